This design comes from an exercise in tuning for small area, a short achievable clock period and few clock cycles per item on the open sky130 flow, not from production work.
At most, simulation tests tie the RTL to the original design; equivalence was not proved.
Order is by start time. A run may have started before the one above it ended, and the first run may already hold edits.
Some runs may be left out. An edit can pass the tests and still lose a function that they never use.
The RTL of runs 2 to 4, 7 to 9, 13, 17 to 19, 22, 25 to 27, 29, 36, 38 and 42 to 45 was laid out without a check of its function.
Power is estimated from default activity; no workload was simulated.

File: flow/run.sh
#!/bin/bash
# synth_recipe.tcl (not shown) runs the flow's synth.tcl, then flattens the netlist and writes it again
# the make line also repeats each setting of config.mk as NAME=value (left out here)
make -C /OpenROAD-flow-scripts/flow DESIGN_CONFIG=/design/flow/config.mk WORK_HOME=/design/flow/orfs CLKGATE_MAP_FILE= SYNTH_SCRIPT=/design/flow/synth_recipe.tcl finish
File: flow/config.mk
export PLATFORM = sky130hd
export DESIGN_NAME = e203_muldiv
export DESIGN_NICKNAME = e203_muldiv
export VERILOG_FILES = /design/flow/design.v
export SDC_FILE = /design/flow/constraint.sdc
export NUM_CORES = 8
export LEC_CHECK = 0
export CAP_MARGIN = 20
export CORE_MARGIN = 2
export CORE_UTILIZATION = 40
export SLEW_MARGIN = 20
File: flow/constraint.sdc
create_clock -name core_clock -period 11.0 [get_ports {clk}]
set_input_delay 2.2000 -clock core_clock [delete_from_list [all_inputs] [get_ports {clk}]]
set_output_delay 2.2000 -clock core_clock [all_outputs]
set_load 0.01 [all_outputs]
File: flow/design.v
module sirv_gnrl_dfflr # (
  parameter DW = 32
) (
  input               lden, 
  input      [DW-1:0] dnxt,
  output     [DW-1:0] qout,
  input               clk,
  input               rst_n
);
reg [DW-1:0] qout_r;
always @(posedge clk or negedge rst_n)
begin : DFFLR_PROC
  if (rst_n == 1'b0)
    qout_r <= {DW{1'b0}};
  else if (lden == 1'b1)
    qout_r <= dnxt;
end
assign qout = qout_r;
endmodule
module sirv_gnrl_dffl # (
  parameter DW = 32
) (
  input               lden, 
  input      [DW-1:0] dnxt,
  output     [DW-1:0] qout,
  input               clk 
);
reg [DW-1:0] qout_r;
always @(posedge clk)
begin : DFFL_PROC
  if (lden == 1'b1)
    qout_r <= dnxt;
end
assign qout = qout_r;
endmodule
module e203_exu_alu_muldiv(
  input  mdv_nob2b,
  input  muldiv_i_valid,  
  output muldiv_i_ready,  
  input  [32-1:0] muldiv_i_rs1,
  input  [32-1:0] muldiv_i_rs2,
  input  [32-1:0] muldiv_i_imm,
  input  [((((((((((((((((((((((0+3-1)+1)+1-1)+1)+1-1)+1)+1-1)+1)+1-1)+1)+1-1)+1)+1-1)+1)+1-1)+1)+1-1)+1)+1-1)+1)+1-1)+1)-1:0] muldiv_i_info,
  input  [1-1:0] muldiv_i_itag,
  output muldiv_i_longpipe,
  input  flush_pulse,
  output muldiv_o_valid,  
  input  muldiv_o_ready,  
  output [32-1:0] muldiv_o_wbck_wdat,
  output muldiv_o_wbck_err,   
  output [35-1:0] muldiv_req_alu_op1,
  output [35-1:0] muldiv_req_alu_op2,
  output                                muldiv_req_alu_add ,
  output                                muldiv_req_alu_sub ,
  input  [35-1:0] muldiv_req_alu_res,
  output          muldiv_sbf_0_ena,
  output [33-1:0] muldiv_sbf_0_nxt,
  input  [33-1:0] muldiv_sbf_0_r,
  output          muldiv_sbf_1_ena,
  output [33-1:0] muldiv_sbf_1_nxt,
  input  [33-1:0] muldiv_sbf_1_r,
  input  clk,
  input  rst_n
  );
  wire muldiv_i_hsked = muldiv_i_valid & muldiv_i_ready;
  wire muldiv_o_hsked = muldiv_o_valid & muldiv_o_ready;
  wire flushed_r;
  wire flushed_set = flush_pulse;
  wire flushed_clr = muldiv_o_hsked & (~flush_pulse);
  wire flushed_ena = flushed_set | flushed_clr;
  wire flushed_nxt = flushed_set | (~flushed_clr);
  sirv_gnrl_dfflr #(1) flushed_dfflr (flushed_ena, flushed_nxt, flushed_r, clk, rst_n);
  wire i_mul    = muldiv_i_info[(((((0+3-1)+1)+1-1)+1)+1-1):((((0+3-1)+1)+1-1)+1)   ]; 
  wire i_mulh   = muldiv_i_info[(((((((0+3-1)+1)+1-1)+1)+1-1)+1)+1-1):((((((0+3-1)+1)+1-1)+1)+1-1)+1)  ];
  wire i_mulhsu = muldiv_i_info[(((((((((0+3-1)+1)+1-1)+1)+1-1)+1)+1-1)+1)+1-1):((((((((0+3-1)+1)+1-1)+1)+1-1)+1)+1-1)+1)];
  wire i_mulhu  = muldiv_i_info[(((((((((((0+3-1)+1)+1-1)+1)+1-1)+1)+1-1)+1)+1-1)+1)+1-1):((((((((((0+3-1)+1)+1-1)+1)+1-1)+1)+1-1)+1)+1-1)+1) ];
  wire i_div    = muldiv_i_info[(((((((((((((0+3-1)+1)+1-1)+1)+1-1)+1)+1-1)+1)+1-1)+1)+1-1)+1)+1-1):((((((((((((0+3-1)+1)+1-1)+1)+1-1)+1)+1-1)+1)+1-1)+1)+1-1)+1)   ];
  wire i_divu   = muldiv_i_info[(((((((((((((((0+3-1)+1)+1-1)+1)+1-1)+1)+1-1)+1)+1-1)+1)+1-1)+1)+1-1)+1)+1-1):((((((((((((((0+3-1)+1)+1-1)+1)+1-1)+1)+1-1)+1)+1-1)+1)+1-1)+1)+1-1)+1)  ];
  wire i_rem    = muldiv_i_info[(((((((((((((((((0+3-1)+1)+1-1)+1)+1-1)+1)+1-1)+1)+1-1)+1)+1-1)+1)+1-1)+1)+1-1)+1)+1-1):((((((((((((((((0+3-1)+1)+1-1)+1)+1-1)+1)+1-1)+1)+1-1)+1)+1-1)+1)+1-1)+1)+1-1)+1)   ];
  wire i_remu   = muldiv_i_info[(((((((((((((((((((0+3-1)+1)+1-1)+1)+1-1)+1)+1-1)+1)+1-1)+1)+1-1)+1)+1-1)+1)+1-1)+1)+1-1)+1)+1-1):((((((((((((((((((0+3-1)+1)+1-1)+1)+1-1)+1)+1-1)+1)+1-1)+1)+1-1)+1)+1-1)+1)+1-1)+1)+1-1)+1)  ];
  wire i_b2b    = muldiv_i_info[(((((((((((((((((((((0+3-1)+1)+1-1)+1)+1-1)+1)+1-1)+1)+1-1)+1)+1-1)+1)+1-1)+1)+1-1)+1)+1-1)+1)+1-1)+1)+1-1):((((((((((((((((((((0+3-1)+1)+1-1)+1)+1-1)+1)+1-1)+1)+1-1)+1)+1-1)+1)+1-1)+1)+1-1)+1)+1-1)+1)+1-1)+1)   ] & (~flushed_r) & (~mdv_nob2b);
  wire back2back_seq = i_b2b;
  wire mul_rs1_sign = (i_mulhu)            ? 1'b0 : muldiv_i_rs1[32-1];
  wire mul_rs2_sign = (i_mulhsu | i_mulhu) ? 1'b0 : muldiv_i_rs2[32-1];
  wire [32:0] mul_op1 = {mul_rs1_sign, muldiv_i_rs1};
  wire [32:0] mul_op2 = {mul_rs2_sign, muldiv_i_rs2};
  wire i_op_mul = i_mul | i_mulh | i_mulhsu | i_mulhu;
  wire i_op_div = i_div | i_divu | i_rem    | i_remu;
  localparam MULDIV_STATE_WIDTH = 3;
  wire [MULDIV_STATE_WIDTH-1:0] muldiv_state_nxt;
  wire [MULDIV_STATE_WIDTH-1:0] muldiv_state_r;
  wire muldiv_state_ena;
  localparam MULDIV_STATE_0TH = 3'd0;
  localparam MULDIV_STATE_EXEC = 3'd1;
  localparam MULDIV_STATE_REMD_CHCK = 3'd2;
  localparam MULDIV_STATE_QUOT_CORR = 3'd3;
  localparam MULDIV_STATE_REMD_CORR = 3'd4;
  wire [MULDIV_STATE_WIDTH-1:0] state_0th_nxt;
  wire [MULDIV_STATE_WIDTH-1:0] state_exec_nxt;
  wire [MULDIV_STATE_WIDTH-1:0] state_remd_chck_nxt;
  wire [MULDIV_STATE_WIDTH-1:0] state_quot_corr_nxt;
  wire [MULDIV_STATE_WIDTH-1:0] state_remd_corr_nxt;
  wire state_0th_exit_ena;
  wire state_exec_exit_ena;
  wire state_remd_chck_exit_ena;
  wire state_quot_corr_exit_ena;
  wire state_remd_corr_exit_ena;
  wire special_cases;
  wire muldiv_i_valid_nb2b = muldiv_i_valid & (~back2back_seq) & (~special_cases);
  wire   muldiv_sta_is_0th       = (muldiv_state_r == MULDIV_STATE_0TH   );
  wire   muldiv_sta_is_exec      = (muldiv_state_r == MULDIV_STATE_EXEC   );
  wire   muldiv_sta_is_remd_chck  = (muldiv_state_r == MULDIV_STATE_REMD_CHCK   );
  wire   muldiv_sta_is_quot_corr = (muldiv_state_r == MULDIV_STATE_QUOT_CORR   );
  wire   muldiv_sta_is_remd_corr = (muldiv_state_r == MULDIV_STATE_REMD_CORR   );
  assign state_0th_exit_ena = muldiv_sta_is_0th & muldiv_i_valid_nb2b & (~flush_pulse);
  assign state_0th_nxt      = MULDIV_STATE_EXEC;
  wire div_need_corrct; 
  wire mul_exec_last_cycle; 
  wire div_exec_last_cycle; 
  wire exec_last_cycle; 
  assign state_exec_exit_ena =  muldiv_sta_is_exec & ((
                           exec_last_cycle 
                         & (i_op_div ? 1'b1
                                            : muldiv_o_hsked))
            | flush_pulse);
  assign state_exec_nxt      = 
                (
                         flush_pulse ? MULDIV_STATE_0TH :
                         i_op_div ? MULDIV_STATE_REMD_CHCK
                                         : MULDIV_STATE_0TH
                );
  assign state_remd_chck_exit_ena = (muldiv_sta_is_remd_chck & ( 
                                              (div_need_corrct ? 1'b1
                                                         : muldiv_o_hsked) 
                                              | flush_pulse )) ;
  assign state_remd_chck_nxt      = flush_pulse ? MULDIV_STATE_0TH :
                         div_need_corrct ? MULDIV_STATE_QUOT_CORR
                                         : MULDIV_STATE_0TH;
  assign state_quot_corr_exit_ena = (muldiv_sta_is_quot_corr & (flush_pulse | 1'b1));
  assign state_quot_corr_nxt      = flush_pulse ? MULDIV_STATE_0TH : MULDIV_STATE_REMD_CORR;
  assign state_remd_corr_exit_ena = (muldiv_sta_is_remd_corr & (flush_pulse | muldiv_o_hsked));
  assign state_remd_corr_nxt      = flush_pulse ? MULDIV_STATE_0TH : MULDIV_STATE_0TH;
  assign muldiv_state_ena = state_0th_exit_ena 
                          | state_exec_exit_ena  
                          | state_remd_chck_exit_ena  
                          | state_quot_corr_exit_ena  
                          | state_remd_corr_exit_ena;  
  assign muldiv_state_nxt = 
              ({MULDIV_STATE_WIDTH{state_0th_exit_ena      }} & state_0th_nxt      )
            | ({MULDIV_STATE_WIDTH{state_exec_exit_ena     }} & state_exec_nxt     )
            | ({MULDIV_STATE_WIDTH{state_remd_chck_exit_ena}} & state_remd_chck_nxt)
            | ({MULDIV_STATE_WIDTH{state_quot_corr_exit_ena}} & state_quot_corr_nxt)
            | ({MULDIV_STATE_WIDTH{state_remd_corr_exit_ena}} & state_remd_corr_nxt)
              ;
  sirv_gnrl_dfflr #(MULDIV_STATE_WIDTH) muldiv_state_dfflr (muldiv_state_ena, muldiv_state_nxt, muldiv_state_r, clk, rst_n);
  wire state_exec_enter_ena = muldiv_state_ena & (muldiv_state_nxt == MULDIV_STATE_EXEC);
  localparam EXEC_CNT_W  = 6;
  localparam EXEC_CNT_1  = 6'd1 ;
  localparam EXEC_CNT_16 = 6'd16;
  localparam EXEC_CNT_32 = 6'd32;
  wire[EXEC_CNT_W-1:0] exec_cnt_r;
  wire exec_cnt_set = state_exec_enter_ena;
  wire exec_cnt_inc = muldiv_sta_is_exec & (~exec_last_cycle); 
  wire exec_cnt_ena = exec_cnt_inc | exec_cnt_set; 
  wire[EXEC_CNT_W-1:0] exec_cnt_nxt = exec_cnt_set ? EXEC_CNT_1 : (exec_cnt_r + 1'b1);
  sirv_gnrl_dfflr #(EXEC_CNT_W) exec_cnt_dfflr (exec_cnt_ena, exec_cnt_nxt, exec_cnt_r, clk, rst_n);
  wire cycle_0th  = muldiv_sta_is_0th;
  wire cycle_16th = (exec_cnt_r == EXEC_CNT_16);
  wire cycle_32nd = (exec_cnt_r == EXEC_CNT_32);
  assign mul_exec_last_cycle = cycle_16th;
  assign div_exec_last_cycle = cycle_32nd;
  assign exec_last_cycle = i_op_mul ? mul_exec_last_cycle : div_exec_last_cycle;
  wire [32:0] part_prdt_hi_r;
  wire [32:0] part_prdt_lo_r;
  wire [32:0] part_prdt_hi_nxt;
  wire [32:0] part_prdt_lo_nxt;
  wire part_prdt_sft1_r;
  wire [2:0] booth_code = cycle_0th  ? {muldiv_i_rs1[1:0],1'b0}
                        : cycle_16th ? {mul_rs1_sign,part_prdt_lo_r[0],part_prdt_sft1_r}
                        : {part_prdt_lo_r[1:0],part_prdt_sft1_r};
  wire booth_sel_zero = (booth_code == 3'b000) | (booth_code == 3'b111);
  wire booth_sel_two  = (booth_code == 3'b011) | (booth_code == 3'b100);
  wire booth_sel_one  = (~booth_sel_zero) & (~booth_sel_two);
  wire booth_sel_sub  = booth_code[2];  
  wire [35-1:0] mul_exe_alu_res = muldiv_req_alu_res;
  wire [35-1:0] mul_exe_alu_op2 = 
      ({35{booth_sel_zero}} & 35'b0) 
    | ({35{booth_sel_one }} & {mul_rs2_sign,mul_rs2_sign,mul_rs2_sign,muldiv_i_rs2}) 
    | ({35{booth_sel_two }} & {mul_rs2_sign,mul_rs2_sign,muldiv_i_rs2,1'b0}) 
      ;
  wire [35-1:0] mul_exe_alu_op1 =
       cycle_0th ? 35'b0 : {part_prdt_hi_r[32],part_prdt_hi_r[32],part_prdt_hi_r};  
  wire mul_exe_alu_add = (~booth_sel_sub);
  wire mul_exe_alu_sub = booth_sel_sub;
  assign part_prdt_hi_nxt = mul_exe_alu_res[34:2];
  assign part_prdt_lo_nxt = {mul_exe_alu_res[1:0],
                         (cycle_0th ? {mul_rs1_sign,muldiv_i_rs1[31:2]} : part_prdt_lo_r[32:2])
                         };
  wire part_prdt_sft1_nxt = cycle_0th ? muldiv_i_rs1[1] : part_prdt_lo_r[1];
  wire mul_exe_cnt_set = exec_cnt_set & i_op_mul;
  wire mul_exe_cnt_inc = exec_cnt_inc & i_op_mul; 
  wire part_prdt_hi_ena = mul_exe_cnt_set | mul_exe_cnt_inc | state_exec_exit_ena;
  wire part_prdt_lo_ena = part_prdt_hi_ena;
  sirv_gnrl_dfflr #(1) part_prdt_sft1_dfflr (part_prdt_lo_ena, part_prdt_sft1_nxt, part_prdt_sft1_r, clk, rst_n);
  wire[32-1:0] mul_res = i_mul ? part_prdt_lo_r[32:1] : mul_exe_alu_res[31:0];
  wire [32:0] part_remd_r;
  wire [32:0] part_quot_r;
  wire div_rs1_sign = (i_divu | i_remu) ? 1'b0 : muldiv_i_rs1[32-1];
  wire div_rs2_sign = (i_divu | i_remu) ? 1'b0 : muldiv_i_rs2[32-1];
  wire [65:0] dividend = {{33{div_rs1_sign}}, div_rs1_sign, muldiv_i_rs1};
  wire [33:0] divisor  = {div_rs2_sign, div_rs2_sign, muldiv_i_rs2};
  wire quot_0cycl = (dividend[65] ^ divisor[33]) ? 1'b0 : 1'b1; 
  wire [66:0] dividend_lsft1 = {dividend[65:0],quot_0cycl};
  wire prev_quot = cycle_0th ? quot_0cycl : part_quot_r[0];
  wire part_remd_sft1_r;
  wire [33:0] div_exe_alu_res = muldiv_req_alu_res[33:0];
  wire [33:0] div_exe_alu_op1 = cycle_0th ? dividend_lsft1[66:33] : {part_remd_sft1_r, part_remd_r[32:0]};
  wire [33:0] div_exe_alu_op2 = divisor;
  wire div_exe_alu_add = (~prev_quot);
  wire div_exe_alu_sub =   prev_quot ;
  wire current_quot = (div_exe_alu_res[33] ^ divisor[33]) ? 1'b0 : 1'b1;
  wire [66:0] div_exe_part_remd;
  assign div_exe_part_remd[66:33] = div_exe_alu_res;
  assign div_exe_part_remd[32: 0] = cycle_0th ? dividend_lsft1[32:0] : part_quot_r[32:0];
  wire [67:0] div_exe_part_remd_lsft1 = {div_exe_part_remd[66:0],current_quot};
  wire part_remd_ena;
  sirv_gnrl_dfflr #(1) part_remd_sft1_dfflr (part_remd_ena, div_exe_alu_res[32], part_remd_sft1_r, clk, rst_n);
  wire div_exe_cnt_set = exec_cnt_set & i_op_div;
  wire div_exe_cnt_inc = exec_cnt_inc & i_op_div; 
  wire corrct_phase = muldiv_sta_is_remd_corr | muldiv_sta_is_quot_corr;
  wire check_phase  = muldiv_sta_is_remd_chck;
  wire [33:0] div_quot_corr_alu_res;
  wire [33:0] div_remd_corr_alu_res;
  wire [32:0] div_remd = check_phase  ? part_remd_r [32:0]:
                         corrct_phase ? div_remd_corr_alu_res[32:0] :
                                        div_exe_part_remd[65:33];
  wire [32:0] div_quot = check_phase  ? part_quot_r [32:0]:
                         corrct_phase ? part_quot_r [32:0]: 
                                        {div_exe_part_remd[31:0],1'b1};
  wire [32:0] part_remd_nxt = corrct_phase ? div_remd_corr_alu_res[32:0] :
                              (muldiv_sta_is_exec & div_exec_last_cycle) ? div_remd :
                                                          div_exe_part_remd_lsft1[65:33];
  wire [32:0] part_quot_nxt = corrct_phase ? div_quot_corr_alu_res[32:0] :
                              (muldiv_sta_is_exec & div_exec_last_cycle) ? div_quot :
                                                          div_exe_part_remd_lsft1[32: 0];
  wire [33:0] div_remd_chck_alu_res = muldiv_req_alu_res[33:0];
  wire [33:0] div_remd_chck_alu_op1 = {part_remd_r[32], part_remd_r};
  wire [33:0] div_remd_chck_alu_op2 = divisor;
  wire div_remd_chck_alu_add = 1'b1;
  wire div_remd_chck_alu_sub = 1'b0;
  wire remd_is_0 = ~(|part_remd_r);
  wire remd_is_neg_divs = ~(|div_remd_chck_alu_res); 
  wire remd_is_divs = (part_remd_r == divisor[32:0]);
  assign div_need_corrct = i_op_div & (
                                ((part_remd_r[32] ^ dividend[65]) & (~remd_is_0))
                              | remd_is_neg_divs
                              | remd_is_divs
                            );
  wire remd_inc_quot_dec = (part_remd_r[32] ^ divisor[33]);
  assign div_quot_corr_alu_res = muldiv_req_alu_res[33:0];
  wire [33:0] div_quot_corr_alu_op1 = {part_quot_r[32], part_quot_r};
  wire [33:0] div_quot_corr_alu_op2 = 34'b1;
  wire div_quot_corr_alu_add = (~remd_inc_quot_dec);
  wire div_quot_corr_alu_sub = remd_inc_quot_dec;
  assign div_remd_corr_alu_res = muldiv_req_alu_res[33:0];
  wire [33:0] div_remd_corr_alu_op1 = {part_remd_r[32], part_remd_r};
  wire [33:0] div_remd_corr_alu_op2 = divisor;
  wire div_remd_corr_alu_add = remd_inc_quot_dec;
  wire div_remd_corr_alu_sub = ~remd_inc_quot_dec;
  assign part_remd_ena = div_exe_cnt_set | div_exe_cnt_inc | state_exec_exit_ena | state_remd_corr_exit_ena;
  wire part_quot_ena = div_exe_cnt_set | div_exe_cnt_inc | state_exec_exit_ena | state_quot_corr_exit_ena;
  wire[32-1:0] div_res = (i_div | i_divu) ? div_quot[32-1:0] : div_remd[32-1:0];
  wire div_by_0 = ~(|muldiv_i_rs2); 
  wire div_ovf  = (i_div | i_rem) & (&muldiv_i_rs2)   
                & muldiv_i_rs1[32-1] & (~(|muldiv_i_rs1[32-2:0]));
  wire[32-1:0] div_by_0_res_quot = ~32'b0;
  wire[32-1:0] div_by_0_res_remd = dividend[32-1:0];
  wire[32-1:0] div_by_0_res = (i_div | i_divu) ? div_by_0_res_quot : div_by_0_res_remd;
  wire[32-1:0] div_ovf_res_quot  = {1'b1,{32-1{1'b0}}};
  wire[32-1:0] div_ovf_res_remd  = 32'b0;
  wire[32-1:0] div_ovf_res = (i_div | i_divu) ? div_ovf_res_quot : div_ovf_res_remd;
  wire div_special_cases = i_op_div & (div_by_0 | div_ovf);
  wire[32-1:0] div_special_res = div_by_0 ? div_by_0_res : div_ovf_res;
  assign special_cases = div_special_cases; 
  wire[32-1:0] special_res = div_special_res; 
  wire [32-1:0] back2back_mul_res = {part_prdt_lo_r[32-2:0],part_prdt_sft1_r}; 
  wire [32-1:0] back2back_mul_rem = part_remd_r[32-1:0];
  wire [32-1:0] back2back_mul_div = part_quot_r[32-1:0];
  wire [32-1:0] back2back_res = (
             ({32{i_mul         }} & back2back_mul_res)
           | ({32{i_rem | i_remu}} & back2back_mul_rem)
           | ({32{i_div | i_divu}} & back2back_mul_div)
     );
  wire wbck_condi = (back2back_seq | special_cases) ? 1'b1 : 
                       (
                           (muldiv_sta_is_exec & exec_last_cycle & (~i_op_div))
                         | (muldiv_sta_is_remd_chck & (~div_need_corrct)) 
                         | muldiv_sta_is_remd_corr 
                       );
  assign muldiv_o_valid = wbck_condi & muldiv_i_valid;
  assign muldiv_i_ready = wbck_condi & muldiv_o_ready;
  wire res_sel_spl = special_cases;
  wire res_sel_b2b  = back2back_seq & (~special_cases);
  wire res_sel_div  = (~back2back_seq) & (~special_cases) & i_op_div;
  wire res_sel_mul  = (~back2back_seq) & (~special_cases) & i_op_mul;
  assign muldiv_o_wbck_wdat = 
               ({32{res_sel_b2b}} & back2back_res)
             | ({32{res_sel_spl}} & special_res)
             | ({32{res_sel_div}} & div_res)
             | ({32{res_sel_mul}} & mul_res);
  assign muldiv_o_wbck_err = 1'b0;
  wire req_alu_sel1 = i_op_mul;
  wire req_alu_sel2 = i_op_div & (muldiv_sta_is_0th | muldiv_sta_is_exec);
  wire req_alu_sel3 = i_op_div & muldiv_sta_is_quot_corr;
  wire req_alu_sel4 = i_op_div & muldiv_sta_is_remd_corr;
  wire req_alu_sel5 = i_op_div & muldiv_sta_is_remd_chck;
  assign muldiv_req_alu_op1 = 
             ({35{req_alu_sel1}} & mul_exe_alu_op1      )
           | ({35{req_alu_sel2}} & {{35-34{1'b0}},div_exe_alu_op1      })
           | ({35{req_alu_sel3}} & {{35-34{1'b0}},div_quot_corr_alu_op1})
           | ({35{req_alu_sel4}} & {{35-34{1'b0}},div_remd_corr_alu_op1}) 
           | ({35{req_alu_sel5}} & {{35-34{1'b0}},div_remd_chck_alu_op1});
  assign muldiv_req_alu_op2 = 
             ({35{req_alu_sel1}} & mul_exe_alu_op2      )
           | ({35{req_alu_sel2}} & {{35-34{1'b0}},div_exe_alu_op2      })
           | ({35{req_alu_sel3}} & {{35-34{1'b0}},div_quot_corr_alu_op2})
           | ({35{req_alu_sel4}} & {{35-34{1'b0}},div_remd_corr_alu_op2}) 
           | ({35{req_alu_sel5}} & {{35-34{1'b0}},div_remd_chck_alu_op2});
  assign muldiv_req_alu_add  = 
             (req_alu_sel1 & mul_exe_alu_add      )
           | (req_alu_sel2 & div_exe_alu_add      )
           | (req_alu_sel3 & div_quot_corr_alu_add)
           | (req_alu_sel4 & div_remd_corr_alu_add) 
           | (req_alu_sel5 & div_remd_chck_alu_add);
  assign muldiv_req_alu_sub  = 
             (req_alu_sel1 & mul_exe_alu_sub      )
           | (req_alu_sel2 & div_exe_alu_sub      )
           | (req_alu_sel3 & div_quot_corr_alu_sub)
           | (req_alu_sel4 & div_remd_corr_alu_sub) 
           | (req_alu_sel5 & div_remd_chck_alu_sub);
  assign muldiv_sbf_0_ena = part_remd_ena | part_prdt_hi_ena;
  assign muldiv_sbf_0_nxt = i_op_mul ? part_prdt_hi_nxt : part_remd_nxt;
  assign muldiv_sbf_1_ena = part_quot_ena | part_prdt_lo_ena;
  assign muldiv_sbf_1_nxt = i_op_mul ? part_prdt_lo_nxt : part_quot_nxt;
  assign part_remd_r = muldiv_sbf_0_r;
  assign part_quot_r = muldiv_sbf_1_r;
  assign part_prdt_hi_r = muldiv_sbf_0_r;
  assign part_prdt_lo_r = muldiv_sbf_1_r;
  assign muldiv_i_longpipe = 1'b0;
endmodule                                      
module e203_muldiv (
  input         clk,
  input         rst_n,
  input         i_valid,
  output        i_ready,
  input  [2:0]  i_op,
  input  [31:0] i_rs1,
  input  [31:0] i_rs2,
  output        o_valid,
  input         o_ready,
  output [31:0] o_wdat
);
  wire [((((((((((((((((((((((0+3-1)+1)+1-1)+1)+1-1)+1)+1-1)+1)+1-1)+1)+1-1)+1)+1-1)+1)+1-1)+1)+1-1)+1)+1-1)+1)+1-1)+1)-1:0] info =
       {{((((((((((((((((((((((0+3-1)+1)+1-1)+1)+1-1)+1)+1-1)+1)+1-1)+1)+1-1)+1)+1-1)+1)+1-1)+1)+1-1)+1)+1-1)+1)+1-1)+1)-1{1'b0}}, 1'b1} << (((((0+3-1)+1)+1-1)+1) + i_op);
  wire [35-1:0] req_alu_op1;
  wire [35-1:0] req_alu_op2;
  wire                                req_alu_add;
  wire                                req_alu_sub;
  wire [35-1:0] req_alu_res;
  wire          sbf_0_ena;
  wire [33-1:0] sbf_0_nxt;
  wire [33-1:0] sbf_0_r;
  wire          sbf_1_ena;
  wire [33-1:0] sbf_1_nxt;
  wire [33-1:0] sbf_1_r;
  e203_exu_alu_muldiv u_muldiv (
    .mdv_nob2b          (1'b1),
    .muldiv_i_valid     (i_valid),
    .muldiv_i_ready     (i_ready),
    .muldiv_i_rs1       (i_rs1),
    .muldiv_i_rs2       (i_rs2),
    .muldiv_i_imm       (32'b0),
    .muldiv_i_info      (info),
    .muldiv_i_itag      ({1{1'b0}}),
    .muldiv_i_longpipe  (),
    .flush_pulse        (1'b0),
    .muldiv_o_valid     (o_valid),
    .muldiv_o_ready     (o_ready),
    .muldiv_o_wbck_wdat (o_wdat),
    .muldiv_o_wbck_err  (),
    .muldiv_req_alu_op1 (req_alu_op1),
    .muldiv_req_alu_op2 (req_alu_op2),
    .muldiv_req_alu_add (req_alu_add),
    .muldiv_req_alu_sub (req_alu_sub),
    .muldiv_req_alu_res (req_alu_res),
    .muldiv_sbf_0_ena   (sbf_0_ena),
    .muldiv_sbf_0_nxt   (sbf_0_nxt),
    .muldiv_sbf_0_r     (sbf_0_r),
    .muldiv_sbf_1_ena   (sbf_1_ena),
    .muldiv_sbf_1_nxt   (sbf_1_nxt),
    .muldiv_sbf_1_r     (sbf_1_r),
    .clk                (clk),
    .rst_n              (rst_n)
  );
  wire adder_addsub = req_alu_add | req_alu_sub;
  wire [35-1:0] adder_in1 = {35{adder_addsub}} & req_alu_op1;
  wire [35-1:0] adder_in2 = {35{adder_addsub}} & (req_alu_sub ? (~req_alu_op2) : req_alu_op2);
  wire adder_cin = adder_addsub & req_alu_sub;
  assign req_alu_res = adder_in1 + adder_in2 + {{35-1{1'b0}}, adder_cin};
  sirv_gnrl_dffl #(33) sbf_0_dffl (sbf_0_ena, sbf_0_nxt, sbf_0_r, clk);
  sirv_gnrl_dffl #(33) sbf_1_dffl (sbf_1_ena, sbf_1_nxt, sbf_1_r, clk);
endmodule
==> results of run 1 <==
-- report_power, final --
group | total (W) | switching [W] | internal (W)
clock network | 0.000357 | 0.000134 | 0.000223
registers | 0.000319 | 0.00000000000000000155 | 0.000319
logic | 0.000338 | 0.000201 | 0.000137
total | 0.00101 | 0.000335 | 0.000679
-- cell usage in the layout (no fill, tap or decap), types with 7 or more instances in the layout --
master and instances:
a211oi_1 8, a21boi_0 15, a21o_1 20, a21oi_1 177, a221o_1 10, a221oi_1 9
a22oi_1 35, a31oi_1 10, and2_1 16, buf_4 61, clkbuf_16 9, clkdlybuf4s50_1 102
dfrtp_1 11, edfxtp_1 66, ha_1 35, inv_1 15, mux2_2 11, mux2i_1 67
nand2_1 214, nand2b_1 11, nand3_1 16, nand4_1 30, nor2_1 144, nor3_1 16
nor4_1 32, o211ai_1 25, o21ai_0 183, o221ai_1 59, o22ai_1 16, o31ai_1 7
xnor2_1 21, xor2_1 49
-- sequential cells by signal, summed over array words and instances (netlist names) --
register and flops:
sbf_1_dffl.qout_r 33, u_muldiv.muldiv_state_dfflr.qout_r 3, u_muldiv.part_remd_sft1_dfflr.qout_r 1, u_muldiv.part_prdt_sft1_dfflr.qout_r 1
sbf_0_dffl.qout_r 33, u_muldiv.exec_cnt_dfflr.qout_r 6
-- layout make-up --
type | count | area [sq um] | area share, %
Timing Repair Buffer | 165 | 1500 | 11.8
Inverter | 17 | 63.8 | 0.499
Tap cell | 341 | 427 | 3.34
Clock inverter | 6 | 111 | 0.871
Sequential cell | 77 | 2260 | 17.7
Clock buffer | 10 | 229 | 1.79
Multi-Input combinational cell | 1321 | 8200 | 64.1
-- worst paths after layout --
path | startpoint | to | cells after the start
max | i_op[0] | i_ready | 22
min | u_muldiv.part_remd_sft1_dfflr.qout_r | u_muldiv.part_remd_sft1_dfflr.qout_r | 2
max reg2reg | u_muldiv.muldiv_state_dfflr.qout_r[1] | sbf_1_dffl.qout_r[15] | 21
min reg2reg | u_muldiv.part_remd_sft1_dfflr.qout_r | u_muldiv.part_remd_sft1_dfflr.qout_r | 2
max in group asynchronous | rst_n | u_muldiv.exec_cnt_dfflr.qout_r[1] | 1
min in group asynchronous | rst_n | u_muldiv.exec_cnt_dfflr.qout_r[0] | 1
-- logic make-up after synthesis --
kind of cell             Yosys count  share of synthesized area (%)
buffers and inverters            138                           4.81
AND/OR/NAND/NOR                  522                           21.7
XOR/XNOR                          72                           5.91
adder cells (fa/ha/maj)           37                           4.38
AO/OA/AOI/OAI                    612                           35.2
flip-flops                        77                           20.7
multiplexers                      78                           7.28
-- worst register-to-register path: cells and delay by family (launching register included) --
family                   cells  cell delay (ns)
adder cells (fa/ha/maj)      2             1.03
XOR/XNOR                     1             0.55
flip-flops                   1             0.94
AND/OR/NAND/NOR              5             1.73
AO/OA/AOI/OAI               11             2.65
multiplexers                 1             0.14
buffers and inverters        1             0.31
-- synthesized netlist by cell type, drive strengths merged (17+ instances only) --
library cell,count
o21ai,184
clkbuf,106
mux2i,67
nor3,19
ha,35
xnor2,22
a21oi,179
a22oi,35
nor2,150
o22ai,17
nand3,17
nand4,30
o221ai,59
xor2,50
a21o,20
edfxtp,66
nor4,32
nand2,215
o211ai,25
-- routing by layer --
layer  global-route usage (%)  up-vias  wire length (um)
met3                     8.49       93              6440
met1                     49.8     6179             21500
met4                     9.36        0              1490
li1                         -     5934                 -
met5                        0        -                 0
met2                     48.8      864             20400
-- timing repair --
item / CTS / global route
buffers inserted: 0 / 0
gates resized for setup: 0 / 1
setup endpoints to repair: 0 / 2
-- through the flow --
stage	util [%]	setup WS [ns]
after floorplan	-	1.66
after global placement	46.2	0.588
after detailed placement	46.2	0.480
after CTS	47.5	0.461
after global routing	47.6	0.0140
final	47.6	0.356
==> run notes, run 1 <==
outcome finished clean; CP startpoint kind input pin; DPL Wire Length 36300 um; leading area contributor after synthesis edfxtp_1; Worst setup EP type output port; Pins Over Slew Limit 0; sequential area share after synthesis 20.7%; CTS sink cnt 77; wire per inst 25.7 um; initial core utilization 40.6%; vias in the first global route 11900; Layout Skew 0.0148 ns; reg-to-reg slack, setup 3.31 ns; slew at the pin with the worst max-slew slack 1.01 ns; total power 0.00101 W; Post-DP Area 12400 sq um; gp weighted congestion 0.976; Clock transition at path regs 0.07 ns; Num CTS Buffers 9; hold_ws 0.580 ns; CP Data Required Time 8.80 ns; Synth top area share 18.1%; Syn Area/Cell 7.11 sq um; Ys Warns 4; # setup viols final 0; core area 26900 sq um; fmax 93.9 MHz; drt initial violations 1983; Fin. Hold Viols 0; TNS Setup 0 ns; initial antenna violation count 0; post-layout net count 1699; cell chain of the critical path clkdlybuf4s50_1 -> a31oi_1 -> mux2_2 -> a21oi_1 -> mux2i_1 -> o21ai_0 -> and2_1 -> buf_4 -> a22oi_1 -> mux2i_1 -> fa_1 -> a21o_1 -> a221o_2 -> a211oi_1 -> o41ai_1 -> xnor2_1 -> and4_1 -> and4b_1 -> nand4bb_2 -> o211ai_1 -> a21boi_1 -> clkdlybuf4s50_1; asr flop ratio synth 14.3%; largest net degree at the start of global routing 96; die extent in y 169 um; via count 13100; Routed Antenna Nets 0; Critical Path Fanout Max 30; CTS H-Tree Depth 3; final worst-path cycle share 96.8%; die footprint 28600 sq um; unrepaired setup endpoints after global routing no; 1st-pass router iterations 8; Post-synth EDFFs 66; Hold Buf Count CTS 0; critical path's top delay family compound AO/OA/AOI/OAI gates; fraction of layout cells with a size suffix above 1 7.52%; WL final 49800 um; Fillers 2793; total leakage power 4.85 nW; slowest CP cell clkdlybuf4s50_1; placed cells 1920; Hold Crit Class flop to flop; Final min period 10.64 ns; Remaining DRCs 0; final instance area 12800 sq um; syn_nets 1644; #FFs+latches synth 77; CTS tree yes; Skew-Pair Late Insertion Delay 0.35 ns; Port Buf Inserts 104; vias per cell 6.75; # diodes 0; relative slew slack 32.7%; Top FF cell, synth edfxtp_1; VDD IR max 0.0656 mV; Overflow after GRT 0; clock root buffer clkbuf_16; PD cells 79.3 nW/um^2; Synth Cell Area 10900 sq um; die width 169 um; Synth cell types 77; Total GRT Usage 33.9%; Bufs and invs on worst path 3; Worst EP arrival 8.44 ns; Largest stage delay, worst path 0.60 ns; site row count 60; area delta synth->final 17.1%; critical path type input pin to output port; first-pass GRT wire length 74500 um; Layout Cells excl Fill 1937; Synth area leaders edfxtp_1, o21ai_0, a21oi_1; Syn Inst Count 1536; MaxCap Viol Count 0; Max Buffers Root-to-Sink 2; io pins 105
Testbench counts, summed over its fixed seeds: cycles 547,702, ops 24,000.
## Run 2: large edit since run 1, in outline
flow/design.v: 412 -> 605 lines; modules unchanged: 0
  e203_muldiv: edited, 62 -> 167 lines, not shown
  mdv_csa: new, 438 lines, not shown
  removed: sirv_gnrl_dfflr, sirv_gnrl_dffl, e203_exu_alu_muldiv
==> run 2 against run 1 <==
Compared with the run above:
- still clean on timing, DRC and antenna
- critical path type is now flop to flop
- global-route usage shrank 5.7 points
- critical endpoint is now rr[5]
- synthesized area rose to 3.2 times the previous value
- clock-buffer cell count increased by 40
- register-to-register slack got worse by 2.2 ns
==> run notes, run 2 <==
RR Startpoint rr[0]; die extent in y 300 um (+77%); io pins 105 (unchanged); Largest stage delay, worst path 0.57 ns (-0.03 ns); fmax 101 MHz (+7.2%); Fillers 8557 (+210%); core area 86600 sq um (+220%); relative slew slack 10.7% (-22 points); WP depth 35 (+59%); Final min period 9.93 ns (-0.712 ns); Worst setup EP type flop; Hold Crit Class flop to flop; slowest CP cell o21a_1; CTS sink cnt 297 (+290%); Synth top cells by count nand2_1, inv_1, xnor2_1, a21oi_1, nor2_1; critical path type flop to flop; post-layout net count 4488 (+160%); Register Area 8580 sq um (+280%); most frequent CP cell o21ai_0; asr flop ratio synth 0.673% (-14 points); Skew-Pair Late Insertion Delay 0.59 ns (+0.24 ns); Top FF cell, synth edfxtp_1; Post-CTS Setup Bufs 0 (unchanged); worst flop-to-flop path endpoint rr[5]; Syn Inst Count 4087 (+170%); commonest non-fill, non-tap cell in the layout nand2_1; Bufs and invs on worst path 5 (+2); Worst EP arrival 10.22 ns (+1.78 ns); fraction of layout cells with a size suffix above 1 6.23% (-1.3 points); CP startpoint kind flop; post-CTS sizing 0 (unchanged); Total GRT Usage 28.2% (-5.7 points); Remaining DRCs 0 (unchanged); Synth cell types 100 (+30%); unrepaired setup endpoints after global routing no; Layout Skew 0.0363 ns (+0.0215 ns); Port Buf Inserts 104 (unchanged); die width 300 um (+77%); first-pass GRT wire length 196000 um (+160%); vias in the first global route 30700 (+160%); commonest cells after routing, fill and taps aside nand2_1, inv_1, xnor2_1, nor2_1, a21oi_1; critical path's top delay family compound AO/OA/AOI/OAI gates; Num CTS Buffers 39 (+30); via count 32500 (+150%); Fin. Hold Viols 0 (unchanged); final worst-path cycle share 90.3% (-6.5 points); TNS Setup 0 ns (unchanged); Synth top area share 22.5% (+4.4 points); slew at the pin with the worst max-slew slack 1.32 ns (+0.309 ns); Largest regs dd: 34 flops, mp: 34 flops; leading area contributor after synthesis edfxtp_1; syn_nets 4513 (+170%); Post-synth EDFFs 262 (+300%); Syn Area/Cell 8.55 sq um (+20%); Ys Warns 1 (-3); gp weighted congestion 0.953 (-2.4%); Hold Buf Count CTS 0 (unchanged); DPL Wire Length 100000 um (+180%); die footprint 89700 sq um (+210%); 1st-pass router iterations 6 (-2); #FFs+latches synth 297 (+290%); reg-to-reg slack, setup 1.07 ns (-2.24 ns); wire per inst 24.7 um (-3.9%); CTS H-Tree Depth 2 (-1); CP startpoint rr[0]; Max Buffers Root-to-Sink 3 (+1); area delta synth->final 10.2%; sequential area share after synthesis 24.6% (+3.9 points); vias per cell 6.19 (-8.2%); Clock transition at path regs 0.06 ns (about the same); Critical Path Fanout Max 28 (-6.7%); Synth area leaders edfxtp_1, fa_1, xnor2_1; R2R depth 35 (+67%); CP Data Required Time 11.28 ns (+2.48 ns); drt initial violations 3828 (+93%); site row count 108 (+80%); # setup viols final 0 (unchanged); clock root buffer clkbuf_16; Overflow after GRT 0 (unchanged); Routed Antenna Nets 0 (unchanged); largest net degree at the start of global routing 78 (-19%); CTS tree yes; Synth Cell Area 34900 sq um (+220%); MaxCap Viol Count 0 (unchanged); most numerous cell in the Yosys netlist nand2_1; outcome finished clean; crit path capture rr[5]; WL final 130000 um (+160%); initial antenna violation count 5 (+5); initial core utilization 40.3% (-0.31 points); area of the multi-input gates 24400 sq um (+200%); Pins Over Slew Limit 0 (unchanged)
run 2: cell count changes after synthesis, sizes merged, moves of 91 or more:
cell	delta
ha	+157
o22ai	+169
mux2i	+91
inv	+291
fa	+161
edfxtp	+196
nand2	+177
a21oi	+107
xnor2	+265
nor2	+133
run 2: per-stage QoR:
step	hold WS [ns]	std cells	setup WS, ns	util [%]	cell area (sq um)
global placement	0.449	5173	1.38	42.8	37100
CTS	0.471	5244	1.21	44.4	38400
detailed placement	0.449	5173	1.24	42.8	37100
global route	0.502	5247	0.255	44.4	38500
floorplan	0.435	4087	0.868	-	34900
finish	0.474	5250	1.07	44.4	38500
run 2: worst min-delay path, delay by kind of cell (launching register included):
family / cells / cell delay (ns)
AO/OA/AOI/OAI: 1 / 0.06
flip-flops: 1 / 0.31
AND/OR/NAND/NOR: 1 / 0.05
run 2: cell families after synthesis:
logic type	count (synthesis)	synth area share, %
compound gates	1229	23.3
simple gates	1081	14.2
buf+inv	546	6.14
xor+xnor	371	9.36
fa+ha+maj	355	16.2
flops	297	24.6
mux	208	6.30
run 2: worst min path at each step:
stage	from	endpoint	slack, ns	cells after the start
5_1_grt	qq[20]	qq[20]	0.50	2
3_3_place_gp	qq[29]	qq[29]	0.45	2
3_5_place_dp	qq[29]	qq[29]	0.45	2
6_report	qq[29]	qq[29]	0.47	2
2_1_floorplan	qq[29]	qq[29]	0.44	2
4_1_cts	qq[29]	qq[29]	0.47	2
run 2: layout make-up:
cell class              instances  share of cell area (%)
flip-flops and latches        297                    22.3
diodes                          3                  0.0195
clock buffers                  50                    2.78
repair buffers                173                    4.13
well taps                    1155                    3.75
inverters                     307                    3.00
multi-input cells            3244                    63.3
clock inverters                21                   0.699
run 2: routing by layer:
| layer | track usage [%] | wire (um) | vias to the layer above |
|---|---|---|---|
| li1 | - | - | 14800 |
| met1 | 39.5 | 56700 | 15900 |
| met2 | 44.3 | 57800 | 1509 |
| met3 | 4.52 | 10300 | 255 |
| met4 | 9.67 | 4920 | 4 |
| met5 | 0 | 27 | - |
Power of run 2 is not shown: default switching activity piles up to over one toggle a cycle in this logic, so the estimate is an artifact.
==> run 3, diff against run 2 <==
--- a/flow/config.mk
+++ b/flow/config.mk
@@ -5,7 +5,9 @@
 export SDC_FILE = /design/flow/constraint.sdc
 export NUM_CORES = 8
 export LEC_CHECK = 0
+export ABC_CLOCK_PERIOD_IN_PS = 4000
 export CAP_MARGIN = 20
 export CORE_MARGIN = 2
 export CORE_UTILIZATION = 40
+export SETUP_SLACK_MARGIN = 5
 export SLEW_MARGIN = 20
==> run 3 against run 2 <==
Compared with the run above:
- still clean
- final area is 11% higher
- worst hold slack worse by 0.0099 ns
- non-clock buffer count is 203 higher
- fmax is 24% higher
- critical path type unchanged
- highest routed layer unchanged
==> run notes, run 3 <==
site row count 108 (unchanged); 1st-pass router iterations 8 (+2); RR Startpoint dd[23]; hold path cells 2 (unchanged); Worst setup EP type flop; commonest non-fill, non-tap cell in the layout nand2_1; CTS tree yes; CP startpoint kind flop; final instance area 42600 sq um (+11%); Remaining DRCs 0 (unchanged); MaxCap Viol Count 0 (unchanged); fraction of layout cells with a size suffix above 1 18.3% (+12 points); commonest cells after routing, fill and taps aside nand2_1, inv_1, xnor2_1, nor2_1, edfxtp_1; Synth Cell Area 34900 sq um (unchanged); initial antenna violation count 6 (+1); largest net degree at the start of global routing 85 (+9.0%); Syn Inst Count 4087 (unchanged); Overflow after GRT 0 (unchanged); via count 34200 (+5.2%); placed cells 5168 (-0.097%); Post-DP Area 37300 sq um (+0.60%); Synth cell types 100 (unchanged); critical path type flop to flop; post-synthesis mux area share 6.30% (unchanged); #FFs+latches synth 297 (unchanged); Fin. Hold Viols 0 (unchanged); Synth top cells by count nand2_1, inv_1, xnor2_1, a21oi_1, nor2_1; Hold Crit Class flop to flop; reg-to-reg slack, setup 2.97 ns (+1.90 ns); io pins 105 (unchanged); wire per inst 25.3 um (+2.3%); clock root buffer clkbuf_16; TNS Setup 0 ns (unchanged); leading area contributor after synthesis edfxtp_1; outcome finished clean; Routed Antenna Nets 0 (unchanged); Post-Synth Simple-Gate Area 14.2% (unchanged); die footprint 89700 sq um (unchanged); most numerous cell in the Yosys netlist nand2_1; final worst-path cycle share 73.0% (-17 points); Num CTS Buffers 40 (+2.6%); post-synthesis xor/xnor area fraction 9.36% (unchanged); drt initial violations 3834 (+0.16%); first-pass GRT wire length 203000 um (+4.0%); Layout Cells excl Fill 5459 (+4.0%); syn_nets 4513 (unchanged); initial core utilization 40.3% (unchanged); CTS sink cnt 297 (unchanged); Largest regs dd: 34 flops, mp: 34 flops; Synth area leaders edfxtp_1, fa_1, xnor2_1; vias in the first global route 32200 (+5.1%); area delta synth->final 21.9%; Clock transition at path regs 0.07 ns (about the same); Max Buffers Root-to-Sink 3 (unchanged); Syn Area/Cell 8.55 sq um (unchanged); main combinational cell family by area after synthesis compound AO/OA/AOI/OAI gates; post-layout net count 4698 (+4.7%); Largest stage delay, worst path 0.41 ns (-0.16 ns); fmax 125 MHz (+24%); CTS H-Tree Depth 2 (unchanged); Synth top area share 22.5% (unchanged); Top FF cell, synth edfxtp_1; Total GRT Usage 29.5% (+1.2 points); Min-Delay Endpoint qq[29]; unrepaired setup endpoints after global routing yes; Post-synth EDFFs 262 (unchanged); vias per cell 6.26 (+1.1%); post-synthesis compound-gate area fraction 23.3% (unchanged); hold_sp qq[29]; # setup viols final 0 (unchanged); Worst EP arrival 8.29 ns (-1.93 ns); Synth Area in Adders 16.2% (unchanged); Layout Skew 0.0300 ns (-0.00629 ns); WL final 138000 um (+6.4%); CP Data Required Time 11.26 ns (-0.02 ns); Hold Buf Count CTS 0 (unchanged); Critical Path Fanout Max 8 (-71%); die extent in y 300 um (unchanged); Final min period 8.03 ns (-1.90 ns); slowest CP cell edfxtp_1; DPL Wire Length 99700 um (-0.43%); sequential area share after synthesis 24.6% (unchanged); Pins Over Slew Limit 0 (unchanged); most frequent CP cell o21ai_4; core area 86600 sq um (unchanged); final core occ 49.2% (+4.7 points); Port Buf Inserts 104 (unchanged); die width 300 um (unchanged); R2R depth 34 (-2.9%); gp weighted congestion 0.928 (-2.6%); slew at the pin with the worst max-slew slack 1.16 ns (-0.162 ns); Ys Warns 1 (unchanged); relative slew slack 22.6% (+12 points); Fillers 8195 (-4.2%); Skew-Pair Late Insertion Delay 0.58 ns (about the same); asr flop ratio synth 0.673% (unchanged); worst flop-to-flop path endpoint rr[17]
[run 3: cell counts after synthesis]
No cell type changed its count.
[run 3: worst max path at each step]
stage	start	end	slack, ns	depth (start not counted)
2_1_floorplan	rr[0]	rr[24]	3.26	39
3_3_place_gp	rr[0]	rr[7]	1.78	34
3_5_place_dp	rr[0]	rr[4]	1.64	34
4_1_cts	rr[0]	rr[18]	3.06	37
5_1_grt	rr[11]	rr[21]	2.75	32
6_report	dd[23]	rr[17]	2.97	34
[run 3: layout make-up]
cell class	count	area [sq um]	area share [%]
tap	1155	1450	3.39
timing repair buffer	376	3540	8.31
multi-input combinational	3250	26500	62.3
antenna	2	5.00	0.0118
inverter	307	1170	2.75
clock inverter	24	268	0.629
sequential	297	8580	20.1
clock buffer	48	1030	2.42
[run 3: what timing repair did]
| action | 4_1_cts | 5_1_grt |
|---|---|---|
| gates cloned | 13 | 2 |
| endpoints found under the hold margin | 0 | 0 |
| pin swaps | 105 | 86 |
| setup endpoints to repair | 185 | 177 |
| resized for setup | 380 | 195 |
| buffers inserted | 134 | 66 |
[run 3: cell families (layout without fill, tap and decap cells)]
kind of cell    count (synthesis)  after routing
simple gates                 1081           1083
compound gates               1229           1233
flops                         297            297
xor+xnor                      371            371
mux                           208            208
fa+ha+maj                     355            355
other cells                     0              2
buf+inv                       546            755
[run 3: through the flow]
stage | setup WS (ns) | hold slack, ns
2_1_floorplan | 3.26 | 0.435
3_3_place_gp | 1.78 | 0.449
3_5_place_dp | 1.64 | 0.453
4_1_cts | 3.06 | 0.467
5_1_grt | 2.75 | 0.487
6_report | 2.97 | 0.464
[run 3: per-layer routing]
layer	GRT usage, %	part of all wire, %	vias up
met4	11.0	4.1	4
met5	0	0.019	-
met3	5.57	9.2	316
met1	40.4	42	16800
li1	-	-	15300
met2	46.1	45	1831
[run 3: worst max-delay path, delay by kind of cell (launching register included)]
family	cells	cell delay [ns]
adder cells (fa/ha/maj)	4	1.01
multiplexers	2	0.56
flip-flops	1	0.41
buffers and inverters	6	0.79
AND/OR/NAND/NOR	3	0.81
AO/OA/AOI/OAI	19	4.08
Power of run 3 is left out for the same reason.
==> run 4: too many edits to list; what changed since run 3 <==
flow/design.v: 605 -> 679 lines; modules unchanged: 0
  e203_muldiv: edited, 167 -> 164 lines, not shown
  mdv_csa: edited, 438 -> 515 lines, shown in part
==> module mdv_csa, changes in run 4, first 24 of 882 lines <==
@@ -1,11 +1,11 @@
 module mdv_csa (
   input  [32:0] x,
-  input  [10:0] y,
-  input  [32:0] s,
-  input  [32:0] c,
+  input  [12:0] y,
+  input  [33:0] s,
+  input  [33:0] c,
   input         g,
-  output [42:0] so,
-  output [42:0] co
+  output [45:0] so,
+  output [45:0] co
 );
   wire [33:0] x34 = {x[32], x};
   wire b0_one = y[0] ^ y[1];
@@ -33,8 +33,13 @@
   wire b4_neg = y[10];
   wire [33:0] m4 = ({34{b4_one}} & x34) | ({34{b4_two}} & {x34[32:0], 1'b0});
   wire [33:0] p4 = (m4 ^ {34{b4_neg}}) ^ 34'h200000000;
-  wire [32:0] se = {s[32] | g, s[31:0] & {32{~g}}};
-  wire [32:0] ce = c & {33{~g}};
+  wire b5_one = y[10] ^ y[11];
--- a/flow/config.mk
+++ b/flow/config.mk
@@ -5,7 +5,7 @@
 export SDC_FILE = /design/flow/constraint.sdc
 export NUM_CORES = 8
 export LEC_CHECK = 0
-export ABC_CLOCK_PERIOD_IN_PS = 4000
+export ABC_CLOCK_PERIOD_IN_PS = 5000
 export CAP_MARGIN = 20
 export CORE_MARGIN = 2
 export CORE_UTILIZATION = 40
==> run 4 against run 3 <==
Compared with the run above:
- sequential share of layout area is 11 points lower
- critical path type is now input pin to flop
- via count is 19% higher
- worst setup slack better by 0.10 ns
- fmax is 1.3% higher
- global-route usage is 11 points higher
- synthesized area is 5.8% lower
- still clean
- register-to-register slack better by 1.2 ns
- clock-buffer cell count is 29 lower
- first-iteration DRC count is 56% higher
- largest cell class unchanged
- critical path depth is 1 higher
==> run notes, run 4 <==
area delta synth->final 35.8%; Post-synth EDFFs 131 (-50%); asr flop ratio synth 1.50% (+0.83 points); via count 40800 (+19%); Remaining DRCs 0 (unchanged); site row count 105 (-2.8%); Total GRT Usage 40.9% (+11 points); Overflow after GRT 0 (unchanged); commonest cells after routing, fill and taps aside buf_4, a21oi_1, o21ai_0, nand2_1, nor2_1; Pins Over Slew Limit 0 (unchanged); critical path type input pin to flop; Synth top area share 12.0% (-11 points); 1st-pass router iterations 14 (+6); Synth Area in Adders 18.4% (+2.2 points); Synth cell types 85 (-15%); die footprint 84500 sq um (-5.8%); syn_nets 4929 (+9.2%); core area 81700 sq um (-5.7%); gp weighted congestion 1.04 (+12%); initial antenna violation count 11 (+5); drt initial violations 5997 (+56%); CTS sink cnt 133 (-55%); Max Buffers Root-to-Sink 2 (-1); sequential area share after synthesis 12.1% (-12 points); CTS H-Tree Depth 4 (+2); Num CTS Buffers 17 (-57%); Top FF cell, synth edfxtp_1; Ys Warns 1 (unchanged); Synth top cells by count o21ai_0, a21oi_1, clkbuf_1, nand2_1; fraction of layout cells with a size suffix above 1 30.5% (+12 points); most numerous cell in the Yosys netlist o21ai_0; Hold Crit Class flop to flop; post-layout net count 5252 (+12%); Synth Cell Area 32900 sq um (-5.8%); Largest stage delay, worst path 0.52 ns (+0.11 ns); # setup viols final 0 (unchanged); fmax 126 MHz (+1.3%); die width 291 um (-2.9%); CTS tree yes; vias per cell 6.91 (+10%); Hold Buf Count CTS 0 (unchanged); main combinational cell family by area after synthesis compound AO/OA/AOI/OAI gates; Fin. Hold Viols 0 (unchanged); vias in the first global route 37100 (+15%); DPL Wire Length 125000 um (+26%); clock root buffer clkbuf_16; first-pass GRT wire length 259000 um (+27%); Synth area leaders edfxtp_1, fa_1, o21ai_0; most frequent CP cell buf_6; Syn Inst Count 4491 (+9.9%); Layout Skew 0.0121 ns (-0.0179 ns); Routed Antenna Nets 0 (unchanged); leading area contributor after synthesis edfxtp_1; Final min period 7.93 ns (-0.101 ns); relative slew slack 17.1% (-5.5 points); initial core utilization 40.3% (-0.072 points); Skew-Pair Late Insertion Delay 0.46 ns (-0.12 ns); wire per inst 31.1 um (+23%); die extent in y 291 um (-2.9%); Fillers 7542 (-8.0%); commonest non-fill, non-tap cell in the layout buf_4; Biggest register cr; post-synthesis mux area share 6.34% (+0.036 points); TNS Setup 0 ns (unchanged); post-synthesis compound-gate area fraction 33.1% (+9.8 points); max reg flops 34; slowest CP cell dlygate4sd2_1; slew at the pin with the worst max-slew slack 1.21 ns (+0.0523 ns); CP Data Required Time 11.20 ns (-0.06 ns); Worst EP arrival 8.13 ns (-0.16 ns); largest net degree at the start of global routing 73 (-14%); Port Buf Inserts 104 (unchanged); final worst-path cycle share 72.1% (-0.92 points); MaxCap Viol Count 0 (unchanged); io pins 105 (unchanged); Critical Path Fanout Max 8 (unchanged); outcome finished clean; WL final 183000 um (+33%); Worst setup EP type flop; Clock transition at path regs 0.07 ns (about the same); post-synthesis xor/xnor area fraction 5.62% (-3.7 points); Syn Area/Cell 7.32 sq um (-14%); Largest regs cr: 34 flops, sr: 33 flops, lo: 24 flops; CP startpoint kind input pin; #FFs+latches synth 133 (-55%); unrepaired setup endpoints after global routing yes; Post-Synth Simple-Gate Area 15.7% (+1.5 points)
-- run 4: worst paths after layout --
kind / slack, ns / start / cells past startpoint / end
worst min-delay path: 0.67 / lo[21] / 2 / lo[23]
worst max register to register: 4.21 / cr[9] / 28 / sr[30]
worst min register to register: 0.67 / lo[21] / 2 / lo[23]
worst max-delay path: 3.07 / i_rs1[2] / 35 / cr[21]
min in group asynchronous: 1.90 / rst_n / 1 / done
max in group asynchronous: 8.99 / rst_n / 1 / busy
-- run 4: final cells by class --
class / count / area [sq um] / area share, %
antenna: 3 / 7.51 / 0.0168
clock buffer: 19 / 433 / 0.969
clock inverter: 13 / 174 / 0.389
inverter: 313 / 1270 / 2.84
multi-input combinational: 3627 / 30200 / 67.5
sequential: 133 / 3980 / 8.91
tap: 1070 / 1340 / 3.00
timing repair buffer: 720 / 7290 / 16.3
timing repair inverter: 2 / 20.0 / 0.0448
-- run 4: cell families (layout without fill, tap and decap cells) --
group / Yosys count / after routing
adder cells (fa/ha/maj): 367 / 367
other: 1 / 4
multiplexers: 202 / 202
buffers and inverters: 749 / 1067
XOR/XNOR: 211 / 211
AO/OA/AOI/OAI: 1719 / 1726
flip-flops: 133 / 133
AND/OR/NAND/NOR: 1109 / 1120
-- run 4: metrics by stage --
stage	cell area, sq um	utilization, %	setup slack (ns)	hold slack (ns)	cells
2_1_floorplan	33800	-	3.48	0.541	4491
3_3_place_gp	35300	43.1	1.24	0.628	5362
3_5_place_dp	35300	43.1	1.19	0.648	5362
4_1_cts	42500	52.0	3.24	0.662	5774
5_1_grt	44700	54.7	2.89	0.723	5898
6_report	44700	54.7	3.07	0.667	5900
-- run 4: layer usage --
metal	wire, um	track usage (%)
met2	75600	61.1
met5	173	0
met1	64900	49.6
met4	17700	28.4
met3	25100	13.6
-- run 4: worst max-delay path, delay by kind of cell --
family	cells	cell delay [ns]
AOI/OAI and AO/OA	17	2.99
buffers and inverters	7	1.27
adders and majority gates	3	0.84
and+or+nand+nor	6	0.50
muxes	2	0.31
-- run 4: what timing repair did --
action                     4_1_cts  5_1_grt
buffers inserted               336      122
setup endpoints to repair      126      120
cloned                          44        1
hold endpoints to repair         0        0
pin swaps                      278      211
resized for setup             1063      344
Power of run 4 is left out for the same reason.
==> run 5, diff against run 4 <==
==> flow/design.v (replaced) <==
module e203_muldiv (
  input         clk,
  input         rst_n,
  input         i_valid,
  output        i_ready,
  input  [2:0]  i_op,
  input  [31:0] i_rs1,
  input  [31:0] i_rs2,
  output        o_valid,
  input         o_ready,
  output [31:0] o_wdat
);
  function [5:0] bitlen;
    input [31:0] v;
    integer i;
    begin
      bitlen = 0;
      for (i = 0; i < 32; i = i + 1)
        if (v[i]) bitlen = i + 1;
    end
  endfunction
  reg busy, done;
  wire start = i_valid & ~busy;
  assign o_valid = done;
  assign i_ready = done & o_ready;
  wire fin = done & o_ready;
  reg        isdiv, rlo, rop, c2, sqn, anr, bz, dneg;
  reg [5:0]  cnt;
  reg [1:0]  nsel;
  reg [34:0] mc;           
  reg [33:0] mp;           
  reg [33:0] acc;          
  reg [35:0] lo;           
  wire op_div = i_op[2];
  wire [32:0] xin = {(i_op[1:0] != 2'd3) & i_rs1[31], i_rs1};
  wire [32:0] yin = {(i_op[1] == 1'b0) & i_rs2[31], i_rs2};
  function [1:0] wcls;
    input [32:0] v;
    begin
      if (v[32:7] == {26{v[32]}}) wcls = 2'd0;
      else if (v[32:11] == {22{v[32]}}) wcls = 2'd1;
      else if (v[32:19] == {14{v[32]}}) wcls = 2'd2;
      else wcls = 2'd3;
    end
  endfunction
  wire [1:0] cx = wcls(xin);
  wire [1:0] cy = wcls(yin);
  wire swap = cx < cy;
  wire [1:0] cm = swap ? cx : cy;
  wire a_neg = ~i_op[0] & i_rs1[31];
  wire b_neg = ~i_op[0] & i_rs2[31];
  wire [5:0] ma = bitlen(i_rs1 ^ {32{a_neg}});
  wire [5:0] mb = bitlen(i_rs2 ^ {32{b_neg}});
  wire [6:0] qs = {1'b0, ma} + {6'd0, a_neg} - {1'b0, mb};
  wire bzero = (i_rs2 == 32'd0);
  wire dskip = qs[6] | bzero;
  wire [32:0] a_ext = {a_neg, i_rs1};
  wire [33:0] r_init = {a_ext[32], a_ext} - {33'd0, a_neg};
  wire [2:0] bc0 = isdiv ? {dneg, dneg, ~dneg} : mp[2:0];
  wire [2:0] bc1 = isdiv ? 3'b000 : mp[4:2];
  function [37:0] booth;
    input [2:0] b;
    input [34:0] x;
    reg one, two, neg;
    reg [37:0] xe, m;
    begin
      one = b[0] ^ b[1];
      two = (b[2] & ~b[1] & ~b[0]) | (~b[2] & b[1] & b[0]);
      neg = b[2];
      xe = {{3{x[34]}}, x};
      m = ({38{one}} & xe) | ({38{two}} & {xe[36:0], 1'b0});
      booth = m ^ {38{neg}};
    end
  endfunction
  wire [37:0] ra = {{4{acc[33]}}, acc};
  wire [37:0] rb = booth(bc0, mc);
  wire [37:0] rc = {booth(bc1, mc), {2{bc1[2]}}};    
  wire [37:0] s1 = ra ^ rb ^ rc;
  wire [37:0] c1 = {(ra[36:0] & rb[36:0]) | (ra[36:0] & rc[36:0]) | (rb[36:0] & rc[36:0]), bc0[2]};
  wire [37:0] sum = s1 + c1 + {37'd0, bc1[2]};
  wire acc_ok = (sum[37] == anr);       
  always @(posedge clk or negedge rst_n) begin
    if (!rst_n) begin
      busy <= 1'b0;
      done <= 1'b0;
    end else if (fin) begin
      busy <= 1'b0;
      done <= 1'b0;
    end else if (start) begin
      busy <= 1'b1;
      done <= op_div & dskip;
    end else if (busy & ~done) begin
      done <= ~c2 & (cnt == 6'd1);
    end
  end
  always @(posedge clk) begin
    if (start) begin
      isdiv <= op_div;
      rlo <= (i_op[1:0] == 2'd0);
      rop <= i_op[1];
      bz <= bzero;
      sqn <= a_neg ^ b_neg;
      anr <= a_neg;
      dneg <= ~(a_neg ^ b_neg);
      nsel <= cm;
      if (op_div) begin
        c2 <= 1'b1;
        cnt <= qs[5:0] + 6'd1;
        acc <= r_init;
        mc <= {{3{i_rs2[31] & ~i_op[0]}}, i_rs2};
        mp <= 34'd0;
        lo <= {30'd0, qs[5:0]};
      end else begin
        c2 <= 1'b0;
        cnt <= (cm == 2'd0) ? 6'd2 : (cm == 2'd1) ? 6'd3 : (cm == 2'd2) ? 6'd5 : 6'd9;
        acc <= 34'd0;
        mc <= swap ? {{2{yin[32]}}, yin} : {{2{xin[32]}}, xin};
        mp <= swap ? {xin, 1'b0} : {yin, 1'b0};
      end
    end else if (busy & ~done) begin
      if (isdiv) begin
        if (c2) begin
          c2 <= 1'b0;
          mc <= mc << lo[5:0];
        end else begin
          cnt <= cnt - 6'd1;
          mc <= {mc[34], mc[34:1]};
          if (acc_ok) acc <= sum[33:0];
          mp <= {mp[32:0], acc_ok};
        end
      end else begin
        cnt <= cnt - 6'd1;
        acc <= sum[37:4];
        mp <= {{4{mp[33]}}, mp[33:4]};
        lo <= {sum[3:0], lo[35:4]};
      end
    end
  end
  reg [63:0] prod;
  always @* begin
    case (nsel)
      2'd0: prod = {{30{acc[33]}}, acc, lo[35:28]};
      2'd1: prod = {{26{acc[33]}}, acc, lo[35:24]};
      2'd2: prod = {{18{acc[33]}}, acc, lo[35:16]};
      default: prod = {acc[27:0], lo};
    endcase
  end
  wire [31:0] mres = rlo ? prod[31:0] : prod[63:32];
  wire [31:0] dval = rop ? acc[31:0] : mp[31:0];
  wire dinv = ~rop & sqn;
  wire dinc = rop ? anr : sqn;
  wire [31:0] dres = (bz & ~rop) ? 32'hFFFFFFFF : (dval ^ {32{dinv}}) + {31'd0, dinc};
  assign o_wdat = isdiv ? dres : mres;
endmodule
==> flow/flow/run.sh (new file) <==
#!/bin/bash
# The standard layout (standard.sh, unchanged synthesis), with timing
# repair aimed at a tighter target than the design's clock: repair_timing
# works until every path has this much setup slack at the design's period.
set -euo pipefail
MARGIN=$(cat flow/margin.txt)
bash standard.sh SETUP_SLACK_MARGIN=$MARGIN finish > run_make.log 2>&1
==> flow/flow/margin.txt (new file) <==
6.2
==> flow/standard.sh (new file) <==
#!/bin/bash
# synth_recipe.tcl (not shown) runs the flow's synth.tcl, then flattens the netlist and writes it again
# the make line also repeats each setting of config.mk as NAME=value (left out here)
make -C /OpenROAD-flow-scripts/flow DESIGN_CONFIG=/design/flow/config.mk WORK_HOME=/design/flow/orfs CLKGATE_MAP_FILE= SYNTH_SCRIPT=/design/flow/synth_recipe.tcl "${@:-finish}"
==> flow/config.mk (replaced) <==
export PLATFORM = sky130hd
export DESIGN_NAME = e203_muldiv
export DESIGN_NICKNAME = e203_muldiv
export VERILOG_FILES = /design/flow/design.v
export SDC_FILE = /design/flow/constraint.sdc
export NUM_CORES = 8
export LEC_CHECK = 0
export CAP_MARGIN = 20
export CORE_MARGIN = 2
export CORE_UTILIZATION = 60
export SLEW_MARGIN = 20
removed: flow/run.sh
==> run 5 against run 4 <==
Compared with the run above:
- first-iteration DRC count is 35% lower
- clock-buffer cell count is 1 lower
- synthesized cell count decreased by 48%
- sequential share of layout area rose by 9.7 points
- final cell count fell by 51%
- clock skew rose by 0.0045 ns
- non-clock buffer count shrank 419
- global-route usage is 7.7 points higher
- synthesized area down 39%
- wire length down 51%
- final area decreased by 44%
- worst setup slack better by 1.8 ns
- critical path type unchanged
- critical endpoint is now done
==> run notes, run 5 <==
post-synthesis compound-gate area fraction 22.6% (-11 points); Pins Over Slew Limit 0 (unchanged); Bufs and invs on worst path 3 (-4); relative slew slack 23.6% (+6.5 points); most frequent CP cell nor2_1; Hold Buf Count CTS 0 (unchanged); sequential area share after synthesis 23.6% (+11 points); die footprint 34700 sq um (-59%); Hold Crit Class flop to flop; Synth Area in Adders 7.62% (-11 points); Top FF cell, synth edfxtp_1; final worst-path cycle share 55.4% (-17 points); worst flop-to-flop path endpoint acc[4]; Fin. Hold Viols 0 (unchanged); Synth top area share 23.3% (+11 points); critical path type input pin to flop; Synth area leaders edfxtp_1, mux2i_1, xnor2_1; Critical Path Fanout Max 3 (-5); Layout Skew 0.0166 ns (+0.00451 ns); slew at the pin with the worst max-slew slack 1.14 ns (-0.0656 ns); hold path cells 1 (-1); Overflow after GRT 0 (unchanged); Post-Synth Simple-Gate Area 16.1% (+0.36 points); first-pass GRT wire length 124000 um (-52%); Post-DP Area 21300 sq um (-40%); hold_sp lo[13]; GR Layer Usage met2 71.4% (+10 points); wire per inst 31.0 um (-0.13%); CTS H-Tree Depth 4 (unchanged); 1st-pass router iterations 7 (-7); Synth top cells by count nand2_1, a21oi_1, nor2_1, mux2i_1, edfxtp_1; final instance area 25200 sq um (-44%); Synth Cell Area 19900 sq um (-39%); die extent in y 186 um (-36%); grt met1 use 62.3% (+13 points); TNS Setup 0 ns (unchanged); Num CTS Buffers 17 (unchanged); main combinational cell family by area after synthesis compound AO/OA/AOI/OAI gates; MaxCap Viol Count 0 (unchanged); Final min period 6.09 ns (-1.84 ns); slowest CP cell or3_1; post-synthesis mux area share 14.6% (+8.3 points); asr flop ratio synth 1.27% (-0.23 points); critical path's top delay family compound AO/OA/AOI/OAI gates; max reg flops 36 (+5.9%); Largest regs lo: 36 flops, mc: 35 flops; Ys Warns 1 (unchanged); unrepaired setup endpoints after global routing yes; Min-Delay Endpoint lo[9]; core area 32600 sq um (-60%); Clock transition at path regs 0.07 ns (about the same); Post-synth EDFFs 155 (+18%); most numerous cell in the Yosys netlist nand2_1; CTS sink cnt 157 (+18%); CP Data Required Time 11.36 ns (+0.16 ns); die width 186 um (-36%); Most Crowded Layer GR met2; fraction of layout cells with a size suffix above 1 28.1% (-2.4 points); WL final 90500 um (-51%); commonest non-fill, non-tap cell in the layout nand2_1; Remaining DRCs 0 (unchanged); post-layout net count 2626 (-50%); Port Buf Inserts 104 (unchanged); Biggest register lo; Max Buffers Root-to-Sink 2 (unchanged); largest net degree at the start of global routing 84 (+15%); drt initial violations 3906 (-35%); reg-to-reg slack, setup 4.92 ns (+0.71 ns); clock root buffer clkbuf_16; syn_nets 2510 (-49%); Largest stage delay, worst path 0.36 ns (-0.16 ns); vias in the first global route 19600 (-47%); initial core utilization 61.1% (+21 points); post-synthesis xor/xnor area fraction 9.51% (+3.9 points); CTS tree yes; R2R depth 20 (-29%); global-route met3 utilization 13.7% (+0.063 points); CP startpoint kind input pin; Worst EP arrival 6.45 ns (-1.68 ns); via count 22200 (-46%); DPL Wire Length 57200 um (-54%); outcome finished clean; Total GRT Usage 48.6% (+7.7 points); fmax 164 MHz (+30%); vias per cell 7.60 (+10%); area delta synth->final 26.5%; commonest cells after routing, fill and taps aside nand2_1, nor2_1, edfxtp_1, mux2i_1, a21oi_1; io pins 105 (unchanged); Worst setup EP type flop; Skew-Pair Late Insertion Delay 0.48 ns (+0.02 ns); site row count 66 (-37%); Routed Antenna Nets 0 (unchanged); Syn Inst Count 2341 (-48%); RR Startpoint mp[2]; leading area contributor after synthesis edfxtp_1; #FFs+latches synth 157 (+18%); Synth cell types 92 (+8.2%); gp weighted congestion 1.02 (-1.8%); Syn Area/Cell 8.52 sq um (+16%); # setup viols final 0 (unchanged); initial antenna violation count 4 (-7)
==> run 5: changes by cell type in the layout (fill, tap and decap cells not counted), moves of 58 or more <==
cell	change
nor2_1	-114
fa_1	-58
nand2_1	-128
inv_1	-192
buf_6	-81
ha_1	-105
o221ai_1	-103
o22ai_1	-94
a21oi_1	-240
fa_2	-99
buf_4	-274
o21ai_0	-259
==> run 5: through the flow <==
step | setup WS, ns | utilization (%) | std cells | hold WS [ns]
CTS | 4.81 | 73.7 | 2854 | 0.544
global placement | 3.10 | 65.2 | 2702 | 0.523
detailed placement | 3.06 | 65.2 | 2702 | 0.527
floorplan | 4.45 | - | 2341 | 0.485
finish | 4.91 | 77.3 | 2917 | 0.569
global route | 4.59 | 77.3 | 2912 | 0.592
==> run 5: worst register-to-register path: cells and delay by family, from the launching register on <==
| kind | cells | cell delay, ns |
|---|---|---|
| AO/OA/AOI/OAI | 10 | 1.94 |
| flip-flops | 1 | 0.41 |
| AND/OR/NAND/NOR | 2 | 0.69 |
| XOR/XNOR | 2 | 1.30 |
| adder cells (fa/ha/maj) | 2 | 0.89 |
| buffers and inverters | 4 | 0.61 |
==> run 5: kinds of logic after synthesis <==
family          Yosys count
simple gates            663
xor+xnor                215
flops                   157
buf+inv                 301
compound gates          683
fa+ha+maj                98
mux                     224
==> run 5: layout make-up <==
type,instances,area (sq um)
clock inverters,14,123
well taps,442,553
multi-input cells,1891,16100
repair buffers,301,2900
diodes,5,12.5
flip-flops and latches,157,4700
fillers,2092,7410
inverters,88,345
clock buffers,18,439
repair inverters,1,6.26
==> run 5: worst max-delay path by stage <==
stage / depth (start not counted) / startpoint / to
after CTS: 26 / i_rs2[9] / done
after detailed placement: 30 / i_rs1[31] / done
after floorplan: 32 / i_op[0] / done
after global placement: 30 / i_rs1[31] / done
final: 30 / i_op[0] / done
after global routing: 29 / i_op[0] / done
==> run 5: per-layer routing <==
metal | part of all wire, % | vias up
met2 | 41 | 2220
li1 | - | 8915
met4 | 9.9 | 6
met1 | 33 | 10400
met3 | 16 | 676
met5 | 0.11 | -
==> run 5: what timing repair did <==
| action | CTS | global route |
|---|---|---|
| endpoints found under the setup margin | 239 | 211 |
| buffers inserted | 101 | 58 |
| cloned | 19 | 0 |
| gates resized for setup | 496 | 265 |
| pin swaps | 120 | 132 |
| endpoints found under the hold margin | 0 | 0 |
Testbench counts for the RTL of run 5, summed over its fixed seeds: cycles 170,925, ops 24,000.
Power of run 5 is left out for the same reason.
==> run 6, diff against run 5 <==
==> flow/run.sh (new file) <==
#!/bin/bash
# synth_recipe.tcl (not shown) runs the flow's synth.tcl, then flattens the netlist and writes it again
# the make line also repeats each setting of config.mk as NAME=value (left out here)
make -C /OpenROAD-flow-scripts/flow DESIGN_CONFIG=/design/flow/config.mk WORK_HOME=/design/flow/orfs CLKGATE_MAP_FILE= SYNTH_SCRIPT=/design/flow/synth_recipe.tcl finish
--- a/flow/config.mk
+++ b/flow/config.mk
@@ -8,4 +8,5 @@
 export CAP_MARGIN = 20
 export CORE_MARGIN = 2
 export CORE_UTILIZATION = 60
+export SETUP_SLACK_MARGIN = 5
 export SLEW_MARGIN = 20
removed: flow/flow/run.sh
removed: flow/flow/margin.txt
removed: flow/standard.sh
==> run 6 against run 5 <==
Compared with the run above:
- final area shrank 12%
- worst setup slack lost 0.10 ns
- flip-flop and latch count is the same
- clock-buffer cell count is the same
- synthesized area is the same
- highest routed layer is now met4
==> run notes, run 6 <==
Remaining DRCs 0 (unchanged); gp weighted congestion 0.988 (-3.0%); post-synthesis mux area share 14.6% (unchanged); Biggest register lo; fraction of layout cells with a size suffix above 1 12.5% (-16 points); largest net degree at the start of global routing 83 (-1.2%); outcome finished clean; Synth Cell Area 19900 sq um (unchanged); area delta synth->final 11.4%; Hold Crit Class flop to flop; sequential area share after synthesis 23.6% (unchanged); die width 186 um (unchanged); initial antenna violation count 4 (unchanged); MaxCap Viol Count 0 (unchanged); most numerous cell in the Yosys netlist nand2_1; Routed Antenna Nets 0 (unchanged); Hold Buf Count CTS 0 (unchanged); io pins 105 (unchanged); Worst setup EP type flop; TNS Setup 0 ns (unchanged); main combinational cell family by area after synthesis compound AO/OA/AOI/OAI gates; core area 32600 sq um (unchanged); via count 19900 (-10%); vias per cell 7.17 (-5.6%); relative slew slack 26.1% (+2.5 points); slew at the pin with the worst max-slew slack 1.10 ns (-0.0388 ns); CTS sink cnt 157 (unchanged); CP Data Required Time 11.35 ns (about the same); Layout Skew 0.0142 ns (-0.00242 ns); Syn Inst Count 2341 (unchanged); Ys Warns 1 (unchanged); WL final 77500 um (-14%); Fin. Hold Viols 0 (unchanged); Largest regs lo: 36 flops, mc: 35 flops; first-pass GRT wire length 114000 um (-8.3%); asr flop ratio synth 1.27% (unchanged); post-synthesis compound-gate area fraction 22.6% (unchanged); Post-Synth Simple-Gate Area 16.1% (unchanged); Worst EP arrival 6.54 ns (+0.09 ns); commonest non-fill, non-tap cell in the layout nand2_1; post-layout net count 2494 (-5.0%); vias in the first global route 18200 (-7.5%); max reg flops 36 (unchanged); unrepaired setup endpoints after global routing yes; Overflow after GRT 0 (unchanged); Synth top cells by count nand2_1, a21oi_1, nor2_1, mux2i_1, edfxtp_1; Post-synth EDFFs 155 (unchanged); Critical Path Fanout Max 13 (+10); Pins Over Slew Limit 0 (unchanged); CTS tree yes; CP startpoint kind input pin; Synth cell types 92 (unchanged); Syn Area/Cell 8.52 sq um (unchanged); leading area contributor after synthesis edfxtp_1; syn_nets 2510 (unchanged); Total GRT Usage 44.5% (-4.1 points); 1st-pass router iterations 7 (unchanged); commonest cells after routing, fill and taps aside nand2_1, nor2_1, a21oi_1, mux2i_1, edfxtp_1; die footprint 34700 sq um (unchanged); CTS H-Tree Depth 4 (unchanged); Register Area 4700 sq um (unchanged); Synth top area share 23.3% (unchanged); Skew-Pair Late Insertion Delay 0.47 ns (about the same); #FFs+latches synth 157 (unchanged); Max Buffers Root-to-Sink 2 (unchanged); Final min period 6.19 ns (+0.102 ns); Top FF cell, synth edfxtp_1; critical path type input pin to flop; area of the multi-input gates 14400 sq um (-11%); final worst-path cycle share 56.3% (+0.93 points); post-synthesis xor/xnor area fraction 9.51% (unchanged); DPL Wire Length 56700 um (-0.71%); Clock transition at path regs 0.07 ns (about the same); die extent in y 186 um (unchanged); wire per inst 27.9 um (-10%); site row count 66 (unchanged); Synth area leaders edfxtp_1, mux2i_1, xnor2_1; fmax 161 MHz (-1.7%); Synth Area in Adders 7.62% (unchanged); drt initial violations 3406 (-13%); Fillers 2670 (+28%); clock root buffer clkbuf_16; initial core utilization 61.1% (unchanged); Num CTS Buffers 17 (unchanged); Port Buf Inserts 104 (unchanged); # setup viols final 0 (unchanged)
run 6: critical path, stage by stage:
cell and delay (ns):
clkdlybuf4s15_1 0.58, inv_1 0.16, o211ai_1 0.19, o21ai_0 0.12, o221ai_2 0.11, a31oi_1 0.12, o21ai_1 0.18, o221ai_2 0.14
nand3_2 0.11, a211oi_2 0.06, or3_1 0.36, ha_1 0.29, inv_2 0.04, ha_4 0.15, fa_2 0.36, a21oi_2 0.14
nor2_1 0.06, nor2_2 0.13, o21bai_1 0.08, a21oi_1 0.18, xor2_1 0.09, o21a_1 0.22, a41oi_2 0.18, a21oi_1 0.08
nor2_1 0.13, a211oi_2 0.05
run 6: cell type report:
cell class | instances | area share [%]
diodes | 2 | 0.0225
clock buffers | 18 | 1.93
clock inverters | 14 | 0.586
inverters | 88 | 1.52
multi-input cells | 1885 | 64.8
flip-flops and latches | 157 | 21.2
well taps | 442 | 2.49
repair buffers | 175 | 7.42
repair inverters | 1 | 0.0282
run 6: cell families after synthesis:
| group | count (synthesis) |
|---|---|
| flops | 157 |
| fa+ha+maj | 98 |
| compound gates | 683 |
| mux | 224 |
| simple gates | 663 |
| buf+inv | 301 |
| xor+xnor | 215 |
run 6: worst paths after layout:
check | startpoint | endpoint | slack [ns] | depth (start not counted)
setup / recovery | i_rs1[19] | done | 4.81 | 26
hold / removal | busy | busy | 0.55 | 2
setup reg to reg | mp[3] | acc[27] | 5.22 | 20
hold reg to reg | busy | busy | 0.55 | 2
max in group asynchronous | rst_n | busy | 8.96 | 1
min in group asynchronous | rst_n | done | 1.91 | 1
run 6: timing repair:
item / CTS / global route
setup buffers: 20 / 15
cloned: 6 / 0
gates resized for setup: 118 / 100
pin swaps: 29 / 34
endpoints found under the setup margin: 75 / 81
run 6: stage by stage:
step | utilization (%) | cells | hold WS [ns] | instance area, sq um | setup slack [ns]
finish | 68.1 | 2782 | 0.550 | 22200 | 4.81
global route | 68.1 | 2780 | 0.591 | 22200 | 4.61
CTS | 67.3 | 2764 | 0.554 | 21900 | 4.77
detailed placement | 64.4 | 2706 | 0.539 | 21000 | 3.04
global placement | 64.4 | 2706 | 0.527 | 21000 | 3.13
floorplan | - | 2341 | 0.485 | 20000 | 4.45
run 6: layer usage:
metal	part of all wire, %	global-route usage [%]
met5	0	0
met4	6.7	25.2
met2	43	65.3
met3	13	12.7
met1	37	59.0
Power of run 6 is left out for the same reason.
==> run 7: too many edits to list; what changed since run 6 <==
flow/design.v: 154 -> 679 lines; modules unchanged: 0
  e203_muldiv: edited, 154 -> 164 lines, not shown
  mdv_csa: new, 515 lines, not shown
==> run 7 against run 6 <==
Compared with the run above:
- the run now fails in global routing
- synthesized cell count up 94%
- synthesized area up 69%
==> run notes, run 7 <==
clock root buffer clkbuf_16; die width 241 um (+29%); most numerous cell in the Yosys netlist a21oi_1; leading area contributor after synthesis edfxtp_1; Top FF cell, synth edfxtp_1; Synth top cells by count a21oi_1, o21ai_0, clkbuf_1, nand2_1, nor2_1; Total GRT Usage 74.2%; gp weighted congestion 1.11 (+12%); initial core utilization 60.9% (-0.23 points); Synth area leaders edfxtp_1, fa_1, a21oi_1; CTS H-Tree Depth 4 (unchanged); worst slack at placement 2.00 ns (-1.04 ns); Synth top area share 11.9% (-11 points); placed cells 5090 (+88%); first error [ERROR GRT-0232] Routing congestion too high. Check the congestion heatmap in the GUI.; Port Buf Inserts 104 (unchanged); syn_nets 4989 (+99%); Max Buffers Root-to-Sink 2 (unchanged); Syn Area/Cell 7.40 sq um (-13%); outcome aborted with a tool error; asr flop ratio synth 1.48% (+0.21 points); Hold Buf Count CTS 0 (unchanged); largest net degree at the start of global routing 71; Post-synth EDFFs 133 (-14%); Synth Cell Area 33600 sq um (+69%); site row count 86 (+30%); Overflow after GRT 87; DPL Wire Length 116000 um (+110%); Ys Warns 1 (unchanged); Halt Stage global routing; Syn Inst Count 4541 (+94%); die extent in y 241 um (+29%); Num CTS Buffers 17 (unchanged); Synth cell types 85 (-7.6%); sequential area share after synthesis 12.0% (-12 points); #FFs+latches synth 135 (-14%); CTS sink cnt 135 (-14%); io pins 105 (unchanged)
run 7: cell count changes after synthesis, sizes merged, moves of 150 or more:
cell    change
a21oi     +303
clkbuf    +237
fa        +156
inv       +150
nand2     +160
o21ai     +329
run 7: worst max path at each step:
stage,from,to,cells after the start,slack (ns)
after floorplan,lowc[0],sr[28],37,4.11
after global placement,i_rs2[31],cr[1],20,2.08
after detailed placement,lowc[0],sr[1],33,2.00
after CTS,lowc[0],sr[28],34,3.49
run 7: logic make-up after synthesis:
family	Yosys count	share of synthesized area, %
AOI/OAI and AO/OA	1767	33.3
xor gates and xnor gates	271	7.11
adders and majority gates	377	18.4
buffers and inverters	679	7.65
DFF	135	12.0
muxes	186	5.85
and+or+nand+nor	1126	15.7
run 7: timing repair:
action	in CTS
pin swaps	320
resized for setup	1183
endpoints found under the setup margin	130
buffers inserted	349
cloned	54
run 7: stage by stage:
| step | util, % | instance area (sq um) | hold WS, ns |
|---|---|---|---|
| 3_5_place_dp | 65.3 | 36000 | 0.690 |
| 3_3_place_gp | 65.3 | 36000 | 0.665 |
| 2_1_floorplan | - | 35200 | 0.605 |
| 4_1_cts | 79.6 | 44000 | 0.708 |
run 7: metal layers:
layer | track usage (%) | GRT overflow
met3 | 57.0 | 0
met1 | 77.2 | 1
met4 | 70.2 | 27
met2 | 90.2 | 59
met5 | 29.4 | 0
==> run 8, diff against run 7 <==
==> flow/flow/run.sh (new file) <==
#!/bin/bash
# The standard layout (standard.sh, unchanged synthesis), with timing
# repair aimed at a tighter target than the design's clock: repair_timing
# works until every path has this much setup slack at the design's period.
set -euo pipefail
MARGIN=$(cat flow/margin.txt)
bash standard.sh SETUP_SLACK_MARGIN=$MARGIN finish > run_make.log 2>&1
==> flow/flow/margin.txt (new file) <==
5.6
==> flow/standard.sh (new file) <==
#!/bin/bash
# synth_recipe.tcl (not shown) runs the flow's synth.tcl, then flattens the netlist and writes it again
# the make line also repeats each setting of config.mk as NAME=value (left out here)
make -C /OpenROAD-flow-scripts/flow DESIGN_CONFIG=/design/flow/config.mk WORK_HOME=/design/flow/orfs CLKGATE_MAP_FILE= SYNTH_SCRIPT=/design/flow/synth_recipe.tcl "${@:-finish}"
--- a/flow/config.mk
+++ b/flow/config.mk
@@ -7,6 +7,5 @@
 export LEC_CHECK = 0
 export CAP_MARGIN = 20
 export CORE_MARGIN = 2
-export CORE_UTILIZATION = 60
-export SETUP_SLACK_MARGIN = 5
+export CORE_UTILIZATION = 45
 export SLEW_MARGIN = 20
removed: flow/run.sh
==> run 8 against run 7 <==
Compared with the run above:
- synthesized cell count did not move
- now clean on timing, DRC and antenna
- synthesized area did not move
==> run notes, run 8 <==
outcome finished clean; 1st-pass router iterations 14; die width 277 um (+15%); Worst EP arrival 7.90 ns; first-pass GRT wire length 266000 um; Synth top cells by count a21oi_1, o21ai_0, clkbuf_1, nand2_1, nor2_1; CP startpoint kind flop; Num CTS Buffers 17 (unchanged); Layout Skew 0.0212 ns; Biggest register sr; Post-Synth Simple-Gate Area 15.7% (unchanged); core area 74200 sq um; Hold Crit Class flop to flop; die footprint 76900 sq um; most numerous cell in the Yosys netlist a21oi_1; slew at the pin with the worst max-slew slack 1.26 ns; final worst-path cycle share 69.7%; Remaining DRCs 0; critical path's top delay family buffers and inverters; Syn Inst Count 4541 (unchanged); drt initial violations 6881; WL final 191000 um; largest net degree at the start of global routing 74; # setup viols final 0; post-synthesis xor/xnor area fraction 7.11% (unchanged); fmax 130 MHz; asr flop ratio synth 1.48% (unchanged); Bufs and invs on worst path 21; main combinational cell family by area after synthesis compound AO/OA/AOI/OAI gates; Fillers 6393; post-layout net count 5269; Synth Cell Area 33600 sq um (unchanged); area delta synth->final 37.5%; initial core utilization 45.3% (-16 points); wire per inst 32.8 um; Largest stage delay, worst path 0.44 ns; Max Buffers Root-to-Sink 2 (unchanged); max reg flops 34; Port Buf Inserts 104 (unchanged); Critical Path Fanout Max 7; Overflow after GRT 0; clock root buffer clkbuf_16; CTS sink cnt 135 (unchanged); commonest non-fill, non-tap cell in the layout buf_4; CP Data Required Time 11.23 ns; commonest cells after routing, fill and taps aside buf_4, a21oi_1, nand2_1, o21ai_0, nor2_1; gp weighted congestion 1.07 (-3.9%); CTS H-Tree Depth 4 (unchanged); Post-synth EDFFs 133 (unchanged); slowest CP cell edfxtp_1; Fin. Hold Viols 0; initial antenna violation count 6; vias in the first global route 37900; die extent in y 277 um (+15%); TNS Setup 0 ns; site row count 100 (+16%); CTS tree yes; Ys Warns 1 (unchanged); most frequent CP cell buf_4; Synth area leaders edfxtp_1, fa_1, a21oi_1; critical path type flop to flop; DPL Wire Length 122000 um (+4.5%); fraction of layout cells with a size suffix above 1 33.0%; leading area contributor after synthesis edfxtp_1; Skew-Pair Late Insertion Delay 0.49 ns; Final min period 7.67 ns; Routed Antenna Nets 0; post-synthesis compound-gate area fraction 33.3% (unchanged); Worst setup EP type flop; Syn Area/Cell 7.40 sq um (unchanged); Largest regs sr: 34 flops, cr: 33 flops, lo: 24 flops; #FFs+latches synth 135 (unchanged); Synth top area share 11.9% (unchanged); sequential area share after synthesis 12.0% (unchanged); Total GRT Usage 46.7%; Clock transition at path regs 0.07 ns; post-synthesis mux area share 5.85% (unchanged); Synth cell types 85 (unchanged); relative slew slack 15.2%; Synth Area in Adders 18.4% (unchanged); Pins Over Slew Limit 0; vias per cell 7.11; unrepaired setup endpoints after global routing yes; syn_nets 4989 (unchanged); final core occ 62.3%; io pins 105 (unchanged); MaxCap Viol Count 0; Top FF cell, synth edfxtp_1; via count 41300
==> run 8: cell counts after synthesis <==
Identical to the previous run, type by type.
==> run 8: cell families (layout without fill, tap and decap cells) <==
kind of cell,after synthesis,after routing
flip-flops,135,135
AO/OA/AOI/OAI,1767,1769
other,0,3
buffers and inverters,679,958
adder cells (fa/ha/maj),377,377
XOR/XNOR,271,272
AND/OR/NAND/NOR,1126,1137
multiplexers,186,186
==> run 8: final timing paths <==
| path | endpoint | depth (start not counted) | slack, ns | start |
|---|---|---|---|---|
| min | cnt[4] | 2 | 0.71 | cnt[4] |
| max | sr[5] | 43 | 3.33 | lowc[1] |
| max in group asynchronous | done | 1 | 8.99 | rst_n |
| min in group asynchronous | busy | 1 | 1.89 | rst_n |
| min reg2reg | cnt[4] | 2 | 0.71 | cnt[4] |
| max reg2reg | sr[5] | 43 | 3.33 | lowc[1] |
==> run 8: worst register-to-register path: cells and delay by family (launching register included) <==
family,cells,cell delay [ns]
buf+inv,21,2.71
mux,1,0.24
fa+ha+maj,3,0.76
flops,1,0.44
simple gates,7,1.18
compound gates,9,1.77
xor+xnor,2,0.35
==> run 8: what timing repair did <==
action | 4_1_cts | 5_1_grt
setup endpoints to repair | 146 | 125
resized for setup | 1150 | 295
setup buffers | 322 | 111
endpoints found under the hold margin | 0 | 0
gates cloned | 42 | 9
pin swaps | 302 | 243
hold buffers | 0 | 0
==> run 8: routing by layer <==
metal	share of wire (%)	global-route usage [%]	routed length (um)	vias up
met5	0.037	0	70	-
met4	11	37.4	20800	10
met3	13	13.4	24900	1110
met2	41	69.5	78800	3405
met1	35	56.4	66100	19400
li1	-	-	-	17300
==> run 8: area by class of cell <==
cell class	count	area [sq um]	share of cell area [%]
Timing Repair inverter	2	16.3	0.0352
Tap cell	969	1210	2.62
Clock inverter	14	196	0.425
Clock buffer	18	429	0.929
Inverter	240	988	2.14
Multi-Input combinational cell	3741	31900	69.1
Sequential cell	135	4040	8.75
Antenna cell	3	7.51	0.0162
Timing Repair Buffer	684	7370	15.9
==> run 8: stage by stage <==
stage	instances	hold WS, ns	setup WS, ns	area [sq um]
3_5_place_dp	5287	0.698	1.85	36400
4_1_cts	5683	0.719	3.49	43900
6_report	5806	0.711	3.33	46200
2_1_floorplan	4541	0.605	4.11	35500
5_1_grt	5803	0.761	3.09	46200
3_3_place_gp	5287	0.693	1.94	36400
Power of run 8 is left out for the same reason.
==> run 9, diff against run 8 <==
==> flow/run.sh (new file) <==
#!/bin/bash
# synth_recipe.tcl (not shown) runs the flow's synth.tcl, then flattens the netlist and writes it again
# the make line also repeats each setting of config.mk as NAME=value (left out here)
make -C /OpenROAD-flow-scripts/flow DESIGN_CONFIG=/design/flow/config.mk WORK_HOME=/design/flow/orfs CLKGATE_MAP_FILE= SYNTH_SCRIPT=/design/flow/synth_recipe.tcl finish
--- a/flow/config.mk
+++ b/flow/config.mk
@@ -8,4 +8,5 @@
 export CAP_MARGIN = 20
 export CORE_MARGIN = 2
 export CORE_UTILIZATION = 45
+export SETUP_SLACK_MARGIN = 5
 export SLEW_MARGIN = 20
removed: flow/flow/run.sh
removed: flow/flow/margin.txt
removed: flow/standard.sh
==> run 9 against run 8 <==
Compared with the run above:
- largest cell class unchanged
- critical path depth is 7 lower
- via count is 3.3% higher
- worst hold slack worse by 0.0030 ns
- global-route usage is 1.7 points higher
- critical endpoint is now sr[6]
==> run notes, run 9 <==
outcome finished clean; via count 42600 (+3.3%); initial core utilization 45.3% (unchanged); Worst setup EP type flop; Routed Antenna Nets 0 (unchanged); sequential area share after synthesis 12.0% (unchanged); Bufs and invs on worst path 7 (-67%); Biggest register sr; max reg flops 34 (unchanged); # setup viols final 0 (unchanged); RR Startpoint lowc[0]; die width 277 um (unchanged); Final min period 7.92 ns (+0.251 ns); Ys Warns 1 (unchanged); clock root buffer clkbuf_16; CTS sink cnt 135 (unchanged); post-synthesis mux area share 5.85% (unchanged); Critical Path Fanout Max 13 (+6); io pins 105 (unchanged); post-layout net count 5362 (+1.8%); reg-to-reg slack, setup 3.08 ns (-0.25 ns); fraction of layout cells with a size suffix above 1 33.7% (+0.68 points); CP Data Required Time 11.22 ns (about the same); slew at the pin with the worst max-slew slack 1.31 ns (+0.0468 ns); MaxCap Viol Count 0 (unchanged); area delta synth->final 38.9%; Largest regs sr: 34 flops, cr: 33 flops, lo: 24 flops; main combinational cell family by area after synthesis compound AO/OA/AOI/OAI gates; most frequent CP cell a21oi_2; unrepaired setup endpoints after global routing yes; hold path cells 2 (unchanged); worst flop-to-flop path endpoint sr[6]; WL final 198000 um (+3.9%); die footprint 76900 sq um (unchanged); Skew-Pair Late Insertion Delay 0.49 ns (about the same); Post-DP Area 36400 sq um (-0.21%); final core occ 62.9% (+0.64 points); initial antenna violation count 9 (+3); critical path's top delay family compound AO/OA/AOI/OAI gates; site row count 100 (unchanged); Port Buf Inserts 104 (unchanged); Post-Synth Simple-Gate Area 15.7% (unchanged); Worst EP arrival 8.14 ns (+0.24 ns); core area 74200 sq um (unchanged); Num CTS Buffers 17 (unchanged); Fin. Hold Viols 0 (unchanged); Post-synth EDFFs 133 (unchanged); Remaining DRCs 0 (unchanged); most numerous cell in the Yosys netlist a21oi_1; Largest stage delay, worst path 0.47 ns (+0.03 ns); Layout Skew 0.0273 ns (+0.00619 ns); largest net degree at the start of global routing 68 (-8.1%); vias per cell 7.22 (+1.6%); Hold Crit Class flop to flop; commonest cells after routing, fill and taps aside buf_4, a21oi_1, nand2_1, o21ai_0, nor2_1; drt initial violations 6975 (+1.4%); leading area contributor after synthesis edfxtp_1; slowest CP cell a2111oi_4; asr flop ratio synth 1.48% (unchanged); Total GRT Usage 48.4% (+1.7 points); CP startpoint kind flop; wire per inst 33.6 um (+2.3%); Synth cell types 85 (unchanged); TNS Setup 0 ns (unchanged); Synth Area in Adders 18.4% (unchanged); #FFs+latches synth 135 (unchanged); first-pass GRT wire length 276000 um (+3.7%); Synth top area share 11.9% (unchanged); vias in the first global route 39500 (+4.3%); Syn Area/Cell 7.40 sq um (unchanged); Pins Over Slew Limit 0 (unchanged); post-synthesis compound-gate area fraction 33.3% (unchanged); gp weighted congestion 1.03 (-3.8%); CTS H-Tree Depth 4 (unchanged); critical path type flop to flop; relative slew slack 12.0% (-3.2 points); R2R depth 36 (-16%); hold_sp done; 1st-pass router iterations 9 (-5); final worst-path cycle share 72.0% (+2.3 points); DPL Wire Length 124000 um (+1.8%); commonest non-fill, non-tap cell in the layout buf_4; Syn Inst Count 4541 (unchanged); Top FF cell, synth edfxtp_1; Overflow after GRT 0 (unchanged); Clock transition at path regs 0.07 ns (about the same); Setup WS post-layout 3.08 ns (-0.251 ns); Min-Delay Endpoint busy; Max Buffers Root-to-Sink 2 (unchanged); fmax 126 MHz (-3.2%); final instance area 46700 sq um (+1.0%); Synth top cells by count a21oi_1, o21ai_0, clkbuf_1, nand2_1, nor2_1; die extent in y 277 um (unchanged); Synth area leaders edfxtp_1, fa_1, a21oi_1; Synth Cell Area 33600 sq um (unchanged); syn_nets 4989 (unchanged); CTS tree yes; post-synthesis xor/xnor area fraction 7.11% (unchanged); worst slack at placement 1.60 ns (-0.248 ns)
-- run 9: cell families after synthesis --
logic type      after synthesis
simple gates               1126
mux                         186
fa+ha+maj                   377
xor+xnor                    271
flops                       135
buf+inv                     679
compound gates             1767
-- run 9: through the flow --
step,hold slack [ns],std cells
floorplan,0.605,4541
global placement,0.697,5309
detailed placement,0.692,5309
CTS,0.706,5785
global route,0.775,5896
finish,0.708,5901
-- run 9: worst max-delay path by stage --
stage             from     end  depth (start not counted)
2_1_floorplan  lowc[0]  sr[28]                         37
3_3_place_gp   lowc[0]   sr[5]                         33
3_5_place_dp   lowc[0]   sr[5]                         31
4_1_cts        lowc[0]   sr[5]                         36
5_1_grt        lowc[0]   sr[6]                         38
6_report       lowc[0]   sr[6]                         36
-- run 9: what timing repair did --
item / 4_1_cts / 5_1_grt
cloned: 45 / 9
pin swaps: 266 / 215
endpoints found under the setup margin: 131 / 121
hold buffers: 0 / 0
resized for setup: 1146 / 312
setup buffers: 399 / 101
-- run 9: cell type report --
class | count | area [sq um]
antenna | 5 | 12.5
tap | 969 | 1210
timing repair buffer | 772 | 7890
timing repair inverter | 6 | 52.6
fill | 6341 | 27500
clock buffer | 19 | 433
multi-input combinational | 3742 | 31900
clock inverter | 13 | 133
inverter | 240 | 1000
sequential | 135 | 4040
-- run 9: worst register-to-register path, delay by kind of cell, from the launching register on --
| family | cells | cell delay [ns] |
|---|---|---|
| muxes | 2 | 0.42 |
| adders and majority gates | 4 | 1.28 |
| AOI/OAI and AO/OA | 16 | 3.32 |
| DFF | 1 | 0.45 |
| buffers and inverters | 7 | 1.05 |
| and+or+nand+nor | 6 | 1.03 |
| xor gates and xnor gates | 1 | 0.14 |
-- run 9: per-layer routing --
metal / up-vias / GRT usage, % / share of wire (%)
li1: 17500 / - / -
met1: 20000 / 57.9 / 34
met2: 3797 / 70.4 / 40
met3: 1354 / 13.8 / 14
met4: 10 / 43.7 / 12
met5: - / 0 / 0.032
Power of run 9 is left out for the same reason.
==> run 10, diff against run 9 <==
==> flow/design.v: back to that of run 5 <==
==> flow/flow/run.sh (new file) <==
#!/bin/bash
# The standard layout (standard.sh, unchanged synthesis) with three
# changes to how it is made:
#  - ports are buffered with a plain buffer (not a delay cell),
#  - the resizer may change a cell's drive strength even when that changes
#    the cell's width (MATCH_CELL_FOOTPRINT 0),
#  - timing repair aims for more setup slack than the design's clock needs.
set -euo pipefail
MARGIN=$(cat flow/margin.txt)
bash standard.sh SETUP_SLACK_MARGIN=$MARGIN MATCH_CELL_FOOTPRINT=0 \
  "BUFFER_PORTS_ARGS=-buffer_cell sky130_fd_sc_hd__buf_4" finish > run_make.log 2>&1
==> flow/flow/margin.txt (new file) <==
5.8
==> flow/standard.sh (new file) <==
#!/bin/bash
# synth_recipe.tcl (not shown) runs the flow's synth.tcl, then flattens the netlist and writes it again
# the make line also repeats each setting of config.mk as NAME=value (left out here)
make -C /OpenROAD-flow-scripts/flow DESIGN_CONFIG=/design/flow/config.mk WORK_HOME=/design/flow/orfs CLKGATE_MAP_FILE= SYNTH_SCRIPT=/design/flow/synth_recipe.tcl "${@:-finish}"
--- a/flow/config.mk
+++ b/flow/config.mk
@@ -7,6 +7,5 @@
 export LEC_CHECK = 0
 export CAP_MARGIN = 20
 export CORE_MARGIN = 2
-export CORE_UTILIZATION = 45
-export SETUP_SLACK_MARGIN = 5
+export CORE_UTILIZATION = 60
 export SLEW_MARGIN = 20
removed: flow/run.sh
==> run 10 against run 9 <==
Compared with the run above:
- core utilization is 10 points higher
- flip-flop and latch count is 22 higher
- clock skew is 0.0042 ns lower
- critical path depth is 8 lower
- register-to-register slack better by 2.5 ns
- largest cell class unchanged
- fmax is 26% higher
- die area is 55% lower
- still clean on timing, DRC and antenna
- first-iteration DRC count is 49% lower
- synthesized cell count is 48% lower
- worst setup slack better by 1.7 ns
==> run notes, run 10 <==
die extent in y 186 um (-33%); Top FF cell, synth edfxtp_1; syn_nets 2510 (-50%); Synth top area share 23.3% (+11 points); most numerous cell in the Yosys netlist nand2_1; max reg flops 36 (+5.9%); vias in the first global route 18800 (-52%); WL final 85000 um (-57%); Total GRT Usage 46.7% (-1.7 points); Layout Skew 0.0232 ns (-0.00417 ns); Hold Crit Class flop to flop; slew at the pin with the worst max-slew slack 1.18 ns (-0.124 ns); Clock transition at path regs 0.06 ns (about the same); Remaining DRCs 0 (unchanged); Worst EP arrival 6.60 ns (-1.54 ns); RR Startpoint mp[0]; DPL Wire Length 57600 um (-53%); Critical Path Fanout Max 5 (-8); hold path cells 2 (unchanged); site row count 66 (-34%); # setup viols final 0 (unchanged); hold_sp busy; drt initial violations 3537 (-49%); Syn Inst Count 2341 (-48%); largest net degree at the start of global routing 70 (+2.9%); asr flop ratio synth 1.27% (-0.21 points); via count 21100 (-50%); area delta synth->final 19.8%; leading area contributor after synthesis edfxtp_1; Pins Over Slew Limit 0 (unchanged); TNS Setup 0 ns (unchanged); Synth Cell Area 19900 sq um (-41%); commonest cells after routing, fill and taps aside buf_4, nand2_1, nor2_1, edfxtp_1, mux2i_1; # diodes 0 (-5); MaxCap Viol Count 0 (unchanged); Num CTS Buffers 17 (unchanged); Routed Antenna Nets 0 (unchanged); Synth cell types 92 (+8.2%); outcome finished clean; Synth area leaders edfxtp_1, mux2i_1, xnor2_1; Largest regs lo: 36 flops, mc: 35 flops; area of the multi-input gates 15300 sq um (-52%); Fillers 2354 (-63%); Final min period 6.26 ns (-1.66 ns); die width 186 um (-33%); fraction of layout cells with a size suffix above 1 23.5% (-10 points); Syn Area/Cell 8.52 sq um (+15%); Min-Delay Endpoint busy; post-layout net count 2582 (-52%); gp weighted congestion 1.04 (+1.6%); worst flop-to-flop path endpoint acc[1]; die footprint 34700 sq um (-55%); Fin. Hold Viols 0 (unchanged); #FFs+latches synth 157 (+16%); CTS H-Tree Depth 4 (unchanged); CP Data Required Time 11.34 ns (+0.12 ns); Largest stage delay, worst path 0.35 ns (-0.12 ns); unrepaired setup endpoints after global routing yes; CTS sink cnt 157 (+16%); io pins 105 (unchanged); critical path type input pin to flop; final worst-path cycle share 56.9% (-15 points); reg-to-reg slack, setup 5.54 ns (+2.46 ns); core area 32600 sq um (-56%); fmax 160 MHz (+26%); Overflow after GRT 0 (unchanged); Ys Warns 1 (unchanged); commonest non-fill, non-tap cell in the layout buf_4; first-pass GRT wire length 119000 um (-57%); Worst setup EP type flop; CTS tree yes; Port Buf Inserts 104 (unchanged); initial core utilization 61.1% (+16 points); relative slew slack 21.2% (+9.2 points); 1st-pass router iterations 6 (-3); CP startpoint kind input pin; Max Buffers Root-to-Sink 2 (unchanged); vias per cell 7.36 (+1.9%); initial antenna violation count 3 (-6); Register Area 4700 sq um (+16%); Skew-Pair Late Insertion Delay 0.47 ns (-0.02 ns); clock root buffer clkbuf_16; Biggest register lo; most frequent CP cell nor2_1; R2R depth 21 (-42%); Synth top cells by count nand2_1, a21oi_1, nor2_1, mux2i_1, edfxtp_1; slowest CP cell fa_2; sequential area share after synthesis 23.6% (+12 points); wire per inst 29.6 um (-12%); Post-synth EDFFs 155 (+17%)
run 10: cell types whose count changed in the layout (fill, tap and decap cells not counted), moves of 99 or more:
cell | previous run | this run
o21ai_0 | 276 | 103
nand2_1 | 323 | 181
ha_1 | 136 | 37
a21oi_1 | 370 | 146
buf_4 | 466 | 210
o21ai_1 | 121 | 12
inv_1 | 187 | 80
o22ai_1 | 162 | 60
fa_2 | 112 | 5
run 10: how the worst max path moves through the flow:
stage,startpoint,endpoint,slack [ns],cells past startpoint
finish,i_op[0],done,4.74,28
global placement,i_op[0],done,3.79,30
CTS,i_op[0],done,4.83,30
global route,i_rs2[31],done,4.54,28
floorplan,i_op[0],done,4.49,32
detailed placement,i_op[0],done,3.70,30
run 10: through the flow:
stage	setup slack (ns)	std cells	instance area (sq um)	utilization [%]	hold WS [ns]
after global placement	3.79	2708	20900	64.0	0.516
final	4.74	2868	23900	73.2	0.563
after global routing	4.54	2868	23900	73.2	0.586
after detailed placement	3.70	2708	20900	64.0	0.537
after floorplan	4.49	2341	20200	-	0.485
after CTS	4.83	2811	22700	69.7	0.551
run 10: final cells by class:
type,count,area share [%]
clock buffer,20,1.87
timing repair inverter,1,0.0367
timing repair buffer,260,9.97
tap,442,2.32
clock inverter,12,0.775
sequential,157,19.7
inverter,88,1.44
multi-input combinational,1888,63.9
run 10: cells by family after synthesis:
logic type | Yosys count | share of synthesized area (%)
compound gates | 683 | 22.6
xor+xnor | 215 | 9.51
fa+ha+maj | 98 | 7.62
buf+inv | 301 | 6.02
flops | 157 | 23.6
mux | 224 | 14.6
simple gates | 663 | 16.1
run 10: per-layer routing:
| layer | part of all wire [%] | global-route usage, % | routed length (um) | vias up |
|---|---|---|---|---|
| li1 | - | - | - | 8821 |
| met1 | 36 | 60.7 | 30300 | 10000 |
| met2 | 42 | 68.6 | 35500 | 1845 |
| met3 | 14 | 13.7 | 12300 | 411 |
| met4 | 8.0 | 28.2 | 6840 | 8 |
| met5 | 0.087 | 1.14 | 74 | - |
run 10: repair_timing:
| item | 4_1_cts | 5_1_grt |
|---|---|---|
| resized for setup | 104 | 139 |
| buffers inserted | 61 | 50 |
| cloned | 10 | 7 |
| pin swaps | 71 | 100 |
| hold buffers | 0 | 0 |
| setup endpoints to repair | 111 | 111 |
run 10: critical path, delay by kind of cell:
family | cells | cell delay [ns]
AO/OA/AOI/OAI | 15 | 2.42
XOR/XNOR | 1 | 0.09
adder cells (fa/ha/maj) | 3 | 0.83
buffers and inverters | 3 | 0.32
AND/OR/NAND/NOR | 6 | 0.72
Testbench counts for the RTL of run 10, summed over its fixed seeds: cycles 170,925, ops 24,000.
Power of run 10 is left out for the same reason.
==> run 11, diff against run 10 <==
==> flow/design.v (replaced) <==
module e203_muldiv (
  input         clk,
  input         rst_n,
  input         i_valid,
  output        i_ready,
  input  [2:0]  i_op,
  input  [31:0] i_rs1,
  input  [31:0] i_rs2,
  output        o_valid,
  input         o_ready,
  output [31:0] o_wdat
);
  function [5:0] bitlen;
    input [31:0] v;
    integer i;
    begin
      bitlen = 0;
      for (i = 0; i < 32; i = i + 1)
        if (v[i]) bitlen = i + 1;
    end
  endfunction
  function [2:0] bsel;
    input [2:0] b;
    begin
      bsel[2] = b[0] ^ b[1];
      bsel[1] = (b[2] & ~b[1] & ~b[0]) | (~b[2] & b[1] & b[0]);
      bsel[0] = b[2];
    end
  endfunction
  reg busy, done;
  wire start = i_valid & ~busy;
  assign o_valid = done;
  assign i_ready = done & o_ready;
  wire fin = done & o_ready;
  reg        isdiv, rlo, rop, sqn, anr, bz, dsub;
  reg        dnorm, dfix;     
  reg [5:0]  cnt;
  reg [1:0]  nsel;
  reg [5:0]  ma, mb;
  reg [34:0] mc;           
  reg [33:0] mp;           
  reg [33:0] acc;          
  reg [35:0] lo;           
  reg [2:0]  s0, s1;       
  reg        p0, p1;       
  wire op_div = i_op[2];
  wire [32:0] xin = {(i_op[1:0] != 2'd3) & i_rs1[31], i_rs1};
  wire [32:0] yin = {(i_op[1] == 1'b0) & i_rs2[31], i_rs2};
  function [1:0] wcls;
    input [32:0] v;
    begin
      if (v[32:7] == {26{v[32]}}) wcls = 2'd0;
      else if (v[32:11] == {22{v[32]}}) wcls = 2'd1;
      else if (v[32:19] == {14{v[32]}}) wcls = 2'd2;
      else wcls = 2'd3;
    end
  endfunction
  wire [1:0] cx = wcls(xin);
  wire [1:0] cy = wcls(yin);
  wire swap = cx < cy;
  wire [1:0] cm = swap ? cx : cy;
  wire [32:0] mpl = swap ? xin : yin;
  wire a_neg = ~i_op[0] & i_rs1[31];
  wire b_neg = ~i_op[0] & i_rs2[31];
  wire [5:0] ma_c = bitlen(i_rs1 ^ {32{a_neg}});
  wire [5:0] mb_c = bitlen(i_rs2 ^ {32{b_neg}});
  wire bzero = (i_rs2 == 32'd0);
  wire dskip = bzero | ((ma_c < mb_c) & ~(a_neg & (ma_c + 6'd1 == mb_c)));
  wire [5:0] qs = ma + {5'd0, anr} - mb;
  function [37:0] pp;
    input [2:0] s;
    input [34:0] x;
    reg [37:0] xe;
    begin
      xe = {{3{x[34]}}, x};
      pp = (({38{s[2]}} & xe) | ({38{s[1]}} & {xe[36:0], 1'b0})) ^ {38{s[0]}};
    end
  endfunction
  wire [37:0] ra = {{4{acc[33]}}, acc};
  wire [37:0] rb = pp(s0, mc);
  wire [37:0] rc = {pp(s1, mc), {2{s1[0]}}};    
  wire [37:0] sx = ra ^ rb ^ rc;
  wire [37:0] cx1 = {(ra[36:0] & rb[36:0]) | (ra[36:0] & rc[36:0]) | (rb[36:0] & rc[36:0]), p0};
  wire [37:0] sum = sx + cx1 + {37'd0, p1};
  wire acc_ok = (sum[37] == anr);       
  always @(posedge clk or negedge rst_n) begin
    if (!rst_n) begin
      busy <= 1'b0;
      done <= 1'b0;
    end else if (fin) begin
      busy <= 1'b0;
      done <= 1'b0;
    end else if (start) begin
      busy <= 1'b1;
      done <= op_div & dskip;
    end else if (busy & ~done) begin
      done <= isdiv ? (dfix ? 1'b1 : dnorm ? 1'b0 : (cnt == 6'd1) & ~(rop & anr))
                    : (cnt == 6'd1);
    end
  end
  wire [4:0] mnext = mp[8:4];
  always @(posedge clk) begin
    if (start) begin
      isdiv <= op_div;
      rlo <= (i_op[1:0] == 2'd0);
      rop <= i_op[1];
      bz <= bzero;
      sqn <= a_neg ^ b_neg;
      anr <= a_neg;
      dsub <= ~(a_neg ^ b_neg);
      nsel <= cm;
      ma <= ma_c;
      mb <= mb_c;
      if (op_div) begin
        dnorm <= ~dskip;
        dfix <= 1'b0;
        acc <= {{2{a_neg}}, i_rs1};
        mc <= {{3{b_neg}}, i_rs2};
        mp <= 34'd0;
        lo <= {36{1'b1}};
        s0 <= {2'b00, a_neg};
        s1 <= 3'b000;
        p0 <= 1'b0;
        p1 <= 1'b0;
      end else begin
        dnorm <= 1'b0;
        dfix <= 1'b0;
        cnt <= (cm == 2'd0) ? 6'd2 : (cm == 2'd1) ? 6'd3 : (cm == 2'd2) ? 6'd5 : 6'd9;
        acc <= 34'd0;
        mc <= swap ? {{2{yin[32]}}, yin} : {{2{xin[32]}}, xin};
        mp <= {mpl, 1'b0};
        s0 <= bsel({mpl[1:0], 1'b0});
        s1 <= bsel(mpl[3:1]);
        p0 <= mpl[1];
        p1 <= mpl[3];
      end
    end else if (busy & ~done) begin
      if (isdiv) begin
        if (dnorm) begin
          dnorm <= 1'b0;
          cnt <= qs + 6'd1;
          mc <= mc << qs;
          acc <= sum[33:0];
          s0 <= {2'b10, dsub};
          p0 <= dsub;
          p1 <= 1'b0;
        end else if (dfix) begin
          acc <= sum[33:0];
        end else begin
          cnt <= cnt - 6'd1;
          mc <= {mc[34], mc[34:1]};
          if (acc_ok) acc <= sum[33:0];
          mp <= {mp[32:0], acc_ok};
          lo <= acc_ok ? {lo[35:32], mp[31:0]} << 1 : {lo[34:0], 1'b1};
          if (cnt == 6'd1) begin
            dfix <= rop & anr;
            s0 <= 3'b000;
            p0 <= 1'b0;
            p1 <= 1'b1;
          end
        end
      end else begin
        cnt <= cnt - 6'd1;
        acc <= sum[37:4];
        mp <= {{4{mp[33]}}, mp[33:4]};
        lo <= {sum[3:0], lo[35:4]};
        s0 <= bsel(mnext[2:0]);
        s1 <= bsel(mnext[4:2]);
        p0 <= mnext[2];
        p1 <= mnext[4];
      end
    end
  end
  reg [63:0] prod;
  always @* begin
    case (nsel)
      2'd0: prod = {{30{acc[33]}}, acc, lo[35:28]};
      2'd1: prod = {{26{acc[33]}}, acc, lo[35:24]};
      2'd2: prod = {{18{acc[33]}}, acc, lo[35:16]};
      default: prod = {acc[27:0], lo};
    endcase
  end
  wire [31:0] mres = rlo ? prod[31:0] : prod[63:32];
  wire [31:0] dres = rop ? acc[31:0] : (bz ? 32'hFFFFFFFF : sqn ? ~lo[31:0] : mp[31:0]);
  assign o_wdat = isdiv ? dres : mres;
endmodule
==> flow/run.sh (new file) <==
#!/bin/bash
# synth_recipe.tcl (not shown) runs the flow's synth.tcl, then flattens the netlist and writes it again
# the make line also repeats each setting of config.mk as NAME=value (left out here)
make -C /OpenROAD-flow-scripts/flow DESIGN_CONFIG=/design/flow/config.mk WORK_HOME=/design/flow/orfs CLKGATE_MAP_FILE= SYNTH_SCRIPT=/design/flow/synth_recipe.tcl finish
--- a/flow/config.mk
+++ b/flow/config.mk
@@ -8,4 +8,5 @@
 export CAP_MARGIN = 20
 export CORE_MARGIN = 2
 export CORE_UTILIZATION = 60
+export SETUP_SLACK_MARGIN = 5
 export SLEW_MARGIN = 20
removed: flow/flow/run.sh
removed: flow/flow/margin.txt
removed: flow/standard.sh
==> run 11 against run 10 <==
Compared with the run above:
- register-to-register slack about the same
- non-clock buffer count decreased by 119
- fmax increased by 5.7%
- synthesized cell count increased by 1.1%
- die area increased by 1.7%
- largest cell class unchanged
==> run notes, run 11 <==
Final min period 5.92 ns (-0.337 ns); wire per inst 28.3 um (-4.6%); most numerous cell in the Yosys netlist nand2_1; initial antenna violation count 3 (unchanged); Post-synth EDFFs 175 (+13%); Hold Crit Class flop to flop; Worst setup EP type flop; Largest stage delay, worst path 0.66 ns (+0.31 ns); Remaining DRCs 0 (unchanged); Top FF cell, synth edfxtp_1; # diodes 0 (unchanged); Bufs and invs on worst path 3 (unchanged); Min-Delay Endpoint mp[33]; vias per cell 7.33 (-0.44%); outcome finished clean; MaxCap Viol Count 0 (unchanged); CTS H-Tree Depth 4 (unchanged); WL final 77700 um (-8.6%); Syn Inst Count 2366 (+1.1%); Skew-Pair Late Insertion Delay 0.46 ns (about the same); Synth area leaders edfxtp_1, mux2i_1, mux4_2; critical path type input pin to flop; DPL Wire Length 55800 um (-3.1%); worst flop-to-flop path endpoint acc[16]; relative slew slack 26.9% (+5.7 points); Critical Path Fanout Max 47 (+42); clock root buffer clkbuf_16; Pins Over Slew Limit 0 (unchanged); cell chain of the critical path clkdlybuf4s50_1 -> or4_1 -> nor4_2 -> o22ai_1 -> a31oi_1 -> nand2b_1 -> a21oi_4 -> clkbuf_8 -> nor2_4 -> buf_8 -> mux2i_1 -> nor2_1 -> a221o_1; hold_sp mp[32]; Synth Cell Area 20300 sq um (+1.7%); Post-DP Area 21200 sq um (+1.7%); Port Buf Inserts 104 (unchanged); Num CTS Buffers 17 (unchanged); first-pass GRT wire length 115000 um (-3.2%); io pins 105 (unchanged); final instance area 22000 sq um (-7.7%); # setup viols final 0 (unchanged); die extent in y 188 um (+0.83%); unrepaired setup endpoints after global routing yes; CP Data Required Time 11.20 ns (-0.14 ns); CTS tree yes; CP startpoint kind input pin; site row count 67 (+1.5%); reg-to-reg slack, setup 5.54 ns (about the same); initial core utilization 60.8% (-0.35 points); fmax 169 MHz (+5.7%); Synth top cells by count nand2_1, o21ai_0, clkbuf_1, nor2_1, edfxtp_1; max reg flops 36 (unchanged); area of the multi-input gates 13900 sq um (-8.9%); Register Area 5330 sq um (+13%); Fillers 2852 (+21%); TNS Setup 0 ns (unchanged); drt initial violations 3344 (-5.5%); via count 20100 (-4.6%); Biggest register lo; die footprint 35300 sq um (+1.7%); Routed Antenna Nets 0 (unchanged); die width 188 um (+0.83%); slowest CP cell or4_1; Worst EP arrival 6.12 ns (-0.48 ns); Syn Area/Cell 8.57 sq um (+0.63%); 1st-pass router iterations 6 (unchanged); Largest regs lo: 36 flops, mc: 35 flops; Total GRT Usage 43.1% (-3.6 points); asr flop ratio synth 1.12% (-0.15 points); leading area contributor after synthesis edfxtp_1; Fin. Hold Viols 0 (unchanged); CTS sink cnt 178 (+13%); Clock transition at path regs 0.07 ns (about the same); hold path cells 1 (-1); commonest cells after routing, fill and taps aside nand2_1, o21ai_0, nor2_1, edfxtp_1, a21oi_1; post-layout net count 2457 (-4.8%); Synth top area share 25.9% (+2.6 points); core area 33400 sq um (+2.3%); slew at the pin with the worst max-slew slack 1.09 ns (-0.0921 ns); syn_nets 2536 (+1.0%); critical path's top delay family simple AND/OR/NAND/NOR gates; sequential area share after synthesis 26.3% (+2.7 points); commonest non-fill, non-tap cell in the layout nand2_1; largest net degree at the start of global routing 105 (+50%); R2R depth 16 (-24%); Synth cell types 85 (-7.6%); gp weighted congestion 1.02 (-1.8%); RR Startpoint s1[0]; #FFs+latches synth 178 (+13%); Ys Warns 1 (unchanged); Max Buffers Root-to-Sink 2 (unchanged); Hold Buf Count CTS 0 (unchanged); vias in the first global route 18500 (-1.7%); fraction of layout cells with a size suffix above 1 8.74% (-15 points); Overflow after GRT 0 (unchanged); Layout Skew 0.0151 ns (-0.00803 ns); final worst-path cycle share 53.8% (-3.1 points); area delta synth->final 8.68%
==> run 11: cell families after synthesis <==
family                     count (synthesis)  synth area share, %
AOI/OAI and AO/OA                        749                 23.7
xor gates and xnor gates                 138                 6.00
adders and majority gates                 99                 7.59
buffers and inverters                    298                 6.04
DFF                                      178                 26.3
muxes                                    228                 14.7
and+or+nand+nor                          676                 15.7
==> run 11: repair_timing <==
item,4_1_cts,5_1_grt
pin swaps,0,1
setup endpoints to repair,16,62
setup buffers,0,1
gates resized for setup,11,23
==> run 11: worst max-delay path by stage <==
stage                        to  cells past startpoint  slack (ns)       from
after CTS                 dnorm                     21        4.90    i_op[0]
after floorplan           dnorm                     19        5.37  i_rs2[31]
final                     mc[4]                     13        5.08  i_rs2[26]
after global routing      dnorm                     20        4.93  i_rs2[11]
after global placement    dnorm                     21        3.70  i_rs2[31]
after detailed placement  dnorm                     21        3.90  i_rs2[31]
==> run 11: final cells by class <==
cell class | count | share of cell area, %
Clock buffer | 17 | 1.93
Sequential cell | 178 | 24.2
Tap cell | 448 | 2.54
Clock inverter | 15 | 0.801
Inverter | 59 | 1.03
Multi-Input combinational cell | 1890 | 63.1
Timing Repair Buffer | 141 | 6.41
==> run 11: routing by layer <==
metal	part of all wire (%)	global-route usage, %	vias to the layer above
li1	-	-	8695
met1	36	57.5	9574
met2	43	63.4	1562
met3	13	9.53	308
met4	7.8	28.3	2
met5	0.017	0	-
==> run 11: stage by stage <==
stage               utilization [%]  setup WS, ns  hold slack, ns  std cells
floorplan                         -          5.37           0.501       2366
global placement               63.6          3.70           0.589       2712
detailed placement             63.6          3.90           0.600       2712
CTS                            65.5          4.90           0.605       2744
global route                   66.1          4.93           0.630       2748
finish                         66.1          5.08           0.609       2748
Testbench counts for the RTL of run 11, summed over its fixed seeds: cycles 171,308, ops 24,000.
Power of run 11 is left out for the same reason.
==> run 12, diff against run 11 <==
==> flow/flow/run.sh (new file) <==
#!/bin/bash
# The standard layout (standard.sh, unchanged synthesis) with three
# changes to how it is made:
#  - ports are buffered with a plain buffer (not a delay cell),
#  - the resizer may change a cell's drive strength even when that changes
#    the cell's width (MATCH_CELL_FOOTPRINT 0),
#  - timing repair aims for more setup slack than the design's clock needs.
set -euo pipefail
MARGIN=$(cat flow/margin.txt)
bash standard.sh SETUP_SLACK_MARGIN=$MARGIN MATCH_CELL_FOOTPRINT=0 \
  "BUFFER_PORTS_ARGS=-buffer_cell sky130_fd_sc_hd__buf_4" finish > run_make.log 2>&1
==> flow/flow/margin.txt (new file) <==
6.0
==> flow/standard.sh (new file) <==
#!/bin/bash
# synth_recipe.tcl (not shown) runs the flow's synth.tcl, then flattens the netlist and writes it again
# the make line also repeats each setting of config.mk as NAME=value (left out here)
make -C /OpenROAD-flow-scripts/flow DESIGN_CONFIG=/design/flow/config.mk WORK_HOME=/design/flow/orfs CLKGATE_MAP_FILE= SYNTH_SCRIPT=/design/flow/synth_recipe.tcl "${@:-finish}"
--- a/flow/config.mk
+++ b/flow/config.mk
@@ -8,5 +8,4 @@
 export CAP_MARGIN = 20
 export CORE_MARGIN = 2
 export CORE_UTILIZATION = 60
-export SETUP_SLACK_MARGIN = 5
 export SLEW_MARGIN = 20
removed: flow/run.sh
==> run 12 against run 11 <==
Compared with the run above:
- synthesized cell count stayed put
- core utilization increased by 0.84 points
- via count is 0.88% higher
- clock skew rose by 0.0066 ns
- final area grew 1.3%
==> run notes, run 12 <==
Synth cell types 85 (unchanged); DPL Wire Length 56000 um (+0.24%); Post-Synth Simple-Gate Area 15.7% (unchanged); Syn Inst Count 2366 (unchanged); asr flop ratio synth 1.12% (unchanged); Clock transition at path regs 0.08 ns (about the same); post-synthesis mux area share 14.7% (unchanged); wire per inst 28.3 um (+0.30%); site row count 67 (unchanged); relative slew slack 25.0% (-2.0 points); post-synthesis compound-gate area fraction 23.7% (unchanged); unrepaired setup endpoints after global routing yes; Worst EP arrival 5.39 ns (-0.73 ns); Critical Path Fanout Max 4 (-91%); # setup viols final 0 (unchanged); M1 WL 29100 um (+3.6%); hold path cells 2 (+1); largest net degree at the start of global routing 101 (-3.8%); Max Buffers Root-to-Sink 2 (unchanged); critical path type input pin to flop; die footprint 35300 sq um (unchanged); drt initial violations 3357 (+0.39%); Synth top cells by count nand2_1, o21ai_0, clkbuf_1, nor2_1, edfxtp_1; CTS sink cnt 178 (unchanged); die width 188 um (unchanged); final worst-path cycle share 47.0% (-6.8 points); Synth top area share 25.9% (unchanged); via count 20300 (+0.88%); # diodes 0 (unchanged); post-synthesis xor/xnor area fraction 6.00% (unchanged); CP Data Required Time 11.22 ns (+0.02 ns); die extent in y 188 um (unchanged); fraction of layout cells with a size suffix above 1 15.1% (+6.4 points); Layout Cells excl Fill 2779 (+1.1%); Layout Skew 0.0217 ns (+0.00656 ns); TNS Setup 0 ns (unchanged); slowest CP cell o221a_2; Biggest register lo; first-pass GRT wire length 116000 um (+0.19%); Fin. Hold Viols 0 (unchanged); routed wl met3 10500 um (+2.9%); Post-synth EDFFs 175 (unchanged); initial core utilization 60.8% (unchanged); Top FF cell, synth edfxtp_1; clock root buffer clkbuf_16; Total GRT Usage 43.5% (+0.34 points); core area 33400 sq um (unchanged); vias per cell 7.31 (-0.24%); Worst setup EP type flop; Largest stage delay, worst path 0.32 ns (-0.34 ns); initial antenna violation count 2 (-1); Remaining DRCs 0 (unchanged); met2 wire len 33800 um (+1.5%); Hold Buf Count CTS 0 (unchanged); fmax 193 MHz (+14%); syn_nets 2536 (unchanged); post-layout net count 2488 (+1.3%); Final min period 5.17 ns (-0.747 ns); Num CTS Buffers 17 (unchanged); CTS tree yes; max reg flops 36 (unchanged); Largest regs lo: 36 flops, mc: 35 flops; cell chain of the critical path buf_8 -> or2_4 -> a21o_1 -> a21oi_2 -> a32oi_2 -> o221ai_1 -> nand3_1 -> a21oi_1 -> o21ai_1 -> o221a_2 -> a2111oi_4 -> ha_2 -> nor2b_1 -> o21a_1 -> o21a_1 -> o21ai_1 -> nand2b_1 -> a21oi_2 -> o32ai_2 -> and3_1; 1st-pass router iterations 7 (+1); outcome finished clean; Overflow after GRT 0 (unchanged); MaxCap Viol Count 0 (unchanged); R2R depth 18 (+2); area delta synth->final 10.1%; gp weighted congestion 1.01 (-1.5%); sequential area share after synthesis 26.3% (unchanged); commonest cells after routing, fill and taps aside nand2_1, o21ai_0, nor2_1, edfxtp_1, a21oi_1; Routed Antenna Nets 0 (unchanged); Port Buf Inserts 104 (unchanged); #FFs+latches synth 178 (unchanged); most numerous cell in the Yosys netlist nand2_1; Pins Over Slew Limit 0 (unchanged); io pins 105 (unchanged); Synth Cell Area 20300 sq um (unchanged); top routing layer used met5; Synth Area in Adders 7.59% (unchanged); vias in the first global route 18500 (+0.23%); placed cells 2709 (-0.11%); Synth area leaders edfxtp_1, mux2i_1, mux4_2; Skew-Pair Late Insertion Delay 0.47 ns (about the same); WL final 78800 um (+1.4%); main combinational cell family by area after synthesis compound AO/OA/AOI/OAI gates; Ys Warns 1 (unchanged); Syn Area/Cell 8.57 sq um (unchanged); commonest non-fill, non-tap cell in the layout nand2_1; leading area contributor after synthesis edfxtp_1; slew at the pin with the worst max-slew slack 1.12 ns (+0.0272 ns); CP startpoint kind input pin; CTS H-Tree Depth 4 (unchanged); Hold Crit Class flop to flop
==> run 12: cells by family (layout without fill, tap and decap cells) <==
logic type,after synthesis,count (layout)
compound gates,749,751
xor+xnor,138,138
fa+ha+maj,99,99
buf+inv,298,259
flops,178,178
mux,228,228
simple gates,676,678
==> run 12: worst paths after layout <==
path                       slack [ns]     end       from
setup / recovery                 5.83   dnorm  i_rs2[11]
hold / removal                   0.66    busy       busy
setup reg to reg                 6.13  acc[8]      s0[0]
hold reg to reg                  0.66    busy       busy
max in group asynchronous        9.41    done      rst_n
min in group asynchronous        1.50    busy      rst_n
==> run 12: final cells by class <==
cell class,instances,area (sq um)
sequential,178,5330
multi-input combinational,1894,14100
fill,2840,11000
timing repair buffer,168,1490
inverter,59,231
tap,448,561
clock inverter,15,191
clock buffer,17,425
==> run 12: routing by layer <==
| metal | vias to the layer above | GRT usage [%] |
|---|---|---|
| met3 | 291 | 9.10 |
| li1 | 8757 | - |
| met4 | 4 | 26.0 |
| met5 | - | 0 |
| met2 | 1648 | 64.2 |
| met1 | 9619 | 59.0 |
==> run 12: through the flow <==
stage	hold WS, ns	instance area (sq um)	worst slack, ns	util [%]
finish	0.658	22300	5.83	66.9
global route	0.674	22300	5.69	66.9
CTS	0.638	21900	5.75	65.8
detailed placement	0.621	21000	4.86	62.9
global placement	0.599	21000	4.88	62.9
floorplan	0.501	20300	5.81	-
==> run 12: repair_timing <==
item | 4_1_cts | 5_1_grt
cloned | 5 | 2
gates resized for setup | 34 | 43
hold endpoints to repair | 0 | 0
pin swaps | 16 | 18
setup endpoints to repair | 117 | 107
setup buffers | 15 | 15
==> run 12: critical path: cells and delay by family <==
kind,cells,cell delay (ns)
compound gates,13,2.12
buf+inv,1,0.10
simple gates,5,0.71
fa+ha+maj,1,0.25
Power of run 12 is left out for the same reason.
==> run 13, diff against run 12 <==
--- a/flow/design.v
+++ b/flow/design.v
@@ -41,17 +41,17 @@
   reg [33:0] mp;           
   reg [33:0] acc;          
   reg [35:0] lo;           
-  reg [2:0]  s0, s1;       
-  reg        p0, p1;       
+  reg [2:0]  s0, s1, s2;   
+  reg        p0, p1, p2;   
   wire op_div = i_op[2];
   wire [32:0] xin = {(i_op[1:0] != 2'd3) & i_rs1[31], i_rs1};
   wire [32:0] yin = {(i_op[1] == 1'b0) & i_rs2[31], i_rs2};
   function [1:0] wcls;
     input [32:0] v;
     begin
-      if (v[32:7] == {26{v[32]}}) wcls = 2'd0;
+      if (v[32:5] == {28{v[32]}}) wcls = 2'd0;
       else if (v[32:11] == {22{v[32]}}) wcls = 2'd1;
-      else if (v[32:19] == {14{v[32]}}) wcls = 2'd2;
+      else if (v[32:17] == {16{v[32]}}) wcls = 2'd2;
       else wcls = 2'd3;
     end
   endfunction
@@ -67,22 +67,25 @@
   wire bzero = (i_rs2 == 32'd0);
   wire dskip = bzero | ((ma_c < mb_c) & ~(a_neg & (ma_c + 6'd1 == mb_c)));
   wire [5:0] qs = ma + {5'd0, anr} - mb;
-  function [37:0] pp;
+  function [39:0] pp;
     input [2:0] s;
     input [34:0] x;
-    reg [37:0] xe;
+    reg [39:0] xe;
     begin
-      xe = {{3{x[34]}}, x};
-      pp = (({38{s[2]}} & xe) | ({38{s[1]}} & {xe[36:0], 1'b0})) ^ {38{s[0]}};
+      xe = {{5{x[34]}}, x};
+      pp = (({40{s[2]}} & xe) | ({40{s[1]}} & {xe[38:0], 1'b0})) ^ {40{s[0]}};
     end
   endfunction
-  wire [37:0] ra = {{4{acc[33]}}, acc};
-  wire [37:0] rb = pp(s0, mc);
-  wire [37:0] rc = {pp(s1, mc), {2{s1[0]}}};    
-  wire [37:0] sx = ra ^ rb ^ rc;
-  wire [37:0] cx1 = {(ra[36:0] & rb[36:0]) | (ra[36:0] & rc[36:0]) | (rb[36:0] & rc[36:0]), p0};
-  wire [37:0] sum = sx + cx1 + {37'd0, p1};
-  wire acc_ok = (sum[37] == anr);       
+  wire [39:0] ra = {{6{acc[33]}}, acc};
+  wire [39:0] rb = pp(s0, mc);
+  wire [39:0] rc = {pp(s1, mc), {2{s1[0]}}};    
+  wire [39:0] rd = {pp(s2, mc), {4{s2[0]}}};    
+  wire [39:0] sx = ra ^ rb ^ rc;
+  wire [39:0] cx1 = {(ra[38:0] & rb[38:0]) | (ra[38:0] & rc[38:0]) | (rb[38:0] & rc[38:0]), p0};
+  wire [39:0] sy = sx ^ cx1 ^ rd;
+  wire [39:0] cy1 = {(sx[38:0] & cx1[38:0]) | (sx[38:0] & rd[38:0]) | (cx1[38:0] & rd[38:0]), p1};
+  wire [39:0] sum = sy + cy1 + {39'd0, p2};
+  wire acc_ok = (sum[39] == anr);       
   always @(posedge clk or negedge rst_n) begin
     if (!rst_n) begin
       busy <= 1'b0;
@@ -98,7 +101,7 @@
                     : (cnt == 6'd1);
     end
   end
-  wire [4:0] mnext = mp[8:4];
+  wire [6:0] mnext = mp[12:6];
   always @(posedge clk) begin
     if (start) begin
       isdiv <= op_div;
@@ -120,19 +123,23 @@
         lo <= {36{1'b1}};
         s0 <= {2'b00, a_neg};
         s1 <= 3'b000;
+        s2 <= 3'b000;
         p0 <= 1'b0;
         p1 <= 1'b0;
+        p2 <= 1'b0;
       end else begin
         dnorm <= 1'b0;
         dfix <= 1'b0;
-        cnt <= (cm == 2'd0) ? 6'd2 : (cm == 2'd1) ? 6'd3 : (cm == 2'd2) ? 6'd5 : 6'd9;
+        cnt <= (cm == 2'd0) ? 6'd1 : (cm == 2'd1) ? 6'd2 : (cm == 2'd2) ? 6'd3 : 6'd6;
         acc <= 34'd0;
         mc <= swap ? {{2{yin[32]}}, yin} : {{2{xin[32]}}, xin};
         mp <= {mpl, 1'b0};
         s0 <= bsel({mpl[1:0], 1'b0});
         s1 <= bsel(mpl[3:1]);
+        s2 <= bsel(mpl[5:3]);
         p0 <= mpl[1];
         p1 <= mpl[3];
+        p2 <= mpl[5];
       end
     end else if (busy & ~done) begin
       if (isdiv) begin
@@ -143,7 +150,6 @@
           acc <= sum[33:0];
           s0 <= {2'b10, dsub};
           p0 <= dsub;
-          p1 <= 1'b0;
         end else if (dfix) begin
           acc <= sum[33:0];
         end else begin
@@ -156,27 +162,29 @@
             dfix <= rop & anr;
             s0 <= 3'b000;
             p0 <= 1'b0;
-            p1 <= 1'b1;
+            p2 <= 1'b1;
           end
         end
       end else begin
         cnt <= cnt - 6'd1;
-        acc <= sum[37:4];
-        mp <= {{4{mp[33]}}, mp[33:4]};
-        lo <= {sum[3:0], lo[35:4]};
+        acc <= sum[39:6];
+        mp <= {{6{mp[33]}}, mp[33:6]};
+        lo <= {sum[5:0], lo[35:6]};
         s0 <= bsel(mnext[2:0]);
         s1 <= bsel(mnext[4:2]);
+        s2 <= bsel(mnext[6:4]);
         p0 <= mnext[2];
         p1 <= mnext[4];
+        p2 <= mnext[6];
       end
     end
   end
   reg [63:0] prod;
   always @* begin
     case (nsel)
-      2'd0: prod = {{30{acc[33]}}, acc, lo[35:28]};
-      2'd1: prod = {{26{acc[33]}}, acc, lo[35:24]};
-      2'd2: prod = {{18{acc[33]}}, acc, lo[35:16]};
+      2'd0: prod = {{24{acc[33]}}, acc, lo[35:30]};
+      2'd1: prod = {{18{acc[33]}}, acc, lo[35:24]};
+      2'd2: prod = {{12{acc[33]}}, acc, lo[35:18]};
       default: prod = {acc[27:0], lo};
     endcase
   end
==> run 13 against run 12 <==
Compared with the run above:
- final area up 16%
- clock-buffer cell count unchanged
- first-iteration DRC count up 15%
- core utilization up 4.3 points
- critical path depth up 2
- flip-flop and latch count up 3
- still clean on timing, DRC and antenna
- synthesized cell count up 9.6%
- wire length up 16%
- non-clock buffer count up 81
- sequential share of layout area down 2.9 points
- global-route usage up 3.3 points
- worst setup slack worse by 0.25 ns
==> run notes, run 13 <==
Hold Buf Count CTS 0 (unchanged); Critical Path Fanout Max 8 (+4); CTS sink cnt 181 (+1.7%); commonest non-fill, non-tap cell in the layout nor2_1; CP startpoint kind flop; fraction of layout cells with a size suffix above 1 20.4% (+5.2 points); CP Data Required Time 11.18 ns (-0.04 ns); most frequent CP cell buf_12; slowest CP cell fa_1; Top FF cell, synth edfxtp_1; fmax 184 MHz (-4.5%); Syn Inst Count 2592 (+9.6%); Synth top cells by count a21oi_1, nor2_1, clkbuf_1; CTS tree yes; area delta synth->final 17.5%; Synth cell types 86 (+1.2%); vias in the first global route 20800 (+12%); drt initial violations 3849 (+15%); DPL Wire Length 62000 um (+11%); final worst-path cycle share 49.3% (+2.2 points); Fillers 2783 (-2.0%); asr flop ratio synth 1.10% (-0.019 points); critical path type flop to flop; via count 22500 (+11%); Hold Crit Class flop to flop; unrepaired setup endpoints after global routing yes; outcome finished clean; Synth area leaders edfxtp_1, mux2i_1, fa_1; Largest stage delay, worst path 0.49 ns (+0.17 ns); Worst EP arrival 5.60 ns (+0.21 ns); Pins Over Slew Limit 0 (unchanged); cell chain of the critical path buf_6 -> buf_12 -> a22oi_1 -> xor2_1 -> fa_1 -> inv_1 -> fa_1 -> ha_1 -> a21o_1 -> a21oi_2 -> o21a_1 -> o21ai_2 -> nand4bb_4 -> a31oi_4 -> a211o_1 -> o311ai_4 -> buf_12 -> xor2_4 -> buf_12 -> buf_12 -> a21oi_4 -> clkbuf_16; Routed Antenna Nets 0 (unchanged); io pins 105 (unchanged); Port Buf Inserts 104 (unchanged); vias per cell 7.28 (-0.37%); Skew-Pair Late Insertion Delay 0.47 ns (about the same); die width 196 um (+4.1%); max reg flops 36 (unchanged); Post-synth EDFFs 178 (+1.7%); slew at the pin with the worst max-slew slack 1.29 ns (+0.168 ns); Total GRT Usage 46.8% (+3.3 points); Remaining DRCs 0 (unchanged); #FFs+latches synth 181 (+1.7%); CTS H-Tree Depth 4 (unchanged); die extent in y 196 um (+4.1%); Worst setup EP type flop; Fin. Hold Viols 0 (unchanged); gp weighted congestion 1.06 (+4.8%); Overflow after GRT 0 (unchanged); clock root buffer clkbuf_16; MaxCap Viol Count 0 (unchanged); syn_nets 2804 (+11%); leading area contributor after synthesis edfxtp_1; 1st-pass router iterations 10 (+3); sequential area share after synthesis 24.6% (-1.7 points); core area 36300 sq um (+8.9%); die footprint 38200 sq um (+8.4%); Largest regs lo: 36 flops, mc: 35 flops; Synth Cell Area 22000 sq um (+8.6%); Synth top area share 24.3% (-1.6 points); Ys Warns 1 (unchanged); initial core utilization 60.6% (-0.22 points); Layout Skew 0.0211 ns (-0.000587 ns); most numerous cell in the Yosys netlist a21oi_1; first-pass GRT wire length 133000 um (+15%); Max Buffers Root-to-Sink 2 (unchanged); Syn Area/Cell 8.49 sq um (-0.91%); WL final 91200 um (+16%); post-layout net count 2817 (+13%); wire per inst 29.5 um (+4.1%); Final min period 5.42 ns (+0.246 ns); site row count 70 (+4.5%); commonest cells after routing, fill and taps aside nor2_1, buf_4, a21oi_1, edfxtp_1, nand2_1; Clock transition at path regs 0.09 ns (about the same); # setup viols final 0 (unchanged); TNS Setup 0 ns (unchanged); Biggest register lo; Num CTS Buffers 17 (unchanged); relative slew slack 14.2% (-11 points); largest net degree at the start of global routing 82 (-19%); initial antenna violation count 1 (-1)
==> run 13: area by class of cell <==
cell class,count,area [sq um],share of cell area (%)
diodes,3,7.51,0.0290
clock buffers,17,425,1.64
clock inverters,15,198,0.764
inverters,161,648,2.51
multi-input cells,1993,16200,62.5
flip-flops and latches,181,5420,20.9
well taps,468,586,2.26
repair buffers,249,2390,9.25
repair inverters,2,17.5,0.0677
==> run 13: critical path: cells and delay by family (launching register included) <==
| kind | cells | cell delay (ns) |
|---|---|---|
| adders and majority gates | 3 | 1.26 |
| xor gates and xnor gates | 2 | 0.36 |
| buffers and inverters | 7 | 1.11 |
| and+or+nand+nor | 1 | 0.21 |
| AOI/OAI and AO/OA | 9 | 1.74 |
| DFF | 1 | 0.45 |
==> run 13: logic make-up (layout without fill, tap and decap cells) <==
logic type / after synthesis / in the layout / share of synthesized area, %
compound gates: 817 / 819 / 23.8
xor+xnor: 175 / 175 / 7.05
fa+ha+maj: 141 / 141 / 10.7
buf+inv: 421 / 444 / 7.55
flops: 181 / 181 / 24.6
mux: 237 / 237 / 13.4
other cells: 0 / 3 / 0
simple gates: 620 / 621 / 12.9
==> run 13: layer usage <==
metal | up-vias | global-route usage (%) | part of all wire [%]
met2 | 1943 | 66.9 | 42
met4 | 0 | 31.1 | 8.3
li1 | 9503 | - | -
met3 | 417 | 13.2 | 15
met5 | - | 0 | 0
met1 | 10600 | 61.9 | 35
==> run 13: repair_timing <==
| item | CTS | global route |
|---|---|---|
| setup endpoints to repair | 272 | 180 |
| buffers inserted | 72 | 22 |
| pin swaps | 56 | 96 |
| gates resized for setup | 142 | 117 |
| hold endpoints to repair | 0 | 0 |
| cloned | 19 | 2 |
==> run 13: path summary, 6_finish.rpt <==
kind	start	end	slack, ns	depth (start not counted)
min reg2reg	mp[32]	mp[33]	0.61	2
min in group asynchronous	rst_n	done	1.50	1
max	s0[2]	acc[20]	5.58	22
min	mp[32]	mp[33]	0.61	2
max reg2reg	s0[2]	acc[20]	5.58	22
max in group asynchronous	rst_n	busy	9.39	1
==> run 13: stage by stage <==
stage	setup WS [ns]	hold WS (ns)	cell area [sq um]	util, %	std cells
5_1_grt	5.47	0.639	25900	71.1	3086
3_5_place_dp	4.39	0.582	22800	62.7	2938
2_1_floorplan	5.68	0.508	22200	-	2592
4_1_cts	5.66	0.592	25100	68.9	3061
6_report	5.58	0.608	25900	71.2	3089
3_3_place_gp	4.40	0.557	22800	62.6	2937
Power of run 13 is left out for the same reason.
==> run 14, diff against run 13 <==
==> flow/design.v: back to that of run 11 <==
==> flow/flow/margin.txt (replaced) <==
6.4
==> run 14 against run 13 <==
Compared with the run above:
- still clean
- synthesized area is 7.9% lower
- worst hold slack worse by 0.016 ns
- clock skew fell by 0.0064 ns
- register-to-register slack better by 0.72 ns
- wire length fell by 6.8%
- via count fell by 5.2%
- final area fell by 7.5%
- global-route usage shrank 0.97 points
- core utilization is 0.52 points higher
- synthesized cell count fell by 8.7%
==> run notes, run 14 <==
outcome finished clean; Hold Crit Class flop to flop; 1st-pass router iterations 11 (+1); site row count 67 (-4.3%); final worst-path cycle share 48.0% (-1.3 points); asr flop ratio synth 1.12% (+0.019 points); most numerous cell in the Yosys netlist nand2_1; Ys Warns 1 (unchanged); Clock transition at path regs 0.07 ns (-0.02 ns); Syn Area/Cell 8.57 sq um (+0.92%); Fin. Hold Viols 0 (unchanged); CP startpoint i_rs2[22]; syn_nets 2536 (-9.6%); Synth top area share 25.9% (+1.6 points); gp weighted congestion 1.03 (-2.9%); CTS tree yes; # setup viols final 0 (unchanged); Biggest register lo; commonest cells after routing, fill and taps aside nand2_1, buf_4, nor2_1, edfxtp_1, o21ai_0; Skew-Pair Late Insertion Delay 0.46 ns (about the same); Worst EP arrival 5.49 ns (-0.11 ns); core area 33400 sq um (-8.2%); sequential area share after synthesis 26.3% (+1.7 points); final instance area 23900 sq um (-7.5%); relative slew slack 22.8% (+8.6 points); Layout Skew 0.0147 ns (-0.00642 ns); leading area contributor after synthesis edfxtp_1; CTS H-Tree Depth 4 (unchanged); Post-synth EDFFs 175 (-1.7%); via count 21300 (-5.2%); # diodes 0 (-3); max reg flops 36 (unchanged); WL final 85000 um (-6.8%); Max Buffers Root-to-Sink 2 (unchanged); Critical Path Fanout Max 12 (+4); CP startpoint kind input pin; Final min period 5.28 ns (-0.138 ns); slew at the pin with the worst max-slew slack 1.15 ns (-0.136 ns); Pins Over Slew Limit 0 (unchanged); Synth top cells by count nand2_1, o21ai_0, clkbuf_1, nor2_1, edfxtp_1; fraction of layout cells with a size suffix above 1 23.0% (+2.6 points); Routed Antenna Nets 0 (unchanged); Synth area leaders edfxtp_1, mux2i_1, mux4_2; unrepaired setup endpoints after global routing yes; Largest regs lo: 36 flops, mc: 35 flops; MaxCap Viol Count 0 (unchanged); drt initial violations 3427 (-11%); Syn Inst Count 2366 (-8.7%); vias in the first global route 19600 (-6.0%); Setup WS post-layout 5.72 ns (+0.138 ns); first-pass GRT wire length 122000 um (-8.2%); wire per inst 29.7 um (+0.66%); fmax 189 MHz (+2.6%); Remaining DRCs 0 (unchanged); io pins 105 (unchanged); initial antenna violation count 0 (-1); Post-DP Area 21000 sq um (-7.6%); clock root buffer clkbuf_16; vias per cell 7.46 (+2.4%); TNS Setup 0 ns (unchanged); die width 188 um (-3.9%); die footprint 35300 sq um (-7.7%); Overflow after GRT 0 (unchanged); Synth cell types 85 (-1.2%); DPL Wire Length 56400 um (-9.0%); initial core utilization 60.8% (+0.22 points); Total GRT Usage 45.8% (-0.97 points); #FFs+latches synth 178 (-1.7%); CTS sink cnt 178 (-1.7%); worst slack at placement 4.78 ns (+0.387 ns); die extent in y 188 um (-3.9%); critical path type input pin to flop; Num CTS Buffers 17 (unchanged); post-layout net count 2571 (-8.7%); RR Startpoint s0[2]; largest net degree at the start of global routing 111 (+35%); Port Buf Inserts 104 (unchanged); Synth Cell Area 20300 sq um (-7.9%); Worst setup EP type flop; commonest non-fill, non-tap cell in the layout nand2_1; Top FF cell, synth edfxtp_1; hold_sp busy; CP Data Required Time 11.21 ns (+0.03 ns); area delta synth->final 18.0%
-- run 14: through the flow --
stage	hold WS (ns)	util [%]	instances
global route	0.619	71.7	2860
finish	0.592	71.7	2860
CTS	0.589	68.3	2809
floorplan	0.507	-	2366
global placement	0.565	63.1	2709
detailed placement	0.573	63.1	2709
-- run 14: logic make-up (layout without fill, tap and decap cells) --
kind of cell    Yosys count  after routing  share of synthesized area (%)
simple gates            676            679                           15.7
xor+xnor                138            138                           6.00
flops                   178            178                           26.3
mux                     228            228                           14.7
buf+inv                 298            340                           6.04
compound gates          749            750                           23.7
fa+ha+maj                99             99                           7.59
-- run 14: final timing paths --
check | endpoint | slack [ns] | depth (start not counted)
min in group asynchronous | busy | 1.51 | 1
min | busy | 0.59 | 2
max | dnorm | 5.72 | 15
max in group asynchronous | done | 9.40 | 1
max reg2reg | acc[21] | 6.30 | 19
min reg2reg | busy | 0.59 | 2
-- run 14: per-layer routing --
layer	GRT usage (%)	share of wire [%]	vias up	wire length, um
met5	0	0	-	0
li1	-	-	8922	-
met3	12.9	15	533	12700
met1	59.2	34	9929	29100
met2	66.5	41	1957	35100
met4	31.8	9.5	0	8060
-- run 14: worst max-delay path, stage by stage --
cell	delay, ns
buf_4	0.16
or4_4	0.56
mux2i_1	0.38
o221ai_1	0.21
a31oi_1	0.58
nor2_1	0.14
inv_1	0.10
ha_1	0.23
o21a_1	0.11
o21a_1	0.16
o21ai_1	0.12
nand2b_1	0.08
a21oi_2	0.13
o32ai_2	0.08
and3_1	0.25
-- run 14: cell type report --
type | instances | area [sq um]
multi-input cells | 1894 | 14800
fillers | 2583 | 9450
flip-flops and latches | 178 | 5330
repair buffers | 250 | 2470
well taps | 448 | 561
clock buffers | 17 | 425
inverters | 59 | 235
clock inverters | 13 | 128
repair inverters | 1 | 7.51
-- run 14: timing repair --
action,4_1_cts,5_1_grt
setup buffers,54,44
endpoints found under the setup margin,202,195
endpoints found under the hold margin,0,0
gates resized for setup,112,159
pin swaps,28,64
hold buffers,0,0
gates cloned,16,7
Testbench counts for the RTL of run 14, summed over its fixed seeds: cycles 171,308, ops 24,000.
Power of run 14 is left out for the same reason.
==> run 15, diff against run 14 <==
==> flow/flow/margin.txt (replaced) <==
6.0
--- a/flow/config.mk
+++ b/flow/config.mk
@@ -7,5 +7,5 @@
 export LEC_CHECK = 0
 export CAP_MARGIN = 20
 export CORE_MARGIN = 2
-export CORE_UTILIZATION = 60
+export CORE_UTILIZATION = 70
 export SLEW_MARGIN = 20
==> run 15 against run 14 <==
Compared with the run above:
- die area shrank 14%
- wire length shrank 3.7%
- core utilization grew 5.6 points
- synthesized area is the same
- clock skew grew 0.0023 ns
- worst hold slack gained 0.025 ns
- synthesized cell count is the same
- final area shrank 7.5%
- worst setup slack gained 0.12 ns
- critical endpoint unchanged
==> run notes, run 15 <==
outcome finished clean; main combinational cell family by area after synthesis compound AO/OA/AOI/OAI gates; io pins 105 (unchanged); Clock transition at path regs 0.07 ns (about the same); post-synthesis xor/xnor area fraction 6.00% (unchanged); Hold Buf Count CTS 0 (unchanged); gp weighted congestion 1.04 (+1.2%); fraction of layout cells with a size suffix above 1 14.6% (-8.4 points); Synth Cell Area 20300 sq um (unchanged); area delta synth->final 9.07%; max reg flops 36 (unchanged); Synth cell types 85 (unchanged); leading area contributor after synthesis edfxtp_1; vias per cell 7.89 (+5.8%); core area 28600 sq um (-14%); vias in the first global route 19700 (+0.74%); Top FF cell, synth edfxtp_1; CTS sink cnt 178 (unchanged); relative slew slack 22.7% (-0.049 points); die width 174 um (-7.3%); post-layout net count 2485 (-3.3%); # setup viols final 0 (unchanged); MaxCap Viol Count 0 (unchanged); site row count 62 (-7.5%); Routed Antenna Nets 0 (unchanged); Port Buf Inserts 104 (unchanged); CTS H-Tree Depth 4 (unchanged); wire per inst 30.1 um (+1.4%); die footprint 30300 sq um (-14%); Pins Over Slew Limit 0 (unchanged); initial antenna violation count 3 (+3); Total GRT Usage 51.5% (+5.7 points); Remaining DRCs 0 (unchanged); CP Data Required Time 11.21 ns (about the same); #FFs+latches synth 178 (unchanged); Synth Area in Adders 7.59% (unchanged); Largest regs lo: 36 flops, mc: 35 flops; CP startpoint kind input pin; Num CTS Buffers 17 (unchanged); drt initial violations 4195 (+22%); Critical Path Fanout Max 2 (-10); Worst setup EP type flop; first-pass GRT wire length 119000 um (-2.7%); Fillers 1928 (-25%); Synth top cells by count nand2_1, o21ai_0, clkbuf_1, nor2_1, edfxtp_1; slew at the pin with the worst max-slew slack 1.16 ns (+0.00830 ns); Fin. Hold Viols 0 (unchanged); TNS Setup 0 ns (unchanged); Syn Area/Cell 8.57 sq um (unchanged); Synth top area share 25.9% (unchanged); reg-to-reg slack, setup 5.86 ns (-0.44 ns); Post-Synth Simple-Gate Area 15.7% (unchanged); DPL Wire Length 56100 um (-0.57%); critical path type input pin to flop; post-synthesis mux area share 14.7% (unchanged); Hold Crit Class flop to flop; fmax 194 MHz (+2.3%); Layout Skew 0.0170 ns (+0.00233 ns); asr flop ratio synth 1.12% (unchanged); Register Area 5330 sq um (unchanged); 1st-pass router iterations 12 (+1); CTS tree yes; sequential area share after synthesis 26.3% (unchanged); area of the multi-input gates 14000 sq um (-5.1%); final worst-path cycle share 47.0% (-1.1 points); commonest non-fill, non-tap cell in the layout nand2_1; Synth area leaders edfxtp_1, mux2i_1, mux4_2; most numerous cell in the Yosys netlist nand2_1; die extent in y 174 um (-7.3%); unrepaired setup endpoints after global routing yes; Skew-Pair Late Insertion Delay 0.45 ns (about the same); syn_nets 2536 (unchanged); Syn Inst Count 2366 (unchanged); post-synthesis compound-gate area fraction 23.7% (unchanged); Worst EP arrival 5.38 ns (-0.11 ns); via count 21400 (+0.47%); initial core utilization 70.8% (+10 points); Final min period 5.17 ns (-0.118 ns); largest net degree at the start of global routing 113 (+1.8%); Post-synth EDFFs 175 (unchanged); Biggest register lo; clock root buffer clkbuf_16; WL final 81800 um (-3.7%); Overflow after GRT 0 (unchanged); Ys Warns 1 (unchanged); Max Buffers Root-to-Sink 2 (unchanged); commonest cells after routing, fill and taps aside nand2_1, o21ai_0, nor2_1, edfxtp_1, mux2i_1
[run 15: cell counts after synthesis]
Identical to the previous run, type by type.
[run 15: cell type report]
type | count | share of cell area, %
sequential | 178 | 24.1
clock inverter | 14 | 0.458
antenna | 4 | 0.0453
timing repair buffer | 167 | 6.95
multi-input combinational | 1892 | 63.3
tap | 384 | 2.17
clock buffer | 18 | 1.94
inverter | 59 | 1.03
[run 15: what timing repair did]
item | CTS | global route
pin swaps | 18 | 17
hold endpoints to repair | 0 | 0
gates cloned | 2 | 3
gates resized for setup | 34 | 38
setup buffers | 15 | 13
setup endpoints to repair | 95 | 142
[run 15: critical path, stage by stage]
cell	delay [ns]
buf_8	0.09
or2_4	0.24
a21o_1	0.19
a21oi_2	0.14
a32oi_1	0.11
o221ai_1	0.20
nand3_1	0.13
a21oi_2	0.14
o21ai_1	0.08
o221a_2	0.34
a2111oi_4	0.27
ha_2	0.25
nor2b_2	0.04
o21a_1	0.17
o21a_1	0.16
o21ai_1	0.11
nand2b_1	0.09
a21oi_2	0.13
o32ai_2	0.08
and3_1	0.24
[run 15: per-stage QoR]
step                      worst slack [ns]  utilization (%)  instances  instance area [sq um]  hold WS (ns)
after floorplan                       5.81                -       2366                  20300         0.501
after global placement                4.94             73.0       2646                  20900         0.578
after detailed placement              4.92             73.1       2647                  20900         0.596
after CTS                             5.82             76.1       2696                  21800         0.615
after global routing                  5.64             77.2       2712                  22100         0.627
final                                 5.83             77.3       2716                  22100         0.617
[run 15: logic make-up (layout without fill, tap and decap cells)]
kind of cell,Yosys count,in the layout
AO/OA/AOI/OAI,749,750
AND/OR/NAND/NOR,676,677
buffers and inverters,298,258
multiplexers,228,228
flip-flops,178,178
XOR/XNOR,138,138
adder cells (fa/ha/maj),99,99
other,0,4
[run 15: path summary, 6_finish.rpt]
kind	startpoint	endpoint	cells after the start
setup / recovery	i_rs2[11]	dnorm	20
hold / removal	mp[32]	mp[33]	1
setup reg to reg	s0[2]	acc[2]	19
hold reg to reg	mp[32]	mp[33]	1
max in group asynchronous	rst_n	done	1
min in group asynchronous	rst_n	busy	1
[run 15: routing by layer]
metal,part of all wire (%),vias up,GRT usage (%)
met5,0,-,0
met4,9.4,0,34.2
met3,16,601,16.6
met2,42,2202,76.3
met1,33,9871,64.5
li1,-,8768,-
Power of run 15 is left out for the same reason.
==> run 16, diff against run 15 <==
--- a/flow/flow/run.sh
+++ b/flow/flow/run.sh
@@ -8,4 +8,4 @@
 set -euo pipefail
 MARGIN=$(cat flow/margin.txt)
 bash standard.sh SETUP_SLACK_MARGIN=$MARGIN MATCH_CELL_FOOTPRINT=0 \
-  "BUFFER_PORTS_ARGS=-buffer_cell sky130_fd_sc_hd__buf_4" finish > run_make.log 2>&1
+  "BUFFER_PORTS_ARGS=-buffer_cell sky130_fd_sc_hd__buf_2" finish > run_make.log 2>&1
--- a/flow/config.mk
+++ b/flow/config.mk
@@ -7,5 +7,6 @@
 export LEC_CHECK = 0
 export CAP_MARGIN = 20
 export CORE_MARGIN = 2
-export CORE_UTILIZATION = 70
+export CORE_UTILIZATION = 60
+export CTS_BUF_LIST = sky130_fd_sc_hd__clkbuf_4 sky130_fd_sc_hd__clkbuf_8
 export SLEW_MARGIN = 20
==> run 16 against run 15 <==
Compared with the run above:
- worst setup slack better by 0.0041 ns
- highest routed layer is now met5
- core utilization fell by 12 points
- still clean on timing, DRC and antenna
- final area shrank 1.6%
- global-route usage down 7.8 points
- fmax about the same
- register-to-register slack gained 0.15 ns
- clock skew up 0.0093 ns
- synthesized area is the same
==> run notes, run 16 <==
outcome finished clean; CP startpoint kind input pin; Largest regs lo: 36 flops, mc: 35 flops; Clock transition at path regs 0.10 ns (+0.03 ns); CTS sink cnt 178 (unchanged); CTS H-Tree Depth 4 (unchanged); clock root buffer clkbuf_8; commonest cells after routing, fill and taps aside nand2_1, o21ai_0, nor2_1, edfxtp_1, a21oi_1; RR Startpoint s0[2]; io pins 105 (unchanged); R2R depth 17 (-2); sequential area share after synthesis 26.3% (unchanged); core area 33400 sq um (+17%); Synth Cell Area 20300 sq um (unchanged); asr flop ratio synth 1.12% (unchanged); Fillers 2936 (+52%); vias per cell 7.26 (-8.1%); Post-synth EDFFs 175 (unchanged); WL final 78000 um (-4.7%); relative slew slack 24.6% (+1.9 points); die footprint 35300 sq um (+16%); #FFs+latches synth 178 (unchanged); CP Data Required Time 11.27 ns (+0.06 ns); Largest stage delay, worst path 0.32 ns (-0.02 ns); drt initial violations 3121 (-26%); # setup viols final 0 (unchanged); via count 20200 (-5.9%); Ys Warns 1 (unchanged); Final min period 5.16 ns (-0.00410 ns); commonest non-fill, non-tap cell in the layout nand2_1; Hold Crit Class flop to flop; Synth top area share 25.9% (unchanged); die extent in y 188 um (+7.8%); largest net degree at the start of global routing 111 (-1.8%); wire per inst 28.1 um (-6.8%); Biggest register lo; worst flop-to-flop path endpoint acc[7]; Skew-Pair Late Insertion Delay 0.53 ns (+0.08 ns); first-pass GRT wire length 117000 um (-1.8%); Syn Area/Cell 8.57 sq um (unchanged); Setup WS post-layout 5.84 ns (+0.00410 ns); final worst-path cycle share 46.9% (about the same); max reg flops 36 (unchanged); site row count 67 (+8.1%); Hold Buf Count CTS 0 (unchanged); slowest CP cell o221a_2; post-layout net count 2487 (+0.080%); 1st-pass router iterations 6 (-6); Fin. Hold Viols 0 (unchanged); crit path capture dnorm; area delta synth->final 7.37%; unrepaired setup endpoints after global routing yes; fmax 194 MHz (about the same); initial core utilization 60.8% (-10 points); TNS Setup 0 ns (unchanged); Routed Antenna Nets 0 (unchanged); CTS tree yes; Port Buf Inserts 104 (unchanged); Worst EP arrival 5.43 ns (+0.05 ns); MaxCap Viol Count 0 (unchanged); reg-to-reg slack, setup 6.01 ns (+0.15 ns); Synth cell types 85 (unchanged); Critical Path Fanout Max 2 (unchanged); initial antenna violation count 3 (unchanged); CP startpoint i_rs2[11]; leading area contributor after synthesis edfxtp_1; Synth top cells by count nand2_1, o21ai_0, clkbuf_1, nor2_1, edfxtp_1; Max Buffers Root-to-Sink 2 (unchanged); hold_sp mp[32]; slew at the pin with the worst max-slew slack 1.12 ns (-0.0349 ns); die width 188 um (+7.8%); syn_nets 2536 (unchanged); Syn Inst Count 2366 (unchanged); Worst setup EP type flop; gp weighted congestion 1.02 (-2.3%); Total GRT Usage 43.7% (-7.8 points); Top FF cell, synth edfxtp_1; most numerous cell in the Yosys netlist nand2_1; Remaining DRCs 0 (unchanged); Overflow after GRT 0 (unchanged); critical path's top delay family compound AO/OA/AOI/OAI gates; worst slack at placement 4.82 ns (-0.0964 ns); Bufs and invs on worst path 1 (unchanged); Layout Skew 0.0263 ns (+0.00927 ns); critical path type input pin to flop; vias in the first global route 18800 (-4.6%); cell chain of the critical path buf_8 -> or2_4 -> a21o_1 -> a21oi_2 -> a32oi_1 -> o221ai_1 -> nand3_1 -> a21oi_1 -> o21ai_1 -> o221a_2 -> a2111oi_4 -> ha_2 -> nor2b_1 -> o21a_1 -> o21a_1 -> o21ai_1 -> nand2b_1 -> a21oi_2 -> o32ai_2 -> and3_1; Num CTS Buffers 17 (unchanged); DPL Wire Length 56100 um (about the same); fraction of layout cells with a size suffix above 1 14.7% (+0.16 points); Pins Over Slew Limit 0 (unchanged); WP depth 20 (unchanged); Synth area leaders edfxtp_1, mux2i_1, mux4_2
[run 16: cell counts after synthesis]
No cell type changed its count.
[run 16: stage by stage]
step	util (%)	area [sq um]	hold WS, ns	std cells
final	65.3	21800	0.624	2779
after global routing	65.2	21800	0.647	2778
after CTS	64.4	21500	0.618	2761
after detailed placement	62.1	20700	0.595	2708
after global placement	62.1	20700	0.576	2708
after floorplan	-	20300	0.501	2366
[run 16: routing by layer]
metal | global-route usage [%] | up-vias | share of wire [%]
li1 | - | 8769 | -
met1 | 57.8 | 9519 | 37
met2 | 63.7 | 1599 | 42
met3 | 11.9 | 278 | 13
met4 | 26.7 | 6 | 7.2
met5 | 0 | - | 0.042
[run 16: cells by family (layout without fill, tap and decap cells)]
group	Yosys count	after routing	synth area share, %
adders and majority gates	99	99	7.59
DFF	178	178	26.3
xor gates and xnor gates	138	138	6.00
other	0	1	0
muxes	228	228	14.7
buffers and inverters	298	259	6.04
and+or+nand+nor	676	677	15.7
AOI/OAI and AO/OA	749	751	23.7
[run 16: worst min path at each step]
stage	end	slack [ns]	depth (start not counted)
final	mp[33]	0.62	1
after CTS	busy	0.62	2
after global routing	mp[33]	0.65	1
after global placement	busy	0.58	2
after floorplan	dfix	0.50	2
after detailed placement	busy	0.59	2
[run 16: timing repair]
item	in CTS	in global routing
pin swaps	15	14
setup buffers	18	15
cloned	3	2
endpoints found under the setup margin	126	146
resized for setup	52	36
[run 16: worst register-to-register path: cells and delay by family (launching register included)]
kind | cells | cell delay (ns)
AND/OR/NAND/NOR | 4 | 0.82
flip-flops | 1 | 0.43
AO/OA/AOI/OAI | 5 | 1.58
adder cells (fa/ha/maj) | 2 | 0.93
buffers and inverters | 4 | 0.65
XOR/XNOR | 2 | 0.33
[run 16: final cells by class]
class | count | area, sq um | area share (%)
repair buffers | 168 | 1220 | 5.59
clock inverters | 15 | 191 | 0.879
inverters | 59 | 231 | 1.06
well taps | 448 | 561 | 2.57
multi-input cells | 1893 | 14000 | 64.4
clock buffers | 17 | 234 | 1.07
flip-flops and latches | 178 | 5330 | 24.5
diodes | 1 | 2.50 | 0.0115
Power of run 16 is left out for the same reason.
==> run 17, diff against run 16 <==
--- a/flow/design.v
+++ b/flow/design.v
@@ -32,7 +32,7 @@
   assign o_valid = done;
   assign i_ready = done & o_ready;
   wire fin = done & o_ready;
-  reg        isdiv, rlo, rop, sqn, anr, bz, dsub;
+  reg        isdiv, rlo, rop, sqn, anr, bz, dsub, ap2, bp2;
   reg        dnorm, dfix;     
   reg [5:0]  cnt;
   reg [1:0]  nsel;
@@ -49,9 +49,9 @@
   function [1:0] wcls;
     input [32:0] v;
     begin
-      if (v[32:7] == {26{v[32]}}) wcls = 2'd0;
-      else if (v[32:11] == {22{v[32]}}) wcls = 2'd1;
-      else if (v[32:19] == {14{v[32]}}) wcls = 2'd2;
+      if (v[32:8] == {25{v[32]}}) wcls = 2'd0;
+      else if (v[32:12] == {21{v[32]}}) wcls = 2'd1;
+      else if (v[32:16] == {17{v[32]}}) wcls = 2'd2;
       else wcls = 2'd3;
     end
   endfunction
@@ -60,13 +60,21 @@
   wire swap = cx < cy;
   wire [1:0] cm = swap ? cx : cy;
   wire [32:0] mpl = swap ? xin : yin;
+  wire [32:0] mcd = swap ? yin : xin;
+  wire [33:0] t0 = {34{mpl[0]}} & {mcd[32], mcd};
   wire a_neg = ~i_op[0] & i_rs1[31];
   wire b_neg = ~i_op[0] & i_rs2[31];
-  wire [5:0] ma_c = bitlen(i_rs1 ^ {32{a_neg}});
-  wire [5:0] mb_c = bitlen(i_rs2 ^ {32{b_neg}});
+  wire [31:0] ax = i_rs1 ^ {32{a_neg}};
+  wire [31:0] bx = i_rs2 ^ {32{b_neg}};
+  wire [5:0] ma_c = bitlen(ax);
+  wire [5:0] mb_c = bitlen(bx);
+  wire a_p2 = a_neg & ~|(ax[31:1] & ~ax[30:0]);
+  wire b_p2 = b_neg & ~|(bx[31:1] & ~bx[30:0]);
   wire bzero = (i_rs2 == 32'd0);
-  wire dskip = bzero | ((ma_c < mb_c) & ~(a_neg & (ma_c + 6'd1 == mb_c)));
-  wire [5:0] qs = ma + {5'd0, anr} - mb;
+  wire mlt = ma_c < mb_c;
+  wire dskip = bzero | (a_p2 == b_p2 ? mlt : a_p2 ? mlt & (ma_c + 6'd1 != mb_c) : mlt | (ma_c == mb_c));
+  wire [6:0] qx = {1'b0, ma} + {6'd0, ap2} - {1'b0, mb} - {6'd0, bp2};
+  wire [5:0] qs = qx[6] ? 6'd0 : qx[5:0];
   function [37:0] pp;
     input [2:0] s;
     input [34:0] x;
@@ -107,6 +115,8 @@
       bz <= bzero;
       sqn <= a_neg ^ b_neg;
       anr <= a_neg;
+      ap2 <= a_p2;
+      bp2 <= b_p2;
       dsub <= ~(a_neg ^ b_neg);
       nsel <= cm;
       ma <= ma_c;
@@ -125,14 +135,15 @@
       end else begin
         dnorm <= 1'b0;
         dfix <= 1'b0;
-        cnt <= (cm == 2'd0) ? 6'd2 : (cm == 2'd1) ? 6'd3 : (cm == 2'd2) ? 6'd5 : 6'd9;
-        acc <= 34'd0;
-        mc <= swap ? {{2{yin[32]}}, yin} : {{2{xin[32]}}, xin};
-        mp <= {mpl, 1'b0};
-        s0 <= bsel({mpl[1:0], 1'b0});
-        s1 <= bsel(mpl[3:1]);
-        p0 <= mpl[1];
-        p1 <= mpl[3];
+        cnt <= (cm == 2'd0) ? 6'd2 : (cm == 2'd1) ? 6'd3 : (cm == 2'd2) ? 6'd4 : 6'd8;
+        acc <= {t0[33], t0[33:1]};
+        lo <= {t0[0], lo[35:1]};
+        mc <= {{2{mcd[32]}}, mcd};
+        mp <= {mpl[32], mpl[32:1], 1'b0};
+        s0 <= bsel({mpl[2:1], 1'b0});
+        s1 <= bsel(mpl[4:2]);
+        p0 <= mpl[2];
+        p1 <= mpl[4];
       end
     end else if (busy & ~done) begin
       if (isdiv) begin
@@ -174,10 +185,10 @@
   reg [63:0] prod;
   always @* begin
     case (nsel)
-      2'd0: prod = {{30{acc[33]}}, acc, lo[35:28]};
-      2'd1: prod = {{26{acc[33]}}, acc, lo[35:24]};
-      2'd2: prod = {{18{acc[33]}}, acc, lo[35:16]};
-      default: prod = {acc[27:0], lo};
+      2'd0: prod = {{21{acc[33]}}, acc, lo[35:27]};
+      2'd1: prod = {{17{acc[33]}}, acc, lo[35:23]};
+      2'd2: prod = {{13{acc[33]}}, acc, lo[35:19]};
+      default: prod = {acc[30:0], lo[35:3]};
     endcase
   end
   wire [31:0] mres = rlo ? prod[31:0] : prod[63:32];
--- a/flow/config.mk
+++ b/flow/config.mk
@@ -8,5 +8,5 @@
 export CAP_MARGIN = 20
 export CORE_MARGIN = 2
 export CORE_UTILIZATION = 60
-export CTS_BUF_LIST = sky130_fd_sc_hd__clkbuf_4 sky130_fd_sc_hd__clkbuf_8
+export CTS_BUF_LIST = sky130_fd_sc_hd__clkbuf_8
 export SLEW_MARGIN = 20
==> run 17 against run 16 <==
Compared with the run above:
- synthesized cell count increased by 6.0%
- flip-flop and latch count increased by 2
- synthesized area increased by 5.9%
- fmax decreased by 2.7%
- worst setup slack got worse by 0.15 ns
- critical path type unchanged
==> run notes, run 17 <==
MaxCap Viol Count 0 (unchanged); most numerous cell in the Yosys netlist mux2i_1; Total GRT Usage 47.9% (+4.2 points); CTS tree yes; WL final 91400 um (+17%); area delta synth->final 13.2%; Port Buf Inserts 104 (unchanged); Worst setup EP type flop; Pins Over Slew Limit 0 (unchanged); outcome finished clean; Biggest register lo; clock root buffer clkbuf_8; Max Buffers Root-to-Sink 2 (unchanged); CTS sink cnt 180 (+1.1%); Fin. Hold Viols 0 (unchanged); hold_ws 0.612 ns (-0.0116 ns); Remaining DRCs 0 (unchanged); initial core utilization 60.7% (-0.12 points); drt initial violations 4211 (+35%); Post-synth EDFFs 177 (+1.1%); critical path type input pin to flop; initial antenna violation count 2 (-1); Critical Path Fanout Max 11 (+9); first-pass GRT wire length 131000 um (+13%); io pins 105 (unchanged); Clock transition at path regs 0.09 ns (about the same); max reg flops 36 (unchanged); Routed Antenna Nets 0 (unchanged); # setup viols final 0 (unchanged); post-layout net count 2709 (+8.9%); Largest regs lo: 36 flops, mc: 35 flops; Ys Warns 1 (unchanged); Worst EP arrival 5.68 ns (+0.25 ns); Hold Crit Class flop to flop; # diodes 0 (-1); DPL Wire Length 62700 um (+12%); gp weighted congestion 1.03 (+1.8%); Synth area leaders edfxtp_1, mux2i_1, a21oi_1; Top FF cell, synth edfxtp_1; Skew-Pair Late Insertion Delay 0.50 ns (-0.03 ns); die width 193 um (+2.8%); slew at the pin with the worst max-slew slack 1.25 ns (+0.129 ns); Synth top cells by count mux2i_1, a21oi_1, nor2_1, clkbuf_1, edfxtp_1; fraction of layout cells with a size suffix above 1 18.2% (+3.5 points); commonest cells after routing, fill and taps aside mux2i_1, a21oi_1, nor2_1, edfxtp_1, o21ai_0; Synth Cell Area 21500 sq um (+5.9%); Synth cell types 91 (+7.1%); Layout Skew 0.0181 ns (-0.00820 ns); Syn Area/Cell 8.56 sq um (-0.11%); largest net degree at the start of global routing 166 (+50%); die footprint 37300 sq um (+5.8%); Final min period 5.31 ns (+0.145 ns); Overflow after GRT 0 (unchanged); final worst-path cycle share 48.2% (+1.3 points); Num CTS Buffers 17 (unchanged); CP startpoint kind input pin; fmax 188 MHz (-2.7%); CTS H-Tree Depth 4 (unchanged); Syn Inst Count 2508 (+6.0%); asr flop ratio synth 1.11% (-0.012 points); vias in the first global route 20700 (+9.8%); 1st-pass router iterations 9 (+3); reg-to-reg slack, setup 6.02 ns (about the same); Hold Buf Count CTS 0 (unchanged); TNS Setup 0 ns (unchanged); leading area contributor after synthesis edfxtp_1; site row count 69 (+3.0%); core area 35400 sq um (+6.1%); via count 22900 (+14%); commonest non-fill, non-tap cell in the layout mux2i_1; #FFs+latches synth 180 (+1.1%); syn_nets 2684 (+5.8%); sequential area share after synthesis 25.1% (-1.2 points); unrepaired setup endpoints after global routing yes; vias per cell 7.61 (+4.9%); die extent in y 193 um (+2.8%); relative slew slack 15.7% (-8.9 points); CP Data Required Time 11.38 ns (+0.11 ns); wire per inst 30.4 um (+8.4%); Synth top area share 24.8% (-1.2 points)
run 17: cell types whose count changed in the layout (fill, tap and decap cells not counted), sizes merged, moves of 15 or more:
cell	change
o31ai	+36
a221oi	+19
mux2i	+68
a222oi	+15
inv	+19
a21oi	+57
and3	-37
buf	+60
o21ai	-49
mux4	-16
nand2	-76
or3	+36
nor2	+26
clkbuf	+16
run 17: cell families (layout without fill, tap and decap cells):
family,count (synthesis),after routing,share of synthesized area [%]
multiplexers,289,290,15.9
adder cells (fa/ha/maj),105,105,7.59
AND/OR/NAND/NOR,646,649,14.5
buffers and inverters,322,355,6.03
XOR/XNOR,134,135,5.53
flip-flops,180,180,25.1
AO/OA/AOI/OAI,832,832,25.4
run 17: worst paths after layout:
check	to	start	cells after the start
max	done	i_rs2[16]	20
min	busy	busy	2
max reg2reg	acc[32]	mc[0]	17
min reg2reg	busy	busy	2
max in group asynchronous	busy	rst_n	1
min in group asynchronous	done	rst_n	1
run 17: area by class of cell:
class	instances	area [sq um]
tap	461	577
timing repair buffer	244	2120
multi-input combinational	2011	15500
clock buffer	17	234
clock inverter	15	145
inverter	79	322
sequential	180	5390
fill	2857	11100
run 17: routing by layer:
layer | routed length (um) | GRT usage [%]
met5 | 25 | 0
met4 | 7920 | 31.1
met3 | 14500 | 15.5
met2 | 36900 | 67.8
met1 | 32100 | 62.6
run 17: critical path, stage by stage:
cell and delay, ns:
clkbuf_4 0.28, inv_4 0.09, o211a_1 0.15, buf_4 0.14, nor3_2 0.10, o21bai_1 0.08
a22o_1 0.22, o31ai_2 0.25, a21oi_1 0.12, a221oi_2 0.27, nor3_2 0.07, or3_4 0.34
o311ai_4 0.12, ha_4 0.26, o21bai_4 0.18, nor3_4 0.18, nand2b_1 0.07, mux2_4 0.27
nor4b_2 0.21, nor2_1 0.06
run 17: metrics by stage:
step	worst slack (ns)	instance area, sq um	instances	utilization, %
after floorplan	5.39	21600	2508	-
after global placement	4.51	21900	2855	61.9
after detailed placement	4.36	21900	2855	61.9
after CTS	5.58	23600	2976	66.7
after global routing	5.60	24300	3007	68.6
final	5.69	24300	3007	68.6
run 17: timing repair:
item                       in CTS  in global routing
buffers inserted               79                 29
cloned                         10                  1
gates resized for setup       124                 96
setup endpoints to repair     165                134
pin swaps                      38                 39
Power of run 17 is left out for the same reason.
==> run 18, diff against run 17 <==
--- a/flow/design.v
+++ b/flow/design.v
@@ -32,10 +32,10 @@
   assign o_valid = done;
   assign i_ready = done & o_ready;
   wire fin = done & o_ready;
-  reg        isdiv, rlo, rop, sqn, anr, bz, dsub, ap2, bp2;
+  reg        isdiv, rop, qneg, anr, bz, dsub, ap2, bp2;
+  reg [3:0]  osl, osh;     
   reg        dnorm, dfix;     
   reg [5:0]  cnt;
-  reg [1:0]  nsel;
   reg [5:0]  ma, mb;
   reg [34:0] mc;           
   reg [33:0] mp;           
@@ -71,8 +71,18 @@
   wire a_p2 = a_neg & ~|(ax[31:1] & ~ax[30:0]);
   wire b_p2 = b_neg & ~|(bx[31:1] & ~bx[30:0]);
   wire bzero = (i_rs2 == 32'd0);
-  wire mlt = ma_c < mb_c;
-  wire dskip = bzero | (a_p2 == b_p2 ? mlt : a_p2 ? mlt & (ma_c + 6'd1 != mb_c) : mlt | (ma_c == mb_c));
+  function [31:0] pfor;
+    input [31:0] v;
+    integer i;
+    begin
+      pfor[31] = v[31];
+      for (i = 30; i >= 0; i = i - 1) pfor[i] = pfor[i + 1] | v[i];
+    end
+  endfunction
+  wire [31:0] ta0 = pfor(ax), tb0 = pfor(bx);
+  wire [32:0] ta = a_p2 ? {ta0, 1'b1} : {1'b0, ta0};
+  wire [32:0] tb = b_p2 ? {tb0, 1'b1} : {1'b0, tb0};
+  wire dskip = bzero | (|(tb & ~ta));
   wire [6:0] qx = {1'b0, ma} + {6'd0, ap2} - {1'b0, mb} - {6'd0, bp2};
   wire [5:0] qs = qx[6] ? 6'd0 : qx[5:0];
   function [37:0] pp;
@@ -102,7 +112,7 @@
       busy <= 1'b1;
       done <= op_div & dskip;
     end else if (busy & ~done) begin
-      done <= isdiv ? (dfix ? 1'b1 : dnorm ? 1'b0 : (cnt == 6'd1) & ~(rop & anr))
+      done <= isdiv ? (dfix ? 1'b1 : dnorm ? 1'b0 : (cnt == 6'd1) & ~(rop ? anr : qneg))
                     : (cnt == 6'd1);
     end
   end
@@ -110,15 +120,15 @@
   always @(posedge clk) begin
     if (start) begin
       isdiv <= op_div;
-      rlo <= (i_op[1:0] == 2'd0);
       rop <= i_op[1];
       bz <= bzero;
-      sqn <= a_neg ^ b_neg;
+      qneg <= (a_neg ^ b_neg) & ~dskip;
+      osl <= (i_op[1:0] == 2'd0) ? (4'b0001 << cm) : 4'b0000;
+      osh <= (i_op[1:0] != 2'd0) ? (4'b0001 << cm) : 4'b0000;
       anr <= a_neg;
       ap2 <= a_p2;
       bp2 <= b_p2;
       dsub <= ~(a_neg ^ b_neg);
-      nsel <= cm;
       ma <= ma_c;
       mb <= mb_c;
       if (op_div) begin
@@ -127,7 +137,6 @@
         acc <= {{2{a_neg}}, i_rs1};
         mc <= {{3{b_neg}}, i_rs2};
         mp <= 34'd0;
-        lo <= {36{1'b1}};
         s0 <= {2'b00, a_neg};
         s1 <= 3'b000;
         p0 <= 1'b0;
@@ -160,14 +169,15 @@
         end else begin
           cnt <= cnt - 6'd1;
           mc <= {mc[34], mc[34:1]};
-          if (acc_ok) acc <= sum[33:0];
+          if (cnt == 6'd1 & ~rop & qneg) acc <= 34'd0;
+          else if (acc_ok) acc <= sum[33:0];
           mp <= {mp[32:0], acc_ok};
-          lo <= acc_ok ? {lo[35:32], mp[31:0]} << 1 : {lo[34:0], 1'b1};
           if (cnt == 6'd1) begin
-            dfix <= rop & anr;
-            s0 <= 3'b000;
-            p0 <= 1'b0;
-            p1 <= 1'b1;
+            dfix <= rop ? anr : qneg;
+            mc <= {mp[33], mp[32:0], acc_ok};
+            s0 <= rop ? 3'b000 : 3'b101;
+            p0 <= ~rop;
+            p1 <= rop;
           end
         end
       end else begin
@@ -182,16 +192,14 @@
       end
     end
   end
-  reg [63:0] prod;
-  always @* begin
-    case (nsel)
-      2'd0: prod = {{21{acc[33]}}, acc, lo[35:27]};
-      2'd1: prod = {{17{acc[33]}}, acc, lo[35:23]};
-      2'd2: prod = {{13{acc[33]}}, acc, lo[35:19]};
-      default: prod = {acc[30:0], lo[35:3]};
-    endcase
-  end
-  wire [31:0] mres = rlo ? prod[31:0] : prod[63:32];
-  wire [31:0] dres = rop ? acc[31:0] : (bz ? 32'hFFFFFFFF : sqn ? ~lo[31:0] : mp[31:0]);
+  wire [63:0] p0w = {{21{acc[33]}}, acc, lo[35:27]};
+  wire [63:0] p1w = {{17{acc[33]}}, acc, lo[35:23]};
+  wire [63:0] p2w = {{13{acc[33]}}, acc, lo[35:19]};
+  wire [63:0] p3w = {acc[30:0], lo[35:3]};
+  wire [31:0] mres = ({32{osl[0]}} & p0w[31:0]) | ({32{osl[1]}} & p1w[31:0])
+                   | ({32{osl[2]}} & p2w[31:0]) | ({32{osl[3]}} & p3w[31:0])
+                   | ({32{osh[0]}} & p0w[63:32]) | ({32{osh[1]}} & p1w[63:32])
+                   | ({32{osh[2]}} & p2w[63:32]) | ({32{osh[3]}} & p3w[63:32]);
+  wire [31:0] dres = (rop | qneg) ? acc[31:0] : (bz ? 32'hFFFFFFFF : mp[31:0]);
   assign o_wdat = isdiv ? dres : mres;
 endmodule
--- a/flow/config.mk
+++ b/flow/config.mk
@@ -7,6 +7,6 @@
 export LEC_CHECK = 0
 export CAP_MARGIN = 20
 export CORE_MARGIN = 2
-export CORE_UTILIZATION = 60
+export CORE_UTILIZATION = 55
 export CTS_BUF_LIST = sky130_fd_sc_hd__clkbuf_8
 export SLEW_MARGIN = 20
==> run 18 against run 17 <==
Compared with the run above:
- via count up 6.8%
- final cell count is 6.0% higher
- final area grew 1.1%
- largest cell class unchanged
- flip-flop and latch count up 2
==> run notes, run 18 <==
Syn Inst Count 2681 (+6.9%); syn_nets 2850 (+6.2%); first-pass GRT wire length 146000 um (+11%); fraction of layout cells with a size suffix above 1 15.4% (-2.8 points); Layout Skew 0.0267 ns (+0.00858 ns); core area 39500 sq um (+12%); max reg flops 35 (-2.8%); Clock transition at path regs 0.12 ns (+0.03 ns); initial core utilization 55.5% (-5.2 points); asr flop ratio synth 1.10% (-0.012 points); Critical Path Fanout Max 14 (+3); drt initial violations 4520 (+7.3%); largest net degree at the start of global routing 70 (-58%); relative slew slack 19.6% (+3.9 points); Synth area leaders edfxtp_1, mux2i_1, a22oi_1; Top FF cell, synth edfxtp_1; Hold Crit Class flop to flop; Synth cell types 101 (+11%); gp weighted congestion 1.05 (+1.8%); # setup viols final 0 (unchanged); Worst EP arrival 5.52 ns (-0.16 ns); area delta synth->final 12.0%; Post-synth EDFFs 179 (+1.1%); Total GRT Usage 47.6% (-0.30 points); most numerous cell in the Yosys netlist nand2_1; WL final 102000 um (+11%); Biggest register mc; slew at the pin with the worst max-slew slack 1.21 ns (-0.0464 ns); wire per inst 31.9 um (+5.1%); vias per cell 7.68 (+0.84%); Fin. Hold Viols 0 (unchanged); Syn Area/Cell 8.18 sq um (-4.4%); io pins 105 (unchanged); fmax 198 MHz (+5.1%); sequential area share after synthesis 24.8% (-0.26 points); CP startpoint kind input pin; critical path type input pin to flop; outcome finished clean; final worst-path cycle share 45.9% (-2.3 points); via count 24500 (+6.8%); Overflow after GRT 0 (unchanged); Routed Antenna Nets 0 (unchanged); TNS Setup 0 ns (unchanged); commonest cells after routing, fill and taps aside nand2_1, edfxtp_1, mux2i_1, o21ai_0, nor2_1; Largest stage delay, worst path 0.55 ns (+0.21 ns); critical path's top delay family compound AO/OA/AOI/OAI gates; die footprint 41500 sq um (+11%); Worst setup EP type flop; die extent in y 204 um (+5.5%); CTS sink cnt 182 (+1.1%); CTS H-Tree Depth 4 (unchanged); commonest non-fill, non-tap cell in the layout nand2_1; Pins Over Slew Limit 0 (unchanged); CP Data Required Time 11.47 ns (+0.09 ns); 1st-pass router iterations 11 (+2); Remaining DRCs 0 (unchanged); CTS tree yes; Synth top area share 24.5% (-0.25 points); die width 204 um (+5.5%); Synth Cell Area 21900 sq um (+2.2%); Skew-Pair Late Insertion Delay 0.59 ns (+0.09 ns); MaxCap Viol Count 0 (unchanged); Ys Warns 1 (unchanged); Num CTS Buffers 17 (unchanged); clock root buffer clkbuf_8; slowest CP cell or4_4; Synth top cells by count nand2_1, clkbuf_1, mux2i_1, edfxtp_1, nor2_1; leading area contributor after synthesis edfxtp_1; Hold Buf Count CTS 0 (unchanged); Final min period 5.05 ns (-0.257 ns); Port Buf Inserts 104 (unchanged); DPL Wire Length 70300 um (+12%); cell chain of the critical path buf_2 -> inv_1 -> a2111oi_2 -> a22oi_2 -> a2111oi_4 -> nand3_4 -> o311a_1 -> o31ai_2 -> o2111ai_1 -> or4_4 -> nor4_4 -> buf_4 -> and2_4; Bufs and invs on worst path 3 (unchanged); unrepaired setup endpoints after global routing yes; site row count 73 (+5.8%); vias in the first global route 22300 (+8.0%); #FFs+latches synth 182 (+1.1%); initial antenna violation count 2 (unchanged); final core occ 62.1% (-6.5 points); Largest regs mc: 35 flops, acc: 34 flops, mp: 34 flops; Max Buffers Root-to-Sink 2 (unchanged); post-layout net count 2816 (+3.9%)
-- run 18: cell count changes after synthesis, sizes merged, moves of 36 or more --
cell / previous run / this run
nand2: 150 / 284
a21oi: 224 / 123
a22oi: 81 / 142
mux2i: 229 / 180
mux4: 38 / 0
a222oi: 15 / 51
-- run 18: path summary, 6_finish.rpt --
kind                                from      end  slack [ns]  depth (start not counted)
worst max-delay path            i_rs1[2]    dnorm        5.95                         13
worst min-delay path               lo[5]    lo[4]        0.58                          2
max in group asynchronous          rst_n     done        9.48                          1
worst min register to register     lo[5]    lo[4]        0.58                          2
min in group asynchronous          rst_n     busy        1.40                          1
worst max register to register     mc[5]  acc[26]        6.13                         17
-- run 18: cells by family after synthesis --
logic type | count (synthesis) | share of synthesized area, %
multiplexers | 202 | 9.34
AND/OR/NAND/NOR | 823 | 18.0
XOR/XNOR | 130 | 5.19
flip-flops | 182 | 24.8
AO/OA/AOI/OAI | 904 | 29.5
adder cells (fa/ha/maj) | 98 | 7.03
buffers and inverters | 342 | 6.15
-- run 18: cell type report --
class / count / area [sq um]
tap: 525 / 657
clock buffer: 17 / 234
clock inverter: 15 / 243
antenna: 1 / 2.50
timing repair inverter: 4 / 35.0
timing repair buffer: 201 / 1730
multi-input combinational: 2159 / 15900
inverter: 82 / 344
sequential: 182 / 5450
fill: 3520 / 15000
-- run 18: through the flow --
step | instance area (sq um) | std cells | setup slack, ns | hold WS, ns
global placement | 22400 | 3082 | 4.03 | 0.541
global route | 24600 | 3185 | 5.89 | 0.608
floorplan | 22000 | 2681 | 5.89 | 0.506
detailed placement | 22400 | 3082 | 3.91 | 0.551
finish | 24600 | 3186 | 5.95 | 0.577
CTS | 23500 | 3141 | 5.99 | 0.576
-- run 18: routing by layer --
layer / GRT usage, % / vias up / wire length, um
li1: - / 10200 / -
met1: 59.4 / 11400 / 35400
met2: 70.3 / 2185 / 41700
met3: 14.6 / 636 / 14800
met4: 32.5 / 6 / 9850
met5: 0 / - / 91
-- run 18: repair_timing --
| action | CTS | global route |
|---|---|---|
| gates cloned | 6 | 8 |
| gates resized for setup | 82 | 135 |
| pin swaps | 20 | 43 |
| endpoints found under the hold margin | 0 | 0 |
| setup endpoints to repair | 133 | 111 |
| buffers inserted | 21 | 35 |
-- run 18: worst min-delay path: stages, from the launching register on --
cell and delay (ns):
edfxtp_1 0.38, nand2_1 0.06, nand2_1 0.05
Power of run 18 is left out for the same reason.
==> run 19, diff against run 18 <==
--- a/flow/design.v
+++ b/flow/design.v
@@ -32,10 +32,10 @@
   assign o_valid = done;
   assign i_ready = done & o_ready;
   wire fin = done & o_ready;
-  reg        isdiv, rop, qneg, anr, bz, dsub, ap2, bp2;
-  reg [3:0]  osl, osh;     
+  reg        isdiv, rlo, rop, sqn, anr, bz, dsub;
   reg        dnorm, dfix;     
   reg [5:0]  cnt;
+  reg [1:0]  nsel;
   reg [5:0]  ma, mb;
   reg [34:0] mc;           
   reg [33:0] mp;           
@@ -64,27 +64,11 @@
   wire [33:0] t0 = {34{mpl[0]}} & {mcd[32], mcd};
   wire a_neg = ~i_op[0] & i_rs1[31];
   wire b_neg = ~i_op[0] & i_rs2[31];
-  wire [31:0] ax = i_rs1 ^ {32{a_neg}};
-  wire [31:0] bx = i_rs2 ^ {32{b_neg}};
-  wire [5:0] ma_c = bitlen(ax);
-  wire [5:0] mb_c = bitlen(bx);
-  wire a_p2 = a_neg & ~|(ax[31:1] & ~ax[30:0]);
-  wire b_p2 = b_neg & ~|(bx[31:1] & ~bx[30:0]);
+  wire [5:0] ma_c = bitlen(i_rs1 ^ {32{a_neg}});
+  wire [5:0] mb_c = bitlen(i_rs2 ^ {32{b_neg}});
   wire bzero = (i_rs2 == 32'd0);
-  function [31:0] pfor;
-    input [31:0] v;
-    integer i;
-    begin
-      pfor[31] = v[31];
-      for (i = 30; i >= 0; i = i - 1) pfor[i] = pfor[i + 1] | v[i];
-    end
-  endfunction
-  wire [31:0] ta0 = pfor(ax), tb0 = pfor(bx);
-  wire [32:0] ta = a_p2 ? {ta0, 1'b1} : {1'b0, ta0};
-  wire [32:0] tb = b_p2 ? {tb0, 1'b1} : {1'b0, tb0};
-  wire dskip = bzero | (|(tb & ~ta));
-  wire [6:0] qx = {1'b0, ma} + {6'd0, ap2} - {1'b0, mb} - {6'd0, bp2};
-  wire [5:0] qs = qx[6] ? 6'd0 : qx[5:0];
+  wire dskip = bzero | ((ma_c < mb_c) & ~(a_neg & (ma_c + 6'd1 == mb_c)));
+  wire [5:0] qs = ma + {5'd0, anr} - mb;
   function [37:0] pp;
     input [2:0] s;
     input [34:0] x;
@@ -112,7 +96,7 @@
       busy <= 1'b1;
       done <= op_div & dskip;
     end else if (busy & ~done) begin
-      done <= isdiv ? (dfix ? 1'b1 : dnorm ? 1'b0 : (cnt == 6'd1) & ~(rop ? anr : qneg))
+      done <= isdiv ? (dfix ? 1'b1 : dnorm ? 1'b0 : (cnt == 6'd1) & ~(rop & anr))
                     : (cnt == 6'd1);
     end
   end
@@ -120,15 +104,13 @@
   always @(posedge clk) begin
     if (start) begin
       isdiv <= op_div;
+      rlo <= (i_op[1:0] == 2'd0);
       rop <= i_op[1];
       bz <= bzero;
-      qneg <= (a_neg ^ b_neg) & ~dskip;
-      osl <= (i_op[1:0] == 2'd0) ? (4'b0001 << cm) : 4'b0000;
-      osh <= (i_op[1:0] != 2'd0) ? (4'b0001 << cm) : 4'b0000;
+      sqn <= a_neg ^ b_neg;
       anr <= a_neg;
-      ap2 <= a_p2;
-      bp2 <= b_p2;
       dsub <= ~(a_neg ^ b_neg);
+      nsel <= cm;
       ma <= ma_c;
       mb <= mb_c;
       if (op_div) begin
@@ -137,6 +119,7 @@
         acc <= {{2{a_neg}}, i_rs1};
         mc <= {{3{b_neg}}, i_rs2};
         mp <= 34'd0;
+        lo <= {36{1'b1}};
         s0 <= {2'b00, a_neg};
         s1 <= 3'b000;
         p0 <= 1'b0;
@@ -169,15 +152,14 @@
         end else begin
           cnt <= cnt - 6'd1;
           mc <= {mc[34], mc[34:1]};
-          if (cnt == 6'd1 & ~rop & qneg) acc <= 34'd0;
-          else if (acc_ok) acc <= sum[33:0];
+          if (acc_ok) acc <= sum[33:0];
           mp <= {mp[32:0], acc_ok};
+          lo <= acc_ok ? {lo[35:32], mp[31:0]} << 1 : {lo[34:0], 1'b1};
           if (cnt == 6'd1) begin
-            dfix <= rop ? anr : qneg;
-            mc <= {mp[33], mp[32:0], acc_ok};
-            s0 <= rop ? 3'b000 : 3'b101;
-            p0 <= ~rop;
-            p1 <= rop;
+            dfix <= rop & anr;
+            s0 <= 3'b000;
+            p0 <= 1'b0;
+            p1 <= 1'b1;
           end
         end
       end else begin
@@ -192,14 +174,16 @@
       end
     end
   end
-  wire [63:0] p0w = {{21{acc[33]}}, acc, lo[35:27]};
-  wire [63:0] p1w = {{17{acc[33]}}, acc, lo[35:23]};
-  wire [63:0] p2w = {{13{acc[33]}}, acc, lo[35:19]};
-  wire [63:0] p3w = {acc[30:0], lo[35:3]};
-  wire [31:0] mres = ({32{osl[0]}} & p0w[31:0]) | ({32{osl[1]}} & p1w[31:0])
-                   | ({32{osl[2]}} & p2w[31:0]) | ({32{osl[3]}} & p3w[31:0])
-                   | ({32{osh[0]}} & p0w[63:32]) | ({32{osh[1]}} & p1w[63:32])
-                   | ({32{osh[2]}} & p2w[63:32]) | ({32{osh[3]}} & p3w[63:32]);
-  wire [31:0] dres = (rop | qneg) ? acc[31:0] : (bz ? 32'hFFFFFFFF : mp[31:0]);
+  reg [63:0] prod;
+  always @* begin
+    case (nsel)
+      2'd0: prod = {{21{acc[33]}}, acc, lo[35:27]};
+      2'd1: prod = {{17{acc[33]}}, acc, lo[35:23]};
+      2'd2: prod = {{13{acc[33]}}, acc, lo[35:19]};
+      default: prod = {acc[30:0], lo[35:3]};
+    endcase
+  end
+  wire [31:0] mres = rlo ? prod[31:0] : prod[63:32];
+  wire [31:0] dres = rop ? acc[31:0] : (bz ? 32'hFFFFFFFF : sqn ? ~lo[31:0] : mp[31:0]);
   assign o_wdat = isdiv ? dres : mres;
 endmodule
--- a/flow/config.mk
+++ b/flow/config.mk
@@ -8,5 +8,5 @@
 export CAP_MARGIN = 20
 export CORE_MARGIN = 2
 export CORE_UTILIZATION = 55
-export CTS_BUF_LIST = sky130_fd_sc_hd__clkbuf_8
+export CTS_BUF_LIST = sky130_fd_sc_hd__clkbuf_8 sky130_fd_sc_hd__clkbuf_16
 export SLEW_MARGIN = 20
==> run 19 against run 18 <==
Compared with the run above:
- via count shrank 6.8%
- synthesized area shrank 5.0%
- worst setup slack lost 0.43 ns
- non-clock buffer count grew 49
- sequential share of layout area is essentially flat
- final cell count shrank 6.3%
- clock-buffer cell count is the same
- core utilization grew 2.0 points
- critical path type unchanged
- largest cell class unchanged
==> run notes, run 19 <==
final instance area 24000 sq um (-2.1%); Syn Area/Cell 8.51 sq um (+4.0%); met2 wire len 40500 um (-3.0%); Bufs and invs on worst path 2 (-1); die footprint 39500 sq um (-4.9%); Largest regs lo: 36 flops, mc: 35 flops; Synth top cells by count clkbuf_1, edfxtp_1, a21oi_1, nand2_1, nor2_1; syn_nets 2620 (-8.1%); Routed Antenna Nets 0 (unchanged); reg-to-reg slack, setup 6.00 ns (-0.13 ns); 1st-pass router iterations 10 (-1); CP Data Required Time 11.23 ns (-0.24 ns); Hold Crit Class flop to flop; Worst setup EP type flop; Layout Skew 0.0249 ns (-0.00180 ns); slowest CP cell buf_2; routed wl met3 15300 um (+3.6%); # setup viols final 0 (unchanged); Synth Cell Area 20800 sq um (-5.0%); vias per cell 7.64 (-0.54%); die width 199 um (-2.5%); critical path type input pin to flop; Synth area leaders edfxtp_1, mux2i_1, mux4_2; Skew-Pair Late Insertion Delay 0.48 ns (-0.11 ns); commonest non-fill, non-tap cell in the layout edfxtp_1; via count 22800 (-6.8%); R2R depth 16 (-1); Largest stage delay, worst path 0.31 ns (-0.24 ns); Final min period 5.47 ns (+0.425 ns); gp weighted congestion 1.04 (-1.6%); clock root buffer clkbuf_16; Total GRT Usage 48.7% (+1.1 points); Overflow after GRT 0 (unchanged); vias in the first global route 20600 (-7.5%); CP startpoint kind input pin; commonest cells after routing, fill and taps aside edfxtp_1, nand2_1, nor2_1, a21oi_1, o21ai_0; Post-DP Area 21400 sq um (-4.5%); Port Buf Inserts 104 (unchanged); cell chain of the critical path buf_2 -> o211ai_1 -> nand4_1 -> a32o_2 -> a21boi_1 -> o211ai_1 -> o221ai_2 -> a211oi_2 -> nor3_1 -> o211ai_1 -> ha_2 -> nor2b_1 -> o21a_1 -> o21a_1 -> o21ai_1 -> nand2b_1 -> a21oi_2 -> o41ai_4 -> buf_4 -> and3_1; max reg flops 36 (+2.9%); Synth cell types 88 (-13%); initial antenna violation count 1 (-1); Remaining DRCs 0 (unchanged); Synth top area share 25.2% (+0.71 points); outcome finished clean; most numerous cell in the Yosys netlist clkbuf_1; initial core utilization 55.6% (+0.14 points); TNS Setup 0 ns (unchanged); Pins Over Slew Limit 0 (unchanged); most frequent CP cell o211ai_1; top routing layer used met5; crit path capture dnorm; Max Buffers Root-to-Sink 2 (unchanged); Fin. Hold Viols 0 (unchanged); leading area contributor after synthesis edfxtp_1; critical path's top delay family compound AO/OA/AOI/OAI gates; fmax 183 MHz (-7.8%); io pins 105 (unchanged); M1 WL 33300 um (-5.8%); DPL Wire Length 67400 um (-4.1%); CTS sink cnt 178 (-2.2%); site row count 71 (-2.7%); Syn Inst Count 2450 (-8.6%); Ys Warns 1 (unchanged); wire per inst 32.8 um (+2.8%); first-pass GRT wire length 140000 um (-4.1%); drt initial violations 4520 (unchanged); Num CTS Buffers 17 (unchanged); die extent in y 199 um (-2.5%); unrepaired setup endpoints after global routing yes; RR Startpoint s1[0]; WP depth 20 (+7); CP startpoint i_rs2[5]; Clock transition at path regs 0.08 ns (-0.04 ns); worst flop-to-flop path endpoint acc[30]; core area 37500 sq um (-5.2%); slew at the pin with the worst max-slew slack 1.13 ns (-0.0749 ns); Biggest register lo; post-layout net count 2630 (-6.6%); Critical Path Fanout Max 9 (-5); final worst-path cycle share 49.8% (+3.9 points); largest net degree at the start of global routing 89 (+27%); WL final 98100 um (-3.6%); #FFs+latches synth 178 (-2.2%); Worst EP arrival 5.71 ns (+0.19 ns); asr flop ratio synth 1.12% (+0.025 points); CTS tree yes; Top FF cell, synth edfxtp_1; relative slew slack 24.6% (+5.0 points); CTS H-Tree Depth 4 (unchanged); area delta synth->final 15.3%; sequential area share after synthesis 25.5% (+0.72 points); fraction of layout cells with a size suffix above 1 19.8% (+4.4 points); Post-synth EDFFs 175 (-2.2%); MaxCap Viol Count 0 (unchanged)
[run 19: per-layer routing]
metal | vias up | global-route usage, %
li1 | 9425 | -
met1 | 10700 | 61.9
met2 | 2083 | 70.8
met3 | 575 | 15.9
met4 | 4 | 31.8
met5 | - | 1.40
[run 19: worst min path at each step]
| stage | to | depth (start not counted) | slack (ns) | start |
|---|---|---|---|---|
| after floorplan | dfix | 2 | 0.50 | dfix |
| after global placement | mp[33] | 2 | 0.54 | mp[32] |
| after detailed placement | busy | 2 | 0.55 | busy |
| after CTS | busy | 2 | 0.57 | busy |
| after global routing | mp[33] | 2 | 0.63 | mp[32] |
| final | busy | 2 | 0.57 | busy |
[run 19: cell type report]
type / instances / area, sq um
timing repair buffer: 250 / 2210
clock buffer: 17 / 425
multi-input combinational: 1948 / 15000
inverter: 65 / 259
tap: 511 / 639
fill: 3207 / 13400
sequential: 178 / 5330
antenna: 2 / 5.00
clock inverter: 15 / 143
[run 19: per-stage QoR]
stage | std cells | hold slack [ns] | setup WS (ns) | util [%]
6_report | 2986 | 0.574 | 5.53 | 64.1
4_1_cts | 2926 | 0.571 | 5.77 | 61.3
2_1_floorplan | 2450 | 0.498 | 5.75 | -
5_1_grt | 2984 | 0.629 | 5.55 | 64.1
3_5_place_dp | 2844 | 0.552 | 4.54 | 57.1
3_3_place_gp | 2841 | 0.539 | 4.36 | 56.9
[run 19: what timing repair did]
item | in CTS | in global routing
hold buffers | 0 | 0
pin swaps | 24 | 50
endpoints found under the setup margin | 166 | 99
cloned | 8 | 4
gates resized for setup | 142 | 104
buffers inserted | 42 | 53
[run 19: tightest hold or removal path, cell delays in order (launching register included)]
cell and delay [ns]:
dfrtp_1 0.40, nor2_1 0.06, nor2_1 0.07
[run 19: logic make-up (layout without fill, tap and decap cells)]
| logic type | Yosys count | after routing | share of synthesized area (%) |
|---|---|---|---|
| compound gates | 856 | 856 | 26.9 |
| xor+xnor | 131 | 131 | 5.50 |
| other cells | 0 | 2 | 0 |
| buf+inv | 327 | 347 | 6.41 |
| fa+ha+maj | 99 | 99 | 7.38 |
| flops | 178 | 178 | 25.5 |
| mux | 206 | 206 | 13.3 |
| simple gates | 653 | 656 | 15.0 |
Power of run 19 is left out for the same reason.
==> run 20, diff against run 19 <==
--- a/flow/design.v
+++ b/flow/design.v
@@ -32,10 +32,10 @@
   assign o_valid = done;
   assign i_ready = done & o_ready;
   wire fin = done & o_ready;
-  reg        isdiv, rlo, rop, sqn, anr, bz, dsub;
+  reg        isdiv, rop, qneg, anr, bz, dsub;
+  reg [3:0]  osl, osh;     
   reg        dnorm, dfix;     
   reg [5:0]  cnt;
-  reg [1:0]  nsel;
   reg [5:0]  ma, mb;
   reg [34:0] mc;           
   reg [33:0] mp;           
@@ -64,10 +64,23 @@
   wire [33:0] t0 = {34{mpl[0]}} & {mcd[32], mcd};
   wire a_neg = ~i_op[0] & i_rs1[31];
   wire b_neg = ~i_op[0] & i_rs2[31];
-  wire [5:0] ma_c = bitlen(i_rs1 ^ {32{a_neg}});
-  wire [5:0] mb_c = bitlen(i_rs2 ^ {32{b_neg}});
+  wire [31:0] ax = i_rs1 ^ {32{a_neg}};
+  wire [31:0] bx = i_rs2 ^ {32{b_neg}};
+  wire [5:0] ma_c = bitlen(ax);
+  wire [5:0] mb_c = bitlen(bx);
   wire bzero = (i_rs2 == 32'd0);
-  wire dskip = bzero | ((ma_c < mb_c) & ~(a_neg & (ma_c + 6'd1 == mb_c)));
+  function [31:0] pfor;
+    input [31:0] v;
+    integer i;
+    begin
+      pfor[31] = v[31];
+      for (i = 30; i >= 0; i = i - 1) pfor[i] = pfor[i + 1] | v[i];
+    end
+  endfunction
+  wire [31:0] ta0 = pfor(ax), tb0 = pfor(bx);
+  wire [32:0] ta = a_neg ? {ta0, 1'b1} : {1'b0, ta0};
+  wire [32:0] tb = {1'b0, tb0};
+  wire dskip = bzero | (|(tb & ~ta));
   wire [5:0] qs = ma + {5'd0, anr} - mb;
   function [37:0] pp;
     input [2:0] s;
@@ -96,7 +109,7 @@
       busy <= 1'b1;
       done <= op_div & dskip;
     end else if (busy & ~done) begin
-      done <= isdiv ? (dfix ? 1'b1 : dnorm ? 1'b0 : (cnt == 6'd1) & ~(rop & anr))
+      done <= isdiv ? (dfix ? 1'b1 : dnorm ? 1'b0 : (cnt == 6'd1) & ~(rop ? anr : qneg))
                     : (cnt == 6'd1);
     end
   end
@@ -104,13 +117,13 @@
   always @(posedge clk) begin
     if (start) begin
       isdiv <= op_div;
-      rlo <= (i_op[1:0] == 2'd0);
       rop <= i_op[1];
       bz <= bzero;
-      sqn <= a_neg ^ b_neg;
+      qneg <= (a_neg ^ b_neg) & ~dskip;
+      osl <= (i_op[1:0] == 2'd0) ? (4'b0001 << cm) : 4'b0000;
+      osh <= (i_op[1:0] != 2'd0) ? (4'b0001 << cm) : 4'b0000;
       anr <= a_neg;
       dsub <= ~(a_neg ^ b_neg);
-      nsel <= cm;
       ma <= ma_c;
       mb <= mb_c;
       if (op_div) begin
@@ -119,7 +132,6 @@
         acc <= {{2{a_neg}}, i_rs1};
         mc <= {{3{b_neg}}, i_rs2};
         mp <= 34'd0;
-        lo <= {36{1'b1}};
         s0 <= {2'b00, a_neg};
         s1 <= 3'b000;
         p0 <= 1'b0;
@@ -152,14 +164,15 @@
         end else begin
           cnt <= cnt - 6'd1;
           mc <= {mc[34], mc[34:1]};
-          if (acc_ok) acc <= sum[33:0];
+          if (cnt == 6'd1 & ~rop & qneg) acc <= 34'd0;
+          else if (acc_ok) acc <= sum[33:0];
           mp <= {mp[32:0], acc_ok};
-          lo <= acc_ok ? {lo[35:32], mp[31:0]} << 1 : {lo[34:0], 1'b1};
           if (cnt == 6'd1) begin
-            dfix <= rop & anr;
-            s0 <= 3'b000;
-            p0 <= 1'b0;
-            p1 <= 1'b1;
+            dfix <= rop ? anr : qneg;
+            mc <= {mp[33], mp[32:0], acc_ok};
+            s0 <= rop ? 3'b000 : 3'b101;
+            p0 <= ~rop;
+            p1 <= rop;
           end
         end
       end else begin
@@ -174,16 +187,14 @@
       end
     end
   end
-  reg [63:0] prod;
-  always @* begin
-    case (nsel)
-      2'd0: prod = {{21{acc[33]}}, acc, lo[35:27]};
-      2'd1: prod = {{17{acc[33]}}, acc, lo[35:23]};
-      2'd2: prod = {{13{acc[33]}}, acc, lo[35:19]};
-      default: prod = {acc[30:0], lo[35:3]};
-    endcase
-  end
-  wire [31:0] mres = rlo ? prod[31:0] : prod[63:32];
-  wire [31:0] dres = rop ? acc[31:0] : (bz ? 32'hFFFFFFFF : sqn ? ~lo[31:0] : mp[31:0]);
+  wire [63:0] p0w = {{21{acc[33]}}, acc, lo[35:27]};
+  wire [63:0] p1w = {{17{acc[33]}}, acc, lo[35:23]};
+  wire [63:0] p2w = {{13{acc[33]}}, acc, lo[35:19]};
+  wire [63:0] p3w = {acc[30:0], lo[35:3]};
+  wire [31:0] mres = ({32{osl[0]}} & p0w[31:0]) | ({32{osl[1]}} & p1w[31:0])
+                   | ({32{osl[2]}} & p2w[31:0]) | ({32{osl[3]}} & p3w[31:0])
+                   | ({32{osh[0]}} & p0w[63:32]) | ({32{osh[1]}} & p1w[63:32])
+                   | ({32{osh[2]}} & p2w[63:32]) | ({32{osh[3]}} & p3w[63:32]);
+  wire [31:0] dres = (rop | qneg) ? acc[31:0] : (bz ? 32'hFFFFFFFF : mp[31:0]);
   assign o_wdat = isdiv ? dres : mres;
 endmodule
==> run 20 against run 19 <==
Compared with the run above:
- still clean
- final cell count is 4.3% lower
- synthesized area is 4.2% lower
- non-clock buffer count shrank 69
- fmax grew 10%
- synthesized cell count shrank 0.61%
- critical path type is now flop to flop
- critical endpoint is now mc[31]
==> run notes, run 20 <==
Total GRT Usage 43.6% (-5.1 points); Top FF cell, synth edfxtp_1; vias in the first global route 19400 (-6.1%); Remaining DRCs 0 (unchanged); unrepaired setup endpoints after global routing yes; Synth area leaders edfxtp_1, nand2_1, mux2i_1; Overflow after GRT 0 (unchanged); final instance area 22100 sq um (-8.3%); slew at the pin with the worst max-slew slack 1.05 ns (-0.0859 ns); clock root buffer clkbuf_16; asr flop ratio synth 1.11% (-0.012 points); via count 21600 (-5.5%); max reg flops 35 (-2.8%); wire per inst 30.4 um (-7.5%); die footprint 37900 sq um (-4.1%); final worst-path cycle share 45.1% (-4.7 points); critical path type flop to flop; CP startpoint kind flop; area delta synth->final 10.4%; area of the multi-input gates 13900 sq um (-7.7%); Max Buffers Root-to-Sink 2 (unchanged); Final min period 4.96 ns (-0.517 ns); Fin. Hold Viols 0 (unchanged); io pins 105 (unchanged); core area 35700 sq um (-4.9%); Register Area 5390 sq um (+1.1%); die extent in y 195 um (-2.1%); Port Buf Inserts 104 (unchanged); vias per cell 7.54 (-1.2%); Hold Buf Count CTS 0 (unchanged); initial core utilization 56.0% (+0.43 points); Routed Antenna Nets 0 (unchanged); Pins Over Slew Limit 0 (unchanged); Biggest register mc; initial antenna violation count 0 (-1); outcome finished clean; Layout Skew 0.0243 ns (-0.000598 ns); Worst EP arrival 5.15 ns (-0.56 ns); Ys Warns 1 (unchanged); CP Data Required Time 11.19 ns (-0.04 ns); Synth top area share 26.6% (+1.4 points); site row count 69 (-2.8%); Syn Inst Count 2435 (-0.61%); gp weighted congestion 1.02 (-1.9%); Skew-Pair Late Insertion Delay 0.47 ns (about the same); Fillers 3157 (-1.6%); Post-DP Area 20500 sq um (-4.1%); hold_ws 0.568 ns (-0.00575 ns); DPL Wire Length 61400 um (-8.8%); Worst setup EP type flop; post-layout net count 2546 (-3.2%); commonest cells after routing, fill and taps aside nand2_1, edfxtp_1, nor2_1, a22oi_1, o21ai_0; MaxCap Viol Count 0 (unchanged); most numerous cell in the Yosys netlist nand2_1; CTS H-Tree Depth 4 (unchanged); Synth Cell Area 20000 sq um (-4.2%); Num CTS Buffers 17 (unchanged); Synth top cells by count nand2_1, clkbuf_1, edfxtp_1, nor2_1, o21ai_0; Post-synth EDFFs 177 (+1.1%); #FFs+latches synth 180 (+1.1%); # setup viols final 0 (unchanged); Critical Path Fanout Max 43 (+34); sequential area share after synthesis 27.0% (+1.4 points); first-pass GRT wire length 124000 um (-11%); drt initial violations 4210 (-6.9%); WL final 86800 um (-12%); CTS tree yes; commonest non-fill, non-tap cell in the layout nand2_1; CTS sink cnt 180 (+1.1%); Clock transition at path regs 0.08 ns (about the same); die width 195 um (-2.1%); Synth cell types 78 (-11%); leading area contributor after synthesis edfxtp_1; Largest regs mc: 35 flops, acc: 34 flops, mp: 34 flops; fmax 202 MHz (+10%); relative slew slack 29.6% (+5.0 points); largest net degree at the start of global routing 83 (-6.7%); syn_nets 2598 (-0.84%); Hold Crit Class flop to flop; fraction of layout cells with a size suffix above 1 14.1% (-5.7 points); Syn Area/Cell 8.20 sq um (-3.6%); TNS Setup 0 ns (unchanged); # diodes 0 (-2); 1st-pass router iterations 15 (+5)
==> run 20: cell count changes after synthesis, sizes merged, moves of 42 or more <==
cell   before  now
a21oi     175  121
mux4       55   13
a22oi      82  139
a31oi      69   20
nand2     170  300
o21ai     200  151
==> run 20: metal layers <==
metal	GRT usage [%]	wire length (um)
met5	0	26
met3	11.9	13700
met4	26.0	6640
met2	60.9	34300
met1	60.1	32100
==> run 20: metrics by stage <==
step	instances	util, %	setup WS [ns]
2_1_floorplan	2435	-	6.01
3_3_place_gp	2788	57.6	4.58
3_5_place_dp	2789	57.6	4.55
4_1_cts	2828	59.9	5.93
5_1_grt	2857	61.9	5.95
6_report	2857	61.9	6.04
==> run 20: timing repair <==
| action | in CTS | in global routing |
|---|---|---|
| gates cloned | 1 | 7 |
| endpoints found under the setup margin | 160 | 110 |
| setup buffers | 6 | 21 |
| pin swaps | 3 | 22 |
| resized for setup | 61 | 78 |
==> run 20: worst max-delay path, stage by stage (launching register included) <==
cell	delay, ns
edfxtp_1	0.40
ha_1	0.29
inv_1	0.04
ha_2	0.19
fa_2	0.57
buf_4	0.52
mux2_2	0.42
o21ai_0	0.81
nor2_1	0.07
a21oi_1	0.39
nand2_1	0.09
o21ai_0	0.26
nor2_1	0.09
a31oi_1	0.36
o221ai_1	0.17
==> run 20: cell families (layout without fill, tap and decap cells) <==
family                   count (synthesis)  in the layout  share of synthesized area (%)
buffers and inverters                  314            274                           6.24
AND/OR/NAND/NOR                        764            765                           17.3
multiplexers                           128            128                           7.28
adder cells (fa/ha/maj)                 92             92                           7.26
AO/OA/AOI/OAI                          823            823                           29.1
flip-flops                             180            180                           27.0
XOR/XNOR                               134            134                           5.87
==> run 20: final timing paths <==
kind                       depth (start not counted)   from     end  slack, ns
max in group asynchronous                          1  rst_n    done       9.40
min in group asynchronous                          1  rst_n    busy       1.51
min                                                2   busy    busy       0.57
max reg2reg                                       14  mb[0]  mc[31]       6.04
min reg2reg                                        2   busy    busy       0.57
max                                               14  mb[0]  mc[31]       6.04
==> run 20: final cells by class <==
cell class	instances	area share [%]
multi-input combinational	1942	62.9
inverter	61	1.11
clock buffer	18	1.99
sequential	180	24.4
timing repair buffer	181	6.38
tap	461	2.62
clock inverter	14	0.584
Testbench counts for the RTL of run 20, summed over its fixed seeds: cycles 160,453, ops 24,000.
Power of run 20 is left out for the same reason.
==> run 21, diff against run 20 <==
--- a/flow/design.v
+++ b/flow/design.v
@@ -36,11 +36,9 @@
   reg [3:0]  osl, osh;     
   reg        dnorm, dfix;     
   reg [5:0]  cnt;
-  reg [5:0]  ma, mb;
   reg [34:0] mc;           
-  reg [33:0] mp;           
+  reg [33:0] pl;
   reg [33:0] acc;          
-  reg [35:0] lo;           
   reg [2:0]  s0, s1;       
   reg        p0, p1;       
   wire op_div = i_op[2];
@@ -81,7 +79,7 @@
   wire [32:0] ta = a_neg ? {ta0, 1'b1} : {1'b0, ta0};
   wire [32:0] tb = {1'b0, tb0};
   wire dskip = bzero | (|(tb & ~ta));
-  wire [5:0] qs = ma + {5'd0, anr} - mb;
+  wire [5:0] qs = pl[5:0] + {5'd0, anr} - pl[11:6];
   function [37:0] pp;
     input [2:0] s;
     input [34:0] x;
@@ -113,7 +111,7 @@
                     : (cnt == 6'd1);
     end
   end
-  wire [4:0] mnext = mp[8:4];
+  wire [4:0] mnext = pl[8:4];
   always @(posedge clk) begin
     if (start) begin
       isdiv <= op_div;
@@ -124,14 +122,12 @@
       osh <= (i_op[1:0] != 2'd0) ? (4'b0001 << cm) : 4'b0000;
       anr <= a_neg;
       dsub <= ~(a_neg ^ b_neg);
-      ma <= ma_c;
-      mb <= mb_c;
       if (op_div) begin
         dnorm <= ~dskip;
         dfix <= 1'b0;
         acc <= {{2{a_neg}}, i_rs1};
         mc <= {{3{b_neg}}, i_rs2};
-        mp <= 34'd0;
+        pl <= {22'd0, {mb_c, ma_c} & {12{~dskip}}};    
         s0 <= {2'b00, a_neg};
         s1 <= 3'b000;
         p0 <= 1'b0;
@@ -141,9 +137,8 @@
         dfix <= 1'b0;
         cnt <= (cm == 2'd0) ? 6'd2 : (cm == 2'd1) ? 6'd3 : (cm == 2'd2) ? 6'd4 : 6'd8;
         acc <= {t0[33], t0[33:1]};
-        lo <= {t0[0], lo[35:1]};
         mc <= {{2{mcd[32]}}, mcd};
-        mp <= {mpl[32], mpl[32:1], 1'b0};
+        pl <= {t0[0], mpl[32:1], 1'b0};
         s0 <= bsel({mpl[2:1], 1'b0});
         s1 <= bsel(mpl[4:2]);
         p0 <= mpl[2];
@@ -155,6 +150,7 @@
           dnorm <= 1'b0;
           cnt <= qs + 6'd1;
           mc <= mc << qs;
+          pl <= 34'd0;
           acc <= sum[33:0];
           s0 <= {2'b10, dsub};
           p0 <= dsub;
@@ -166,10 +162,10 @@
           mc <= {mc[34], mc[34:1]};
           if (cnt == 6'd1 & ~rop & qneg) acc <= 34'd0;
           else if (acc_ok) acc <= sum[33:0];
-          mp <= {mp[32:0], acc_ok};
+          pl <= {pl[32:0], acc_ok};
           if (cnt == 6'd1) begin
             dfix <= rop ? anr : qneg;
-            mc <= {mp[33], mp[32:0], acc_ok};
+            mc <= {2'b00, pl[31:0], acc_ok};
             s0 <= rop ? 3'b000 : 3'b101;
             p0 <= ~rop;
             p1 <= rop;
@@ -178,8 +174,7 @@
       end else begin
         cnt <= cnt - 6'd1;
         acc <= sum[37:4];
-        mp <= {{4{mp[33]}}, mp[33:4]};
-        lo <= {sum[3:0], lo[35:4]};
+        pl <= {sum[3:0], pl[33:4]};
         s0 <= bsel(mnext[2:0]);
         s1 <= bsel(mnext[4:2]);
         p0 <= mnext[2];
@@ -187,14 +182,14 @@
       end
     end
   end
-  wire [63:0] p0w = {{21{acc[33]}}, acc, lo[35:27]};
-  wire [63:0] p1w = {{17{acc[33]}}, acc, lo[35:23]};
-  wire [63:0] p2w = {{13{acc[33]}}, acc, lo[35:19]};
-  wire [63:0] p3w = {acc[30:0], lo[35:3]};
+  wire [63:0] p0w = {{21{acc[33]}}, acc, pl[33:25]};
+  wire [63:0] p1w = {{17{acc[33]}}, acc, pl[33:21]};
+  wire [63:0] p2w = {{13{acc[33]}}, acc, pl[33:17]};
+  wire [63:0] p3w = {acc[30:0], pl[33:1]};
   wire [31:0] mres = ({32{osl[0]}} & p0w[31:0]) | ({32{osl[1]}} & p1w[31:0])
                    | ({32{osl[2]}} & p2w[31:0]) | ({32{osl[3]}} & p3w[31:0])
                    | ({32{osh[0]}} & p0w[63:32]) | ({32{osh[1]}} & p1w[63:32])
                    | ({32{osh[2]}} & p2w[63:32]) | ({32{osh[3]}} & p3w[63:32]);
-  wire [31:0] dres = (rop | qneg) ? acc[31:0] : (bz ? 32'hFFFFFFFF : mp[31:0]);
+  wire [31:0] dres = (rop | qneg) ? acc[31:0] : (bz ? 32'hFFFFFFFF : pl[31:0]);
   assign o_wdat = isdiv ? dres : mres;
 endmodule
==> run 21 against run 20 <==
Compared with the run above:
- final cell count barely moved
- non-clock buffer count up 25
- worst setup slack got worse by 0.097 ns
- critical path depth unchanged
- clock skew shrank 0.0098 ns
- fmax is 1.9% lower
- flip-flop and latch count shrank 45
- clock-buffer cell count grew 4
- wire length is 6.0% higher
- register-to-register slack worse by 0.04 ns
- still clean on timing, DRC and antenna
- largest cell class unchanged
==> run notes, run 21 <==
first-pass GRT wire length 131000 um (+5.2%); clock root buffer clkbuf_16; syn_nets 2575 (-0.89%); DPL Wire Length 65300 um (+6.3%); post-layout net count 2551 (+0.20%); drt initial violations 4369 (+3.8%); main combinational cell family by area after synthesis compound AO/OA/AOI/OAI gates; cell chain of the critical path buf_12 -> or4_4 -> nor3_4 -> a31oi_1 -> or3_4 -> ha_4 -> nor2_4 -> a31oi_4 -> buf_6 -> buf_12 -> nand2b_4 -> buf_12 -> mux2i_1 -> o221ai_1; vias per cell 7.78 (+3.1%); Routed Antenna Nets 0 (unchanged); critical path type input pin to flop; wire per inst 32.2 um (+6.0%); fmax 198 MHz (-1.9%); outcome finished clean; CTS H-Tree Depth 4 (unchanged); Max Buffers Root-to-Sink 2 (unchanged); max reg flops 35 (unchanged); area delta synth->final 11.7%; fraction of layout cells with a size suffix above 1 15.5% (+1.4 points); Synth Cell Area 19100 sq um (-4.3%); initial core utilization 55.6% (-0.43 points); Worst setup EP type flop; Synth top area share 20.7% (-5.9 points); leading area contributor after synthesis edfxtp_1; post-synthesis compound-gate area fraction 31.5% (+2.4 points); vias in the first global route 19800 (+1.9%); unrepaired setup endpoints after global routing yes; asr flop ratio synth 1.48% (+0.37 points); 1st-pass router iterations 11 (-4); Pins Over Slew Limit 0 (unchanged); Synth cell types 100 (+28%); Fillers 3083 (-2.3%); Port Buf Inserts 104 (unchanged); Clock transition at path regs 0.06 ns (-0.02 ns); Bufs and invs on worst path 4 (+2); Top FF cell, synth edfxtp_1; post-synthesis mux area share 8.96% (+1.7 points); commonest cells after routing, fill and taps aside nand2_1, nor2_1, o21ai_0, a22oi_1, edfxtp_1; most frequent CP cell buf_12; CTS tree yes; WL final 92000 um (+6.0%); CTS sink cnt 135 (-25%); relative slew slack 23.5% (-6.1 points); Largest regs mc: 35 flops, acc: 34 flops, pl: 34 flops; gp weighted congestion 1.08 (+5.9%); most numerous cell in the Yosys netlist nand2_1; Hold Buf Count CTS 0 (unchanged); Synth Area in Adders 7.59% (+0.33 points); final core occ 62.1% (+0.27 points); commonest non-fill, non-tap cell in the layout nand2_1; site row count 68 (-1.4%); CP startpoint kind input pin; Post-Synth Simple-Gate Area 17.5% (+0.22 points); MaxCap Viol Count 0 (unchanged); Remaining DRCs 0 (unchanged); post-synthesis xor/xnor area fraction 6.37% (+0.50 points); io pins 105 (unchanged); Total GRT Usage 48.9% (+5.3 points); die extent in y 190 um (-2.2%); Synth area leaders edfxtp_1, mux2i_1, a22oi_1; critical path's top delay family simple AND/OR/NAND/NOR gates; sequential area share after synthesis 21.1% (-5.8 points); TNS Setup 0 ns (unchanged); largest net degree at the start of global routing 56 (-33%); Overflow after GRT 0 (unchanged); slew at the pin with the worst max-slew slack 1.14 ns (+0.0913 ns); slowest CP cell or4_4; Hold Crit Class flop to flop; Largest stage delay, worst path 0.54 ns (-0.27 ns); Final min period 5.06 ns (+0.0970 ns); final worst-path cycle share 46.0% (+0.88 points); Biggest register mc; die width 190 um (-2.2%); Synth top cells by count nand2_1, o21ai_0, clkbuf_1, nor2_1, a22oi_1; # setup viols final 0 (unchanged); via count 22200 (+3.1%); Syn Area/Cell 7.92 sq um (-3.4%); CP Data Required Time 11.15 ns (-0.04 ns); Skew-Pair Late Insertion Delay 0.44 ns (-0.03 ns); Worst EP arrival 5.20 ns (+0.05 ns); initial antenna violation count 0 (unchanged); Critical Path Fanout Max 10 (-77%); Num CTS Buffers 17 (unchanged); core area 34400 sq um (-3.6%); Post-synth EDFFs 132 (-25%); Syn Inst Count 2412 (-0.94%); Fin. Hold Viols 0 (unchanged); Layout Skew 0.0145 ns (-0.00981 ns); Ys Warns 1 (unchanged); #FFs+latches synth 135 (-25%); die footprint 36300 sq um (-4.3%)
==> run 21: changes by cell type after synthesis, sizes merged, moves of 12 or more <==
cell    change
nand2      -66
o21ai      +46
edfxtp     -45
nor3       -37
a222oi     -27
a221oi     -19
a21oi      +17
nor2       +17
a22oi      +16
mux2i      +12
nand4      +12
o211ai     -12
o221ai     +12
==> run 21: worst paths after layout <==
path / startpoint / depth (start not counted) / endpoint / slack [ns]
setup reg to reg: acc[0] / 14 / acc[26] / 6.00
hold reg to reg: busy / 2 / done / 0.61
min in group asynchronous: rst_n / 1 / done / 1.54
setup / recovery: i_rs1[18] / 14 / mc[25] / 5.94
max in group asynchronous: rst_n / 1 / busy / 9.36
hold / removal: busy / 2 / done / 0.61
==> run 21: metrics by stage <==
step	cells	worst slack [ns]	instance area [sq um]	hold WS, ns
2_1_floorplan	2412	5.92	19200	0.529
3_3_place_gp	2763	4.77	19500	0.569
3_5_place_dp	2763	4.66	19500	0.580
4_1_cts	2819	6.01	20600	0.600
5_1_grt	2856	5.87	21300	0.642
6_report	2858	5.94	21400	0.609
==> run 21: what timing repair did <==
action	CTS	global route
resized for setup	57	86
endpoints found under the setup margin	155	136
pin swaps	3	18
setup buffers	17	30
cloned	7	5
==> run 21: area by class of cell <==
type	instances	area [sq um]	share of cell area, %
Multi-Input combinational cell	1972	14200	66.7
Sequential cell	135	4030	18.9
Timing Repair Buffer	206	1710	8.01
Tap cell	455	569	2.67
Clock buffer	22	494	2.31
Inverter	56	210	0.984
Clock inverter	10	82.6	0.387
Antenna cell	2	5.00	0.0234
==> run 21: cells by family (layout without fill, tap and decap cells) <==
| logic type | Yosys count | count (layout) |
|---|---|---|
| flip-flops | 135 | 135 |
| other | 0 | 2 |
| buffers and inverters | 306 | 294 |
| multiplexers | 151 | 151 |
| AO/OA/AOI/OAI | 875 | 876 |
| XOR/XNOR | 139 | 139 |
| AND/OR/NAND/NOR | 714 | 714 |
| adder cells (fa/ha/maj) | 92 | 92 |
==> run 21: routing by layer <==
layer | vias to the layer above | global-route usage (%) | wire length (um)
li1 | 9150 | - | -
met5 | - | 0 | 0
met2 | 2005 | 70.8 | 37100
met1 | 10500 | 63.1 | 32300
met4 | 0 | 31.3 | 8820
met3 | 586 | 15.1 | 13800
==> run 21: worst min-delay path: cells and delay by family, from the launching register on <==
| kind | cells | cell delay, ns |
|---|---|---|
| flops | 1 | 0.40 |
| compound gates | 1 | 0.11 |
| simple gates | 1 | 0.06 |
Testbench counts for the RTL of run 21, summed over its fixed seeds: cycles 160,453, ops 24,000.
Power of run 21 is left out for the same reason.
==> run 22, diff against run 21 <==
--- a/flow/design.v
+++ b/flow/design.v
@@ -79,7 +79,8 @@
   wire [32:0] ta = a_neg ? {ta0, 1'b1} : {1'b0, ta0};
   wire [32:0] tb = {1'b0, tb0};
   wire dskip = bzero | (|(tb & ~ta));
-  wire [5:0] qs = pl[5:0] + {5'd0, anr} - pl[11:6];
+  wire [5:0] qs_c = ma_c + {5'd0, a_neg} - mb_c;
+  wire [5:0] qs = pl[5:0];
   function [37:0] pp;
     input [2:0] s;
     input [34:0] x;
@@ -127,7 +128,8 @@
         dfix <= 1'b0;
         acc <= {{2{a_neg}}, i_rs1};
         mc <= {{3{b_neg}}, i_rs2};
-        pl <= {22'd0, {mb_c, ma_c} & {12{~dskip}}};    
+        pl <= {28'd0, qs_c & {6{~dskip}}};    
+        cnt <= qs_c + 6'd1;
         s0 <= {2'b00, a_neg};
         s1 <= 3'b000;
         p0 <= 1'b0;
@@ -148,7 +150,6 @@
       if (isdiv) begin
         if (dnorm) begin
           dnorm <= 1'b0;
-          cnt <= qs + 6'd1;
           mc <= mc << qs;
           pl <= 34'd0;
           acc <= sum[33:0];
==> run 22 against run 21 <==
Compared with the run above:
- still clean
- sequential share of layout area shrank 0.25 points
- flip-flop and latch count did not move
- final area grew 1.4%
- register-to-register slack improved by 0.06 ns
- critical path depth grew 8
- synthesized area down 3.2%
- wire length fell by 1.6%
- die area shrank 3.1%
- first-iteration DRC count decreased by 12%
- clock skew about the same
- clock-buffer cell count fell by 5
- critical path type unchanged
- critical endpoint is now pl[4]
==> run notes, run 22 <==
fraction of layout cells with a size suffix above 1 18.4% (+2.8 points); Synth Cell Area 18500 sq um (-3.2%); Hold Crit Class flop to flop; final worst-path cycle share 54.1% (+8.2 points); outcome finished clean; Post-DP Area 18900 sq um (-3.0%); Synth area leaders edfxtp_1, a22oi_1, xnor2_1; Synth cell types 93 (-7.0%); largest net degree at the start of global routing 72 (+29%); Overflow after GRT 0 (unchanged); Largest stage delay, worst path 0.42 ns (-0.12 ns); 1st-pass router iterations 14 (+3); Total GRT Usage 49.5% (+0.55 points); Syn Area/Cell 7.84 sq um (-1.0%); Ys Warns 1 (unchanged); post-synthesis xor/xnor area fraction 6.39% (+0.020 points); Syn Inst Count 2359 (-2.2%); CTS H-Tree Depth 4 (unchanged); most numerous cell in the Yosys netlist nand2_1; slew at the pin with the worst max-slew slack 1.14 ns (+0.00616 ns); Num CTS Buffers 17 (unchanged); CP startpoint kind input pin; critical path type input pin to flop; Post-Synth Simple-Gate Area 18.2% (+0.70 points); Routed Antenna Nets 0 (unchanged); TNS Setup 0 ns (unchanged); post-layout net count 2519 (-1.3%); commonest cells after routing, fill and taps aside nand2_1, a21oi_1, a22oi_1, o21ai_0, nor2_1; area of the multi-input gates 14200 sq um (-0.58%); main combinational cell family by area after synthesis compound AO/OA/AOI/OAI gates; io pins 105 (unchanged); area delta synth->final 16.9%; die footprint 35100 sq um (-3.1%); core area 33400 sq um (-2.9%); Largest regs mc: 35 flops, acc: 34 flops, pl: 34 flops; commonest non-fill, non-tap cell in the layout nand2_1; Layout Skew 0.0143 ns (-0.000122 ns); initial antenna violation count 4 (+4); vias in the first global route 20000 (+1.4%); post-synthesis mux area share 7.07% (-1.9 points); Synth Area in Adders 7.91% (+0.32 points); Register Area 4030 sq um (unchanged); wire per inst 32.1 um (-0.26%); Skew-Pair Late Insertion Delay 0.44 ns (about the same); Pins Over Slew Limit 0 (unchanged); placed cells 2691 (-2.6%); Biggest register mc; CTS tree yes; Fin. Hold Viols 0 (unchanged); clock root buffer clkbuf_16; via count 21800 (-1.7%); Critical Path Fanout Max 14 (+4); DPL Wire Length 62300 um (-4.6%); Clock transition at path regs 0.06 ns (about the same); first-pass GRT wire length 130000 um (-0.78%); drt initial violations 3841 (-12%); initial core utilization 55.5% (-0.14 points); WL final 90600 um (-1.6%); Post-synth EDFFs 132 (unchanged); asr flop ratio synth 1.48% (unchanged); fmax 168 MHz (-15%); syn_nets 2523 (-2.0%); Max Buffers Root-to-Sink 2 (unchanged); #FFs+latches synth 135 (unchanged); Hold Buf Count CTS 0 (unchanged); final instance area 21600 sq um (+1.4%); sequential area share after synthesis 21.8% (+0.69 points); die extent in y 187 um (-1.6%); relative slew slack 23.3% (-0.26 points); post-synthesis compound-gate area fraction 31.8% (+0.38 points); final core occ 64.9% (+2.7 points); slowest CP cell fa_2; site row count 67 (-1.5%); Top FF cell, synth edfxtp_1; # setup viols final 0 (unchanged); die width 187 um (-1.6%); CP Data Required Time 11.18 ns (+0.03 ns); Final min period 5.95 ns (+0.899 ns); Worst setup EP type flop; Port Buf Inserts 104 (unchanged); vias per cell 7.74 (-0.45%); Layout Cells excl Fill 2821 (-1.3%); gp weighted congestion 1.06 (-1.3%); MaxCap Viol Count 0 (unchanged); leading area contributor after synthesis edfxtp_1; Remaining DRCs 0 (unchanged); Worst EP arrival 6.14 ns (+0.94 ns); cell chain of the critical path clkbuf_4 -> or3_1 -> nand2_1 -> o221ai_2 -> a222oi_1 -> buf_4 -> o21ai_2 -> a21boi_2 -> o221ai_2 -> nand3_2 -> a21oi_1 -> o22a_1 -> ha_1 -> inv_2 -> ha_4 -> fa_2 -> a21oi_2 -> nor2_1 -> nor2_2 -> xnor2_2 -> buf_4 -> a221o_1; CTS sink cnt 135 (unchanged); unrepaired setup endpoints after global routing yes; Fillers 2942 (-4.6%); Synth top cells by count nand2_1, clkbuf_1, a21oi_1, a22oi_1, o21ai_0; Synth top area share 21.4% (+0.68 points); max reg flops 35 (unchanged)
## run 22: logic make-up after synthesis
logic type / count (synthesis)
fa+ha+maj: 93
buf+inv: 313
compound gates: 863
flops: 135
simple gates: 709
xor+xnor: 135
mux: 111
## run 22: final timing paths
check | cells after the start | slack [ns] | endpoint | start
setup / recovery | 22 | 5.05 | pl[4] | i_rs1[8]
setup reg to reg | 16 | 6.06 | acc[14] | s0[0]
hold reg to reg | 2 | 0.58 | busy | busy
max in group asynchronous | 1 | 9.37 | busy | rst_n
hold / removal | 2 | 0.58 | busy | busy
min in group asynchronous | 1 | 1.54 | done | rst_n
## run 22: repair_timing
| action | CTS | global route |
|---|---|---|
| pin swaps | 42 | 68 |
| resized for setup | 122 | 132 |
| setup buffers | 37 | 37 |
| setup endpoints to repair | 141 | 90 |
| cloned | 12 | 3 |
## run 22: through the flow
| step | hold WS [ns] | worst slack, ns |
|---|---|---|
| 2_1_floorplan | 0.510 | 4.91 |
| 3_3_place_gp | 0.545 | 3.57 |
| 3_5_place_dp | 0.569 | 3.50 |
| 4_1_cts | 0.579 | 5.05 |
| 5_1_grt | 0.634 | 4.91 |
| 6_report | 0.578 | 5.05 |
## run 22: critical path: cells and delay by family
family          cells  cell delay, ns
buf+inv             4            0.60
simple gates        5            0.81
fa+ha+maj           3            0.86
compound gates      9            1.56
xor+xnor            1            0.09
## run 22: area by class of cell
type	instances	share of cell area, %
diodes	5	0.0578
clock buffers	17	1.97
clock inverters	15	0.861
inverters	60	1.10
multi-input cells	1914	65.4
flip-flops and latches	135	18.6
well taps	448	2.59
repair buffers	225	9.26
repair inverters	2	0.0809
## run 22: layer usage
layer	global-route usage, %	vias up	part of all wire [%]
met5	0.962	-	0.0099
met2	71.6	2102	41
met3	18.1	538	16
met1	61.8	10200	35
li1	-	8976	-
met4	32.5	2	8.5
Power of run 22 is left out for the same reason.
==> run 23, diff against run 22 <==
--- a/flow/design.v
+++ b/flow/design.v
@@ -79,8 +79,7 @@
   wire [32:0] ta = a_neg ? {ta0, 1'b1} : {1'b0, ta0};
   wire [32:0] tb = {1'b0, tb0};
   wire dskip = bzero | (|(tb & ~ta));
-  wire [5:0] qs_c = ma_c + {5'd0, a_neg} - mb_c;
-  wire [5:0] qs = pl[5:0];
+  wire [5:0] qs = pl[5:0] + {5'd0, anr} - pl[11:6];
   function [37:0] pp;
     input [2:0] s;
     input [34:0] x;
@@ -128,8 +127,7 @@
         dfix <= 1'b0;
         acc <= {{2{a_neg}}, i_rs1};
         mc <= {{3{b_neg}}, i_rs2};
-        pl <= {28'd0, qs_c & {6{~dskip}}};    
-        cnt <= qs_c + 6'd1;
+        pl <= {22'd0, {mb_c, ma_c} & {12{~dskip}}};    
         s0 <= {2'b00, a_neg};
         s1 <= 3'b000;
         p0 <= 1'b0;
@@ -150,6 +148,7 @@
       if (isdiv) begin
         if (dnorm) begin
           dnorm <= 1'b0;
+          cnt <= qs + 6'd1;
           mc <= mc << qs;
           pl <= 34'd0;
           acc <= sum[33:0];
--- a/flow/config.mk
+++ b/flow/config.mk
@@ -9,4 +9,6 @@
 export CORE_MARGIN = 2
 export CORE_UTILIZATION = 55
 export CTS_BUF_LIST = sky130_fd_sc_hd__clkbuf_8 sky130_fd_sc_hd__clkbuf_16
+export CTS_CLUSTER_DIAMETER = 60
+export CTS_CLUSTER_SIZE = 30
 export SLEW_MARGIN = 20
==> run 23 against run 22 <==
Compared with the run above:
- still clean
- clock skew barely moved
- synthesized cell count rose by 2.2%
- fmax is 18% higher
- global-route usage is 0.55 points lower
- critical path depth shrank 8
- worst setup slack better by 0.90 ns
- flip-flop and latch count is the same
- critical path type unchanged
- highest routed layer is now met4
==> run notes, run 23 <==
# setup viols final 0 (unchanged); Largest stage delay, worst path 0.54 ns (+0.12 ns); Routed Antenna Nets 0 (unchanged); syn_nets 2575 (+2.1%); Min-Delay Endpoint done; die width 190 um (+1.6%); Synth top area share 20.7% (-0.68 points); drt initial violations 4369 (+14%); gp weighted congestion 1.08 (+1.3%); Syn Area/Cell 7.92 sq um (+1.0%); first-pass GRT wire length 131000 um (+0.79%); outcome finished clean; Largest regs mc: 35 flops, acc: 34 flops, pl: 34 flops; largest net degree at the start of global routing 56 (-22%); Synth Cell Area 19100 sq um (+3.3%); fmax 198 MHz (+18%); Synth top cells by count nand2_1, o21ai_0, clkbuf_1, nor2_1, a22oi_1; leading area contributor after synthesis edfxtp_1; Total GRT Usage 48.9% (-0.55 points); Syn Inst Count 2412 (+2.2%); via count 22200 (+1.8%); die extent in y 190 um (+1.6%); initial core utilization 55.6% (+0.14 points); Layout Skew 0.0145 ns (+0.000122 ns); initial antenna violation count 0 (-4); Post-synth EDFFs 132 (unchanged); Final min period 5.06 ns (-0.899 ns); Critical Path Fanout Max 10 (-4); 1st-pass router iterations 11 (-3); unrepaired setup endpoints after global routing yes; Hold Buf Count CTS 0 (unchanged); Remaining DRCs 0 (unchanged); Biggest register mc; WL final 92000 um (+1.6%); Max Buffers Root-to-Sink 2 (unchanged); reg-to-reg slack, setup 6.00 ns (-0.06 ns); Pins Over Slew Limit 0 (unchanged); post-layout net count 2551 (+1.3%); area of the multi-input gates 14200 sq um (+0.58%); hold_sp busy; vias in the first global route 19800 (-1.4%); Synth cell types 100 (+7.5%); Ys Warns 1 (unchanged); CTS H-Tree Depth 4 (unchanged); Overflow after GRT 0 (unchanged); CP startpoint kind input pin; Fillers 3083 (+4.8%); max reg flops 35 (unchanged); wire per inst 32.2 um (+0.26%); Top FF cell, synth edfxtp_1; Register Area 4030 sq um (unchanged); Num CTS Buffers 17 (unchanged); clock root buffer clkbuf_16; MaxCap Viol Count 0 (unchanged); CTS sink cnt 135 (unchanged); Worst EP arrival 5.20 ns (-0.94 ns); DPL Wire Length 65300 um (+4.8%); #FFs+latches synth 135 (unchanged); hold path cells 2 (unchanged); commonest cells after routing, fill and taps aside nand2_1, nor2_1, o21ai_0, a22oi_1, edfxtp_1; relative slew slack 23.5% (+0.26 points); CP Data Required Time 11.15 ns (-0.03 ns); critical path's top delay family simple AND/OR/NAND/NOR gates; io pins 105 (unchanged); slowest CP cell or4_4; TNS Setup 0 ns (unchanged); Skew-Pair Late Insertion Delay 0.44 ns (about the same); area delta synth->final 11.7%; critical path type input pin to flop; commonest non-fill, non-tap cell in the layout nand2_1; RR Startpoint acc[0]; R2R depth 14 (-2); slew at the pin with the worst max-slew slack 1.14 ns (-0.00616 ns); vias per cell 7.78 (+0.45%); final worst-path cycle share 46.0% (-8.2 points); die footprint 36300 sq um (+3.2%); core area 34400 sq um (+3.0%); sequential area share after synthesis 21.1% (-0.69 points); asr flop ratio synth 1.48% (unchanged); Port Buf Inserts 104 (unchanged); Fin. Hold Viols 0 (unchanged); Hold Crit Class flop to flop; Worst setup EP type flop; Clock transition at path regs 0.06 ns (about the same); most frequent CP cell buf_12; fraction of layout cells with a size suffix above 1 15.5% (-2.8 points); cell chain of the critical path buf_12 -> or4_4 -> nor3_4 -> a31oi_1 -> or3_4 -> ha_4 -> nor2_4 -> a31oi_4 -> buf_6 -> buf_12 -> nand2b_4 -> buf_12 -> mux2i_1 -> o221ai_1; Synth area leaders edfxtp_1, mux2i_1, a22oi_1; CTS tree yes; site row count 68 (+1.5%); Bufs and invs on worst path 4 (unchanged); worst flop-to-flop path endpoint acc[26]; most numerous cell in the Yosys netlist nand2_1
run 23: changes by cell type after synthesis, sizes merged, moves of 15 or more:
| cell | change |
|---|---|
| a21oi | -43 |
| nor2 | +36 |
| a221oi | -35 |
| mux2i | +33 |
| o21ai | +31 |
| nand2 | -26 |
| nand3 | +20 |
| a41o | +17 |
| o221ai | +15 |
run 23: final cells by class:
| cell class | instances | share of cell area [%] |
|---|---|---|
| clock inverters | 10 | 0.387 |
| repair buffers | 206 | 8.01 |
| flip-flops and latches | 135 | 18.9 |
| diodes | 2 | 0.0234 |
| multi-input cells | 1972 | 66.7 |
| clock buffers | 22 | 2.31 |
| well taps | 455 | 2.67 |
| inverters | 56 | 0.984 |
run 23: per-layer routing:
metal / vias to the layer above / wire length, um / global-route usage [%]
li1: 9150 / - / -
met1: 10500 / 32300 / 63.1
met2: 2005 / 37100 / 70.8
met3: 586 / 13800 / 15.1
met4: 0 / 8820 / 31.3
met5: - / 0 / 0
run 23: timing repair:
action	CTS	global route
buffers inserted	17	30
gates resized for setup	57	86
pin swaps	3	18
endpoints found under the setup margin	155	136
gates cloned	7	5
run 23: through the flow:
stage	hold slack, ns	utilization [%]	cell area, sq um	std cells	setup WS, ns
after floorplan	0.529	-	19200	2412	5.92
after global placement	0.569	56.8	19500	2763	4.77
after detailed placement	0.580	56.8	19500	2763	4.66
after CTS	0.600	60.0	20600	2819	6.01
after global routing	0.642	62.1	21300	2856	5.87
final	0.609	62.1	21400	2858	5.94
run 23: worst reg2reg max path, cell delays in order (launching register included):
cell	delay [ns]
edfxtp_1	0.65
inv_1	0.19
fa_1	0.66
inv_1	0.08
fa_2	0.41
fa_1	0.50
a211oi_2	0.29
o21ai_1	0.16
a311o_1	0.40
nand4_1	0.21
nand3_1	0.14
a31oi_2	0.29
xor2_2	0.31
o221ai_1	0.26
o21a_1	0.20
run 23: kinds of logic (layout without fill, tap and decap cells):
logic type / count (synthesis) / after routing / synth area share (%)
xor gates and xnor gates: 139 / 139 / 6.37
buffers and inverters: 306 / 294 / 6.98
and+or+nand+nor: 714 / 714 / 17.5
muxes: 151 / 151 / 8.96
DFF: 135 / 135 / 21.1
AOI/OAI and AO/OA: 875 / 876 / 31.5
adders and majority gates: 92 / 92 / 7.59
other: 0 / 2 / 0
run 23: how the worst max path moves through the flow:
stage,from,to,slack (ns),depth (start not counted)
after floorplan,i_rs1[23],pl[11],5.92,13
after detailed placement,i_rs1[31],acc[27],4.66,13
after CTS,i_rs1[21],mc[0],6.01,17
after global routing,i_rs1[18],mc[0],5.87,15
final,i_rs1[18],mc[25],5.94,14
after global placement,i_rs1[31],acc[27],4.77,13
Testbench counts for the RTL of run 23, summed over its fixed seeds: cycles 160,453, ops 24,000.
Power of run 23 is left out for the same reason.
==> run 24, diff against run 23 <==
==> flow/flow/margin.txt (replaced) <==
5.7
--- a/flow/config.mk
+++ b/flow/config.mk
@@ -9,6 +9,4 @@
 export CORE_MARGIN = 2
 export CORE_UTILIZATION = 55
 export CTS_BUF_LIST = sky130_fd_sc_hd__clkbuf_8 sky130_fd_sc_hd__clkbuf_16
-export CTS_CLUSTER_DIAMETER = 60
-export CTS_CLUSTER_SIZE = 30
 export SLEW_MARGIN = 20
==> run 24 against run 23 <==
Compared with the run above:
- register-to-register slack worse by 0.24 ns
- clock skew is 0.0038 ns lower
- die area stayed put
- first-iteration DRC count is 3.7% lower
- critical path depth is 2 lower
- core utilization is 2.6 points lower
- fmax is 4.6% lower
- synthesized area stayed put
- final area is 4.2% lower
- global-route usage is 1.1 points lower
- critical path type unchanged
- highest routed layer unchanged
==> run notes, run 24 <==
outcome finished clean; slew at the pin with the worst max-slew slack 1.15 ns (+0.0124 ns); 1st-pass router iterations 15 (+4); die extent in y 190 um (unchanged); most numerous cell in the Yosys netlist nand2_1; sequential area share after synthesis 21.1% (unchanged); commonest non-fill, non-tap cell in the layout nand2_1; io pins 105 (unchanged); Worst EP arrival 5.44 ns (+0.24 ns); Hold Crit Class flop to flop; Biggest register mc; Largest regs mc: 35 flops, acc: 34 flops, pl: 34 flops; first-pass GRT wire length 129000 um (-1.4%); Port Buf Inserts 104 (unchanged); Syn Area/Cell 7.92 sq um (unchanged); Top FF cell, synth edfxtp_1; area delta synth->final 7.04%; Num CTS Buffers 17 (unchanged); Critical Path Fanout Max 20 (+10); CP startpoint kind input pin; Fillers 3282 (+6.5%); TNS Setup 0 ns (unchanged); Pins Over Slew Limit 0 (unchanged); critical path type input pin to flop; gp weighted congestion 1.10 (+2.6%); Overflow after GRT 0 (unchanged); Total GRT Usage 47.8% (-1.1 points); CP Data Required Time 11.15 ns (about the same); reg-to-reg slack, setup 5.76 ns (-0.24 ns); Syn Inst Count 2412 (unchanged); DPL Wire Length 64400 um (-1.4%); Synth cell types 100 (unchanged); met2 wire len 36400 um (-1.8%); initial antenna violation count 3 (+3); Ys Warns 1 (unchanged); unrepaired setup endpoints after global routing no; clock root buffer clkbuf_16; #FFs+latches synth 135 (unchanged); Skew-Pair Late Insertion Delay 0.43 ns (about the same); final worst-path cycle share 48.2% (+2.2 points); CTS sink cnt 135 (unchanged); Synth top area share 20.7% (unchanged); Routed Antenna Nets 0 (unchanged); drt initial violations 4209 (-3.7%); M1 WL 32600 um (+0.91%); largest net degree at the start of global routing 53 (-5.4%); post-layout net count 2499 (-2.0%); Fin. Hold Viols 0 (unchanged); wire per inst 31.8 um (-1.4%); initial core utilization 55.6% (unchanged); die width 190 um (unchanged); fraction of layout cells with a size suffix above 1 12.1% (-3.4 points); leading area contributor after synthesis edfxtp_1; CTS H-Tree Depth 4 (unchanged); syn_nets 2575 (unchanged); fmax 189 MHz (-4.6%); relative slew slack 23.4% (-0.13 points); site row count 68 (unchanged); Worst setup EP type flop; CTS tree yes; Synth Cell Area 19100 sq um (unchanged); # setup viols final 0 (unchanged); Final min period 5.30 ns (+0.244 ns); top routing layer used met4; Layout Skew 0.0106 ns (-0.00380 ns); core area 34400 sq um (unchanged); asr flop ratio synth 1.48% (unchanged); commonest cells after routing, fill and taps aside nand2_1, o21ai_0, nor2_1, a22oi_1, a21oi_1; vias in the first global route 19600 (-0.84%); max reg flops 35 (unchanged); vias per cell 7.70 (-0.95%); WL final 89100 um (-3.2%); Remaining DRCs 0 (unchanged); MaxCap Viol Count 0 (unchanged); Synth top cells by count nand2_1, o21ai_0, clkbuf_1, nor2_1, a22oi_1; Max Buffers Root-to-Sink 2 (unchanged); Clock transition at path regs 0.06 ns (about the same); die footprint 36300 sq um (unchanged); Post-synth EDFFs 132 (unchanged); Synth area leaders edfxtp_1, mux2i_1, a22oi_1; via count 21600 (-2.7%); routed wl met3 13000 um (-5.7%)
[run 24: cell count changes in the layout (fill, tap and decap cells not counted), sizes merged]
cell,delta
nand2b,+2
buf,-48
inv,+1
bufinv,+2
clkbuf,-10
a21oi,-1
clkinv,+2
[run 24: logic make-up (layout without fill, tap and decap cells)]
group / Yosys count / in the layout / share of synthesized area [%]
buf+inv: 306 / 241 / 6.98
other cells: 0 / 2 / 0
compound gates: 875 / 875 / 31.5
flops: 135 / 135 / 21.1
mux: 151 / 151 / 8.96
xor+xnor: 139 / 139 / 6.37
simple gates: 714 / 716 / 17.5
fa+ha+maj: 92 / 92 / 7.59
[run 24: what timing repair did]
| action | 4_1_cts | 5_1_grt |
|---|---|---|
| pin swaps | 1 | 0 |
| gates cloned | 4 | 1 |
| hold endpoints to repair | 0 | 0 |
| endpoints found under the setup margin | 118 | 79 |
| buffers inserted | 4 | 3 |
| gates resized for setup | 27 | 24 |
| hold buffers | 0 | 0 |
[run 24: final timing paths]
| check | depth (start not counted) | start | end |
|---|---|---|---|
| worst min register to register | 2 | busy | done |
| worst max-delay path | 12 | i_rs1[29] | mc[28] |
| max in group asynchronous | 1 | rst_n | busy |
| worst min-delay path | 2 | busy | done |
| min in group asynchronous | 1 | rst_n | done |
| worst max register to register | 15 | s0[2] | acc[26] |
[run 24: worst max-delay path, cell delays in order]
cell      delay (ns)
buf_2           0.20
or4_1           0.56
nor3_2          0.16
a31oi_1         0.06
or3_1           0.42
ha_1            0.31
nor2_1          0.07
a31oi_4         0.18
buf_12          0.21
nand2b_2        0.35
a21oi_1         0.51
o221ai_1        0.20
[run 24: per-stage QoR]
stage                     util (%)  instance area (sq um)  hold WS (ns)  instances  worst slack (ns)
after floorplan                  -                  19100         0.529       2412              5.76
after global placement        56.6                  19500         0.560       2757              4.36
after detailed placement      56.6                  19500         0.566       2757              4.34
after CTS                     58.9                  20300         0.585       2797              5.72
after global routing          59.5                  20500         0.621       2804              5.70
final                         59.5                  20500         0.580       2806              5.70
[run 24: routing by layer]
metal  GRT usage [%]  vias to the layer above
met4            29.0                        0
met2            69.0                     1954
met5               0                        -
met3            14.1                      438
met1            63.0                    10200
li1                -                     9033
[run 24: area by class of cell]
| class | count | area (sq um) | share of cell area [%] |
|---|---|---|---|
| Clock inverter | 15 | 163 | 0.795 |
| Timing Repair Buffer | 153 | 1040 | 5.10 |
| Clock buffer | 17 | 425 | 2.08 |
| Multi-Input combinational cell | 1973 | 14000 | 68.5 |
| Antenna cell | 2 | 5.00 | 0.0245 |
| Sequential cell | 135 | 4030 | 19.7 |
| Tap cell | 455 | 569 | 2.78 |
| Inverter | 56 | 213 | 1.04 |
Power of run 24 is left out for the same reason.
==> run 25, diff against run 24 <==
--- a/flow/design.v
+++ b/flow/design.v
@@ -59,7 +59,15 @@
   wire [1:0] cm = swap ? cx : cy;
   wire [32:0] mpl = swap ? xin : yin;
   wire [32:0] mcd = swap ? yin : xin;
-  wire [33:0] t0 = {34{mpl[0]}} & {mcd[32], mcd};
+  wire [33:0] tx = {34{xin[0]}} & {yin[32], yin};
+  wire [33:0] ty = {34{yin[0]}} & {xin[32], xin};
+  wire [33:0] t0 = swap ? tx : ty;
+  wire [7:0] bx0 = {bsel({xin[2:1], 1'b0}), bsel(xin[4:2]), xin[2], xin[4]};
+  wire [7:0] by0 = {bsel({yin[2:1], 1'b0}), bsel(yin[4:2]), yin[2], yin[4]};
+  wire [7:0] bs0 = swap ? bx0 : by0;
+  wire [3:0] ohx = 4'b0001 << cx;
+  wire [3:0] ohy = 4'b0001 << cy;
+  wire [3:0] ohm = swap ? ohx : ohy;
   wire a_neg = ~i_op[0] & i_rs1[31];
   wire b_neg = ~i_op[0] & i_rs2[31];
   wire [31:0] ax = i_rs1 ^ {32{a_neg}};
@@ -118,8 +126,8 @@
       rop <= i_op[1];
       bz <= bzero;
       qneg <= (a_neg ^ b_neg) & ~dskip;
-      osl <= (i_op[1:0] == 2'd0) ? (4'b0001 << cm) : 4'b0000;
-      osh <= (i_op[1:0] != 2'd0) ? (4'b0001 << cm) : 4'b0000;
+      osl <= (i_op[1:0] == 2'd0) ? ohm : 4'b0000;
+      osh <= (i_op[1:0] != 2'd0) ? ohm : 4'b0000;
       anr <= a_neg;
       dsub <= ~(a_neg ^ b_neg);
       if (op_div) begin
@@ -135,14 +143,11 @@
       end else begin
         dnorm <= 1'b0;
         dfix <= 1'b0;
-        cnt <= (cm == 2'd0) ? 6'd2 : (cm == 2'd1) ? 6'd3 : (cm == 2'd2) ? 6'd4 : 6'd8;
+        cnt <= {2'b00, ohm[3], ohm[2], ohm[1] | ohm[0], ohm[1]};    
         acc <= {t0[33], t0[33:1]};
         mc <= {{2{mcd[32]}}, mcd};
         pl <= {t0[0], mpl[32:1], 1'b0};
-        s0 <= bsel({mpl[2:1], 1'b0});
-        s1 <= bsel(mpl[4:2]);
-        p0 <= mpl[2];
-        p1 <= mpl[4];
+        {s0, s1, p0, p1} <= bs0;
       end
     end else if (busy & ~done) begin
       if (isdiv) begin
==> flow/flow/margin.txt (replaced) <==
6.0
==> run 25 against run 24 <==
Compared with the run above:
- via count down 0.60%
- fmax up 3.5%
- critical endpoint is now cnt[3]
- global-route usage up 0.96 points
- flip-flop and latch count unchanged
- critical path type unchanged
- core utilization up 4.8 points
- highest routed layer is now met5
- register-to-register slack better by 0.30 ns
- die area down 4.2%
- worst setup slack better by 0.18 ns
==> run notes, run 25 <==
via count 21500 (-0.60%); Synth top area share 21.7% (+0.92 points); most numerous cell in the Yosys netlist nand2_1; Pins Over Slew Limit 0 (unchanged); Bufs and invs on worst path 3 (+1); initial core utilization 56.1% (+0.50 points); drt initial violations 4042 (-4.0%); hold_ws 0.711 ns (+0.131 ns); initial antenna violation count 3 (unchanged); die footprint 34700 sq um (-4.2%); 1st-pass router iterations 21 (+6); worst flop-to-flop path endpoint mc[28]; area delta synth->final 14.6%; TNS Setup 0 ns (unchanged); Most Crowded Layer GR met2; reg-to-reg slack, setup 6.06 ns (+0.30 ns); slew at the pin with the worst max-slew slack 1.23 ns (+0.0839 ns); first-pass GRT wire length 128000 um (-1.2%); outcome finished clean; io pins 105 (unchanged); Max Buffers Root-to-Sink 2 (unchanged); Top FF cell, synth edfxtp_1; Synth Cell Area 18300 sq um (-4.3%); Worst setup EP type flop; die width 186 um (-2.1%); Post-synth EDFFs 132 (unchanged); final instance area 21000 sq um (+2.5%); CTS sink cnt 135 (unchanged); Remaining DRCs 0 (unchanged); Layout Skew 0.0134 ns (+0.00273 ns); site row count 66 (-2.9%); MaxCap Viol Count 0 (unchanged); # setup viols final 0 (unchanged); vias per cell 7.71 (+0.11%); clock root buffer clkbuf_16; Synth cell types 89 (-11%); relative slew slack 17.8% (-5.6 points); largest net degree at the start of global routing 77 (+45%); fraction of layout cells with a size suffix above 1 17.1% (+5.0 points); gp weighted congestion 1.09 (-1.4%); critical path type input pin to flop; Clock transition at path regs 0.07 ns (about the same); Skew-Pair Late Insertion Delay 0.45 ns (+0.02 ns); final core occ 64.3% (+4.8 points); cell chain of the critical path buf_12 -> or4_4 -> nand4b_1 -> a21oi_2 -> and2_4 -> ha_4 -> nor2b_4 -> a221oi_4 -> buf_12 -> mux2i_1 -> inv_1 -> nand2_1 -> o21ai_0; R2R depth 10 (-5); commonest cells after routing, fill and taps aside nand2_1, o21ai_0, a22oi_1, nor2_1, a21oi_1; die extent in y 186 um (-2.1%); most frequent CP cell buf_12; max reg flops 35 (unchanged); WL final 88700 um (-0.44%); DPL Wire Length 61700 um (-4.2%); Final min period 5.12 ns (-0.179 ns); Ys Warns 1 (unchanged); commonest non-fill, non-tap cell in the layout nand2_1; Syn Area/Cell 7.80 sq um (-1.5%); GR Layer Usage met2 69.9% (+0.81 points); post-layout net count 2493 (-0.24%); Hold Crit Class flop to flop; grt met1 use 62.1% (-0.89 points); hold path cells 4 (+2); CP Data Required Time 11.17 ns (+0.02 ns); Hold Buf Count CTS 0 (unchanged); Min-Delay Endpoint mc[8]; Synth top cells by count nand2_1, clkbuf_1, o21ai_0, a22oi_1, nor2_1; hold_sp mc[9]; area of the multi-input gates 13900 sq um (-1.1%); CP startpoint kind input pin; syn_nets 2509 (-2.6%); Syn Inst Count 2345 (-2.8%); Port Buf Inserts 104 (unchanged); sequential area share after synthesis 22.0% (+0.94 points); Fin. Hold Viols 0 (unchanged); Worst EP arrival 5.29 ns (-0.15 ns); vias in the first global route 19500 (-0.46%); fmax 195 MHz (+3.5%); wire per inst 31.8 um (+0.27%); unrepaired setup endpoints after global routing yes; Largest regs mc: 35 flops, acc: 34 flops, pl: 34 flops; leading area contributor after synthesis edfxtp_1; #FFs+latches synth 135 (unchanged); Overflow after GRT 0 (unchanged); Synth area leaders edfxtp_1, a22oi_1, nand2_1; asr flop ratio synth 1.48% (unchanged); Num CTS Buffers 17 (unchanged); slowest CP cell or4_4; Critical Path Fanout Max 7 (-65%); global-route met3 utilization 16.6% (+2.5 points); core area 32600 sq um (-5.1%); Biggest register mc; critical path's top delay family simple AND/OR/NAND/NOR gates; CTS tree yes; Routed Antenna Nets 0 (unchanged); Post-DP Area 18900 sq um (-2.7%); CTS H-Tree Depth 4 (unchanged); Largest stage delay, worst path 0.54 ns (-0.02 ns); final worst-path cycle share 46.5% (-1.6 points); Register Area 4030 sq um (unchanged); Fillers 2906 (-11%); Total GRT Usage 48.8% (+0.96 points); RR Startpoint pl[7]
run 25: changes by cell type after synthesis, moves of 12 or more:
cell | previous run | this run
o31ai_1 | 22 | 5
o21a_1 | 19 | 7
nor2_1 | 180 | 167
mux2i_1 | 119 | 79
or3_1 | 36 | 53
nor3_1 | 59 | 36
a21oi_1 | 138 | 150
o22ai_1 | 32 | 13
a41o_1 | 18 | 0
a22oi_1 | 155 | 172
clkbuf_1 | 183 | 211
nand2_1 | 234 | 260
o221ai_1 | 36 | 23
o21ai_1 | 9 | 21
run 25: metrics by stage:
step	worst slack (ns)	cells
floorplan	5.83	2345
global placement	3.94	2679
detailed placement	3.84	2679
CTS	5.97	2756
global route	5.87	2785
finish	5.88	2786
run 25: worst max-delay path by stage:
stage / start / endpoint / cells past startpoint
floorplan: i_rs2[23] / pl[10] / 12
global placement: i_rs2[31] / acc[29] / 16
detailed placement: i_rs2[31] / acc[22] / 16
CTS: s0[2] / acc[22] / 17
global route: i_rs2[25] / mc[0] / 15
finish: i_rs2[25] / cnt[3] / 13
run 25: cells by family after synthesis:
| kind of cell | after synthesis | synth area share [%] |
|---|---|---|
| AOI/OAI and AO/OA | 872 | 32.4 |
| and+or+nand+nor | 708 | 18.2 |
| buffers and inverters | 300 | 6.24 |
| DFF | 135 | 22.0 |
| xor gates and xnor gates | 131 | 6.27 |
| muxes | 106 | 6.84 |
| adders and majority gates | 93 | 8.00 |
run 25: layer usage:
layer | vias to the layer above | part of all wire (%)
met3 | 533 | 16
met5 | - | 0.081
met2 | 2082 | 40
li1 | 8896 | -
met4 | 2 | 9.0
met1 | 9977 | 34
run 25: area by class of cell:
cell class,instances,share of cell area (%)
diodes,2,0.0239
clock buffers,18,2.09
clock inverters,14,0.763
inverters,49,0.936
multi-input cells,1911,66.0
flip-flops and latches,135,19.2
well taps,442,2.64
repair buffers,215,8.30
run 25: timing repair:
item | 4_1_cts | 5_1_grt
gates cloned | 7 | 4
pin swaps | 18 | 36
setup buffers | 38 | 20
gates resized for setup | 92 | 83
endpoints found under the setup margin | 158 | 113
run 25: worst reg2reg max path, cell delays in order, from the launching register on:
cell and delay (ns):
edfxtp_1 0.73, inv_1 0.14, ha_1 0.37, fa_4 1.17, mux2_2 0.43, o21ai_0 0.24
o21ai_0 0.25, o21ai_0 0.50, nor2_1 0.07, o21ai_0 0.52, o221ai_1 0.23
Power of run 25 is left out for the same reason.
==> run 26, diff against run 25 <==
--- a/flow/config.mk
+++ b/flow/config.mk
@@ -5,8 +5,9 @@
 export SDC_FILE = /design/flow/constraint.sdc
 export NUM_CORES = 8
 export LEC_CHECK = 0
+export ABC_AREA = 1
 export CAP_MARGIN = 20
 export CORE_MARGIN = 2
-export CORE_UTILIZATION = 55
+export CORE_UTILIZATION = 45
 export CTS_BUF_LIST = sky130_fd_sc_hd__clkbuf_8 sky130_fd_sc_hd__clkbuf_16
 export SLEW_MARGIN = 20
==> run 26 against run 25 <==
Compared with the run above:
- still clean on timing, DRC and antenna
- core utilization shrank 10 points
- final area grew 0.25%
- worst hold slack lost 0.14 ns
- via count grew 4.9%
==> run notes, run 26 <==
outcome finished clean; Final min period 5.08 ns (-0.0419 ns); commonest cells after routing, fill and taps aside nand2_1, o21ai_0, inv_1, nor2_1, a21oi_1; via count 22500 (+4.9%); Synth top area share 22.3% (+0.66 points); drt initial violations 4260 (+5.4%); Skew-Pair Late Insertion Delay 0.44 ns (about the same); 1st-pass router iterations 8 (-62%); worst flop-to-flop path endpoint mc[26]; initial core utilization 45.7% (-10 points); clock root buffer clkbuf_16; DPL Wire Length 77100 um (+25%); Clock transition at path regs 0.06 ns (about the same); hold_sp dfix; Synth cell types 66 (-26%); Largest regs mc: 35 flops, acc: 34 flops, pl: 34 flops; largest net degree at the start of global routing 71 (-7.8%); TNS Setup 0 ns (unchanged); Overflow after GRT 0 (unchanged); WL final 103000 um (+16%); most numerous cell in the Yosys netlist nand2_1; Hold Buf Count CTS 0 (unchanged); core area 38800 sq um (+19%); first-pass GRT wire length 142000 um (+11%); MaxCap Viol Count 0 (unchanged); wire per inst 31.7 um (-0.51%); RR Startpoint pl[7]; #FFs+latches synth 135 (unchanged); Pins Over Slew Limit 0 (unchanged); reg-to-reg slack, setup 5.98 ns (-0.08 ns); vias in the first global route 20300 (+4.0%); CTS tree yes; Hold Crit Class flop to flop; CTS H-Tree Depth 4 (unchanged); Min-Delay Endpoint dfix; site row count 72 (+9.1%); Remaining DRCs 0 (unchanged); Worst setup EP type output port; Fillers 3912 (+35%); final worst-path cycle share 46.2% (-0.38 points); Layout Skew 0.0115 ns (-0.00183 ns); Post-synth EDFFs 132 (unchanged); asr flop ratio synth 1.48% (unchanged); fmax 197 MHz (+0.82%); max reg flops 35 (unchanged); die width 203 um (+8.7%); unrepaired setup endpoints after global routing yes; die extent in y 203 um (+8.7%); # setup viols final 0 (unchanged); Critical Path Fanout Max 11 (+4); die footprint 41100 sq um (+18%); Synth top cells by count nand2_1, o21ai_0, inv_1, nor2_1, a21oi_1; CP startpoint kind flop; Num CTS Buffers 17 (unchanged); Routed Antenna Nets 0 (unchanged); critical path type flop to output port; R2R depth 12 (+2); Syn Area/Cell 6.80 sq um (-13%); vias per cell 6.92 (-10%); sequential area share after synthesis 22.7% (+0.67 points); Ys Warns 1 (unchanged); Biggest register mc; syn_nets 2775 (+11%); Worst EP arrival 2.88 ns (-2.41 ns); CTS sink cnt 135 (unchanged); initial antenna violation count 8 (+5); gp weighted congestion 1.09 (-0.16%); Fin. Hold Viols 0 (unchanged); hold path cells 2 (-2); leading area contributor after synthesis edfxtp_1; fraction of layout cells with a size suffix above 1 16.6% (-0.46 points); Top FF cell, synth edfxtp_1; CP Data Required Time 8.80 ns (-2.37 ns); area delta synth->final 18.4%; relative slew slack 14.5% (-3.3 points); Total GRT Usage 48.2% (-0.60 points); Syn Inst Count 2611 (+11%); Synth area leaders edfxtp_1, nand2_1, o21ai_0; Synth Cell Area 17800 sq um (-3.0%); Port Buf Inserts 104 (unchanged); commonest non-fill, non-tap cell in the layout nand2_1; io pins 105 (unchanged); post-layout net count 2889 (+16%); slew at the pin with the worst max-slew slack 1.27 ns (+0.0364 ns); Max Buffers Root-to-Sink 2 (unchanged)
## run 26: cell families after synthesis
kind of cell / count (synthesis) / share of synthesized area, %
AOI/OAI and AO/OA: 862 / 29.1
xor gates and xnor gates: 149 / 7.52
adders and majority gates: 93 / 8.24
buffers and inverters: 463 / 10.2
DFF: 135 / 22.7
muxes: 22 / 1.24
and+or+nand+nor: 887 / 21.0
## run 26: cell type report
class | count | area (sq um) | area share [%]
clock inverters | 15 | 130 | 0.619
repair inverters | 9 | 60.1 | 0.286
flip-flops and latches | 135 | 4030 | 19.2
diodes | 3 | 7.51 | 0.0357
inverters | 310 | 1260 | 5.98
clock buffers | 17 | 425 | 2.02
repair buffers | 238 | 1820 | 8.66
well taps | 518 | 648 | 3.08
multi-input cells | 2014 | 12600 | 60.1
## run 26: routing by layer
metal	wire length, um	global-route usage [%]
met5	61	0
met4	9570	32.5
met3	16300	17.3
met2	41800	70.5
met1	35500	59.5
## run 26: worst max-delay path by stage
stage,startpoint,endpoint
global route,s0[2],acc[25]
floorplan,s1[0],acc[0]
finish,osl[1],o_wdat[1]
detailed placement,s0[2],acc[18]
CTS,i_op[0],pl[3]
global placement,i_rs1[31],mc[17]
## run 26: repair_timing
item | CTS | global route
buffers inserted | 41 | 54
cloned | 13 | 5
pin swaps | 12 | 49
endpoints found under the setup margin | 135 | 128
gates resized for setup | 121 | 123
## run 26: worst max-delay path: stages (launching register included)
cell	delay [ns]
edfxtp_1	0.56
clkinvlp_4	0.33
o22ai_1	0.12
a221o_1	0.28
a221oi_1	0.43
a31oi_1	0.22
a21oi_2	0.27
inv_1	0.07
buf_2	0.14
## run 26: stage by stage
step	instances	instance area, sq um	worst slack (ns)	utilization, %	hold slack [ns]
global route	3256	21000	5.86	54.1	0.566
floorplan	2611	17800	6.01	-	0.490
detailed placement	3111	18600	4.22	47.8	0.535
CTS	3197	20000	5.95	51.4	0.543
finish	3259	21000	5.92	54.2	0.569
global placement	3111	18600	4.20	47.8	0.519
Power of run 26 is left out for the same reason.
==> run 27, diff against run 26 <==
--- a/flow/design.v
+++ b/flow/design.v
@@ -35,6 +35,7 @@
   reg        isdiv, rop, qneg, anr, bz, dsub;
   reg [3:0]  osl, osh;     
   reg        dnorm, dfix;     
+  reg        dfirst;          
   reg [5:0]  cnt;
   reg [34:0] mc;           
   reg [33:0] pl;
@@ -103,7 +104,10 @@
   wire [37:0] sx = ra ^ rb ^ rc;
   wire [37:0] cx1 = {(ra[36:0] & rb[36:0]) | (ra[36:0] & rc[36:0]) | (rb[36:0] & rc[36:0]), p0};
   wire [37:0] sum = sx + cx1 + {37'd0, p1};
-  wire acc_ok = (sum[37] == anr);       
+  wire rpos = (acc[33] == anr);
+  wire npos = (sum[37] == anr);
+  wire last = (cnt == 6'd1);
+  wire rfix = anr | ~npos;              
   always @(posedge clk or negedge rst_n) begin
     if (!rst_n) begin
       busy <= 1'b0;
@@ -115,7 +119,7 @@
       busy <= 1'b1;
       done <= op_div & dskip;
     end else if (busy & ~done) begin
-      done <= isdiv ? (dfix ? 1'b1 : dnorm ? 1'b0 : (cnt == 6'd1) & ~(rop ? anr : qneg))
+      done <= isdiv ? (dfix ? 1'b1 : dnorm ? 1'b0 : last & ~(rop ? rfix : qneg))
                     : (cnt == 6'd1);
     end
   end
@@ -160,20 +164,25 @@
           s0 <= {2'b10, dsub};
           p0 <= dsub;
           p1 <= 1'b0;
+          dfirst <= 1'b1;
         end else if (dfix) begin
           acc <= sum[33:0];
         end else begin
           cnt <= cnt - 6'd1;
-          mc <= {mc[34], mc[34:1]};
-          if (cnt == 6'd1 & ~rop & qneg) acc <= 34'd0;
-          else if (acc_ok) acc <= sum[33:0];
-          pl <= {pl[32:0], acc_ok};
-          if (cnt == 6'd1) begin
-            dfix <= rop ? anr : qneg;
-            mc <= {2'b00, pl[31:0], acc_ok};
-            s0 <= rop ? 3'b000 : 3'b101;
-            p0 <= ~rop;
-            p1 <= rop;
+          dfirst <= 1'b0;
+          acc <= (last & ~rop & qneg) ? 34'd0 : sum[33:0];
+          s0 <= {2'b10, ~(npos ^ dsub)};
+          p0 <= ~(npos ^ dsub);
+          if (~last) begin
+            mc <= {mc[34], mc[34:1]};
+            if (~dfirst) pl <= {pl[32:0], rpos};
+          end else begin
+            pl <= dfirst ? {pl[32:0], npos} : {pl[31:0], rpos, npos};
+            dfix <= rop ? rfix : qneg;
+            if (~rop) mc <= dfirst ? {2'b00, pl[31:0], npos} : {2'b00, pl[30:0], rpos, npos};
+            s0 <= rop ? (npos ? 3'b000 : {2'b10, ~dsub}) : 3'b101;
+            p0 <= rop ? ~npos & ~dsub : 1'b1;
+            p1 <= rop & anr;
           end
         end
       end else begin
--- a/flow/config.mk
+++ b/flow/config.mk
@@ -5,7 +5,6 @@
 export SDC_FILE = /design/flow/constraint.sdc
 export NUM_CORES = 8
 export LEC_CHECK = 0
-export ABC_AREA = 1
 export CAP_MARGIN = 20
 export CORE_MARGIN = 2
 export CORE_UTILIZATION = 45
==> run 27 against run 26 <==
Compared with the run above:
- still clean
- die area up 8.9%
- core utilization decreased by 2.9 points
- final cell count is 7.5% lower
- synthesized cell count fell by 3.4%
- fmax shrank 6.8%
- global-route usage fell by 5.6 points
- critical endpoint is now s0[0]
- highest routed layer unchanged
==> run notes, run 27 <==
outcome finished clean; via count 22300 (-1.2%); Clock transition at path regs 0.07 ns (about the same); Overflow after GRT 0 (unchanged); Worst setup EP type flop; die extent in y 211 um (+4.3%); critical path type flop to flop; drt initial violations 4287 (+0.63%); Max Buffers Root-to-Sink 2 (unchanged); asr flop ratio synth 1.47% (-0.011 points); CTS sink cnt 136 (+0.74%); Synth cell types 84 (+27%); Total GRT Usage 42.6% (-5.6 points); core area 42200 sq um (+8.8%); wire per inst 32.6 um (+2.8%); initial antenna violation count 3 (-5); Port Buf Inserts 104 (unchanged); slew at the pin with the worst max-slew slack 1.20 ns (-0.0697 ns); Synth top area share 20.6% (-1.7 points); Hold Crit Class flop to flop; CP startpoint kind flop; CTS H-Tree Depth 4 (unchanged); area delta synth->final 11.9%; post-layout net count 2629 (-9.0%); MaxCap Viol Count 0 (unchanged); first-pass GRT wire length 139000 um (-2.3%); vias per cell 7.39 (+6.8%); sequential area share after synthesis 21.0% (-1.7 points); unrepaired setup endpoints after global routing yes; Synth area leaders edfxtp_1, a22oi_1, nand2_1; Fin. Hold Viols 0 (unchanged); # diodes 0 (-3); commonest cells after routing, fill and taps aside nand2_1, a21oi_1, nor2_1, a22oi_1, o21ai_0; max reg flops 35 (unchanged); WL final 98200 um (-4.9%); relative slew slack 20.0% (+5.5 points); Synth top cells by count nand2_1, clkbuf_1, a21oi_1, nor2_1, a22oi_1; #FFs+latches synth 136 (+0.74%); Syn Area/Cell 7.67 sq um (+13%); initial core utilization 45.9% (+0.12 points); io pins 105 (unchanged); die footprint 44700 sq um (+8.9%); Fillers 4159 (+6.3%); Pins Over Slew Limit 0 (unchanged); CTS tree yes; Routed Antenna Nets 0 (unchanged); Critical Path Fanout Max 8 (-3); Layout Skew 0.0132 ns (+0.00165 ns); clock root buffer clkbuf_16; CP Data Required Time 11.23 ns (+2.43 ns); Skew-Pair Late Insertion Delay 0.46 ns (+0.02 ns); Worst EP arrival 5.67 ns (+2.79 ns); Top FF cell, synth edfxtp_1; Largest regs mc: 35 flops, acc: 34 flops, pl: 34 flops; fmax 184 MHz (-6.8%); syn_nets 2689 (-3.1%); Ys Warns 1 (unchanged); final worst-path cycle share 49.5% (+3.4 points); fraction of layout cells with a size suffix above 1 14.9% (-1.7 points); commonest non-fill, non-tap cell in the layout nand2_1; Num CTS Buffers 17 (unchanged); Syn Inst Count 2523 (-3.4%); Post-synth EDFFs 133 (+0.76%); Biggest register mc; gp weighted congestion 1.06 (-2.3%); 1st-pass router iterations 11 (+3); largest net degree at the start of global routing 65 (-8.5%); most numerous cell in the Yosys netlist nand2_1; Final min period 5.45 ns (+0.371 ns); vias in the first global route 20000 (-1.1%); # setup viols final 0 (unchanged); site row count 75 (+4.2%); leading area contributor after synthesis edfxtp_1; Synth Cell Area 19400 sq um (+9.1%); Remaining DRCs 0 (unchanged); die width 211 um (+4.3%); TNS Setup 0 ns (unchanged); DPL Wire Length 68800 um (-11%)
[run 27: worst paths after layout]
| path | end | cells after the start | startpoint | slack [ns] |
|---|---|---|---|---|
| worst max-delay path | s0[0] | 22 | mc[0] | 5.55 |
| worst min-delay path | dfix | 2 | dfix | 0.59 |
| worst max register to register | s0[0] | 22 | mc[0] | 5.55 |
| worst min register to register | dfix | 2 | dfix | 0.59 |
| max in group asynchronous | busy | 1 | rst_n | 9.40 |
| min in group asynchronous | done | 1 | rst_n | 1.51 |
[run 27: routing by layer]
layer / wire, um / vias up / track usage [%]
li1: - / 9405 / -
met1: 36300 / 10700 / 55.6
met2: 40400 / 1789 / 61.9
met3: 13800 / 405 / 12.4
met4: 7630 / 6 / 26.2
met5: 110 / - / 0.445
[run 27: through the flow]
step / std cells / util, % / cell area [sq um] / setup WS, ns / hold slack (ns)
3_3_place_gp: 2938 / 47.4 / 20000 / 4.89 / 0.539
2_1_floorplan: 2523 / - / 19500 / 5.87 / 0.472
4_1_cts: 2991 / 49.8 / 21000 / 5.41 / 0.566
5_1_grt: 3015 / 51.3 / 21700 / 5.39 / 0.642
3_5_place_dp: 2938 / 47.4 / 20000 / 4.76 / 0.546
6_report: 3015 / 51.3 / 21700 / 5.55 / 0.591
[run 27: cell families after synthesis]
kind of cell	count (synthesis)	synth area share, %
DFF	136	21.0
xor gates and xnor gates	138	6.24
AOI/OAI and AO/OA	891	31.8
muxes	138	7.93
and+or+nand+nor	788	18.6
adders and majority gates	95	7.69
buffers and inverters	337	6.75
[run 27: worst max-delay path, stage by stage, from the launching register on]
cell	delay [ns]
edfxtp_1	0.58
nand2_2	0.10
xor2_1	0.16
fa_1	0.49
inv_1	0.06
fa_2	0.35
a21o_1	0.22
a21oi_4	0.17
o21ai_2	0.09
a2111o_1	0.47
a22oi_2	0.32
o2111ai_4	0.20
a2111oi_4	0.35
nor3_2	0.10
a21o_1	0.19
xor2_2	0.25
ha_4	0.26
ha_4	0.15
nor3b_2	0.16
a21oi_1	0.07
o2111ai_1	0.21
nand2b_1	0.10
a21o_1	0.15
[run 27: timing repair]
action                     in CTS  in global routing
hold buffers                    0                  0
setup buffers                  16                 19
cloned                          5                  4
setup endpoints to repair     116                 86
gates resized for setup        63                 81
pin swaps                      20                 37
[run 27: layout make-up]
cell class | count | area [sq um] | share of cell area, %
Timing Repair Buffer | 190 | 1440 | 6.63
Multi-Input combinational cell | 2053 | 14700 | 67.8
Tap cell | 539 | 674 | 3.11
Inverter | 65 | 250 | 1.16
Sequential cell | 136 | 4060 | 18.8
Clock inverter | 15 | 129 | 0.595
Clock buffer | 17 | 425 | 1.96
Power of run 27 is left out for the same reason.
==> run 28, diff against run 27 <==
--- a/flow/design.v
+++ b/flow/design.v
@@ -35,7 +35,6 @@
   reg        isdiv, rop, qneg, anr, bz, dsub;
   reg [3:0]  osl, osh;     
   reg        dnorm, dfix;     
-  reg        dfirst;          
   reg [5:0]  cnt;
   reg [34:0] mc;           
   reg [33:0] pl;
@@ -45,19 +44,12 @@
   wire op_div = i_op[2];
   wire [32:0] xin = {(i_op[1:0] != 2'd3) & i_rs1[31], i_rs1};
   wire [32:0] yin = {(i_op[1] == 1'b0) & i_rs2[31], i_rs2};
-  function [1:0] wcls;
-    input [32:0] v;
-    begin
-      if (v[32:8] == {25{v[32]}}) wcls = 2'd0;
-      else if (v[32:12] == {21{v[32]}}) wcls = 2'd1;
-      else if (v[32:16] == {17{v[32]}}) wcls = 2'd2;
-      else wcls = 2'd3;
-    end
-  endfunction
-  wire [1:0] cx = wcls(xin);
-  wire [1:0] cy = wcls(yin);
-  wire swap = cx < cy;
-  wire [1:0] cm = swap ? cx : cy;
+  wire fx0 = (xin[32:8] == {25{xin[32]}}), fy0 = (yin[32:8] == {25{yin[32]}});
+  wire fx1 = (xin[32:12] == {21{xin[32]}}), fy1 = (yin[32:12] == {21{yin[32]}});
+  wire fx2 = (xin[32:16] == {17{xin[32]}}), fy2 = (yin[32:16] == {17{yin[32]}});
+  wire swap = (fx0 & ~fy0) | (fx1 & ~fy1) | (fx2 & ~fy2);
+  wire f0 = fx0 | fy0, f1 = fx1 | fy1, f2 = fx2 | fy2;
+  wire [3:0] ohm = {~f2, f2 & ~f1, f1 & ~f0, f0};
   wire [32:0] mpl = swap ? xin : yin;
   wire [32:0] mcd = swap ? yin : xin;
   wire [33:0] tx = {34{xin[0]}} & {yin[32], yin};
@@ -66,9 +58,6 @@
   wire [7:0] bx0 = {bsel({xin[2:1], 1'b0}), bsel(xin[4:2]), xin[2], xin[4]};
   wire [7:0] by0 = {bsel({yin[2:1], 1'b0}), bsel(yin[4:2]), yin[2], yin[4]};
   wire [7:0] bs0 = swap ? bx0 : by0;
-  wire [3:0] ohx = 4'b0001 << cx;
-  wire [3:0] ohy = 4'b0001 << cy;
-  wire [3:0] ohm = swap ? ohx : ohy;
   wire a_neg = ~i_op[0] & i_rs1[31];
   wire b_neg = ~i_op[0] & i_rs2[31];
   wire [31:0] ax = i_rs1 ^ {32{a_neg}};
@@ -104,10 +93,7 @@
   wire [37:0] sx = ra ^ rb ^ rc;
   wire [37:0] cx1 = {(ra[36:0] & rb[36:0]) | (ra[36:0] & rc[36:0]) | (rb[36:0] & rc[36:0]), p0};
   wire [37:0] sum = sx + cx1 + {37'd0, p1};
-  wire rpos = (acc[33] == anr);
-  wire npos = (sum[37] == anr);
-  wire last = (cnt == 6'd1);
-  wire rfix = anr | ~npos;              
+  wire acc_ok = (sum[37] == anr);       
   always @(posedge clk or negedge rst_n) begin
     if (!rst_n) begin
       busy <= 1'b0;
@@ -119,7 +105,7 @@
       busy <= 1'b1;
       done <= op_div & dskip;
     end else if (busy & ~done) begin
-      done <= isdiv ? (dfix ? 1'b1 : dnorm ? 1'b0 : last & ~(rop ? rfix : qneg))
+      done <= isdiv ? (dfix ? 1'b1 : dnorm ? 1'b0 : (cnt == 6'd1) & ~(rop ? anr : qneg))
                     : (cnt == 6'd1);
     end
   end
@@ -164,25 +150,20 @@
           s0 <= {2'b10, dsub};
           p0 <= dsub;
           p1 <= 1'b0;
-          dfirst <= 1'b1;
         end else if (dfix) begin
           acc <= sum[33:0];
         end else begin
           cnt <= cnt - 6'd1;
-          dfirst <= 1'b0;
-          acc <= (last & ~rop & qneg) ? 34'd0 : sum[33:0];
-          s0 <= {2'b10, ~(npos ^ dsub)};
-          p0 <= ~(npos ^ dsub);
-          if (~last) begin
-            mc <= {mc[34], mc[34:1]};
-            if (~dfirst) pl <= {pl[32:0], rpos};
-          end else begin
-            pl <= dfirst ? {pl[32:0], npos} : {pl[31:0], rpos, npos};
-            dfix <= rop ? rfix : qneg;
-            if (~rop) mc <= dfirst ? {2'b00, pl[31:0], npos} : {2'b00, pl[30:0], rpos, npos};
-            s0 <= rop ? (npos ? 3'b000 : {2'b10, ~dsub}) : 3'b101;
-            p0 <= rop ? ~npos & ~dsub : 1'b1;
-            p1 <= rop & anr;
+          mc <= {mc[34], mc[34:1]};
+          if (cnt == 6'd1 & ~rop & qneg) acc <= 34'd0;
+          else if (acc_ok) acc <= sum[33:0];
+          pl <= {pl[32:0], acc_ok};
+          if (cnt == 6'd1) begin
+            dfix <= rop ? anr : qneg;
+            mc <= {2'b00, pl[31:0], acc_ok};
+            s0 <= rop ? 3'b000 : 3'b101;
+            p0 <= ~rop;
+            p1 <= rop;
           end
         end
       end else begin
--- a/flow/config.mk
+++ b/flow/config.mk
@@ -5,6 +5,7 @@
 export SDC_FILE = /design/flow/constraint.sdc
 export NUM_CORES = 8
 export LEC_CHECK = 0
+export ABC_AREA = 1
 export CAP_MARGIN = 20
 export CORE_MARGIN = 2
 export CORE_UTILIZATION = 45
==> run 28 against run 27 <==
Compared with the run above:
- core utilization is 0.27 points higher
- non-clock buffer count shrank 17
- via count fell by 3.6%
- worst setup slack better by 0.40 ns
- sequential share of layout area grew 1.4 points
- synthesized area is 8.4% lower
- flip-flop and latch count down 1
- highest routed layer unchanged
==> run notes, run 28 <==
largest net degree at the start of global routing 73 (+12%); Synth top cells by count nand2_1, o21ai_0, inv_1, a21oi_1, nor2_1; Worst setup EP type output port; relative slew slack 37.2% (+17 points); final worst-path cycle share 45.9% (-3.6 points); Biggest register mc; # setup viols final 0 (unchanged); Post-synth EDFFs 132 (-0.75%); Synth Cell Area 17700 sq um (-8.4%); area delta synth->final 12.9%; TNS Setup 0 ns (unchanged); Max Buffers Root-to-Sink 2 (unchanged); initial antenna violation count 5 (+2); Pins Over Slew Limit 0 (unchanged); fmax 198 MHz (+7.8%); Overflow after GRT 0 (unchanged); Total GRT Usage 44.4% (+1.8 points); Hold Crit Class flop to flop; Fin. Hold Viols 0 (unchanged); Final min period 5.05 ns (-0.396 ns); Fillers 3931 (-5.5%); sequential area share after synthesis 22.7% (+1.7 points); Syn Inst Count 2573 (+2.0%); Critical Path Fanout Max 21 (+13); Post-DP Area 18600 sq um (-7.2%); commonest cells after routing, fill and taps aside nand2_1, inv_1, o21ai_0, a21oi_1, nor2_1; Clock transition at path regs 0.06 ns (about the same); CTS H-Tree Depth 4 (unchanged); unrepaired setup endpoints after global routing yes; CP Data Required Time 8.80 ns (-2.43 ns); slew at the pin with the worst max-slew slack 0.935 ns (-0.265 ns); Top FF cell, synth edfxtp_1; Remaining DRCs 0 (unchanged); Synth area leaders edfxtp_1, nand2_1, o21ai_0; Ys Warns 1 (unchanged); WL final 94600 um (-3.7%); via count 21500 (-3.6%); Syn Area/Cell 6.90 sq um (-10%); asr flop ratio synth 1.48% (+0.011 points); M1 WL 34700 um (-4.6%); Num CTS Buffers 17 (unchanged); 1st-pass router iterations 6 (-5); initial core utilization 45.7% (-0.16 points); core area 38800 sq um (-8.1%); Port Buf Inserts 104 (unchanged); CTS sink cnt 135 (-0.74%); met2 wire len 39600 um (-1.9%); Skew-Pair Late Insertion Delay 0.46 ns (about the same); critical path type flop to output port; drt initial violations 3493 (-19%); vias per cell 6.81 (-7.8%); io pins 105 (unchanged); Largest regs mc: 35 flops, acc: 34 flops, pl: 34 flops; MaxCap Viol Count 0 (unchanged); clock root buffer clkbuf_16; die extent in y 203 um (-4.2%); CP startpoint kind flop; leading area contributor after synthesis edfxtp_1; Synth cell types 70 (-17%); Layout Skew 0.0124 ns (-0.000822 ns); gp weighted congestion 1.04 (-2.1%); post-layout net count 2778 (+5.7%); die footprint 41000 sq um (-8.2%); final instance area 20000 sq um (-7.6%); fraction of layout cells with a size suffix above 1 11.9% (-3.0 points); most numerous cell in the Yosys netlist nand2_1; Worst EP arrival 2.85 ns (-2.82 ns); commonest non-fill, non-tap cell in the layout nand2_1; die width 203 um (-4.2%); R2R depth 26 (+18%); syn_nets 2735 (+1.7%); vias in the first global route 19900 (-0.91%); site row count 72 (-4.0%); Synth top area share 22.3% (+1.7 points); final core occ 51.6% (+0.27 points); wire per inst 30.0 um (-7.9%); #FFs+latches synth 135 (-0.74%); first-pass GRT wire length 133000 um (-4.0%); DPL Wire Length 71900 um (+4.5%); routed wl met3 12500 um (-9.3%); Routed Antenna Nets 0 (unchanged); max reg flops 35 (unchanged); hold path cells 2 (unchanged); top routing layer used met5; outcome finished clean; CTS tree yes; Hold Buf Count CTS 0 (unchanged)
[run 28: cell count changes in the layout (fill, tap and decap cells not counted), sizes merged, moves of 35 or more]
cell and delta:
nand2 +211, inv +207, o21ai +135, a22oi -120, xor2 +101, o22ai +99, xnor2 -90, mux2i -89
nor3 -46, nand3 +35
[run 28: routing by layer]
| layer | GRT usage (%) | vias to the layer above |
|---|---|---|
| li1 | - | 9222 |
| met4 | 29.8 | 2 |
| met3 | 11.2 | 379 |
| met2 | 66.1 | 1784 |
| met5 | 0 | - |
| met1 | 56.8 | 10100 |
[run 28: timing repair]
action,CTS,global route
setup buffers,12,18
resized for setup,64,64
pin swaps,8,21
endpoints found under the setup margin,143,109
gates cloned,5,5
[run 28: worst paths after layout]
kind                        start   endpoint  slack (ns)
max                        osl[1]  o_wdat[9]        5.95
min                          busy       busy        0.59
max reg2reg                 mc[2]     acc[1]        6.22
min reg2reg                  busy       busy        0.59
max in group asynchronous   rst_n       done        9.39
min in group asynchronous   rst_n       busy        1.52
[run 28: final cells by class]
class / instances / area [sq um] / area share, %
diodes: 5 / 12.5 / 0.0625
repair buffers: 173 / 1260 / 6.31
inverters: 284 / 1100 / 5.52
flip-flops and latches: 135 / 4030 / 20.1
clock inverters: 15 / 129 / 0.644
well taps: 518 / 648 / 3.24
multi-input cells: 2001 / 12400 / 61.8
clock buffers: 17 / 425 / 2.12
repair inverters: 4 / 30.0 / 0.150
[run 28: through the flow]
step                worst slack, ns  hold slack (ns)  instances
detailed placement             4.51            0.580       3074
global placement               4.61            0.562       3074
CTS                            5.98            0.596       3123
floorplan                      6.01            0.495       2573
finish                         5.95            0.593       3152
global route                   5.88            0.636       3147
[run 28: cells by family after synthesis]
group | after synthesis | share of synthesized area [%]
compound gates | 885 | 30.5
simple gates | 850 | 19.6
buf+inv | 438 | 9.65
xor+xnor | 149 | 7.93
flops | 135 | 22.7
fa+ha+maj | 91 | 8.11
mux | 25 | 1.41
[run 28: worst max-delay path, cell delays in order (launching register included)]
cell,delay (ns)
edfxtp_1,0.77
clkinvlp_4,0.60
o221ai_1,0.34
a221oi_1,0.11
a41oi_1,0.24
a21oi_1,0.09
inv_1,0.08
buf_2,0.16
Testbench counts for the RTL of run 28, summed over its fixed seeds: cycles 160,453, ops 24,000.
Power of run 28 is left out for the same reason.
==> run 29, diff against run 28 <==
--- a/flow/design.v
+++ b/flow/design.v
@@ -32,8 +32,9 @@
   assign o_valid = done;
   assign i_ready = done & o_ready;
   wire fin = done & o_ready;
-  reg        isdiv, rop, qneg, anr, bz, dsub;
+  reg        isdiv, rop, qneg, anr, dsub;
   reg [3:0]  osl, osh;     
+  reg        sda, sdq, sd1;   
   reg        dnorm, dfix;     
   reg [5:0]  cnt;
   reg [34:0] mc;           
@@ -44,9 +45,21 @@
   wire op_div = i_op[2];
   wire [32:0] xin = {(i_op[1:0] != 2'd3) & i_rs1[31], i_rs1};
   wire [32:0] yin = {(i_op[1] == 1'b0) & i_rs2[31], i_rs2};
-  wire fx0 = (xin[32:8] == {25{xin[32]}}), fy0 = (yin[32:8] == {25{yin[32]}});
-  wire fx1 = (xin[32:12] == {21{xin[32]}}), fy1 = (yin[32:12] == {21{yin[32]}});
-  wire fx2 = (xin[32:16] == {17{xin[32]}}), fy2 = (yin[32:16] == {17{yin[32]}});
+  wire xsg = (i_op[1:0] != 2'd3), ysg = (i_op[1] == 1'b0);
+  function [2:0] fits;
+    input [31:0] v;
+    input sg;
+    begin
+      fits[0] = sg ? (v[31:8] == {24{v[31]}}) : (v[31:8] == 24'd0);
+      fits[1] = sg ? (v[31:12] == {20{v[31]}}) : (v[31:12] == 20'd0);
+      fits[2] = sg ? (v[31:16] == {16{v[31]}}) : (v[31:16] == 16'd0);
+    end
+  endfunction
+  wire [2:0] fxs = fits(i_rs1, 1'b1), fxu = fits(i_rs1, 1'b0);
+  wire [2:0] fys = fits(i_rs2, 1'b1), fyu = fits(i_rs2, 1'b0);
+  wire [2:0] fxv = xsg ? fxs : fxu, fyv = ysg ? fys : fyu;
+  wire fx0 = fxv[0], fx1 = fxv[1], fx2 = fxv[2];
+  wire fy0 = fyv[0], fy1 = fyv[1], fy2 = fyv[2];
   wire swap = (fx0 & ~fy0) | (fx1 & ~fy1) | (fx2 & ~fy2);
   wire f0 = fx0 | fy0, f1 = fx1 | fy1, f2 = fx2 | fy2;
   wire [3:0] ohm = {~f2, f2 & ~f1, f1 & ~f0, f0};
@@ -114,10 +127,12 @@
     if (start) begin
       isdiv <= op_div;
       rop <= i_op[1];
-      bz <= bzero;
       qneg <= (a_neg ^ b_neg) & ~dskip;
-      osl <= (i_op[1:0] == 2'd0) ? ohm : 4'b0000;
-      osh <= (i_op[1:0] != 2'd0) ? ohm : 4'b0000;
+      osl <= (i_op == 3'd0) ? ohm : 4'b0000;
+      osh <= (~i_op[2] & (i_op[1:0] != 2'd0)) ? ohm : 4'b0000;
+      sda <= op_div & (i_op[1] | ((a_neg ^ b_neg) & ~dskip));
+      sdq <= op_div & ~i_op[1] & ~bzero & ~((a_neg ^ b_neg) & ~dskip);
+      sd1 <= op_div & ~i_op[1] & bzero;
       anr <= a_neg;
       dsub <= ~(a_neg ^ b_neg);
       if (op_div) begin
@@ -185,6 +200,5 @@
                    | ({32{osl[2]}} & p2w[31:0]) | ({32{osl[3]}} & p3w[31:0])
                    | ({32{osh[0]}} & p0w[63:32]) | ({32{osh[1]}} & p1w[63:32])
                    | ({32{osh[2]}} & p2w[63:32]) | ({32{osh[3]}} & p3w[63:32]);
-  wire [31:0] dres = (rop | qneg) ? acc[31:0] : (bz ? 32'hFFFFFFFF : pl[31:0]);
-  assign o_wdat = isdiv ? dres : mres;
+  assign o_wdat = mres | ({32{sda}} & acc[31:0]) | ({32{sdq}} & pl[31:0]) | {32{sd1}};
 endmodule
==> run 29 against run 28 <==
Compared with the run above:
- first-iteration DRC count rose by 7.0%
- global-route usage rose by 2.0 points
- critical path depth increased by 18
- synthesized area decreased by 0.93%
- critical endpoint is now acc[0]
- final area increased by 4.9%
- clock skew is 0.0071 ns lower
==> run notes, run 29 <==
core area 38600 sq um (-0.70%); Worst setup EP type flop; site row count 72 (unchanged); first-pass GRT wire length 138000 um (+3.4%); initial core utilization 45.6% (-0.11 points); die width 202 um (-0.46%); vias per cell 6.83 (+0.20%); Synth cell types 64 (-8.6%); CP Data Required Time 11.21 ns (+2.41 ns); Skew-Pair Late Insertion Delay 0.45 ns (about the same); Num CTS Buffers 17 (unchanged); Syn Inst Count 2553 (-0.78%); Post-synth EDFFs 134 (+1.5%); asr flop ratio synth 1.46% (-0.022 points); drt initial violations 3738 (+7.0%); largest net degree at the start of global routing 70 (-4.1%); Overflow after GRT 0 (unchanged); critical path type flop to flop; Layout Skew 0.00526 ns (-0.00711 ns); Syn Area/Cell 6.88 sq um (-0.15%); Largest stage delay, worst path 0.47 ns (-0.30 ns); Fillers 3944 (+0.33%); Routed Antenna Nets 0 (unchanged); Clock transition at path regs 0.06 ns (about the same); Synth top cells by count nand2_1, inv_1, o21ai_0, nor2_1, a21oi_1; vias in the first global route 20000 (+0.89%); CTS tree yes; Synth Cell Area 17600 sq um (-0.93%); Max Buffers Root-to-Sink 2 (unchanged); Synth top area share 22.9% (+0.55 points); MaxCap Viol Count 0 (unchanged); wire per inst 30.4 um (+1.3%); WL final 97100 um (+2.7%); Hold Crit Class flop to flop; CTS H-Tree Depth 4 (unchanged); Biggest register mc; initial antenna violation count 5 (unchanged); area delta synth->final 19.5%; die extent in y 202 um (-0.46%); Fin. Hold Viols 0 (unchanged); clock root buffer clkbuf_16; fraction of layout cells with a size suffix above 1 16.7% (+4.8 points); sequential area share after synthesis 23.3% (+0.56 points); unrepaired setup endpoints after global routing yes; gp weighted congestion 1.10 (+5.7%); TNS Setup 0 ns (unchanged); max reg flops 35 (unchanged); most numerous cell in the Yosys netlist nand2_1; #FFs+latches synth 137 (+1.5%); syn_nets 2717 (-0.66%); Ys Warns 1 (unchanged); Remaining DRCs 0 (unchanged); Largest regs mc: 35 flops, acc: 34 flops, pl: 34 flops; final instance area 21000 sq um (+4.9%); io pins 105 (unchanged); Post-DP Area 18400 sq um (-0.77%); Critical Path Fanout Max 8 (-62%); leading area contributor after synthesis edfxtp_1; Synth area leaders edfxtp_1, nand2_1, o21ai_0; Register Area 4090 sq um (+1.5%); slowest CP cell fa_1; 1st-pass router iterations 9 (+3); Port Buf Inserts 104 (unchanged); final worst-path cycle share 46.6% (+0.63 points); Top FF cell, synth edfxtp_1; Final min period 5.12 ns (+0.0697 ns); die footprint 40700 sq um (-0.91%); outcome finished clean; Total GRT Usage 46.4% (+2.0 points); via count 21800 (+1.6%); area of the multi-input gates 12800 sq um (+3.3%); slew at the pin with the worst max-slew slack 1.17 ns (+0.235 ns); commonest cells after routing, fill and taps aside nand2_1, inv_1, o21ai_0, nor2_1, a21oi_1; CTS sink cnt 137 (+1.5%); fmax 195 MHz (-1.4%); # setup viols final 0 (unchanged); CP startpoint kind flop; Worst EP arrival 5.33 ns (+2.48 ns); Pins Over Slew Limit 0 (unchanged); post-layout net count 2827 (+1.8%); relative slew slack 21.7% (-16 points); DPL Wire Length 71700 um (-0.32%); commonest non-fill, non-tap cell in the layout nand2_1
run 29: worst paths after layout:
kind                       start  endpoint  slack (ns)  depth (start not counted)
setup / recovery           s1[2]    acc[0]        5.88                         25
hold / removal              dfix      dfix        0.53                          2
setup reg to reg           s1[2]    acc[0]        5.88                         25
hold reg to reg             dfix      dfix        0.53                          2
max in group asynchronous  rst_n      done        9.39                          1
min in group asynchronous  rst_n      busy        1.52                          1
run 29: layout make-up:
cell class              count  share of cell area [%]
flip-flops and latches    137                    19.5
diodes                      2                  0.0238
inverters                 288                    5.45
repair inverters            5                   0.143
clock inverters            15                   0.566
repair buffers            224                    8.36
clock buffers              17                    2.03
well taps                 518                    3.09
multi-input cells        1990                    60.9
run 29: cells by family after synthesis:
logic type	after synthesis	synth area share [%]
adders and majority gates	93	8.33
xor gates and xnor gates	150	7.56
muxes	18	1.03
AOI/OAI and AO/OA	839	29.4
DFF	137	23.3
buffers and inverters	433	9.44
and+or+nand+nor	883	20.9
run 29: critical path, delay by kind of cell, from the launching register on:
family	cells	cell delay, ns
compound gates	10	1.66
buf+inv	5	0.94
fa+ha+maj	2	0.77
simple gates	6	0.67
flops	1	0.44
xor+xnor	2	0.36
run 29: per-stage QoR:
step	hold WS [ns]	setup WS, ns	util [%]	cells
floorplan	0.495	5.99	-	2553
global placement	0.523	4.01	47.8	3058
detailed placement	0.524	3.94	47.8	3058
CTS	0.534	5.92	52.5	3157
global route	0.578	5.80	54.5	3194
finish	0.532	5.88	54.5	3196
run 29: what timing repair did:
| action | CTS | global route |
|---|---|---|
| hold buffers | 0 | 0 |
| resized for setup | 140 | 113 |
| cloned | 14 | 6 |
| pin swaps | 44 | 48 |
| endpoints found under the setup margin | 147 | 129 |
| setup buffers | 53 | 31 |
run 29: layer usage:
layer	vias to the layer above	GRT usage (%)	wire length [um]
met5	-	0	57
met4	8	28.9	8020
met3	405	13.4	13400
met2	1896	68.6	40000
met1	10200	59.5	35700
li1	9271	-	-
Power of run 29 is left out for the same reason.
==> run 30, diff against run 29 <==
==> flow/design.v: back to that of run 28 <==
==> flow/flow/margin.txt (replaced) <==
5.6
==> run 30 against run 29 <==
Compared with the run above:
- critical path depth is 18 lower
- first-iteration DRC count down 2.5%
- synthesized area is 0.94% higher
- clock skew up 0.0086 ns
- sequential share of layout area rose by 1.1 points
- final cell count decreased by 2.1%
- worst setup slack worse by 0.30 ns
- clock-buffer cell count did not move
- final area shrank 6.9%
- critical path type is now flop to output port
- critical endpoint is now o_wdat[9]
- highest routed layer unchanged
==> run notes, run 30 <==
outcome finished clean; worst slack at placement 4.35 ns (+0.409 ns); sequential area share after synthesis 22.7% (-0.56 points); critical path type flop to output port; largest net degree at the start of global routing 75 (+7.1%); initial core utilization 45.7% (+0.11 points); io pins 105 (unchanged); hold path cells 2 (unchanged); die extent in y 203 um (+0.46%); worst flop-to-flop path endpoint acc[19]; Post-synth EDFFs 132 (-1.5%); Synth top cells by count nand2_1, o21ai_0, inv_1, a21oi_1, nor2_1; MaxCap Viol Count 0 (unchanged); # diodes 0 (-2); Worst setup EP type output port; # setup viols final 0 (unchanged); Min-Delay Endpoint dfix; syn_nets 2735 (+0.66%); Fin. Hold Viols 0 (unchanged); die footprint 41000 sq um (+0.92%); #FFs+latches synth 135 (-1.5%); Total GRT Usage 43.9% (-2.5 points); R2R depth 25 (unchanged); Worst EP arrival 3.22 ns (-2.11 ns); final instance area 19500 sq um (-6.9%); core area 38800 sq um (+0.70%); Pins Over Slew Limit 0 (unchanged); Port Buf Inserts 104 (unchanged); reg-to-reg slack, setup 5.82 ns (-0.06 ns); vias per cell 6.76 (-0.99%); die width 203 um (+0.46%); Synth Cell Area 17700 sq um (+0.94%); Layout Skew 0.0139 ns (+0.00864 ns); Top FF cell, synth edfxtp_1; post-layout net count 2760 (-2.4%); RR Startpoint s0[0]; Largest regs mc: 35 flops, acc: 34 flops, pl: 34 flops; relative slew slack 24.7% (+3.0 points); initial antenna violation count 2 (-3); Syn Area/Cell 6.90 sq um (+0.16%); hold_ws 0.590 ns (+0.0580 ns); CP Data Required Time 8.80 ns (-2.41 ns); vias in the first global route 19400 (-3.1%); final worst-path cycle share 49.3% (+2.8 points); Synth area leaders edfxtp_1, nand2_1, o21ai_0; CTS sink cnt 135 (-1.5%); commonest non-fill, non-tap cell in the layout nand2_1; Skew-Pair Late Insertion Delay 0.46 ns (about the same); fraction of layout cells with a size suffix above 1 9.92% (-6.8 points); Clock transition at path regs 0.07 ns (about the same); Num CTS Buffers 17 (unchanged); Synth cell types 70 (+9.4%); Overflow after GRT 0 (unchanged); Hold Crit Class flop to flop; Hold Buf Count CTS 0 (unchanged); asr flop ratio synth 1.48% (+0.022 points); unrepaired setup endpoints after global routing yes; Synth top area share 22.3% (-0.55 points); clock root buffer clkbuf_16; TNS Setup 0 ns (unchanged); CP startpoint kind flop; commonest cells after routing, fill and taps aside nand2_1, inv_1, o21ai_0, a21oi_1, nor2_1; wire per inst 29.5 um (-2.8%); Biggest register mc; Max Buffers Root-to-Sink 2 (unchanged); most numerous cell in the Yosys netlist nand2_1; max reg flops 35 (unchanged); Remaining DRCs 0 (unchanged); Post-DP Area 18600 sq um (+0.76%); Critical Path Fanout Max 21 (+13); gp weighted congestion 1.07 (-2.4%); drt initial violations 3646 (-2.5%); DPL Wire Length 71800 um (+0.25%); CTS tree yes; hold_sp dfix; via count 21100 (-3.1%); WL final 92400 um (-4.9%); fmax 184 MHz (-5.6%); slew at the pin with the worst max-slew slack 1.13 ns (-0.0452 ns); area delta synth->final 10.2%; Routed Antenna Nets 0 (unchanged); Syn Inst Count 2573 (+0.78%); Setup WS post-layout 5.58 ns (-0.303 ns); Ys Warns 1 (unchanged); 1st-pass router iterations 6 (-3); Final min period 5.42 ns (+0.303 ns); CTS H-Tree Depth 4 (unchanged); leading area contributor after synthesis edfxtp_1; Fillers 3974 (+0.76%); site row count 72 (unchanged); first-pass GRT wire length 131000 um (-4.9%)
[run 30: cell types whose count changed in the layout (fill, tap and decap cells not counted), sizes merged, moves of 9 or more]
cell,delta
buf,-64
a21oi,+26
o21ai,+21
a221oi,-17
a211oi,+16
nand3,-16
o211ai,+10
o22ai,-10
clkinvlp,-9
[run 30: per-layer routing]
metal | up-vias | GRT usage [%] | share of wire [%]
met5 | - | 0 | 0.029
met4 | 4 | 31.4 | 8.5
met3 | 357 | 9.20 | 12
met2 | 1682 | 65.6 | 42
met1 | 9920 | 56.4 | 37
li1 | 9184 | - | -
[run 30: kinds of logic after synthesis]
| group | count (synthesis) | synth area share, % |
|---|---|---|
| AOI/OAI and AO/OA | 885 | 30.5 |
| xor gates and xnor gates | 149 | 7.93 |
| adders and majority gates | 91 | 8.11 |
| buffers and inverters | 438 | 9.65 |
| DFF | 135 | 22.7 |
| muxes | 25 | 1.41 |
| and+or+nand+nor | 850 | 19.6 |
[run 30: how the worst max path moves through the flow]
| stage | from | endpoint | slack [ns] | depth (start not counted) |
|---|---|---|---|---|
| 2_1_floorplan | s0[0] | acc[0] | 5.82 | 24 |
| 3_3_place_gp | i_rs2[31] | mc[28] | 4.22 | 15 |
| 3_5_place_dp | i_rs2[31] | mc[28] | 4.35 | 15 |
| 4_1_cts | s1[0] | acc[12] | 5.61 | 25 |
| 5_1_grt | s0[1] | acc[30] | 5.45 | 20 |
| 6_report | osl[1] | o_wdat[9] | 5.58 | 7 |
[run 30: final cells by class]
class,count,area (sq um),area share [%]
sequential,135,4030,20.6
clock buffer,17,425,2.18
timing repair inverter,5,32.5,0.166
inverter,284,1100,5.61
timing repair buffer,154,985,5.04
multi-input combinational,2001,12200,62.3
clock inverter,15,153,0.781
tap,518,648,3.32
[run 30: repair_timing]
action / in CTS / in global routing
setup endpoints to repair: 108 / 122
buffers inserted: 12 / 4
resized for setup: 26 / 37
pin swaps: 0 / 3
cloned: 5 / 2
[run 30: worst max-delay path: stages, from the launching register on]
cell and delay, ns:
edfxtp_1 0.66, clkinvlp_4 0.45, o221ai_1 0.17, a221oi_1 0.32, a41oi_1 0.22, a21oi_1 0.68, inv_1 0.08, buf_2 0.17
[run 30: metrics by stage]
step                cells  utilization (%)
finish               3129             50.3
global route         3129             50.3
CTS                  3123             49.9
detailed placement   3074             47.8
global placement     3074             47.8
floorplan            2573                -
Testbench counts for the RTL of run 30, summed over its fixed seeds: cycles 160,453, ops 24,000.
Power of run 30 is left out for the same reason.
==> run 31, diff against run 30 <==
==> flow/flow/margin.txt (replaced) <==
6.2
==> run 31 against run 30 <==
Compared with the run above:
- clock skew shrank 0.0029 ns
- synthesized cell count is the same
- critical endpoint is now pl[13]
- via count grew 1.9%
- die area is the same
- worst hold slack lost 0.028 ns
- critical path depth grew 4
- largest cell class unchanged
- fmax grew 12%
- register-to-register slack gained 0.57 ns
==> run notes, run 31 <==
post-synthesis compound-gate area fraction 30.5% (unchanged); vias per cell 6.70 (-0.85%); die extent in y 203 um (unchanged); CTS H-Tree Depth 4 (unchanged); final instance area 20900 sq um (+7.0%); Synth cell types 70 (unchanged); first-pass GRT wire length 132000 um (+0.93%); most numerous cell in the Yosys netlist nand2_1; Skew-Pair Late Insertion Delay 0.44 ns (-0.02 ns); TNS Setup 0 ns (unchanged); drt initial violations 3664 (+0.49%); CP Data Required Time 11.15 ns (+2.35 ns); DPL Wire Length 69500 um (-3.2%); Fin. Hold Viols 0 (unchanged); via count 21600 (+1.9%); outcome finished clean; slowest CP cell o21ai_0; leading area contributor after synthesis edfxtp_1; RR Startpoint s1[1]; # setup viols final 0 (unchanged); area delta synth->final 17.9%; WL final 92800 um (+0.48%); commonest cells after routing, fill and taps aside nand2_1, o21ai_0, inv_1, a21oi_1, nor2_1; Pins Over Slew Limit 0 (unchanged); site row count 72 (unchanged); Synth top area share 22.3% (unchanged); Syn Inst Count 2573 (unchanged); Fillers 3871 (-2.6%); post-synthesis xor/xnor area fraction 7.93% (unchanged); Critical Path Fanout Max 14 (-33%); Remaining DRCs 0 (unchanged); critical path type input pin to flop; Total GRT Usage 43.8% (-0.094 points); Post-synth EDFFs 132 (unchanged); Largest regs mc: 35 flops, acc: 34 flops, pl: 34 flops; initial antenna violation count 1 (-1); worst flop-to-flop path endpoint acc[30]; R2R depth 21 (-16%); Syn Area/Cell 6.90 sq um (unchanged); Post-Synth Simple-Gate Area 19.6% (unchanged); MaxCap Viol Count 0 (unchanged); reg-to-reg slack, setup 6.39 ns (+0.57 ns); CTS sink cnt 135 (unchanged); largest net degree at the start of global routing 82 (+9.3%); Overflow after GRT 0 (unchanged); final worst-path cycle share 44.1% (-5.2 points); CP startpoint kind input pin; hold_ws 0.563 ns (-0.0276 ns); fraction of layout cells with a size suffix above 1 15.3% (+5.4 points); syn_nets 2735 (unchanged); sequential area share after synthesis 22.7% (unchanged); post-synthesis mux area share 1.41% (unchanged); crit path capture pl[13]; Post-DP Area 18600 sq um (about the same); commonest non-fill, non-tap cell in the layout nand2_1; Routed Antenna Nets 0 (unchanged); Final min period 4.85 ns (-0.575 ns); Synth Area in Adders 8.11% (unchanged); Port Buf Inserts 104 (unchanged); post-layout net count 2847 (+3.2%); die footprint 41000 sq um (unchanged); relative slew slack 30.9% (+6.2 points); Num CTS Buffers 17 (unchanged); CTS tree yes; # diodes 0 (unchanged); main combinational cell family by area after synthesis compound AO/OA/AOI/OAI gates; vias in the first global route 20000 (+3.2%); unrepaired setup endpoints after global routing yes; WP depth 11 (+4); Synth Cell Area 17700 sq um (unchanged); die width 203 um (unchanged); Register Area 4030 sq um (unchanged); Layout Skew 0.0110 ns (-0.00287 ns); clock root buffer clkbuf_16; initial core utilization 45.7% (unchanged); gp weighted congestion 1.12 (+4.3%); Worst EP arrival 5.00 ns (+1.78 ns); Synth top cells by count nand2_1, o21ai_0, inv_1, a21oi_1, nor2_1; Hold Crit Class flop to flop; Bufs and invs on worst path 1 (-2); slew at the pin with the worst max-slew slack 1.03 ns (-0.0919 ns); hold path cells 2 (unchanged); cell chain of the critical path clkbuf_4 -> nor4_1 -> nand4_1 -> nand2_1 -> nand4_1 -> nor2_1 -> o21ai_1 -> nand3_2 -> nand3_1 -> o21ai_0 -> o221ai_1; most frequent CP cell nand4_1; Largest stage delay, worst path 0.63 ns (-0.05 ns); Biggest register mc; core area 38800 sq um (unchanged); Clock transition at path regs 0.06 ns (about the same); Max Buffers Root-to-Sink 2 (unchanged); #FFs+latches synth 135 (unchanged); Ys Warns 1 (unchanged); fmax 206 MHz (+12%); wire per inst 28.9 um (-2.2%); Top FF cell, synth edfxtp_1; Synth area leaders edfxtp_1, nand2_1, o21ai_0; io pins 105 (unchanged); 1st-pass router iterations 10 (+4); asr flop ratio synth 1.48% (unchanged); max reg flops 35 (unchanged); CP startpoint i_rs2[24]; area of the multi-input gates 12500 sq um (+2.8%); Worst setup EP type flop; critical path's top delay family simple AND/OR/NAND/NOR gates
[run 31: worst min path at each step]
stage                     from   end  slack (ns)
after floorplan           dfix  dfix        0.50
after global placement    dfix  dfix        0.54
after detailed placement  dfix  dfix        0.55
after CTS                 dfix  dfix        0.56
after global routing      dfix  dfix        0.58
final                     dfix  dfix        0.56
[run 31: through the flow]
step | setup WS, ns | cells | utilization [%]
2_1_floorplan | 6.21 | 2573 | -
3_3_place_gp | 4.68 | 3071 | 47.8
3_5_place_dp | 4.58 | 3072 | 47.8
4_1_cts | 6.13 | 3158 | 51.6
5_1_grt | 6.15 | 3216 | 53.9
6_report | 6.15 | 3216 | 53.9
[run 31: cell families (layout without fill, tap and decap cells)]
group	after synthesis	count (layout)
and+or+nand+nor	850	851
muxes	25	25
AOI/OAI and AO/OA	885	885
DFF	135	135
xor gates and xnor gates	149	149
adders and majority gates	91	91
buffers and inverters	438	562
[run 31: worst reg2reg max path: stages, from the launching register on]
cell	delay (ns)
edfxtp_1	0.32
buf_4	0.16
clkinvlp_4	0.19
buf_4	0.19
buf_4	0.12
o22ai_1	0.13
xor2_1	0.21
fa_1	0.47
ha_1	0.37
a21oi_1	0.11
o21ai_0	0.18
a21oi_1	0.09
o21ai_1	0.25
a21oi_2	0.09
o21ai_2	0.19
a21boi_2	0.11
o21ai_2	0.19
a31oi_1	0.13
or2_2	0.29
a32o_1	0.29
nand2_1	0.09
nand3_1	0.15
[run 31: per-layer routing]
layer  share of wire, %  vias up  track usage (%)  routed length (um)
met4                8.6        2             29.5                8010
met3                 13      393             10.7               11800
li1                   -     9352                -                   -
met5              0.016        -                0                  15
met1                 37    10000             56.1               34300
met2                 42     1766             65.4               38700
[run 31: layout make-up]
type | instances | area share, %
clock buffers | 17 | 2.03
inverters | 284 | 5.43
repair buffers | 236 | 9.14
repair inverters | 10 | 0.323
well taps | 518 | 3.10
flip-flops and latches | 135 | 19.3
multi-input cells | 2001 | 59.8
clock inverters | 15 | 0.850
[run 31: what timing repair did]
action | in CTS | in global routing
setup endpoints to repair | 174 | 158
hold buffers | 0 | 0
resized for setup | 91 | 95
pin swaps | 15 | 43
setup buffers | 38 | 55
cloned | 16 | 3
Power of run 31 is left out for the same reason.
==> run 32, diff against run 31 <==
--- a/flow/flow/run.sh
+++ b/flow/flow/run.sh
@@ -8,4 +8,4 @@
 set -euo pipefail
 MARGIN=$(cat flow/margin.txt)
 bash standard.sh SETUP_SLACK_MARGIN=$MARGIN MATCH_CELL_FOOTPRINT=0 \
-  "BUFFER_PORTS_ARGS=-buffer_cell sky130_fd_sc_hd__buf_2" finish > run_make.log 2>&1
+  "BUFFER_PORTS_ARGS=-buffer_cell sky130_fd_sc_hd__buf_1" finish > run_make.log 2>&1
==> flow/flow/margin.txt (replaced) <==
6.0
--- a/flow/config.mk
+++ b/flow/config.mk
@@ -9,5 +9,5 @@
 export CAP_MARGIN = 20
 export CORE_MARGIN = 2
 export CORE_UTILIZATION = 45
-export CTS_BUF_LIST = sky130_fd_sc_hd__clkbuf_8 sky130_fd_sc_hd__clkbuf_16
+export CTS_BUF_LIST = sky130_fd_sc_hd__clkbuf_8
 export SLEW_MARGIN = 20
==> run 32 against run 31 <==
Compared with the run above:
- still clean
- wire length is 3.6% higher
- worst setup slack worse by 0.13 ns
- die area unchanged
- flip-flop and latch count unchanged
- synthesized area is the same
- synthesized cell count is the same
- first-iteration DRC count shrank 0.30%
- critical path depth rose by 7
- register-to-register slack got worse by 0.29 ns
- core utilization decreased by 1.7 points
- sequential share of layout area is 0.64 points higher
- fmax decreased by 2.6%
- highest routed layer unchanged
==> run notes, run 32 <==
commonest non-fill, non-tap cell in the layout nand2_1; fraction of layout cells with a size suffix above 1 10.7% (-4.6 points); crit path capture acc[33]; CP startpoint i_rs1[19]; routed wl met3 12400 um (+4.7%); die extent in y 203 um (unchanged); reg-to-reg slack, setup 6.10 ns (-0.29 ns); drt initial violations 3653 (-0.30%); CTS tree yes; TNS Setup 0 ns (unchanged); #FFs+latches synth 135 (unchanged); largest net degree at the start of global routing 69 (-16%); wire per inst 30.1 um (+4.4%); met2 wire len 40400 um (+4.4%); site row count 72 (unchanged); CP startpoint kind input pin; Biggest register mc; # setup viols final 0 (unchanged); post-layout net count 2820 (-0.95%); CTS H-Tree Depth 4 (unchanged); Final min period 4.98 ns (+0.128 ns); Overflow after GRT 0 (unchanged); Largest regs mc: 35 flops, acc: 34 flops, pl: 34 flops; Remaining DRCs 0 (unchanged); Ys Warns 1 (unchanged); Post-synth EDFFs 132 (unchanged); die width 203 um (unchanged); sequential area share after synthesis 22.7% (unchanged); asr flop ratio synth 1.48% (unchanged); Layout Cells excl Fill 3192 (-0.75%); outcome finished clean; placed cells 3077 (+0.16%); WP depth 18 (+7); Setup WS post-layout 6.02 ns (-0.128 ns); critical path's top delay family simple AND/OR/NAND/NOR gates; final instance area 20200 sq um (-3.2%); io pins 105 (unchanged); final worst-path cycle share 45.3% (+1.2 points); syn_nets 2735 (unchanged); MaxCap Viol Count 0 (unchanged); Syn Inst Count 2573 (unchanged); Num CTS Buffers 17 (unchanged); initial antenna violation count 4 (+3); Fin. Hold Viols 0 (unchanged); core area 38800 sq um (unchanged); Critical Path Fanout Max 19 (+5); Synth Cell Area 17700 sq um (unchanged); Syn Area/Cell 6.90 sq um (unchanged); WL final 96200 um (+3.6%); first-pass GRT wire length 134000 um (+1.0%); Post-DP Area 18500 sq um (-0.57%); CP Data Required Time 11.23 ns (+0.08 ns); Pins Over Slew Limit 0 (unchanged); vias per cell 6.78 (+1.2%); Top FF cell, synth edfxtp_1; Synth top cells by count nand2_1, o21ai_0, inv_1, a21oi_1, nor2_1; Clock transition at path regs 0.09 ns (+0.03 ns); critical path type input pin to flop; Total GRT Usage 44.8% (+0.96 points); most numerous cell in the Yosys netlist nand2_1; top routing layer used met5; Max Buffers Root-to-Sink 2 (unchanged); Synth area leaders edfxtp_1, nand2_1, o21ai_0; 1st-pass router iterations 7 (-3); gp weighted congestion 1.08 (-3.5%); initial core utilization 45.7% (unchanged); Worst setup EP type flop; CTS sink cnt 135 (unchanged); Synth cell types 70 (unchanged); vias in the first global route 19700 (-1.8%); relative slew slack 20.9% (-10 points); Hold Crit Class flop to flop; slowest CP cell o41ai_4; DPL Wire Length 71200 um (+2.5%); Synth top area share 22.3% (unchanged); unrepaired setup endpoints after global routing yes; Largest stage delay, worst path 0.41 ns (-0.22 ns); RR Startpoint pl[7]; Port Buf Inserts 104 (unchanged); Layout Skew 0.0151 ns (+0.00402 ns); cell chain of the critical path buf_1 -> inv_2 -> nor4_2 -> nand3_1 -> o41ai_4 -> nand2_2 -> nor2_4 -> nand3_2 -> nand2_4 -> buf_12 -> inv_2 -> nand2_4 -> buf_12 -> o21ai_1 -> nand3_1 -> o41ai_2 -> o21ai_2 -> o211ai_1; Fillers 3895 (+0.62%); worst slack at placement 4.30 ns (-0.280 ns); Routed Antenna Nets 0 (unchanged); area delta synth->final 14.1%; commonest cells after routing, fill and taps aside nand2_1, o21ai_0, inv_1, a21oi_1, nor2_1; max reg flops 35 (unchanged); fmax 201 MHz (-2.6%); slew at the pin with the worst max-slew slack 1.18 ns (+0.143 ns); worst flop-to-flop path endpoint cnt[5]; Worst EP arrival 5.21 ns (+0.21 ns); Hold Buf Count CTS 0 (unchanged); Skew-Pair Late Insertion Delay 0.51 ns (+0.07 ns); die footprint 41000 sq um (unchanged); M1 WL 35300 um (+2.7%); leading area contributor after synthesis edfxtp_1; via count 21600 (+0.45%); R2R depth 11 (-48%); clock root buffer clkbuf_8; Bufs and invs on worst path 5 (+4)
==> run 32: cell counts after synthesis <==
Identical to the previous run, type by type.
==> run 32: timing repair <==
action | 4_1_cts | 5_1_grt
setup endpoints to repair | 156 | 140
resized for setup | 68 | 98
gates cloned | 10 | 10
buffers inserted | 25 | 34
pin swaps | 6 | 34
==> run 32: layer usage <==
metal  up-vias  GRT usage [%]
met3       385           11.4
met4         4           31.3
met2      1798           66.5
met1     10200           56.9
met5         -              0
li1       9296              -
==> run 32: tightest hold or removal path: cells and delay by family, from the launching register on <==
family | cells | cell delay, ns
DFF | 1 | 0.31
buffers and inverters | 1 | 0.15
AOI/OAI and AO/OA | 1 | 0.09
==> run 32: worst min path at each step <==
stage,startpoint,to,depth (start not counted)
2_1_floorplan,dfix,dfix,2
3_3_place_gp,dfix,dfix,2
3_5_place_dp,dfix,dfix,2
4_1_cts,dfix,dfix,2
5_1_grt,dfix,dfix,2
6_report,dfix,dfix,2
==> run 32: stage by stage <==
step                util [%]  hold WS, ns
global placement        47.6        0.553
floorplan                  -        0.495
finish                  52.1        0.589
detailed placement      47.6        0.564
CTS                     49.9        0.580
global route            52.1        0.610
==> run 32: logic make-up after synthesis <==
group	Yosys count	synth area share, %
compound gates	885	30.5
simple gates	850	19.6
buf+inv	438	9.65
xor+xnor	149	7.93
flops	135	22.7
fa+ha+maj	91	8.11
mux	25	1.41
==> run 32: area by class of cell <==
type                    instances  area (sq um)  share of cell area [%]
repair buffers                209          1530                    7.54
inverters                     284          1140                    5.64
flip-flops and latches        135          4030                    19.9
clock inverters                15           134                   0.661
diodes                          3          7.51                  0.0371
well taps                     518           648                    3.20
multi-input cells            2002         12500                    61.5
repair inverters                9          66.3                   0.328
clock buffers                  17           234                    1.16
Power of run 32 is left out for the same reason.
==> run 33, diff against run 32 <==
--- a/flow/flow/run.sh
+++ b/flow/flow/run.sh
@@ -8,4 +8,4 @@
 set -euo pipefail
 MARGIN=$(cat flow/margin.txt)
 bash standard.sh SETUP_SLACK_MARGIN=$MARGIN MATCH_CELL_FOOTPRINT=0 \
-  "BUFFER_PORTS_ARGS=-buffer_cell sky130_fd_sc_hd__buf_1" finish > run_make.log 2>&1
+  "BUFFER_PORTS_ARGS=-buffer_cell sky130_fd_sc_hd__buf_2" finish > run_make.log 2>&1
--- a/flow/config.mk
+++ b/flow/config.mk
@@ -6,8 +6,8 @@
 export NUM_CORES = 8
 export LEC_CHECK = 0
 export ABC_AREA = 1
-export CAP_MARGIN = 20
+export CAP_MARGIN = 5
 export CORE_MARGIN = 2
 export CORE_UTILIZATION = 45
-export CTS_BUF_LIST = sky130_fd_sc_hd__clkbuf_8
-export SLEW_MARGIN = 20
+export CTS_BUF_LIST = sky130_fd_sc_hd__clkbuf_8 sky130_fd_sc_hd__clkbuf_16
+export SLEW_MARGIN = 5
==> run 33 against run 32 <==
Compared with the run above:
- worst hold slack improved by 0.0019 ns
- die area unchanged
- global-route usage down 0.36 points
- clock skew shrank 0.0054 ns
- clock-buffer cell count unchanged
- largest cell class unchanged
==> run notes, run 33 <==
outcome finished clean; max reg flops 35 (unchanged); first-pass GRT wire length 133000 um (-0.31%); syn_nets 2735 (unchanged); Synth cell types 70 (unchanged); largest net degree at the start of global routing 73 (+5.8%); Skew-Pair Late Insertion Delay 0.45 ns (-0.06 ns); Fin. Hold Viols 0 (unchanged); Top FF cell, synth edfxtp_1; Final min period 4.99 ns (+0.0111 ns); slowest CP cell o41ai_2; die width 203 um (unchanged); critical path type input pin to flop; TNS Setup 0 ns (unchanged); CP startpoint kind input pin; most numerous cell in the Yosys netlist nand2_1; area delta synth->final 12.9%; die footprint 41000 sq um (unchanged); final worst-path cycle share 45.4% (+0.10 points); #FFs+latches synth 135 (unchanged); Bufs and invs on worst path 7 (+2); post-layout net count 2782 (-1.3%); Remaining DRCs 0 (unchanged); Critical Path Fanout Max 19 (unchanged); Largest regs mc: 35 flops, acc: 34 flops, pl: 34 flops; Port Buf Inserts 104 (unchanged); Routed Antenna Nets 0 (unchanged); unrepaired setup endpoints after global routing yes; CTS sink cnt 135 (unchanged); Layout Skew 0.00970 ns (-0.00536 ns); MaxCap Viol Count 0 (unchanged); initial antenna violation count 5 (+1); reg-to-reg slack, setup 6.22 ns (+0.12 ns); Synth top cells by count nand2_1, o21ai_0, inv_1, a21oi_1, nor2_1; Num CTS Buffers 17 (unchanged); Total GRT Usage 44.4% (-0.36 points); commonest non-fill, non-tap cell in the layout nand2_1; CTS H-Tree Depth 4 (unchanged); via count 21600 (-0.14%); hold path cells 2 (unchanged); site row count 72 (unchanged); leading area contributor after synthesis edfxtp_1; Synth area leaders edfxtp_1, nand2_1, o21ai_0; Fillers 3938 (+1.1%); Hold Crit Class flop to flop; Max Buffers Root-to-Sink 2 (unchanged); R2R depth 26 (+15); Biggest register mc; Hold Buf Count CTS 0 (unchanged); CP Data Required Time 11.19 ns (-0.04 ns); DPL Wire Length 71900 um (+0.90%); drt initial violations 3609 (-1.2%); clock root buffer clkbuf_16; fmax 200 MHz (-0.22%); Post-synth EDFFs 132 (unchanged); gp weighted congestion 1.04 (-3.7%); 1st-pass router iterations 8 (+1); Largest stage delay, worst path 0.39 ns (-0.02 ns); Min-Delay Endpoint busy; vias per cell 6.85 (+0.96%); relative slew slack 15.8% (-5.1 points); Worst setup EP type flop; vias in the first global route 19900 (+0.88%); wire per inst 30.1 um (-0.23%); Overflow after GRT 0 (unchanged); Clock transition at path regs 0.06 ns (-0.03 ns); Synth Cell Area 17700 sq um (unchanged); Syn Inst Count 2573 (unchanged); fraction of layout cells with a size suffix above 1 12.0% (+1.3 points); Ys Warns 1 (unchanged); asr flop ratio synth 1.48% (unchanged); slew at the pin with the worst max-slew slack 1.26 ns (+0.0829 ns); Layout Cells excl Fill 3157 (-1.1%); worst flop-to-flop path endpoint acc[33]; critical path's top delay family compound AO/OA/AOI/OAI gates; core area 38800 sq um (unchanged); initial core utilization 45.7% (unchanged); Synth top area share 22.3% (unchanged); Syn Area/Cell 6.90 sq um (unchanged); RR Startpoint s0[0]; hold_sp busy; commonest cells after routing, fill and taps aside nand2_1, inv_1, o21ai_0, a21oi_1, nor2_1; placed cells 3074 (-0.097%); cell chain of the critical path clkbuf_4 -> clkinv_4 -> buf_4 -> o21ai_2 -> inv_1 -> nand3_1 -> o41ai_2 -> nand2_2 -> nor2_4 -> nand3_2 -> nand2_4 -> buf_12 -> inv_2 -> nand2_4 -> buf_12 -> o21ai_2 -> nand3_1 -> o41ai_2 -> a211oi_2 -> a31oi_1; Worst EP arrival 5.18 ns (-0.03 ns); CTS tree yes; WL final 94900 um (-1.3%); # setup viols final 0 (unchanged); die extent in y 203 um (unchanged); io pins 105 (unchanged); Pins Over Slew Limit 0 (unchanged); sequential area share after synthesis 22.7% (unchanged)
## run 33: cell counts after synthesis
Identical to the previous run, type by type.
## run 33: worst max path at each step
stage | from | end | slack [ns] | cells past startpoint
final | i_op[0] | acc[31] | 6.01 | 20
after global routing | i_op[0] | acc[33] | 5.93 | 21
after CTS | i_op[0] | acc[31] | 5.98 | 19
after detailed placement | s1[2] | acc[20] | 4.51 | 22
after global placement | s1[2] | acc[20] | 4.61 | 22
after floorplan | s1[0] | acc[0] | 6.01 | 21
## run 33: final cells by class
type / count / area, sq um / share of cell area (%)
multi-input cells: 2001 / 12400 / 61.7
flip-flops and latches: 135 / 4030 / 20.1
repair buffers: 175 / 1270 / 6.35
inverters: 284 / 1100 / 5.51
well taps: 518 / 648 / 3.24
clock buffers: 17 / 425 / 2.12
clock inverters: 15 / 129 / 0.643
repair inverters: 6 / 42.5 / 0.212
diodes: 6 / 15.0 / 0.0749
## run 33: cell families after synthesis
family                     Yosys count  synth area share (%)
AOI/OAI and AO/OA                  885                  30.5
xor gates and xnor gates           149                  7.93
adders and majority gates           91                  8.11
buffers and inverters              438                  9.65
DFF                                135                  22.7
muxes                               25                  1.41
and+or+nand+nor                    850                  19.6
## run 33: tightest hold or removal path, cell delays in order (launching register included)
cell and delay, ns:
dfrtp_1 0.41, inv_1 0.08, a21oi_1 0.06
## run 33: what timing repair did
item | in CTS | in global routing
hold endpoints to repair | 0 | 0
gates cloned | 5 | 7
setup buffers | 12 | 21
resized for setup | 64 | 64
pin swaps | 8 | 21
endpoints found under the setup margin | 143 | 110
## run 33: metrics by stage
| step | util [%] | hold slack (ns) | area [sq um] | worst slack, ns |
|---|---|---|---|---|
| final | 51.6 | 0.591 | 20000 | 6.01 |
| after global routing | 51.6 | 0.636 | 20000 | 5.93 |
| after detailed placement | 47.8 | 0.580 | 18600 | 4.51 |
| after floorplan | - | 0.495 | 17800 | 6.01 |
| after CTS | 50.2 | 0.596 | 19500 | 5.98 |
| after global placement | 47.8 | 0.562 | 18600 | 4.61 |
## run 33: metal layers
| layer | vias up | GRT usage [%] | part of all wire [%] |
|---|---|---|---|
| met4 | 2 | 29.8 | 8.6 |
| met2 | 1836 | 66.1 | 42 |
| met5 | - | 0 | 0.046 |
| li1 | 9229 | - | - |
| met1 | 10100 | 56.8 | 37 |
| met3 | 404 | 11.2 | 13 |
Power of run 33 is left out for the same reason.
==> run 34, diff against run 33 <==
--- a/flow/config.mk
+++ b/flow/config.mk
@@ -8,6 +8,6 @@
 export ABC_AREA = 1
 export CAP_MARGIN = 5
 export CORE_MARGIN = 2
-export CORE_UTILIZATION = 45
+export CORE_UTILIZATION = 38
 export CTS_BUF_LIST = sky130_fd_sc_hd__clkbuf_8 sky130_fd_sc_hd__clkbuf_16
 export SLEW_MARGIN = 5
==> run 34 against run 33 <==
Compared with the run above:
- still clean on timing, DRC and antenna
- non-clock buffer count rose by 22
- global-route usage fell by 3.6 points
- die area rose by 18%
- clock skew rose by 0.0011 ns
- first-iteration DRC count rose by 5.8%
- clock-buffer cell count did not move
- fmax rose by 1.5%
- critical path depth fell by 7
- critical endpoint is now mc[10]
- largest cell class unchanged
- highest routed layer is now met4
==> run notes, run 34 <==
Worst setup EP type flop; 1st-pass router iterations 8 (unchanged); Worst EP arrival 5.14 ns (-0.04 ns); #FFs+latches synth 135 (unchanged); Synth area leaders edfxtp_1, nand2_1, o21ai_0; Critical Path Fanout Max 33 (+14); Port Buf Inserts 104 (unchanged); cell chain of the critical path inv_1 -> ha_1 -> fa_1 -> a21oi_1 -> o21ai_0 -> xnor2_2 -> buf_4 -> clkinv_1 -> nor2_1 -> nand2_1 -> inv_1 -> a21oi_1 -> o21ai_0; Top FF cell, synth edfxtp_1; die extent in y 220 um (+8.6%); R2R depth 13 (-50%); sequential area share after synthesis 22.7% (unchanged); Num CTS Buffers 17 (unchanged); drt initial violations 3818 (+5.8%); Synth Cell Area 17700 sq um (unchanged); gp weighted congestion 1.11 (+7.1%); Skew-Pair Late Insertion Delay 0.45 ns (about the same); # setup viols final 0 (unchanged); core area 46400 sq um (+19%); wire per inst 31.1 um (+3.5%); largest net degree at the start of global routing 74 (+1.4%); Clock transition at path regs 0.07 ns (about the same); CP startpoint kind flop; outcome finished clean; post-layout net count 2803 (+0.75%); via count 21800 (+0.87%); most numerous cell in the Yosys netlist nand2_1; DPL Wire Length 77700 um (+8.1%); Fillers 4776 (+21%); slew at the pin with the worst max-slew slack 1.21 ns (-0.0480 ns); clock root buffer clkbuf_16; initial core utilization 38.3% (-7.4 points); CP Data Required Time 11.23 ns (+0.04 ns); first-pass GRT wire length 141000 um (+5.8%); Overflow after GRT 0 (unchanged); Synth top cells by count nand2_1, o21ai_0, inv_1, a21oi_1, nor2_1; CTS tree yes; vias per cell 6.68 (-2.4%); syn_nets 2735 (unchanged); CTS H-Tree Depth 4 (unchanged); site row count 79 (+9.7%); TNS Setup 0 ns (unchanged); commonest non-fill, non-tap cell in the layout nand2_1; Fin. Hold Viols 0 (unchanged); initial antenna violation count 2 (-3); Synth top area share 22.3% (unchanged); Post-synth EDFFs 132 (unchanged); final worst-path cycle share 44.7% (-0.67 points); vias in the first global route 19700 (-0.74%); area delta synth->final 15.9%; commonest cells after routing, fill and taps aside nand2_1, inv_1, o21ai_0, a21oi_1, nor2_1; Routed Antenna Nets 0 (unchanged); Pins Over Slew Limit 0 (unchanged); Hold Buf Count CTS 0 (unchanged); Largest regs mc: 35 flops, acc: 34 flops, pl: 34 flops; Biggest register mc; die footprint 48400 sq um (+18%); hold path cells 2 (unchanged); Total GRT Usage 40.8% (-3.6 points); relative slew slack 18.9% (+3.1 points); unrepaired setup endpoints after global routing no; die width 220 um (+8.6%); Max Buffers Root-to-Sink 2 (unchanged); Remaining DRCs 0 (unchanged); Hold Crit Class flop to flop; MaxCap Viol Count 0 (unchanged); asr flop ratio synth 1.48% (unchanged); Ys Warns 1 (unchanged); leading area contributor after synthesis edfxtp_1; CTS sink cnt 135 (unchanged); Largest stage delay, worst path 0.59 ns (+0.20 ns); max reg flops 35 (unchanged); fraction of layout cells with a size suffix above 1 13.9% (+1.9 points); Layout Skew 0.0108 ns (+0.00107 ns); WL final 102000 um (+7.0%); Final min period 4.92 ns (-0.0732 ns); slowest CP cell clkinv_1; critical path type flop to flop; fmax 203 MHz (+1.5%); Syn Inst Count 2573 (unchanged); Syn Area/Cell 6.90 sq um (unchanged); Synth cell types 70 (unchanged); io pins 105 (unchanged)
run 34: cell count changes in the layout (fill, tap and decap cells not counted), moves of 5 or more:
cell     before  now
o21ai_1      14   19
o22ai_1     120  115
o21ai_2      10   15
nand2_1     509  503
buf_4        57   77
o21ai_0     259  247
nor2_1      175  170
nor2_2        4    9
nand2_2       4   10
xor2_2       11   16
inv_1       261  256
run 34: what timing repair did:
item,CTS,global route
buffers inserted,16,40
cloned,5,4
pin swaps,6,22
setup endpoints to repair,155,129
resized for setup,70,102
run 34: cell families after synthesis:
group / after synthesis / share of synthesized area, %
flip-flops: 135 / 22.7
XOR/XNOR: 149 / 7.93
AO/OA/AOI/OAI: 885 / 30.5
buffers and inverters: 438 / 9.65
AND/OR/NAND/NOR: 850 / 19.6
adder cells (fa/ha/maj): 91 / 8.11
multiplexers: 25 / 1.41
run 34: through the flow:
| stage | instances | instance area, sq um | setup slack, ns | util, % | hold WS (ns) |
|---|---|---|---|---|---|
| 2_1_floorplan | 2573 | 17800 | 6.01 | - | 0.495 |
| 3_3_place_gp | 3164 | 18700 | 4.40 | 40.3 | 0.566 |
| 3_5_place_dp | 3164 | 18700 | 4.33 | 40.3 | 0.584 |
| 4_1_cts | 3216 | 19700 | 5.99 | 42.5 | 0.592 |
| 5_1_grt | 3260 | 20500 | 5.96 | 44.3 | 0.614 |
| 6_report | 3262 | 20600 | 6.08 | 44.3 | 0.598 |
run 34: metal layers:
| layer | vias up | routed length, um | track usage, % | part of all wire (%) |
|---|---|---|---|---|
| met2 | 1773 | 42900 | 61.8 | 42 |
| met4 | 0 | 8690 | 27.3 | 8.6 |
| met5 | - | 0 | 0 | 0 |
| met3 | 437 | 11900 | 8.65 | 12 |
| li1 | 9270 | - | - | - |
| met1 | 10300 | 38000 | 52.1 | 37 |
run 34: layout make-up:
| type | instances | area (sq um) | area share (%) |
|---|---|---|---|
| multi-input combinational | 2002 | 12600 | 61.1 |
| sequential | 135 | 4030 | 19.6 |
| timing repair buffer | 197 | 1440 | 7.00 |
| inverter | 284 | 1120 | 5.44 |
| tap | 607 | 759 | 3.69 |
| clock buffer | 17 | 425 | 2.07 |
| clock inverter | 14 | 186 | 0.907 |
| timing repair inverter | 4 | 27.5 | 0.134 |
| antenna | 2 | 5.00 | 0.0243 |
run 34: worst max-delay path, delay by kind of cell (launching register included):
family / cells / cell delay (ns)
compound gates: 4 / 0.69
xor+xnor: 1 / 0.16
simple gates: 2 / 0.49
flops: 1 / 0.47
fa+ha+maj: 2 / 0.85
buf+inv: 4 / 1.99
run 34: path summary, 6_finish.rpt:
check / start / endpoint / slack (ns)
setup / recovery: pl[7] / mc[10] / 6.08
hold / removal: dfix / dfix / 0.60
min in group asynchronous: rst_n / busy / 1.52
setup reg to reg: pl[7] / mc[10] / 6.08
max in group asynchronous: rst_n / done / 9.38
hold reg to reg: dfix / dfix / 0.60
Power of run 34 is left out for the same reason.
==> run 35, diff against run 34 <==
==> flow/flow/margin.txt (replaced) <==
6.1
--- a/flow/config.mk
+++ b/flow/config.mk
@@ -8,6 +8,6 @@
 export ABC_AREA = 1
 export CAP_MARGIN = 5
 export CORE_MARGIN = 2
-export CORE_UTILIZATION = 38
+export CORE_UTILIZATION = 45
 export CTS_BUF_LIST = sky130_fd_sc_hd__clkbuf_8 sky130_fd_sc_hd__clkbuf_16
 export SLEW_MARGIN = 5
==> run 35 against run 34 <==
Compared with the run above:
- final cell count is 1.8% lower
- worst setup slack improved by 0.038 ns
- critical path depth fell by 8
- final area rose by 0.82%
- global-route usage is 4.2 points higher
- largest cell class unchanged
- synthesized cell count stayed put
- critical endpoint is now o_wdat[9]
- critical path type is now flop to output port
- first-iteration DRC count increased by 0.76%
==> run notes, run 35 <==
slew at the pin with the worst max-slew slack 1.10 ns (-0.108 ns); final worst-path cycle share 44.3% (-0.34 points); Synth top cells by count nand2_1, o21ai_0, inv_1, a21oi_1, nor2_1; leading area contributor after synthesis edfxtp_1; wire per inst 30.2 um (-3.0%); CP startpoint bz; MaxCap Viol Count 0 (unchanged); Top FF cell, synth edfxtp_1; WL final 96700 um (-4.7%); outcome finished clean; drt initial violations 3847 (+0.76%); Synth top area share 22.3% (unchanged); TNS Setup 0 ns (unchanged); Total GRT Usage 45.0% (+4.2 points); Synth area leaders edfxtp_1, nand2_1, o21ai_0; syn_nets 2735 (unchanged); largest net degree at the start of global routing 81 (+9.5%); Layout Skew 0.00975 ns (-0.00102 ns); Critical Path Fanout Max 18 (-45%); commonest non-fill, non-tap cell in the layout nand2_1; Pins Over Slew Limit 0 (unchanged); CTS H-Tree Depth 4 (unchanged); Hold Buf Count CTS 0 (unchanged); 1st-pass router iterations 10 (+2); area delta synth->final 16.8%; site row count 72 (-8.9%); Skew-Pair Late Insertion Delay 0.45 ns (about the same); Num CTS Buffers 17 (unchanged); Worst EP arrival 2.68 ns (-2.46 ns); Overflow after GRT 0 (unchanged); Routed Antenna Nets 0 (unchanged); Synth Cell Area 17700 sq um (unchanged); post-layout net count 2827 (+0.86%); fraction of layout cells with a size suffix above 1 15.0% (+1.2 points); Fin. Hold Viols 0 (unchanged); CTS sink cnt 135 (unchanged); Synth cell types 70 (unchanged); via count 21800 (+0.14%); Biggest register mc; Ys Warns 1 (unchanged); Final min period 4.88 ns (-0.0376 ns); CTS tree yes; io pins 105 (unchanged); gp weighted congestion 1.08 (-2.7%); Clock transition at path regs 0.06 ns (about the same); die width 203 um (-8.0%); clock root buffer clkbuf_16; first-pass GRT wire length 135000 um (-4.4%); commonest cells after routing, fill and taps aside nand2_1, o21ai_0, inv_1, a21oi_1, nor2_1; Hold Crit Class flop to flop; Worst setup EP type output port; Syn Area/Cell 6.90 sq um (unchanged); asr flop ratio synth 1.48% (unchanged); vias in the first global route 20000 (+1.3%); RR Startpoint s0[2]; die footprint 41000 sq um (-15%); die extent in y 203 um (-8.0%); #FFs+latches synth 135 (unchanged); Syn Inst Count 2573 (unchanged); Max Buffers Root-to-Sink 2 (unchanged); worst flop-to-flop path endpoint acc[28]; sequential area share after synthesis 22.7% (unchanged); DPL Wire Length 72600 um (-6.6%); R2R depth 25 (+12); vias per cell 6.81 (+2.0%); max reg flops 35 (unchanged); Largest regs mc: 35 flops, acc: 34 flops, pl: 34 flops; reg-to-reg slack, setup 6.13 ns (+0.05 ns); Port Buf Inserts 104 (unchanged); CP Data Required Time 8.80 ns (-2.43 ns); initial core utilization 45.7% (+7.4 points); initial antenna violation count 8 (+6); most numerous cell in the Yosys netlist nand2_1; fmax 205 MHz (+0.77%); core area 38800 sq um (-16%); relative slew slack 26.5% (+7.6 points); critical path type flop to output port; # setup viols final 0 (unchanged); crit path capture o_wdat[9]; Post-synth EDFFs 132 (unchanged); Remaining DRCs 0 (unchanged); unrepaired setup endpoints after global routing yes; CP startpoint kind flop
==> run 35: cell types whose count changed in the layout (fill, tap and decap cells not counted), sizes merged <==
| cell | before | now |
|---|---|---|
| nand2 | 518 | 517 |
| inv | 274 | 272 |
| clkinv | 11 | 12 |
| bufinv | 3 | 2 |
| buf | 192 | 206 |
| clkbuf | 22 | 28 |
| clkinvlp | 14 | 22 |
| diode | 2 | 8 |
==> run 35: critical path: stages (launching register included) <==
cell        delay (ns)
edfxtp_1          0.81
clkinvlp_4        0.61
a31oi_1           0.43
a21oi_1           0.15
inv_1             0.07
buf_2             0.15
==> run 35: cell type report <==
type                       instances  area, sq um
timing repair buffer             217         1650
clock buffer                      17          425
fill                            3870        18100
antenna                            8         20.0
multi-input combinational       2001        12600
tap                              518          648
sequential                       135         4030
timing repair inverter             9         65.1
inverter                         284         1130
clock inverter                    15          151
==> run 35: timing repair <==
item                                    CTS  global route
cloned                                   11             7
buffers inserted                         33            42
endpoints found under the setup margin  164           121
pin swaps                                12            41
resized for setup                        82           104
==> run 35: cell families (layout without fill, tap and decap cells) <==
family	count (synthesis)	after routing	share of synthesized area, %
adders and majority gates	91	91	8.11
muxes	25	25	1.41
buffers and inverters	438	542	9.65
xor gates and xnor gates	149	149	7.93
AOI/OAI and AO/OA	885	885	30.5
DFF	135	135	22.7
other	0	8	0
and+or+nand+nor	850	851	19.6
==> run 35: how the worst min path moves through the flow <==
stage | startpoint | endpoint | slack [ns] | cells after the start
floorplan | dfix | dfix | 0.50 | 2
CTS | dfix | dfix | 0.59 | 2
global route | dfix | dfix | 0.61 | 2
finish | busy | busy | 0.59 | 2
detailed placement | dfix | dfix | 0.58 | 2
global placement | done | busy | 0.56 | 3
==> run 35: stage by stage <==
stage | utilization [%] | hold slack [ns] | setup WS, ns | instances | cell area, sq um
after floorplan | - | 0.495 | 6.13 | 2573 | 17800
after global placement | 47.8 | 0.555 | 4.48 | 3071 | 18600
after detailed placement | 47.8 | 0.580 | 4.44 | 3071 | 18600
after CTS | 51.0 | 0.588 | 6.10 | 3147 | 19800
after global routing | 53.3 | 0.613 | 6.01 | 3198 | 20700
final | 53.4 | 0.586 | 6.12 | 3204 | 20700
==> run 35: per-layer routing <==
layer | share of wire, % | up-vias | GRT usage, %
met5 | 0.031 | - | 0
li1 | - | 9323 | -
met1 | 36 | 10200 | 56.3
met2 | 42 | 1870 | 67.4
met4 | 8.8 | 4 | 31.0
met3 | 13 | 456 | 12.2
Power of run 35 is left out for the same reason.
==> run 36, diff against run 35 <==
--- a/flow/design.v
+++ b/flow/design.v
@@ -126,34 +126,23 @@
         acc <= {{2{a_neg}}, i_rs1};
         mc <= {{3{b_neg}}, i_rs2};
         pl <= {22'd0, {mb_c, ma_c} & {12{~dskip}}};    
-        s0 <= {2'b00, a_neg};
-        s1 <= 3'b000;
-        p0 <= 1'b0;
-        p1 <= 1'b0;
       end else begin
         dnorm <= 1'b0;
         dfix <= 1'b0;
-        cnt <= {2'b00, ohm[3], ohm[2], ohm[1] | ohm[0], ohm[1]};    
         acc <= {t0[33], t0[33:1]};
         mc <= {{2{mcd[32]}}, mcd};
         pl <= {t0[0], mpl[32:1], 1'b0};
-        {s0, s1, p0, p1} <= bs0;
       end
     end else if (busy & ~done) begin
       if (isdiv) begin
         if (dnorm) begin
           dnorm <= 1'b0;
-          cnt <= qs + 6'd1;
           mc <= mc << qs;
           pl <= 34'd0;
           acc <= sum[33:0];
-          s0 <= {2'b10, dsub};
-          p0 <= dsub;
-          p1 <= 1'b0;
         end else if (dfix) begin
           acc <= sum[33:0];
         end else begin
-          cnt <= cnt - 6'd1;
           mc <= {mc[34], mc[34:1]};
           if (cnt == 6'd1 & ~rop & qneg) acc <= 34'd0;
           else if (acc_ok) acc <= sum[33:0];
@@ -161,20 +150,39 @@
           if (cnt == 6'd1) begin
             dfix <= rop ? anr : qneg;
             mc <= {2'b00, pl[31:0], acc_ok};
-            s0 <= rop ? 3'b000 : 3'b101;
-            p0 <= ~rop;
-            p1 <= rop;
           end
         end
       end else begin
-        cnt <= cnt - 6'd1;
         acc <= sum[37:4];
         pl <= {sum[3:0], pl[33:4]};
-        s0 <= bsel(mnext[2:0]);
-        s1 <= bsel(mnext[4:2]);
-        p0 <= mnext[2];
-        p1 <= mnext[4];
       end
+    end
+  end
+  always @(posedge clk) begin
+    if (start) begin
+      if (op_div) begin
+        cnt <= 6'd0;
+        {s0, s1, p0, p1} <= {2'b00, a_neg, 3'b000, 2'b00};
+      end else begin
+        cnt <= {2'b00, ohm[3], ohm[2], ohm[1] | ohm[0], ohm[1]};    
+        {s0, s1, p0, p1} <= bs0;
+      end
+    end else if (isdiv) begin
+      if (dnorm) begin
+        cnt <= qs + 6'd1;
+        {s0, p0, p1} <= {2'b10, dsub, dsub, 1'b0};
+      end else begin
+        cnt <= cnt - 6'd1;
+        if (cnt == 6'd1) {s0, p0, p1} <= rop ? 5'b00001 : 5'b10110;
+        else {s0, p0, p1} <= {2'b10, dsub, dsub, 1'b0};
+      end
+      s1 <= 3'b000;
+    end else begin
+      cnt <= cnt - 6'd1;
+      s0 <= bsel(mnext[2:0]);
+      s1 <= bsel(mnext[4:2]);
+      p0 <= mnext[2];
+      p1 <= mnext[4];
     end
   end
   wire [63:0] p0w = {{21{acc[33]}}, acc, pl[33:25]};
==> flow/flow/margin.txt (replaced) <==
6.0
==> run 36 against run 35 <==
Compared with the run above:
- synthesized cell count up 2.0%
- final area decreased by 2.5%
- register-to-register slack worse by 0.098 ns
- clock-buffer cell count stayed put
- highest routed layer unchanged
==> run notes, run 36 <==
Critical Path Fanout Max 34 (+16); initial antenna violation count 2 (-6); site row count 72 (unchanged); Routed Antenna Nets 0 (unchanged); critical path type flop to flop; asr flop ratio synth 1.48% (unchanged); largest net degree at the start of global routing 74 (-8.6%); CTS H-Tree Depth 4 (unchanged); Layout Cells excl Fill 3214 (+0.31%); Layout Skew 0.0131 ns (+0.00340 ns); via count 21700 (-0.73%); unrepaired setup endpoints after global routing yes; CP Data Required Time 11.17 ns (+2.37 ns); commonest non-fill, non-tap cell in the layout nand2_1; drt initial violations 3601 (-6.4%); Hold Buf Count CTS 0 (unchanged); max reg flops 35 (unchanged); commonest cells after routing, fill and taps aside nand2_1, inv_1, o21ai_0, nor2_1, a21oi_1; Largest regs mc: 35 flops, acc: 34 flops, pl: 34 flops; Overflow after GRT 0 (unchanged); Synth area leaders edfxtp_1, nand2_1, o21ai_0; placed cells 3119 (+1.6%); final worst-path cycle share 45.2% (+0.82 points); sequential area share after synthesis 21.9% (-0.80 points); area delta synth->final 13.9%; CP startpoint pl[8]; Largest stage delay, worst path 0.70 ns (-0.11 ns); first-pass GRT wire length 134000 um (-0.89%); MaxCap Viol Count 0 (unchanged); Total GRT Usage 44.3% (-0.62 points); Syn Area/Cell 6.76 sq um (-1.9%); Clock transition at path regs 0.07 ns (about the same); TNS Setup 0 ns (unchanged); Final min period 4.97 ns (+0.0904 ns); Num CTS Buffers 17 (unchanged); fmax 201 MHz (-1.8%); clock root buffer clkbuf_16; Syn Inst Count 2624 (+2.0%); relative slew slack 10.2% (-16 points); most numerous cell in the Yosys netlist nand2_1; wire per inst 29.5 um (-2.1%); cell chain of the critical path inv_1 -> ha_1 -> ha_1 -> a21oi_1 -> inv_1 -> a31oi_1 -> or2_2 -> nand2_1 -> buf_4 -> clkinvlp_4 -> o21ai_1 -> o21ai_0 -> a21oi_1 -> o21ai_0; Port Buf Inserts 104 (unchanged); Ys Warns 1 (unchanged); Synth top area share 20.0% (-2.4 points); Synth cell types 66 (-5.7%); Worst setup EP type flop; fraction of layout cells with a size suffix above 1 13.7% (-1.4 points); vias in the first global route 19600 (-1.7%); # setup viols final 0 (unchanged); DPL Wire Length 71900 um (-0.91%); critical path's top delay family compound AO/OA/AOI/OAI gates; Skew-Pair Late Insertion Delay 0.44 ns (about the same); RR Startpoint pl[8]; die width 203 um (about the same); initial core utilization 45.7% (about the same); slew at the pin with the worst max-slew slack 1.33 ns (+0.230 ns); Worst EP arrival 5.14 ns (+2.46 ns); leading area contributor after synthesis edfxtp_1; io pins 105 (unchanged); gp weighted congestion 1.05 (-2.8%); syn_nets 2786 (+1.9%); CTS sink cnt 135 (unchanged); Synth Cell Area 17700 sq um (about the same); die extent in y 203 um (about the same); Pins Over Slew Limit 0 (unchanged); final core occ 52.0% (-1.3 points); 1st-pass router iterations 7 (-3); WL final 94900 um (-1.8%); Remaining DRCs 0 (unchanged); #FFs+latches synth 135 (unchanged); Post-synth EDFFs 118 (-11%); Top FF cell, synth edfxtp_1; Synth top cells by count nand2_1, inv_1, o21ai_0, nor2_1, a21oi_1; vias per cell 6.74 (-1.0%); Max Buffers Root-to-Sink 2 (unchanged); Hold Crit Class flop to flop; Bufs and invs on worst path 4 (+1); CP startpoint kind flop; slowest CP cell o21ai_1; Fin. Hold Viols 0 (unchanged); outcome finished clean; core area 38800 sq um (unchanged); post-layout net count 2843 (+0.57%); die footprint 41000 sq um (about the same); Biggest register mc; hold_sp cnt[5]; CTS tree yes
-- run 36: cell types whose count changed after synthesis, moves of 10 or more --
cell,before,now
inv_1,265,290
dfxtp_1,1,15
o2111ai_1,22,9
nand2_1,515,503
o22ai_1,122,144
nor2_1,182,196
edfxtp_1,132,118
nor4_1,15,25
nor3_1,24,39
a21oi_1,204,190
-- run 36: layout make-up --
| class | instances | area (sq um) |
|---|---|---|
| repair buffers | 181 | 1260 |
| multi-input cells | 2029 | 12500 |
| fillers | 4052 | 18600 |
| clock inverters | 15 | 140 |
| inverters | 309 | 1240 |
| diodes | 2 | 5.00 |
| repair inverters | 8 | 55.1 |
| flip-flops and latches | 135 | 3910 |
| well taps | 518 | 648 |
| clock buffers | 17 | 425 |
-- run 36: repair_timing --
item,4_1_cts,5_1_grt
gates resized for setup,77,102
endpoints found under the setup margin,140,142
cloned,7,7
pin swaps,9,27
buffers inserted,13,34
-- run 36: path summary, 6_finish.rpt --
check | cells after the start | slack, ns | to
hold / removal | 3 | 0.58 | cnt[5]
max in group asynchronous | 1 | 9.37 | busy
setup reg to reg | 14 | 6.03 | mc[28]
hold reg to reg | 3 | 0.58 | cnt[5]
min in group asynchronous | 1 | 1.54 | busy
setup / recovery | 14 | 6.03 | mc[28]
-- run 36: cells by family after synthesis --
kind of cell | after synthesis | share of synthesized area (%)
buffers and inverters | 463 | 10.4
multiplexers | 18 | 1.02
XOR/XNOR | 143 | 7.25
AO/OA/AOI/OAI | 876 | 30.0
flip-flops | 135 | 21.9
adder cells (fa/ha/maj) | 91 | 8.11
AND/OR/NAND/NOR | 898 | 21.3
-- run 36: metrics by stage --
step	setup slack, ns	area, sq um	hold slack [ns]
floorplan	6.00	17800	0.496
global placement	4.69	18500	0.549
detailed placement	4.64	18500	0.566
CTS	5.97	19500	0.582
global route	5.94	20200	0.633
finish	6.03	20200	0.583
-- run 36: worst min-delay path: cells and delay by family, from the launching register on --
| kind | cells | cell delay [ns] |
|---|---|---|
| AOI/OAI and AO/OA | 1 | 0.05 |
| DFF | 1 | 0.36 |
| xor gates and xnor gates | 1 | 0.08 |
| and+or+nand+nor | 1 | 0.05 |
-- run 36: routing by layer --
metal	vias to the layer above	GRT usage [%]	part of all wire, %
li1	9363	-	-
met1	10100	58.9	38
met2	1781	64.3	41
met3	385	12.1	14
met4	4	26.4	7.6
met5	-	0	0.028
Power of run 36 is left out for the same reason.
==> run 37, diff against run 36 <==
==> flow/design.v: back to that of run 21 <==
==> run 37 against run 36 <==
Compared with the run above:
- flip-flop and latch count unchanged
- synthesized cell count rose by 2.2%
- final area rose by 2.6%
- clock skew is essentially flat
- global-route usage decreased by 0.62 points
- critical path depth unchanged
- final cell count is 2.6% higher
- sequential share of layout area is 0.10 points higher
- wire length down 1.2%
- worst hold slack lost 0.041 ns
- via count increased by 0.50%
- die area increased by 0.99%
==> run notes, run 37 <==
outcome finished clean; Final min period 5.03 ns (+0.0659 ns); Most Crowded Layer GR met2; final worst-path cycle share 45.8% (+0.60 points); # setup viols final 0 (unchanged); Syn Area/Cell 6.68 sq um (-1.2%); Worst EP arrival 5.22 ns (+0.08 ns); Overflow after GRT 0 (unchanged); asr flop ratio synth 1.48% (unchanged); CTS tree yes; gp weighted congestion 1.05 (-0.38%); hold path cells 2 (-1); R2R depth 26 (+12); Layout Skew 0.0127 ns (-0.000485 ns); Synth area leaders edfxtp_1, nand2_1, o21ai_0; Synth Cell Area 17900 sq um (+1.0%); die footprint 41500 sq um (+0.99%); MaxCap Viol Count 0 (unchanged); fraction of layout cells with a size suffix above 1 14.0% (+0.32 points); Pins Over Slew Limit 0 (unchanged); grt met1 use 54.5% (-4.4 points); die width 204 um (+0.49%); Total GRT Usage 43.7% (-0.62 points); reg-to-reg slack, setup 6.14 ns (+0.11 ns); vias per cell 6.61 (-2.0%); Min-Delay Endpoint dfix; Hold Buf Count CTS 0 (unchanged); Synth top area share 22.1% (+2.1 points); vias in the first global route 20000 (+1.8%); GR Layer Usage met2 65.8% (+1.5 points); WL final 93800 um (-1.2%); max reg flops 35 (unchanged); Post-synth EDFFs 132 (+12%); Port Buf Inserts 104 (unchanged); unrepaired setup endpoints after global routing yes; relative slew slack 29.7% (+19 points); hold_sp dfix; leading area contributor after synthesis edfxtp_1; Top FF cell, synth edfxtp_1; Remaining DRCs 0 (unchanged); Synth top cells by count nand2_1, o21ai_0, inv_1, a21oi_1, nor2_1; Largest regs mc: 35 flops, acc: 34 flops, pl: 34 flops; Clock transition at path regs 0.07 ns (about the same); die extent in y 204 um (+0.49%); initial antenna violation count 3 (+1); io pins 105 (unchanged); 1st-pass router iterations 9 (+2); largest net degree at the start of global routing 75 (+1.4%); Max Buffers Root-to-Sink 2 (unchanged); Hold Crit Class flop to flop; initial core utilization 45.3% (-0.38 points); CTS sink cnt 135 (unchanged); Worst setup EP type flop; post-layout net count 2919 (+2.7%); Syn Inst Count 2683 (+2.2%); critical path type input pin to flop; Routed Antenna Nets 0 (unchanged); Biggest register mc; drt initial violations 3239 (-10%); wire per inst 28.4 um (-3.7%); RR Startpoint s0[2]; global-route met3 utilization 13.6% (+1.5 points); area delta synth->final 15.7%; Synth cell types 62 (-6.1%); slew at the pin with the worst max-slew slack 1.05 ns (-0.278 ns); first-pass GRT wire length 132000 um (-1.2%); core area 39500 sq um (+1.9%); via count 21800 (+0.50%); syn_nets 2846 (+2.2%); CTS H-Tree Depth 4 (unchanged); CP Data Required Time 11.18 ns (about the same); Num CTS Buffers 17 (unchanged); Critical Path Fanout Max 36 (+5.9%); DPL Wire Length 70400 um (-2.1%); commonest non-fill, non-tap cell in the layout nand2_1; most numerous cell in the Yosys netlist nand2_1; fmax 199 MHz (-1.3%); clock root buffer clkbuf_16; sequential area share after synthesis 22.5% (+0.56 points); worst flop-to-flop path endpoint acc[8]; site row count 73 (+1.4%); Fin. Hold Viols 0 (unchanged); Ys Warns 1 (unchanged); CP startpoint kind input pin; commonest cells after routing, fill and taps aside nand2_1, inv_1, o21ai_0, a21oi_1, nor2_1; #FFs+latches synth 135 (unchanged); Skew-Pair Late Insertion Delay 0.46 ns (+0.02 ns); TNS Setup 0 ns (unchanged)
==> run 37: cell count changes after synthesis, sizes merged, moves of 7 or more <==
cell	before	now
a21oi	190	180
a22oi	33	45
a41oi	8	1
dfxtp	15	1
edfxtp	118	132
inv	298	324
nand2	510	561
nand3	79	111
nor2	206	184
o211ai	74	27
o21ai	287	328
o22ai	144	128
or2	16	7
==> run 37: layout make-up <==
class / count / area, sq um
tap: 525 / 657
antenna: 2 / 5.00
multi-input combinational: 2061 / 12600
clock buffer: 17 / 425
timing repair buffer: 203 / 1520
sequential: 135 / 4030
timing repair inverter: 4 / 25.0
fill: 4030 / 18800
inverter: 334 / 1290
clock inverter: 15 / 156
==> run 37: timing repair <==
action,CTS,global route
buffers inserted,22,38
endpoints found under the setup margin,169,132
cloned,6,7
resized for setup,96,105
pin swaps,16,47
==> run 37: how the worst max path moves through the flow <==
| stage | slack [ns] | startpoint | endpoint | depth (start not counted) |
|---|---|---|---|---|
| 2_1_floorplan | 6.04 | i_valid | mc[34] | 9 |
| 3_3_place_gp | 4.41 | i_rs2[24] | acc[0] | 16 |
| 3_5_place_dp | 4.36 | i_rs2[24] | acc[0] | 16 |
| 4_1_cts | 6.00 | i_rs1[31] | mc[6] | 12 |
| 5_1_grt | 5.89 | i_rs1[31] | pl[0] | 37 |
| 6_report | 5.97 | i_rs2[31] | mc[16] | 14 |
==> run 37: routing by layer <==
metal,up-vias,wire (um)
met4,4,7120
met3,354,12400
li1,9519,-
met5,-,63
met2,1614,39900
met1,10300,34200
==> run 37: kinds of logic after synthesis <==
| group | Yosys count | synth area share [%] |
|---|---|---|
| buf+inv | 491 | 10.6 |
| simple gates | 941 | 21.9 |
| fa+ha+maj | 92 | 8.10 |
| compound gates | 857 | 28.5 |
| mux | 19 | 1.06 |
| xor+xnor | 148 | 7.36 |
| flops | 135 | 22.5 |
==> run 37: through the flow <==
step           hold slack, ns  instances  util [%]  cell area (sq um)  worst slack, ns
6_report                0.542       3296      52.4              20700             5.97
5_1_grt                 0.551       3294      52.4              20700             5.89
4_1_cts                 0.531       3249      50.4              19900             6.00
3_5_place_dp            0.520       3189      47.5              18800             4.36
3_3_place_gp            0.509       3189      47.5              18800             4.41
2_1_floorplan           0.484       2683         -              17900             6.04
==> run 37: critical path, stage by stage <==
cell and delay [ns]:
clkbuf_4 0.19, nor4_1 0.62, nand4_1 0.27, nand2_1 0.14, nand3_2 0.12, nor2_4 0.17, ha_4 0.22, nand2_4 0.13
nand2_8 0.13, buf_16 0.20, o21ai_0 0.24, o21ai_0 0.33, nand2_1 0.15, nand3_1 0.07
Testbench counts for the RTL of run 37, summed over its fixed seeds: cycles 160,453, ops 24,000.
Power of run 37 is left out for the same reason.
==> run 38, diff against run 37 <==
--- a/flow/design.v
+++ b/flow/design.v
@@ -59,7 +59,15 @@
   wire [1:0] cm = swap ? cx : cy;
   wire [32:0] mpl = swap ? xin : yin;
   wire [32:0] mcd = swap ? yin : xin;
-  wire [33:0] t0 = {34{mpl[0]}} & {mcd[32], mcd};
+  wire [33:0] tx = {34{xin[0]}} & {yin[32], yin};
+  wire [33:0] ty = {34{yin[0]}} & {xin[32], xin};
+  wire [33:0] t0 = swap ? tx : ty;
+  wire [7:0] bx0 = {bsel({xin[2:1], 1'b0}), bsel(xin[4:2]), xin[2], xin[4]};
+  wire [7:0] by0 = {bsel({yin[2:1], 1'b0}), bsel(yin[4:2]), yin[2], yin[4]};
+  wire [7:0] bs0 = swap ? bx0 : by0;
+  wire [3:0] ohx = 4'b0001 << cx;
+  wire [3:0] ohy = 4'b0001 << cy;
+  wire [3:0] ohm = swap ? ohx : ohy;
   wire a_neg = ~i_op[0] & i_rs1[31];
   wire b_neg = ~i_op[0] & i_rs2[31];
   wire [31:0] ax = i_rs1 ^ {32{a_neg}};
@@ -118,8 +126,8 @@
       rop <= i_op[1];
       bz <= bzero;
       qneg <= (a_neg ^ b_neg) & ~dskip;
-      osl <= (i_op[1:0] == 2'd0) ? (4'b0001 << cm) : 4'b0000;
-      osh <= (i_op[1:0] != 2'd0) ? (4'b0001 << cm) : 4'b0000;
+      osl <= (i_op[1:0] == 2'd0) ? ohm : 4'b0000;
+      osh <= (i_op[1:0] != 2'd0) ? ohm : 4'b0000;
       anr <= a_neg;
       dsub <= ~(a_neg ^ b_neg);
       if (op_div) begin
@@ -135,14 +143,11 @@
       end else begin
         dnorm <= 1'b0;
         dfix <= 1'b0;
-        cnt <= (cm == 2'd0) ? 6'd2 : (cm == 2'd1) ? 6'd3 : (cm == 2'd2) ? 6'd4 : 6'd8;
+        cnt <= {2'b00, ohm[3], ohm[2], ohm[1] | ohm[0], ohm[1]};    
         acc <= {t0[33], t0[33:1]};
         mc <= {{2{mcd[32]}}, mcd};
         pl <= {t0[0], mpl[32:1], 1'b0};
-        s0 <= bsel({mpl[2:1], 1'b0});
-        s1 <= bsel(mpl[4:2]);
-        p0 <= mpl[2];
-        p1 <= mpl[4];
+        {s0, s1, p0, p1} <= bs0;
       end
     end else if (busy & ~done) begin
       if (isdiv) begin
==> run 38 against run 37 <==
Compared with the run above:
- clock-buffer cell count is the same
- final cell count shrank 1.1%
- core utilization grew 1.7 points
- first-iteration DRC count grew 32%
- synthesized cell count shrank 2.7%
- final area grew 1.4%
- flip-flop and latch count is the same
- worst setup slack lost 0.044 ns
- still clean
- global-route usage grew 4.5 points
- critical path depth shrank 6
- synthesized area shrank 0.96%
- register-to-register slack lost 0.16 ns
==> run notes, run 38 <==
Ys Warns 1 (unchanged); leading area contributor after synthesis edfxtp_1; Post-Synth Simple-Gate Area 21.0% (-0.84 points); final worst-path cycle share 46.2% (+0.40 points); TNS Setup 0 ns (unchanged); most numerous cell in the Yosys netlist nand2_1; sequential area share after synthesis 22.7% (+0.22 points); Top FF cell, synth edfxtp_1; Hold Crit Class flop to flop; hold_sp dfix; post-layout net count 2889 (-1.0%); io pins 105 (unchanged); Remaining DRCs 0 (unchanged); Largest regs mc: 35 flops, acc: 34 flops, pl: 34 flops; asr flop ratio synth 1.48% (unchanged); Total GRT Usage 48.2% (+4.5 points); Overflow after GRT 0 (unchanged); fraction of layout cells with a size suffix above 1 16.6% (+2.6 points); post-synthesis xor/xnor area fraction 7.52% (+0.16 points); area delta synth->final 18.4%; first-pass GRT wire length 142000 um (+7.7%); syn_nets 2775 (-2.5%); commonest cells after routing, fill and taps aside nand2_1, o21ai_0, inv_1, nor2_1, a21oi_1; Pins Over Slew Limit 0 (unchanged); Synth Area in Adders 8.24% (+0.15 points); via count 22500 (+3.5%); Synth Cell Area 17800 sq um (-0.96%); commonest non-fill, non-tap cell in the layout nand2_1; drt initial violations 4260 (+32%); Synth top area share 22.3% (+0.21 points); MaxCap Viol Count 0 (unchanged); initial antenna violation count 8 (+5); die width 203 um (-0.47%); vias in the first global route 20300 (+1.3%); Final min period 5.08 ns (+0.0436 ns); Layout Skew 0.0115 ns (-0.00111 ns); area of the multi-input gates 12600 sq um (+0.23%); max reg flops 35 (unchanged); Synth area leaders edfxtp_1, nand2_1, o21ai_0; die extent in y 203 um (-0.47%); Fillers 3912 (-2.9%); CP Data Required Time 8.80 ns (-2.38 ns); Syn Area/Cell 6.80 sq um (+1.8%); relative slew slack 14.5% (-15 points); CP startpoint osl[1]; CTS tree yes; slew at the pin with the worst max-slew slack 1.27 ns (+0.215 ns); die footprint 41100 sq um (-0.94%); 1st-pass router iterations 8 (-1); site row count 72 (-1.4%); Fin. Hold Viols 0 (unchanged); CTS H-Tree Depth 4 (unchanged); CTS sink cnt 135 (unchanged); Clock transition at path regs 0.06 ns (about the same); Skew-Pair Late Insertion Delay 0.44 ns (-0.02 ns); #FFs+latches synth 135 (unchanged); CP startpoint kind flop; Post-synth EDFFs 132 (unchanged); Worst setup EP type output port; Worst EP arrival 2.88 ns (-2.34 ns); initial core utilization 45.7% (+0.40 points); Synth cell types 66 (+6.5%); gp weighted congestion 1.09 (+3.7%); DPL Wire Length 77100 um (+9.5%); post-synthesis compound-gate area fraction 29.1% (+0.57 points); Port Buf Inserts 104 (unchanged); Max Buffers Root-to-Sink 2 (unchanged); Routed Antenna Nets 0 (unchanged); RR Startpoint pl[7]; Num CTS Buffers 17 (unchanged); fmax 197 MHz (-0.86%); vias per cell 6.92 (+4.7%); Syn Inst Count 2611 (-2.7%); Synth top cells by count nand2_1, o21ai_0, inv_1, nor2_1, a21oi_1; clock root buffer clkbuf_16; post-synthesis mux area share 1.24% (+0.18 points); main combinational cell family by area after synthesis compound AO/OA/AOI/OAI gates; Critical Path Fanout Max 11 (-69%); wire per inst 31.7 um (+11%); WL final 103000 um (+10%); unrepaired setup endpoints after global routing yes; Register Area 4030 sq um (unchanged); critical path type flop to output port; largest net degree at the start of global routing 71 (-5.3%); # setup viols final 0 (unchanged); outcome finished clean; core area 38800 sq um (-1.8%); Biggest register mc
## run 38: changes by cell type in the layout (fill, tap and decap cells not counted), moves of 14 or more
| cell | change |
|---|---|
| nand2_1 | -56 |
| nand3_1 | -45 |
| inv_1 | -33 |
| nor2_1 | +30 |
| buf_4 | +29 |
| a21oi_1 | -15 |
| nor3_1 | +14 |
| o211ai_1 | +14 |
## run 38: area by class of cell
class / count / share of cell area (%)
clock buffer: 17 / 2.02
sequential: 135 / 19.2
clock inverter: 15 / 0.619
timing repair buffer: 238 / 8.66
tap: 518 / 3.08
inverter: 310 / 5.98
antenna: 3 / 0.0357
timing repair inverter: 9 / 0.286
multi-input combinational: 2014 / 60.1
## run 38: critical path, stage by stage, from the launching register on
cell and delay, ns:
edfxtp_1 0.56, clkinvlp_4 0.33, o22ai_1 0.12, a221o_1 0.28
a221oi_1 0.43, a31oi_1 0.22, a21oi_2 0.27, inv_1 0.07
buf_2 0.14
## run 38: repair_timing
item                       4_1_cts  5_1_grt
setup buffers                   41       54
resized for setup              121      123
hold buffers                     0        0
pin swaps                       12       49
setup endpoints to repair      135      128
cloned                          13        5
## run 38: cells by family (layout without fill, tap and decap cells)
| group | after synthesis | count (layout) |
|---|---|---|
| xor gates and xnor gates | 149 | 149 |
| adders and majority gates | 93 | 93 |
| DFF | 135 | 135 |
| AOI/OAI and AO/OA | 862 | 862 |
| other | 0 | 3 |
| buffers and inverters | 463 | 589 |
| muxes | 22 | 22 |
| and+or+nand+nor | 887 | 888 |
## run 38: path summary, 6_finish.rpt
path / to / slack, ns / depth (start not counted)
max reg2reg: mc[26] / 5.98 / 12
min: dfix / 0.57 / 2
max in group asynchronous: busy / 9.37 / 1
min reg2reg: dfix / 0.57 / 2
min in group asynchronous: done / 1.53 / 1
max: o_wdat[1] / 5.92 / 8
## run 38: through the flow
step / hold slack (ns) / setup slack [ns] / cells / utilization [%] / cell area, sq um
detailed placement: 0.535 / 4.22 / 3111 / 47.8 / 18600
finish: 0.569 / 5.92 / 3259 / 54.2 / 21000
global route: 0.566 / 5.86 / 3256 / 54.1 / 21000
CTS: 0.543 / 5.95 / 3197 / 51.4 / 20000
floorplan: 0.490 / 6.01 / 2611 / - / 17800
global placement: 0.519 / 4.20 / 3111 / 47.8 / 18600
## run 38: layer usage
layer  up-vias  global-route usage [%]  part of all wire (%)
li1       9390                       -                     -
met1     10400                    59.5                    34
met2      2182                    70.5                    40
met3       562                    17.3                    16
met4        10                    32.5                   9.3
met5         -                       0                 0.059
Power of run 38 is left out for the same reason.
==> run 39, diff against run 38 <==
--- a/flow/design.v
+++ b/flow/design.v
@@ -44,19 +44,12 @@
   wire op_div = i_op[2];
   wire [32:0] xin = {(i_op[1:0] != 2'd3) & i_rs1[31], i_rs1};
   wire [32:0] yin = {(i_op[1] == 1'b0) & i_rs2[31], i_rs2};
-  function [1:0] wcls;
-    input [32:0] v;
-    begin
-      if (v[32:8] == {25{v[32]}}) wcls = 2'd0;
-      else if (v[32:12] == {21{v[32]}}) wcls = 2'd1;
-      else if (v[32:16] == {17{v[32]}}) wcls = 2'd2;
-      else wcls = 2'd3;
-    end
-  endfunction
-  wire [1:0] cx = wcls(xin);
-  wire [1:0] cy = wcls(yin);
-  wire swap = cx < cy;
-  wire [1:0] cm = swap ? cx : cy;
+  wire fx0 = (xin[32:8] == {25{xin[32]}}), fy0 = (yin[32:8] == {25{yin[32]}});
+  wire fx1 = (xin[32:12] == {21{xin[32]}}), fy1 = (yin[32:12] == {21{yin[32]}});
+  wire fx2 = (xin[32:16] == {17{xin[32]}}), fy2 = (yin[32:16] == {17{yin[32]}});
+  wire swap = (fx0 & ~fy0) | (fx1 & ~fy1) | (fx2 & ~fy2);
+  wire f0 = fx0 | fy0, f1 = fx1 | fy1, f2 = fx2 | fy2;
+  wire [3:0] ohm = {~f2, f2 & ~f1, f1 & ~f0, f0};
   wire [32:0] mpl = swap ? xin : yin;
   wire [32:0] mcd = swap ? yin : xin;
   wire [33:0] tx = {34{xin[0]}} & {yin[32], yin};
@@ -65,9 +58,6 @@
   wire [7:0] bx0 = {bsel({xin[2:1], 1'b0}), bsel(xin[4:2]), xin[2], xin[4]};
   wire [7:0] by0 = {bsel({yin[2:1], 1'b0}), bsel(yin[4:2]), yin[2], yin[4]};
   wire [7:0] bs0 = swap ? bx0 : by0;
-  wire [3:0] ohx = 4'b0001 << cx;
-  wire [3:0] ohy = 4'b0001 << cy;
-  wire [3:0] ohm = swap ? ohx : ohy;
   wire a_neg = ~i_op[0] & i_rs1[31];
   wire b_neg = ~i_op[0] & i_rs2[31];
   wire [31:0] ax = i_rs1 ^ {32{a_neg}};
==> flow/run.sh (new file) <==
#!/bin/bash
# synth_recipe.tcl (not shown) runs the flow's synth.tcl, then flattens the netlist and writes it again
# the make line also repeats each setting of config.mk as NAME=value (left out here)
make -C /OpenROAD-flow-scripts/flow DESIGN_CONFIG=/design/flow/config.mk WORK_HOME=/design/flow/orfs CLKGATE_MAP_FILE= SYNTH_SCRIPT=/design/flow/synth_recipe.tcl finish
--- a/flow/config.mk
+++ b/flow/config.mk
@@ -9,5 +9,5 @@
 export CAP_MARGIN = 5
 export CORE_MARGIN = 2
 export CORE_UTILIZATION = 45
-export CTS_BUF_LIST = sky130_fd_sc_hd__clkbuf_8 sky130_fd_sc_hd__clkbuf_16
+export SETUP_SLACK_MARGIN = 5
 export SLEW_MARGIN = 5
removed: flow/flow/run.sh
removed: flow/flow/margin.txt
removed: flow/standard.sh
==> run 39 against run 38 <==
Compared with the run above:
- worst hold slack worse by 0.013 ns
- die area hardly changed
- register-to-register slack worse by 0.77 ns
- critical path depth is 7 higher
- critical endpoint is now mc[0]
- largest cell class unchanged
- highest routed layer unchanged
==> run notes, run 39 <==
die width 203 um (about the same); most frequent CP cell nand4_1; Largest stage delay, worst path 0.83 ns (+0.27 ns); fraction of layout cells with a size suffix above 1 5.09% (-12 points); CP Data Required Time 11.16 ns (+2.36 ns); Num CTS Buffers 17 (unchanged); gp weighted congestion 1.08 (-0.27%); Synth area leaders edfxtp_1, nand2_1, o21ai_0; clock root buffer clkbuf_16; Hold Crit Class flop to flop; slowest CP cell clkdlybuf4s50_1; reg-to-reg slack, setup 5.21 ns (-0.77 ns); Register Area 4030 sq um (unchanged); Max Buffers Root-to-Sink 2 (unchanged); MaxCap Viol Count 0 (unchanged); Layout Skew 0.0107 ns (-0.000868 ns); WL final 93100 um (-9.8%); max reg flops 35 (unchanged); largest net degree at the start of global routing 80 (+13%); Final min period 5.88 ns (+0.805 ns); CTS tree yes; leading area contributor after synthesis edfxtp_1; Fin. Hold Viols 0 (unchanged); CTS sink cnt 135 (unchanged); Ys Warns 1 (unchanged); critical path's top delay family buffers and inverters; Remaining DRCs 0 (unchanged); vias in the first global route 19700 (-2.9%); Post-synth EDFFs 132 (unchanged); commonest cells after routing, fill and taps aside nand2_1, o21ai_0, inv_1, a21oi_1, nor2_1; Syn Area/Cell 6.90 sq um (+1.4%); Overflow after GRT 0 (unchanged); Bufs and invs on worst path 5 (+2); Syn Inst Count 2573 (-1.5%); site row count 72 (unchanged); Largest regs mc: 35 flops, acc: 34 flops, pl: 34 flops; Port Buf Inserts 104 (unchanged); fmax 170 MHz (-14%); critical path type input pin to flop; RR Startpoint s1[0]; Synth top cells by count nand2_1, o21ai_0, inv_1, a21oi_1, nor2_1; relative slew slack 19.7% (+5.2 points); outcome finished clean; Biggest register mc; drt initial violations 3334 (-22%); io pins 105 (unchanged); 1st-pass router iterations 6 (-2); CP startpoint kind input pin; vias per cell 6.89 (-0.33%); area of the multi-input gates 12100 sq um (-4.0%); sequential area share after synthesis 22.7% (about the same); initial core utilization 45.7% (about the same); hold path cells 2 (unchanged); die extent in y 203 um (about the same); worst flop-to-flop path endpoint acc[22]; via count 21400 (-4.9%); most numerous cell in the Yosys netlist nand2_1; CTS H-Tree Depth 4 (unchanged); area delta synth->final 11.7%; Pins Over Slew Limit 0 (unchanged); Synth top area share 22.3% (about the same); core area 38800 sq um (unchanged); commonest non-fill, non-tap cell in the layout nand2_1; Worst setup EP type flop; # setup viols final 0 (unchanged); post-layout net count 2741 (-5.1%); Clock transition at path regs 0.06 ns (about the same); Skew-Pair Late Insertion Delay 0.45 ns (about the same); syn_nets 2735 (-1.4%); Worst EP arrival 6.05 ns (+3.17 ns); asr flop ratio synth 1.48% (unchanged); Synth Cell Area 17700 sq um (about the same); cell chain of the critical path clkdlybuf4s50_1 -> nand4_1 -> o41ai_4 -> nand4_1 -> nor2_1 -> o21ai_1 -> nand3_1 -> nand2_1 -> buf_6 -> nor2_4 -> clkbuf_8 -> clkinvlp_4 -> buf_4 -> o21ai_0 -> o211ai_1; initial antenna violation count 3 (-5); Routed Antenna Nets 0 (unchanged); Top FF cell, synth edfxtp_1; R2R depth 25 (+13); hold_sp dfix; Min-Delay Endpoint dfix; TNS Setup 0 ns (unchanged); Critical Path Fanout Max 61 (+50); final worst-path cycle share 53.5% (+7.3 points); Total GRT Usage 44.4% (-3.9 points); wire per inst 29.9 um (-5.5%); Fillers 3965 (+1.4%); unrepaired setup endpoints after global routing no; die footprint 41000 sq um (about the same); #FFs+latches synth 135 (unchanged); DPL Wire Length 71300 um (-7.5%); slew at the pin with the worst max-slew slack 1.20 ns (-0.0656 ns); Synth cell types 70 (+6.1%); first-pass GRT wire length 133000 um (-6.4%)
run 39: cell types whose count changed in the layout (fill, tap and decap cells not counted), sizes merged, moves of 13 or more:
cell / before / now
a21oi: 175 / 206
buf: 230 / 35
clkdlybuf4s50: 0 / 98
clkinvlp: 27 / 6
inv: 294 / 277
nand3: 62 / 75
nor2: 209 / 187
nor3: 53 / 24
o211ai: 41 / 72
o21ai: 328 / 283
o22ai: 135 / 122
run 39: worst register-to-register path, cell delays in order, from the launching register on:
cell,delay [ns]
edfxtp_1,0.36
buf_8,0.31
inv_1,0.27
fa_1,0.61
inv_1,0.07
fa_1,0.48
nand3_1,0.14
nand2_1,0.10
nand2_1,0.09
nand2_1,0.11
a21boi_1,0.25
o21ai_1,0.14
a21boi_1,0.29
inv_1,0.08
a21oi_1,0.27
o21ai_1,0.15
a21oi_1,0.26
o21ai_1,0.19
xor2_2,0.34
inv_1,0.10
nand2_1,0.07
nand2_1,0.09
o21ai_0,0.09
o21ai_1,0.08
clkinv_1,0.14
buf_6,0.34
run 39: cells by family (layout without fill, tap and decap cells):
family	count (synthesis)	in the layout	share of synthesized area [%]
other	0	1	0
xor gates and xnor gates	149	149	7.93
buffers and inverters	438	457	9.65
AOI/OAI and AO/OA	885	885	30.5
and+or+nand+nor	850	850	19.6
DFF	135	135	22.7
adders and majority gates	91	91	8.11
muxes	25	25	1.41
run 39: how the worst max path moves through the flow:
stage,endpoint,startpoint,depth (start not counted),slack (ns)
6_report,mc[0],i_rs2[25],15,5.12
5_1_grt,acc[22],s1[0],25,5.00
4_1_cts,acc[31],i_rs1[31],17,5.05
3_5_place_dp,acc[31],i_rs1[31],17,3.37
3_3_place_gp,acc[33],i_rs1[31],17,3.45
2_1_floorplan,acc[0],s0[0],24,5.82
run 39: repair_timing:
item | in CTS | in global routing
buffers inserted | 3 | 0
endpoints found under the setup margin | 130 | 107
endpoints found under the hold margin | 0 | 0
cloned | 1 | 0
pin swaps | 1 | 0
gates resized for setup | 23 | 24
hold buffers | 0 | 0
run 39: per-stage QoR:
stage          hold slack [ns]  setup WS, ns  utilization, %  instances  cell area (sq um)
5_1_grt                  0.596          5.00            51.1       3110              19800
4_1_cts                  0.547          5.05            50.8       3110              19700
3_5_place_dp             0.539          3.37            49.2       3074              19100
3_3_place_gp             0.532          3.45            49.2       3074              19100
6_report                 0.556          5.12            51.1       3111              19800
2_1_floorplan            0.495          5.82               -       2573              17700
run 39: final cells by class:
cell class / instances / share of cell area [%]
Timing Repair inverter: 1 / 0.0379
Timing Repair Buffer: 140 / 6.77
Antenna cell: 1 / 0.0126
Multi-Input combinational cell: 2000 / 61.3
Tap cell: 518 / 3.27
Clock buffer: 18 / 2.16
Inverter: 284 / 5.46
Clock inverter: 14 / 0.682
Sequential cell: 135 / 20.3
run 39: layer usage:
metal | global-route usage [%] | vias to the layer above | part of all wire, %
li1 | - | 9127 | -
met1 | 58.0 | 10100 | 37
met2 | 65.6 | 1865 | 42
met3 | 10.7 | 387 | 14
met4 | 28.2 | 2 | 7.6
met5 | 0 | - | 0.011
Testbench counts for the RTL of run 39, summed over its fixed seeds: cycles 160,453, ops 24,000.
Power of run 39 is left out for the same reason.
==> run 40, diff against run 39 <==
==> flow/flow/run.sh (new file) <==
#!/bin/bash
# The standard layout (standard.sh, unchanged synthesis) with three
# changes to how it is made:
#  - ports are buffered with a plain buffer (not a delay cell),
#  - the resizer may change a cell's drive strength even when that changes
#    the cell's width (MATCH_CELL_FOOTPRINT 0),
#  - timing repair aims for more setup slack than the design's clock needs.
set -euo pipefail
MARGIN=$(cat flow/margin.txt)
bash standard.sh SETUP_SLACK_MARGIN=$MARGIN MATCH_CELL_FOOTPRINT=0 \
  "BUFFER_PORTS_ARGS=-buffer_cell sky130_fd_sc_hd__buf_2" finish > run_make.log 2>&1
==> flow/flow/margin.txt (new file) <==
6.0
==> flow/standard.sh (new file) <==
#!/bin/bash
# synth_recipe.tcl (not shown) runs the flow's synth.tcl, then flattens the netlist and writes it again
# the make line also repeats each setting of config.mk as NAME=value (left out here)
make -C /OpenROAD-flow-scripts/flow DESIGN_CONFIG=/design/flow/config.mk WORK_HOME=/design/flow/orfs CLKGATE_MAP_FILE= SYNTH_SCRIPT=/design/flow/synth_recipe.tcl "${@:-finish}"
--- a/flow/config.mk
+++ b/flow/config.mk
@@ -9,5 +9,6 @@
 export CAP_MARGIN = 5
 export CORE_MARGIN = 2
 export CORE_UTILIZATION = 45
-export SETUP_SLACK_MARGIN = 5
+export CTS_BUF_LIST = sky130_fd_sc_hd__clkbuf_8 sky130_fd_sc_hd__clkbuf_16
+export PLACE_DENSITY = 0.75
 export SLEW_MARGIN = 5
removed: flow/run.sh
==> run 40 against run 39 <==
Compared with the run above:
- clock-buffer cell count is the same
- clock skew is essentially flat
- die area is the same
- sequential share of layout area shrank 0.73 points
- worst hold slack gained 0.040 ns
- synthesized cell count is the same
- final cell count grew 2.4%
- critical endpoint is now pl[7]
==> run notes, run 40 <==
Routed Antenna Nets 0 (unchanged); CP startpoint kind input pin; Largest regs mc: 35 flops, acc: 34 flops, pl: 34 flops; site row count 72 (unchanged); die width 203 um (unchanged); via count 21900 (+2.2%); CTS tree yes; # setup viols final 0 (unchanged); wire per inst 30.5 um (+1.9%); die extent in y 203 um (unchanged); Layout Skew 0.0103 ns (-0.000371 ns); max reg flops 35 (unchanged); sequential area share after synthesis 22.7% (unchanged); Skew-Pair Late Insertion Delay 0.45 ns (about the same); fmax 194 MHz (+14%); critical path type input pin to flop; vias per cell 6.88 (-0.28%); vias in the first global route 20200 (+2.8%); Worst EP arrival 5.32 ns (-0.73 ns); initial antenna violation count 9 (+6); Top FF cell, synth edfxtp_1; initial core utilization 45.7% (unchanged); CTS sink cnt 135 (unchanged); Pins Over Slew Limit 0 (unchanged); Syn Inst Count 2573 (unchanged); Max Buffers Root-to-Sink 2 (unchanged); slew at the pin with the worst max-slew slack 1.14 ns (-0.0678 ns); WL final 97200 um (+4.4%); post-layout net count 2815 (+2.7%); area delta synth->final 15.9%; first-pass GRT wire length 138000 um (+3.3%); unrepaired setup endpoints after global routing yes; leading area contributor after synthesis edfxtp_1; Synth top area share 22.3% (unchanged); commonest cells after routing, fill and taps aside nand2_1, inv_1, o21ai_0, a21oi_1, nor2_1; die footprint 41000 sq um (unchanged); Clock transition at path regs 0.07 ns (about the same); Fin. Hold Viols 0 (unchanged); final worst-path cycle share 46.8% (-6.7 points); Synth top cells by count nand2_1, o21ai_0, inv_1, a21oi_1, nor2_1; drt initial violations 4003 (+20%); most numerous cell in the Yosys netlist nand2_1; Remaining DRCs 0 (unchanged); gp weighted congestion 1.09 (+0.79%); Total GRT Usage 45.8% (+1.4 points); CTS H-Tree Depth 4 (unchanged); TNS Setup 0 ns (unchanged); Overflow after GRT 0 (unchanged); Num CTS Buffers 17 (unchanged); largest net degree at the start of global routing 62 (-23%); Post-synth EDFFs 132 (unchanged); Largest stage delay, worst path 0.88 ns (+0.05 ns); Critical Path Fanout Max 5 (-92%); Syn Area/Cell 6.90 sq um (unchanged); Ys Warns 1 (unchanged); MaxCap Viol Count 0 (unchanged); fraction of layout cells with a size suffix above 1 14.6% (+9.5 points); outcome finished clean; 1st-pass router iterations 8 (+2); clock root buffer clkbuf_16; Biggest register mc; asr flop ratio synth 1.48% (unchanged); CP Data Required Time 11.17 ns (about the same); commonest non-fill, non-tap cell in the layout nand2_1; syn_nets 2735 (unchanged); slowest CP cell nor4_1; #FFs+latches synth 135 (unchanged); DPL Wire Length 73400 um (+3.0%); cell chain of the critical path buf_2 -> nor4_1 -> nand2_1 -> nor4_1 -> a21oi_1 -> o21ai_0 -> nor3_1 -> o211ai_1 -> a21oi_2 -> nand3_4 -> nor2_4 -> o21ai_2 -> o211ai_1; Fillers 3881 (-2.1%); Final min period 5.15 ns (-0.732 ns); io pins 105 (unchanged); Port Buf Inserts 104 (unchanged); Synth Cell Area 17700 sq um (unchanged); relative slew slack 24.2% (+4.5 points); Worst setup EP type flop; Hold Crit Class flop to flop; Synth cell types 70 (unchanged); core area 38800 sq um (unchanged); Synth area leaders edfxtp_1, nand2_1, o21ai_0
run 40: cell counts after synthesis:
Identical to the previous run, type by type.
run 40: cell families after synthesis:
logic type / count (synthesis) / share of synthesized area (%)
AO/OA/AOI/OAI: 885 / 30.5
AND/OR/NAND/NOR: 850 / 19.6
buffers and inverters: 438 / 9.65
XOR/XNOR: 149 / 7.93
flip-flops: 135 / 22.7
adder cells (fa/ha/maj): 91 / 8.11
multiplexers: 25 / 1.41
run 40: timing repair:
item / 4_1_cts / 5_1_grt
hold endpoints to repair: 0 / 0
setup buffers: 32 / 33
gates cloned: 11 / 4
pin swaps: 14 / 37
setup endpoints to repair: 168 / 150
hold buffers: 0 / 0
resized for setup: 97 / 97
run 40: layout make-up:
class,count,area [sq um],share of cell area (%)
diodes,3,7.51,0.0365
clock buffers,18,439,2.14
clock inverters,14,155,0.755
inverters,284,1130,5.51
multi-input cells,2002,12600,61.1
flip-flops and latches,135,4030,19.6
well taps,518,648,3.15
repair buffers,205,1520,7.39
repair inverters,8,60.1,0.292
run 40: path summary, 6_finish.rpt:
check | start | to | slack (ns) | depth (start not counted)
max | i_rs2[8] | pl[7] | 5.85 | 13
min | dfix | dfix | 0.60 | 2
max reg2reg | s0[1] | acc[15] | 6.12 | 23
min reg2reg | dfix | dfix | 0.60 | 2
max in group asynchronous | rst_n | done | 9.39 | 1
min in group asynchronous | rst_n | busy | 1.52 | 1
run 40: critical path, delay by kind of cell:
kind                   cells  cell delay [ns]
and+or+nand+nor            6             1.88
AOI/OAI and AO/OA          6             1.07
buffers and inverters      1             0.15
run 40: per-stage QoR:
step,utilization (%),instances,area (sq um),hold slack [ns],worst slack [ns]
2_1_floorplan,-,2573,17800,0.495,6.01
3_3_place_gp,47.8,3072,18600,0.563,4.06
3_5_place_dp,47.8,3072,18600,0.571,4.06
4_1_cts,50.9,3147,19800,0.585,5.92
5_1_grt,52.9,3184,20600,0.624,5.88
6_report,53.0,3187,20600,0.596,5.85
run 40: metal layers:
metal	up-vias	GRT usage [%]	wire length, um
li1	9290	-	-
met1	10100	56.4	33200
met2	2010	69.0	40500
met3	499	12.8	14200
met4	4	32.7	9360
met5	-	0	26
Power of run 40 is left out for the same reason.
==> run 41, diff against run 40 <==
--- a/flow/config.mk
+++ b/flow/config.mk
@@ -10,5 +10,5 @@
 export CORE_MARGIN = 2
 export CORE_UTILIZATION = 45
 export CTS_BUF_LIST = sky130_fd_sc_hd__clkbuf_8 sky130_fd_sc_hd__clkbuf_16
-export PLACE_DENSITY = 0.75
+export PLACE_DENSITY = 0.45
 export SLEW_MARGIN = 5
==> run 41 against run 40 <==
Compared with the run above:
- still clean on timing, DRC and antenna
- sequential share of layout area is essentially flat
- non-clock buffer count shrank 1
- die area is the same
- synthesized cell count is the same
- register-to-register slack lost 0.06 ns
- flip-flop and latch count is the same
- final area grew 0.24%
- fmax grew 1.7%
- via count shrank 1.5%
- clock skew grew 0.00070 ns
==> run notes, run 41 <==
# setup viols final 0 (unchanged); WL final 94500 um (-2.8%); Syn Inst Count 2573 (unchanged); Fillers 3842 (-1.0%); Pins Over Slew Limit 0 (unchanged); wire per inst 29.7 um (-2.7%); area delta synth->final 16.2%; core area 38800 sq um (unchanged); most numerous cell in the Yosys netlist nand2_1; Post-synth EDFFs 132 (unchanged); Routed Antenna Nets 0 (unchanged); CTS sink cnt 135 (unchanged); 1st-pass router iterations 7 (-1); leading area contributor after synthesis edfxtp_1; site row count 72 (unchanged); main combinational cell family by area after synthesis compound AO/OA/AOI/OAI gates; #FFs+latches synth 135 (unchanged); TNS Setup 0 ns (unchanged); placed cells 3067 (-0.16%); vias in the first global route 19700 (-2.5%); Post-Synth Simple-Gate Area 19.6% (unchanged); commonest non-fill, non-tap cell in the layout nand2_1; max reg flops 35 (unchanged); Layout Cells excl Fill 3184 (-0.094%); initial core utilization 45.7% (unchanged); Biggest register mc; Worst setup EP type flop; hold_sp dfix; first-pass GRT wire length 132000 um (-4.1%); Ys Warns 1 (unchanged); Critical Path Fanout Max 14 (+9); sequential area share after synthesis 22.7% (unchanged); drt initial violations 3437 (-14%); vias per cell 6.78 (-1.4%); Synth top cells by count nand2_1, o21ai_0, inv_1, a21oi_1, nor2_1; Largest regs mc: 35 flops, acc: 34 flops, pl: 34 flops; post-synthesis xor/xnor area fraction 7.93% (unchanged); post-layout net count 2815 (unchanged); critical path type input pin to flop; CP Data Required Time 11.13 ns (-0.04 ns); largest net degree at the start of global routing 82 (+32%); gp weighted congestion 1.07 (-1.7%); io pins 105 (unchanged); MaxCap Viol Count 0 (unchanged); post-synthesis mux area share 1.41% (unchanged); Total GRT Usage 44.0% (-1.8 points); Worst EP arrival 5.19 ns (-0.13 ns); die extent in y 203 um (unchanged); R2R depth 25 (+8.7%); Synth area leaders edfxtp_1, nand2_1, o21ai_0; Synth Cell Area 17700 sq um (unchanged); CTS tree yes; initial antenna violation count 4 (-5); relative slew slack 12.7% (-11 points); Final min period 5.07 ns (-0.0839 ns); Fin. Hold Viols 0 (unchanged); Port Buf Inserts 104 (unchanged); final worst-path cycle share 46.1% (-0.76 points); RR Startpoint s0[2]; fmax 197 MHz (+1.7%); Remaining DRCs 0 (unchanged); Num CTS Buffers 17 (unchanged); Syn Area/Cell 6.90 sq um (unchanged); Min-Delay Endpoint dfix; commonest cells after routing, fill and taps aside nand2_1, o21ai_0, inv_1, a21oi_1, nor2_1; CP startpoint kind input pin; Skew-Pair Late Insertion Delay 0.44 ns (about the same); worst flop-to-flop path endpoint acc[7]; Synth Area in Adders 8.11% (unchanged); slew at the pin with the worst max-slew slack 1.31 ns (+0.173 ns); Overflow after GRT 0 (unchanged); Clock transition at path regs 0.07 ns (about the same); via count 21600 (-1.5%); Synth cell types 70 (unchanged); clock root buffer clkbuf_16; die width 203 um (unchanged); die footprint 41000 sq um (unchanged); Synth top area share 22.3% (unchanged); Hold Crit Class flop to flop; Top FF cell, synth edfxtp_1; Max Buffers Root-to-Sink 2 (unchanged); reg-to-reg slack, setup 6.06 ns (-0.06 ns); hold path cells 2 (unchanged); syn_nets 2735 (unchanged); post-synthesis compound-gate area fraction 30.5% (unchanged); CTS H-Tree Depth 4 (unchanged); DPL Wire Length 70600 um (-3.8%); outcome finished clean; final instance area 20600 sq um (+0.24%); fraction of layout cells with a size suffix above 1 14.7% (+0.16 points); asr flop ratio synth 1.48% (unchanged); unrepaired setup endpoints after global routing yes; Layout Skew 0.0110 ns (+0.000704 ns); Post-DP Area 18500 sq um (-0.20%)
[run 41: cell counts after synthesis]
No cell type changed its count.
[run 41: logic make-up after synthesis]
group | Yosys count
AO/OA/AOI/OAI | 885
AND/OR/NAND/NOR | 850
buffers and inverters | 438
multiplexers | 25
XOR/XNOR | 149
flip-flops | 135
adder cells (fa/ha/maj) | 91
[run 41: cell type report]
cell class | instances | area [sq um] | share of cell area [%]
antenna | 1 | 2.50 | 0.0121
clock buffer | 17 | 425 | 2.06
clock inverter | 14 | 149 | 0.722
inverter | 284 | 1120 | 5.41
multi-input combinational | 2002 | 12600 | 61.3
sequential | 135 | 4030 | 19.6
tap | 518 | 648 | 3.14
timing repair buffer | 204 | 1530 | 7.42
timing repair inverter | 9 | 62.6 | 0.304
[run 41: routing by layer]
| metal | track usage (%) | vias to the layer above | wire length [um] |
|---|---|---|---|
| li1 | - | 9285 | - |
| met1 | 55.5 | 10200 | 34100 |
| met2 | 65.8 | 1765 | 39500 |
| met3 | 12.1 | 373 | 12600 |
| met4 | 29.3 | 4 | 8180 |
| met5 | 0 | - | 52 |
[run 41: what timing repair did]
| item | in CTS | in global routing |
|---|---|---|
| hold buffers | 0 | 0 |
| cloned | 11 | 5 |
| pin swaps | 6 | 47 |
| setup endpoints to repair | 148 | 133 |
| setup buffers | 28 | 41 |
| gates resized for setup | 65 | 114 |
[run 41: worst max-delay path, stage by stage]
cell      delay, ns
buf_4          0.23
inv_2          0.13
nor2_4         0.16
inv_1          0.15
o41ai_4        0.31
nand4_1        0.19
nor2_1         0.12
o21ai_1        0.09
nand3_1        0.18
nand3_1        0.39
o21ai_0        0.74
o221ai_1       0.30
[run 41: per-stage QoR]
step,setup WS (ns),hold WS (ns),util (%)
after global placement,4.25,0.532,47.7
after floorplan,6.01,0.495,-
final,5.93,0.585,53.1
after CTS,5.95,0.571,50.7
after detailed placement,4.21,0.562,47.7
after global routing,5.87,0.600,53.1
[run 41: worst max path at each step]
stage | endpoint | cells past startpoint | startpoint | slack, ns
finish | pl[13] | 12 | i_rs2[31] | 5.93
global route | acc[28] | 26 | s0[2] | 5.87
CTS | pl[27] | 10 | i_valid | 5.95
detailed placement | mc[0] | 16 | i_rs2[31] | 4.21
global placement | mc[0] | 16 | i_rs2[31] | 4.25
floorplan | acc[0] | 21 | s1[0] | 6.01
Power of run 41 is left out for the same reason.
==> run 42, diff against run 41 <==
==> flow/design.v: back to that of run 29 <==
--- a/flow/config.mk
+++ b/flow/config.mk
@@ -10,5 +10,4 @@
 export CORE_MARGIN = 2
 export CORE_UTILIZATION = 45
 export CTS_BUF_LIST = sky130_fd_sc_hd__clkbuf_8 sky130_fd_sc_hd__clkbuf_16
-export PLACE_DENSITY = 0.45
 export SLEW_MARGIN = 5
==> run 42 against run 41 <==
Compared with the run above:
- die area is 0.91% lower
- clock skew is 0.0057 ns lower
- register-to-register slack worse by 0.18 ns
- critical path type is now flop to flop
- fmax is 1.1% lower
==> run notes, run 42 <==
Syn Area/Cell 6.88 sq um (-0.15%); site row count 72 (unchanged); final worst-path cycle share 46.6% (+0.50 points); sequential area share after synthesis 23.3% (+0.56 points); initial core utilization 45.6% (-0.11 points); Bufs and invs on worst path 5 (+2); wire per inst 30.4 um (+2.4%); critical path type flop to flop; #FFs+latches synth 137 (+1.5%); CTS tree yes; Port Buf Inserts 104 (unchanged); initial antenna violation count 5 (+1); WL final 97100 um (+2.8%); Post-synth EDFFs 134 (+1.5%); gp weighted congestion 1.10 (+2.4%); Hold Crit Class flop to flop; worst flop-to-flop path endpoint acc[0]; MaxCap Viol Count 0 (unchanged); Largest stage delay, worst path 0.47 ns (-0.27 ns); Syn Inst Count 2553 (-0.78%); Synth cell types 64 (-8.6%); CTS sink cnt 137 (+1.5%); Fin. Hold Viols 0 (unchanged); Synth top cells by count nand2_1, inv_1, o21ai_0, nor2_1, a21oi_1; outcome finished clean; 1st-pass router iterations 9 (+2); Total GRT Usage 46.4% (+2.4 points); Clock transition at path regs 0.06 ns (about the same); R2R depth 25 (unchanged); area delta synth->final 19.5%; largest net degree at the start of global routing 70 (-15%); CTS H-Tree Depth 4 (unchanged); Top FF cell, synth edfxtp_1; reg-to-reg slack, setup 5.88 ns (-0.18 ns); first-pass GRT wire length 138000 um (+4.5%); Critical Path Fanout Max 8 (-6); commonest non-fill, non-tap cell in the layout nand2_1; post-layout net count 2827 (+0.43%); commonest cells after routing, fill and taps aside nand2_1, inv_1, o21ai_0, nor2_1, a21oi_1; asr flop ratio synth 1.46% (-0.022 points); most numerous cell in the Yosys netlist nand2_1; Min-Delay Endpoint dfix; io pins 105 (unchanged); die width 202 um (-0.46%); Biggest register mc; Pins Over Slew Limit 0 (unchanged); Skew-Pair Late Insertion Delay 0.45 ns (about the same); DPL Wire Length 71700 um (+1.4%); Routed Antenna Nets 0 (unchanged); hold_sp dfix; Max Buffers Root-to-Sink 2 (unchanged); Worst EP arrival 5.33 ns (+0.14 ns); unrepaired setup endpoints after global routing yes; vias in the first global route 20000 (+1.6%); syn_nets 2717 (-0.66%); fraction of layout cells with a size suffix above 1 16.7% (+2.0 points); die extent in y 202 um (-0.46%); Layout Skew 0.00526 ns (-0.00575 ns); Fillers 3944 (+2.7%); hold path cells 2 (unchanged); Synth Cell Area 17600 sq um (-0.93%); max reg flops 35 (unchanged); core area 38600 sq um (-0.70%); clock root buffer clkbuf_16; slew at the pin with the worst max-slew slack 1.17 ns (-0.139 ns); die footprint 40700 sq um (-0.91%); Num CTS Buffers 17 (unchanged); Final min period 5.12 ns (+0.0547 ns); hold_ws 0.532 ns (-0.0526 ns); Synth area leaders edfxtp_1, nand2_1, o21ai_0; critical path's top delay family compound AO/OA/AOI/OAI gates; Synth top area share 22.9% (+0.55 points); Largest regs mc: 35 flops, acc: 34 flops, pl: 34 flops; TNS Setup 0 ns (unchanged); Worst setup EP type flop; fmax 195 MHz (-1.1%); RR Startpoint s1[2]; Overflow after GRT 0 (unchanged); leading area contributor after synthesis edfxtp_1; relative slew slack 21.7% (+9.0 points); drt initial violations 3738 (+8.8%); Hold Buf Count CTS 0 (unchanged); via count 21800 (+1.1%); slowest CP cell fa_1; Remaining DRCs 0 (unchanged); CP startpoint kind flop; CP Data Required Time 11.21 ns (+0.08 ns); # setup viols final 0 (unchanged); vias per cell 6.83 (+0.72%); Ys Warns 1 (unchanged)
-- run 42: changes by cell type after synthesis, moves of 9 or more --
cell      previous run  this run
o21ai_1             15         5
a211oi_1            16         0
o211ai_1            71        62
a21oi_1            204       179
buf_2               14         5
o21ai_0            268       257
a221oi_1            21        38
nand3_1             73        91
xor2_1             114       125
o22ai_1            122       132
xor2_2              11         2
-- run 42: cell families (layout without fill, tap and decap cells) --
logic type / Yosys count / count (layout) / share of synthesized area, %
other: 0 / 2 / 0
AND/OR/NAND/NOR: 883 / 890 / 20.9
multiplexers: 18 / 18 / 1.03
XOR/XNOR: 150 / 150 / 7.56
adder cells (fa/ha/maj): 93 / 93 / 8.33
flip-flops: 137 / 137 / 23.3
AO/OA/AOI/OAI: 839 / 839 / 29.4
buffers and inverters: 433 / 549 / 9.44
-- run 42: cell type report --
class | instances | area, sq um | area share, %
Multi-Input combinational cell | 1990 | 12800 | 60.9
Sequential cell | 137 | 4090 | 19.5
Timing Repair Buffer | 224 | 1760 | 8.36
Inverter | 288 | 1140 | 5.45
Tap cell | 518 | 648 | 3.09
Clock buffer | 17 | 425 | 2.03
Clock inverter | 15 | 119 | 0.566
Timing Repair inverter | 5 | 30.0 | 0.143
Antenna cell | 2 | 5.00 | 0.0238
-- run 42: through the flow --
stage               std cells  util, %  setup WS (ns)  cell area, sq um
floorplan                2553        -           5.99             17600
global placement         3058     47.8           4.01             18400
detailed placement       3058     47.8           3.94             18400
CTS                      3157     52.5           5.92             20300
global route             3194     54.5           5.80             21000
finish                   3196     54.5           5.88             21000
-- run 42: worst min-delay path, cell delays in order, from the launching register on --
cell and delay [ns]:
dfxtp_1 0.30, inv_1 0.11, a21oi_1 0.08
-- run 42: per-layer routing --
layer  GRT usage, %  share of wire [%]  routed length (um)
met5              0              0.059                  57
met4           28.9                8.3                8020
met3           13.4                 14               13400
met2           68.6                 41               40000
met1           59.5                 37               35700
-- run 42: timing repair --
item,CTS,global route
gates resized for setup,140,113
buffers inserted,53,31
endpoints found under the setup margin,147,129
pin swaps,44,48
cloned,14,6
-- run 42: worst max path at each step --
stage	start	to	cells after the start
after global placement	i_rs2[31]	acc[33]	19
final	s1[2]	acc[0]	25
after global routing	s1[2]	acc[0]	25
after CTS	i_op[0]	sdq	22
after floorplan	i_valid	mc[34]	8
after detailed placement	i_rs1[31]	acc[33]	19
Power of run 42 is left out for the same reason.
==> run 43, diff against run 42 <==
--- a/flow/design.v
+++ b/flow/design.v
@@ -32,9 +32,8 @@
   assign o_valid = done;
   assign i_ready = done & o_ready;
   wire fin = done & o_ready;
-  reg        isdiv, rop, qneg, anr, dsub;
+  reg        isdiv, rop, qneg, anr, bz, dsub;
   reg [3:0]  osl, osh;     
-  reg        sda, sdq, sd1;   
   reg        dnorm, dfix;     
   reg [5:0]  cnt;
   reg [34:0] mc;           
@@ -45,21 +44,9 @@
   wire op_div = i_op[2];
   wire [32:0] xin = {(i_op[1:0] != 2'd3) & i_rs1[31], i_rs1};
   wire [32:0] yin = {(i_op[1] == 1'b0) & i_rs2[31], i_rs2};
-  wire xsg = (i_op[1:0] != 2'd3), ysg = (i_op[1] == 1'b0);
-  function [2:0] fits;
-    input [31:0] v;
-    input sg;
-    begin
-      fits[0] = sg ? (v[31:8] == {24{v[31]}}) : (v[31:8] == 24'd0);
-      fits[1] = sg ? (v[31:12] == {20{v[31]}}) : (v[31:12] == 20'd0);
-      fits[2] = sg ? (v[31:16] == {16{v[31]}}) : (v[31:16] == 16'd0);
-    end
-  endfunction
-  wire [2:0] fxs = fits(i_rs1, 1'b1), fxu = fits(i_rs1, 1'b0);
-  wire [2:0] fys = fits(i_rs2, 1'b1), fyu = fits(i_rs2, 1'b0);
-  wire [2:0] fxv = xsg ? fxs : fxu, fyv = ysg ? fys : fyu;
-  wire fx0 = fxv[0], fx1 = fxv[1], fx2 = fxv[2];
-  wire fy0 = fyv[0], fy1 = fyv[1], fy2 = fyv[2];
+  wire fx0 = (xin[32:8] == {25{xin[32]}}), fy0 = (yin[32:8] == {25{yin[32]}});
+  wire fx1 = (xin[32:12] == {21{xin[32]}}), fy1 = (yin[32:12] == {21{yin[32]}});
+  wire fx2 = (xin[32:16] == {17{xin[32]}}), fy2 = (yin[32:16] == {17{yin[32]}});
   wire swap = (fx0 & ~fy0) | (fx1 & ~fy1) | (fx2 & ~fy2);
   wire f0 = fx0 | fy0, f1 = fx1 | fy1, f2 = fx2 | fy2;
   wire [3:0] ohm = {~f2, f2 & ~f1, f1 & ~f0, f0};
@@ -127,18 +114,15 @@
     if (start) begin
       isdiv <= op_div;
       rop <= i_op[1];
+      bz <= bzero;
       qneg <= (a_neg ^ b_neg) & ~dskip;
-      osl <= (i_op == 3'd0) ? ohm : 4'b0000;
-      osh <= (~i_op[2] & (i_op[1:0] != 2'd0)) ? ohm : 4'b0000;
-      sda <= op_div & (i_op[1] | ((a_neg ^ b_neg) & ~dskip));
-      sdq <= op_div & ~i_op[1] & ~bzero & ~((a_neg ^ b_neg) & ~dskip);
-      sd1 <= op_div & ~i_op[1] & bzero;
+      osl <= (i_op[1:0] == 2'd0) ? ohm : 4'b0000;
+      osh <= (i_op[1:0] != 2'd0) ? ohm : 4'b0000;
       anr <= a_neg;
       dsub <= ~(a_neg ^ b_neg);
       if (op_div) begin
         dnorm <= ~dskip;
         dfix <= 1'b0;
-        acc <= {{2{a_neg}}, i_rs1};
         mc <= {{3{b_neg}}, i_rs2};
         pl <= {22'd0, {mb_c, ma_c} & {12{~dskip}}};    
         s0 <= {2'b00, a_neg};
@@ -149,7 +133,6 @@
         dnorm <= 1'b0;
         dfix <= 1'b0;
         cnt <= {2'b00, ohm[3], ohm[2], ohm[1] | ohm[0], ohm[1]};    
-        acc <= {t0[33], t0[33:1]};
         mc <= {{2{mcd[32]}}, mcd};
         pl <= {t0[0], mpl[32:1], 1'b0};
         {s0, s1, p0, p1} <= bs0;
@@ -161,17 +144,13 @@
           cnt <= qs + 6'd1;
           mc <= mc << qs;
           pl <= 34'd0;
-          acc <= sum[33:0];
           s0 <= {2'b10, dsub};
           p0 <= dsub;
           p1 <= 1'b0;
         end else if (dfix) begin
-          acc <= sum[33:0];
         end else begin
           cnt <= cnt - 6'd1;
           mc <= {mc[34], mc[34:1]};
-          if (cnt == 6'd1 & ~rop & qneg) acc <= 34'd0;
-          else if (acc_ok) acc <= sum[33:0];
           pl <= {pl[32:0], acc_ok};
           if (cnt == 6'd1) begin
             dfix <= rop ? anr : qneg;
@@ -183,7 +162,6 @@
         end
       end else begin
         cnt <= cnt - 6'd1;
-        acc <= sum[37:4];
         pl <= {sum[3:0], pl[33:4]};
         s0 <= bsel(mnext[2:0]);
         s1 <= bsel(mnext[4:2]);
@@ -192,6 +170,13 @@
       end
     end
   end
+  wire [33:0] sum_al = isdiv ? sum[33:0] : sum[37:4];
+  wire [33:0] acc_early = ~start ? ((isdiv & ~dnorm & ~dfix & (cnt == 6'd1) & ~rop & qneg) ? 34'd0 : acc)
+                        : op_div ? {{2{a_neg}}, i_rs1} : {t0[33], t0[33:1]};
+  wire take_sum = ~start & (~isdiv | dnorm | dfix | acc_ok)
+                & ~(isdiv & ~dnorm & ~dfix & (cnt == 6'd1) & ~rop & qneg);
+  always @(posedge clk)
+    if (start | (busy & ~done)) acc <= take_sum ? sum_al : acc_early;
   wire [63:0] p0w = {{21{acc[33]}}, acc, pl[33:25]};
   wire [63:0] p1w = {{17{acc[33]}}, acc, pl[33:21]};
   wire [63:0] p2w = {{13{acc[33]}}, acc, pl[33:17]};
@@ -200,5 +185,6 @@
                    | ({32{osl[2]}} & p2w[31:0]) | ({32{osl[3]}} & p3w[31:0])
                    | ({32{osh[0]}} & p0w[63:32]) | ({32{osh[1]}} & p1w[63:32])
                    | ({32{osh[2]}} & p2w[63:32]) | ({32{osh[3]}} & p3w[63:32]);
-  assign o_wdat = mres | ({32{sda}} & acc[31:0]) | ({32{sdq}} & pl[31:0]) | {32{sd1}};
+  wire [31:0] dres = (rop | qneg) ? acc[31:0] : (bz ? 32'hFFFFFFFF : pl[31:0]);
+  assign o_wdat = isdiv ? dres : mres;
 endmodule
==> run 43 against run 42 <==
Compared with the run above:
- clock skew up 0.010 ns
- final cell count up 7.2%
- via count up 6.8%
- wire length up 6.0%
- synthesized cell count up 7.9%
- global-route usage up 0.14 points
- core utilization down 0.29 points
- die area up 4.6%
- still clean on timing, DRC and antenna
- highest routed layer unchanged
- worst hold slack better by 0.0022 ns
- fmax up 1.4%
- final area up 4.9%
==> run notes, run 43 <==
CP startpoint kind input pin; Num CTS Buffers 17 (unchanged); worst flop-to-flop path endpoint acc[33]; drt initial violations 4047 (+8.3%); Layout Skew 0.0153 ns (+0.0101 ns); slew at the pin with the worst max-slew slack 1.15 ns (-0.0175 ns); outcome finished clean; die footprint 42500 sq um (+4.6%); Fin. Hold Viols 0 (unchanged); Synth Cell Area 18400 sq um (+4.7%); fraction of layout cells with a size suffix above 1 16.8% (+0.078 points); Pins Over Slew Limit 0 (unchanged); Critical Path Fanout Max 5 (-3); commonest non-fill, non-tap cell in the layout nand2_1; Register Area 4030 sq um (-1.5%); Top FF cell, synth edfxtp_1; Overflow after GRT 0 (unchanged); Post-DP Area 19200 sq um (+4.2%); CP Data Required Time 11.18 ns (-0.03 ns); Ys Warns 1 (unchanged); core area 40600 sq um (+5.4%); Setup WS post-layout 5.95 ns (+0.0686 ns); Remaining DRCs 0 (unchanged); area delta synth->final 19.6%; CTS H-Tree Depth 4 (unchanged); hold_ws 0.535 ns (+0.00222 ns); syn_nets 2916 (+7.3%); MaxCap Viol Count 0 (unchanged); slowest CP cell a31oi_1; critical path type input pin to flop; clock root buffer clkbuf_16; Synth cell types 64 (unchanged); CTS sink cnt 135 (-1.5%); wire per inst 30.0 um (-1.2%); Syn Area/Cell 6.68 sq um (-2.9%); Largest stage delay, worst path 0.54 ns (+0.07 ns); #FFs+latches synth 135 (-1.5%); site row count 74 (+2.8%); final worst-path cycle share 45.9% (-0.62 points); CTS tree yes; 1st-pass router iterations 9 (unchanged); Synth area leaders edfxtp_1, nand2_1, o21ai_0; Skew-Pair Late Insertion Delay 0.45 ns (about the same); fmax 198 MHz (+1.4%); Hold Crit Class flop to flop; DPL Wire Length 74900 um (+4.5%); first-pass GRT wire length 142000 um (+2.8%); Final min period 5.05 ns (-0.0686 ns); Max Buffers Root-to-Sink 2 (unchanged); TNS Setup 0 ns (unchanged); Port Buf Inserts 104 (unchanged); R2R depth 29 (+16%); WL final 103000 um (+6.0%); initial core utilization 45.3% (-0.30 points); Syn Inst Count 2754 (+7.9%); Post-synth EDFFs 132 (-1.5%); leading area contributor after synthesis edfxtp_1; Largest regs mc: 35 flops, acc: 34 flops, pl: 34 flops; vias in the first global route 20700 (+3.3%); area of the multi-input gates 13300 sq um (+3.9%); unrepaired setup endpoints after global routing yes; most frequent CP cell buf_4; Fillers 4141 (+5.0%); worst slack at placement 4.54 ns (+0.597 ns); Worst EP arrival 5.24 ns (-0.09 ns); Biggest register mc; max reg flops 35 (unchanged); Clock transition at path regs 0.06 ns (about the same); # setup viols final 0 (unchanged); vias per cell 6.80 (-0.37%); Routed Antenna Nets 0 (unchanged); hold path cells 2 (unchanged); cell chain of the critical path buf_16 -> clkinv_8 -> nor2_4 -> buf_12 -> nand2_4 -> nand2_2 -> buf_4 -> buf_4 -> buf_4 -> buf_4 -> buf_4 -> buf_4 -> buf_4 -> buf_4 -> buf_4 -> buf_4 -> buf_4 -> buf_4 -> buf_4 -> nor2_2 -> nand3_2 -> a31oi_1 -> o21bai_4; largest net degree at the start of global routing 77 (+10%); most numerous cell in the Yosys netlist nand2_1; reg-to-reg slack, setup 5.99 ns (+0.11 ns); io pins 105 (unchanged); sequential area share after synthesis 21.9% (-1.4 points); Worst setup EP type flop; die extent in y 206 um (+2.3%); Total GRT Usage 46.5% (+0.14 points); initial antenna violation count 7 (+2); post-layout net count 3040 (+7.5%); relative slew slack 22.3% (+0.64 points); Synth top cells by count nand2_1, o21ai_0, inv_1, a21oi_1, nor2_1; die width 206 um (+2.3%); Synth top area share 21.5% (-1.4 points); RR Startpoint s0[1]; Hold Buf Count CTS 0 (unchanged); Min-Delay Endpoint dfix; via count 23300 (+6.8%); hold_sp dfix; gp weighted congestion 1.05 (-4.8%); asr flop ratio synth 1.48% (+0.022 points); commonest cells after routing, fill and taps aside nand2_1, inv_1, o21ai_0, a21oi_1, nor2_1; final instance area 22000 sq um (+4.9%)
==> run 43: area by class of cell <==
class / count / area share, %
repair buffers: 259 / 9.15
clock buffers: 17 / 1.93
clock inverters: 14 / 0.841
multi-input cells: 2115 / 60.3
flip-flops and latches: 135 / 18.3
well taps: 532 / 3.02
diodes: 4 / 0.0454
inverters: 341 / 6.13
repair inverters: 9 / 0.261
==> run 43: worst max-delay path by stage <==
stage               from      end
2_1_floorplan      s0[0]   acc[0]
3_3_place_gp   i_rs1[23]    mc[0]
3_5_place_dp       s0[2]  acc[20]
4_1_cts        i_rs1[31]    pl[9]
5_1_grt            s0[1]  acc[24]
6_report       i_rs1[31]    pl[2]
==> run 43: per-stage QoR <==
stage | util [%] | cells
final | 54.2 | 3426
after global routing | 54.2 | 3422
after CTS | 51.3 | 3369
after detailed placement | 47.3 | 3256
after global placement | 47.3 | 3256
after floorplan | - | 2754
==> run 43: what timing repair did <==
item                       CTS  global route
setup endpoints to repair  165           139
gates resized for setup    107           172
setup buffers               69            47
gates cloned                13             6
pin swaps                   27            59
==> run 43: kinds of logic after synthesis <==
group / count (synthesis) / synth area share (%)
adder cells (fa/ha/maj): 91 / 7.82
XOR/XNOR: 142 / 6.84
flip-flops: 135 / 21.9
AO/OA/AOI/OAI: 891 / 29.1
AND/OR/NAND/NOR: 968 / 22.6
multiplexers: 21 / 1.14
buffers and inverters: 506 / 10.6
==> run 43: worst max-delay path: cells and delay by family <==
family | cells | cell delay [ns]
AO/OA/AOI/OAI | 2 | 0.65
buffers and inverters | 16 | 1.91
AND/OR/NAND/NOR | 5 | 0.47
==> run 43: layer usage <==
metal	GRT usage (%)	up-vias	wire, um
li1	-	9935	-
met1	57.7	10900	36700
met2	68.9	1946	42700
met3	13.9	536	13900
met4	32.6	6	9540
met5	0	-	43
Power of run 43 is left out for the same reason.
==> run 44, diff against run 43 <==
==> flow/design.v: back to that of run 29 <==
==> flow/flow/margin.txt (replaced) <==
6.2
==> run 44 against run 43 <==
Compared with the run above:
- still clean on timing, DRC and antenna
- flip-flop and latch count increased by 2
- synthesized cell count decreased by 7.3%
- via count decreased by 5.0%
- first-iteration DRC count decreased by 9.6%
- wire length decreased by 5.9%
- synthesized area decreased by 4.5%
- global-route usage decreased by 1.6 points
- clock-buffer cell count unchanged
==> run notes, run 44 <==
Remaining DRCs 0 (unchanged); largest net degree at the start of global routing 70 (-9.1%); # setup viols final 0 (unchanged); slew at the pin with the worst max-slew slack 1.16 ns (+0.00459 ns); MaxCap Viol Count 0 (unchanged); Syn Area/Cell 6.88 sq um (+3.0%); post-layout net count 2860 (-5.9%); DPL Wire Length 70900 um (-5.3%); Pins Over Slew Limit 0 (unchanged); Max Buffers Root-to-Sink 2 (unchanged); sequential area share after synthesis 23.3% (+1.4 points); Synth top area share 22.9% (+1.4 points); Total GRT Usage 45.0% (-1.6 points); final worst-path cycle share 44.6% (-1.4 points); Synth top cells by count nand2_1, inv_1, o21ai_0, nor2_1, a21oi_1; Skew-Pair Late Insertion Delay 0.45 ns (about the same); R2R depth 24 (-17%); Worst setup EP type flop; via count 22100 (-5.0%); Synth area leaders edfxtp_1, nand2_1, o21ai_0; CP Data Required Time 11.16 ns (-0.02 ns); Worst EP arrival 5.06 ns (-0.18 ns); Final min period 4.90 ns (-0.151 ns); commonest non-fill, non-tap cell in the layout nand2_1; most numerous cell in the Yosys netlist nand2_1; worst slack at placement 4.51 ns (-0.0256 ns); Biggest register mc; die extent in y 202 um (-2.2%); Routed Antenna Nets 0 (unchanged); Post-synth EDFFs 134 (+1.5%); Hold Crit Class flop to flop; drt initial violations 3658 (-9.6%); WL final 96800 um (-5.9%); Num CTS Buffers 17 (unchanged); worst flop-to-flop path endpoint acc[11]; Hold Buf Count CTS 0 (unchanged); crit path capture mc[19]; Critical Path Fanout Max 50 (+45); TNS Setup 0 ns (unchanged); #FFs+latches synth 137 (+1.5%); vias in the first global route 20000 (-3.4%); area delta synth->final 23.7%; commonest cells after routing, fill and taps aside nand2_1, inv_1, o21ai_0, nor2_1, a21oi_1; Clock transition at path regs 0.06 ns (about the same); CP startpoint kind input pin; relative slew slack 22.6% (+0.22 points); Overflow after GRT 0 (unchanged); Setup WS post-layout 6.10 ns (+0.151 ns); fraction of layout cells with a size suffix above 1 18.9% (+2.1 points); initial core utilization 45.6% (+0.30 points); syn_nets 2717 (-6.8%); Top FF cell, synth edfxtp_1; gp weighted congestion 1.06 (+1.6%); asr flop ratio synth 1.46% (-0.022 points); Layout Skew 0.0147 ns (-0.000647 ns); CP startpoint i_rs2[27]; Ys Warns 1 (unchanged); wire per inst 30.0 um (-0.12%); leading area contributor after synthesis edfxtp_1; grt met1 use 56.8% (-0.86 points); fmax 204 MHz (+3.1%); RR Startpoint mc[5]; CTS sink cnt 137 (+1.5%); max reg flops 35 (unchanged); Fin. Hold Viols 0 (unchanged); io pins 105 (unchanged); critical path type input pin to flop; CTS tree yes; Port Buf Inserts 104 (unchanged); first-pass GRT wire length 135000 um (-4.8%); Synth Cell Area 17600 sq um (-4.5%); initial antenna violation count 4 (-3); Most Crowded Layer GR met2; core area 38600 sq um (-5.1%); Syn Inst Count 2553 (-7.3%); global-route met3 utilization 12.6% (-1.3 points); clock root buffer clkbuf_16; Synth cell types 64 (unchanged); Largest regs mc: 35 flops, acc: 34 flops, pl: 34 flops; CTS H-Tree Depth 4 (unchanged); unrepaired setup endpoints after global routing yes; site row count 72 (-2.7%); outcome finished clean; 1st-pass router iterations 8 (-1); # diodes 0 (-4); reg-to-reg slack, setup 6.18 ns (+0.19 ns); die footprint 40700 sq um (-4.4%); GR Layer Usage met2 67.6% (-1.3 points); die width 202 um (-2.2%); vias per cell 6.86 (+0.84%)
## run 44: changes by cell type in the layout (fill, tap and decap cells not counted), moves of 14 or more
cell,previous run,this run
o21ai_0,303,236
o221ai_1,28,42
a221oi_1,18,38
buf_2,96,74
nand2_1,509,476
o211ai_1,32,62
buf_12,7,24
nand3_1,111,81
o21ai_1,32,15
inv_1,315,245
nor4_1,27,8
o311ai_0,29,3
## run 44: logic make-up (layout without fill, tap and decap cells)
group           after synthesis  in the layout  synth area share, %
compound gates              839            839                 29.4
xor+xnor                    150            150                 7.56
fa+ha+maj                    93             93                 8.33
buf+inv                     433            588                 9.44
flops                       137            137                 23.3
mux                          18             18                 1.03
simple gates                883            884                 20.9
## run 44: stage by stage
step,hold slack (ns),util [%],instance area [sq um],cells
after CTS,0.555,51.9,20000,3148
after floorplan,0.495,-,17600,2553
after global placement,0.536,47.9,18500,3062
after global routing,0.601,56.4,21700,3227
final,0.560,56.4,21700,3227
after detailed placement,0.546,47.9,18500,3062
## run 44: final cells by class
class / instances / area [sq um]
flip-flops and latches: 137 / 4090
inverters: 288 / 1180
multi-input cells: 1984 / 12800
well taps: 518 / 648
clock inverters: 15 / 126
repair inverters: 5 / 32.5
repair buffers: 263 / 2420
fillers: 3833 / 16800
clock buffers: 17 / 425
## run 44: how the worst min path moves through the flow
stage,startpoint,end,slack [ns],depth (start not counted)
global route,dfix,dfix,0.60,2
CTS,dfix,dfix,0.56,2
global placement,dfix,dfix,0.54,2
floorplan,dfix,dfix,0.50,2
detailed placement,dfix,dfix,0.55,2
finish,dfix,dfix,0.56,2
## run 44: per-layer routing
metal	wire length [um]	share of wire [%]
met1	34600	36
met2	40200	41
met3	13300	14
met4	8670	9.0
met5	59	0.061
## run 44: worst max-delay path: stages
cell      delay [ns]
clkbuf_4        0.16
inv_2           0.12
nand4_1         0.12
nor3_2          0.20
nand3_1         0.12
nand2_1         0.10
nand4_1         0.11
inv_2           0.10
o211ai_1        0.10
o21a_1          0.20
nand2_2         0.11
nand2_4         0.06
buf_12          0.14
nor2_4          0.10
inv_1           0.05
buf_4           0.29
o21ai_0         0.56
o211ai_1        0.18
## run 44: repair_timing
| item | in CTS | in global routing |
|---|---|---|
| buffers inserted | 46 | 70 |
| pin swaps | 25 | 80 |
| gates cloned | 8 | 9 |
| gates resized for setup | 136 | 253 |
| endpoints found under the setup margin | 151 | 157 |
Power of run 44 is left out for the same reason.
==> run 45, diff against run 44 <==
==> flow/design.v: back to that of run 36 <==
==> run 45 against run 44 <==
Compared with the run above:
- global-route usage is 1.3 points higher
- first-iteration DRC count is 2.9% higher
- final cell count is 0.65% higher
- wire length is 2.6% higher
- worst setup slack better by 0.11 ns
- critical path type is now flop to flop
- final area is 3.1% lower
- via count is 0.45% higher
- core utilization is 2.2 points lower
- clock skew is 0.0018 ns higher
- fmax is 2.2% higher
- register-to-register slack better by 0.02 ns
- sequential share of layout area is 0.27 points lower
==> run notes, run 45 <==
Syn Inst Count 2624 (+2.8%); post-synthesis xor/xnor area fraction 7.25% (-0.31 points); initial antenna violation count 5 (+1); syn_nets 2786 (+2.5%); io pins 105 (unchanged); crit path capture acc[11]; die footprint 41000 sq um (+0.95%); final worst-path cycle share 43.6% (-0.96 points); CTS sink cnt 135 (-1.5%); site row count 72 (unchanged); CP Data Required Time 11.20 ns (+0.04 ns); vias in the first global route 20400 (+2.0%); Top FF cell, synth edfxtp_1; outcome finished clean; global-route met3 utilization 15.1% (+2.5 points); Num CTS Buffers 17 (unchanged); Skew-Pair Late Insertion Delay 0.46 ns (about the same); #FFs+latches synth 135 (-1.5%); RR Startpoint mc[4]; grt met1 use 59.6% (+2.8 points); CP startpoint mc[4]; Hold Buf Count CTS 0 (unchanged); Synth top cells by count nand2_1, inv_1, o21ai_0, nor2_1, a21oi_1; area of the multi-input gates 12900 sq um (+0.98%); fmax 208 MHz (+2.2%); R2R depth 23 (-4.2%); die extent in y 203 um (+0.48%); drt initial violations 3764 (+2.9%); Largest stage delay, worst path 0.50 ns (-0.06 ns); critical path's top delay family compound AO/OA/AOI/OAI gates; Largest regs mc: 35 flops, acc: 34 flops, pl: 34 flops; GR Layer Usage met2 67.3% (-0.29 points); Layout Cells excl Fill 3248 (+0.65%); Max Buffers Root-to-Sink 2 (unchanged); Synth Area in Adders 8.11% (-0.22 points); slowest CP cell fa_1; worst flop-to-flop path endpoint acc[11]; CTS H-Tree Depth 4 (unchanged); initial core utilization 45.7% (+0.12 points); WP depth 23 (+5); Hold Crit Class flop to flop; post-synthesis mux area share 1.02% (-0.0099 points); Worst EP arrival 5.00 ns (-0.06 ns); Biggest register mc; Post-synth EDFFs 118 (-12%); Synth cell types 66 (+3.1%); Overflow after GRT 0 (unchanged); 1st-pass router iterations 6 (-2); Register Area 3910 sq um (-4.6%); Synth top area share 20.0% (-2.9 points); sequential area share after synthesis 21.9% (-1.4 points); Fin. Hold Viols 0 (unchanged); gp weighted congestion 1.07 (+1.0%); worst slack at placement 4.56 ns (+0.0436 ns); CP startpoint kind flop; MaxCap Viol Count 0 (unchanged); Bufs and invs on worst path 4 (-2); Final min period 4.80 ns (-0.106 ns); Ys Warns 1 (unchanged); Port Buf Inserts 104 (unchanged); cell chain of the critical path inv_1 -> o22ai_1 -> xor2_1 -> fa_1 -> ha_4 -> inv_1 -> nor3_2 -> a21oi_2 -> o21ai_2 -> a21oi_2 -> o21a_1 -> o21ai_2 -> a21boi_2 -> o21ai_2 -> nand2_1 -> nand3_1 -> nand2_2 -> or2_1 -> a21oi_1 -> nand4_1 -> nand2_2 -> clkinvlp_4 -> buf_4; Synth Cell Area 17700 sq um (+0.98%); slew at the pin with the worst max-slew slack 1.18 ns (+0.0261 ns); placed cells 3122 (+2.0%); Total GRT Usage 46.3% (+1.3 points); Remaining DRCs 0 (unchanged); unrepaired setup endpoints after global routing yes; Clock transition at path regs 0.07 ns (about the same); max reg flops 35 (unchanged); area delta synth->final 18.6%; commonest non-fill, non-tap cell in the layout nand2_1; vias per cell 6.84 (-0.20%); post-synthesis compound-gate area fraction 30.0% (+0.53 points); Pins Over Slew Limit 0 (unchanged); most numerous cell in the Yosys netlist nand2_1; DPL Wire Length 73500 um (+3.7%); relative slew slack 20.6% (-2.0 points); final core occ 54.2% (-2.2 points); TNS Setup 0 ns (unchanged); commonest cells after routing, fill and taps aside nand2_1, inv_1, o21ai_0, nor2_1, a21oi_1; die width 203 um (+0.48%); asr flop ratio synth 1.48% (+0.022 points); core area 38800 sq um (+0.70%); fraction of layout cells with a size suffix above 1 16.9% (-2.0 points); Layout Skew 0.0164 ns (+0.00175 ns); wire per inst 30.6 um (+1.9%); CTS tree yes; # setup viols final 0 (unchanged); largest net degree at the start of global routing 72 (+2.9%); WL final 99400 um (+2.6%); Setup WS post-layout 6.20 ns (+0.106 ns); Worst setup EP type flop; Fillers 3878 (+1.2%); Critical Path Fanout Max 11 (-78%); Syn Area/Cell 6.76 sq um (-1.8%); Routed Antenna Nets 0 (unchanged); Most Crowded Layer GR met2; Post-Synth Simple-Gate Area 21.3% (+0.43 points); main combinational cell family by area after synthesis compound AO/OA/AOI/OAI gates; Synth area leaders edfxtp_1, nand2_1, o21ai_0; # diodes 0 (unchanged); first-pass GRT wire length 140000 um (+3.4%); via count 22200 (+0.45%); most frequent CP cell o21ai_2; reg-to-reg slack, setup 6.20 ns (+0.02 ns); post-layout net count 2879 (+0.66%); critical path type flop to flop; leading area contributor after synthesis edfxtp_1; clock root buffer clkbuf_16
==> run 45: cell count changes in the layout (fill, tap and decap cells not counted), sizes merged, moves of 14 or more <==
cell / before / now
clkbuf: 39 / 23
a221oi: 38 / 17
o21ai: 262 / 287
inv: 265 / 297
dfxtp: 1 / 15
edfxtp: 134 / 118
buf: 241 / 208
nor3: 25 / 39
==> run 45: how the worst min path moves through the flow <==
| stage | from | to | slack [ns] | depth (start not counted) |
|---|---|---|---|---|
| after floorplan | dfix | dfix | 0.50 | 2 |
| after global placement | dfix | dfix | 0.56 | 2 |
| after detailed placement | dfix | dfix | 0.56 | 2 |
| after CTS | dfix | dfix | 0.57 | 2 |
| after global routing | dfix | dfix | 0.60 | 2 |
| final | dfix | dfix | 0.59 | 2 |
==> run 45: timing repair <==
action / CTS / global route
endpoints found under the setup margin: 154 / 139
setup buffers: 23 / 52
pin swaps: 14 / 58
gates resized for setup: 131 / 150
gates cloned: 10 / 9
endpoints found under the hold margin: 0 / 0
==> run 45: cell type report <==
cell class	count	share of cell area, %
multi-input combinational	2032	61.5
clock buffer	17	2.02
clock inverter	15	0.743
sequential	135	18.6
inverter	309	6.04
timing repair buffer	214	7.87
tap	518	3.08
timing repair inverter	8	0.238
==> run 45: cells by family (layout without fill, tap and decap cells) <==
group	Yosys count	in the layout
AO/OA/AOI/OAI	876	876
XOR/XNOR	143	143
flip-flops	135	135
multiplexers	18	18
AND/OR/NAND/NOR	898	904
buffers and inverters	463	563
adder cells (fa/ha/maj)	91	91
==> run 45: through the flow <==
step	area (sq um)	hold WS (ns)
final	21100	0.592
after global placement	18500	0.555
after floorplan	17800	0.496
after CTS	19800	0.570
after global routing	21100	0.602
after detailed placement	18500	0.559
==> run 45: metal layers <==
layer / share of wire, % / wire [um]
met5: 0.060 / 60
met4: 7.9 / 7830
met3: 15 / 14800
met2: 41 / 40800
met1: 36 / 35900
==> run 45: tightest hold or removal path, stage by stage, from the launching register on <==
cell and delay [ns]:
dfxtp_1 0.30, inv_1 0.16, a21oi_1 0.09
Power of run 45 is left out for the same reason.

## static timing again, ports no longer ideal
How much do the figures lean on ideal ports? The routed layouts below were timed once more, with nothing changed but the port constraints.
Step 1: set_driving_cell puts a clkbuf_16 on clk and a buf_2 on each other input, an assumption about the parent block.
Step 2 moves the port delays by t, midway between the first and last clock arrival at a register: inputs arrive t later, outputs are due t later. That takes back most of the time a late clock gives input paths.
a / b / c = ideal / step 1 / step 2; a / b = the first two.
run	t (ns)	slack for setup (ns)	latest minus earliest clock arrival (ns)
run 1	0.393	0.356 / 0.320 / 0.320	0.015 / 0.015
run 2	0.633	1.067 / 1.067 / 1.067	0.038 / 0.038
run 3	0.636	2.968 / 2.968 / 2.968	0.036 / 0.036
run 4	0.504	3.069 / 3.098 / 2.594	0.015 / 0.015
run 5	0.525	4.910 / 4.916 / 4.393	0.017 / 0.016
run 6	0.522	4.808 / 4.843 / 4.322	0.015 / 0.015
run 8	0.527	3.334 / 3.334 / 3.334	0.026 / 0.026
run 9	0.528	3.084 / 3.084 / 3.084	0.028 / 0.028
run 10	0.514	4.741 / 4.733 / 4.219	0.024 / 0.023
run 11	0.508	5.078 / 5.114 / 4.607	0.016 / 0.015
run 12	0.520	5.825 / 5.835 / 5.315	0.022 / 0.022
run 13	0.522	5.579 / 5.579 / 5.197	0.021 / 0.021
run 14	0.512	5.717 / 5.753 / 5.241	0.014 / 0.015
run 15	0.499	5.835 / 5.850 / 5.350	0.018 / 0.017
run 16	0.565	5.839 / 5.849 / 5.284	0.027 / 0.026
run 17	0.540	5.694 / 5.698 / 5.158	0.018 / 0.018
run 18	0.633	5.951 / 5.828 / 5.196	0.027 / 0.027
run 19	0.524	5.525 / 5.547 / 5.023	0.025 / 0.025
run 20	0.515	6.042 / 6.042 / 5.565	0.025 / 0.024
run 21	0.487	5.945 / 5.938 / 5.451	0.015 / 0.015
run 22	0.490	5.046 / 4.926 / 4.436	0.015 / 0.015
run 23	0.487	5.945 / 5.938 / 5.451	0.015 / 0.015
run 24	0.483	5.701 / 5.732 / 5.249	0.013 / 0.012
run 25	0.494	5.880 / 5.889 / 5.395	0.014 / 0.014
run 26	0.487	5.922 / 5.874 / 5.480	0.012 / 0.012
run 27	0.514	5.551 / 5.551 / 5.512	0.013 / 0.013
run 28	0.504	5.948 / 5.894 / 5.528	0.012 / 0.013
run 29	0.504	5.878 / 5.878 / 5.484	0.007 / 0.007
run 30	0.502	5.576 / 5.523 / 5.206	0.014 / 0.014
run 31	0.486	6.150 / 6.156 / 5.698	0.012 / 0.012
run 32	0.560	6.022 / 6.023 / 5.494	0.015 / 0.015
run 33	0.504	6.011 / 5.988 / 5.532	0.010 / 0.011
run 34	0.499	6.084 / 6.038 / 5.607	0.010 / 0.011
run 35	0.504	6.122 / 6.066 / 5.650	0.010 / 0.010
run 36	0.491	6.031 / 5.976 / 5.620	0.013 / 0.013
run 37	0.504	5.966 / 5.947 / 5.489	0.013 / 0.013
run 38	0.487	5.922 / 5.874 / 5.480	0.012 / 0.012
run 39	0.499	5.117 / 5.147 / 4.648	0.010 / 0.010
run 40	0.498	5.849 / 5.883 / 5.385	0.010 / 0.010
run 41	0.489	5.933 / 5.884 / 5.472	0.011 / 0.011
run 42	0.504	5.878 / 5.878 / 5.484	0.007 / 0.007
run 43	0.506	5.947 / 5.917 / 5.435	0.015 / 0.015
run 44	0.506	6.098 / 6.047 / 5.541	0.014 / 0.014
run 45	0.505	6.204 / 6.180 / 5.675	0.016 / 0.016
After both steps every run listed still meets setup and hold. For run 18, which loses most, drivers alone change the setup slack by -0.123 ns; drivers and shift together by -0.755 ns.
